This design comes from an exercise in tuning for small area and a short achievable clock period on the open sky130 flow, not from production work. RTL that was checked went through simulation tests only; none was proved equivalent to the original. Runs are listed by start time; runs that overlapped did not see each other's results, and the first one shown may already differ from the original design. Not every run is shown, and edits may drop behaviour that the tests do not exercise. For runs 2 to 8, 13 to 15 and 26, only the layout was checked, not whether the RTL still works.

File: flow/config.mk
export PLATFORM = sky130hd
export DESIGN_NAME = nes_cpu
export DESIGN_NICKNAME = nes_cpu
export VERILOG_FILES = /design/flow/design.v
export SDC_FILE = /design/flow/constraint.sdc
export NUM_CORES = 4
export LEC_CHECK = 0
export CAP_MARGIN = 20
export CORE_MARGIN = 2
export CORE_UTILIZATION = 40
export SLEW_MARGIN = 20
File: flow/constraint.sdc
create_clock -name core_clock -period 12.0 [get_ports {clk}]
set_input_delay 2.4000 -clock core_clock [delete_from_list [all_inputs] [get_ports {clk}]]
set_output_delay 2.4000 -clock core_clock [all_outputs]
set_load 0.01 [all_outputs]
File: flow/design.v
  parameter OR  = 2'b00;     
  parameter AND = 2'b01;     
  parameter XOR = 2'b10;     
  parameter ADC = 2'b11;     
  parameter SHR = 2'b00;     
  parameter SHL = 2'b01;     
  parameter INC = 2'b10;     
  parameter DEC = 2'b11;     
  parameter PCL_to_ADL    = 3'b000;
  parameter SP_to_ADL     = 3'b001;
  parameter DIR_to_ADL    = 3'b010;
  parameter ALUout_to_ADL = 3'b011;
  parameter DMABy_to_ADL  = 3'b100;
  parameter PPU04_to_ADL  = 3'b101;
  parameter PCH_to_ADH    = 3'b000;
  parameter SB_to_ADH     = 3'b001;
  parameter DIR_to_ADH    = 3'b010;
  parameter Pg0_to_ADH    = 3'b011;
  parameter Pg1_to_ADH    = 3'b100;
  parameter DMAPg_to_ADH  = 3'b101;
  parameter PPU20_to_ADH  = 3'b110;
  parameter PR_to_DB      = 3'b000;
  parameter DIR_to_DB     = 3'b001;
  parameter PCL_to_DB     = 3'b010;
  parameter PCH_to_DB     = 3'b011;
  parameter ACC_to_DB     = 3'b100;
  parameter SB_to_DB      = 3'b101;
  parameter ADL_to_SB      = 3'b000;
  parameter ADH_to_SB     = 3'b001;
  parameter XR_to_SB      = 3'b010;
  parameter YR_to_SB      = 3'b011;
  parameter ACC_to_SB     = 3'b100;
  parameter SP_to_SB      = 3'b101;
  parameter ALUout_to_SB  = 3'b110;
  parameter Zero_to_OpAB  = 1'b0;
  parameter SB_to_OpAB    = 1'b1;
  parameter ADH_to_OpBB   = 2'b00;
  parameter ADL_to_OpBB   = 2'b01;
  parameter DB_to_OpBB    = 2'b10;
  parameter bDB_to_OpBB   = 2'b11;
  parameter PCp1_to_PCB     = 3'b000;
  parameter ADDp1_to_PCB    = 3'b001;
  parameter VctIRQ_to_PCB   = 3'b010;
  parameter VctNMI_to_PCB   = 3'b011;
  parameter VctSTART_to_PCB = 3'b100;
  parameter ADD_to_PCB      = 3'b101;   
 parameter En    = 1'b1,
           Dis   = 1'b0,
           Read  = 1'b1,
           Write = 1'b0,
           On    = 1'b1,
           Off   = 1'b0,
           bOn   = 1'b0,
           bOff  = 1'b1;
 parameter [5:0] IS0 = 6'b000000,
                 IS1 = 6'b000001,
                 IS2 = 6'b000010,
                 IS3 = 6'b000011,
                 IS4 = 6'b000100,
                 IS5 = 6'b000101,
                 IS6 = 6'b000110,
                 ST0 = 6'b000111,
              ST1_01 = 6'b001000,
              ST1_02 = 6'b001001,
              ST1_03 = 6'b001010,
              ST1_04 = 6'b001011,
              ST1_05 = 6'b001100,
              ST1_06 = 6'b001101,
              ST1_07 = 6'b001110,
              ST2_01 = 6'b001111,
              ST2_02 = 6'b010000,
              ST2_03 = 6'b010001,
              ST2_04 = 6'b010010,
              ST2_05 = 6'b010011,
              ST2_06 = 6'b010100,
              ST2_07 = 6'b010101,
              ST2_08 = 6'b010110,
              ST2_09 = 6'b010111,
              ST2_10 = 6'b011000,
              ST3_01 = 6'b011001,
              ST3_02 = 6'b011010,
              ST3_03 = 6'b011011,
              ST3_04 = 6'b011100,
              ST3_05 = 6'b011101,
              ST3_06 = 6'b011110,
              ST3_07 = 6'b011111,
              ST3_08 = 6'b100000,
              ST3_09 = 6'b100001,
              ST4_01 = 6'b100010,
              ST4_02 = 6'b100011,
              ST4_03 = 6'b100100,
              ST4_04 = 6'b100101,
              ST5_01 = 6'b100110,
              ST5_02 = 6'b100111,
                DMA0 = 6'b101000,
                DMA1 = 6'b101001;
module NES_ALU #(parameter NumB=8)(
  input [1:0] ALU_Funct,                
  input [1:0] ALU_OpB_Funct,            
  input       ALU_OpB_FunctEn,          
  input       Cin,                      
  output reg [NumB-1:0] ALU_Rslt,       
  output      CFlg, NFlg, VFlg, ZFlg,   
	input [NumB-1:0] OpA,			            
	input [NumB-1:0] OpB			            
  );
  parameter OR  = 2'b00;     
  parameter AND = 2'b01;     
  parameter XOR = 2'b10;     
  parameter ADC = 2'b11;     
  parameter SHR = 2'b00;     
  parameter SHL = 2'b01;     
  parameter INC = 2'b10;     
  parameter DEC = 2'b11;     
  reg [NumB-1:0] OpB_reg;
  reg            CShFlg_reg;
  reg            CAdFlg_reg;
  always @*
  begin
    if(ALU_OpB_FunctEn)
      case (ALU_OpB_Funct)
        SHR:     {OpB_reg, CShFlg_reg} = {Cin, OpB[NumB-1:0]};
        SHL:     {CShFlg_reg, OpB_reg} = {OpB[NumB-1:0], Cin};
        INC:     {CShFlg_reg, OpB_reg} = OpB + 1'b1;
        DEC:     {CShFlg_reg, OpB_reg} = OpB - 1'b1;
        default: {CShFlg_reg, OpB_reg} = {1'b0, OpB};
      endcase
    else
      {CShFlg_reg, OpB_reg} = {1'b0, OpB};
  end
  always @*
  begin
    case (ALU_Funct)
      OR:       {CAdFlg_reg, ALU_Rslt} = {1'b0, OpA | OpB_reg};
      AND:      {CAdFlg_reg, ALU_Rslt} = {1'b0, OpA & OpB_reg};
      XOR:      {CAdFlg_reg, ALU_Rslt} = {1'b0, OpA ^ OpB_reg};
      ADC:      {CAdFlg_reg, ALU_Rslt} = OpA + OpB_reg + Cin;
      default:  {CAdFlg_reg, ALU_Rslt} = {1'b0, OpA | OpB_reg};
    endcase
  end
  assign NFlg = ALU_Rslt[NumB-1];
  assign ZFlg = (ALU_Rslt) ? 1'b0 : 1'b1;
  assign VFlg = (ALU_Funct == AND) ? ALU_Rslt[NumB-2] :
                (ALU_Funct == ADC) ? ( (OpA[NumB-1] ~^ OpB_reg[NumB-1]) & (OpA[NumB-1] ^ ALU_Rslt[NumB-1]) ) :
                1'b0;
  assign CFlg = (ALU_Funct == ADC) ? CAdFlg_reg : CShFlg_reg;
endmodule:NES_ALU
module CPU_DP #(parameter NumDb=8)(
  input clk, b_rst,
  input CU_R_bW,
  input CU_PCH_EN, CU_PCL_EN, CU_SP_EN, CU_ABL_EN, CU_ABH_EN, CU_DIR_EN, CU_DMA_By_EN, CU_InstrR_EN,
        CU_PstInstrR_EN, CU_PstInstrR_Clr,
        CU_XR_EN, CU_YR_EN, CU_ACC_EN, CU_OpA_EN, CU_OpB_EN,
  input [2:0] CU_PCB_Sel, CU_ADL_Sel, CU_ADH_Sel, CU_DB_Sel, CU_SB_Sel,
  input       CU_OpAB_Sel,
  input [1:0] CU_OpBB_Sel,
  input CU_NFlgB, CU_VFlgB, CU_BFlgB, CU_DFlgB, CU_IFlgB, CU_ZFlgB, CU_CFlgB,
  input CU_PR_EN, CU_NFlg_EN, CU_VFlg_EN, CU_BFlg_EN, CU_DFlg_EN, CU_IFlg_EN, CU_ZFlg_EN, CU_CFlg_EN,
  output reg [NumDb-1:0] o_DP_InstrR, o_DP_PstInstrR, o_DP_DMA_By,
  output reg o_DP_bDMA_Flg, o_DP_NFlg, o_DP_ZFlg, o_DP_CFlg, o_DP_VFlg, o_DP_IFlg,
  output o_DP_OpB_sign,
  input [NumDb-1:0] ALU_Rslt,
  output [NumDb-1:0] ALU_OpA, ALU_OpB,
  output reg r_bw,
  output [2*NumDb-1:0] addr,
  input  [NumDb-1:0] data_in,
  output [NumDb-1:0] data_out
  );
  parameter OR  = 2'b00;     
  parameter AND = 2'b01;     
  parameter XOR = 2'b10;     
  parameter ADC = 2'b11;     
  parameter SHR = 2'b00;     
  parameter SHL = 2'b01;     
  parameter INC = 2'b10;     
  parameter DEC = 2'b11;     
  parameter PCL_to_ADL    = 3'b000;
  parameter SP_to_ADL     = 3'b001;
  parameter DIR_to_ADL    = 3'b010;
  parameter ALUout_to_ADL = 3'b011;
  parameter DMABy_to_ADL  = 3'b100;
  parameter PPU04_to_ADL  = 3'b101;
  parameter PCH_to_ADH    = 3'b000;
  parameter SB_to_ADH     = 3'b001;
  parameter DIR_to_ADH    = 3'b010;
  parameter Pg0_to_ADH    = 3'b011;
  parameter Pg1_to_ADH    = 3'b100;
  parameter DMAPg_to_ADH  = 3'b101;
  parameter PPU20_to_ADH  = 3'b110;
  parameter PR_to_DB      = 3'b000;
  parameter DIR_to_DB     = 3'b001;
  parameter PCL_to_DB     = 3'b010;
  parameter PCH_to_DB     = 3'b011;
  parameter ACC_to_DB     = 3'b100;
  parameter SB_to_DB      = 3'b101;
  parameter ADL_to_SB      = 3'b000;
  parameter ADH_to_SB     = 3'b001;
  parameter XR_to_SB      = 3'b010;
  parameter YR_to_SB      = 3'b011;
  parameter ACC_to_SB     = 3'b100;
  parameter SP_to_SB      = 3'b101;
  parameter ALUout_to_SB  = 3'b110;
  parameter Zero_to_OpAB  = 1'b0;
  parameter SB_to_OpAB    = 1'b1;
  parameter ADH_to_OpBB   = 2'b00;
  parameter ADL_to_OpBB   = 2'b01;
  parameter DB_to_OpBB    = 2'b10;
  parameter bDB_to_OpBB   = 2'b11;
  parameter PCp1_to_PCB     = 3'b000;
  parameter ADDp1_to_PCB    = 3'b001;
  parameter VctIRQ_to_PCB   = 3'b010;
  parameter VctNMI_to_PCB   = 3'b011;
  parameter VctSTART_to_PCB = 3'b100;
  parameter ADD_to_PCB      = 3'b101;   
 parameter En    = 1'b1,
           Dis   = 1'b0,
           Read  = 1'b1,
           Write = 1'b0,
           On    = 1'b1,
           Off   = 1'b0,
           bOn   = 1'b0,
           bOff  = 1'b1;
 parameter [5:0] IS0 = 6'b000000,
                 IS1 = 6'b000001,
                 IS2 = 6'b000010,
                 IS3 = 6'b000011,
                 IS4 = 6'b000100,
                 IS5 = 6'b000101,
                 IS6 = 6'b000110,
                 ST0 = 6'b000111,
              ST1_01 = 6'b001000,
              ST1_02 = 6'b001001,
              ST1_03 = 6'b001010,
              ST1_04 = 6'b001011,
              ST1_05 = 6'b001100,
              ST1_06 = 6'b001101,
              ST1_07 = 6'b001110,
              ST2_01 = 6'b001111,
              ST2_02 = 6'b010000,
              ST2_03 = 6'b010001,
              ST2_04 = 6'b010010,
              ST2_05 = 6'b010011,
              ST2_06 = 6'b010100,
              ST2_07 = 6'b010101,
              ST2_08 = 6'b010110,
              ST2_09 = 6'b010111,
              ST2_10 = 6'b011000,
              ST3_01 = 6'b011001,
              ST3_02 = 6'b011010,
              ST3_03 = 6'b011011,
              ST3_04 = 6'b011100,
              ST3_05 = 6'b011101,
              ST3_06 = 6'b011110,
              ST3_07 = 6'b011111,
              ST3_08 = 6'b100000,
              ST3_09 = 6'b100001,
              ST4_01 = 6'b100010,
              ST4_02 = 6'b100011,
              ST4_03 = 6'b100100,
              ST4_04 = 6'b100101,
              ST5_01 = 6'b100110,
              ST5_02 = 6'b100111,
                DMA0 = 6'b101000,
                DMA1 = 6'b101001;
  wire [NumDb-1:0] DP_PCLB;    
  wire [NumDb-1:0] DP_PCHB;    
  reg [NumDb-1:0] DP_PCL;     
  reg [NumDb-1:0] DP_PCH;     
  reg [NumDb-1:0] DP_SP; 
  wire [NumDb-1:0] DP_ADL;     
  wire [NumDb-1:0] DP_ADH;     
  reg [NumDb-1:0] DP_ABL;     
  reg [NumDb-1:0] DP_ABH;     
  reg [NumDb-1:0] DP_DOR;         
  reg [NumDb-1:0] DP_DIR;         
  reg [NumDb-1:0] DP_InstrR;      
  reg [NumDb-1:0] DP_PstInstrR;   
  reg [NumDb-1:0] DP_XR;          
  reg [NumDb-1:0] DP_YR;          
  reg [NumDb-1:0] DP_ACC;         
  reg [NumDb-1:0] DP_OpA;         
  reg [NumDb-1:0] DP_OpB;         
  wire [NumDb-1:0] DP_DB;      
  wire [NumDb-1:0] DP_SB;      
  wire [NumDb-1:0] DP_OpAB;    
  wire [NumDb-1:0] DP_OpBB;    
  reg DP_NFlg;          
  reg DP_ZFlg;          
  reg DP_CFlg;          
  reg DP_VFlg;          
  reg DP_IFlg;          
  reg DP_BFlg;          
  reg DP_DFlg;          
  wire [NumDb-1:0] DP_PR;
  assign DP_PR = {DP_NFlg,DP_VFlg,1'b1,DP_BFlg,DP_DFlg,DP_IFlg,DP_ZFlg,DP_CFlg};
  wire [NumDb-1:0] DP_ALUout;
  reg   DP_bDMA_Flg;
  reg [NumDb-1:0] DP_DMA_Pg;
  reg [NumDb-1:0] DP_DMA_By;
  always_comb
    begin
      o_DP_InstrR = DP_InstrR;
      o_DP_PstInstrR = DP_PstInstrR;
      o_DP_bDMA_Flg = DP_bDMA_Flg;
      o_DP_DMA_By = DP_DMA_By;
      o_DP_NFlg = DP_NFlg;
      o_DP_ZFlg = DP_ZFlg;
      o_DP_CFlg = DP_CFlg;
      o_DP_VFlg = DP_VFlg;
      o_DP_IFlg = DP_IFlg;
    end
  always @ (posedge clk or negedge b_rst)    
  begin
    if (!b_rst)
    begin
      DP_bDMA_Flg <= bOff;
      DP_DMA_Pg <= {NumDb{1'b0}};
      DP_DMA_By <= {NumDb{1'b0}};
    end
    else if (!r_bw & addr==16'h4014)
    begin
      DP_bDMA_Flg <= bOn;
      DP_DMA_Pg <= ext_data;
      DP_DMA_By <= {NumDb{1'b0}};
    end
    else if (CU_DMA_By_EN)
      DP_DMA_By <= DP_DMA_By + 8'd1;
    else
      DP_bDMA_Flg <= bOff;
  end
  always @(negedge clk or negedge b_rst)
  begin
    if (!b_rst)
    begin
      DP_DOR <= {NumDb{1'b0}};
      DP_ABL <= {NumDb{1'b0}};
      DP_ABH <= {NumDb{1'b0}};
      r_bw <= 1'b1;
    end
    else
    begin
    DP_DOR <= DP_DB;
    if (CU_ABL_EN)
      DP_ABL <= DP_ADL;
    if (CU_ABH_EN)
      DP_ABH <= DP_ADH;
    r_bw <= CU_R_bW;
    end
  end
  wire [NumDb-1:0] ext_data;
  assign ext_data = r_bw ? data_in : DP_DOR;
  assign data_out = DP_DOR;
  assign addr = {DP_ABH,DP_ABL};
  always @(posedge clk or negedge b_rst)
  begin
    if (!b_rst)
    begin
      DP_InstrR <= 8'hEA;
      DP_PstInstrR <= {NumDb{1'b0}};
      DP_PCL <= {NumDb{1'b0}};
      DP_PCH <= {NumDb{1'b0}};
      DP_SP <= {NumDb{1'b0}};
      DP_DIR <= {NumDb{1'b0}};
      DP_XR <= {NumDb{1'b0}};
      DP_YR <= {NumDb{1'b0}};
      DP_ACC <= {NumDb{1'b0}};
      DP_OpA <= {NumDb{1'b0}};
      DP_OpB <= {NumDb{1'b0}};
      {DP_NFlg,DP_VFlg,DP_BFlg,DP_DFlg,DP_IFlg,DP_ZFlg,DP_CFlg} <= 7'b0;
    end
    else
    begin
    if (CU_InstrR_EN)
      DP_InstrR <= ext_data;
    if (CU_PstInstrR_Clr)
      DP_PstInstrR <= {NumDb{1'b0}};
    else if (CU_PstInstrR_EN)
      DP_PstInstrR <= DP_InstrR;
    if (CU_PCL_EN)
      DP_PCL <= DP_PCLB;
    if (CU_PCH_EN)
      DP_PCH <= DP_PCHB;
    if (CU_SP_EN)
      DP_SP <= DP_SB;
    if (CU_DIR_EN)
      DP_DIR <= ext_data;
    if (CU_XR_EN)
      DP_XR <= DP_SB;
    if (CU_YR_EN)
      DP_YR <= DP_SB;
    if (CU_ACC_EN)
      DP_ACC <= DP_SB;
    if (CU_OpA_EN)
      DP_OpA <= DP_OpAB;
    if (CU_OpB_EN)
      DP_OpB <= DP_OpBB;
    if (CU_PR_EN)
      {DP_NFlg,DP_VFlg,DP_BFlg,DP_DFlg,DP_IFlg,DP_ZFlg,DP_CFlg} <= {DP_DB[7:6],DP_DB[4:0]};
    else
    begin
      if (CU_NFlg_EN)
        DP_NFlg <= CU_NFlgB;
      if (CU_VFlg_EN)
        DP_VFlg <= CU_VFlgB;
      if (CU_BFlg_EN)
        DP_BFlg <= CU_BFlgB;
      if (CU_DFlg_EN)
        DP_DFlg <= CU_DFlgB;
      if (CU_IFlg_EN)
        DP_IFlg <= CU_IFlgB;
      if (CU_ZFlg_EN)
        DP_ZFlg <= CU_ZFlgB;
      if (CU_CFlg_EN)
        DP_CFlg <= CU_CFlgB;
    end  
    end
  end
  reg [NumDb-1:0] DP_ADL_m, DP_ADH_base, DP_SB_m, DP_ADH_m, DP_DB_m, DP_OpAB_m, DP_OpBB_m;
  reg [2*NumDb-1:0] DP_PCB_m;
  always @*
  begin
    case (CU_ADL_Sel)
      PCL_to_ADL:    DP_ADL_m = DP_PCL;
      SP_to_ADL:     DP_ADL_m = DP_SP;
      DIR_to_ADL:    DP_ADL_m = DP_DIR;
      ALUout_to_ADL: DP_ADL_m = DP_ALUout;
      DMABy_to_ADL:  DP_ADL_m = DP_DMA_By;
      PPU04_to_ADL:  DP_ADL_m = 8'h04;
      default:       DP_ADL_m = {NumDb{1'b0}};
    endcase
    case (CU_ADH_Sel)
      PCH_to_ADH:    DP_ADH_base = DP_PCH;
      DIR_to_ADH:    DP_ADH_base = DP_DIR;
      Pg0_to_ADH:    DP_ADH_base = {NumDb{1'b0}};
      Pg1_to_ADH:    DP_ADH_base = {{(NumDb-1){1'b0}},1'b1};
      DMAPg_to_ADH:  DP_ADH_base = DP_DMA_Pg;
      PPU20_to_ADH:  DP_ADH_base = 8'h20;
      default:       DP_ADH_base = {NumDb{1'b0}};
    endcase
    case (CU_SB_Sel)
      ADL_to_SB:     DP_SB_m = DP_ADL_m;
      ADH_to_SB:     DP_SB_m = DP_ADH_base;
      XR_to_SB:      DP_SB_m = DP_XR;
      YR_to_SB:      DP_SB_m = DP_YR;
      ACC_to_SB:     DP_SB_m = DP_ACC;
      SP_to_SB:      DP_SB_m = DP_SP;
      ALUout_to_SB:  DP_SB_m = DP_ALUout;
      default:       DP_SB_m = {NumDb{1'b0}};
    endcase
    DP_ADH_m = (CU_ADH_Sel==SB_to_ADH) ? DP_SB_m : DP_ADH_base;
    case (CU_DB_Sel)
      SB_to_DB:      DP_DB_m = DP_SB_m;
      PR_to_DB:      DP_DB_m = DP_PR;
      DIR_to_DB:     DP_DB_m = DP_DIR;
      PCL_to_DB:     DP_DB_m = DP_PCL;
      PCH_to_DB:     DP_DB_m = DP_PCH;
      ACC_to_DB:     DP_DB_m = DP_ACC;
      default:       DP_DB_m = {NumDb{1'b0}};
    endcase
    DP_OpAB_m = (CU_OpAB_Sel==SB_to_OpAB) ? DP_SB_m : {NumDb{1'b0}};
    case (CU_OpBB_Sel)
      ADH_to_OpBB:   DP_OpBB_m = DP_ADH_m;
      ADL_to_OpBB:   DP_OpBB_m = DP_ADL_m;
      DB_to_OpBB:    DP_OpBB_m = DP_DB_m;
      default:       DP_OpBB_m = ~DP_DB_m;
    endcase
    case (CU_PCB_Sel)
      PCp1_to_PCB:     DP_PCB_m = {DP_PCH,DP_PCL} + 1'b1;
      ADDp1_to_PCB:    DP_PCB_m = {DP_ADH_m,DP_ADL_m} + 1'b1;
      VctIRQ_to_PCB:   DP_PCB_m = {{2*NumDb-3{1'b1}},3'b110};
      VctNMI_to_PCB:   DP_PCB_m = {{2*NumDb-3{1'b1}},3'b010};
      VctSTART_to_PCB: DP_PCB_m = {{2*NumDb-3{1'b1}},3'b100};
      ADD_to_PCB:      DP_PCB_m = {DP_ADH_m,DP_ADL_m};
      default:         DP_PCB_m = {2*NumDb{1'b0}};
    endcase
  end
  assign DP_ADL = DP_ADL_m;
  assign DP_ADH = DP_ADH_m;
  assign DP_SB  = DP_SB_m;
  assign DP_DB  = DP_DB_m;
  assign DP_OpAB = DP_OpAB_m;
  assign DP_OpBB = DP_OpBB_m;
  assign {DP_PCHB,DP_PCLB} = DP_PCB_m;
 	assign o_DP_OpB_sign = DP_OpB[NumDb-1];
 	assign DP_ALUout = ALU_Rslt;
  assign ALU_OpA = DP_OpA;
  assign ALU_OpB = DP_OpB;
endmodule:CPU_DP
module CU_IntCpt(
  input  CU_clk, CU_bRST,    
  input  CU_bNMI, CU_bIRQ,   
  input  CU_bNMI_SD,         
  input  CU_bIRQ_SD,         
  output reg CU_bNMI_Flg,    
  output reg CU_bIRQ_Flg     
  );
  parameter OR  = 2'b00;     
  parameter AND = 2'b01;     
  parameter XOR = 2'b10;     
  parameter ADC = 2'b11;     
  parameter SHR = 2'b00;     
  parameter SHL = 2'b01;     
  parameter INC = 2'b10;     
  parameter DEC = 2'b11;     
  parameter PCL_to_ADL    = 3'b000;
  parameter SP_to_ADL     = 3'b001;
  parameter DIR_to_ADL    = 3'b010;
  parameter ALUout_to_ADL = 3'b011;
  parameter DMABy_to_ADL  = 3'b100;
  parameter PPU04_to_ADL  = 3'b101;
  parameter PCH_to_ADH    = 3'b000;
  parameter SB_to_ADH     = 3'b001;
  parameter DIR_to_ADH    = 3'b010;
  parameter Pg0_to_ADH    = 3'b011;
  parameter Pg1_to_ADH    = 3'b100;
  parameter DMAPg_to_ADH  = 3'b101;
  parameter PPU20_to_ADH  = 3'b110;
  parameter PR_to_DB      = 3'b000;
  parameter DIR_to_DB     = 3'b001;
  parameter PCL_to_DB     = 3'b010;
  parameter PCH_to_DB     = 3'b011;
  parameter ACC_to_DB     = 3'b100;
  parameter SB_to_DB      = 3'b101;
  parameter ADL_to_SB      = 3'b000;
  parameter ADH_to_SB     = 3'b001;
  parameter XR_to_SB      = 3'b010;
  parameter YR_to_SB      = 3'b011;
  parameter ACC_to_SB     = 3'b100;
  parameter SP_to_SB      = 3'b101;
  parameter ALUout_to_SB  = 3'b110;
  parameter Zero_to_OpAB  = 1'b0;
  parameter SB_to_OpAB    = 1'b1;
  parameter ADH_to_OpBB   = 2'b00;
  parameter ADL_to_OpBB   = 2'b01;
  parameter DB_to_OpBB    = 2'b10;
  parameter bDB_to_OpBB   = 2'b11;
  parameter PCp1_to_PCB     = 3'b000;
  parameter ADDp1_to_PCB    = 3'b001;
  parameter VctIRQ_to_PCB   = 3'b010;
  parameter VctNMI_to_PCB   = 3'b011;
  parameter VctSTART_to_PCB = 3'b100;
  parameter ADD_to_PCB      = 3'b101;   
 parameter En    = 1'b1,
           Dis   = 1'b0,
           Read  = 1'b1,
           Write = 1'b0,
           On    = 1'b1,
           Off   = 1'b0,
           bOn   = 1'b0,
           bOff  = 1'b1;
 parameter [5:0] IS0 = 6'b000000,
                 IS1 = 6'b000001,
                 IS2 = 6'b000010,
                 IS3 = 6'b000011,
                 IS4 = 6'b000100,
                 IS5 = 6'b000101,
                 IS6 = 6'b000110,
                 ST0 = 6'b000111,
              ST1_01 = 6'b001000,
              ST1_02 = 6'b001001,
              ST1_03 = 6'b001010,
              ST1_04 = 6'b001011,
              ST1_05 = 6'b001100,
              ST1_06 = 6'b001101,
              ST1_07 = 6'b001110,
              ST2_01 = 6'b001111,
              ST2_02 = 6'b010000,
              ST2_03 = 6'b010001,
              ST2_04 = 6'b010010,
              ST2_05 = 6'b010011,
              ST2_06 = 6'b010100,
              ST2_07 = 6'b010101,
              ST2_08 = 6'b010110,
              ST2_09 = 6'b010111,
              ST2_10 = 6'b011000,
              ST3_01 = 6'b011001,
              ST3_02 = 6'b011010,
              ST3_03 = 6'b011011,
              ST3_04 = 6'b011100,
              ST3_05 = 6'b011101,
              ST3_06 = 6'b011110,
              ST3_07 = 6'b011111,
              ST3_08 = 6'b100000,
              ST3_09 = 6'b100001,
              ST4_01 = 6'b100010,
              ST4_02 = 6'b100011,
              ST4_03 = 6'b100100,
              ST4_04 = 6'b100101,
              ST5_01 = 6'b100110,
              ST5_02 = 6'b100111,
                DMA0 = 6'b101000,
                DMA1 = 6'b101001;
  reg CU_bNMI_d, CU_bIRQ_d;
always @ (posedge CU_clk or negedge CU_bRST)
  begin
    if (!CU_bRST)
    begin
      CU_bNMI_d   <= 1'b1;
      CU_bIRQ_d   <= 1'b1;
      CU_bNMI_Flg <= bOff;
      CU_bIRQ_Flg <= bOff;
    end
    else
    begin
      CU_bNMI_d <= CU_bNMI;
      CU_bIRQ_d <= CU_bIRQ;
      if (~CU_bNMI_SD)
        CU_bNMI_Flg <= bOff;
      else if (CU_bNMI_d & ~CU_bNMI)
        CU_bNMI_Flg <= bOn;
      if (~CU_bIRQ_SD)
        CU_bIRQ_Flg <= bOff;
      else if (CU_bIRQ_d & ~CU_bIRQ)
        CU_bIRQ_Flg <= bOn;
    end
  end
endmodule:CU_IntCpt
module CU_FSM(
  input CU_phi2, CU_bRST,      
  input CU_bIRQ_Flg, CU_bNMI_Flg, CU_ALU_CFlg, CU_OpB_sign,
        CU_IFlg, CU_NFlg, CU_VFlg, CU_CFlg, CU_ZFlg,
        CU_bDMA_Flg,
  input [7:0] CU_DMA_By,
  input [2:0] CU_InstrX,
  input [2:0] CU_InstrY,
  input [1:0] CU_InstrZ,
  input [2:0] CU_PstInstrX,
  output reg [5:0] cur_state,
  output reg [5:0] next_state
  );
  parameter OR  = 2'b00;     
  parameter AND = 2'b01;     
  parameter XOR = 2'b10;     
  parameter ADC = 2'b11;     
  parameter SHR = 2'b00;     
  parameter SHL = 2'b01;     
  parameter INC = 2'b10;     
  parameter DEC = 2'b11;     
  parameter PCL_to_ADL    = 3'b000;
  parameter SP_to_ADL     = 3'b001;
  parameter DIR_to_ADL    = 3'b010;
  parameter ALUout_to_ADL = 3'b011;
  parameter DMABy_to_ADL  = 3'b100;
  parameter PPU04_to_ADL  = 3'b101;
  parameter PCH_to_ADH    = 3'b000;
  parameter SB_to_ADH     = 3'b001;
  parameter DIR_to_ADH    = 3'b010;
  parameter Pg0_to_ADH    = 3'b011;
  parameter Pg1_to_ADH    = 3'b100;
  parameter DMAPg_to_ADH  = 3'b101;
  parameter PPU20_to_ADH  = 3'b110;
  parameter PR_to_DB      = 3'b000;
  parameter DIR_to_DB     = 3'b001;
  parameter PCL_to_DB     = 3'b010;
  parameter PCH_to_DB     = 3'b011;
  parameter ACC_to_DB     = 3'b100;
  parameter SB_to_DB      = 3'b101;
  parameter ADL_to_SB      = 3'b000;
  parameter ADH_to_SB     = 3'b001;
  parameter XR_to_SB      = 3'b010;
  parameter YR_to_SB      = 3'b011;
  parameter ACC_to_SB     = 3'b100;
  parameter SP_to_SB      = 3'b101;
  parameter ALUout_to_SB  = 3'b110;
  parameter Zero_to_OpAB  = 1'b0;
  parameter SB_to_OpAB    = 1'b1;
  parameter ADH_to_OpBB   = 2'b00;
  parameter ADL_to_OpBB   = 2'b01;
  parameter DB_to_OpBB    = 2'b10;
  parameter bDB_to_OpBB   = 2'b11;
  parameter PCp1_to_PCB     = 3'b000;
  parameter ADDp1_to_PCB    = 3'b001;
  parameter VctIRQ_to_PCB   = 3'b010;
  parameter VctNMI_to_PCB   = 3'b011;
  parameter VctSTART_to_PCB = 3'b100;
  parameter ADD_to_PCB      = 3'b101;   
 parameter En    = 1'b1,
           Dis   = 1'b0,
           Read  = 1'b1,
           Write = 1'b0,
           On    = 1'b1,
           Off   = 1'b0,
           bOn   = 1'b0,
           bOff  = 1'b1;
 parameter [5:0] IS0 = 6'b000000,
                 IS1 = 6'b000001,
                 IS2 = 6'b000010,
                 IS3 = 6'b000011,
                 IS4 = 6'b000100,
                 IS5 = 6'b000101,
                 IS6 = 6'b000110,
                 ST0 = 6'b000111,
              ST1_01 = 6'b001000,
              ST1_02 = 6'b001001,
              ST1_03 = 6'b001010,
              ST1_04 = 6'b001011,
              ST1_05 = 6'b001100,
              ST1_06 = 6'b001101,
              ST1_07 = 6'b001110,
              ST2_01 = 6'b001111,
              ST2_02 = 6'b010000,
              ST2_03 = 6'b010001,
              ST2_04 = 6'b010010,
              ST2_05 = 6'b010011,
              ST2_06 = 6'b010100,
              ST2_07 = 6'b010101,
              ST2_08 = 6'b010110,
              ST2_09 = 6'b010111,
              ST2_10 = 6'b011000,
              ST3_01 = 6'b011001,
              ST3_02 = 6'b011010,
              ST3_03 = 6'b011011,
              ST3_04 = 6'b011100,
              ST3_05 = 6'b011101,
              ST3_06 = 6'b011110,
              ST3_07 = 6'b011111,
              ST3_08 = 6'b100000,
              ST3_09 = 6'b100001,
              ST4_01 = 6'b100010,
              ST4_02 = 6'b100011,
              ST4_03 = 6'b100100,
              ST4_04 = 6'b100101,
              ST5_01 = 6'b100110,
              ST5_02 = 6'b100111,
                DMA0 = 6'b101000,
                DMA1 = 6'b101001;
always @(posedge CU_phi2 or negedge CU_bRST)
  begin
    if (!CU_bRST)
      cur_state <= IS0;
    else
      cur_state <= next_state;  
  end
always @*
begin
  case (cur_state)
    IS0:
      next_state = IS1;
    IS1:
      next_state = IS2;
    IS2:
      next_state = IS3;
    IS3:
      next_state = IS4;
    IS4:
      next_state = IS5;
    IS5:
      next_state = IS6;
    IS6:
    begin
      if ((!CU_bIRQ_Flg & !CU_IFlg) | (!CU_bNMI_Flg))
        next_state = IS0;
      else
        next_state = ST0;
    end
    ST0:
      begin
        if ((((CU_InstrX[2:1]==2'b11)|(CU_InstrX[2]==1'b0))&(CU_InstrY==3'b101)&(CU_InstrZ==2'b10)) | ((CU_InstrY==3'b101)&(((CU_InstrX[2:1]==2'b10)&(CU_InstrZ[0]==1'b0))|(CU_InstrZ==2'b01))) | ((CU_InstrY==3'b100)&(CU_InstrZ==2'b01)))
          next_state = ST1_01;
        else if ((((CU_InstrY[2:1]==2'b11)&(CU_InstrZ==2'b01))|((CU_InstrX==3'b101)&(CU_InstrY==3'b111)&(CU_InstrZ[0]==1'b0))) |(((CU_InstrX[2]==1'b0)|(CU_InstrX[2:1]==2'b11))&(CU_InstrY==3'b111)&(CU_InstrZ==2'b10))|(((CU_InstrY==3'b010)&(CU_InstrZ==2'b01)&(CU_InstrX!=3'b100))|((CU_InstrY==3'b000)&(((CU_InstrX==3'b101)&(CU_InstrZ[0]==1'b0))|((CU_InstrX[2:1]==2'b11)&(CU_InstrZ==2'b00))))))
          next_state = ST1_02;
        else if (((((((CU_InstrX[2]==1'b0)|(CU_InstrX[2:1]==2'b11))&(CU_InstrY==3'b010))|((CU_InstrX[2:1]==2'b10)&(CU_InstrY[1:0]==2'b10)))&(CU_InstrZ==2'b10))|(((CU_InstrY==3'b110)|((CU_InstrX[2]==1'b1)&(CU_InstrY==3'b010)))&(CU_InstrZ==2'b00))))
          next_state = ST1_03;
        else if (((CU_InstrY==3'b011)&((CU_InstrZ==2'b01)|((CU_InstrX[2:1]==2'b10)&(CU_InstrZ[0]==1'b0))|((CU_InstrZ==2'b00)&((CU_InstrX[2:1]==2'b11)|(CU_InstrX==3'b001))))) | (((CU_InstrX[2]==1'b0)|(CU_InstrX[2:1]==2'b11))&(CU_InstrY==3'b011)&(CU_InstrZ==2'b10)) | ((CU_InstrX==3'b010)&(CU_InstrY==3'b011)&(CU_InstrZ==2'b00)) | ((CU_InstrX==3'b011)&(CU_InstrY==3'b011)&(CU_InstrZ==2'b00)) | ((CU_InstrY==3'b100)&(CU_InstrZ==2'b00)))
          next_state = ST1_04;
        else if (((CU_InstrY==3'b000)&(CU_InstrZ==2'b01)) | (((CU_InstrX[2]==1'b0)|(CU_InstrX[2:1]==2'b11))&(CU_InstrY==3'b001)&(CU_InstrZ==2'b10)) | ((CU_InstrY==3'b001)&((CU_InstrZ==2'b01)|((CU_InstrX[2:1]==2'b10)&(CU_InstrZ[0]==1'b0))|(((CU_InstrX[2:1]==2'b11)|(CU_InstrX==3'b001))&(CU_InstrZ==2'b00)))))
          next_state = ST1_05;
        else if (((CU_InstrX==3'b001)&(CU_InstrY==3'b000)&(CU_InstrZ==2'b00)))
          next_state = ST1_06;
        else if (((CU_InstrX[2]==1'b0)&(CU_InstrX[0]==1'b1)&(CU_InstrY==3'b010)&(CU_InstrZ==2'b00)) | ((CU_InstrX==3'b010)&(CU_InstrY==3'b000)&(CU_InstrZ==2'b00)) | ((CU_InstrX==3'b011)&(CU_InstrY==3'b000)&(CU_InstrZ==2'b00)) | ((CU_InstrX[2]==1'b0)&(CU_InstrX[0]==1'b0)&(CU_InstrY==3'b010)&(CU_InstrZ==2'b00)))
          next_state = ST1_07;
        else
          next_state = IS1;
      end
    ST1_01:
      begin
        if ((((CU_InstrX[2:1]==2'b11)|(CU_InstrX[2]==1'b0))&(CU_InstrY==3'b101)&(CU_InstrZ==2'b10)) | ((CU_InstrY==3'b101)&(((CU_InstrX[2:1]==2'b10)&(CU_InstrZ[0]==1'b0))|(CU_InstrZ==2'b01))))
          next_state = ST2_01;
        else if (((CU_InstrY==3'b100)&(CU_InstrZ==2'b01)))
          next_state = ST2_02;
        else
          next_state = IS1;
      end 
    ST1_02:
      begin
        if ((((CU_InstrY[2:1]==2'b11)&(CU_InstrZ==2'b01))|((CU_InstrX==3'b101)&(CU_InstrY==3'b111)&(CU_InstrZ[0]==1'b0)))|(((CU_InstrX[2]==1'b0)|(CU_InstrX[2:1]==2'b11))&(CU_InstrY==3'b111)&(CU_InstrZ==2'b10)))
          next_state = ST2_03;
        else if ((((CU_InstrY==3'b010)&(CU_InstrZ==2'b01)&(CU_InstrX!=3'b100))|((CU_InstrY==3'b000)&(((CU_InstrX==3'b101)&(CU_InstrZ[0]==1'b0))|((CU_InstrX[2:1]==2'b11)&(CU_InstrZ==2'b00))))))
        begin
          if ((!CU_bIRQ_Flg & !CU_IFlg) | (!CU_bNMI_Flg))
            next_state = IS0;
          else
            next_state = ST0;
        end
        else
          next_state = IS1;
      end
    ST1_03:
    begin
      if ((!CU_bIRQ_Flg & !CU_IFlg) | (!CU_bNMI_Flg))
        next_state = IS0;
      else
        next_state = ST0;
    end
    ST1_04:
      begin
        if (((CU_InstrY==3'b011)&((CU_InstrZ==2'b01)|((CU_InstrX[2:1]==2'b10)&(CU_InstrZ[0]==1'b0))|((CU_InstrZ==2'b00)&((CU_InstrX[2:1]==2'b11)|(CU_InstrX==3'b001))))) | (((CU_InstrX[2]==1'b0)|(CU_InstrX[2:1]==2'b11))&(CU_InstrY==3'b011)&(CU_InstrZ==2'b10)) | ((CU_InstrX==3'b010)&(CU_InstrY==3'b011)&(CU_InstrZ==2'b00)) | ((CU_InstrX==3'b011)&(CU_InstrY==3'b011)&(CU_InstrZ==2'b00)))
          next_state = ST2_04;
        else if (((CU_InstrY==3'b100)&(CU_InstrZ==2'b00)))
          next_state = ST2_05;
        else
          next_state = IS1;
      end
    ST1_05:
    begin
      if (((CU_InstrY==3'b000)&(CU_InstrZ==2'b01)))
        next_state = ST2_01;
      else if ((((CU_InstrX[2]==1'b0)|(CU_InstrX[2:1]==2'b11))&(CU_InstrY==3'b001)&(CU_InstrZ==2'b10)))
        next_state = ST2_06;
      else if (((CU_InstrY==3'b001)&((CU_InstrZ==2'b01)|((CU_InstrX[2:1]==2'b10)&(CU_InstrZ[0]==1'b0))|(((CU_InstrX[2:1]==2'b11)|(CU_InstrX==3'b001))&(CU_InstrZ==2'b00)))))
        next_state = ST2_07;
      else
        next_state = IS1;
    end
    ST1_06:
	  next_state = ST2_08;
    ST1_07:
    begin
      if (((CU_InstrX[2]==1'b0)&(CU_InstrX[0]==1'b1)&(CU_InstrY==3'b010)&(CU_InstrZ==2'b00)) | ((CU_InstrX==3'b010)&(CU_InstrY==3'b000)&(CU_InstrZ==2'b00)) | ((CU_InstrX==3'b011)&(CU_InstrY==3'b000)&(CU_InstrZ==2'b00)))
        next_state = ST2_09;
      else if (((CU_InstrX[2]==1'b0)&(CU_InstrX[0]==1'b0)&(CU_InstrY==3'b010)&(CU_InstrZ==2'b00)))
        next_state = ST2_10;
      else
          next_state = IS1;
    end
    ST2_01:
    begin
      if ((((CU_InstrX[2:1]==2'b11)|(CU_InstrX[2]==1'b0))&(CU_InstrY==3'b101)&(CU_InstrZ==2'b10)))
        next_state = ST2_06;
      else if (((CU_InstrY==3'b101)&(((CU_InstrX[2:1]==2'b10)&(CU_InstrZ[0]==1'b0))|(CU_InstrZ==2'b01))))
        next_state = ST2_07;
      else if (((CU_InstrY==3'b000)&(CU_InstrZ==2'b01)))
        next_state = ST3_05;
      else
        next_state = IS1;
    end
    ST2_02:
      next_state = ST2_03;
    ST2_03:
    begin
      if (((((CU_InstrY[2:1]==2'b11)&(CU_InstrZ==2'b01))|((CU_InstrX==3'b101)&(CU_InstrY==3'b111)&(CU_InstrZ[0]==1'b0))) | ((CU_InstrY==3'b100)&(CU_InstrZ==2'b01))) & (CU_ALU_CFlg))
        next_state = ST3_01;
      else if ((((CU_InstrX[2]==1'b0)|(CU_InstrX[2:1]==2'b11))&(CU_InstrY==3'b111)&(CU_InstrZ==2'b10)))
        next_state = ST3_02;
      else if (((((CU_InstrY[2:1]==2'b11)&(CU_InstrZ==2'b01))|((CU_InstrX==3'b101)&(CU_InstrY==3'b111)&(CU_InstrZ[0]==1'b0))) | ((CU_InstrY==3'b100)&(CU_InstrZ==2'b01))))
        next_state = ST2_07;      
      else 
        next_state = IS1;
    end
    ST2_04:
    begin
      if (((CU_InstrY==3'b011)&((CU_InstrZ==2'b01)|((CU_InstrX[2:1]==2'b10)&(CU_InstrZ[0]==1'b0))|((CU_InstrZ==2'b00)&((CU_InstrX[2:1]==2'b11)|(CU_InstrX==3'b001))))) |((CU_InstrY==3'b000)&(CU_InstrZ==2'b01)))
        next_state = ST2_07;
      else if ((((CU_InstrX[2]==1'b0)|(CU_InstrX[2:1]==2'b11))&(CU_InstrY==3'b011)&(CU_InstrZ==2'b10)))
        next_state = ST2_06;
      else if (((CU_InstrX==3'b011)&(CU_InstrY==3'b011)&(CU_InstrZ==2'b00)))
        next_state = ST3_03;
      else if (((CU_InstrX==3'b010)&(CU_InstrY==3'b011)&(CU_InstrZ==2'b00)) | ((CU_InstrX==3'b011)&(CU_InstrY==3'b011)&(CU_InstrZ==2'b00)))
      begin
        if ((!CU_bIRQ_Flg & !CU_IFlg) | (!CU_bNMI_Flg))
          next_state = IS0;
        else
          next_state = ST0;
      end
      else
        next_state = IS1;
    end
    ST2_05:     
    begin
      if (((CU_PstInstrX==3'b000) & ~CU_NFlg) | ((CU_PstInstrX==3'b001) & CU_NFlg) | ((CU_PstInstrX==3'b010) & ~CU_VFlg) | ((CU_PstInstrX==3'b011) & CU_VFlg) | ((CU_PstInstrX==3'b100) & ~CU_CFlg) | ((CU_PstInstrX==3'b101) & CU_CFlg) | ((CU_PstInstrX==3'b110) & ~CU_ZFlg) | ((CU_PstInstrX==3'b111) & CU_ZFlg))
      begin  
        if (((~CU_OpB_sign & CU_ALU_CFlg)|(CU_OpB_sign & ~CU_ALU_CFlg)))
          next_state = ST3_04;
        else 
        begin
          if ((!CU_bIRQ_Flg & !CU_IFlg) | (!CU_bNMI_Flg))
            next_state = IS0;
          else
            next_state = ST0;
        end
      end
      else
      begin
        if ((((CU_InstrX[2:1]==2'b11)|(CU_InstrX[2]==1'b0))&(CU_InstrY==3'b101)&(CU_InstrZ==2'b10)) | ((CU_InstrY==3'b101)&(((CU_InstrX[2:1]==2'b10)&(CU_InstrZ[0]==1'b0))|(CU_InstrZ==2'b01))) | ((CU_InstrY==3'b100)&(CU_InstrZ==2'b01)))
          next_state = ST1_01;
        else if ((((CU_InstrY[2:1]==2'b11)&(CU_InstrZ==2'b01))|((CU_InstrX==3'b101)&(CU_InstrY==3'b111)&(CU_InstrZ[0]==1'b0))) |(((CU_InstrX[2]==1'b0)|(CU_InstrX[2:1]==2'b11))&(CU_InstrY==3'b111)&(CU_InstrZ==2'b10))|(((CU_InstrY==3'b010)&(CU_InstrZ==2'b01)&(CU_InstrX!=3'b100))|((CU_InstrY==3'b000)&(((CU_InstrX==3'b101)&(CU_InstrZ[0]==1'b0))|((CU_InstrX[2:1]==2'b11)&(CU_InstrZ==2'b00))))))
          next_state = ST1_02;
        else if (((((((CU_InstrX[2]==1'b0)|(CU_InstrX[2:1]==2'b11))&(CU_InstrY==3'b010))|((CU_InstrX[2:1]==2'b10)&(CU_InstrY[1:0]==2'b10)))&(CU_InstrZ==2'b10))|(((CU_InstrY==3'b110)|((CU_InstrX[2]==1'b1)&(CU_InstrY==3'b010)))&(CU_InstrZ==2'b00))))
          next_state = ST1_03;
        else if (((CU_InstrY==3'b011)&((CU_InstrZ==2'b01)|((CU_InstrX[2:1]==2'b10)&(CU_InstrZ[0]==1'b0))|((CU_InstrZ==2'b00)&((CU_InstrX[2:1]==2'b11)|(CU_InstrX==3'b001))))) | (((CU_InstrX[2]==1'b0)|(CU_InstrX[2:1]==2'b11))&(CU_InstrY==3'b011)&(CU_InstrZ==2'b10)) | ((CU_InstrX==3'b010)&(CU_InstrY==3'b011)&(CU_InstrZ==2'b00)) | ((CU_InstrX==3'b011)&(CU_InstrY==3'b011)&(CU_InstrZ==2'b00)) | ((CU_InstrY==3'b100)&(CU_InstrZ==2'b00)))
          next_state = ST1_04;
        else if (((CU_InstrY==3'b000)&(CU_InstrZ==2'b01)) | (((CU_InstrX[2]==1'b0)|(CU_InstrX[2:1]==2'b11))&(CU_InstrY==3'b001)&(CU_InstrZ==2'b10)) | ((CU_InstrY==3'b001)&((CU_InstrZ==2'b01)|((CU_InstrX[2:1]==2'b10)&(CU_InstrZ[0]==1'b0))|(((CU_InstrX[2:1]==2'b11)|(CU_InstrX==3'b001))&(CU_InstrZ==2'b00)))))
          next_state = ST1_05;
        else if (((CU_InstrX==3'b001)&(CU_InstrY==3'b000)&(CU_InstrZ==2'b00)))
          next_state = ST1_06;
        else if (((CU_InstrX[2]==1'b0)&(CU_InstrX[0]==1'b1)&(CU_InstrY==3'b010)&(CU_InstrZ==2'b00)) | ((CU_InstrX==3'b010)&(CU_InstrY==3'b000)&(CU_InstrZ==2'b00)) | ((CU_InstrX==3'b011)&(CU_InstrY==3'b000)&(CU_InstrZ==2'b00)) | ((CU_InstrX[2]==1'b0)&(CU_InstrX[0]==1'b0)&(CU_InstrY==3'b010)&(CU_InstrZ==2'b00)))
          next_state = ST1_07;
        else
          next_state = IS1;
      end
    end
    ST2_06:
    begin
      if ((((CU_InstrX[2]==1'b0)|(CU_InstrX[2:1]==2'b11))&(CU_InstrY==3'b001)&(CU_InstrZ==2'b10))|(((CU_InstrX[2]==1'b0)|(CU_InstrX[2:1]==2'b11))&(CU_InstrY==3'b011)&(CU_InstrZ==2'b10))|(((CU_InstrX[2]==1'b0)|(CU_InstrX[2:1]==2'b11))&(CU_InstrY==3'b111)&(CU_InstrZ==2'b10))|(((CU_InstrX[2:1]==2'b11)|(CU_InstrX[2]==1'b0))&(CU_InstrY==3'b101)&(CU_InstrZ==2'b10)))
	    next_state = ST3_06;
	  else
        next_state = IS1;
    end
    ST2_07:
    begin
      if(((CU_InstrY==3'b001)&((CU_InstrZ==2'b01)|((CU_InstrX[2:1]==2'b10)&(CU_InstrZ[0]==1'b0))|(((CU_InstrX[2:1]==2'b11)|(CU_InstrX==3'b001))&(CU_InstrZ==2'b00))))|((CU_InstrY==3'b011)&((CU_InstrZ==2'b01)|((CU_InstrX[2:1]==2'b10)&(CU_InstrZ[0]==1'b0))|((CU_InstrZ==2'b00)&((CU_InstrX[2:1]==2'b11)|(CU_InstrX==3'b001)))))|((CU_InstrY==3'b101)&(((CU_InstrX[2:1]==2'b10)&(CU_InstrZ[0]==1'b0))|(CU_InstrZ==2'b01))) |(((CU_InstrY[2:1]==2'b11)&(CU_InstrZ==2'b01))|((CU_InstrX==3'b101)&(CU_InstrY==3'b111)&(CU_InstrZ[0]==1'b0))) |((CU_InstrY==3'b000)&(CU_InstrZ==2'b01)) | ((CU_InstrY==3'b100)&(CU_InstrZ==2'b01)))
      begin
        if (!CU_bDMA_Flg)
          next_state = DMA0;
        else if ((!CU_bIRQ_Flg & !CU_IFlg) | (!CU_bNMI_Flg))
          next_state = IS0;
        else
          next_state = ST0;
      end
      else
        next_state = IS1;
    end
    ST2_08:
      next_state = ST3_07;
    ST2_09:
    begin
      if (((CU_InstrX[2]==1'b0)&(CU_InstrX[0]==1'b1)&(CU_InstrY==3'b010)&(CU_InstrZ==2'b00)))
        next_state = ST3_08;
      else if (((CU_InstrX==3'b010)&(CU_InstrY==3'b000)&(CU_InstrZ==2'b00)) | ((CU_InstrX==3'b011)&(CU_InstrY==3'b000)&(CU_InstrZ==2'b00)))
        next_state = ST3_09;
      else
        next_state = IS1;
    end
    ST2_10:
    begin
      if (((CU_InstrX[2]==1'b0)&(CU_InstrX[0]==1'b0)&(CU_InstrY==3'b010)&(CU_InstrZ==2'b00)))
      begin
        if ((!CU_bIRQ_Flg & !CU_IFlg) | (!CU_bNMI_Flg))
          next_state = IS0;
        else
          next_state = ST0;
      end
      else if (((CU_InstrX==3'b001)&(CU_InstrY==3'b000)&(CU_InstrZ==2'b00)))
        next_state = ST5_01;
      else
        next_state = IS1;
    end
    ST3_01:
    begin
      if ((((CU_InstrY[2:1]==2'b11)&(CU_InstrZ==2'b01))|((CU_InstrX==3'b101)&(CU_InstrY==3'b111)&(CU_InstrZ[0]==1'b0))) | ((CU_InstrY==3'b100)&(CU_InstrZ==2'b01)))
        next_state = ST2_07;
      else
        next_state = IS1;
    end
    ST3_02:
      next_state = ST2_06;
    ST3_03:
      next_state = ST4_04;
    ST3_04:
    begin
      if ((!CU_bIRQ_Flg & !CU_IFlg) | (!CU_bNMI_Flg))
        next_state = IS0;
      else
        next_state = ST0;
    end
    ST3_05:
      next_state = ST2_04;
    ST3_06:
    begin
      if ((((CU_InstrX[2]==1'b0)|(CU_InstrX[2:1]==2'b11))&(CU_InstrY==3'b001)&(CU_InstrZ==2'b10))|(((CU_InstrX[2]==1'b0)|(CU_InstrX[2:1]==2'b11))&(CU_InstrY==3'b011)&(CU_InstrZ==2'b10))|(((CU_InstrX[2]==1'b0)|(CU_InstrX[2:1]==2'b11))&(CU_InstrY==3'b111)&(CU_InstrZ==2'b10))|(((CU_InstrX[2:1]==2'b11)|(CU_InstrX[2]==1'b0))&(CU_InstrY==3'b101)&(CU_InstrZ==2'b10)))
        next_state = ST4_01;
      else
        next_state = IS1;
    end
    ST3_07:
      next_state = ST2_10;
    ST3_08:
    begin
      if ((!CU_bIRQ_Flg & !CU_IFlg) | (!CU_bNMI_Flg))
        next_state = IS0;
      else
        next_state = ST0;
    end
    ST3_09:
    begin
      if (((CU_InstrX==3'b010)&(CU_InstrY==3'b000)&(CU_InstrZ==2'b00)))
        next_state = ST4_02;
      else if (((CU_InstrX==3'b011)&(CU_InstrY==3'b000)&(CU_InstrZ==2'b00)))
        next_state = ST4_03;
      else
        next_state = IS1;
    end
    ST4_01:
    begin
      if((((CU_InstrX[2]==1'b0)|(CU_InstrX[2:1]==2'b11))&(CU_InstrY==3'b001)&(CU_InstrZ==2'b10))|(((CU_InstrX[2]==1'b0)|(CU_InstrX[2:1]==2'b11))&(CU_InstrY==3'b011)&(CU_InstrZ==2'b10))|(((CU_InstrX[2]==1'b0)|(CU_InstrX[2:1]==2'b11))&(CU_InstrY==3'b111)&(CU_InstrZ==2'b10))|(((CU_InstrX[2:1]==2'b11)|(CU_InstrX[2]==1'b0))&(CU_InstrY==3'b101)&(CU_InstrZ==2'b10)))
      begin
        if ((!CU_bIRQ_Flg & !CU_IFlg) | (!CU_bNMI_Flg))
          next_state = IS0;
        else
          next_state = ST0;
      end
      else
        next_state = IS1;
    end
    ST4_02:
      next_state = ST5_01;
    ST4_03:
      next_state = ST5_02;
    ST4_04:
    begin
      if ((!CU_bIRQ_Flg & !CU_IFlg) | (!CU_bNMI_Flg))
        next_state = IS0;
      else
        next_state = ST0;
    end
    ST5_01:
    begin
      if (((CU_InstrX==3'b010)&(CU_InstrY==3'b000)&(CU_InstrZ==2'b00)) |((CU_InstrX==3'b001)&(CU_InstrY==3'b000)&(CU_InstrZ==2'b00)))
      begin
        if ((!CU_bIRQ_Flg & !CU_IFlg) | (!CU_bNMI_Flg))
          next_state = IS0;
        else
          next_state = ST0;
      end
      else
        next_state = IS1;
    end
    ST5_02:
    begin
      if ((!CU_bIRQ_Flg & !CU_IFlg) | (!CU_bNMI_Flg))
        next_state = IS0;
      else
        next_state = ST0;
    end
    DMA0:
      next_state = DMA1;
    DMA1:
    begin
      if (CU_DMA_By == 8'h00)
      begin
        if ((!CU_bIRQ_Flg & !CU_IFlg) | (!CU_bNMI_Flg))
          next_state = IS0;
        else
          next_state = ST0;
      end
      else
        next_state = DMA0;
    end
    default: 
		next_state = IS0;
  endcase
end
endmodule:CU_FSM
module CU_CtlGen (
  input CU_phi2, CU_bRST,       
  input [5:0] cur_state,
  input [5:0] next_state,
  input CU_bIRQ_Flg, CU_bNMI_Flg,
  input CU_bDMA_Flg,
  input [7:0] CU_DMA_By,
  input [7:0] CU_InstrR,
  input [7:0] CU_PstInstrR,
  input CU_OpB_sign,
  input CU_ZFlg, CU_NFlg, CU_CFlg, CU_VFlg, CU_IFlg,
  input CU_ALU_ZFlg, CU_ALU_VFlg, CU_ALU_CFlg, CU_ALU_NFlg,
  output reg CU_ALU_Cin,
  output reg [1:0] CU_ALU_Funct,
  output reg [1:0] CU_ALU_OpBFunct,
  output reg CU_ALU_OpBFunctEN,
  output reg CU_R_bW,
  output reg CU_DMA_By_EN, CU_PCH_EN, CU_PCL_EN, CU_SP_EN, CU_ABL_EN, CU_ABH_EN, CU_DIR_EN, CU_InstrR_EN, CU_PstInstrR_EN,
  output reg CU_PstInstrR_Clr,
  output reg CU_XR_EN, CU_YR_EN, CU_ACC_EN, CU_OpA_EN, CU_OpB_EN,
  output reg [2:0] CU_PC_Bus_Sel,
  output reg [2:0] CU_ADL_Sel,
  output reg [2:0] CU_ADH_Sel,
  output reg [2:0] CU_DB_Sel,
  output reg [2:0] CU_SB_Sel,
  output reg       CU_OpA_Bus_Sel,
  output reg [1:0] CU_OpB_Bus_Sel,
  output reg CU_BFlgB, CU_DFlgB, CU_IFlgB, CU_ZFlgB, CU_NFlgB, CU_CFlgB, CU_VFlgB,
  output reg CU_PR_EN, CU_NFlg_EN, CU_VFlg_EN, CU_BFlg_EN, CU_DFlg_EN, CU_IFlg_EN, CU_ZFlg_EN, CU_CFlg_EN,
  output reg CU_bNMI_SD, CU_bIRQ_SD,
  output [2:0] CU_InstrX,
  output [2:0] CU_InstrY,
  output [1:0] CU_InstrZ,
  output [2:0] CU_PstInstrX
  );
  parameter OR  = 2'b00;     
  parameter AND = 2'b01;     
  parameter XOR = 2'b10;     
  parameter ADC = 2'b11;     
  parameter SHR = 2'b00;     
  parameter SHL = 2'b01;     
  parameter INC = 2'b10;     
  parameter DEC = 2'b11;     
  parameter PCL_to_ADL    = 3'b000;
  parameter SP_to_ADL     = 3'b001;
  parameter DIR_to_ADL    = 3'b010;
  parameter ALUout_to_ADL = 3'b011;
  parameter DMABy_to_ADL  = 3'b100;
  parameter PPU04_to_ADL  = 3'b101;
  parameter PCH_to_ADH    = 3'b000;
  parameter SB_to_ADH     = 3'b001;
  parameter DIR_to_ADH    = 3'b010;
  parameter Pg0_to_ADH    = 3'b011;
  parameter Pg1_to_ADH    = 3'b100;
  parameter DMAPg_to_ADH  = 3'b101;
  parameter PPU20_to_ADH  = 3'b110;
  parameter PR_to_DB      = 3'b000;
  parameter DIR_to_DB     = 3'b001;
  parameter PCL_to_DB     = 3'b010;
  parameter PCH_to_DB     = 3'b011;
  parameter ACC_to_DB     = 3'b100;
  parameter SB_to_DB      = 3'b101;
  parameter ADL_to_SB      = 3'b000;
  parameter ADH_to_SB     = 3'b001;
  parameter XR_to_SB      = 3'b010;
  parameter YR_to_SB      = 3'b011;
  parameter ACC_to_SB     = 3'b100;
  parameter SP_to_SB      = 3'b101;
  parameter ALUout_to_SB  = 3'b110;
  parameter Zero_to_OpAB  = 1'b0;
  parameter SB_to_OpAB    = 1'b1;
  parameter ADH_to_OpBB   = 2'b00;
  parameter ADL_to_OpBB   = 2'b01;
  parameter DB_to_OpBB    = 2'b10;
  parameter bDB_to_OpBB   = 2'b11;
  parameter PCp1_to_PCB     = 3'b000;
  parameter ADDp1_to_PCB    = 3'b001;
  parameter VctIRQ_to_PCB   = 3'b010;
  parameter VctNMI_to_PCB   = 3'b011;
  parameter VctSTART_to_PCB = 3'b100;
  parameter ADD_to_PCB      = 3'b101;   
 parameter En    = 1'b1,
           Dis   = 1'b0,
           Read  = 1'b1,
           Write = 1'b0,
           On    = 1'b1,
           Off   = 1'b0,
           bOn   = 1'b0,
           bOff  = 1'b1;
 parameter [5:0] IS0 = 6'b000000,
                 IS1 = 6'b000001,
                 IS2 = 6'b000010,
                 IS3 = 6'b000011,
                 IS4 = 6'b000100,
                 IS5 = 6'b000101,
                 IS6 = 6'b000110,
                 ST0 = 6'b000111,
              ST1_01 = 6'b001000,
              ST1_02 = 6'b001001,
              ST1_03 = 6'b001010,
              ST1_04 = 6'b001011,
              ST1_05 = 6'b001100,
              ST1_06 = 6'b001101,
              ST1_07 = 6'b001110,
              ST2_01 = 6'b001111,
              ST2_02 = 6'b010000,
              ST2_03 = 6'b010001,
              ST2_04 = 6'b010010,
              ST2_05 = 6'b010011,
              ST2_06 = 6'b010100,
              ST2_07 = 6'b010101,
              ST2_08 = 6'b010110,
              ST2_09 = 6'b010111,
              ST2_10 = 6'b011000,
              ST3_01 = 6'b011001,
              ST3_02 = 6'b011010,
              ST3_03 = 6'b011011,
              ST3_04 = 6'b011100,
              ST3_05 = 6'b011101,
              ST3_06 = 6'b011110,
              ST3_07 = 6'b011111,
              ST3_08 = 6'b100000,
              ST3_09 = 6'b100001,
              ST4_01 = 6'b100010,
              ST4_02 = 6'b100011,
              ST4_03 = 6'b100100,
              ST4_04 = 6'b100101,
              ST5_01 = 6'b100110,
              ST5_02 = 6'b100111,
                DMA0 = 6'b101000,
                DMA1 = 6'b101001;
  reg Offset_sign;
  reg Offset_carry;
  wire [2:0] CU_PstInstrY;
  wire [1:0] CU_PstInstrZ;
  assign CU_InstrX = CU_InstrR[7:5];
  assign CU_InstrY = CU_InstrR[4:2];
  assign CU_InstrZ = CU_InstrR[1:0];
  assign CU_PstInstrX = CU_PstInstrR[7:5];
  assign CU_PstInstrY = CU_PstInstrR[4:2];
  assign CU_PstInstrZ = CU_PstInstrR[1:0];
always @(posedge CU_phi2 or negedge CU_bRST)
  begin      
    if (!CU_bRST)
    begin
      Offset_sign <= 1'b0;
      Offset_carry <= 1'b0;
    end
    else if (cur_state == ST2_05)
    begin
      Offset_sign <= CU_OpB_sign;
      Offset_carry <= CU_ALU_CFlg;
    end
  end
always @*
 begin
 CU_ALU_Cin = Off;
 CU_ALU_Funct = OR;
 CU_ALU_OpBFunct = INC;
 CU_ALU_OpBFunctEN = Dis;
 CU_R_bW = Read;
 CU_DMA_By_EN = Dis;
 CU_PCH_EN = Dis;
 CU_PCL_EN = Dis;
 CU_SP_EN = Dis;
 CU_ABL_EN = En;
 CU_ABH_EN = En;
 CU_DIR_EN = Dis;
 CU_InstrR_EN = Dis;
 CU_PstInstrR_EN = Dis;
 CU_PstInstrR_Clr = Off;
 CU_XR_EN = Dis;
 CU_YR_EN = Dis;
 CU_ACC_EN = Dis;
 CU_OpA_EN = Dis;
 CU_OpB_EN = Dis;
 CU_PC_Bus_Sel = PCp1_to_PCB;
 CU_ADL_Sel = PCL_to_ADL;
 CU_ADH_Sel = PCH_to_ADH;
 CU_DB_Sel = DIR_to_DB;
 CU_SB_Sel = ALUout_to_SB;
 CU_OpA_Bus_Sel = Zero_to_OpAB;
 CU_OpB_Bus_Sel = ADH_to_OpBB;
 CU_BFlgB = Off;
 CU_DFlgB = Off;
 CU_IFlgB = Off;
 CU_ZFlgB = Off;
 CU_NFlgB = Off;
 CU_CFlgB = Off;
 CU_VFlgB = Off;
 CU_PR_EN = Dis;
 CU_NFlg_EN = Dis;
 CU_VFlg_EN = Dis;
 CU_BFlg_EN = Dis;
 CU_DFlg_EN = Dis;
 CU_IFlg_EN = Dis;
 CU_ZFlg_EN = Dis;
 CU_CFlg_EN = Dis;
 CU_bNMI_SD = bOff;
 CU_bIRQ_SD = bOff;
   case (cur_state)
    IS0:                          
    begin
      CU_R_bW = Read;
      CU_ADL_Sel = PCL_to_ADL;
      CU_ADH_Sel = PCH_to_ADH;
    end
    IS1:
    begin
      if (!CU_bIRQ_Flg |((CU_InstrX==3'b000)&(CU_InstrY==3'b000)&(CU_InstrZ==2'b00)) |!CU_bNMI_Flg)
        CU_R_bW = Write;
      else 
        CU_R_bW = Read;
      CU_IFlgB = On;
      CU_ADL_Sel = SP_to_ADL;
      CU_ADH_Sel = Pg1_to_ADH;
      CU_DB_Sel = PCH_to_DB;
    end
    IS2:
    begin
      if (!CU_bIRQ_Flg |((CU_InstrX==3'b000)&(CU_InstrY==3'b000)&(CU_InstrZ==2'b00)) |!CU_bNMI_Flg)
        CU_R_bW = Write;
      else 
        CU_R_bW = Read;
      CU_ALU_Funct = OR;
      CU_ALU_OpBFunct = DEC;
      CU_ALU_OpBFunctEN = En;
      CU_ADL_Sel = ALUout_to_ADL;
      CU_ADH_Sel = Pg1_to_ADH;
      CU_DB_Sel = PCL_to_DB;
    end
    IS3:
    begin
      if (!CU_bIRQ_Flg |((CU_InstrX==3'b000)&(CU_InstrY==3'b000)&(CU_InstrZ==2'b00)) |!CU_bNMI_Flg)
        CU_R_bW = Write;
      else 
        CU_R_bW = Read;
      CU_ALU_Funct = OR;
      CU_ALU_OpBFunct = DEC;
      CU_ALU_OpBFunctEN = En;
      CU_ADL_Sel = ALUout_to_ADL;
      CU_ADH_Sel = Pg1_to_ADH;
      CU_DB_Sel = PR_to_DB;
    end
    IS4:
    begin
      CU_R_bW = Read;
      CU_ALU_Funct = OR;
      CU_ALU_OpBFunct = DEC;
      CU_ALU_OpBFunctEN = En;
      CU_SB_Sel = ALUout_to_SB;
      CU_ADL_Sel = PCL_to_ADL;
      CU_ADH_Sel = PCH_to_ADH;
    end
    IS5:
    begin
      CU_R_bW = Read;
      CU_ADL_Sel = PCL_to_ADL;
      CU_ADH_Sel = PCH_to_ADH;
      CU_DB_Sel = DIR_to_DB;
      CU_bNMI_SD = bOn;
      CU_bIRQ_SD = bOn;
    end
    IS6:
    begin
      CU_R_bW = Read;
      CU_ALU_Funct = OR;
      CU_ADH_Sel = DIR_to_ADH;
      CU_ADL_Sel = ALUout_to_ADL;
      CU_bNMI_SD = bOff;
      CU_bIRQ_SD = bOff;
    end
    ST0:
    begin
      CU_R_bW = Read;
      CU_ADH_Sel = PCH_to_ADH;
      CU_ADL_Sel = PCL_to_ADL;      
    end
    ST1_01:
    begin
      CU_R_bW = Read;
      CU_ADH_Sel = Pg0_to_ADH;
      CU_ADL_Sel = DIR_to_ADL;
      if (((CU_InstrX[2:1]==2'b10)&(CU_InstrZ==2'b10)))
        CU_SB_Sel = YR_to_SB;
      else
        CU_SB_Sel = XR_to_SB;
    end
    ST1_02:
    begin
      CU_R_bW = Read;
      CU_DB_Sel = DIR_to_DB;
      CU_ADH_Sel = PCH_to_ADH;
      CU_ADL_Sel = PCL_to_ADL;
      if ((((CU_InstrY==3'b010)&(CU_InstrZ==2'b01)&(CU_InstrX!=3'b100))|((CU_InstrY==3'b000)&(((CU_InstrX==3'b101)&(CU_InstrZ[0]==1'b0))|((CU_InstrX[2:1]==2'b11)&(CU_InstrZ==2'b00))))) & ((CU_InstrX==3'b111) & ((CU_InstrY==3'b011)|(CU_InstrY==3'b001)|(CU_InstrY==3'b000)) & (CU_InstrZ==2'b00)))
        CU_SB_Sel = XR_to_SB;
      else if ((((CU_InstrY==3'b010)&(CU_InstrZ==2'b01)&(CU_InstrX!=3'b100))|((CU_InstrY==3'b000)&(((CU_InstrX==3'b101)&(CU_InstrZ[0]==1'b0))|((CU_InstrX[2:1]==2'b11)&(CU_InstrZ==2'b00))))) & ((CU_InstrX==3'b110) & ((CU_InstrY==3'b011)|(CU_InstrY==3'b001)|(CU_InstrY==3'b000)) & (CU_InstrZ==2'b00)))
        CU_SB_Sel = YR_to_SB;
      else if ((((CU_InstrY==3'b010)&(CU_InstrZ==2'b01)&(CU_InstrX!=3'b100))|((CU_InstrY==3'b000)&(((CU_InstrX==3'b101)&(CU_InstrZ[0]==1'b0))|((CU_InstrX[2:1]==2'b11)&(CU_InstrZ==2'b00))))))
        CU_SB_Sel = ACC_to_SB;
      else if (((CU_InstrY[0]==1'b1) & (CU_InstrZ[1]==1'b0)) | (((CU_InstrX[2]==1'b0)|(CU_InstrX[2:1]==2'b11))&(CU_InstrY==3'b111)&(CU_InstrZ==2'b10)))
        CU_SB_Sel = XR_to_SB;
      else if (((CU_InstrY[0]==1'b0) | (CU_InstrZ[1]==1'b1)))
        CU_SB_Sel = YR_to_SB;      
    end
    ST1_03:
    begin
      CU_R_bW = Read;
      CU_DB_Sel = SB_to_DB;
      CU_ADH_Sel = PCH_to_ADH;
      CU_ADL_Sel = PCL_to_ADL;
      if ((((CU_InstrX==3'b101)&(CU_InstrY==3'b010))&(CU_InstrZ[0]==1'b0)) | ((CU_InstrX[2]==1'b0) & (CU_InstrY==3'b010) & (CU_InstrZ==2'b10)))
        CU_SB_Sel = ACC_to_SB;
      else if (((CU_InstrR==8'hE8)|(((((CU_InstrX==3'b100)|(CU_InstrX==3'b110))&(CU_InstrY==3'b010))|((CU_InstrX==3'b100)&(CU_InstrY==3'b110)))&(CU_InstrZ==2'b10))))
        CU_SB_Sel = XR_to_SB;
      else if (((CU_InstrZ==2'b00)&(((CU_InstrX==3'b100)&((CU_InstrY==3'b110)|(CU_InstrY==3'b010)))|((CU_InstrX==3'b110)&(CU_InstrY==3'b010)))))
        CU_SB_Sel = YR_to_SB;
      else if (((CU_InstrX==3'b101)&(CU_InstrY==3'b110)&(CU_InstrZ==2'b10)))
        CU_SB_Sel = SP_to_SB;
    end
    ST1_04:
    begin
      CU_R_bW = Read;
      CU_DB_Sel = DIR_to_DB;
      CU_SB_Sel = ADL_to_SB;
      CU_ADH_Sel = PCH_to_ADH;
      CU_ADL_Sel = PCL_to_ADL;
    end
    ST1_05:
    begin
      CU_ADH_Sel = Pg0_to_ADH;
      CU_ADL_Sel = DIR_to_ADL;
      if((CU_InstrX==3'b100) & ~((CU_InstrY==3'b000)&(CU_InstrZ==2'b01)))
        begin
        CU_R_bW = Write;
        CU_DB_Sel = SB_to_DB;
        end
      else
        CU_R_bW = Read;
      if ((CU_InstrX==3'b100) & (CU_InstrZ==2'b00))
        CU_SB_Sel = YR_to_SB;
      else if ((CU_InstrX==3'b100) & (CU_InstrZ==2'b01))
        CU_SB_Sel = ACC_to_SB;
      else
        CU_SB_Sel = XR_to_SB;
    end
    ST1_06:
    begin
      CU_R_bW = Read;
      CU_ADH_Sel = Pg1_to_ADH;
      CU_ADL_Sel = SP_to_ADL;
    end
    ST1_07:
    begin
      CU_ADH_Sel = Pg1_to_ADH;
      CU_ADL_Sel = SP_to_ADL;
      if(((CU_InstrX[2]==1'b0)&(CU_InstrX[0]==1'b0)&(CU_InstrY==3'b010)&(CU_InstrZ==2'b00)))
        CU_R_bW = Write;
      else
        CU_R_bW = Read;
      if ((CU_InstrX[1]==1'b0) & ((CU_InstrX[2]==1'b0)&(CU_InstrX[0]==1'b0)&(CU_InstrY==3'b010)&(CU_InstrZ==2'b00)))
        CU_DB_Sel = PR_to_DB;
      else if ((CU_InstrX[1]==1'b1) & ((CU_InstrX[2]==1'b0)&(CU_InstrX[0]==1'b0)&(CU_InstrY==3'b010)&(CU_InstrZ==2'b00)))
        CU_DB_Sel = ACC_to_DB;
      else
        CU_DB_Sel = PR_to_DB;   
    end
    ST2_01:
    begin
      CU_ALU_Funct = ADC;
      CU_ALU_Cin = Off;
      CU_ADH_Sel = Pg0_to_ADH;
      CU_ADL_Sel = ALUout_to_ADL;
      if((CU_InstrX==3'b100) & ~((CU_InstrY==3'b000)&(CU_InstrZ==2'b01)))
        begin
        CU_R_bW = Write;
        CU_DB_Sel = SB_to_DB;
        end
      else
        CU_R_bW = Read;
      if ((CU_InstrX==3'b100) & (CU_InstrZ==2'b00))
        CU_SB_Sel = YR_to_SB;
      else if ((CU_InstrX==3'b100) & (CU_InstrZ==2'b01))
        CU_SB_Sel = ACC_to_SB;
      else
        CU_SB_Sel = XR_to_SB;
    end
    ST2_02:
    begin
      CU_R_bW = Read;
      CU_SB_Sel = YR_to_SB;
      CU_DB_Sel = DIR_to_DB;
      CU_ALU_Funct = OR;
      CU_ALU_OpBFunct = INC;
      CU_ALU_OpBFunctEN = En;
      CU_ADH_Sel = Pg0_to_ADH;
      CU_ADL_Sel = ALUout_to_ADL;
    end
    ST2_03:
    begin 
      CU_DB_Sel = ACC_to_DB;
      CU_ALU_Funct = ADC;
      CU_ALU_Cin = Dis;
      CU_ADL_Sel = ALUout_to_ADL;
      CU_ADH_Sel = DIR_to_ADH;
      if ((CU_InstrX==3'b100) & !(CU_ALU_CFlg))
        CU_R_bW = Write;
      else 
        CU_R_bW = Read;
        CU_ABL_EN = En;
        CU_ABH_EN = En;
    end
    ST2_04:
    begin
      CU_R_bW = Read;
      CU_ALU_Funct = OR;
      CU_ADH_Sel = DIR_to_ADH;
      CU_ADL_Sel = ALUout_to_ADL;
      if((CU_InstrX==3'b100))
        begin
        CU_R_bW = Write;
        CU_DB_Sel = SB_to_DB;
        end
      else
        CU_R_bW = Read;
      if ((CU_InstrX==3'b100) & (CU_InstrZ==2'b00))
        CU_SB_Sel = YR_to_SB;
      else if ((CU_InstrX==3'b100) & (CU_InstrZ==2'b01))
        CU_SB_Sel = ACC_to_SB;
      else
        CU_SB_Sel = XR_to_SB;
    end
    ST2_05:
    begin
      if (((CU_PstInstrX==3'b000) & ~CU_NFlg) | ((CU_PstInstrX==3'b001) & CU_NFlg) | ((CU_PstInstrX==3'b010) & ~CU_VFlg) | ((CU_PstInstrX==3'b011) & CU_VFlg) | ((CU_PstInstrX==3'b100) & ~CU_CFlg) | ((CU_PstInstrX==3'b101) & CU_CFlg) | ((CU_PstInstrX==3'b110) & ~CU_ZFlg) | ((CU_PstInstrX==3'b111) & CU_ZFlg))
        begin
          CU_R_bW = Read;
          CU_ALU_Funct = ADC;
          CU_ALU_Cin = Off;
          CU_ADH_Sel = PCH_to_ADH;
          CU_ADL_Sel = ALUout_to_ADL;
        end
      else
      begin
        CU_R_bW = Read;
        CU_ADH_Sel = PCH_to_ADH;
        CU_ADL_Sel = PCL_to_ADL;
      end 
    end
    ST2_06:
    begin
      CU_ABL_EN = Dis;  
      CU_ABH_EN = Dis;
      CU_R_bW = Write;
      CU_DB_Sel = DIR_to_DB;
    end
    ST2_07:
    begin
      if (!CU_bDMA_Flg)
      begin
        CU_R_bW = Read;
        CU_ADL_Sel = DMABy_to_ADL;
        CU_ADH_Sel = DMAPg_to_ADH;
      end
      else
      begin
        CU_R_bW = Read;
        CU_DB_Sel = DIR_to_DB;
        CU_ADH_Sel = PCH_to_ADH;
        CU_ADL_Sel = PCL_to_ADL;
        if (((CU_InstrX==3'b111) & ((CU_InstrY==3'b011)|(CU_InstrY==3'b001)|(CU_InstrY==3'b000)) & (CU_InstrZ==2'b00)))
          CU_SB_Sel = XR_to_SB;
        else if (((CU_InstrX==3'b110) & ((CU_InstrY==3'b011)|(CU_InstrY==3'b001)|(CU_InstrY==3'b000)) & (CU_InstrZ==2'b00)))
          CU_SB_Sel = YR_to_SB;
        else 
          CU_SB_Sel = ACC_to_SB;
      end
    end
    ST2_08:
    begin
      CU_R_bW = Write;
      CU_DB_Sel = PCH_to_DB;
      CU_ADH_Sel = Pg1_to_ADH;
      CU_ADL_Sel = SP_to_ADL;  
    end
    ST2_09:
    begin
      CU_R_bW = Read;
      CU_ALU_Funct = OR;
      CU_ALU_OpBFunct = INC;
      CU_ALU_OpBFunctEN = En;
      CU_DB_Sel = DIR_to_DB;
      CU_SB_Sel = ALUout_to_SB;
      CU_ADL_Sel = ALUout_to_ADL;
      CU_ADH_Sel = Pg1_to_ADH;
   end
    ST2_10:
    begin
      CU_R_bW = Read;
      CU_ALU_Funct = OR;
      CU_ALU_OpBFunct = DEC;
      CU_ALU_OpBFunctEN = En;
      CU_DB_Sel = DIR_to_DB;
      CU_SB_Sel = ALUout_to_SB;
      CU_ADL_Sel = PCL_to_ADL;
      CU_ADH_Sel = PCH_to_ADH;
    end
    ST3_01:
    begin
      CU_ALU_Funct = OR;
      CU_ALU_OpBFunct = INC;
      CU_ALU_OpBFunctEN = En;
      CU_SB_Sel = ALUout_to_SB;
      CU_ADH_Sel = SB_to_ADH;
      if((CU_InstrX==3'b100))
        begin
          CU_R_bW = Write;
        end
      else
        CU_R_bW = Read; 
      CU_ABL_EN = Dis;
      CU_ABH_EN = En;
    end
    ST3_02:
    begin
      CU_ABH_EN = Dis;
      CU_ABL_EN = Dis;
      CU_R_bW = Read;  
    end
    ST3_03: 
    begin
      CU_R_bW = Read;
      CU_DB_Sel = DIR_to_DB;
      CU_ADL_Sel = PCL_to_ADL;
      CU_ADH_Sel = PCH_to_ADH;
    end
    ST3_04:
    begin
      if (~Offset_sign)
        begin
          CU_ALU_Funct = OR;
          CU_ALU_OpBFunct = INC;
          CU_ALU_OpBFunctEN = En;
        end
      else if (Offset_sign)
        begin
          CU_ALU_Funct = OR;
          CU_ALU_OpBFunct = DEC;
          CU_ALU_OpBFunctEN = En;
        end
      CU_SB_Sel = ALUout_to_SB;
      CU_ADH_Sel = SB_to_ADH;
    end
    ST3_05:
    begin
      CU_R_bW = Read;
      CU_DB_Sel = DIR_to_DB;
      CU_ALU_Funct = ADC;
      CU_ALU_Cin = On;
      CU_ADL_Sel = ALUout_to_ADL;
      CU_ADH_Sel = Pg0_to_ADH;
    end
    ST3_06:
    begin
      CU_ABH_EN = Dis;
      CU_ABL_EN = Dis;
      CU_R_bW = Write; 
      if ((CU_InstrX==3'b000))
        begin
        CU_ALU_Funct = OR;
        CU_ALU_OpBFunct = SHL;
        CU_ALU_OpBFunctEN = En;
        CU_ALU_Cin = Off; 
        end
      else if ((CU_InstrX==3'b010))
      begin
        CU_ALU_Funct = OR;
        CU_ALU_OpBFunct = SHR;
        CU_ALU_OpBFunctEN = En;
        CU_ALU_Cin = Off;
      end
      else if ((CU_InstrX==3'b001))
      begin
        CU_ALU_Funct = OR;
        CU_ALU_OpBFunct = SHL;
        CU_ALU_OpBFunctEN = En;
        CU_ALU_Cin = CU_CFlg;
      end
      else if ((CU_InstrX==3'b011))
      begin
        CU_ALU_Funct = OR;
        CU_ALU_OpBFunct = SHR;
        CU_ALU_OpBFunctEN = En;
        CU_ALU_Cin = CU_CFlg;
      end
      else if ((CU_InstrX==3'b110))
      begin
        CU_ALU_Funct = OR;
        CU_ALU_OpBFunct = DEC;
        CU_ALU_OpBFunctEN = En;
      end
      else if ((CU_InstrX==3'b111))
      begin
        CU_ALU_Funct = OR;
        CU_ALU_OpBFunct = INC;
        CU_ALU_OpBFunctEN = En;
      end
        CU_SB_Sel = ALUout_to_SB;
        CU_DB_Sel = SB_to_DB;
    end
    ST3_07:
    begin
      CU_R_bW = Write;
      CU_DB_Sel = PCL_to_DB;
      CU_ALU_Funct = OR;
      CU_ALU_OpBFunct = DEC;
      CU_ALU_OpBFunctEN = En;
      CU_ADL_Sel = ALUout_to_ADL;
      CU_ADH_Sel = Pg1_to_ADH;      
    end
    ST3_08:
    begin
      CU_R_bW = Read;
      CU_DB_Sel = DIR_to_DB;
      CU_ADL_Sel = PCL_to_ADL;
      CU_ADH_Sel = PCH_to_ADH;
    end
    ST3_09:
    begin
      CU_R_bW = Read;
      CU_ALU_Funct = OR;
      CU_ALU_OpBFunct = INC;
      CU_ALU_OpBFunctEN = En;
      CU_DB_Sel = DIR_to_DB;
      CU_SB_Sel = ALUout_to_SB;
      CU_ADL_Sel = ALUout_to_ADL;
      CU_ADH_Sel = Pg1_to_ADH;
    end
    ST4_01:
    begin
      CU_ABH_EN = En;
      CU_ABL_EN = En;
      CU_R_bW = Read;
      CU_ADL_Sel = PCL_to_ADL;
      CU_ADH_Sel = PCH_to_ADH;
    end
    ST4_02:
    begin
      CU_R_bW = Read;
      CU_ALU_Funct = OR;
      CU_ALU_OpBFunct = INC;
      CU_ALU_OpBFunctEN = En;
      CU_SB_Sel = ALUout_to_SB;
      CU_ADL_Sel = ALUout_to_ADL;
      CU_ADH_Sel = Pg1_to_ADH;
      CU_DB_Sel = DIR_to_DB;
    end
    ST4_03:
    begin
      CU_R_bW = Read;
      CU_ALU_Funct = OR;
      CU_ADL_Sel = ALUout_to_ADL;
      CU_ADH_Sel = DIR_to_ADH;
    end
    ST4_04:
    begin
      CU_R_bW = Read;
      CU_ALU_Funct = OR;
      CU_ADH_Sel = DIR_to_ADH;
      CU_ADL_Sel = ALUout_to_ADL;
      CU_R_bW = Read;
    end
    ST5_01:
    begin
      CU_R_bW = Read;
      CU_ALU_Funct = OR;
      CU_ADL_Sel = ALUout_to_ADL;
      CU_ADH_Sel = DIR_to_ADH;
    end
    ST5_02:
    begin
      CU_R_bW = Read;
      CU_ADL_Sel = PCL_to_ADL;
      CU_ADH_Sel = PCH_to_ADH;
    end
    DMA0:
    begin
      CU_R_bW = Write;
      CU_ADL_Sel = PPU04_to_ADL;
      CU_ADH_Sel = PPU20_to_ADH;
    end
    DMA1:
    begin
      if(CU_DMA_By == 8'h00)
      begin
        CU_R_bW = Read;
        CU_DB_Sel = DIR_to_DB;
        CU_ADH_Sel = PCH_to_ADH;
        CU_ADL_Sel = PCL_to_ADL;
        if (((CU_InstrX==3'b111) & ((CU_InstrY==3'b011)|(CU_InstrY==3'b001)|(CU_InstrY==3'b000)) & (CU_InstrZ==2'b00)))
          CU_SB_Sel = XR_to_SB;
        else if (((CU_InstrX==3'b110) & ((CU_InstrY==3'b011)|(CU_InstrY==3'b001)|(CU_InstrY==3'b000)) & (CU_InstrZ==2'b00)))
          CU_SB_Sel = YR_to_SB;
        else 
          CU_SB_Sel = ACC_to_SB;
      end
      else
      begin
        CU_R_bW = Read;
        CU_ADL_Sel = DMABy_to_ADL;
        CU_ADH_Sel = DMAPg_to_ADH;
      end
    end
  endcase
    case (next_state)
    IS0:
    begin
      CU_InstrR_EN =  En;
      CU_PCH_EN = En;
      CU_PCL_EN = En;
      CU_PC_Bus_Sel = ADD_to_PCB;
    end
    IS1:
    begin
     CU_DIR_EN = Dis; 
     CU_PstInstrR_Clr = On;
    end
    IS2:
    begin
      CU_IFlg_EN = En;
      CU_OpB_Bus_Sel = ADL_to_OpBB;
      CU_OpA_Bus_Sel = Zero_to_OpAB;
      CU_OpA_EN = En;
      CU_OpB_EN = En;
    end
    IS3:
    begin
      CU_OpB_Bus_Sel = ADL_to_OpBB;
      CU_OpA_Bus_Sel = Zero_to_OpAB;
      CU_OpA_EN = En;
      CU_OpB_EN = En;
    end
    IS4:
    begin
      CU_OpB_Bus_Sel = ADL_to_OpBB;
      CU_OpA_Bus_Sel = Zero_to_OpAB;
      CU_OpA_EN = En;
      CU_OpB_EN = En;
      if (!CU_bNMI_Flg)
        CU_PC_Bus_Sel = VctNMI_to_PCB;
      else if (!CU_bIRQ_Flg | ((CU_InstrX==3'b000)&(CU_InstrY==3'b000)&(CU_InstrZ==2'b00)))
        CU_PC_Bus_Sel = VctIRQ_to_PCB;
      else 
        CU_PC_Bus_Sel = VctSTART_to_PCB;
      CU_PCH_EN = En;
      CU_PCL_EN = En;
    end
    IS5:
    begin
      CU_DIR_EN = En;
      CU_PC_Bus_Sel = PCp1_to_PCB;
      CU_PCH_EN = En;
      CU_PCL_EN = En;
      CU_SP_EN = En;
    end
    IS6:
    begin
      CU_DIR_EN = En;
      CU_OpB_Bus_Sel = DB_to_OpBB;
      CU_OpA_Bus_Sel = Zero_to_OpAB;
      CU_OpA_EN = En;
      CU_OpB_EN = En;
    end
    ST0:
    begin
      CU_InstrR_EN =  En;
      CU_PCH_EN = En;
      CU_PCL_EN = En;
      if (((CU_PstInstrX==3'b001)&(CU_PstInstrY==3'b000)&(CU_PstInstrZ==2'b00)) | ((CU_PstInstrX==3'b010)&(CU_PstInstrY==3'b011)&(CU_PstInstrZ==2'b00)) | ((CU_PstInstrX==3'b011)&(CU_PstInstrY==3'b011)&(CU_PstInstrZ==2'b00)) | ((CU_PstInstrX[2]==1'b0)&(CU_PstInstrX[0]==1'b0)&(CU_PstInstrY==3'b010)&(CU_PstInstrZ==2'b00)) | ((CU_PstInstrX==3'b010)&(CU_PstInstrY==3'b000)&(CU_PstInstrZ==2'b00)))  
        CU_PC_Bus_Sel = ADDp1_to_PCB;
      else
        CU_PC_Bus_Sel = ADDp1_to_PCB;
    end
    ST1_01:
    begin
      CU_DIR_EN = En;
      CU_PC_Bus_Sel = PCp1_to_PCB;
      CU_PCH_EN = En;
      CU_PCL_EN = En;
      CU_PstInstrR_EN = En;
    end
    ST1_02:
    begin
      CU_DIR_EN = En;
      CU_PC_Bus_Sel = PCp1_to_PCB;
      CU_PCH_EN = En;
      CU_PCL_EN = En;
      CU_PstInstrR_EN = En;
    end
    ST1_03:
    begin
      CU_DIR_EN = Dis; 
      CU_PstInstrR_EN = En;
    end
    ST1_04:
    begin
      CU_DIR_EN = En;
      CU_PC_Bus_Sel = PCp1_to_PCB;
      CU_PCH_EN = En;
      CU_PCL_EN = En;
      CU_PstInstrR_EN = En;
    end
    ST1_05:
    begin
      CU_DIR_EN = En;
      CU_PC_Bus_Sel = PCp1_to_PCB;
      CU_PCH_EN = En;
      CU_PCL_EN = En;
      CU_PstInstrR_EN = En;
    end
    ST1_06:
    begin
      CU_DIR_EN = En;
      CU_PC_Bus_Sel = PCp1_to_PCB;
      CU_PCH_EN = En;
      CU_PCL_EN = En;
      CU_PstInstrR_EN = En;
    end
    ST1_07:
    begin
      CU_DIR_EN = Dis;
      CU_PstInstrR_EN = En;
    end
    ST2_01:
    begin
      CU_DIR_EN = Dis;
      CU_OpB_Bus_Sel = ADL_to_OpBB;
      CU_OpA_Bus_Sel = SB_to_OpAB;
      CU_OpA_EN = En;
      CU_OpB_EN = En;
    end
    ST2_02:
    begin
      CU_DIR_EN = En;
      CU_OpB_Bus_Sel = ADL_to_OpBB;
      CU_OpA_Bus_Sel = Zero_to_OpAB;
      CU_OpA_EN = En;
      CU_OpB_EN = En;
    end
    ST2_03:
    begin
      CU_DIR_EN = En;
      CU_OpB_Bus_Sel = DB_to_OpBB;
      CU_OpA_Bus_Sel = SB_to_OpAB;
      CU_OpA_EN = En;
      CU_OpB_EN = En;
      CU_PC_Bus_Sel = PCp1_to_PCB;
      if (((CU_InstrY==3'b100)&(CU_InstrZ==2'b01)))
      begin
        CU_PCH_EN = Dis;
        CU_PCL_EN = Dis;
      end
      else
      begin
        CU_PCH_EN = En;
        CU_PCL_EN = En;
      end
    end
    ST2_04:
    begin
      CU_DIR_EN = En;
      CU_OpB_Bus_Sel = DB_to_OpBB;
      CU_OpA_Bus_Sel = Zero_to_OpAB;
      CU_OpA_EN = En;
      CU_OpB_EN = En;
      CU_PC_Bus_Sel = PCp1_to_PCB;
      if (((CU_InstrY==3'b000)&(CU_InstrZ==2'b01)))
        begin
        CU_PCH_EN = Dis;
        CU_PCL_EN = Dis;
        end
      else
        begin
        CU_PCH_EN = En;
        CU_PCL_EN = En;
        end
    end
    ST2_05:
    begin
      CU_InstrR_EN = En;
      CU_OpB_Bus_Sel = DB_to_OpBB;
      CU_OpA_Bus_Sel = SB_to_OpAB;
      CU_OpA_EN = En;
      CU_OpB_EN = En;
      CU_ABH_EN = En;
      CU_ABL_EN = En;
      if (((CU_PstInstrX==3'b000) & ~CU_NFlg) | ((CU_PstInstrX==3'b001) & CU_NFlg) | ((CU_PstInstrX==3'b010) & ~CU_VFlg) | ((CU_PstInstrX==3'b011) & CU_VFlg) | ((CU_PstInstrX==3'b100) & ~CU_CFlg) | ((CU_PstInstrX==3'b101) & CU_CFlg) | ((CU_PstInstrX==3'b110) & ~CU_ZFlg) | ((CU_PstInstrX==3'b111) & CU_ZFlg) )
        CU_PC_Bus_Sel = ADD_to_PCB;
      else
        CU_PC_Bus_Sel = ADDp1_to_PCB;
      CU_PCH_EN = En;
      CU_PCL_EN = En;
    end
    ST2_06:
    begin
      CU_DIR_EN = En;
    end
    ST2_07:
    begin
      if ((CU_InstrX==3'b100))
        CU_DIR_EN = Dis;
      else
        CU_DIR_EN = En; 
    end
    ST2_08:
    begin
      CU_DIR_EN = Dis;
    end
    ST2_09:
    begin
      CU_DIR_EN = Dis;
      CU_OpB_Bus_Sel = ADL_to_OpBB;
      CU_OpA_Bus_Sel = Zero_to_OpAB;
      CU_OpA_EN = En;
      CU_OpB_EN = En;
    end
    ST2_10:
    begin
      CU_OpB_Bus_Sel = ADL_to_OpBB;
      CU_OpA_Bus_Sel = Zero_to_OpAB;
      CU_OpA_EN = En;
      CU_OpB_EN = En;
      CU_PCH_EN = Dis;
      CU_PCL_EN = Dis;
    end
    ST3_01:
    begin
      CU_DIR_EN = Dis;
      CU_OpB_Bus_Sel = ADH_to_OpBB;
      CU_OpA_Bus_Sel = Zero_to_OpAB;
      CU_OpA_EN = En;
      CU_OpB_EN = En;
    end
    ST3_02:
    begin
      CU_DIR_EN = Dis;
    end
    ST3_03:
    begin
      CU_DIR_EN = En;
      CU_PC_Bus_Sel = ADDp1_to_PCB;
      CU_PCH_EN = En;
      CU_PCL_EN = En;
    end
    ST3_04:
    begin
      CU_PC_Bus_Sel = ADD_to_PCB;
      CU_OpB_Bus_Sel = ADH_to_OpBB;
      CU_OpA_Bus_Sel = Zero_to_OpAB;
      CU_OpA_EN = En;
      CU_OpB_EN = En;
      CU_DIR_EN = Dis;
      CU_PCH_EN = Dis;
      CU_PCL_EN = En;
      CU_ABL_EN = Dis;
      CU_ABH_EN = En;
    end
    ST3_05:
    begin
      CU_DIR_EN = En;
      CU_ABL_EN = En;
      CU_ABH_EN = En;
    end
    ST3_06:
    begin
      CU_DIR_EN = Dis;
      CU_OpB_Bus_Sel = DB_to_OpBB;
      CU_OpA_Bus_Sel = Zero_to_OpAB;
      CU_OpA_EN = En;
      CU_OpB_EN = En;
    end
    ST3_07:
    begin
      CU_OpB_Bus_Sel = ADL_to_OpBB;
      CU_OpA_Bus_Sel = Zero_to_OpAB;
      CU_OpA_EN = En;
      CU_OpB_EN = En;
    end
    ST3_08:
    begin
      CU_DIR_EN = En;
      CU_SP_EN = En;
    end
    ST3_09:
    begin
      CU_DIR_EN = En;
      CU_OpB_Bus_Sel = ADL_to_OpBB;
      CU_OpA_Bus_Sel = Zero_to_OpAB;
      CU_OpA_EN = En;
      CU_OpB_EN = En;
    end
    ST4_01:
    begin
      CU_NFlgB = CU_ALU_NFlg;
      CU_ZFlgB = CU_ALU_ZFlg;
      CU_CFlgB = CU_ALU_CFlg;
      CU_NFlg_EN = En;
      CU_ZFlg_EN = En;
      if (((CU_InstrX[2]==1'b0)&(CU_InstrZ==2'b10)))
        CU_CFlg_EN = En; 
    end
    ST4_02:
    begin
      CU_DIR_EN = En;
      CU_OpB_Bus_Sel = ADL_to_OpBB;
      CU_OpA_Bus_Sel = Zero_to_OpAB;
      CU_OpA_EN = En;
      CU_OpB_EN = En;
      CU_PR_EN = En;
    end
    ST4_03:
    begin
      CU_DIR_EN = En;
      CU_SP_EN = En;
      CU_OpB_Bus_Sel = DB_to_OpBB;
      CU_OpA_Bus_Sel = Zero_to_OpAB;
      CU_OpA_EN = En;
      CU_OpB_EN = En;  
    end
    ST4_04:
    begin
      CU_DIR_EN = En;
      CU_OpB_Bus_Sel = DB_to_OpBB;
      CU_OpA_Bus_Sel = Zero_to_OpAB;
      CU_OpA_EN = En;
      CU_OpB_EN = En;
      CU_PC_Bus_Sel = PCp1_to_PCB;
      CU_PCH_EN = En;
      CU_PCL_EN = En;   
    end
    ST5_01:
    begin
      CU_DIR_EN = En;
      CU_SP_EN = En;
      CU_OpB_Bus_Sel = DB_to_OpBB;
      CU_OpA_Bus_Sel = Zero_to_OpAB;
      CU_OpA_EN = En;
      CU_OpB_EN = En;  
    end
    ST5_02:
    begin
      CU_DIR_EN = Dis;
      CU_PC_Bus_Sel = ADDp1_to_PCB;
      CU_PCH_EN = En;
      CU_PCL_EN = En;
    end
    DMA0:
    begin
      CU_DMA_By_EN = En;
      CU_DIR_EN = En;
    end
    DMA1:
    begin
      if(CU_DMA_By == 8'hFF)
      begin
        if ((CU_InstrX==3'b100))
          CU_DIR_EN = Dis;
        else
          CU_DIR_EN = En; 
      end
    end 
  endcase
    if (cur_state == ST0 | cur_state == IS0)
    if (((CU_PstInstrX==3'b000) & (CU_PstInstrZ==2'b01)))
    begin
      CU_ALU_Funct = OR;
      CU_SB_Sel = ALUout_to_SB;
    end
    else if (((CU_PstInstrX==3'b001) & (CU_PstInstrZ==2'b01)))
    begin
      CU_ALU_Funct = AND;
      CU_SB_Sel = ALUout_to_SB;
    end
    else if (((CU_PstInstrX==3'b010) & (CU_PstInstrZ==2'b01)))
    begin
      CU_ALU_Funct = XOR;
      CU_SB_Sel = ALUout_to_SB;
    end
    else if (((CU_PstInstrX==3'b011) & (CU_PstInstrZ==2'b01)))
    begin
      CU_ALU_Funct = ADC;
      CU_SB_Sel = ALUout_to_SB;
      CU_ALU_Cin = CU_CFlg;
    end
    else if (((CU_PstInstrX==3'b101) & (CU_PstInstrZ==2'b01)) | ((CU_PstInstrX==3'b101) & (CU_PstInstrZ==2'b10) & (CU_PstInstrY!=3'b010) & (CU_PstInstrY!=3'b100) & (CU_PstInstrY!=3'b110)) | ((CU_PstInstrX==3'b101) & (CU_PstInstrZ==2'b00) & (CU_PstInstrY!=3'b010) & (CU_PstInstrY!=3'b100) & (CU_PstInstrY!=3'b110)) |((CU_PstInstrX==3'b101)&(CU_PstInstrY==3'b110)&(CU_PstInstrZ==2'b10)) |((CU_PstInstrX==3'b100)&(CU_PstInstrY[1:0]==2'b10)&(CU_PstInstrZ==2'b10)) |((CU_PstInstrX==3'b100)&(CU_PstInstrY==3'b110)&(CU_PstInstrZ==2'b00)) |((CU_PstInstrX==3'b101)&(CU_PstInstrY==3'b010)&(CU_PstInstrZ[0]==1'b0)) | ((CU_PstInstrX[2]==1'b0)&(CU_PstInstrX[0]==1'b1)&(CU_PstInstrY==3'b010)&(CU_PstInstrZ==2'b00)))
    begin
      CU_ALU_Funct = OR;
      CU_DB_Sel = SB_to_DB;
      if (((CU_PstInstrX==3'b101)&(CU_PstInstrY==3'b010)&(CU_PstInstrZ[0]==1'b0)))
        CU_SB_Sel = ACC_to_SB;
      else if (((CU_PstInstrX==3'b100)&(CU_PstInstrY[1:0]==2'b10)&(CU_PstInstrZ==2'b10)))
        CU_SB_Sel = XR_to_SB;
      else if (((CU_PstInstrX==3'b100)&(CU_PstInstrY==3'b110)&(CU_PstInstrZ==2'b00)))
        CU_SB_Sel = YR_to_SB;
      else if (((CU_PstInstrX==3'b101)&(CU_PstInstrY==3'b110)&(CU_PstInstrZ==2'b10)))
        CU_SB_Sel = SP_to_SB;
      else
        CU_SB_Sel = ALUout_to_SB;
    end
    else if (((CU_PstInstrX==3'b110) & (CU_PstInstrZ==2'b01)))
    begin
      CU_ALU_Funct = ADC;
      CU_ALU_Cin = On;
      CU_SB_Sel = ALUout_to_SB;
    end
    else if (((CU_PstInstrX==3'b111) & (CU_PstInstrZ==2'b01)) )
    begin
      CU_ALU_Funct = ADC;
      CU_ALU_Cin = CU_CFlg;
      CU_SB_Sel = ALUout_to_SB;
    end
    else if (((CU_PstInstrZ==2'b00) & (CU_PstInstrX==3'b111) & ((CU_PstInstrY==3'b000) | (CU_PstInstrY==3'b001) | (CU_PstInstrY==3'b011))) |((CU_PstInstrZ==2'b00) & (CU_PstInstrX==3'b110) & ((CU_PstInstrY==3'b000) | (CU_PstInstrY==3'b001) | (CU_PstInstrY==3'b011))))
    begin
      CU_ALU_Funct = ADC;
      CU_ALU_Cin = On;
      CU_SB_Sel = ALUout_to_SB;
    end
    else if (((CU_PstInstrX==3'b001) & ((CU_PstInstrY==3'b001)|(CU_PstInstrY==3'b011))&(CU_PstInstrZ==2'b00)))
    begin
      CU_ALU_Funct = AND;
      CU_SB_Sel = ALUout_to_SB;
    end
    else if (((CU_PstInstrX==3'b000) & (CU_PstInstrY==3'b010) & (CU_PstInstrZ==2'b10)))
    begin
      CU_ALU_Funct = OR;
      CU_ALU_OpBFunct = SHL;
      CU_ALU_OpBFunctEN = En;
      CU_SB_Sel = ALUout_to_SB;
    end
    else if (((CU_PstInstrX==3'b010) & (CU_PstInstrY==3'b010) & (CU_PstInstrZ==2'b10)))
    begin
      CU_ALU_Funct = OR;
      CU_ALU_OpBFunct = SHR;
      CU_ALU_OpBFunctEN = En;
      CU_SB_Sel = ALUout_to_SB;
    end
    else if (((CU_PstInstrX==3'b001) & (CU_PstInstrY==3'b010) & (CU_PstInstrZ==2'b10)))
    begin
      CU_ALU_Funct = OR;
      CU_ALU_OpBFunct = SHL;
      CU_ALU_OpBFunctEN = En;
      CU_ALU_Cin = CU_CFlg;
      CU_SB_Sel = ALUout_to_SB;
    end
    else if (((CU_PstInstrX==3'b011) & (CU_PstInstrY==3'b010) & (CU_PstInstrZ==2'b10)))
    begin
      CU_ALU_Funct = OR;
      CU_ALU_OpBFunct = SHR;
      CU_ALU_OpBFunctEN = En;
      CU_ALU_Cin = CU_CFlg;
      CU_SB_Sel = ALUout_to_SB;
    end
    else if (((((CU_PstInstrX==3'b100) & (CU_PstInstrZ==2'b00)) | ((CU_PstInstrX==3'b110) & (CU_PstInstrZ==2'b10))) & (CU_PstInstrY==3'b010)))
    begin
      CU_ALU_Funct = OR;
      CU_ALU_OpBFunct = DEC;
      CU_ALU_OpBFunctEN = En;
      CU_SB_Sel = ALUout_to_SB;
    end
    else if (((CU_PstInstrX[2:1]==2'b11) & (CU_PstInstrY==3'b010) & (CU_PstInstrZ==2'b00)))
    begin
      CU_ALU_Funct = OR;
      CU_ALU_OpBFunct = INC;
      CU_ALU_OpBFunctEN = En;
      CU_SB_Sel = ALUout_to_SB;
    end    
  if (next_state == ST0 | next_state == IS0)
    if (((CU_PstInstrX==3'b000) & (CU_PstInstrZ==2'b01)) | ((CU_PstInstrX==3'b001) & (CU_PstInstrZ==2'b01)) | ((CU_PstInstrX==3'b010) & (CU_PstInstrZ==2'b01)) | ((CU_PstInstrX==3'b011) & (CU_PstInstrZ==2'b01)) | ((CU_PstInstrX==3'b001) & ((CU_PstInstrY==3'b001)|(CU_PstInstrY==3'b011))&(CU_PstInstrZ==2'b00)))
      begin
        CU_OpA_Bus_Sel = SB_to_OpAB;
        CU_OpB_Bus_Sel = DB_to_OpBB;
        CU_OpA_EN = En;
        CU_OpB_EN = En;
      end
    else if (((CU_PstInstrX==3'b101) & (CU_PstInstrZ==2'b01)) | ((CU_PstInstrX==3'b101) & (CU_PstInstrZ==2'b10) & (CU_PstInstrY!=3'b010) & (CU_PstInstrY!=3'b100) & (CU_PstInstrY!=3'b110)) | ((CU_PstInstrX==3'b101) & (CU_PstInstrZ==2'b00) & (CU_PstInstrY!=3'b010) & (CU_PstInstrY!=3'b100) & (CU_PstInstrY!=3'b110)) |((CU_PstInstrX==3'b101)&(CU_PstInstrY==3'b110)&(CU_PstInstrZ==2'b10)) |((CU_PstInstrX==3'b100)&(CU_PstInstrY[1:0]==2'b10)&(CU_PstInstrZ==2'b10)) |((CU_PstInstrX==3'b100)&(CU_PstInstrY==3'b110)&(CU_PstInstrZ==2'b00)) |((CU_PstInstrX==3'b101)&(CU_PstInstrY==3'b010)&(CU_PstInstrZ[0]==1'b0)) | ((CU_PstInstrX[2]==1'b0)&(CU_PstInstrX[0]==1'b1)&(CU_PstInstrY==3'b010)&(CU_PstInstrZ==2'b00)) |((CU_PstInstrX==3'b000) & (CU_PstInstrY==3'b010) & (CU_PstInstrZ==2'b10)) | ((CU_PstInstrX==3'b010) & (CU_PstInstrY==3'b010) & (CU_PstInstrZ==2'b10)) |((CU_PstInstrX==3'b001) & (CU_PstInstrY==3'b010) & (CU_PstInstrZ==2'b10)) |((CU_PstInstrX==3'b011) & (CU_PstInstrY==3'b010) & (CU_PstInstrZ==2'b10)) |((((CU_PstInstrX==3'b100) & (CU_PstInstrZ==2'b00)) | ((CU_PstInstrX==3'b110) & (CU_PstInstrZ==2'b10))) & (CU_PstInstrY==3'b010)) |((CU_PstInstrX[2:1]==2'b11) & (CU_PstInstrY==3'b010) & (CU_PstInstrZ==2'b00)))
      begin
        CU_OpA_Bus_Sel = Zero_to_OpAB;
        CU_OpB_Bus_Sel = DB_to_OpBB;
        CU_OpA_EN = En;
        CU_OpB_EN = En;
      end
    else if (((CU_PstInstrX==3'b110) & (CU_PstInstrZ==2'b01)) | ((CU_PstInstrX==3'b111) & (CU_PstInstrZ==2'b01)) |((CU_PstInstrZ==2'b00) & (CU_PstInstrX==3'b111) & ((CU_PstInstrY==3'b000) | (CU_PstInstrY==3'b001) | (CU_PstInstrY==3'b011))) |((CU_PstInstrZ==2'b00) & (CU_PstInstrX==3'b110) & ((CU_PstInstrY==3'b000) | (CU_PstInstrY==3'b001) | (CU_PstInstrY==3'b011))))
      begin
        CU_OpA_Bus_Sel = SB_to_OpAB;
        CU_OpB_Bus_Sel = bDB_to_OpBB;
        CU_OpA_EN = En;
        CU_OpB_EN = En;
      end
    else if (((CU_PstInstrX[2]==1'b0)&(CU_PstInstrX[0]==1'b0)&(CU_PstInstrY==3'b010)&(CU_PstInstrZ==2'b00))) 
      begin
          CU_SP_EN = En;
      end
    else if (((CU_PstInstrY==3'b110) & (CU_PstInstrZ==2'b00) &(CU_PstInstrX==3'b010)))
      begin
        CU_IFlgB = Off;
        CU_IFlg_EN = En;
      end
    else if (((CU_PstInstrY==3'b110) & (CU_PstInstrZ==2'b00) &(CU_PstInstrX==3'b011)))
      begin
        CU_IFlgB = On;
        CU_IFlg_EN = En;
      end
    else if (((CU_PstInstrY==3'b110) & (CU_PstInstrZ==2'b00) &(CU_PstInstrX==3'b000)))
      begin
        CU_CFlgB = Off;
        CU_CFlg_EN = En;
      end
    else if (((CU_PstInstrY==3'b110) & (CU_PstInstrZ==2'b00) &(CU_PstInstrX==3'b001)))
      begin
        CU_CFlgB = On;
        CU_CFlg_EN = En;
      end
    else if (((CU_PstInstrY==3'b110) & (CU_PstInstrZ==2'b00) &(CU_PstInstrX==3'b101)))
      begin
        CU_VFlgB = Off;
        CU_VFlg_EN = En;
      end
    else if (((CU_PstInstrY==3'b110) & (CU_PstInstrZ==2'b00) &(CU_PstInstrX==3'b111)))
      begin
        CU_DFlgB = On;
        CU_DFlg_EN = En;
      end
    else if (((CU_PstInstrY==3'b110) & (CU_PstInstrZ==2'b00) &(CU_PstInstrX==3'b110)))
      begin
        CU_DFlgB = Off;
        CU_DFlg_EN = En;
      end
    if ((next_state == ST1_01) | (next_state == ST1_02) | (next_state == ST1_03) | (next_state == ST1_04) | (next_state == ST1_05) | (next_state == ST1_06) | (next_state == ST1_07) | (next_state == IS1))
      begin
        CU_NFlgB = CU_ALU_NFlg;
        CU_ZFlgB = CU_ALU_ZFlg; 
        CU_CFlgB = CU_ALU_CFlg;
        CU_VFlgB = CU_ALU_VFlg;
        if (((CU_PstInstrZ==2'b01) & (CU_PstInstrX!=3'b100) & (CU_PstInstrX!=3'b110)) | (((CU_PstInstrX==3'b011) |(CU_PstInstrX==3'b000)|(CU_PstInstrX==3'b001)|(CU_PstInstrX==3'b010)) & (CU_PstInstrY==3'b010) & (CU_PstInstrZ==2'b10)) | ((CU_PstInstrX==3'b101) & (CU_PstInstrZ==2'b10) & (CU_PstInstrY!=3'b010) & (CU_PstInstrY!=3'b100) & (CU_PstInstrY!=3'b110)) |((CU_PstInstrX==3'b101) & (CU_PstInstrZ==2'b00) & (CU_PstInstrY!=3'b010) & (CU_PstInstrY!=3'b100) & (CU_PstInstrY!=3'b110)) | ((CU_PstInstrX==3'b110) & (CU_PstInstrZ==2'b01)) | ((CU_PstInstrZ==2'b00) & (CU_PstInstrX==3'b111) & ((CU_PstInstrY==3'b000) | (CU_PstInstrY==3'b001) | (CU_PstInstrY==3'b011))) | ((CU_PstInstrZ==2'b00) & (CU_PstInstrX==3'b110) & ((CU_PstInstrY==3'b000) | (CU_PstInstrY==3'b001) | (CU_PstInstrY==3'b011))) | ((CU_PstInstrX==3'b011)&(CU_PstInstrY==3'b010)&(CU_PstInstrZ==2'b00)) | ((CU_PstInstrX==3'b100)&(((CU_PstInstrY==3'b010)&(CU_PstInstrZ==2'b10))|((CU_PstInstrY==3'b110)&(CU_PstInstrZ==2'b00)))) |((((((CU_PstInstrX==3'b110)|(CU_PstInstrX==3'b101))&(CU_PstInstrY==3'b010))|((CU_PstInstrX==3'b101)&(CU_PstInstrY==3'b110)))&(CU_PstInstrZ==2'b10))|(CU_PstInstrR==8'hE8)) | (((CU_PstInstrX==3'b101)|(CU_PstInstrX==3'b100)|(CU_PstInstrX==3'b110))&(CU_PstInstrY==3'b010)&(CU_PstInstrZ==2'b00)) | ((CU_PstInstrX==3'b001) & ((CU_PstInstrY==3'b001)|(CU_PstInstrY==3'b011))&(CU_PstInstrZ==2'b00)))
        begin
          CU_NFlg_EN = En;
          CU_ZFlg_EN = En;
        end
        if (((CU_PstInstrX==3'b110) & (CU_PstInstrZ==2'b01)) | ((CU_PstInstrZ==2'b00) & (CU_PstInstrX==3'b111) & ((CU_PstInstrY==3'b000) | (CU_PstInstrY==3'b001) | (CU_PstInstrY==3'b011))) | ((CU_PstInstrZ==2'b00) & (CU_PstInstrX==3'b110) & ((CU_PstInstrY==3'b000) | (CU_PstInstrY==3'b001) | (CU_PstInstrY==3'b011))) | ((CU_PstInstrX==3'b011) & (CU_PstInstrZ==2'b01)) | ((CU_PstInstrX==3'b111) & (CU_PstInstrZ==2'b01)) | (((CU_PstInstrX==3'b011) |(CU_PstInstrX==3'b000)|(CU_PstInstrX==3'b001)|(CU_PstInstrX==3'b010)) & (CU_PstInstrY==3'b010) & (CU_PstInstrZ==2'b10)))
          CU_CFlg_EN = En;
        if (((CU_PstInstrX==3'b001) & ((CU_PstInstrY==3'b001)|(CU_PstInstrY==3'b011))&(CU_PstInstrZ==2'b00)) | ((CU_PstInstrX==3'b011) & (CU_PstInstrZ==2'b01)) | ((CU_PstInstrX==3'b111) & (CU_PstInstrZ==2'b01)))
          CU_VFlg_EN = En;
        if (((CU_PstInstrX==3'b100)&(CU_PstInstrY==3'b110)&(CU_PstInstrZ==2'b10)))
          CU_SP_EN = En;
        else if(((CU_PstInstrZ==2'b01) & (CU_PstInstrX!=3'b100) & (CU_PstInstrX!=3'b110)) | (((CU_PstInstrX==3'b011) |(CU_PstInstrX==3'b000)|(CU_PstInstrX==3'b001)|(CU_PstInstrX==3'b010)) & (CU_PstInstrY==3'b010) & (CU_PstInstrZ==2'b10)) | ((CU_PstInstrX==3'b011)&(CU_PstInstrY==3'b010)&(CU_PstInstrZ==2'b00)) | ((CU_PstInstrX==3'b100)&(((CU_PstInstrY==3'b010)&(CU_PstInstrZ==2'b10))|((CU_PstInstrY==3'b110)&(CU_PstInstrZ==2'b00)))))
          CU_ACC_EN = En;
        else if (((CU_PstInstrX==3'b101) & (CU_PstInstrZ==2'b10) & (CU_PstInstrY!=3'b010) & (CU_PstInstrY!=3'b100) & (CU_PstInstrY!=3'b110)) | ((((((CU_PstInstrX==3'b110)|(CU_PstInstrX==3'b101))&(CU_PstInstrY==3'b010))|((CU_PstInstrX==3'b101)&(CU_PstInstrY==3'b110)))&(CU_PstInstrZ==2'b10))|(CU_PstInstrR==8'hE8)))
          CU_XR_EN = En;
        else if (((CU_PstInstrX==3'b101) & (CU_PstInstrZ==2'b00) & (CU_PstInstrY!=3'b010) & (CU_PstInstrY!=3'b100) & (CU_PstInstrY!=3'b110)) | (((CU_PstInstrX==3'b101)|(CU_PstInstrX==3'b100)|(CU_PstInstrX==3'b110))&(CU_PstInstrY==3'b010)&(CU_PstInstrZ==2'b00)))
          CU_YR_EN = En;
        if (((CU_PstInstrX==3'b001)&(CU_PstInstrY==3'b010)&(CU_PstInstrZ==2'b00)))
          CU_PR_EN = En;
      end           
end
endmodule:CU_CtlGen
module nes_cpu (
  input         clk,        
  input         b_rst,      
  input         b_nmi,      
  input         b_irq,      
  input  [7:0]  data_in,    
  output [15:0] addr,       
  output        r_bw,       
  output [7:0]  data_out    
  );
  wire CU_R_bW;
  wire CU_DMA_By_EN, CU_PCH_EN, CU_PCL_EN, CU_SP_EN, CU_ABL_EN, CU_ABH_EN, CU_DIR_EN, CU_InstrR_EN, CU_PstInstrR_EN;
  wire CU_PstInstrR_Clr;
  wire CU_XR_EN, CU_YR_EN, CU_ACC_EN, CU_OpA_EN, CU_OpB_EN;
  wire [2:0] CU_PCB_Sel, CU_ADL_Sel, CU_ADH_Sel, CU_DB_Sel, CU_SB_Sel;
  wire       CU_OpAB_Sel;
  wire [1:0] CU_OpBB_Sel;
  wire CU_BFlgB, CU_DFlgB, CU_IFlgB, CU_ZFlgB, CU_NFlgB, CU_CFlgB, CU_VFlgB;
  wire CU_PR_EN, CU_NFlg_EN, CU_VFlg_EN, CU_BFlg_EN, CU_DFlg_EN, CU_IFlg_EN, CU_ZFlg_EN, CU_CFlg_EN;
  wire [7:0] DP_InstrR, DP_PstInstrR, DP_DMA_By;
  wire DP_bDMA_Flg, DP_NFlg, DP_ZFlg, DP_CFlg, DP_VFlg, DP_IFlg, DP_OpB_sign;
  wire [1:0] ALU_Funct, ALU_OpB_Funct;
  wire ALU_OpB_FunctEn, ALU_Cin;
  wire [7:0] ALU_Rslt, ALU_OpA, ALU_OpB;
  wire ALU_CFlg, ALU_NFlg, ALU_VFlg, ALU_ZFlg;
  wire [5:0] cur_state, nxt_state;
  wire bnmi_flg, birq_flg, bnmi_sd, birq_sd;
  wire [2:0] instrX, instrY, pst_instrX;
  wire [1:0] instrZ;
  CPU_DP CPU_DP_I0(
    .clk(clk), .b_rst(b_rst),
    .CU_R_bW(CU_R_bW),
    .CU_PCH_EN(CU_PCH_EN), .CU_PCL_EN(CU_PCL_EN), .CU_SP_EN(CU_SP_EN), .CU_ABL_EN(CU_ABL_EN),
    .CU_ABH_EN(CU_ABH_EN), .CU_DIR_EN(CU_DIR_EN), .CU_DMA_By_EN(CU_DMA_By_EN), .CU_InstrR_EN(CU_InstrR_EN),
    .CU_PstInstrR_EN(CU_PstInstrR_EN), .CU_PstInstrR_Clr(CU_PstInstrR_Clr),
    .CU_XR_EN(CU_XR_EN), .CU_YR_EN(CU_YR_EN), .CU_ACC_EN(CU_ACC_EN), .CU_OpA_EN(CU_OpA_EN), .CU_OpB_EN(CU_OpB_EN),
    .CU_PCB_Sel(CU_PCB_Sel), .CU_ADL_Sel(CU_ADL_Sel), .CU_ADH_Sel(CU_ADH_Sel), .CU_DB_Sel(CU_DB_Sel),
    .CU_SB_Sel(CU_SB_Sel), .CU_OpAB_Sel(CU_OpAB_Sel), .CU_OpBB_Sel(CU_OpBB_Sel),
    .CU_NFlgB(CU_NFlgB), .CU_VFlgB(CU_VFlgB), .CU_BFlgB(CU_BFlgB), .CU_DFlgB(CU_DFlgB),
    .CU_IFlgB(CU_IFlgB), .CU_ZFlgB(CU_ZFlgB), .CU_CFlgB(CU_CFlgB),
    .CU_PR_EN(CU_PR_EN), .CU_NFlg_EN(CU_NFlg_EN), .CU_VFlg_EN(CU_VFlg_EN), .CU_BFlg_EN(CU_BFlg_EN),
    .CU_DFlg_EN(CU_DFlg_EN), .CU_IFlg_EN(CU_IFlg_EN), .CU_ZFlg_EN(CU_ZFlg_EN), .CU_CFlg_EN(CU_CFlg_EN),
    .o_DP_InstrR(DP_InstrR), .o_DP_PstInstrR(DP_PstInstrR), .o_DP_DMA_By(DP_DMA_By),
    .o_DP_bDMA_Flg(DP_bDMA_Flg), .o_DP_NFlg(DP_NFlg), .o_DP_ZFlg(DP_ZFlg), .o_DP_CFlg(DP_CFlg), .o_DP_VFlg(DP_VFlg), .o_DP_IFlg(DP_IFlg),
    .o_DP_OpB_sign(DP_OpB_sign),
    .ALU_Rslt(ALU_Rslt), .ALU_OpA(ALU_OpA), .ALU_OpB(ALU_OpB),
    .r_bw(r_bw), .addr(addr), .data_in(data_in), .data_out(data_out)
  );
  NES_ALU NES_ALU_I0(
    .ALU_Funct(ALU_Funct), .ALU_OpB_Funct(ALU_OpB_Funct), .ALU_OpB_FunctEn(ALU_OpB_FunctEn), .Cin(ALU_Cin),
    .ALU_Rslt(ALU_Rslt), .CFlg(ALU_CFlg), .NFlg(ALU_NFlg), .VFlg(ALU_VFlg), .ZFlg(ALU_ZFlg),
    .OpA(ALU_OpA), .OpB(ALU_OpB)
  );
  CU_IntCpt CU_IntCpt_I0(
    .CU_clk(clk), .CU_bRST(b_rst),
    .CU_bNMI(b_nmi), .CU_bIRQ(b_irq),
    .CU_bNMI_SD(bnmi_sd), .CU_bIRQ_SD(birq_sd),
    .CU_bNMI_Flg(bnmi_flg), .CU_bIRQ_Flg(birq_flg)
  );
  CU_CtlGen CU_CtlGen_I0(
    .CU_phi2(clk), .CU_bRST(b_rst),
    .cur_state(cur_state), .next_state(nxt_state),
    .CU_bIRQ_Flg(birq_flg), .CU_bNMI_Flg(bnmi_flg),
    .CU_bDMA_Flg(DP_bDMA_Flg), .CU_DMA_By(DP_DMA_By), .CU_InstrR(DP_InstrR), .CU_PstInstrR(DP_PstInstrR),
    .CU_OpB_sign(DP_OpB_sign),
    .CU_ZFlg(DP_ZFlg), .CU_NFlg(DP_NFlg), .CU_CFlg(DP_CFlg), .CU_VFlg(DP_VFlg), .CU_IFlg(DP_IFlg),
    .CU_ALU_ZFlg(ALU_ZFlg), .CU_ALU_VFlg(ALU_VFlg), .CU_ALU_CFlg(ALU_CFlg), .CU_ALU_NFlg(ALU_NFlg),
    .CU_ALU_Cin(ALU_Cin), .CU_ALU_Funct(ALU_Funct), .CU_ALU_OpBFunct(ALU_OpB_Funct), .CU_ALU_OpBFunctEN(ALU_OpB_FunctEn),
    .CU_R_bW(CU_R_bW),
    .CU_DMA_By_EN(CU_DMA_By_EN), .CU_PCH_EN(CU_PCH_EN), .CU_PCL_EN(CU_PCL_EN), .CU_SP_EN(CU_SP_EN),
    .CU_ABL_EN(CU_ABL_EN), .CU_ABH_EN(CU_ABH_EN), .CU_DIR_EN(CU_DIR_EN), .CU_InstrR_EN(CU_InstrR_EN),
    .CU_PstInstrR_EN(CU_PstInstrR_EN), .CU_PstInstrR_Clr(CU_PstInstrR_Clr),
    .CU_XR_EN(CU_XR_EN), .CU_YR_EN(CU_YR_EN), .CU_ACC_EN(CU_ACC_EN), .CU_OpA_EN(CU_OpA_EN), .CU_OpB_EN(CU_OpB_EN),
    .CU_PC_Bus_Sel(CU_PCB_Sel), .CU_ADL_Sel(CU_ADL_Sel), .CU_ADH_Sel(CU_ADH_Sel), .CU_DB_Sel(CU_DB_Sel),
    .CU_SB_Sel(CU_SB_Sel), .CU_OpA_Bus_Sel(CU_OpAB_Sel), .CU_OpB_Bus_Sel(CU_OpBB_Sel),
    .CU_BFlgB(CU_BFlgB), .CU_DFlgB(CU_DFlgB), .CU_IFlgB(CU_IFlgB), .CU_ZFlgB(CU_ZFlgB),
    .CU_NFlgB(CU_NFlgB), .CU_CFlgB(CU_CFlgB), .CU_VFlgB(CU_VFlgB),
    .CU_PR_EN(CU_PR_EN), .CU_NFlg_EN(CU_NFlg_EN), .CU_VFlg_EN(CU_VFlg_EN), .CU_BFlg_EN(CU_BFlg_EN),
    .CU_DFlg_EN(CU_DFlg_EN), .CU_IFlg_EN(CU_IFlg_EN), .CU_ZFlg_EN(CU_ZFlg_EN), .CU_CFlg_EN(CU_CFlg_EN),
    .CU_bNMI_SD(bnmi_sd), .CU_bIRQ_SD(birq_sd),
    .CU_InstrX(instrX), .CU_InstrY(instrY), .CU_InstrZ(instrZ), .CU_PstInstrX(pst_instrX)
  );
  CU_FSM CU_FSM_I0(
    .CU_phi2(clk), .CU_bRST(b_rst),
    .CU_bIRQ_Flg(birq_flg), .CU_bNMI_Flg(bnmi_flg), .CU_ALU_CFlg(ALU_CFlg), .CU_OpB_sign(DP_OpB_sign),
    .CU_IFlg(DP_IFlg), .CU_NFlg(DP_NFlg), .CU_VFlg(DP_VFlg), .CU_CFlg(DP_CFlg), .CU_ZFlg(DP_ZFlg),
    .CU_bDMA_Flg(DP_bDMA_Flg), .CU_DMA_By(DP_DMA_By),
    .CU_InstrX(instrX), .CU_InstrY(instrY), .CU_InstrZ(instrZ), .CU_PstInstrX(pst_instrX),
    .cur_state(cur_state), .next_state(nxt_state)
  );
endmodule
File: flow/run.sh
#!/bin/bash
# synth_recipe.tcl (not shown) runs the flow's synth.tcl, then flattens the netlist and writes it again
# the make line also repeats each setting of config.mk as NAME=value (left out here)
make -C /OpenROAD-flow-scripts/flow DESIGN_CONFIG=/design/flow/config.mk WORK_HOME=/design/flow/orfs CLKGATE_MAP_FILE= SYNTH_SCRIPT=/design/flow/synth_recipe.tcl finish
==> results of run 1 <==
-- cell families after synthesis --
family,count (synthesis)
XOR/XNOR,32
AND/OR/NAND/NOR,661
adder cells (fa/ha/maj),24
buffers and inverters,179
AO/OA/AOI/OAI,542
flip-flops,148
multiplexers,112
-- placed cells by master (no fill, tap or decap), drive strengths merged, types with 10 or more instances in the layout --
| cell | netlist | routed |
|---|---|---|
| a221o | 17 | 17 |
| dfrtp | 113 | 113 |
| dfstp | 11 | 11 |
| and2 | 14 | 14 |
| o211ai | 19 | 19 |
| nand3 | 68 | 68 |
| nor2b | 35 | 35 |
| clkdlybuf4s50 | 0 | 35 |
| xnor2 | 22 | 22 |
| a22oi | 20 | 20 |
| mux2i | 35 | 35 |
| or3 | 17 | 17 |
| nor2 | 167 | 167 |
| or2 | 18 | 18 |
| xor2 | 10 | 10 |
| mux2 | 76 | 76 |
| a21boi | 13 | 13 |
| a21oi | 123 | 123 |
| clkbuf | 77 | 19 |
| nor3b | 10 | 10 |
| nand2b | 29 | 29 |
| nor4 | 21 | 21 |
| a222oi | 14 | 14 |
| nand2 | 130 | 130 |
| inv | 63 | 71 |
| buf | 39 | 78 |
| a211oi | 24 | 24 |
| a22o | 17 | 17 |
| a21o | 21 | 21 |
| dfrtn | 24 | 24 |
| o21ai | 87 | 87 |
| or4 | 10 | 10 |
| a211o | 12 | 12 |
| a221oi | 14 | 14 |
| and3 | 16 | 16 |
| nor3 | 69 | 69 |
| o22ai | 19 | 19 |
| nand4 | 18 | 18 |
| a31oi | 27 | 27 |
| ha | 21 | 21 |
-- worst reg2reg max path, stage by stage, from the launching register on --
cell      delay [ns]
dfrtp_1         0.49
or3_1           0.41
a21o_1          0.34
or4_1           0.53
and3_4          0.29
a21oi_1         0.18
o22ai_1         0.10
a22oi_1         0.14
nand2_1         0.07
a21oi_1         0.13
a31oi_1         0.06
mux2_2          0.29
inv_1           0.06
ha_1            0.25
a21boi_0        0.14
o21ai_0         0.27
a21oi_1         0.11
nor3_1          0.28
o31ai_1         0.15
buf_4           0.22
a221o_1         0.42
a221oi_1        0.27
buf_4           0.20
a21oi_1         0.07
-- timing repair --
action | 4_1_cts | 5_1_grt
setup endpoints to repair | 0 | 2
endpoints found under the hold margin | 0 | 0
resized for setup | 0 | 2
-- layer usage --
layer  track usage  routed length, microns
met5             0                       9
met3        0.0844                    7460
met2         0.488                   25000
met4         0.150                    3160
met1         0.490                   25800
-- synthesized netlist by cell type, types with 17 or more instances --
library cell    n
a221o_1        17
nand2_1       130
a21oi_1       123
nor4_1         19
clkbuf_1       77
o22ai_1        19
a211oi_1       22
or3_1          17
ha_1           21
mux2i_1        35
nor2b_1        35
a31oi_1        27
nor2_1        166
a21o_1         21
buf_2          24
nand4_1        18
or2_2          18
nand3_1        68
xnor2_1        21
dfrtn_1        24
nor3_1         68
dfrtp_1       113
nand2b_1       29
a22oi_1        20
inv_1          61
o21ai_0        80
mux2_2         74
-- worst max path at each step --
stage                                start                   to  slack (ns)  depth (start not counted)
finish              CU_FSM_I0.cur_state[1]  CPU_DP_I0.DP_ABH[5]        0.32                         23
global route        CU_FSM_I0.cur_state[1]  CPU_DP_I0.DP_ABH[6]        0.01                         20
CTS                 CU_FSM_I0.cur_state[1]  CPU_DP_I0.DP_ABH[5]        0.37                         22
detailed placement  CU_FSM_I0.cur_state[1]  CPU_DP_I0.DP_ABH[5]        0.44                         22
global placement    CU_FSM_I0.cur_state[1]  CPU_DP_I0.DP_ABH[5]        0.53                         22
floorplan           CU_FSM_I0.cur_state[2]  CPU_DP_I0.DP_ABL[6]        0.31                         24
-- flip-flops by register name, indices dropped and copies added (netlist names), 6 cells and up --
register                flops
CPU_DP_I0.DP_ACC            8
CPU_DP_I0.DP_InstrR         8
CPU_DP_I0.DP_DIR            8
CPU_DP_I0.DP_DMA_By         8
CPU_DP_I0.DP_PCH            8
CPU_DP_I0.DP_DOR            8
CPU_DP_I0.DP_DMA_Pg         8
CU_FSM_I0.cur_state         6
CPU_DP_I0.DP_OpA            8
CPU_DP_I0.DP_SP             8
CPU_DP_I0.DP_XR             8
CPU_DP_I0.DP_ABH            8
CPU_DP_I0.DP_OpB            8
CPU_DP_I0.DP_PCL            8
CPU_DP_I0.DP_PstInstrR      8
CPU_DP_I0.DP_YR             8
CPU_DP_I0.DP_ABL            8
-- per-stage QoR --
stage / cells / util
detailed placement: 2143 / 0.437
CTS: 2175 / 0.455
global route: 2175 / 0.455
global placement: 2142 / 0.437
finish: 2175 / 0.455
floorplan: 1698 / -
-- final cells by class --
| type | count | share of cell area |
|---|---|---|
| multi-input cells | 1371 | 0.602 |
| flip-flops and latches | 148 | 0.244 |
| repair buffers | 113 | 0.0627 |
| well taps | 448 | 0.0368 |
| clock buffers | 19 | 0.0305 |
| inverters | 62 | 0.0153 |
| clock inverters | 14 | 0.00920 |
==> impl_metrics.toml, run 1 <==
[critical_path]
endpoint_kind = "register"
path_max_fanout = 22
worst-setup-path-type = "register to register"
reg2reg_from = "CU_FSM_I0.cur_state[1]"
crit_required_ns = 6.24
path_cells = "or3_1 > a21o_1 > or4_1 > and3_4 > a21oi_1 > o22ai_1 > a22oi_1 > nand2_1 > a21oi_1 > a31oi_1 > mux2_2 > inv_1 > ha_1 > a21boi_0 > o21ai_0 > a21oi_1 > nor3_1 > o31ai_1 > buf_4 > a221o_1 > a221oi_1 > buf_4 > a21oi_1"
r2r_cells = 23
start_kind = "register"
cp_common_cell = "a21oi_1"
cpMaxStageDelayCell = "or4_1"
crit_arrival_ns = 5.92
regToRegEndpoint = "CPU_DP_I0.DP_ABH[5]"
worst-r2r-setup-slack_ns = 0.32
crit_buf_inv = 3
critPathTopFamily = "compound AO/OA/AOI/OAI gates"
slowest_delay_ns = 0.53

[floorplan]
dieArea_sq_um = 35400
die_height_microns = 188
fp.dieW_microns = 188
core_area_sq_um = 33400
row_count = 67
io_pins = 37
start_util = 0.405

[sta]
worstMarginPinSlew_ns = 1.17
slew_headroom = 0.217
slew_viol_final = 0
fin_skew_ns = 0.0389
setup_viol = 0
hold_violations = 0
setup_ws_ns = 0.317
hold_ws_ns = 0.478
rsz0062_at_grt = "false"
tns_ns = 0

[grt]
overflow = 0
grt_antenna_before_repair = 2
grt_pass1_vias = 13700
track_usage = 0.343
grt_pass1_wl_mm = 91.1
grt_max_degree = 74

[logic_synthesis]
synthMuxAreaShare = 0.0909
synth_edf_count = 0
yosysSeqAreaShare = 0.274
synth.avg_cell_area_sq_um = 7.98
synth-main-ff-cell = "dfrtp_1"
synth-xor-area-share = 0.0212
synth_fa_ha_area_frac = 0.0231
async_reset_ff_frac = 1.00
ys_seq_elements = 148
synth_simple_gate_area_frac = 0.250
synth_top_family_by_area = "compound AO/OA/AOI/OAI gates"
synth_area_leaders = "dfrtp_1 21%, mux2_2 6.1%, nor2_1 4.6%, a21oi_1 4.5%, dfrtn_1 4.4%"
ys_types = 103
syn_nets = 1733
synth_top_area_frac = 0.209
ys_warn_count = 5
synth_compound_area_frac = 0.287
yosysTopAreaCell = "dfrtp_1"
synthCells = 1698
synthesis.area_sq_um = 13600

[drt]
ant_nets = 0
drc = 0
firstDrtPassIters = 7
wire_per_inst_microns = 28.2
vias_per_cell = 6.83
first_iter_violations = 2359
routed_wl_mm = 61.4
routed-via-count = 14900

[min_path]
hold_path_depth = 1
hold_path.class = "register to register"
hold_end = "CPU_DP_I0.DP_ABL[2]"
hp-start = "CPU_DP_I0.DP_ABL[2]"

[clocking]
cts_setup_buffers = 0
cts-htree-levels = 4
path_clk_slew_ns = 0.06
cts_hold_buf = 0
clock_latency_ns = 0.45
clockBufferDepth = 2
cts.sinks = 148
cts-root-buf = "clkbuf_16"
cts_tree = "yes"
cts-buffers-inserted = 17

[layout]
fin_area_sq_um = 15200
multi_input_area_sq_um = 9160
seq_area_sq_um = 3720
area_delta_synth_final_pct = 12.4
n_antenna_cell = 0
nFillCells = 3266
fin_nets = 1749
drive_above_1_share = 0.152

[placed_design]
dp_slack_ns = 0.435
dpl_cell_area_sq_um = 14600
gp_congestion = 1.04
hpwl_mm = 47.1
port_buffers = 36

[run]
max_cap_violations = 0

[run_status]
status = "finished clean"
Power of run 1 is not shown: the default activity estimate is doubtful for this run.
==> run 2: changes to the inputs <==
--- a/flow/design.v
+++ b/flow/design.v
@@ -328,25 +328,27 @@
     else
       DP_bDMA_Flg <= bOff;
   end
-  always @(negedge clk or negedge b_rst)
+  reg [NumDb-1:0] DP_ABL_q, DP_ABH_q;
+  always @(posedge clk or negedge b_rst)
   begin
     if (!b_rst)
     begin
-      DP_DOR <= {NumDb{1'b0}};
-      DP_ABL <= {NumDb{1'b0}};
-      DP_ABH <= {NumDb{1'b0}};
-      r_bw <= 1'b1;
+      DP_ABL_q <= {NumDb{1'b0}};
+      DP_ABH_q <= {NumDb{1'b0}};
     end
     else
     begin
-    DP_DOR <= DP_DB;
-    if (CU_ABL_EN)
-      DP_ABL <= DP_ADL;
-    if (CU_ABH_EN)
-      DP_ABH <= DP_ADH;
-    r_bw <= CU_R_bW;
+      DP_ABL_q <= DP_ABL;
+      DP_ABH_q <= DP_ABH;
     end
   end
+  always @*
+  begin
+    DP_DOR = DP_DB;
+    DP_ABL = CU_ABL_EN ? DP_ADL : DP_ABL_q;
+    DP_ABH = CU_ABH_EN ? DP_ADH : DP_ABH_q;
+    r_bw = CU_R_bW;
+  end
   wire [NumDb-1:0] ext_data;
   assign ext_data = r_bw ? data_in : DP_DOR;
   assign data_out = DP_DOR;
==> run 2 against run 1 <==
Still clean. Worst hold slack better by 0.0024 ns. Area after synthesis is 0.91% higher. Cell count is 1.3% higher. Global-route usage is 1.1 points higher. Setup slack better by 0.64 ns. Count of clock-buffer cells in the layout is 2 higher. Largest cell class unchanged.
==> impl_metrics.toml, run 2 <==
[run_status]
status = "finished clean"

[sta]
rsz0062_at_grt = "false"
setup_viol = 0
hold_violations = 0
max_freq_ghz = 0.0906
finalCriticalPeriod_ns = 11.04
tns_ns = 0
fin_crit_sh = 0.920
slew_viol_final = 0
slew_headroom = 0.214
worstMarginPinSlew_ns = 1.16
hold_ws_ns = 0.481
fin_skew_ns = 0.0143

[clocking]
post_cts_resized = 0
cts-buffers-inserted = 17
clockBufferDepth = 2
cts_hold_buf = 0
clock_latency_ns = 0.45
cts-root-buf = "clkbuf_16"
path_clk_slew_ns = 0.07
cts_setup_buffers = 0
cts-htree-levels = 4
cts.sinks = 139
cts_tree = "yes"

[layout]
layout_common_cells = "186 x nand2_1, 167 x nor2_1, 129 x dfrtp_1"
mostFrequentLayoutCell = "nand2_1"
area_delta_synth_final_pct = 9.71
drive_above_1_share = 0.112
fin_nets = 1778
n_antenna_cell = 0

[critical_path]
cpMaxStageDelayCell = "nor4bb_1"
start_kind = "register"
crit_required_ns = 9.60
path_max_fanout = 16
cp_common_cell = "a21oi_1"
endpoint_kind = "primary output"
regToRegEndpoint = "CPU_DP_I0.DP_PCH[0]"
crit_path_start = "CU_FSM_I0.cur_state[1]"
worst-r2r-setup-slack_ns = 2.18
r2r_cells = 32
reg2reg_from = "CU_FSM_I0.cur_state[1]"
crit_arrival_ns = 8.64
slowest_delay_ns = 1.01
worst-setup-path-type = "register to primary output"

[drt]
routed_wl_mm = 63.6
firstDrtPassIters = 9
ant_nets = 0
first_iter_violations = 2244
vias_per_cell = 7.02
drc = 0
routed-via-count = 15500
wire_per_inst_microns = 28.9

[logic_synthesis]
synth_fa_ha_area_frac = 0.0229
ys_warn_count = 5
ys_seq_elements = 139
synth-xor-area-share = 0.0254
synth_top_family_by_area = "compound AO/OA/AOI/OAI gates"
synth_compound_area_frac = 0.299
synth_top_area_frac = 0.236
yosysTopAreaCell = "dfrtp_1"
synth.avg_cell_area_sq_um = 7.74
ys_types = 116
yosysMostFrequentCell = "nand2_1"
synthCells = 1767
synth_area_leaders = "dfrtp_1 24%, nand2_1 5.1%, nor2_1 4.6%, a21oi_1 4.0%, mux2_2 3.9%"
synth_simple_gate_area_frac = 0.273
synthMuxAreaShare = 0.0633
synth_edf_count = 0
yosysSeqAreaShare = 0.255
async_reset_ff_frac = 1.00
synth_common_cells = "186 x nand2_1, 167 x nor2_1, 129 x dfrtp_1"
synth-main-ff-cell = "dfrtp_1"
syn_nets = 1802
synthesis.area_sq_um = 13700

[floorplan]
fp.dieW_microns = 189
dieArea_sq_um = 35700
io_pins = 37
die_height_microns = 189
row_count = 67
core_area_sq_um = 33600
start_util = 0.407

[grt]
grt_antenna_before_repair = 0
overflow = 0
track_usage = 0.354
met2_usage = 0.520
grt_pass1_wl_mm = 95.4
grt.busiest_layer = "met2"
grt_pass1_vias = 14400
grtUsageMet1 = 0.512
use_met3 = 0.0749
grt_max_degree = 93

[placed_design]
gp_congestion = 1.05
hpwl_mm = 48.0
port_buffers = 36

[min_path]
hold_end = "CPU_DP_I0.DP_YR[6]"
hold_path_depth = 2
hp-start = "CPU_DP_I0.DP_YR[6]"
hold_path.class = "register to register"

[run]
max_cap_violations = 0
## run 2: stage by stage
| stage | utilization | area (sq um) | instances | setup slack, ns |
|---|---|---|---|---|
| after floorplan | - | 13700 | 1767 | 4.44 |
| after global placement | 0.429 | 14400 | 2172 | 1.96 |
| after detailed placement | 0.429 | 14400 | 2172 | 1.88 |
| after CTS | 0.446 | 15000 | 2204 | 1.40 |
| after global routing | 0.446 | 15000 | 2204 | 0.768 |
| final | 0.446 | 15000 | 2204 | 0.957 |
## run 2: how the worst max path moves through the flow
stage                   to  slack [ns]  cells after the start
6_report       data_out[7]        0.96                     26
5_1_grt        data_out[7]        0.77                     27
4_1_cts        data_out[7]        1.40                     26
3_5_place_dp   data_out[7]        1.88                     26
3_3_place_gp   data_out[7]        1.96                     26
2_1_floorplan  data_out[7]        4.44                     27
## run 2: cell type report
cell class	instances	area, sq um
flip-flops and latches	139	3490
clock buffers	21	450
clock inverters	11	135
repair buffers	90	767
fillers	3372	18600
inverters	64	240
well taps	448	561
multi-input cells	1431	9360
## run 2: critical path, delay by kind of cell (launching register included)
family | cells | cell delay (ns)
simple gates | 3 | 1.62
mux | 1 | 0.18
buf+inv | 4 | 1.15
compound gates | 16 | 4.22
flops | 1 | 0.53
xor+xnor | 1 | 0.15
fa+ha+maj | 1 | 0.33
## run 2: per-layer routing
metal / vias up / part of all wire
met5: - / 0
met4: 0 / 0.038
met3: 165 / 0.11
met2: 1078 / 0.42
met1: 7580 / 0.43
li1: 6649 / -
## run 2: kinds of logic (layout without fill, tap and decap cells)
| kind of cell | count (synthesis) | after routing |
|---|---|---|
| and+or+nand+nor | 722 | 722 |
| AOI/OAI and AO/OA | 568 | 568 |
| buffers and inverters | 197 | 186 |
| DFF | 139 | 139 |
| muxes | 79 | 79 |
| xor gates and xnor gates | 38 | 38 |
| adders and majority gates | 24 | 24 |
Power of run 2 is not shown: the default activity estimate is doubtful for this run.
==> run 3: changes to the inputs <==
--- a/flow/config.mk
+++ b/flow/config.mk
@@ -5,6 +5,7 @@
 export SDC_FILE = /design/flow/constraint.sdc
 export NUM_CORES = 4
 export LEC_CHECK = 0
+export ABC_CLOCK_PERIOD_IN_PS = 7000
 export CAP_MARGIN = 20
 export CORE_MARGIN = 2
 export CORE_UTILIZATION = 40
==> run 3 against run 2 <==
Utilization unchanged. Via count unchanged. Wire length unchanged. Clock skew unchanged. Flip-flop and latch count unchanged. Fmax unchanged. Still clean on timing, DRC and antenna. Synthesized cell count unchanged. Design area unchanged. First-iteration DRC count unchanged.
==> impl_metrics.toml, run 3 <==
[clocking]
cts_setup_buffers = 0
cts-root-buf = "clkbuf_16"
clock_latency_ns = 0.45
cts.sinks = 139
cts_hold_buf = 0
clockBufferDepth = 2
post_cts_resized = 0
path_clk_slew_ns = 0.07
cts-htree-levels = 4
cts-buffers-inserted = 17
cts_tree = "yes"

[floorplan]
start_util = 0.407
dieArea_sq_um = 35700
die_height_microns = 189
row_count = 67
io_pins = 37
fp.dieW_microns = 189
core_area_sq_um = 33600

[drt]
routed_wl_mm = 63.6
wl_met1_mm = 27.2
drc = 0
vias_per_cell = 7.02
top_layer = "met4"
firstDrtPassIters = 9
wl_met2_mm = 26.7
routed-via-count = 15500
first_iter_violations = 2244
ant_nets = 0
met3_length_mm = 7.25
wire_per_inst_microns = 28.9

[layout]
mostFrequentLayoutCell = "nand2_1"
fin_area_sq_um = 15000
area_delta_synth_final_pct = 9.71
layout_common_cells = "186 x nand2_1, 167 x nor2_1, 129 x dfrtp_1"
drive_above_1_share = 0.112
nFillCells = 3372
fin_nets = 1778
seq_area_sq_um = 3490
n_antenna_cell = 0
post-route-util = 0.446
multi_input_area_sq_um = 9360

[grt]
grt_max_degree = 93
track_usage = 0.354
grt_pass1_wl_mm = 95.4
grt_pass1_vias = 14400
overflow = 0
grt_antenna_before_repair = 0

[sta]
worstMarginPinSlew_ns = 1.16
fin_skew_ns = 0.0143
max_freq_ghz = 0.0906
slew_headroom = 0.214
rsz0062_at_grt = "false"
hold_violations = 0
fin_crit_sh = 0.920
hold_ws_ns = 0.481
slew_viol_final = 0
setup_viol = 0
finalCriticalPeriod_ns = 11.04
tns_ns = 0

[critical_path]
worst-setup-path-type = "register to primary output"
endpoint_kind = "primary output"
slowest_delay_ns = 1.01
crit_required_ns = 9.60
r2r_cells = 32
crit_arrival_ns = 8.64
start_kind = "register"
regToRegEndpoint = "CPU_DP_I0.DP_PCH[0]"
cpMaxStageDelayCell = "nor4bb_1"
crit_path_start = "CU_FSM_I0.cur_state[1]"
crit_path_end = "data_out[7]"
path_max_fanout = 16
reg2reg_from = "CU_FSM_I0.cur_state[1]"
cp_common_cell = "a21oi_1"
worst-r2r-setup-slack_ns = 2.18
critPathTopFamily = "compound AO/OA/AOI/OAI gates"
cp_num_cells = 26
crit_buf_inv = 4

[logic_synthesis]
ys_types = 116
yosysSeqAreaShare = 0.255
synth_area_leaders = "dfrtp_1 24%, nand2_1 5.1%, nor2_1 4.6%, a21oi_1 4.0%, mux2_2 3.9%"
synth-main-ff-cell = "dfrtp_1"
async_reset_ff_frac = 1.00
yosysTopAreaCell = "dfrtp_1"
synth.avg_cell_area_sq_um = 7.74
ys_seq_elements = 139
syn_nets = 1802
yosysMostFrequentCell = "nand2_1"
synth_top_area_frac = 0.236
synth_edf_count = 0
synthesis.area_sq_um = 13700
ys_warn_count = 5
synth_common_cells = "186 x nand2_1, 167 x nor2_1, 129 x dfrtp_1"
synthCells = 1767

[placed_design]
gp_congestion = 1.05
dpl_cell_area_sq_um = 14400
port_buffers = 36
hpwl_mm = 48.0

[min_path]
hold_path.class = "register to register"

[run_status]
status = "finished clean"

[run]
max_cap_violations = 0
## run 3: cell counts after synthesis
Identical to the previous run, type by type.
## run 3: routing by layer
layer  track usage  vias to the layer above
met2         0.520                     1078
li1              -                     6649
met1         0.512                     7580
met3        0.0749                      165
met4         0.123                        0
met5             0                        -
## run 3: stage by stage
step / setup WS [ns] / std cells
after floorplan: 4.44 / 1767
after global placement: 1.96 / 2172
after detailed placement: 1.88 / 2172
after CTS: 1.40 / 2204
after global routing: 0.768 / 2204
final: 0.957 / 2204
## run 3: final cells by class
class | count | area share
Clock buffer | 21 | 0.0300
Clock inverter | 11 | 0.00900
Inverter | 64 | 0.0160
Multi-Input combinational cell | 1431 | 0.624
Sequential cell | 139 | 0.233
Tap cell | 448 | 0.0373
Timing Repair Buffer | 90 | 0.0511
## run 3: worst reg2reg max path: cells and delay by family, from the launching register on
family,cells,cell delay (ns)
AO/OA/AOI/OAI,14,4.37
adder cells (fa/ha/maj),2,0.53
multiplexers,1,0.49
flip-flops,1,0.53
AND/OR/NAND/NOR,13,3.22
buffers and inverters,1,0.30
XOR/XNOR,1,0.27
## run 3: worst min-delay path by stage
| stage | start | end | slack, ns | depth (start not counted) |
|---|---|---|---|---|
| after CTS | CPU_DP_I0.DP_YR[6] | CPU_DP_I0.DP_YR[6] | 0.48 | 2 |
| after floorplan | CPU_DP_I0.DP_YR[6] | CPU_DP_I0.DP_YR[6] | 0.44 | 2 |
| after global routing | CPU_DP_I0.DP_YR[7] | CPU_DP_I0.DP_YR[7] | 0.50 | 2 |
| after detailed placement | CPU_DP_I0.DP_YR[6] | CPU_DP_I0.DP_YR[6] | 0.47 | 2 |
| final | CPU_DP_I0.DP_YR[6] | CPU_DP_I0.DP_YR[6] | 0.48 | 2 |
| after global placement | CPU_DP_I0.DP_YR[6] | CPU_DP_I0.DP_YR[6] | 0.46 | 2 |
## run 3: cells by family (layout without fill, tap and decap cells)
group / count (synthesis) / count (layout) / synth area share
AO/OA/AOI/OAI: 568 / 568 / 0.299
XOR/XNOR: 38 / 38 / 0.0254
adder cells (fa/ha/maj): 24 / 24 / 0.0229
buffers and inverters: 197 / 186 / 0.0606
flip-flops: 139 / 139 / 0.255
multiplexers: 79 / 79 / 0.0633
AND/OR/NAND/NOR: 722 / 722 / 0.273
Power of run 3 is not shown: the default activity estimate is doubtful for this run.
==> run 4: changes to the inputs <==
--- a/flow/config.mk
+++ b/flow/config.mk
@@ -5,8 +5,8 @@
 export SDC_FILE = /design/flow/constraint.sdc
 export NUM_CORES = 4
 export LEC_CHECK = 0
-export ABC_CLOCK_PERIOD_IN_PS = 7000
 export CAP_MARGIN = 20
 export CORE_MARGIN = 2
 export CORE_UTILIZATION = 40
+export SETUP_SLACK_MARGIN = 3.5
 export SLEW_MARGIN = 20
==> run 4 against run 3 <==
Setup slack improved by 2.6 ns. Critical endpoint is now data_out[0]. Wire length rose by 3.3%. Flip-flop and latch count unchanged. Non-clock buffer count rose by 66. Area after synthesis unchanged. Count of clock-buffer cells in the layout stayed put. Global-route usage rose by 1.0 points. Fmax increased by 31%. Critical path depth fell by 13. First-iteration DRC count increased by 16%. Via count grew 2.0%. Utilization increased by 4.0 points.
==> impl_metrics.toml, run 4 <==
[logic_synthesis]
synth_simple_gate_area_frac = 0.273
synth_edf_count = 0
synth-main-ff-cell = "dfrtp_1"
yosysMostFrequentCell = "nand2_1"
async_reset_ff_frac = 1.00
synth_common_cells = "186 x nand2_1, 167 x nor2_1, 129 x dfrtp_1"
synthesis.area_sq_um = 13700
ys_types = 116
synth_top_area_frac = 0.236
synthMuxAreaShare = 0.0633
yosysTopAreaCell = "dfrtp_1"
synth_top_family_by_area = "compound AO/OA/AOI/OAI gates"
ys_seq_elements = 139
synthCells = 1767
synth-xor-area-share = 0.0254
syn_nets = 1802
synth.avg_cell_area_sq_um = 7.74
synth_area_leaders = "dfrtp_1 24%, nand2_1 5.1%, nor2_1 4.6%, a21oi_1 4.0%, mux2_2 3.9%"
yosysSeqAreaShare = 0.255
synth_fa_ha_area_frac = 0.0229
ys_warn_count = 5
synth_compound_area_frac = 0.299

[sta]
worstMarginPinSlew_ns = 1.19
hold_violations = 0
finalCriticalPeriod_ns = 8.45
fin_skew_ns = 0.0133
setup_viol = 0
max_freq_ghz = 0.118
slew_headroom = 0.197
slew_viol_final = 0
rsz0062_at_grt = "true"
fin_crit_sh = 0.704
tns_ns = 0

[layout]
area_delta_synth_final_pct = 19.4
nFillCells = 3285
drive_above_1_share = 0.206
n_antenna_cell = 0
layout_common_cells = "185 x nand2_1, 164 x nor2_1, 120 x dfrtp_1"
fin_nets = 1845
multi_input_area_sq_um = 10100
mostFrequentLayoutCell = "nand2_1"
seq_area_sq_um = 3520

[grt]
grt_pass1_vias = 14800
grt_pass1_wl_mm = 98.0
grt_max_degree = 93
grt_antenna_before_repair = 0
overflow = 0
track_usage = 0.364

[critical_path]
worst-setup-path-type = "register to primary output"
crit_required_ns = 9.60
slowest_delay_ns = 0.58
path_cells = "buf_12 > nor2b_1 > buf_4 > nand3_1 > o21ai_2 > a31o_1 > a22oi_1 > a21o_1 > o31ai_2 > o21ai_0 > a311o_1 > a221o_1 > clkdlybuf4s50_1"
crit_arrival_ns = 6.05
worst-r2r-setup-slack_ns = 3.96
path_max_fanout = 34
start_kind = "register"
cpMaxStageDelayCell = "o31ai_2"
endpoint_kind = "primary output"

[drt]
routed-via-count = 15800
drc = 0
wl_met2_mm = 27.9
firstDrtPassIters = 8
wl_met1_mm = 27.6
ant_nets = 0
routed_wl_mm = 65.7
vias_per_cell = 6.95
first_iter_violations = 2608
met3_length_mm = 7.51
top_layer = "met4"
wire_per_inst_microns = 28.9

[floorplan]
row_count = 67
core_area_sq_um = 33600
start_util = 0.407
fp.dieW_microns = 189
dieArea_sq_um = 35700
io_pins = 37
die_height_microns = 189

[clocking]
cts-htree-levels = 4
cts-buffers-inserted = 17
cts_tree = "yes"
clockBufferDepth = 2
path_clk_slew_ns = 0.07
clock_latency_ns = 0.45
cts_hold_buf = 0
cts-root-buf = "clkbuf_16"
cts.sinks = 139

[placed_design]
port_buffers = 36
gp_congestion = 1.05
hpwl_mm = 48.0

[min_path]
hold_path.class = "register to register"

[run]
max_cap_violations = 0

[run_status]
status = "finished clean"
==> run 4: cell counts after synthesis <==
No cell type changed its count.
==> run 4: cell families after synthesis <==
group / Yosys count
muxes: 79
DFF: 139
xor gates and xnor gates: 38
buffers and inverters: 197
and+or+nand+nor: 722
adders and majority gates: 24
AOI/OAI and AO/OA: 568
==> run 4: worst paths after layout <==
check	to	startpoint	cells past startpoint
max in group asynchronous	CPU_DP_I0.DP_PstInstrR[7]	b_rst	2
min in group asynchronous	CPU_DP_I0.DP_ABL_q[5]	b_rst	1
worst max register to register	CPU_DP_I0.DP_PCH[4]	CU_FSM_I0.cur_state[5]	33
worst max-delay path	data_out[0]	CU_FSM_I0.cur_state[4]	13
worst min-delay path	CPU_DP_I0.DP_XR[6]	CPU_DP_I0.DP_XR[6]	2
worst min register to register	CPU_DP_I0.DP_XR[6]	CPU_DP_I0.DP_XR[6]	2
==> run 4: repair_timing <==
action / CTS / global route
cloned: 1 / 0
endpoints found under the setup margin: 33 / 28
pin swaps: 30 / 48
gates resized for setup: 117 / 88
setup buffers: 34 / 32
==> run 4: worst max-delay path: cells and delay by family, from the launching register on <==
family	cells	cell delay [ns]
flops	1	0.46
buf+inv	3	0.98
simple gates	2	0.52
compound gates	8	3.61
==> run 4: routing by layer <==
layer | vias to the layer above | global-route usage
met5 | - | 0
met4 | 0 | 0.127
met3 | 182 | 0.0808
met2 | 1065 | 0.540
met1 | 7753 | 0.519
li1 | 6776 | -
==> run 4: per-stage QoR <==
step	std cells	hold slack (ns)	setup WS [ns]	utilization	cell area, sq um
after floorplan	1767	0.445	4.44	-	13700
after global placement	2172	0.457	1.96	0.429	14400
after detailed placement	2172	0.466	1.88	0.429	14400
after CTS	2239	0.486	3.30	0.469	15800
after global routing	2271	0.501	3.41	0.486	16300
final	2271	0.485	3.55	0.486	16300
==> run 4: area by class of cell <==
type                       count  area share
tap                          448      0.0343
clock buffer                  21      0.0276
multi-input combinational   1432       0.618
inverter                      64      0.0149
timing repair buffer         156      0.0811
clock inverter                11     0.00827
sequential                   139       0.215
Power of run 4 is not shown: the default activity estimate is doubtful for this run.
==> run 5: changes to the inputs <==
--- a/flow/config.mk
+++ b/flow/config.mk
@@ -8,5 +8,5 @@
 export CAP_MARGIN = 20
 export CORE_MARGIN = 2
 export CORE_UTILIZATION = 40
-export SETUP_SLACK_MARGIN = 3.5
+export SETUP_SLACK_MARGIN = 5
 export SLEW_MARGIN = 20
==> run 5 against run 4 <==
Still clean on timing, DRC and antenna. Critical path depth is 13 higher. Cell count is 7.0% higher. Setup slack better by 0.24 ns. Sequential share of layout area is 2.9 points lower. Utilization is 7.8 points higher. Register-to-register slack better by 0.45 ns. Via count is 9.0% higher. Design area is 16% higher. Clock skew is 0.0066 ns higher. Critical path type unchanged. Critical endpoint is now data_out[6]. Largest cell class unchanged.
==> impl_metrics.toml, run 5 <==
[run_status]
status = "finished clean"

[logic_synthesis]
synth.avg_cell_area_sq_um = 7.74
ys_warn_count = 5
yosysTopAreaCell = "dfrtp_1"
synthCells = 1767
yosysSeqAreaShare = 0.255
synth_area_leaders = "dfrtp_1 24%, nand2_1 5.1%, nor2_1 4.6%, a21oi_1 4.0%, mux2_2 3.9%"
synthesis.area_sq_um = 13700
ys_seq_elements = 139
yosysMostFrequentCell = "nand2_1"
synth-main-ff-cell = "dfrtp_1"
syn_nets = 1802
synth_edf_count = 0
synth_common_cells = "186 x nand2_1, 167 x nor2_1, 129 x dfrtp_1"
ys_types = 116
async_reset_ff_frac = 1.00
synth_top_area_frac = 0.236

[layout]
layout_common_cells = "206 x buf_4, 172 x nand2_1, 152 x nor2_1"
post-route-util = 0.564
fin_area_sq_um = 19000
mostFrequentLayoutCell = "buf_4"
fin_nets = 2003
area_delta_synth_final_pct = 38.6
nFillCells = 2970
drive_above_1_share = 0.343

[clocking]
cts-root-buf = "clkbuf_16"
cts.sinks = 139
cts-buffers-inserted = 17
cts-htree-levels = 4
clockBufferDepth = 2
path_clk_slew_ns = 0.07
clock_latency_ns = 0.46
cts_tree = "yes"

[sta]
worstMarginPinSlew_ns = 1.12
rsz0062_at_grt = "true"
fin_skew_ns = 0.0199
slew_headroom = 0.252
hold_violations = 0
slew_viol_final = 0
tns_ns = 0
fin_crit_sh = 0.684
finalCriticalPeriod_ns = 8.21
setup_viol = 0
max_freq_ghz = 0.122

[grt]
grt_pass1_vias = 15400
grt_pass1_wl_mm = 104
track_usage = 0.390
grt_antenna_before_repair = 3
grt_max_degree = 82
overflow = 0

[placed_design]
port_buffers = 36
dpl_cell_area_sq_um = 14600
gp_congestion = 1.03
hpwl_mm = 49.0

[floorplan]
start_util = 0.407
die_height_microns = 189
fp.dieW_microns = 189
row_count = 67
io_pins = 37
dieArea_sq_um = 35700
core_area_sq_um = 33600

[min_path]
hp-start = "CPU_DP_I0.DP_XR[5]"
hold_path.class = "register to register"

[drt]
drc = 0
firstDrtPassIters = 7
first_iter_violations = 2984
vias_per_cell = 7.08
wire_per_inst_microns = 30.2
ant_nets = 0
routed_wl_mm = 73.4
routed-via-count = 17200

[critical_path]
crit_required_ns = 9.60
path_max_fanout = 9
worst-setup-path-type = "register to primary output"
reg2reg_from = "CPU_DP_I0.DP_InstrR[7]"
endpoint_kind = "primary output"
start_kind = "register"
crit_path_start = "CPU_DP_I0.DP_InstrR[7]"
crit_arrival_ns = 5.81

[run]
max_cap_violations = 0
[run 5: changes by cell type in the layout (fill, tap and decap cells not counted), moves of 9 or more]
cell | previous run | this run
clkdlybuf4s50_1 | 25 | 12
buf_2 | 0 | 11
buf_6 | 9 | 60
nor2_1 | 164 | 152
buf_4 | 107 | 206
nand3_1 | 59 | 49
buf_12 | 3 | 12
nand2_1 | 185 | 172
nor2_4 | 1 | 10
[run 5: path summary, 6_finish.rpt]
path	depth (start not counted)	slack (ns)	end
worst max-delay path	26	3.79	data_out[6]
worst max register to register	38	4.41	CPU_DP_I0.DP_PCH[0]
worst min register to register	2	0.49	CPU_DP_I0.DP_XR[5]
min in group asynchronous	1	2.01	CPU_DP_I0.DP_ABL_q[7]
max in group asynchronous	2	8.50	CPU_DP_I0.DP_PstInstrR[6]
worst min-delay path	2	0.49	CPU_DP_I0.DP_XR[5]
[run 5: repair_timing]
action	4_1_cts	5_1_grt
endpoints found under the setup margin	131	111
gates resized for setup	311	197
hold buffers	0	0
setup buffers	126	86
cloned	7	7
pin swaps	91	101
[run 5: layer usage]
metal / vias to the layer above / GRT usage / share of wire
li1: 7094 / - / -
met4: 4 / 0.155 / 0.053
met2: 1436 / 0.567 / 0.41
met3: 323 / 0.126 / 0.14
met1: 8343 / 0.533 / 0.40
met5: - / 0 / 0.00031
[run 5: cells by family after synthesis]
logic type / after synthesis / synth area share
XOR/XNOR: 38 / 0.0254
flip-flops: 139 / 0.255
buffers and inverters: 197 / 0.0606
AND/OR/NAND/NOR: 722 / 0.273
adder cells (fa/ha/maj): 24 / 0.0229
multiplexers: 79 / 0.0633
AO/OA/AOI/OAI: 568 / 0.299
[run 5: final cells by class]
class,count,area (sq um),area share
timing repair buffer,313,2920,0.154
clock buffer,19,433,0.0228
sequential,139,3530,0.186
clock inverter,13,144,0.00759
tap,448,561,0.0296
multi-input combinational,1433,11100,0.586
inverter,64,250,0.0132
antenna,2,5.00,0.000264
[run 5: worst max-delay path, stage by stage, from the launching register on]
cell	delay, ns
dfstp_4	0.71
buf_4	0.15
nor2b_4	0.21
o32ai_1	0.12
a211o_1	0.31
a211oi_2	0.33
buf_6	0.18
nor3_4	0.05
a21oi_2	0.15
o21ai_2	0.09
inv_2	0.07
fa_2	0.21
inv_2	0.04
fa_2	0.35
a21oi_2	0.18
buf_4	0.16
o2111ai_4	0.13
a32o_2	0.31
o211ai_1	0.23
a21oi_2	0.09
o31ai_1	0.24
o21ai_1	0.13
a22oi_2	0.25
a21oi_4	0.05
o2111ai_2	0.23
buf_6	0.16
clkdlybuf4s15_2	0.22
[run 5: stage by stage]
| stage | std cells | setup WS [ns] | hold WS (ns) |
|---|---|---|---|
| after floorplan | 1767 | 4.90 | 0.445 |
| after global placement | 2171 | 2.64 | 0.459 |
| after detailed placement | 2171 | 2.65 | 0.471 |
| after CTS | 2336 | 3.90 | 0.486 |
| after global routing | 2429 | 3.70 | 0.518 |
| final | 2431 | 3.79 | 0.486 |
Power of run 5 is not shown: the default activity estimate is doubtful for this run.
==> run 6: changes to the inputs <==
--- a/flow/design.v
+++ b/flow/design.v
@@ -159,6 +159,7 @@
   output reg [NumDb-1:0] o_DP_InstrR, o_DP_PstInstrR, o_DP_DMA_By,
   output reg o_DP_bDMA_Flg, o_DP_NFlg, o_DP_ZFlg, o_DP_CFlg, o_DP_VFlg, o_DP_IFlg,
   output o_DP_OpB_sign,
+  output [NumDb-1:0] o_DP_InstrR_D, o_DP_PstInstrR_D,    
   input [NumDb-1:0] ALU_Rslt,
   output [NumDb-1:0] ALU_OpA, ALU_OpB,
   output reg r_bw,
@@ -353,6 +354,8 @@
   assign ext_data = r_bw ? data_in : DP_DOR;
   assign data_out = DP_DOR;
   assign addr = {DP_ABH,DP_ABL};
+  assign o_DP_InstrR_D = CU_InstrR_EN ? ext_data : DP_InstrR;
+  assign o_DP_PstInstrR_D = CU_PstInstrR_Clr ? {NumDb{1'b0}} : CU_PstInstrR_EN ? DP_InstrR : DP_PstInstrR;
   always @(posedge clk or negedge b_rst)
   begin
     if (!b_rst)
@@ -494,7 +497,9 @@
   input  CU_bNMI_SD,         
   input  CU_bIRQ_SD,         
   output reg CU_bNMI_Flg,    
-  output reg CU_bIRQ_Flg     
+  output reg CU_bIRQ_Flg,    
+  output CU_bNMI_Flg_D,      
+  output CU_bIRQ_Flg_D
   );
   parameter OR  = 2'b00;     
   parameter AND = 2'b01;     
@@ -593,6 +598,8 @@
                 DMA0 = 6'b101000,
                 DMA1 = 6'b101001;
   reg CU_bNMI_d, CU_bIRQ_d;
+  assign CU_bNMI_Flg_D = ~CU_bNMI_SD ? bOff : (CU_bNMI_d & ~CU_bNMI) ? bOn : CU_bNMI_Flg;
+  assign CU_bIRQ_Flg_D = ~CU_bIRQ_SD ? bOff : (CU_bIRQ_d & ~CU_bIRQ) ? bOn : CU_bIRQ_Flg;
 always @ (posedge CU_clk or negedge CU_bRST)
   begin
     if (!CU_bRST)
@@ -1063,40 +1070,12 @@
   endcase
 end
 endmodule:CU_FSM
-module CU_CtlGen (
-  input CU_phi2, CU_bRST,       
+module CU_CurDec (
   input [5:0] cur_state,
-  input [5:0] next_state,
-  input CU_bIRQ_Flg, CU_bNMI_Flg,
-  input CU_bDMA_Flg,
-  input [7:0] CU_DMA_By,
   input [7:0] CU_InstrR,
   input [7:0] CU_PstInstrR,
-  input CU_OpB_sign,
-  input CU_ZFlg, CU_NFlg, CU_CFlg, CU_VFlg, CU_IFlg,
-  input CU_ALU_ZFlg, CU_ALU_VFlg, CU_ALU_CFlg, CU_ALU_NFlg,
-  output reg CU_ALU_Cin,
-  output reg [1:0] CU_ALU_Funct,
-  output reg [1:0] CU_ALU_OpBFunct,
-  output reg CU_ALU_OpBFunctEN,
-  output reg CU_R_bW,
-  output reg CU_DMA_By_EN, CU_PCH_EN, CU_PCL_EN, CU_SP_EN, CU_ABL_EN, CU_ABH_EN, CU_DIR_EN, CU_InstrR_EN, CU_PstInstrR_EN,
-  output reg CU_PstInstrR_Clr,
-  output reg CU_XR_EN, CU_YR_EN, CU_ACC_EN, CU_OpA_EN, CU_OpB_EN,
-  output reg [2:0] CU_PC_Bus_Sel,
-  output reg [2:0] CU_ADL_Sel,
-  output reg [2:0] CU_ADH_Sel,
-  output reg [2:0] CU_DB_Sel,
-  output reg [2:0] CU_SB_Sel,
-  output reg       CU_OpA_Bus_Sel,
-  output reg [1:0] CU_OpB_Bus_Sel,
-  output reg CU_BFlgB, CU_DFlgB, CU_IFlgB, CU_ZFlgB, CU_NFlgB, CU_CFlgB, CU_VFlgB,
-  output reg CU_PR_EN, CU_NFlg_EN, CU_VFlg_EN, CU_BFlg_EN, CU_DFlg_EN, CU_IFlg_EN, CU_ZFlg_EN, CU_CFlg_EN,
-  output reg CU_bNMI_SD, CU_bIRQ_SD,
-  output [2:0] CU_InstrX,
-  output [2:0] CU_InstrY,
-  output [1:0] CU_InstrZ,
-  output [2:0] CU_PstInstrX
+  input CU_bIRQ_Flg, CU_bNMI_Flg,
+  output [29:0] ctl
   );
   parameter OR  = 2'b00;     
   parameter AND = 2'b01;     
@@ -1194,73 +1173,41 @@
               ST5_02 = 6'b100111,
                 DMA0 = 6'b101000,
                 DMA1 = 6'b101001;
-  reg Offset_sign;
-  reg Offset_carry;
-  wire [2:0] CU_PstInstrY;
-  wire [1:0] CU_PstInstrZ;
-  assign CU_InstrX = CU_InstrR[7:5];
-  assign CU_InstrY = CU_InstrR[4:2];
-  assign CU_InstrZ = CU_InstrR[1:0];
-  assign CU_PstInstrX = CU_PstInstrR[7:5];
-  assign CU_PstInstrY = CU_PstInstrR[4:2];
-  assign CU_PstInstrZ = CU_PstInstrR[1:0];
-always @(posedge CU_phi2 or negedge CU_bRST)
-  begin      
-    if (!CU_bRST)
-    begin
-      Offset_sign <= 1'b0;
-      Offset_carry <= 1'b0;
-    end
-    else if (cur_state == ST2_05)
-    begin
-      Offset_sign <= CU_OpB_sign;
-      Offset_carry <= CU_ALU_CFlg;
-    end
-  end
+  wire [2:0] CU_InstrX = CU_InstrR[7:5];
+  wire [2:0] CU_InstrY = CU_InstrR[4:2];
+  wire [1:0] CU_InstrZ = CU_InstrR[1:0];
+  wire [2:0] CU_PstInstrX = CU_PstInstrR[7:5];
+  wire [2:0] CU_PstInstrY = CU_PstInstrR[4:2];
+  wire [1:0] CU_PstInstrZ = CU_PstInstrR[1:0];
+  reg CU_ALU_Cin, CinUseC;
+  reg [1:0] CU_ALU_Funct, CU_ALU_OpBFunct;
+  reg CU_ALU_OpBFunctEN, CU_R_bW, W203, S205, S207, S304, SDMA1;
+  reg [2:0] CU_ADL_Sel, CU_ADH_Sel, CU_DB_Sel, CU_SB_Sel;
+  reg CU_bNMI_SD, CU_bIRQ_SD, CU_IFlgB, CU_ABL_EN, CU_ABH_EN;
+  assign ctl = {CU_ALU_Cin, CinUseC, CU_ALU_Funct, CU_ALU_OpBFunct, CU_ALU_OpBFunctEN, CU_R_bW,
+                W203, S205, S207, S304, SDMA1,
+                CU_ADL_Sel, CU_ADH_Sel, CU_DB_Sel, CU_SB_Sel,
+                CU_bNMI_SD, CU_bIRQ_SD, CU_IFlgB, CU_ABL_EN, CU_ABH_EN};
 always @*
  begin
  CU_ALU_Cin = Off;
+ CinUseC = 1'b0;
  CU_ALU_Funct = OR;
  CU_ALU_OpBFunct = INC;
  CU_ALU_OpBFunctEN = Dis;
  CU_R_bW = Read;
- CU_DMA_By_EN = Dis;
- CU_PCH_EN = Dis;
- CU_PCL_EN = Dis;
- CU_SP_EN = Dis;
+ W203 = 1'b0;
+ S205 = 1'b0;
+ S207 = 1'b0;
+ S304 = 1'b0;
+ SDMA1 = 1'b0;
  CU_ABL_EN = En;
  CU_ABH_EN = En;
- CU_DIR_EN = Dis;
- CU_InstrR_EN = Dis;
- CU_PstInstrR_EN = Dis;
- CU_PstInstrR_Clr = Off;
- CU_XR_EN = Dis;
- CU_YR_EN = Dis;
- CU_ACC_EN = Dis;
- CU_OpA_EN = Dis;
- CU_OpB_EN = Dis;
- CU_PC_Bus_Sel = PCp1_to_PCB;
  CU_ADL_Sel = PCL_to_ADL;
  CU_ADH_Sel = PCH_to_ADH;
  CU_DB_Sel = DIR_to_DB;
  CU_SB_Sel = ALUout_to_SB;
- CU_OpA_Bus_Sel = Zero_to_OpAB;
- CU_OpB_Bus_Sel = ADH_to_OpBB;
- CU_BFlgB = Off;
- CU_DFlgB = Off;
  CU_IFlgB = Off;
- CU_ZFlgB = Off;
- CU_NFlgB = Off;
- CU_CFlgB = Off;
- CU_VFlgB = Off;
- CU_PR_EN = Dis;
- CU_NFlg_EN = Dis;
- CU_VFlg_EN = Dis;
- CU_BFlg_EN = Dis;
- CU_DFlg_EN = Dis;
- CU_IFlg_EN = Dis;
- CU_ZFlg_EN = Dis;
- CU_CFlg_EN = Dis;
  CU_bNMI_SD = bOff;
  CU_bIRQ_SD = bOff;
    case (cur_state)
@@ -1468,10 +1415,8 @@
       CU_ALU_Cin = Dis;
       CU_ADL_Sel = ALUout_to_ADL;
       CU_ADH_Sel = DIR_to_ADH;
-      if ((CU_InstrX==3'b100) & !(CU_ALU_CFlg))
-        CU_R_bW = Write;
-      else 
-        CU_R_bW = Read;
+      CU_R_bW = Read;
+      W203 = (CU_InstrX==3'b100);
         CU_ABL_EN = En;
         CU_ABH_EN = En;
     end
@@ -1497,20 +1442,10 @@
     end
     ST2_05:
     begin
-      if (((CU_PstInstrX==3'b000) & ~CU_NFlg) | ((CU_PstInstrX==3'b001) & CU_NFlg) | ((CU_PstInstrX==3'b010) & ~CU_VFlg) | ((CU_PstInstrX==3'b011) & CU_VFlg) | ((CU_PstInstrX==3'b100) & ~CU_CFlg) | ((CU_PstInstrX==3'b101) & CU_CFlg) | ((CU_PstInstrX==3'b110) & ~CU_ZFlg) | ((CU_PstInstrX==3'b111) & CU_ZFlg))
-        begin
-          CU_R_bW = Read;
-          CU_ALU_Funct = ADC;
-          CU_ALU_Cin = Off;
-          CU_ADH_Sel = PCH_to_ADH;
-          CU_ADL_Sel = ALUout_to_ADL;
-        end
-      else
-      begin
-        CU_R_bW = Read;
-        CU_ADH_Sel = PCH_to_ADH;
-        CU_ADL_Sel = PCL_to_ADL;
-      end 
+      S205 = 1'b1;
+      CU_R_bW = Read;
+      CU_ADH_Sel = PCH_to_ADH;
+      CU_ADL_Sel = PCL_to_ADL;
     end
     ST2_06:
     begin
@@ -1521,13 +1456,7 @@
     end
     ST2_07:
     begin
-      if (!CU_bDMA_Flg)
-      begin
-        CU_R_bW = Read;
-        CU_ADL_Sel = DMABy_to_ADL;
-        CU_ADH_Sel = DMAPg_to_ADH;
-      end
-      else
+      S207 = 1'b1;
       begin
         CU_R_bW = Read;
         CU_DB_Sel = DIR_to_DB;
@@ -1601,18 +1530,10 @@
     end
     ST3_04:
     begin
-      if (~Offset_sign)
-        begin
-          CU_ALU_Funct = OR;
-          CU_ALU_OpBFunct = INC;
-          CU_ALU_OpBFunctEN = En;
-        end
-      else if (Offset_sign)
-        begin
-          CU_ALU_Funct = OR;
-          CU_ALU_OpBFunct = DEC;
-          CU_ALU_OpBFunctEN = En;
-        end
+      S304 = 1'b1;
+      CU_ALU_Funct = OR;
+      CU_ALU_OpBFunct = INC;
+      CU_ALU_OpBFunctEN = En;
       CU_SB_Sel = ALUout_to_SB;
       CU_ADH_Sel = SB_to_ADH;
     end
@@ -1649,14 +1570,14 @@
         CU_ALU_Funct = OR;
         CU_ALU_OpBFunct = SHL;
         CU_ALU_OpBFunctEN = En;
-        CU_ALU_Cin = CU_CFlg;
+        CU_ALU_Cin = Off; CinUseC = 1'b1;
       end
       else if ((CU_InstrX==3'b011))
       begin
         CU_ALU_Funct = OR;
         CU_ALU_OpBFunct = SHR;
         CU_ALU_OpBFunctEN = En;
-        CU_ALU_Cin = CU_CFlg;
+        CU_ALU_Cin = Off; CinUseC = 1'b1;
       end
       else if ((CU_InstrX==3'b110))
       begin
@@ -1756,7 +1677,7 @@
     end
     DMA1:
     begin
-      if(CU_DMA_By == 8'h00)
+      SDMA1 = 1'b1;
       begin
         CU_R_bW = Read;
         CU_DB_Sel = DIR_to_DB;
@@ -1769,14 +1690,337 @@
         else 
           CU_SB_Sel = ACC_to_SB;
       end
-      else
-      begin
-        CU_R_bW = Read;
-        CU_ADL_Sel = DMABy_to_ADL;
-        CU_ADH_Sel = DMAPg_to_ADH;
-      end
     end
   endcase
+    if (cur_state == ST0 | cur_state == IS0)
+    if (((CU_PstInstrX==3'b000) & (CU_PstInstrZ==2'b01)))
+    begin
+      CU_ALU_Funct = OR;
+      CU_SB_Sel = ALUout_to_SB;
+    end
+    else if (((CU_PstInstrX==3'b001) & (CU_PstInstrZ==2'b01)))
+    begin
+      CU_ALU_Funct = AND;
+      CU_SB_Sel = ALUout_to_SB;
+    end
+    else if (((CU_PstInstrX==3'b010) & (CU_PstInstrZ==2'b01)))
+    begin
+      CU_ALU_Funct = XOR;
+      CU_SB_Sel = ALUout_to_SB;
+    end
+    else if (((CU_PstInstrX==3'b011) & (CU_PstInstrZ==2'b01)))
+    begin
+      CU_ALU_Funct = ADC;
+      CU_SB_Sel = ALUout_to_SB;
+      CU_ALU_Cin = Off; CinUseC = 1'b1;
+    end
+    else if (((CU_PstInstrX==3'b101) & (CU_PstInstrZ==2'b01)) | ((CU_PstInstrX==3'b101) & (CU_PstInstrZ==2'b10) & (CU_PstInstrY!=3'b010) & (CU_PstInstrY!=3'b100) & (CU_PstInstrY!=3'b110)) | ((CU_PstInstrX==3'b101) & (CU_PstInstrZ==2'b00) & (CU_PstInstrY!=3'b010) & (CU_PstInstrY!=3'b100) & (CU_PstInstrY!=3'b110)) |((CU_PstInstrX==3'b101)&(CU_PstInstrY==3'b110)&(CU_PstInstrZ==2'b10)) |((CU_PstInstrX==3'b100)&(CU_PstInstrY[1:0]==2'b10)&(CU_PstInstrZ==2'b10)) |((CU_PstInstrX==3'b100)&(CU_PstInstrY==3'b110)&(CU_PstInstrZ==2'b00)) |((CU_PstInstrX==3'b101)&(CU_PstInstrY==3'b010)&(CU_PstInstrZ[0]==1'b0)) | ((CU_PstInstrX[2]==1'b0)&(CU_PstInstrX[0]==1'b1)&(CU_PstInstrY==3'b010)&(CU_PstInstrZ==2'b00)))
+    begin
+      CU_ALU_Funct = OR;
+      CU_DB_Sel = SB_to_DB;
+      if (((CU_PstInstrX==3'b101)&(CU_PstInstrY==3'b010)&(CU_PstInstrZ[0]==1'b0)))
+        CU_SB_Sel = ACC_to_SB;
+      else if (((CU_PstInstrX==3'b100)&(CU_PstInstrY[1:0]==2'b10)&(CU_PstInstrZ==2'b10)))
+        CU_SB_Sel = XR_to_SB;
+      else if (((CU_PstInstrX==3'b100)&(CU_PstInstrY==3'b110)&(CU_PstInstrZ==2'b00)))
+        CU_SB_Sel = YR_to_SB;
+      else if (((CU_PstInstrX==3'b101)&(CU_PstInstrY==3'b110)&(CU_PstInstrZ==2'b10)))
+        CU_SB_Sel = SP_to_SB;
+      else
+        CU_SB_Sel = ALUout_to_SB;
+    end
+    else if (((CU_PstInstrX==3'b110) & (CU_PstInstrZ==2'b01)))
+    begin
+      CU_ALU_Funct = ADC;
+      CU_ALU_Cin = On;
+      CU_SB_Sel = ALUout_to_SB;
+    end
+    else if (((CU_PstInstrX==3'b111) & (CU_PstInstrZ==2'b01)) )
+    begin
+      CU_ALU_Funct = ADC;
+      CU_ALU_Cin = Off; CinUseC = 1'b1;
+      CU_SB_Sel = ALUout_to_SB;
+    end
+    else if (((CU_PstInstrZ==2'b00) & (CU_PstInstrX==3'b111) & ((CU_PstInstrY==3'b000) | (CU_PstInstrY==3'b001) | (CU_PstInstrY==3'b011))) |((CU_PstInstrZ==2'b00) & (CU_PstInstrX==3'b110) & ((CU_PstInstrY==3'b000) | (CU_PstInstrY==3'b001) | (CU_PstInstrY==3'b011))))
+    begin
+      CU_ALU_Funct = ADC;
+      CU_ALU_Cin = On;
+      CU_SB_Sel = ALUout_to_SB;
+    end
+    else if (((CU_PstInstrX==3'b001) & ((CU_PstInstrY==3'b001)|(CU_PstInstrY==3'b011))&(CU_PstInstrZ==2'b00)))
+    begin
+      CU_ALU_Funct = AND;
+      CU_SB_Sel = ALUout_to_SB;
+    end
+    else if (((CU_PstInstrX==3'b000) & (CU_PstInstrY==3'b010) & (CU_PstInstrZ==2'b10)))
+    begin
+      CU_ALU_Funct = OR;
+      CU_ALU_OpBFunct = SHL;
+      CU_ALU_OpBFunctEN = En;
+      CU_SB_Sel = ALUout_to_SB;
+    end
+    else if (((CU_PstInstrX==3'b010) & (CU_PstInstrY==3'b010) & (CU_PstInstrZ==2'b10)))
+    begin
+      CU_ALU_Funct = OR;
+      CU_ALU_OpBFunct = SHR;
+      CU_ALU_OpBFunctEN = En;
+      CU_SB_Sel = ALUout_to_SB;
+    end
+    else if (((CU_PstInstrX==3'b001) & (CU_PstInstrY==3'b010) & (CU_PstInstrZ==2'b10)))
+    begin
+      CU_ALU_Funct = OR;
+      CU_ALU_OpBFunct = SHL;
+      CU_ALU_OpBFunctEN = En;
+      CU_ALU_Cin = Off; CinUseC = 1'b1;
+      CU_SB_Sel = ALUout_to_SB;
+    end
+    else if (((CU_PstInstrX==3'b011) & (CU_PstInstrY==3'b010) & (CU_PstInstrZ==2'b10)))
+    begin
+      CU_ALU_Funct = OR;
+      CU_ALU_OpBFunct = SHR;
+      CU_ALU_OpBFunctEN = En;
+      CU_ALU_Cin = Off; CinUseC = 1'b1;
+      CU_SB_Sel = ALUout_to_SB;
+    end
+    else if (((((CU_PstInstrX==3'b100) & (CU_PstInstrZ==2'b00)) | ((CU_PstInstrX==3'b110) & (CU_PstInstrZ==2'b10))) & (CU_PstInstrY==3'b010)))
+    begin
+      CU_ALU_Funct = OR;
+      CU_ALU_OpBFunct = DEC;
+      CU_ALU_OpBFunctEN = En;
+      CU_SB_Sel = ALUout_to_SB;
+    end
+    else if (((CU_PstInstrX[2:1]==2'b11) & (CU_PstInstrY==3'b010) & (CU_PstInstrZ==2'b00)))
+    begin
+      CU_ALU_Funct = OR;
+      CU_ALU_OpBFunct = INC;
+      CU_ALU_OpBFunctEN = En;
+      CU_SB_Sel = ALUout_to_SB;
+    end    
+end
+endmodule:CU_CurDec
+module CU_CtlGen (
+  input CU_phi2, CU_bRST,       
+  input [5:0] cur_state,
+  input [5:0] next_state,
+  input CU_bIRQ_Flg, CU_bNMI_Flg,
+  input CU_bDMA_Flg,
+  input [7:0] CU_DMA_By,
+  input [7:0] CU_InstrR,
+  input [7:0] CU_PstInstrR,
+  input [7:0] CU_InstrR_D,
+  input [7:0] CU_PstInstrR_D,
+  input CU_bIRQ_Flg_D, CU_bNMI_Flg_D,
+  input CU_OpB_sign,
+  input CU_ZFlg, CU_NFlg, CU_CFlg, CU_VFlg, CU_IFlg,
+  input CU_ALU_ZFlg, CU_ALU_VFlg, CU_ALU_CFlg, CU_ALU_NFlg,
+  output reg CU_ALU_Cin,
+  output reg [1:0] CU_ALU_Funct,
+  output reg [1:0] CU_ALU_OpBFunct,
+  output reg CU_ALU_OpBFunctEN,
+  output reg CU_R_bW,
+  output reg CU_DMA_By_EN, CU_PCH_EN, CU_PCL_EN, CU_SP_EN, CU_ABL_EN, CU_ABH_EN, CU_DIR_EN, CU_InstrR_EN, CU_PstInstrR_EN,
+  output reg CU_PstInstrR_Clr,
+  output reg CU_XR_EN, CU_YR_EN, CU_ACC_EN, CU_OpA_EN, CU_OpB_EN,
+  output reg [2:0] CU_PC_Bus_Sel,
+  output reg [2:0] CU_ADL_Sel,
+  output reg [2:0] CU_ADH_Sel,
+  output reg [2:0] CU_DB_Sel,
+  output reg [2:0] CU_SB_Sel,
+  output reg       CU_OpA_Bus_Sel,
+  output reg [1:0] CU_OpB_Bus_Sel,
+  output reg CU_BFlgB, CU_DFlgB, CU_IFlgB, CU_ZFlgB, CU_NFlgB, CU_CFlgB, CU_VFlgB,
+  output reg CU_PR_EN, CU_NFlg_EN, CU_VFlg_EN, CU_BFlg_EN, CU_DFlg_EN, CU_IFlg_EN, CU_ZFlg_EN, CU_CFlg_EN,
+  output reg CU_bNMI_SD, CU_bIRQ_SD,
+  output [2:0] CU_InstrX,
+  output [2:0] CU_InstrY,
+  output [1:0] CU_InstrZ,
+  output [2:0] CU_PstInstrX
+  );
+  parameter OR  = 2'b00;     
+  parameter AND = 2'b01;     
+  parameter XOR = 2'b10;     
+  parameter ADC = 2'b11;     
+  parameter SHR = 2'b00;     
+  parameter SHL = 2'b01;     
+  parameter INC = 2'b10;     
+  parameter DEC = 2'b11;     
+  parameter PCL_to_ADL    = 3'b000;
+  parameter SP_to_ADL     = 3'b001;
+  parameter DIR_to_ADL    = 3'b010;
+  parameter ALUout_to_ADL = 3'b011;
+  parameter DMABy_to_ADL  = 3'b100;
+  parameter PPU04_to_ADL  = 3'b101;
+  parameter PCH_to_ADH    = 3'b000;
+  parameter SB_to_ADH     = 3'b001;
+  parameter DIR_to_ADH    = 3'b010;
+  parameter Pg0_to_ADH    = 3'b011;
+  parameter Pg1_to_ADH    = 3'b100;
+  parameter DMAPg_to_ADH  = 3'b101;
+  parameter PPU20_to_ADH  = 3'b110;
+  parameter PR_to_DB      = 3'b000;
+  parameter DIR_to_DB     = 3'b001;
+  parameter PCL_to_DB     = 3'b010;
+  parameter PCH_to_DB     = 3'b011;
+  parameter ACC_to_DB     = 3'b100;
+  parameter SB_to_DB      = 3'b101;
+  parameter ADL_to_SB      = 3'b000;
+  parameter ADH_to_SB     = 3'b001;
+  parameter XR_to_SB      = 3'b010;
+  parameter YR_to_SB      = 3'b011;
+  parameter ACC_to_SB     = 3'b100;
+  parameter SP_to_SB      = 3'b101;
+  parameter ALUout_to_SB  = 3'b110;
+  parameter Zero_to_OpAB  = 1'b0;
+  parameter SB_to_OpAB    = 1'b1;
+  parameter ADH_to_OpBB   = 2'b00;
+  parameter ADL_to_OpBB   = 2'b01;
+  parameter DB_to_OpBB    = 2'b10;
+  parameter bDB_to_OpBB   = 2'b11;
+  parameter PCp1_to_PCB     = 3'b000;
+  parameter ADDp1_to_PCB    = 3'b001;
+  parameter VctIRQ_to_PCB   = 3'b010;
+  parameter VctNMI_to_PCB   = 3'b011;
+  parameter VctSTART_to_PCB = 3'b100;
+  parameter ADD_to_PCB      = 3'b101;   
+ parameter En    = 1'b1,
+           Dis   = 1'b0,
+           Read  = 1'b1,
+           Write = 1'b0,
+           On    = 1'b1,
+           Off   = 1'b0,
+           bOn   = 1'b0,
+           bOff  = 1'b1;
+ parameter [5:0] IS0 = 6'b000000,
+                 IS1 = 6'b000001,
+                 IS2 = 6'b000010,
+                 IS3 = 6'b000011,
+                 IS4 = 6'b000100,
+                 IS5 = 6'b000101,
+                 IS6 = 6'b000110,
+                 ST0 = 6'b000111,
+              ST1_01 = 6'b001000,
+              ST1_02 = 6'b001001,
+              ST1_03 = 6'b001010,
+              ST1_04 = 6'b001011,
+              ST1_05 = 6'b001100,
+              ST1_06 = 6'b001101,
+              ST1_07 = 6'b001110,
+              ST2_01 = 6'b001111,
+              ST2_02 = 6'b010000,
+              ST2_03 = 6'b010001,
+              ST2_04 = 6'b010010,
+              ST2_05 = 6'b010011,
+              ST2_06 = 6'b010100,
+              ST2_07 = 6'b010101,
+              ST2_08 = 6'b010110,
+              ST2_09 = 6'b010111,
+              ST2_10 = 6'b011000,
+              ST3_01 = 6'b011001,
+              ST3_02 = 6'b011010,
+              ST3_03 = 6'b011011,
+              ST3_04 = 6'b011100,
+              ST3_05 = 6'b011101,
+              ST3_06 = 6'b011110,
+              ST3_07 = 6'b011111,
+              ST3_08 = 6'b100000,
+              ST3_09 = 6'b100001,
+              ST4_01 = 6'b100010,
+              ST4_02 = 6'b100011,
+              ST4_03 = 6'b100100,
+              ST4_04 = 6'b100101,
+              ST5_01 = 6'b100110,
+              ST5_02 = 6'b100111,
+                DMA0 = 6'b101000,
+                DMA1 = 6'b101001;
+  reg Offset_sign;
+  wire [2:0] CU_PstInstrY;
+  wire [1:0] CU_PstInstrZ;
+  assign CU_InstrX = CU_InstrR[7:5];
+  assign CU_InstrY = CU_InstrR[4:2];
+  assign CU_InstrZ = CU_InstrR[1:0];
+  assign CU_PstInstrX = CU_PstInstrR[7:5];
+  assign CU_PstInstrY = CU_PstInstrR[4:2];
+  assign CU_PstInstrZ = CU_PstInstrR[1:0];
+always @(posedge CU_phi2 or negedge CU_bRST)
+  begin      
+    if (!CU_bRST)
+      Offset_sign <= 1'b0;
+    else if (cur_state == ST2_05)
+      Offset_sign <= CU_OpB_sign;
+  end
+  wire [29:0] ctl_d;
+  reg  [29:0] ctl_q;
+  CU_CurDec CU_CurDec_I0(
+    .cur_state(next_state), .CU_InstrR(CU_InstrR_D), .CU_PstInstrR(CU_PstInstrR_D),
+    .CU_bIRQ_Flg(CU_bIRQ_Flg_D), .CU_bNMI_Flg(CU_bNMI_Flg_D), .ctl(ctl_d));
+  always @(posedge CU_phi2 or negedge CU_bRST)
+    if (!CU_bRST)
+      ctl_q <= {1'b0, 1'b0, OR, INC, Dis, Read, 5'b00000,
+                PCL_to_ADL, PCH_to_ADH, DIR_to_DB, ALUout_to_SB,
+                bOff, bOff, Off, En, En};
+    else
+      ctl_q <= ctl_d;
+  wire cq_Cin, cq_CinUseC, cq_OpBFEN, cq_RbW, cq_W203, cq_S205, cq_S207, cq_S304, cq_SDMA1;
+  wire [1:0] cq_Funct, cq_OpBF;
+  wire [2:0] cq_ADL, cq_ADH, cq_DB, cq_SB;
+  wire cq_NMI_SD, cq_IRQ_SD, cq_IFlgB, cq_ABL_EN, cq_ABH_EN;
+  assign {cq_Cin, cq_CinUseC, cq_Funct, cq_OpBF, cq_OpBFEN, cq_RbW,
+          cq_W203, cq_S205, cq_S207, cq_S304, cq_SDMA1,
+          cq_ADL, cq_ADH, cq_DB, cq_SB,
+          cq_NMI_SD, cq_IRQ_SD, cq_IFlgB, cq_ABL_EN, cq_ABH_EN} = ctl_q;
+  wire br_taken = ((CU_PstInstrX==3'b000) & ~CU_NFlg) | ((CU_PstInstrX==3'b001) & CU_NFlg) | ((CU_PstInstrX==3'b010) & ~CU_VFlg) | ((CU_PstInstrX==3'b011) & CU_VFlg) | ((CU_PstInstrX==3'b100) & ~CU_CFlg) | ((CU_PstInstrX==3'b101) & CU_CFlg) | ((CU_PstInstrX==3'b110) & ~CU_ZFlg) | ((CU_PstInstrX==3'b111) & CU_ZFlg);
+  wire br_add = cq_S205 & br_taken;
+  wire dma_sel = (cq_S207 & !CU_bDMA_Flg) | (cq_SDMA1 & (CU_DMA_By != 8'h00));
+  always @*
+  begin
+    CU_ALU_Cin = cq_Cin | (cq_CinUseC & CU_CFlg);
+    CU_ALU_Funct = br_add ? ADC : cq_Funct;
+    CU_ALU_OpBFunct = {cq_OpBF[1], cq_OpBF[0] | (cq_S304 & Offset_sign)};
+    CU_ALU_OpBFunctEN = cq_OpBFEN;
+    CU_R_bW = cq_RbW & ~(cq_W203 & ~CU_ALU_CFlg);
+    CU_ADL_Sel = br_add ? ALUout_to_ADL : dma_sel ? DMABy_to_ADL : cq_ADL;
+    CU_ADH_Sel = dma_sel ? DMAPg_to_ADH : cq_ADH;
+    CU_DB_Sel = cq_DB;
+    CU_SB_Sel = dma_sel ? ALUout_to_SB : cq_SB;
+    CU_bNMI_SD = cq_NMI_SD;
+    CU_bIRQ_SD = cq_IRQ_SD;
+  end
+always @*
+ begin
+ begin
+ CU_DMA_By_EN = Dis;
+ CU_PCH_EN = Dis;
+ CU_PCL_EN = Dis;
+ CU_SP_EN = Dis;
+ CU_ABL_EN = cq_ABL_EN;
+ CU_ABH_EN = cq_ABH_EN;
+ CU_DIR_EN = Dis;
+ CU_InstrR_EN = Dis;
+ CU_PstInstrR_EN = Dis;
+ CU_PstInstrR_Clr = Off;
+ CU_XR_EN = Dis;
+ CU_YR_EN = Dis;
+ CU_ACC_EN = Dis;
+ CU_OpA_EN = Dis;
+ CU_OpB_EN = Dis;
+ CU_PC_Bus_Sel = PCp1_to_PCB;
+ CU_OpA_Bus_Sel = Zero_to_OpAB;
+ CU_OpB_Bus_Sel = ADH_to_OpBB;
+ CU_BFlgB = Off;
+ CU_DFlgB = Off;
+ CU_IFlgB = cq_IFlgB;
+ CU_ZFlgB = Off;
+ CU_NFlgB = Off;
+ CU_CFlgB = Off;
+ CU_VFlgB = Off;
+ CU_PR_EN = Dis;
+ CU_NFlg_EN = Dis;
+ CU_VFlg_EN = Dis;
+ CU_BFlg_EN = Dis;
+ CU_DFlg_EN = Dis;
+ CU_IFlg_EN = Dis;
+ CU_ZFlg_EN = Dis;
+ CU_CFlg_EN = Dis;
     case (next_state)
     IS0:
     begin
@@ -2135,110 +2379,6 @@
       end
     end 
   endcase
-    if (cur_state == ST0 | cur_state == IS0)
-    if (((CU_PstInstrX==3'b000) & (CU_PstInstrZ==2'b01)))
-    begin
-      CU_ALU_Funct = OR;
-      CU_SB_Sel = ALUout_to_SB;
-    end
-    else if (((CU_PstInstrX==3'b001) & (CU_PstInstrZ==2'b01)))
-    begin
-      CU_ALU_Funct = AND;
-      CU_SB_Sel = ALUout_to_SB;
-    end
-    else if (((CU_PstInstrX==3'b010) & (CU_PstInstrZ==2'b01)))
-    begin
-      CU_ALU_Funct = XOR;
-      CU_SB_Sel = ALUout_to_SB;
-    end
-    else if (((CU_PstInstrX==3'b011) & (CU_PstInstrZ==2'b01)))
-    begin
-      CU_ALU_Funct = ADC;
-      CU_SB_Sel = ALUout_to_SB;
-      CU_ALU_Cin = CU_CFlg;
-    end
-    else if (((CU_PstInstrX==3'b101) & (CU_PstInstrZ==2'b01)) | ((CU_PstInstrX==3'b101) & (CU_PstInstrZ==2'b10) & (CU_PstInstrY!=3'b010) & (CU_PstInstrY!=3'b100) & (CU_PstInstrY!=3'b110)) | ((CU_PstInstrX==3'b101) & (CU_PstInstrZ==2'b00) & (CU_PstInstrY!=3'b010) & (CU_PstInstrY!=3'b100) & (CU_PstInstrY!=3'b110)) |((CU_PstInstrX==3'b101)&(CU_PstInstrY==3'b110)&(CU_PstInstrZ==2'b10)) |((CU_PstInstrX==3'b100)&(CU_PstInstrY[1:0]==2'b10)&(CU_PstInstrZ==2'b10)) |((CU_PstInstrX==3'b100)&(CU_PstInstrY==3'b110)&(CU_PstInstrZ==2'b00)) |((CU_PstInstrX==3'b101)&(CU_PstInstrY==3'b010)&(CU_PstInstrZ[0]==1'b0)) | ((CU_PstInstrX[2]==1'b0)&(CU_PstInstrX[0]==1'b1)&(CU_PstInstrY==3'b010)&(CU_PstInstrZ==2'b00)))
-    begin
-      CU_ALU_Funct = OR;
-      CU_DB_Sel = SB_to_DB;
-      if (((CU_PstInstrX==3'b101)&(CU_PstInstrY==3'b010)&(CU_PstInstrZ[0]==1'b0)))
-        CU_SB_Sel = ACC_to_SB;
-      else if (((CU_PstInstrX==3'b100)&(CU_PstInstrY[1:0]==2'b10)&(CU_PstInstrZ==2'b10)))
-        CU_SB_Sel = XR_to_SB;
-      else if (((CU_PstInstrX==3'b100)&(CU_PstInstrY==3'b110)&(CU_PstInstrZ==2'b00)))
-        CU_SB_Sel = YR_to_SB;
-      else if (((CU_PstInstrX==3'b101)&(CU_PstInstrY==3'b110)&(CU_PstInstrZ==2'b10)))
-        CU_SB_Sel = SP_to_SB;
-      else
-        CU_SB_Sel = ALUout_to_SB;
-    end
-    else if (((CU_PstInstrX==3'b110) & (CU_PstInstrZ==2'b01)))
-    begin
-      CU_ALU_Funct = ADC;
-      CU_ALU_Cin = On;
-      CU_SB_Sel = ALUout_to_SB;
-    end
-    else if (((CU_PstInstrX==3'b111) & (CU_PstInstrZ==2'b01)) )
-    begin
-      CU_ALU_Funct = ADC;
-      CU_ALU_Cin = CU_CFlg;
-      CU_SB_Sel = ALUout_to_SB;
-    end
-    else if (((CU_PstInstrZ==2'b00) & (CU_PstInstrX==3'b111) & ((CU_PstInstrY==3'b000) | (CU_PstInstrY==3'b001) | (CU_PstInstrY==3'b011))) |((CU_PstInstrZ==2'b00) & (CU_PstInstrX==3'b110) & ((CU_PstInstrY==3'b000) | (CU_PstInstrY==3'b001) | (CU_PstInstrY==3'b011))))
-    begin
-      CU_ALU_Funct = ADC;
-      CU_ALU_Cin = On;
-      CU_SB_Sel = ALUout_to_SB;
-    end
-    else if (((CU_PstInstrX==3'b001) & ((CU_PstInstrY==3'b001)|(CU_PstInstrY==3'b011))&(CU_PstInstrZ==2'b00)))
-    begin
-      CU_ALU_Funct = AND;
-      CU_SB_Sel = ALUout_to_SB;
-    end
-    else if (((CU_PstInstrX==3'b000) & (CU_PstInstrY==3'b010) & (CU_PstInstrZ==2'b10)))
-    begin
-      CU_ALU_Funct = OR;
-      CU_ALU_OpBFunct = SHL;
-      CU_ALU_OpBFunctEN = En;
-      CU_SB_Sel = ALUout_to_SB;
-    end
-    else if (((CU_PstInstrX==3'b010) & (CU_PstInstrY==3'b010) & (CU_PstInstrZ==2'b10)))
-    begin
-      CU_ALU_Funct = OR;
-      CU_ALU_OpBFunct = SHR;
-      CU_ALU_OpBFunctEN = En;
-      CU_SB_Sel = ALUout_to_SB;
-    end
-    else if (((CU_PstInstrX==3'b001) & (CU_PstInstrY==3'b010) & (CU_PstInstrZ==2'b10)))
-    begin
-      CU_ALU_Funct = OR;
-      CU_ALU_OpBFunct = SHL;
-      CU_ALU_OpBFunctEN = En;
-      CU_ALU_Cin = CU_CFlg;
-      CU_SB_Sel = ALUout_to_SB;
-    end
-    else if (((CU_PstInstrX==3'b011) & (CU_PstInstrY==3'b010) & (CU_PstInstrZ==2'b10)))
-    begin
-      CU_ALU_Funct = OR;
-      CU_ALU_OpBFunct = SHR;
-      CU_ALU_OpBFunctEN = En;
-      CU_ALU_Cin = CU_CFlg;
-      CU_SB_Sel = ALUout_to_SB;
-    end
-    else if (((((CU_PstInstrX==3'b100) & (CU_PstInstrZ==2'b00)) | ((CU_PstInstrX==3'b110) & (CU_PstInstrZ==2'b10))) & (CU_PstInstrY==3'b010)))
-    begin
-      CU_ALU_Funct = OR;
-      CU_ALU_OpBFunct = DEC;
-      CU_ALU_OpBFunctEN = En;
-      CU_SB_Sel = ALUout_to_SB;
-    end
-    else if (((CU_PstInstrX[2:1]==2'b11) & (CU_PstInstrY==3'b010) & (CU_PstInstrZ==2'b00)))
-    begin
-      CU_ALU_Funct = OR;
-      CU_ALU_OpBFunct = INC;
-      CU_ALU_OpBFunctEN = En;
-      CU_SB_Sel = ALUout_to_SB;
-    end    
   if (next_state == ST0 | next_state == IS0)
     if (((CU_PstInstrX==3'b000) & (CU_PstInstrZ==2'b01)) | ((CU_PstInstrX==3'b001) & (CU_PstInstrZ==2'b01)) | ((CU_PstInstrX==3'b010) & (CU_PstInstrZ==2'b01)) | ((CU_PstInstrX==3'b011) & (CU_PstInstrZ==2'b01)) | ((CU_PstInstrX==3'b001) & ((CU_PstInstrY==3'b001)|(CU_PstInstrY==3'b011))&(CU_PstInstrZ==2'b00)))
       begin
@@ -2327,6 +2467,7 @@
           CU_PR_EN = En;
       end           
 end
+end
 endmodule:CU_CtlGen
 module nes_cpu (
   input         clk,        
@@ -2354,7 +2495,8 @@
   wire [7:0] ALU_Rslt, ALU_OpA, ALU_OpB;
   wire ALU_CFlg, ALU_NFlg, ALU_VFlg, ALU_ZFlg;
   wire [5:0] cur_state, nxt_state;
-  wire bnmi_flg, birq_flg, bnmi_sd, birq_sd;
+  wire bnmi_flg, birq_flg, bnmi_sd, birq_sd, bnmi_flg_d, birq_flg_d;
+  wire [7:0] DP_InstrR_D, DP_PstInstrR_D;
   wire [2:0] instrX, instrY, pst_instrX;
   wire [1:0] instrZ;
   CPU_DP CPU_DP_I0(
@@ -2372,7 +2514,7 @@
     .CU_DFlg_EN(CU_DFlg_EN), .CU_IFlg_EN(CU_IFlg_EN), .CU_ZFlg_EN(CU_ZFlg_EN), .CU_CFlg_EN(CU_CFlg_EN),
     .o_DP_InstrR(DP_InstrR), .o_DP_PstInstrR(DP_PstInstrR), .o_DP_DMA_By(DP_DMA_By),
     .o_DP_bDMA_Flg(DP_bDMA_Flg), .o_DP_NFlg(DP_NFlg), .o_DP_ZFlg(DP_ZFlg), .o_DP_CFlg(DP_CFlg), .o_DP_VFlg(DP_VFlg), .o_DP_IFlg(DP_IFlg),
-    .o_DP_OpB_sign(DP_OpB_sign),
+    .o_DP_OpB_sign(DP_OpB_sign), .o_DP_InstrR_D(DP_InstrR_D), .o_DP_PstInstrR_D(DP_PstInstrR_D),
     .ALU_Rslt(ALU_Rslt), .ALU_OpA(ALU_OpA), .ALU_OpB(ALU_OpB),
     .r_bw(r_bw), .addr(addr), .data_in(data_in), .data_out(data_out)
   );
@@ -2385,13 +2527,15 @@
     .CU_clk(clk), .CU_bRST(b_rst),
     .CU_bNMI(b_nmi), .CU_bIRQ(b_irq),
     .CU_bNMI_SD(bnmi_sd), .CU_bIRQ_SD(birq_sd),
-    .CU_bNMI_Flg(bnmi_flg), .CU_bIRQ_Flg(birq_flg)
+    .CU_bNMI_Flg(bnmi_flg), .CU_bIRQ_Flg(birq_flg),
+    .CU_bNMI_Flg_D(bnmi_flg_d), .CU_bIRQ_Flg_D(birq_flg_d)
   );
   CU_CtlGen CU_CtlGen_I0(
     .CU_phi2(clk), .CU_bRST(b_rst),
     .cur_state(cur_state), .next_state(nxt_state),
     .CU_bIRQ_Flg(birq_flg), .CU_bNMI_Flg(bnmi_flg),
     .CU_bDMA_Flg(DP_bDMA_Flg), .CU_DMA_By(DP_DMA_By), .CU_InstrR(DP_InstrR), .CU_PstInstrR(DP_PstInstrR),
+    .CU_InstrR_D(DP_InstrR_D), .CU_PstInstrR_D(DP_PstInstrR_D), .CU_bIRQ_Flg_D(birq_flg_d), .CU_bNMI_Flg_D(bnmi_flg_d),
     .CU_OpB_sign(DP_OpB_sign),
     .CU_ZFlg(DP_ZFlg), .CU_NFlg(DP_NFlg), .CU_CFlg(DP_CFlg), .CU_VFlg(DP_VFlg), .CU_IFlg(DP_IFlg),
     .CU_ALU_ZFlg(ALU_ZFlg), .CU_ALU_VFlg(ALU_VFlg), .CU_ALU_CFlg(ALU_CFlg), .CU_ALU_NFlg(ALU_NFlg),
--- a/flow/config.mk
+++ b/flow/config.mk
@@ -8,5 +8,5 @@
 export CAP_MARGIN = 20
 export CORE_MARGIN = 2
 export CORE_UTILIZATION = 40
-export SETUP_SLACK_MARGIN = 5
+export SETUP_SLACK_MARGIN = 3.5
 export SLEW_MARGIN = 20
==> run 6 against run 5 <==
First-iteration DRC count down 24%. Setup slack worse by 0.090 ns. Critical path depth down 10. Utilization down 13 points. Register-to-register slack worse by 0.06 ns. Area after synthesis up 13%. Worst hold slack worse by 0.0051 ns. Fmax down 1.1%. Clock skew down 0.0021 ns. Via count down 6.6%. Sequential share of layout area up 6.8 points. Cell count down 2.6%. Largest cell class unchanged.
==> impl_metrics.toml, run 6 <==
[critical_path]
worst-setup-path-type = "register to primary output"
start_kind = "register"
crit_required_ns = 9.60
path_max_fanout = 15
endpoint_kind = "primary output"
crit_arrival_ns = 5.90

[drt]
ant_nets = 0
vias_per_cell = 6.78
first_iter_violations = 2261
firstDrtPassIters = 6
wire_per_inst_microns = 28.3
routed-via-count = 16100
routed_wl_mm = 67.0
drc = 0

[clocking]
clockBufferDepth = 2
cts-buffers-inserted = 17
path_clk_slew_ns = 0.07
cts-root-buf = "clkbuf_16"
cts.sinks = 168
cts_tree = "yes"
post_cts_resized = 0
cts_hold_buf = 0
cts_setup_buffers = 0
cts-htree-levels = 4
clock_latency_ns = 0.50

[run]
max_cap_violations = 0

[grt]
grt_pass1_wl_mm = 99.5
grt_pass1_vias = 14800
grt_max_degree = 78
grt_antenna_before_repair = 0
track_usage = 0.330
overflow = 0

[logic_synthesis]
syn_nets = 1929
async_reset_ff_frac = 1.00
synth_top_area_frac = 0.243
synth_edf_count = 0
ys_warn_count = 6
synth_simple_gate_area_frac = 0.276
ys_types = 125
yosysSeqAreaShare = 0.274
yosysMostFrequentCell = "nor2_1"
ys_seq_elements = 168
synth_compound_area_frac = 0.248
synth_common_cells = "185 x nor2_1, 156 x nand2_1, 150 x dfrtp_1"
yosysTopAreaCell = "dfrtp_1"
synth-xor-area-share = 0.0175
synth_fa_ha_area_frac = 0.0196
synthMuxAreaShare = 0.101
synth-main-ff-cell = "dfrtp_1"
synthesis.area_sq_um = 15400
synth_area_leaders = "dfrtp_1 24%, mux2_2 5.0%, nor2_1 4.5%, mux2i_1 3.9%, nand2_1 3.8%"
synth.avg_cell_area_sq_um = 8.14
synthCells = 1894
synth_top_family_by_area = "simple AND/OR/NAND/NOR gates"

[layout]
fin_nets = 1881
top_register = "CU_CtlGen_I0.ctl_q"
fin_cells = 2369
nFillCells = 3878
drive_above_1_share = 0.125
post-route-util = 0.439
largest_reg_flops = 29
area_delta_synth_final_pct = 7.64
n_antenna_cell = 0
layout_common_cells = "185 x nor2_1, 156 x nand2_1, 150 x dfrtp_1"
mostFrequentLayoutCell = "nor2_1"

[sta]
rsz0062_at_grt = "false"
slew_headroom = 0.267
fin_skew_ns = 0.0178
fin_crit_sh = 0.692
tns_ns = 0
worstMarginPinSlew_ns = 1.09
hold_ws_ns = 0.481
setup_viol = 0
hold_violations = 0
slew_viol_final = 0
max_freq_ghz = 0.120
finalCriticalPeriod_ns = 8.30

[floorplan]
dieArea_sq_um = 40100
start_util = 0.407
die_height_microns = 200
fp.dieW_microns = 200
io_pins = 37
core_area_sq_um = 37800
row_count = 71

[placed_design]
hpwl_mm = 51.1
port_buffers = 36
gp_congestion = 1.02
placed_cells = 2338

[min_path]
hold_path.class = "register to register"

[run_status]
status = "finished clean"
==> run 6: cell count changes in the layout (fill, tap and decap cells not counted), moves of 23 or more <==
cell	before	now
buf_6	60	2
mux2_2	44	68
nand3_1	49	73
a21oi_1	81	104
o21ai_0	66	96
mux2i_1	22	60
dfrtp_1	116	150
buf_4	206	28
nor2_1	152	185
inv_1	53	79
clkdlybuf4s50_1	12	35
==> run 6: worst paths after layout <==
kind / start / slack, ns / end / cells past startpoint
max: CU_CtlGen_I0.ctl_q[18] / 3.70 / addr[10] / 16
min: CU_CtlGen_I0.ctl_q[4] / 0.48 / CU_IntCpt_I0.CU_bIRQ_Flg / 1
max reg2reg: CU_CtlGen_I0.ctl_q[18] / 4.35 / CPU_DP_I0.DP_PCH[6] / 28
min reg2reg: CU_CtlGen_I0.ctl_q[4] / 0.48 / CU_IntCpt_I0.CU_bIRQ_Flg / 1
max in group asynchronous: b_rst / 8.37 / CPU_DP_I0.DP_OpA[5] / 3
min in group asynchronous: b_rst / 1.85 / CU_FSM_I0.cur_state[4] / 1
==> run 6: per-layer routing <==
layer | vias to the layer above | wire length, microns | GRT usage
met3 | 151 | 6090 | 0.0545
li1 | 7045 | - | -
met4 | 0 | 2260 | 0.121
met2 | 943 | 29400 | 0.501
met5 | - | 0 | 0
met1 | 7932 | 29200 | 0.469
==> run 6: layout make-up <==
cell class | count | area [sq um] | share of cell area
clock inverters | 10 | 145 | 0.00874
flip-flops and latches | 168 | 4230 | 0.255
clock buffers | 21 | 450 | 0.0271
inverters | 84 | 318 | 0.0191
multi-input cells | 1510 | 10200 | 0.617
well taps | 511 | 639 | 0.0385
repair buffers | 65 | 583 | 0.0351
==> run 6: critical path: stages (launching register included) <==
cell	delay, ns
dfrtp_1	0.48
a21o_2	0.34
nor2_1	0.06
a21oi_1	0.12
o211ai_1	0.09
o21ai_0	0.15
inv_1	0.11
fa_1	0.44
fa_1	0.43
a31oi_1	0.17
o221ai_1	0.28
a22oi_1	0.65
o21ai_1	0.36
mux2i_1	0.60
inv_1	0.26
mux2_2	0.38
clkdlybuf4s50_1	0.50
==> run 6: per-stage QoR <==
step           setup WS, ns  instance area (sq um)
2_1_floorplan          5.50                  15400
3_3_place_gp           4.21                  16000
3_5_place_dp           4.18                  16000
4_1_cts                3.63                  16600
5_1_grt                3.55                  16600
6_report               3.70                  16600
==> run 6: logic make-up after synthesis <==
family | after synthesis
muxes | 138
xor gates and xnor gates | 30
buffers and inverters | 216
AOI/OAI and AO/OA | 539
and+or+nand+nor | 780
adders and majority gates | 23
DFF | 168
Power of run 6 is not shown: the default activity estimate is doubtful for this run.
==> run 7: changes to the inputs <==
--- a/flow/config.mk
+++ b/flow/config.mk
@@ -8,5 +8,5 @@
 export CAP_MARGIN = 20
 export CORE_MARGIN = 2
 export CORE_UTILIZATION = 40
-export SETUP_SLACK_MARGIN = 3.5
+export SETUP_SLACK_MARGIN = 5
 export SLEW_MARGIN = 20
==> run 7 against run 6 <==
Setup slack improved by 1.1 ns. Utilization increased by 2.5 points. Die area is the same. Still clean on timing, DRC and antenna. Fmax is 15% higher. Synthesized cell count did not move. Critical path type unchanged. Area after synthesis did not move.
==> impl_metrics.toml, run 7 <==
[sta]
setup_viol = 0
tns_ns = 0
slew_headroom = 0.269
slew_viol_final = 0
rsz0062_at_grt = "true"
fin_skew_ns = 0.0189
fin_crit_sh = 0.600
max_freq_ghz = 0.139
finalCriticalPeriod_ns = 7.20
hold_violations = 0
worstMarginPinSlew_ns = 1.09

[grt]
track_usage = 0.334
met2_usage = 0.510
grtUsageMet1 = 0.473
use_met3 = 0.0605
grt_pass1_wl_mm = 101
grt.busiest_layer = "met2"
grt_pass1_vias = 15100
grt_antenna_before_repair = 1
overflow = 0
grt_max_degree = 78

[drt]
first_iter_violations = 2236
vias_per_cell = 6.75
routed-via-count = 16400
ant_nets = 0
drc = 0
firstDrtPassIters = 7
wire_per_inst_microns = 28.2
routed_wl_mm = 68.7

[floorplan]
start_util = 0.407
dieArea_sq_um = 40100
fp.dieW_microns = 200
row_count = 71
die_height_microns = 200
core_area_sq_um = 37800
io_pins = 37

[placed_design]
port_buffers = 36
placed_cells = 2338
hpwl_mm = 51.1
gp_congestion = 1.02

[logic_synthesis]
synth-main-ff-cell = "dfrtp_1"
synth_area_leaders = "dfrtp_1 24%, mux2_2 5.0%, nor2_1 4.5%, mux2i_1 3.9%, nand2_1 3.8%"
synth_edf_count = 0
synthCells = 1894
yosysSeqAreaShare = 0.274
syn_nets = 1929
yosysTopAreaCell = "dfrtp_1"
yosysMostFrequentCell = "nor2_1"
ys_seq_elements = 168
synth_common_cells = "185 x nor2_1, 156 x nand2_1, 150 x dfrtp_1"
ys_types = 125
synthesis.area_sq_um = 15400
ys_warn_count = 6
synth.avg_cell_area_sq_um = 8.14
synth_top_area_frac = 0.243
async_reset_ff_frac = 1.00

[clocking]
cts.sinks = 168
cts-buffers-inserted = 17
cts-root-buf = "clkbuf_16"
cts-htree-levels = 4
clockBufferDepth = 2
clock_latency_ns = 0.51
path_clk_slew_ns = 0.07
cts_tree = "yes"
cts_hold_buf = 0

[layout]
fin_nets = 1948
largest_reg_flops = 29
area_delta_synth_final_pct = 13.8
n_antenna_cell = 0
drive_above_1_share = 0.203
layout_common_cells = "181 x nor2_1, 152 x nand2_1, 141 x dfrtp_1"
fin_cells = 2436
mostFrequentLayoutCell = "nor2_1"
top_register = "CU_CtlGen_I0.ctl_q"

[min_path]
hold_path.class = "register to register"
hold_path_depth = 1
hold_end = "CU_IntCpt_I0.CU_bIRQ_Flg"
hp-start = "CU_CtlGen_I0.ctl_q[4]"

[critical_path]
worst-setup-path-type = "register to primary output"
worst-r2r-setup-slack_ns = 5.18
regToRegEndpoint = "CPU_DP_I0.DP_PCH[6]"
crit_required_ns = 9.60
endpoint_kind = "primary output"
reg2reg_from = "CU_CtlGen_I0.ctl_q[18]"
path_max_fanout = 6
slowest_delay_ns = 0.48
crit_arrival_ns = 4.80
start_kind = "register"
path_cells = "a21o_4 > a21oi_2 > o211ai_1 > o21ai_1 > inv_1 > fa_2 > fa_2 > nor2b_4 > o2111a_1 > o211ai_1 > buf_4 > a21oi_4 > or4_4 > and2_4 > inv_4 > or3_4 > buf_4 > mux2_2 > buf_2"
r2r_cells = 31
cpMaxStageDelayCell = "dfrtp_2"

[run]
max_cap_violations = 0

[run_status]
status = "finished clean"
[run 7: cell counts after synthesis]
Identical to the previous run, type by type.
[run 7: logic make-up (layout without fill, tap and decap cells)]
group	after synthesis	after routing	synth area share
adder cells (fa/ha/maj)	23	23	0.0196
flip-flops	168	168	0.274
XOR/XNOR	30	30	0.0175
buffers and inverters	216	246	0.0642
multiplexers	138	138	0.101
AND/OR/NAND/NOR	780	780	0.276
AO/OA/AOI/OAI	539	540	0.248
[run 7: how the worst max path moves through the flow]
stage                     depth (start not counted)  endpoint  slack, ns                   start
after floorplan                                  17   addr[9]       5.50  CU_CtlGen_I0.ctl_q[25]
after global placement                           18   addr[9]       4.21  CU_CtlGen_I0.ctl_q[18]
after detailed placement                         18   addr[9]       4.18  CU_CtlGen_I0.ctl_q[18]
after CTS                                        18   addr[5]       4.83  CU_CtlGen_I0.ctl_q[18]
after global routing                             17   addr[7]       4.76  CU_CtlGen_I0.ctl_q[18]
final                                            19  addr[15]       4.80  CU_CtlGen_I0.ctl_q[18]
[run 7: layout make-up]
cell class              count  area (sq um)
fillers                  3811         20300
flip-flops and latches    168          4240
multi-input cells        1511         10700
repair buffers            131          1070
inverters                  84           328
clock buffers              21           450
well taps                 511           639
clock inverters            10           145
[run 7: critical path: cells and delay by family, from the launching register on]
family	cells	cell delay [ns]
AOI/OAI and AO/OA	7	1.19
and+or+nand+nor	4	0.96
adders and majority gates	2	0.75
buffers and inverters	5	0.61
DFF	1	0.48
muxes	1	0.29
[run 7: metal layers]
layer	routed length [microns]	share of wire
met5	10	0.00015
met1	29600	0.43
met2	30200	0.44
met4	2410	0.035
met3	6490	0.095
[run 7: per-stage QoR]
step                utilization  setup WS [ns]  hold slack (ns)  area (sq um)
floorplan                     -           5.50            0.441         15400
global placement          0.422           4.21            0.457         16000
detailed placement        0.422           4.18            0.462         16000
CTS                       0.452           4.83            0.482         17100
global route              0.464           4.76            0.507         17600
finish                    0.464           4.80            0.482         17600
[run 7: timing repair]
action	4_1_cts	5_1_grt
resized for setup	113	72
cloned	0	1
setup endpoints to repair	29	29
pin swaps	16	18
setup buffers	37	29
Power of run 7 is not shown: the default activity estimate is doubtful for this run.
==> run 8: changes to the inputs <==
--- a/flow/config.mk
+++ b/flow/config.mk
@@ -5,8 +5,9 @@
 export SDC_FILE = /design/flow/constraint.sdc
 export NUM_CORES = 4
 export LEC_CHECK = 0
+export ABC_AREA = 1
 export CAP_MARGIN = 20
 export CORE_MARGIN = 2
 export CORE_UTILIZATION = 40
-export SETUP_SLACK_MARGIN = 5
+export SETUP_SLACK_MARGIN = 4
 export SLEW_MARGIN = 20
==> run 8 against run 7 <==
Still clean on timing, DRC and antenna. Count of clock-buffer cells in the layout decreased by 4. Die area fell by 5.8%. Fmax fell by 7.5%. Clock skew fell by 0.0039 ns. Flip-flop and latch count unchanged. Via count fell by 0.16%. Global-route usage about the same. First-iteration DRC count is 20% lower. Wire length is 7.9% lower. Critical path type unchanged. Critical endpoint is now addr[10].
==> impl_metrics.toml, run 8 <==
[run_status]
status = "finished clean"

[floorplan]
fp.dieW_microns = 194
die_height_microns = 194
start_util = 0.407
dieArea_sq_um = 37800
io_pins = 37
row_count = 69
core_area_sq_um = 35700

[logic_synthesis]
synth_simple_gate_area_frac = 0.431
synthCells = 2332
synth_fa_ha_area_frac = 0.0209
synthesis.area_sq_um = 14500
synth_common_cells = "679 x nand2_1, 312 x inv_1, 288 x nor2_1"
synthMuxAreaShare = 0.000690
async_reset_ff_frac = 1.00
synth_area_leaders = "dfrtp_1 26%, nand2_1 18%, inv_1 8.1%, nand3_1 7.6%, nor2_1 7.5%"
ys_seq_elements = 168
synth_edf_count = 0
yosysSeqAreaShare = 0.291
yosysTopAreaCell = "dfrtp_1"
yosysMostFrequentCell = "nand2_1"
ys_warn_count = 6
synth_top_area_frac = 0.259
synth.avg_cell_area_sq_um = 6.22
synth-main-ff-cell = "dfrtp_1"
synth_compound_area_frac = 0.146
syn_nets = 2367
synth-xor-area-share = 0.00604
synth_top_family_by_area = "simple AND/OR/NAND/NOR gates"
ys_types = 66

[sta]
tns_ns = 0
slew_viol_final = 0
fin_crit_sh = 0.648
fin_skew_ns = 0.0151
setup_viol = 0
finalCriticalPeriod_ns = 7.78
slew_headroom = 0.308
worstMarginPinSlew_ns = 1.03
hold_ws_ns = 0.478
max_freq_ghz = 0.129
rsz0062_at_grt = "true"
hold_violations = 0

[critical_path]
crit_buf_inv = 7
path_max_fanout = 9
crit_arrival_ns = 5.38
cpMaxStageDelayCell = "dfstp_2"
start_kind = "register"
worst-setup-path-type = "register to primary output"
crit_required_ns = 9.60
critPathTopFamily = "simple AND/OR/NAND/NOR gates"
slowest_delay_ns = 0.64
endpoint_kind = "primary output"
cp_common_cell = "inv_1"

[placed_design]
hpwl_mm = 50.6
port_buffers = 36
gp_congestion = 1.02

[clocking]
clockBufferDepth = 2
cts_hold_buf = 0
cts-buffers-inserted = 17
cts-htree-levels = 4
cts.sinks = 168
path_clk_slew_ns = 0.08
cts-root-buf = "clkbuf_16"
clock_latency_ns = 0.48
cts_tree = "yes"

[grt]
overflow = 0
grt_antenna_before_repair = 0
grt_max_degree = 101
grt_pass1_wl_mm = 95.5
grt_pass1_vias = 15200
track_usage = 0.334

[layout]
area_delta_synth_final_pct = 11.6
nFillCells = 3857
largest_reg_flops = 29
layout_common_cells = "677 x nand2_1, 309 x inv_1, 283 x nor2_1"
top_register = "CU_CtlGen_I0.ctl_q"
fin_nets = 2407
mostFrequentLayoutCell = "nand2_1"
drive_above_1_share = 0.0990

[drt]
ant_nets = 0
wire_per_inst_microns = 22.2
vias_per_cell = 5.77
routed_wl_mm = 63.3
first_iter_violations = 1798
drc = 0
firstDrtPassIters = 19
routed-via-count = 16400

[run]
max_cap_violations = 0

[min_path]
hold_path.class = "register to register"
-- run 8: changes by cell type in the layout (fill, tap and decap cells not counted), moves of 21 or more --
cell / change
mux2_2: -64
a21oi_1: -22
and3_1: -22
nor2_1: +102
nor4_1: -21
o21ai_0: +43
mux2i_1: -55
nand3_1: +149
nand2b_1: -26
nand2_1: +525
nor2b_1: -26
inv_2: +23
buf_4: -69
inv_1: +236
-- run 8: repair_timing --
action,in CTS,in global routing
resized for setup,12,29
pin swaps,0,4
setup buffers,0,14
gates cloned,0,2
endpoints found under the setup margin,16,16
-- run 8: worst paths after layout --
path | start | cells past startpoint | endpoint | slack (ns)
max | CU_CtlGen_I0.ctl_q[25] | 25 | addr[10] | 4.22
min | CU_CtlGen_I0.ctl_q[4] | 1 | CU_IntCpt_I0.CU_bIRQ_Flg | 0.48
max reg2reg | CU_CtlGen_I0.ctl_q[25] | 28 | CPU_DP_I0.DP_OpB[7] | 5.81
min reg2reg | CU_CtlGen_I0.ctl_q[4] | 1 | CU_IntCpt_I0.CU_bIRQ_Flg | 0.48
max in group asynchronous | b_rst | 2 | CPU_DP_I0.DP_OpB[2] | 8.49
min in group asynchronous | b_rst | 1 | CPU_DP_I0.DP_ACC[5] | 1.96
-- run 8: worst reg2reg max path, delay by kind of cell (launching register included) --
kind	cells	cell delay, ns
compound gates	5	0.84
simple gates	15	2.84
flops	1	0.64
fa+ha+maj	2	0.80
buf+inv	6	0.98
-- run 8: per-stage QoR --
step                area (sq um)   util  setup slack (ns)  instances
finish                     16200  0.454              4.22       2847
global route               16200  0.454              3.93       2846
CTS                        15900  0.447              4.00       2830
detailed placement         15300  0.428              4.23       2798
global placement           15300  0.428              4.36       2798
floorplan                  14500      -              5.58       2332
-- run 8: cells by family after synthesis --
kind of cell | after synthesis
DFF | 168
muxes | 1
adders and majority gates | 23
and+or+nand+nor | 1394
buffers and inverters | 381
xor gates and xnor gates | 10
AOI/OAI and AO/OA | 355
-- run 8: cell type report --
cell class	instances	area (sq um)	area share
diodes	1	2.50	0.000155
clock buffers	17	425	0.0263
clock inverters	15	189	0.0117
inverters	342	1290	0.0795
multi-input cells	1785	8910	0.551
flip-flops and latches	168	4230	0.261
well taps	461	577	0.0357
repair buffers	58	554	0.0343
-- run 8: layer usage --
layer,track usage,up-vias,wire [microns]
met4,0.142,0,2920
met5,0,-,0
met2,0.534,772,28700
met1,0.455,7773,27100
li1,-,7737,-
met3,0.0451,135,4530
Power of run 8 is not shown: the default activity estimate is doubtful for this run.
==> run 9: changes to the inputs <==
--- a/flow/design.v
+++ b/flow/design.v
@@ -115,33 +115,34 @@
   reg [NumB-1:0] OpB_reg;
   reg            CShFlg_reg;
   reg            CAdFlg_reg;
+  wire           dec = ALU_OpB_Funct[0];
+  wire [NumB-1:0] OpB_x = OpB ^ {NumB{dec}};
+  wire [NumB:0]   OpB_inc = {1'b0, OpB_x} + 1'b1;
   always @*
   begin
     if(ALU_OpB_FunctEn)
       case (ALU_OpB_Funct)
         SHR:     {OpB_reg, CShFlg_reg} = {Cin, OpB[NumB-1:0]};
         SHL:     {CShFlg_reg, OpB_reg} = {OpB[NumB-1:0], Cin};
-        INC:     {CShFlg_reg, OpB_reg} = OpB + 1'b1;
-        DEC:     {CShFlg_reg, OpB_reg} = OpB - 1'b1;
-        default: {CShFlg_reg, OpB_reg} = {1'b0, OpB};
+        default: {CShFlg_reg, OpB_reg} = {OpB_inc[NumB], OpB_inc[NumB-1:0] ^ {NumB{dec}}};
       endcase
     else
       {CShFlg_reg, OpB_reg} = {1'b0, OpB};
   end
+  wire [NumB:0] Sum = OpA + OpB + Cin;
   always @*
   begin
     case (ALU_Funct)
       OR:       {CAdFlg_reg, ALU_Rslt} = {1'b0, OpA | OpB_reg};
       AND:      {CAdFlg_reg, ALU_Rslt} = {1'b0, OpA & OpB_reg};
       XOR:      {CAdFlg_reg, ALU_Rslt} = {1'b0, OpA ^ OpB_reg};
-      ADC:      {CAdFlg_reg, ALU_Rslt} = OpA + OpB_reg + Cin;
-      default:  {CAdFlg_reg, ALU_Rslt} = {1'b0, OpA | OpB_reg};
+      default:  {CAdFlg_reg, ALU_Rslt} = Sum;
     endcase
   end
   assign NFlg = ALU_Rslt[NumB-1];
   assign ZFlg = (ALU_Rslt) ? 1'b0 : 1'b1;
   assign VFlg = (ALU_Funct == AND) ? ALU_Rslt[NumB-2] :
-                (ALU_Funct == ADC) ? ( (OpA[NumB-1] ~^ OpB_reg[NumB-1]) & (OpA[NumB-1] ^ ALU_Rslt[NumB-1]) ) :
+                (ALU_Funct == ADC) ? ( (OpA[NumB-1] ~^ OpB[NumB-1]) & (OpA[NumB-1] ^ ALU_Rslt[NumB-1]) ) :
                 1'b0;
   assign CFlg = (ALU_Funct == ADC) ? CAdFlg_reg : CShFlg_reg;
 endmodule:NES_ALU
@@ -421,7 +422,7 @@
     end
   end
   reg [NumDb-1:0] DP_ADL_m, DP_ADH_base, DP_SB_m, DP_ADH_m, DP_DB_m, DP_OpAB_m, DP_OpBB_m;
-  reg [2*NumDb-1:0] DP_PCB_m;
+  reg [2*NumDb-1:0] DP_PCB_m, DP_PCB_inc;
   always @*
   begin
     case (CU_ADL_Sel)
@@ -469,13 +470,15 @@
       DB_to_OpBB:    DP_OpBB_m = DP_DB_m;
       default:       DP_OpBB_m = ~DP_DB_m;
     endcase
+    DP_PCB_inc = ((CU_PCB_Sel==PCp1_to_PCB) ? {DP_PCH,DP_PCL} : {DP_ADH_m,DP_ADL_m})
+                 + (CU_PCB_Sel==PCp1_to_PCB || CU_PCB_Sel==ADDp1_to_PCB);
     case (CU_PCB_Sel)
-      PCp1_to_PCB:     DP_PCB_m = {DP_PCH,DP_PCL} + 1'b1;
-      ADDp1_to_PCB:    DP_PCB_m = {DP_ADH_m,DP_ADL_m} + 1'b1;
+      PCp1_to_PCB,
+      ADDp1_to_PCB,
+      ADD_to_PCB:      DP_PCB_m = DP_PCB_inc;
       VctIRQ_to_PCB:   DP_PCB_m = {{2*NumDb-3{1'b1}},3'b110};
       VctNMI_to_PCB:   DP_PCB_m = {{2*NumDb-3{1'b1}},3'b010};
       VctSTART_to_PCB: DP_PCB_m = {{2*NumDb-3{1'b1}},3'b100};
-      ADD_to_PCB:      DP_PCB_m = {DP_ADH_m,DP_ADL_m};
       default:         DP_PCB_m = {2*NumDb{1'b0}};
     endcase
   end
--- a/flow/config.mk
+++ b/flow/config.mk
@@ -5,9 +5,8 @@
 export SDC_FILE = /design/flow/constraint.sdc
 export NUM_CORES = 4
 export LEC_CHECK = 0
-export ABC_AREA = 1
 export CAP_MARGIN = 20
 export CORE_MARGIN = 2
 export CORE_UTILIZATION = 40
-export SETUP_SLACK_MARGIN = 4
+export SETUP_SLACK_MARGIN = 5
 export SLEW_MARGIN = 20
==> run 9 against run 8 <==
Clock skew is 0.0081 ns higher. Critical path depth is 14 lower. Register-to-register slack worse by 0.50 ns. Still clean on timing, DRC and antenna. Cell count is 13% lower. Synthesized cell count is 17% lower. Setup slack better by 0.66 ns. Area after synthesis is 5.8% higher. Fmax is 9.3% higher. Utilization is 0.89 points higher. Count of clock-buffer cells in the layout is 2 higher. Via count is 1.6% higher. Critical endpoint unchanged.
==> impl_metrics.toml, run 9 <==
[logic_synthesis]
yosysMostFrequentCell = "nor2_1"
ys_warn_count = 6
synthCells = 1943
synth_area_leaders = "dfrtp_1 24%, nor2_1 5.0%, mux2_2 4.3%, nand2_1 4.3%, o21ai_0 3.8%"
ys_seq_elements = 168
syn_nets = 1984
yosysSeqAreaShare = 0.276
synth-main-ff-cell = "dfrtp_1"
yosysTopAreaCell = "dfrtp_1"
synth_common_cells = "204 x nor2_1, 176 x nand2_1, 150 x dfrtp_1"
synthesis.area_sq_um = 15300
synth.avg_cell_area_sq_um = 7.89
ys_types = 114
synth_edf_count = 0
async_reset_ff_frac = 1.00
synth_top_area_frac = 0.245

[critical_path]
critPathTopFamily = "compound AO/OA/AOI/OAI gates"
start_kind = "register"
crit_required_ns = 9.60
slowest_delay_ns = 0.68
crit_arrival_ns = 4.72
path_cells = "inv_1 > ha_1 > nor3b_2 > o211a_2 > nand2_1 > a221oi_1 > nor2_1 > a211o_2 > a21o_1 > mux2_2 > clkdlybuf4s50_1"
crit_buf_inv = 2
worst-setup-path-type = "register to primary output"
path_max_fanout = 18
cpMaxStageDelayCell = "a221oi_1"
endpoint_kind = "primary output"
worst-r2r-setup-slack_ns = 5.31

[layout]
largest_reg_flops = 29
layout_common_cells = "202 x nor2_1, 172 x nand2_1, 132 x dfrtp_1"
post-route-util = 0.463
area_delta_synth_final_pct = 13.9
fin_nets = 1988
mostFrequentLayoutCell = "nor2_1"
fin_cells = 2471
fin_area_sq_um = 17500
n_antenna_cell = 0
top_register = "CU_CtlGen_I0.ctl_q"
drive_above_1_share = 0.166

[run_status]
status = "finished clean"

[grt]
grt_max_degree = 99
grt_antenna_before_repair = 0
overflow = 0
grt_pass1_wl_mm = 102
track_usage = 0.344
grt_pass1_vias = 15700

[clocking]
path_clk_slew_ns = 0.08
cts.sinks = 168
clock_latency_ns = 0.48
cts_tree = "yes"
cts-buffers-inserted = 17
cts-root-buf = "clkbuf_16"
cts-htree-levels = 4
clockBufferDepth = 2

[placed_design]
port_buffers = 36
hpwl_mm = 51.7
gp_congestion = 1.02
placed_cells = 2395
dpl_cell_area_sq_um = 16000

[sta]
setup_viol = 0
rsz0062_at_grt = "true"
tns_ns = 0
hold_violations = 0
slew_headroom = 0.261
fin_skew_ns = 0.0232
fin_crit_sh = 0.593
max_freq_ghz = 0.140
finalCriticalPeriod_ns = 7.12
slew_viol_final = 0
worstMarginPinSlew_ns = 1.10

[run]
max_cap_violations = 0

[drt]
drc = 0
first_iter_violations = 1982
wire_per_inst_microns = 27.8
ant_nets = 0
firstDrtPassIters = 6
routed_wl_mm = 68.6
vias_per_cell = 6.75
routed-via-count = 16700

[floorplan]
io_pins = 37
row_count = 71
start_util = 0.406
fp.dieW_microns = 200
die_height_microns = 200
core_area_sq_um = 37800
dieArea_sq_um = 39900

[min_path]
hold_path.class = "register to register"
-- run 9: metal layers --
layer	up-vias	GRT usage	part of all wire
met3	154	0.0736	0.097
met1	8277	0.481	0.43
li1	7299	-	-
met5	-	0	0
met2	951	0.526	0.44
met4	0	0.120	0.036
-- run 9: stage by stage --
step / hold WS, ns / setup slack, ns
after global routing: 0.503 / 4.81
after global placement: 0.467 / 4.24
after CTS: 0.492 / 5.01
final: 0.485 / 4.88
after floorplan: 0.441 / 5.65
after detailed placement: 0.474 / 4.12
-- run 9: path summary, 6_finish.rpt --
check                                        from                         to  cells after the start
setup / recovery           CPU_DP_I0.DP_DMA_By[0]                   addr[10]                     11
hold / removal              CPU_DP_I0.DP_ABH_q[7]      CPU_DP_I0.DP_ABH_q[7]                      2
setup reg to reg           CU_FSM_I0.cur_state[4]        CPU_DP_I0.DP_OpB[2]                     18
hold reg to reg             CPU_DP_I0.DP_ABH_q[7]      CPU_DP_I0.DP_ABH_q[7]                      2
max in group asynchronous                   b_rst        CPU_DP_I0.DP_OpB[4]                      2
min in group asynchronous                   b_rst  CPU_DP_I0.DP_PstInstrR[2]                      1
-- run 9: cell families after synthesis --
family,share of synthesized area
AND/OR/NAND/NOR,0.282
AO/OA/AOI/OAI,0.260
buffers and inverters,0.0509
flip-flops,0.276
multiplexers,0.0969
adder cells (fa/ha/maj),0.0246
XOR/XNOR,0.0103
-- run 9: layout make-up --
cell class,instances,area (sq um)
sequential,168,4270
multi-input combinational,1585,10800
timing repair buffer,100,895
clock inverter,13,183
fill,3758,20300
clock buffer,19,443
tap,511,639
inverter,75,287
-- run 9: tightest hold or removal path, stage by stage (launching register included) --
cell     delay, ns
dfrtp_1       0.33
nand2_1       0.05
o21ai_2       0.07
-- run 9: what timing repair did --
action,CTS,global route
gates resized for setup,93,51
endpoints found under the setup margin,45,29
gates cloned,0,1
hold buffers,0,0
setup buffers,31,12
pin swaps,18,12
Power of run 9 is not shown: the default activity estimate is doubtful for this run.
==> run 10: changes to the inputs <==
--- a/flow/config.mk
+++ b/flow/config.mk
@@ -5,8 +5,9 @@
 export SDC_FILE = /design/flow/constraint.sdc
 export NUM_CORES = 4
 export LEC_CHECK = 0
+export ABC_AREA = 1
 export CAP_MARGIN = 20
 export CORE_MARGIN = 2
-export CORE_UTILIZATION = 40
+export CORE_UTILIZATION = 60
 export SETUP_SLACK_MARGIN = 5
 export SLEW_MARGIN = 20
==> run 10 against run 9 <==
Still clean. Synthesized cell count grew 13%. Die area shrank 40%. Non-clock buffer count shrank 47. Critical path depth grew 9. Count of clock-buffer cells in the layout shrank 1. Worst hold slack gained 0.0046 ns. Flip-flop and latch count is the same. Clock skew shrank 0.0057 ns. Design area shrank 13%. Via count shrank 2.8%. Area after synthesis shrank 10%. Largest cell class unchanged.
==> impl_metrics.toml, run 10 <==
[drt]
first_iter_violations = 2648
drc = 0
ant_nets = 0
firstDrtPassIters = 10
wire_per_inst_microns = 22.3
vias_per_cell = 6.41
routed_wl_mm = 56.4
routed-via-count = 16200

[critical_path]
crit_path_start = "CPU_DP_I0.DP_DMA_By[0]"
worst-r2r-setup-slack_ns = 6.77
worst-setup-path-type = "register to primary output"
crit_required_ns = 9.60
crit_path_end = "addr[12]"
endpoint_kind = "primary output"
start_kind = "register"
slowest_delay_ns = 0.55
cpMaxStageDelayCell = "clkdlybuf4s50_1"
reg2reg_from = "CPU_DP_I0.DP_PstInstrR[5]"
path_max_fanout = 10
path_cells = "inv_1 > ha_1 > and3_1 > nand2_1 > nand2_1 > nand2_2 > inv_1 > a21oi_1 > inv_1 > nor2_1 > o2bb2ai_1 > nor2_1 > nand2_1 > nand2_1 > nand4_1 > inv_1 > nor2_1 > nor2_1 > a21oi_2 > clkdlybuf4s50_1"
crit_arrival_ns = 4.52
r2r_cells = 33
regToRegEndpoint = "CPU_DP_I0.DP_PCH[6]"

[run_status]
status = "finished clean"

[logic_synthesis]
synth_top_area_frac = 0.273
synth_simple_gate_area_frac = 0.398
synth_edf_count = 0
synthesis.area_sq_um = 13700
synth_top_family_by_area = "simple AND/OR/NAND/NOR gates"
synth_area_leaders = "dfrtp_1 27%, nand2_1 17%, inv_1 8.6%, nor2_1 7.3%, nand3_1 6.1%"
synth-xor-area-share = 0.00701
yosysTopAreaCell = "dfrtp_1"
yosysSeqAreaShare = 0.307
ys_types = 64
synthMuxAreaShare = 0
synth_common_cells = "640 x nand2_1, 314 x inv_1, 267 x nor2_1"
ys_seq_elements = 168
synth_compound_area_frac = 0.154
synthCells = 2194
synth-main-ff-cell = "dfrtp_1"
synth.avg_cell_area_sq_um = 6.27
async_reset_ff_frac = 1.00
yosysMostFrequentCell = "nand2_1"
synth_fa_ha_area_frac = 0.0275
syn_nets = 2235
ys_warn_count = 6

[floorplan]
fp.dieW_microns = 155
row_count = 55
core_area_sq_um = 22600
io_pins = 37
start_util = 0.609
die_height_microns = 155
dieArea_sq_um = 24100

[sta]
max_freq_ghz = 0.144
setup_ws_ns = 5.08
finalCriticalPeriod_ns = 6.92
fin_skew_ns = 0.0175
rsz0062_at_grt = "true"
slew_headroom = 0.217
setup_viol = 0
hold_violations = 0
slew_viol_final = 0
tns_ns = 0
hold_ws_ns = 0.490
fin_crit_sh = 0.577
worstMarginPinSlew_ns = 1.17

[layout]
nFillCells = 2031
area_delta_synth_final_pct = 10.2
top_register = "CU_CtlGen_I0.ctl_q"
layout_common_cells = "634 x nand2_1, 314 x inv_1, 260 x nor2_1"
largest_reg_flops = 29
fin_nets = 2274
seq_area_sq_um = 4230
fin_cells = 2532
mostFrequentLayoutCell = "nand2_1"
multi_input_area_sq_um = 8180
drive_above_1_share = 0.0833

[grt]
grt_pass1_wl_mm = 84.0
grt_max_degree = 110
grt_pass1_vias = 14700
track_usage = 0.460
overflow = 0
grt_antenna_before_repair = 2

[clocking]
cts-root-buf = "clkbuf_16"
cts.sinks = 168
clockBufferDepth = 2
path_clk_slew_ns = 0.07
clock_latency_ns = 0.46
cts_hold_buf = 0
cts-htree-levels = 4
cts_tree = "yes"
cts-buffers-inserted = 17

[placed_design]
dp_slack_ns = 5.03
port_buffers = 36
hpwl_mm = 44.5
gp_congestion = 1.16
placed_cells = 2491

[min_path]
hold_path.class = "register to register"

[run]
max_cap_violations = 0
## run 10: cell types whose count changed in the layout (fill, tap and decap cells not counted), sizes merged, moves of 40 or more
| cell | before | now |
|---|---|---|
| nor2 | 204 | 285 |
| inv | 79 | 343 |
| mux2 | 70 | 0 |
| nor2b | 45 | 1 |
| o21ai | 124 | 167 |
| mux2i | 57 | 0 |
| nand2 | 178 | 661 |
| nand3 | 89 | 175 |
| buf | 65 | 16 |
| nand2b | 41 | 1 |
## run 10: worst min-delay path by stage
stage	start	to	slack [ns]	depth (start not counted)
4_1_cts	CPU_DP_I0.DP_DMA_Pg[7]	CPU_DP_I0.DP_DMA_Pg[7]	0.49	2
5_1_grt	CPU_DP_I0.DP_DMA_Pg[0]	CPU_DP_I0.DP_DMA_Pg[0]	0.50	2
3_3_place_gp	CPU_DP_I0.DP_PCH[2]	CPU_DP_I0.DP_PCH[2]	0.46	2
2_1_floorplan	CU_CtlGen_I0.ctl_q[4]	CU_IntCpt_I0.CU_bIRQ_Flg	0.45	1
6_report	CPU_DP_I0.DP_DMA_Pg[0]	CPU_DP_I0.DP_DMA_Pg[0]	0.49	2
3_5_place_dp	CPU_DP_I0.DP_DMA_Pg[7]	CPU_DP_I0.DP_DMA_Pg[7]	0.47	2
## run 10: timing repair
action,4_1_cts,5_1_grt
setup buffers,1,6
endpoints found under the setup margin,17,20
cloned,0,0
pin swaps,0,6
gates resized for setup,8,43
## run 10: cell type report
cell class                      count  share of cell area
Antenna cell                        1            0.000165
Clock buffer                       18              0.0283
Clock inverter                     14             0.00991
Inverter                          338              0.0837
Multi-Input combinational cell   1655               0.540
Sequential cell                   168               0.279
Tap cell                          285              0.0235
Timing Repair Buffer               53              0.0351
## run 10: critical path, delay by kind of cell, from the launching register on
kind,cells,cell delay (ns)
AND/OR/NAND/NOR,11,1.64
buffers and inverters,5,1.05
AO/OA/AOI/OAI,3,0.79
flip-flops,1,0.36
adder cells (fa/ha/maj),1,0.20
## run 10: metal layers
| metal | share of wire | wire (microns) | GRT usage |
|---|---|---|---|
| met5 | 0.00021 | 12 | 0 |
| met4 | 0.062 | 3500 | 0.230 |
| met3 | 0.14 | 8000 | 0.145 |
| met2 | 0.42 | 23700 | 0.693 |
| met1 | 0.37 | 21100 | 0.598 |
## run 10: kinds of logic (layout without fill, tap and decap cells)
| group | count (synthesis) | after routing |
|---|---|---|
| other cells | 0 | 1 |
| xor+xnor | 11 | 11 |
| simple gates | 1259 | 1259 |
| compound gates | 356 | 356 |
| buf+inv | 371 | 423 |
| fa+ha+maj | 29 | 29 |
| flops | 168 | 168 |
## run 10: through the flow
step | instance area [sq um] | utilization
after CTS | 15000 | 0.663
after global routing | 15100 | 0.671
after detailed placement | 14300 | 0.635
final | 15200 | 0.671
after floorplan | 13700 | -
after global placement | 14300 | 0.635
Power of run 10 is not shown: the default activity estimate is doubtful for this run.
==> run 11: changes to the inputs <==
--- a/flow/config.mk
+++ b/flow/config.mk
@@ -8,6 +8,7 @@
 export ABC_AREA = 1
 export CAP_MARGIN = 20
 export CORE_MARGIN = 2
-export CORE_UTILIZATION = 60
+export CORE_UTILIZATION = 40
+export CTS_BUF_LIST = sky130_fd_sc_hd__clkbuf_4 sky130_fd_sc_hd__clkbuf_8
 export SETUP_SLACK_MARGIN = 5
 export SLEW_MARGIN = 20
==> run 11 against run 10 <==
Still clean on timing, DRC and antenna. Utilization decreased by 22 points. First-iteration DRC count decreased by 29%. Fmax increased by 0.15%. Area after synthesis unchanged. Cell count increased by 6.4%. Clock skew increased by 0.0045 ns. Non-clock buffer count increased by 1. Count of clock-buffer cells in the layout increased by 1. Sequential share of layout area about the same. Critical path depth increased by 1. Wire length increased by 6.6%. Largest cell class unchanged.
==> impl_metrics.toml, run 11 <==
[run_status]
status = "finished clean"

[floorplan]
fp.dieW_microns = 189
core_area_sq_um = 33700
dieArea_sq_um = 35900
io_pins = 37
row_count = 67
start_util = 0.408
die_height_microns = 189

[sta]
worstMarginPinSlew_ns = 1.19
fin_crit_sh = 0.576
finalCriticalPeriod_ns = 6.91
slew_viol_final = 0
fin_skew_ns = 0.0220
tns_ns = 0
setup_viol = 0
max_freq_ghz = 0.145
slew_headroom = 0.201
rsz0062_at_grt = "true"
hold_violations = 0

[logic_synthesis]
synth_common_cells = "640 x nand2_1, 314 x inv_1, 267 x nor2_1"
async_reset_ff_frac = 1.00
yosysSeqAreaShare = 0.307
synth.avg_cell_area_sq_um = 6.27
yosysTopAreaCell = "dfrtp_1"
synth_edf_count = 0
synthesis.area_sq_um = 13700
syn_nets = 2235
synth_area_leaders = "dfrtp_1 27%, nand2_1 17%, inv_1 8.6%, nor2_1 7.3%, nand3_1 6.1%"
ys_warn_count = 6
synth_top_area_frac = 0.273
synthCells = 2194
yosysMostFrequentCell = "nand2_1"
ys_types = 64
synth-main-ff-cell = "dfrtp_1"
ys_seq_elements = 168

[drt]
ant_nets = 0
first_iter_violations = 1877
routed-via-count = 15600
routed_wl_mm = 60.1
wire_per_inst_microns = 22.3
vias_per_cell = 5.79
firstDrtPassIters = 6
drc = 0

[placed_design]
hpwl_mm = 48.7
placed_cells = 2653
gp_congestion = 1.01
port_buffers = 36

[critical_path]
slowest_delay_ns = 0.59
path_cells = "inv_2 > nor2_1 > inv_1 > nor2_2 > inv_1 > nor2_1 > nor2_1 > and2_0 > nand3_1 > nor2_1 > nand2_1 > a21oi_1 > nand2_2 > nor2_4 > nand3_2 > nand2_1 > inv_2 > nand3b_1 > buf_12 > o21ai_0 > clkdlybuf4s50_1"
start_kind = "register"
crit_arrival_ns = 4.51
endpoint_kind = "primary output"
cp_common_cell = "nor2_1"
crit_required_ns = 9.60
critPathTopFamily = "simple AND/OR/NAND/NOR gates"
cpMaxStageDelayCell = "clkdlybuf4s50_1"
worst-setup-path-type = "register to primary output"
path_max_fanout = 16
crit_buf_inv = 6

[grt]
track_usage = 0.336
grt_pass1_vias = 14100
grt_max_degree = 102
grt_pass1_wl_mm = 90.2
overflow = 0
grt_antenna_before_repair = 0

[clocking]
cts-htree-levels = 4
cts_hold_buf = 0
path_clk_slew_ns = 0.09
clockBufferDepth = 2
clock_latency_ns = 0.52
cts_tree = "yes"
cts.sinks = 168
cts-buffers-inserted = 17
cts-root-buf = "clkbuf_8"

[layout]
area_delta_synth_final_pct = 10.2
mostFrequentLayoutCell = "nand2_1"
fin_cells = 2695
n_antenna_cell = 0
largest_reg_flops = 29
drive_above_1_share = 0.0872
layout_common_cells = "634 x nand2_1, 314 x inv_1, 260 x nor2_1"
top_register = "CU_CtlGen_I0.ctl_q"
fin_nets = 2275

[run]
max_cap_violations = 0

[min_path]
hold_path.class = "register to register"
-- run 11: cell count changes in the layout (fill, tap and decap cells not counted), sizes merged, moves of 2 or more --
cell | before | now
dlygate4sd2 | 0 | 6
clkdlybuf4s50 | 23 | 20
dlymetal6s2s | 12 | 9
inv | 343 | 340
buf | 16 | 18
-- run 11: stage by stage --
stage               area [sq um]  hold slack (ns)  setup slack (ns)   util
floorplan                  13700            0.447              6.23      -
global placement           14500            0.467              5.15  0.431
detailed placement         14500            0.469              5.04  0.431
CTS                        14900            0.491              4.93  0.444
global route               15200            0.522              4.85  0.450
finish                     15200            0.487              5.09  0.450
-- run 11: path summary, 6_finish.rpt --
path,endpoint,cells past startpoint,from,slack (ns)
setup / recovery,addr[14],21,CPU_DP_I0.DP_InstrR[0],5.09
hold / removal,CPU_DP_I0.DP_PCH[7],2,CPU_DP_I0.DP_PCH[7],0.49
setup reg to reg,CPU_DP_I0.DP_PCH[6],33,CPU_DP_I0.DP_PstInstrR[7],6.63
hold reg to reg,CPU_DP_I0.DP_PCH[7],2,CPU_DP_I0.DP_PCH[7],0.49
max in group asynchronous,CPU_DP_I0.DP_InstrR[2],2,b_rst,8.53
min in group asynchronous,CPU_DP_I0.DP_OpB[5],1,b_rst,2.01
-- run 11: cell type report --
type,count,area (sq um)
Clock inverter,13,96.3
Inverter,338,1270
Clock buffer,19,255
Timing Repair Buffer,54,524
Multi-Input combinational cell,1655,8220
Tap cell,448,561
Fill cell,3618,18500
Sequential cell,168,4230
-- run 11: cells by family (layout without fill, tap and decap cells) --
group           after synthesis  in the layout  synth area share
flops                       168            168             0.307
compound gates              356            356             0.154
simple gates               1259           1259             0.398
xor+xnor                     11             11           0.00701
fa+ha+maj                    29             29            0.0275
buf+inv                     371            424             0.106
-- run 11: worst register-to-register path: cells and delay by family (launching register included) --
family / cells / cell delay (ns)
AOI/OAI and AO/OA: 1 / 0.21
adders and majority gates: 2 / 0.47
buffers and inverters: 2 / 0.34
DFF: 1 / 0.54
and+or+nand+nor: 28 / 3.70
-- run 11: timing repair --
item / CTS / global route
gates resized for setup: 18 / 42
pin swaps: 1 / 5
setup buffers: 2 / 8
setup endpoints to repair: 17 / 23
cloned: 0 / 0
-- run 11: per-layer routing --
metal  track usage  wire length [microns]
met5             0                      0
met4         0.111                   1990
met3        0.0580                   5770
met2         0.500                  25700
met1         0.490                  26700
Power of run 11 is not shown: the default activity estimate is doubtful for this run.
==> run 12: changes to the inputs <==
--- a/flow/config.mk
+++ b/flow/config.mk
@@ -9,6 +9,5 @@
 export CAP_MARGIN = 20
 export CORE_MARGIN = 2
 export CORE_UTILIZATION = 40
-export CTS_BUF_LIST = sky130_fd_sc_hd__clkbuf_4 sky130_fd_sc_hd__clkbuf_8
 export SETUP_SLACK_MARGIN = 5
 export SLEW_MARGIN = 20
==> run 12 against run 11 <==
Via count shrank 0.19%. Fmax increased by 1.0%. Die area unchanged. Count of clock-buffer cells in the layout unchanged. Sequential share of layout area shrank 0.25 points. Critical path depth increased by 3. Register-to-register slack worse by 0.12 ns. Global-route usage increased by 0.091 points. Worst hold slack got worse by 0.0058 ns. Synthesized cell count is the same. Non-clock buffer count decreased by 4. Critical endpoint is now data_out[7].
==> impl_metrics.toml, run 12 <==
[drt]
firstDrtPassIters = 7
ant_nets = 0
drc = 0
routed-via-count = 15600
vias_per_cell = 5.79
wire_per_inst_microns = 22.3
routed_wl_mm = 60.1
first_iter_violations = 1991

[critical_path]
crit_required_ns = 9.60
endpoint_kind = "primary output"
worst-r2r-setup-slack_ns = 6.51
reg2reg_from = "CPU_DP_I0.DP_InstrR[6]"
path_max_fanout = 13
start_kind = "register"
regToRegEndpoint = "CU_CtlGen_I0.ctl_q[6]"
crit_arrival_ns = 4.44
cpMaxStageDelayCell = "clkdlybuf4s50_1"
path_cells = "nand2_4 > nand2_4 > nand2_1 > nand2_1 > inv_1 > nand2_1 > nor2_2 > nand2_1 > nor2_2 > nand3_1 > a21oi_1 > o21ai_0 > a22oi_2 > inv_1 > ha_1 > a21oi_1 > o211ai_1 > nand3_1 > nand2_1 > nand2_1 > nand2_1 > nand2_1 > nand2_4 > clkdlybuf4s50_1"
cp_common_cell = "nand2_1"
r2r_cells = 25
worst-setup-path-type = "register to primary output"
slowest_delay_ns = 0.55

[sta]
rsz0062_at_grt = "true"
setup_viol = 0
worstMarginPinSlew_ns = 1.12
tns_ns = 0
fin_crit_sh = 0.570
slew_viol_final = 0
finalCriticalPeriod_ns = 6.84
setup_ws_ns = 5.16
max_freq_ghz = 0.146
hold_violations = 0
slew_headroom = 0.245
fin_skew_ns = 0.0121

[logic_synthesis]
syn_nets = 2235
synth-main-ff-cell = "dfrtp_1"
yosysSeqAreaShare = 0.307
synth_area_leaders = "dfrtp_1 27%, nand2_1 17%, inv_1 8.6%, nor2_1 7.3%, nand3_1 6.1%"
yosysMostFrequentCell = "nand2_1"
ys_types = 64
ys_seq_elements = 168
yosysTopAreaCell = "dfrtp_1"
synthesis.area_sq_um = 13700
synth_common_cells = "640 x nand2_1, 314 x inv_1, 267 x nor2_1"
synthCells = 2194
synth_edf_count = 0
synth.avg_cell_area_sq_um = 6.27
async_reset_ff_frac = 1.00
ys_warn_count = 6
synth_top_area_frac = 0.273

[floorplan]
core_area_sq_um = 33700
row_count = 67
io_pins = 37
fp.dieW_microns = 189
die_height_microns = 189
start_util = 0.408
dieArea_sq_um = 35900

[layout]
mostFrequentLayoutCell = "nand2_1"
nFillCells = 3593
fin_cells = 2691
post-route-util = 0.454
drive_above_1_share = 0.0811
layout_common_cells = "637 x nand2_1, 314 x inv_1, 262 x nor2_1"
fin_nets = 2271
n_antenna_cell = 0
top_register = "CU_CtlGen_I0.ctl_q"
largest_reg_flops = 29
area_delta_synth_final_pct = 11.2

[clocking]
cts-htree-levels = 4
cts-root-buf = "clkbuf_16"
clockBufferDepth = 2
cts.sinks = 168
path_clk_slew_ns = 0.07
clock_latency_ns = 0.47
cts-buffers-inserted = 17
cts_tree = "yes"

[grt]
grt.busiest_layer = "met2"
grt_antenna_before_repair = 0
use_met3 = 0.0647
grtUsageMet1 = 0.490
met2_usage = 0.502
grt_pass1_wl_mm = 90.3
grt_max_degree = 102
overflow = 0
track_usage = 0.336
grt_pass1_vias = 14200

[placed_design]
port_buffers = 36
placed_cells = 2653
gp_congestion = 1.01
hpwl_mm = 48.7
dp_slack_ns = 5.04

[run_status]
status = "finished clean"

[min_path]
hp-start = "CPU_DP_I0.DP_PCH[7]"
hold_path_depth = 2
hold_path.class = "register to register"
hold_end = "CPU_DP_I0.DP_PCH[7]"

[run]
max_cap_violations = 0
## run 12: repair_timing
item	in CTS	in global routing
setup buffers	1	5
hold buffers	0	0
cloned	0	0
gates resized for setup	6	43
pin swaps	1	4
setup endpoints to repair	17	24
## run 12: metrics by stage
step	instance area [sq um]	hold slack [ns]
4_1_cts	15100	0.485
5_1_grt	15300	0.516
3_3_place_gp	14500	0.467
3_5_place_dp	14500	0.469
6_report	15300	0.481
2_1_floorplan	13700	0.447
## run 12: final cells by class
cell class                      instances  area [sq um]  area share
Multi-Input combinational cell       1655          8180       0.535
Clock inverter                         13          96.3     0.00630
Clock buffer                           19           443      0.0290
Sequential cell                       168          4230       0.277
Inverter                              338          1270      0.0830
Timing Repair Buffer                   50           513      0.0335
Tap cell                              448           561      0.0367
## run 12: metal layers
layer	vias to the layer above	routed length, microns
li1	7231	-
met1	7358	27000
met2	868	25600
met3	122	5600
met4	0	1900
met5	-	0
## run 12: logic make-up (layout without fill, tap and decap cells)
logic type | after synthesis | in the layout | share of synthesized area
DFF | 168 | 168 | 0.307
xor gates and xnor gates | 11 | 11 | 0.00701
AOI/OAI and AO/OA | 356 | 356 | 0.154
and+or+nand+nor | 1259 | 1259 | 0.398
adders and majority gates | 29 | 29 | 0.0275
buffers and inverters | 371 | 420 | 0.106
## run 12: worst max path at each step
stage                                        start           to  cells after the start
after floorplan                CPU_DP_I0.DP_OpB[0]     addr[15]                     20
after global placement           CPU_DP_I0.DP_CFlg      addr[9]                     20
after detailed placement         CPU_DP_I0.DP_CFlg     addr[15]                     20
after CTS                 CU_CtlGen_I0.Offset_sign     addr[15]                     24
after global routing        CPU_DP_I0.DP_DMA_By[1]      addr[9]                     18
final                     CU_CtlGen_I0.Offset_sign  data_out[7]                     24
## run 12: critical path, delay by kind of cell, from the launching register on
kind | cells | cell delay [ns]
AND/OR/NAND/NOR | 15 | 1.80
flip-flops | 1 | 0.41
AO/OA/AOI/OAI | 5 | 0.80
buffers and inverters | 3 | 0.70
adder cells (fa/ha/maj) | 1 | 0.28
Power of run 12 is not shown: the default activity estimate is doubtful for this run.
==> run 13: changes to the inputs <==
--- a/flow/design.v
+++ b/flow/design.v
@@ -1972,15 +1972,18 @@
           cq_ADL, cq_ADH, cq_DB, cq_SB,
           cq_NMI_SD, cq_IRQ_SD, cq_IFlgB, cq_ABL_EN, cq_ABH_EN} = ctl_q;
   wire br_taken = ((CU_PstInstrX==3'b000) & ~CU_NFlg) | ((CU_PstInstrX==3'b001) & CU_NFlg) | ((CU_PstInstrX==3'b010) & ~CU_VFlg) | ((CU_PstInstrX==3'b011) & CU_VFlg) | ((CU_PstInstrX==3'b100) & ~CU_CFlg) | ((CU_PstInstrX==3'b101) & CU_CFlg) | ((CU_PstInstrX==3'b110) & ~CU_ZFlg) | ((CU_PstInstrX==3'b111) & CU_ZFlg);
-  wire br_add = cq_S205 & br_taken;
-  wire dma_sel = (cq_S207 & !CU_bDMA_Flg) | (cq_SDMA1 & (CU_DMA_By != 8'h00));
+  wire cs_S205 = (cur_state == ST2_05);
+  wire cs_S304 = (cur_state == ST3_04);
+  wire cs_W203 = (cur_state == ST2_03) & (CU_InstrX==3'b100);
+  wire br_add = cs_S205 & br_taken;
+  wire dma_sel = ((cur_state == ST2_07) & !CU_bDMA_Flg) | ((cur_state == DMA1) & (CU_DMA_By != 8'h00));
   always @*
   begin
     CU_ALU_Cin = cq_Cin | (cq_CinUseC & CU_CFlg);
     CU_ALU_Funct = br_add ? ADC : cq_Funct;
-    CU_ALU_OpBFunct = {cq_OpBF[1], cq_OpBF[0] | (cq_S304 & Offset_sign)};
+    CU_ALU_OpBFunct = {cq_OpBF[1], cq_OpBF[0] | (cs_S304 & Offset_sign)};
     CU_ALU_OpBFunctEN = cq_OpBFEN;
-    CU_R_bW = cq_RbW & ~(cq_W203 & ~CU_ALU_CFlg);
+    CU_R_bW = cq_RbW & ~(cs_W203 & ~CU_ALU_CFlg);
     CU_ADL_Sel = br_add ? ALUout_to_ADL : dma_sel ? DMABy_to_ADL : cq_ADL;
     CU_ADH_Sel = dma_sel ? DMAPg_to_ADH : cq_ADH;
     CU_DB_Sel = cq_DB;
@@ -1995,7 +1998,7 @@
  CU_PCH_EN = Dis;
  CU_PCL_EN = Dis;
  CU_SP_EN = Dis;
- CU_ABL_EN = cq_ABL_EN;
+ CU_ABL_EN = cq_ABL_EN & ~(br_add & (CU_OpB_sign ^ CU_ALU_CFlg));
  CU_ABH_EN = cq_ABH_EN;
  CU_DIR_EN = Dis;
  CU_InstrR_EN = Dis;
@@ -2204,8 +2207,6 @@
       CU_OpA_Bus_Sel = SB_to_OpAB;
       CU_OpA_EN = En;
       CU_OpB_EN = En;
-      CU_ABH_EN = En;
-      CU_ABL_EN = En;
       if (((CU_PstInstrX==3'b000) & ~CU_NFlg) | ((CU_PstInstrX==3'b001) & CU_NFlg) | ((CU_PstInstrX==3'b010) & ~CU_VFlg) | ((CU_PstInstrX==3'b011) & CU_VFlg) | ((CU_PstInstrX==3'b100) & ~CU_CFlg) | ((CU_PstInstrX==3'b101) & CU_CFlg) | ((CU_PstInstrX==3'b110) & ~CU_ZFlg) | ((CU_PstInstrX==3'b111) & CU_ZFlg) )
         CU_PC_Bus_Sel = ADD_to_PCB;
       else
@@ -2274,14 +2275,10 @@
       CU_DIR_EN = Dis;
       CU_PCH_EN = Dis;
       CU_PCL_EN = En;
-      CU_ABL_EN = Dis;
-      CU_ABH_EN = En;
     end
     ST3_05:
     begin
       CU_DIR_EN = En;
-      CU_ABL_EN = En;
-      CU_ABH_EN = En;
     end
     ST3_06:
     begin
==> run 13 against run 12 <==
Worst hold slack improved by 0.0084 ns. Critical path depth up 5. Count of clock-buffer cells in the layout is the same. Global-route usage increased by 0.12 points. Cell count grew 2.8%. Critical endpoint is now addr[12].
==> impl_metrics.toml, run 13 <==
[drt]
wl_met2_mm = 26.4
vias_per_cell = 5.87
drc = 0
routed-via-count = 16200
routed_wl_mm = 61.7
wire_per_inst_microns = 22.3
wl_met1_mm = 26.5
firstDrtPassIters = 6
top_layer = "met4"
ant_nets = 0
first_iter_violations = 1938
met3_length_mm = 6.19

[critical_path]
worst-setup-path-type = "register to primary output"
cpMaxStageDelayCell = "clkdlybuf4s50_1"
crit_path_start = "CU_FSM_I0.cur_state[1]"
endpoint_kind = "primary output"
crit_arrival_ns = 4.53
crit_required_ns = 9.60
path_max_fanout = 5
r2r_cells = 28
reg2reg_from = "CPU_DP_I0.DP_InstrR[4]"
start_kind = "register"
cp_common_cell = "nand2_1"
slowest_delay_ns = 0.54

[logic_synthesis]
synth-xor-area-share = 0.00557
ys_seq_elements = 163
syn_nets = 2287
yosysSeqAreaShare = 0.290
synthesis.area_sq_um = 14200
yosysMostFrequentCell = "nand2_1"
synth_common_cells = "619 x nand2_1, 310 x inv_1, 265 x nor2_1"
synth_fa_ha_area_frac = 0.0267
synth_top_family_by_area = "simple AND/OR/NAND/NOR gates"
synth_compound_area_frac = 0.154
async_reset_ff_frac = 1.00
synthMuxAreaShare = 0
ys_warn_count = 6
synth_edf_count = 0
synth_top_area_frac = 0.256
ys_types = 66
synthCells = 2246
synth-main-ff-cell = "dfrtp_1"
synth.avg_cell_area_sq_um = 6.30
yosysTopAreaCell = "dfrtp_1"
synth_simple_gate_area_frac = 0.411
synth_area_leaders = "dfrtp_1 26%, nand2_1 16%, inv_1 8.2%, nor2_1 7.0%, nand3_1 5.9%"

[sta]
setup_viol = 0
hold_ws_ns = 0.489
finalCriticalPeriod_ns = 6.93
fin_skew_ns = 0.0186
hold_violations = 0
slew_headroom = 0.174
worstMarginPinSlew_ns = 1.24
rsz0062_at_grt = "true"
max_freq_ghz = 0.144
tns_ns = 0
fin_crit_sh = 0.577
slew_viol_final = 0

[layout]
nFillCells = 3735
largest_reg_flops = 24
layout_common_cells = "605 x nand2_1, 305 x inv_1, 253 x nor2_1"
seq_area_sq_um = 4110
area_delta_synth_final_pct = 13.2
top_register = "CU_CtlGen_I0.ctl_q"
drive_above_1_share = 0.139
fin_nets = 2340
mostFrequentLayoutCell = "nand2_1"
multi_input_area_sq_um = 8750
n_antenna_cell = 0

[run]
max_cap_violations = 0

[grt]
grt_pass1_wl_mm = 92.6
grt_pass1_vias = 15200
grt_antenna_before_repair = 1
overflow = 0
grt_max_degree = 95
track_usage = 0.338

[min_path]
hp-start = "CPU_DP_I0.DP_NFlg"
hold_path_depth = 2
hold_path.class = "register to register"

[clocking]
clockBufferDepth = 2
cts_tree = "yes"
cts-buffers-inserted = 17
cts-root-buf = "clkbuf_16"
cts-htree-levels = 4
cts.sinks = 163
cts_hold_buf = 0
path_clk_slew_ns = 0.08
clock_latency_ns = 0.47

[placed_design]
gp_congestion = 1.06
hpwl_mm = 48.5
port_buffers = 36

[floorplan]
core_area_sq_um = 34700
row_count = 68
die_height_microns = 192
start_util = 0.408
dieArea_sq_um = 36900
io_pins = 37
fp.dieW_microns = 192

[run_status]
status = "finished clean"
run 13: cell count changes after synthesis, moves of 7 or more:
cell / previous run / this run
a21oi_1: 74 / 58
inv_2: 22 / 53
nand2_1: 640 / 619
nand2_2: 11 / 33
nor2_2: 12 / 21
o21ai_0: 142 / 133
o21ai_1: 14 / 41
o31ai_1: 4 / 11
run 13: kinds of logic after synthesis:
family,after synthesis
and+or+nand+nor,1276
buffers and inverters,402
AOI/OAI and AO/OA,367
DFF,163
adders and majority gates,29
xor gates and xnor gates,9
run 13: final timing paths:
check / end / slack, ns
max: addr[12] / 5.07
max reg2reg: CPU_DP_I0.DP_PCH[0] / 5.96
min in group asynchronous: CPU_DP_I0.DP_PstInstrR[1] / 2.01
max in group asynchronous: CPU_DP_I0.DP_CFlg / 8.34
min: CPU_DP_I0.DP_NFlg / 0.49
min reg2reg: CPU_DP_I0.DP_NFlg / 0.49
run 13: timing repair:
action | 4_1_cts | 5_1_grt
pin swaps | 8 | 16
buffers inserted | 12 | 16
resized for setup | 38 | 61
endpoints found under the setup margin | 21 | 25
run 13: routing by layer:
layer  GRT usage  vias up
met5           0        -
met4       0.146        0
met3      0.0755      169
met2       0.509      961
met1       0.462     7661
li1            -     7447
run 13: final cells by class:
cell class / instances / area share
Sequential cell: 163 / 0.256
Clock buffer: 19 / 0.0276
Multi-Input combinational cell: 1681 / 0.546
Clock inverter: 13 / 0.00882
Inverter: 366 / 0.0858
Tap cell: 455 / 0.0355
Timing Repair Buffer: 70 / 0.0401
run 13: per-stage QoR:
step                std cells  utilization  setup slack [ns]  area (sq um)
floorplan                2246            -              6.39         14200
global placement         2707        0.430              4.66         14900
detailed placement       2707        0.430              4.68         14900
CTS                      2751        0.452              4.93         15700
global route             2767        0.462              4.78         16000
finish                   2767        0.462              5.07         16000
run 13: critical path, delay by kind of cell (launching register included):
kind | cells | cell delay [ns]
AND/OR/NAND/NOR | 17 | 1.78
buffers and inverters | 7 | 1.04
AO/OA/AOI/OAI | 4 | 0.48
flip-flops | 1 | 0.45
adder cells (fa/ha/maj) | 1 | 0.28
Power of run 13 is not shown: the default activity estimate is doubtful for this run.
==> run 14: changes to the inputs <==
--- a/flow/design.v
+++ b/flow/design.v
@@ -633,6 +633,7 @@
         CU_IFlg, CU_NFlg, CU_VFlg, CU_CFlg, CU_ZFlg,
         CU_bDMA_Flg,
   input [7:0] CU_DMA_By,
+  input [7:0] CU_InstrR,
   input [2:0] CU_InstrX,
   input [2:0] CU_InstrY,
   input [1:0] CU_InstrZ,
@@ -743,28 +744,18 @@
     else
       cur_state <= next_state;  
   end
+  wire intr = (!CU_bIRQ_Flg & !CU_IFlg) | (!CU_bNMI_Flg);
+  wire br_taken = ((CU_PstInstrX==3'b000) & ~CU_NFlg) | ((CU_PstInstrX==3'b001) & CU_NFlg) | ((CU_PstInstrX==3'b010) & ~CU_VFlg) | ((CU_PstInstrX==3'b011) & CU_VFlg) | ((CU_PstInstrX==3'b100) & ~CU_CFlg) | ((CU_PstInstrX==3'b101) & CU_CFlg) | ((CU_PstInstrX==3'b110) & ~CU_ZFlg) | ((CU_PstInstrX==3'b111) & CU_ZFlg);
 always @*
 begin
   case (cur_state)
-    IS0:
-      next_state = IS1;
-    IS1:
-      next_state = IS2;
-    IS2:
-      next_state = IS3;
-    IS3:
-      next_state = IS4;
-    IS4:
-      next_state = IS5;
-    IS5:
-      next_state = IS6;
-    IS6:
-    begin
-      if ((!CU_bIRQ_Flg & !CU_IFlg) | (!CU_bNMI_Flg))
-        next_state = IS0;
-      else
-        next_state = ST0;
-    end
+    IS0: next_state = IS1;
+    IS1: next_state = IS2;
+    IS2: next_state = IS3;
+    IS3: next_state = IS4;
+    IS4: next_state = IS5;
+    IS5: next_state = IS6;
+    IS6: next_state = (intr ? IS0 : ST0);
     ST0:
       begin
         if ((((CU_InstrX[2:1]==2'b11)|(CU_InstrX[2]==1'b0))&(CU_InstrY==3'b101)&(CU_InstrZ==2'b10)) | ((CU_InstrY==3'b101)&(((CU_InstrX[2:1]==2'b10)&(CU_InstrZ[0]==1'b0))|(CU_InstrZ==2'b01))) | ((CU_InstrY==3'b100)&(CU_InstrZ==2'b01)))
@@ -785,108 +776,69 @@
           next_state = IS1;
       end
     ST1_01:
-      begin
-        if ((((CU_InstrX[2:1]==2'b11)|(CU_InstrX[2]==1'b0))&(CU_InstrY==3'b101)&(CU_InstrZ==2'b10)) | ((CU_InstrY==3'b101)&(((CU_InstrX[2:1]==2'b10)&(CU_InstrZ[0]==1'b0))|(CU_InstrZ==2'b01))))
-          next_state = ST2_01;
-        else if (((CU_InstrY==3'b100)&(CU_InstrZ==2'b01)))
-          next_state = ST2_02;
-        else
-          next_state = IS1;
-      end 
+      case (CU_InstrR[2])
+        1'b1: next_state = ST2_01;
+        default: next_state = ST2_02;
+      endcase
     ST1_02:
-      begin
-        if ((((CU_InstrY[2:1]==2'b11)&(CU_InstrZ==2'b01))|((CU_InstrX==3'b101)&(CU_InstrY==3'b111)&(CU_InstrZ[0]==1'b0)))|(((CU_InstrX[2]==1'b0)|(CU_InstrX[2:1]==2'b11))&(CU_InstrY==3'b111)&(CU_InstrZ==2'b10)))
-          next_state = ST2_03;
-        else if ((((CU_InstrY==3'b010)&(CU_InstrZ==2'b01)&(CU_InstrX!=3'b100))|((CU_InstrY==3'b000)&(((CU_InstrX==3'b101)&(CU_InstrZ[0]==1'b0))|((CU_InstrX[2:1]==2'b11)&(CU_InstrZ==2'b00))))))
-        begin
-          if ((!CU_bIRQ_Flg & !CU_IFlg) | (!CU_bNMI_Flg))
-            next_state = IS0;
-          else
-            next_state = ST0;
-        end
-        else
-          next_state = IS1;
-      end
-    ST1_03:
-    begin
-      if ((!CU_bIRQ_Flg & !CU_IFlg) | (!CU_bNMI_Flg))
-        next_state = IS0;
-      else
-        next_state = ST0;
-    end
+      case (CU_InstrR[4])
+        1'b1: next_state = ST2_03;
+        default: next_state = (intr ? IS0 : ST0);
+      endcase
+    ST1_03: next_state = (intr ? IS0 : ST0);
     ST1_04:
-      begin
-        if (((CU_InstrY==3'b011)&((CU_InstrZ==2'b01)|((CU_InstrX[2:1]==2'b10)&(CU_InstrZ[0]==1'b0))|((CU_InstrZ==2'b00)&((CU_InstrX[2:1]==2'b11)|(CU_InstrX==3'b001))))) | (((CU_InstrX[2]==1'b0)|(CU_InstrX[2:1]==2'b11))&(CU_InstrY==3'b011)&(CU_InstrZ==2'b10)) | ((CU_InstrX==3'b010)&(CU_InstrY==3'b011)&(CU_InstrZ==2'b00)) | ((CU_InstrX==3'b011)&(CU_InstrY==3'b011)&(CU_InstrZ==2'b00)))
-          next_state = ST2_04;
-        else if (((CU_InstrY==3'b100)&(CU_InstrZ==2'b00)))
-          next_state = ST2_05;
-        else
-          next_state = IS1;
-      end
+      case (CU_InstrR[2])
+        1'b0: next_state = ST2_05;
+        default: next_state = ST2_04;
+      endcase
     ST1_05:
-    begin
-      if (((CU_InstrY==3'b000)&(CU_InstrZ==2'b01)))
-        next_state = ST2_01;
-      else if ((((CU_InstrX[2]==1'b0)|(CU_InstrX[2:1]==2'b11))&(CU_InstrY==3'b001)&(CU_InstrZ==2'b10)))
-        next_state = ST2_06;
-      else if (((CU_InstrY==3'b001)&((CU_InstrZ==2'b01)|((CU_InstrX[2:1]==2'b10)&(CU_InstrZ[0]==1'b0))|(((CU_InstrX[2:1]==2'b11)|(CU_InstrX==3'b001))&(CU_InstrZ==2'b00)))))
-        next_state = ST2_07;
-      else
-        next_state = IS1;
-    end
-    ST1_06:
-	  next_state = ST2_08;
+      case ({CU_InstrR[1],CU_InstrR[2],CU_InstrR[6],CU_InstrR[7]})
+        4'b0000: next_state = ST2_01;
+        4'b0001: next_state = ST2_01;
+        4'b0010: next_state = ST2_01;
+        4'b0011: next_state = ST2_01;
+        4'b1100: next_state = ST2_06;
+        4'b1110: next_state = ST2_06;
+        4'b1111: next_state = ST2_06;
+        default: next_state = ST2_07;
+      endcase
+    ST1_06: next_state = ST2_08;
     ST1_07:
-    begin
-      if (((CU_InstrX[2]==1'b0)&(CU_InstrX[0]==1'b1)&(CU_InstrY==3'b010)&(CU_InstrZ==2'b00)) | ((CU_InstrX==3'b010)&(CU_InstrY==3'b000)&(CU_InstrZ==2'b00)) | ((CU_InstrX==3'b011)&(CU_InstrY==3'b000)&(CU_InstrZ==2'b00)))
-        next_state = ST2_09;
-      else if (((CU_InstrX[2]==1'b0)&(CU_InstrX[0]==1'b0)&(CU_InstrY==3'b010)&(CU_InstrZ==2'b00)))
-        next_state = ST2_10;
-      else
-          next_state = IS1;
-    end
+      case ({CU_InstrR[3],CU_InstrR[5]})
+        2'b10: next_state = ST2_10;
+        default: next_state = ST2_09;
+      endcase
     ST2_01:
-    begin
-      if ((((CU_InstrX[2:1]==2'b11)|(CU_InstrX[2]==1'b0))&(CU_InstrY==3'b101)&(CU_InstrZ==2'b10)))
-        next_state = ST2_06;
-      else if (((CU_InstrY==3'b101)&(((CU_InstrX[2:1]==2'b10)&(CU_InstrZ[0]==1'b0))|(CU_InstrZ==2'b01))))
-        next_state = ST2_07;
-      else if (((CU_InstrY==3'b000)&(CU_InstrZ==2'b01)))
-        next_state = ST3_05;
-      else
-        next_state = IS1;
-    end
-    ST2_02:
-      next_state = ST2_03;
+      case ({CU_InstrR[0],CU_InstrR[2],CU_InstrR[6],CU_InstrR[7]})
+        4'b0100: next_state = ST2_06;
+        4'b0110: next_state = ST2_06;
+        4'b0111: next_state = ST2_06;
+        4'b1000: next_state = ST3_05;
+        4'b1001: next_state = ST3_05;
+        4'b1010: next_state = ST3_05;
+        4'b1011: next_state = ST3_05;
+        default: next_state = ST2_07;
+      endcase
+    ST2_02: next_state = ST2_03;
     ST2_03:
-    begin
-      if (((((CU_InstrY[2:1]==2'b11)&(CU_InstrZ==2'b01))|((CU_InstrX==3'b101)&(CU_InstrY==3'b111)&(CU_InstrZ[0]==1'b0))) | ((CU_InstrY==3'b100)&(CU_InstrZ==2'b01))) & (CU_ALU_CFlg))
-        next_state = ST3_01;
-      else if ((((CU_InstrX[2]==1'b0)|(CU_InstrX[2:1]==2'b11))&(CU_InstrY==3'b111)&(CU_InstrZ==2'b10)))
-        next_state = ST3_02;
-      else if (((((CU_InstrY[2:1]==2'b11)&(CU_InstrZ==2'b01))|((CU_InstrX==3'b101)&(CU_InstrY==3'b111)&(CU_InstrZ[0]==1'b0))) | ((CU_InstrY==3'b100)&(CU_InstrZ==2'b01))))
-        next_state = ST2_07;      
-      else 
-        next_state = IS1;
-    end
+      case ({CU_InstrR[0],CU_InstrR[6],CU_InstrR[7]})
+        3'b000: next_state = ST3_02;
+        3'b010: next_state = ST3_02;
+        3'b011: next_state = ST3_02;
+        default: next_state = (CU_ALU_CFlg ? ST3_01 : ST2_07);
+      endcase
     ST2_04:
-    begin
-      if (((CU_InstrY==3'b011)&((CU_InstrZ==2'b01)|((CU_InstrX[2:1]==2'b10)&(CU_InstrZ[0]==1'b0))|((CU_InstrZ==2'b00)&((CU_InstrX[2:1]==2'b11)|(CU_InstrX==3'b001))))) |((CU_InstrY==3'b000)&(CU_InstrZ==2'b01)))
-        next_state = ST2_07;
-      else if ((((CU_InstrX[2]==1'b0)|(CU_InstrX[2:1]==2'b11))&(CU_InstrY==3'b011)&(CU_InstrZ==2'b10)))
-        next_state = ST2_06;
-      else if (((CU_InstrX==3'b011)&(CU_InstrY==3'b011)&(CU_InstrZ==2'b00)))
-        next_state = ST3_03;
-      else if (((CU_InstrX==3'b010)&(CU_InstrY==3'b011)&(CU_InstrZ==2'b00)) | ((CU_InstrX==3'b011)&(CU_InstrY==3'b011)&(CU_InstrZ==2'b00)))
-      begin
-        if ((!CU_bIRQ_Flg & !CU_IFlg) | (!CU_bNMI_Flg))
-          next_state = IS0;
-        else
-          next_state = ST0;
-      end
-      else
-        next_state = IS1;
-    end
+      case ({CU_InstrR[0],CU_InstrR[1],CU_InstrR[5],CU_InstrR[6],CU_InstrR[7]})
+        5'b00010: next_state = (intr ? IS0 : ST0);
+        5'b00110: next_state = ST3_03;
+        5'b01000: next_state = ST2_06;
+        5'b01010: next_state = ST2_06;
+        5'b01011: next_state = ST2_06;
+        5'b01100: next_state = ST2_06;
+        5'b01110: next_state = ST2_06;
+        5'b01111: next_state = ST2_06;
+        default: next_state = ST2_07;
+      endcase
     ST2_05:     
     begin
       if (((CU_PstInstrX==3'b000) & ~CU_NFlg) | ((CU_PstInstrX==3'b001) & CU_NFlg) | ((CU_PstInstrX==3'b010) & ~CU_VFlg) | ((CU_PstInstrX==3'b011) & CU_VFlg) | ((CU_PstInstrX==3'b100) & ~CU_CFlg) | ((CU_PstInstrX==3'b101) & CU_CFlg) | ((CU_PstInstrX==3'b110) & ~CU_ZFlg) | ((CU_PstInstrX==3'b111) & CU_ZFlg))
@@ -921,153 +873,40 @@
           next_state = IS1;
       end
     end
-    ST2_06:
-    begin
-      if ((((CU_InstrX[2]==1'b0)|(CU_InstrX[2:1]==2'b11))&(CU_InstrY==3'b001)&(CU_InstrZ==2'b10))|(((CU_InstrX[2]==1'b0)|(CU_InstrX[2:1]==2'b11))&(CU_InstrY==3'b011)&(CU_InstrZ==2'b10))|(((CU_InstrX[2]==1'b0)|(CU_InstrX[2:1]==2'b11))&(CU_InstrY==3'b111)&(CU_InstrZ==2'b10))|(((CU_InstrX[2:1]==2'b11)|(CU_InstrX[2]==1'b0))&(CU_InstrY==3'b101)&(CU_InstrZ==2'b10)))
-	    next_state = ST3_06;
-	  else
-        next_state = IS1;
-    end
-    ST2_07:
-    begin
-      if(((CU_InstrY==3'b001)&((CU_InstrZ==2'b01)|((CU_InstrX[2:1]==2'b10)&(CU_InstrZ[0]==1'b0))|(((CU_InstrX[2:1]==2'b11)|(CU_InstrX==3'b001))&(CU_InstrZ==2'b00))))|((CU_InstrY==3'b011)&((CU_InstrZ==2'b01)|((CU_InstrX[2:1]==2'b10)&(CU_InstrZ[0]==1'b0))|((CU_InstrZ==2'b00)&((CU_InstrX[2:1]==2'b11)|(CU_InstrX==3'b001)))))|((CU_InstrY==3'b101)&(((CU_InstrX[2:1]==2'b10)&(CU_InstrZ[0]==1'b0))|(CU_InstrZ==2'b01))) |(((CU_InstrY[2:1]==2'b11)&(CU_InstrZ==2'b01))|((CU_InstrX==3'b101)&(CU_InstrY==3'b111)&(CU_InstrZ[0]==1'b0))) |((CU_InstrY==3'b000)&(CU_InstrZ==2'b01)) | ((CU_InstrY==3'b100)&(CU_InstrZ==2'b01)))
-      begin
-        if (!CU_bDMA_Flg)
-          next_state = DMA0;
-        else if ((!CU_bIRQ_Flg & !CU_IFlg) | (!CU_bNMI_Flg))
-          next_state = IS0;
-        else
-          next_state = ST0;
-      end
-      else
-        next_state = IS1;
-    end
-    ST2_08:
-      next_state = ST3_07;
+    ST2_06: next_state = ST3_06;
+    ST2_07: next_state = (intr ? (!CU_bDMA_Flg ? DMA0 : IS0) : (!CU_bDMA_Flg ? DMA0 : ST0));
+    ST2_08: next_state = ST3_07;
     ST2_09:
-    begin
-      if (((CU_InstrX[2]==1'b0)&(CU_InstrX[0]==1'b1)&(CU_InstrY==3'b010)&(CU_InstrZ==2'b00)))
-        next_state = ST3_08;
-      else if (((CU_InstrX==3'b010)&(CU_InstrY==3'b000)&(CU_InstrZ==2'b00)) | ((CU_InstrX==3'b011)&(CU_InstrY==3'b000)&(CU_InstrZ==2'b00)))
-        next_state = ST3_09;
-      else
-        next_state = IS1;
-    end
+      case (CU_InstrR[3])
+        1'b0: next_state = ST3_09;
+        default: next_state = ST3_08;
+      endcase
     ST2_10:
-    begin
-      if (((CU_InstrX[2]==1'b0)&(CU_InstrX[0]==1'b0)&(CU_InstrY==3'b010)&(CU_InstrZ==2'b00)))
-      begin
-        if ((!CU_bIRQ_Flg & !CU_IFlg) | (!CU_bNMI_Flg))
-          next_state = IS0;
-        else
-          next_state = ST0;
-      end
-      else if (((CU_InstrX==3'b001)&(CU_InstrY==3'b000)&(CU_InstrZ==2'b00)))
-        next_state = ST5_01;
-      else
-        next_state = IS1;
-    end
-    ST3_01:
-    begin
-      if ((((CU_InstrY[2:1]==2'b11)&(CU_InstrZ==2'b01))|((CU_InstrX==3'b101)&(CU_InstrY==3'b111)&(CU_InstrZ[0]==1'b0))) | ((CU_InstrY==3'b100)&(CU_InstrZ==2'b01)))
-        next_state = ST2_07;
-      else
-        next_state = IS1;
-    end
-    ST3_02:
-      next_state = ST2_06;
-    ST3_03:
-      next_state = ST4_04;
-    ST3_04:
-    begin
-      if ((!CU_bIRQ_Flg & !CU_IFlg) | (!CU_bNMI_Flg))
-        next_state = IS0;
-      else
-        next_state = ST0;
-    end
-    ST3_05:
-      next_state = ST2_04;
-    ST3_06:
-    begin
-      if ((((CU_InstrX[2]==1'b0)|(CU_InstrX[2:1]==2'b11))&(CU_InstrY==3'b001)&(CU_InstrZ==2'b10))|(((CU_InstrX[2]==1'b0)|(CU_InstrX[2:1]==2'b11))&(CU_InstrY==3'b011)&(CU_InstrZ==2'b10))|(((CU_InstrX[2]==1'b0)|(CU_InstrX[2:1]==2'b11))&(CU_InstrY==3'b111)&(CU_InstrZ==2'b10))|(((CU_InstrX[2:1]==2'b11)|(CU_InstrX[2]==1'b0))&(CU_InstrY==3'b101)&(CU_InstrZ==2'b10)))
-        next_state = ST4_01;
-      else
-        next_state = IS1;
-    end
-    ST3_07:
-      next_state = ST2_10;
-    ST3_08:
-    begin
-      if ((!CU_bIRQ_Flg & !CU_IFlg) | (!CU_bNMI_Flg))
-        next_state = IS0;
-      else
-        next_state = ST0;
-    end
+      case (CU_InstrR[3])
+        1'b0: next_state = ST5_01;
+        default: next_state = (intr ? IS0 : ST0);
+      endcase
+    ST3_01: next_state = ST2_07;
+    ST3_02: next_state = ST2_06;
+    ST3_03: next_state = ST4_04;
+    ST3_04: next_state = (intr ? IS0 : ST0);
+    ST3_05: next_state = ST2_04;
+    ST3_06: next_state = ST4_01;
+    ST3_07: next_state = ST2_10;
+    ST3_08: next_state = (intr ? IS0 : ST0);
     ST3_09:
-    begin
-      if (((CU_InstrX==3'b010)&(CU_InstrY==3'b000)&(CU_InstrZ==2'b00)))
-        next_state = ST4_02;
-      else if (((CU_InstrX==3'b011)&(CU_InstrY==3'b000)&(CU_InstrZ==2'b00)))
-        next_state = ST4_03;
-      else
-        next_state = IS1;
-    end
-    ST4_01:
-    begin
-      if((((CU_InstrX[2]==1'b0)|(CU_InstrX[2:1]==2'b11))&(CU_InstrY==3'b001)&(CU_InstrZ==2'b10))|(((CU_InstrX[2]==1'b0)|(CU_InstrX[2:1]==2'b11))&(CU_InstrY==3'b011)&(CU_InstrZ==2'b10))|(((CU_InstrX[2]==1'b0)|(CU_InstrX[2:1]==2'b11))&(CU_InstrY==3'b111)&(CU_InstrZ==2'b10))|(((CU_InstrX[2:1]==2'b11)|(CU_InstrX[2]==1'b0))&(CU_InstrY==3'b101)&(CU_InstrZ==2'b10)))
-      begin
-        if ((!CU_bIRQ_Flg & !CU_IFlg) | (!CU_bNMI_Flg))
-          next_state = IS0;
-        else
-          next_state = ST0;
-      end
-      else
-        next_state = IS1;
-    end
-    ST4_02:
-      next_state = ST5_01;
-    ST4_03:
-      next_state = ST5_02;
-    ST4_04:
-    begin
-      if ((!CU_bIRQ_Flg & !CU_IFlg) | (!CU_bNMI_Flg))
-        next_state = IS0;
-      else
-        next_state = ST0;
-    end
-    ST5_01:
-    begin
-      if (((CU_InstrX==3'b010)&(CU_InstrY==3'b000)&(CU_InstrZ==2'b00)) |((CU_InstrX==3'b001)&(CU_InstrY==3'b000)&(CU_InstrZ==2'b00)))
-      begin
-        if ((!CU_bIRQ_Flg & !CU_IFlg) | (!CU_bNMI_Flg))
-          next_state = IS0;
-        else
-          next_state = ST0;
-      end
-      else
-        next_state = IS1;
-    end
-    ST5_02:
-    begin
-      if ((!CU_bIRQ_Flg & !CU_IFlg) | (!CU_bNMI_Flg))
-        next_state = IS0;
-      else
-        next_state = ST0;
-    end
-    DMA0:
-      next_state = DMA1;
-    DMA1:
-    begin
-      if (CU_DMA_By == 8'h00)
-      begin
-        if ((!CU_bIRQ_Flg & !CU_IFlg) | (!CU_bNMI_Flg))
-          next_state = IS0;
-        else
-          next_state = ST0;
-      end
-      else
-        next_state = DMA0;
-    end
+      case (CU_InstrR[5])
+        1'b1: next_state = ST4_03;
+        default: next_state = ST4_02;
+      endcase
+    ST4_01: next_state = (intr ? IS0 : ST0);
+    ST4_02: next_state = ST5_01;
+    ST4_03: next_state = ST5_02;
+    ST4_04: next_state = (intr ? IS0 : ST0);
+    ST5_01: next_state = (intr ? IS0 : ST0);
+    ST5_02: next_state = (intr ? IS0 : ST0);
+    DMA0: next_state = DMA1;
+    DMA1: next_state = (intr ? ((CU_DMA_By == 8'h00) ? IS0 : DMA0) : ((CU_DMA_By == 8'h00) ? ST0 : DMA0));
     default: 
 		next_state = IS0;
   endcase
@@ -2559,7 +2398,7 @@
     .CU_bIRQ_Flg(birq_flg), .CU_bNMI_Flg(bnmi_flg), .CU_ALU_CFlg(ALU_CFlg), .CU_OpB_sign(DP_OpB_sign),
     .CU_IFlg(DP_IFlg), .CU_NFlg(DP_NFlg), .CU_VFlg(DP_VFlg), .CU_CFlg(DP_CFlg), .CU_ZFlg(DP_ZFlg),
     .CU_bDMA_Flg(DP_bDMA_Flg), .CU_DMA_By(DP_DMA_By),
-    .CU_InstrX(instrX), .CU_InstrY(instrY), .CU_InstrZ(instrZ), .CU_PstInstrX(pst_instrX),
+    .CU_InstrR(DP_InstrR), .CU_InstrX(instrX), .CU_InstrY(instrY), .CU_InstrZ(instrZ), .CU_PstInstrX(pst_instrX),
     .cur_state(cur_state), .next_state(nxt_state)
   );
 endmodule
==> run 14 against run 13 <==
Setup slack better by 0.014 ns. Via count is 6.4% lower. Sequential share of layout area is 1.0 points higher. Worst hold slack hardly changed. Die area is 4.2% lower. Critical path type unchanged.
==> impl_metrics.toml, run 14 <==
[logic_synthesis]
synth_edf_count = 0
ys_seq_elements = 163
synthCells = 2119
synthesis.area_sq_um = 13600
synth_common_cells = "564 x nand2_1, 312 x inv_1, 240 x nor2_1"
yosysTopAreaCell = "dfrtp_1"
ys_warn_count = 6
synth.avg_cell_area_sq_um = 6.40
ys_types = 62
syn_nets = 2160
synth-main-ff-cell = "dfrtp_1"
synth_top_area_frac = 0.268
synth_area_leaders = "dfrtp_1 27%, nand2_1 16%, inv_1 8.6%, nor2_1 6.6%, nand3_1 5.7%"
async_reset_ff_frac = 1.00
yosysMostFrequentCell = "nand2_1"
yosysSeqAreaShare = 0.303

[layout]
largest_reg_flops = 24
area_delta_synth_final_pct = 13.7
nFillCells = 3505
post-route-util = 0.461
layout_common_cells = "552 x nand2_1, 309 x inv_1, 233 x nor2_1"
fin_nets = 2217
top_register = "CU_CtlGen_I0.ctl_q"
mostFrequentLayoutCell = "nand2_1"
drive_above_1_share = 0.121
n_antenna_cell = 0

[drt]
vias_per_cell = 5.76
firstDrtPassIters = 8
first_iter_violations = 2265
wire_per_inst_microns = 22.4
drc = 0
ant_nets = 0
routed-via-count = 15200
routed_wl_mm = 59.0

[sta]
hold_violations = 0
tns_ns = 0
worstMarginPinSlew_ns = 1.08
fin_skew_ns = 0.0147
finalCriticalPeriod_ns = 6.91
slew_viol_final = 0
fin_crit_sh = 0.576
rsz0062_at_grt = "true"
max_freq_ghz = 0.145
setup_ws_ns = 5.09
hold_ws_ns = 0.489
setup_viol = 0
slew_headroom = 0.276

[critical_path]
endpoint_kind = "primary output"
crit_buf_inv = 8
path_max_fanout = 5
slowest_delay_ns = 0.64
path_cells = "nor2_8 > nand4_4 > buf_4 > buf_4 > nand4_1 > nand2_1 > inv_1 > nor2_4 > inv_1 > nor2_1 > inv_1 > a21oi_1 > o21ai_0 > nand3_1 > o21ai_2 > inv_1 > ha_1 > o21ai_0 > o211ai_1 > nand3_1 > nand2_1 > inv_1 > o21ai_0 > clkdlybuf4s50_1"
crit_path_start = "CU_FSM_I0.cur_state[5]"
crit_arrival_ns = 4.51
crit_required_ns = 9.60
reg2reg_from = "CPU_DP_I0.DP_InstrR[6]"
critPathTopFamily = "buffers and inverters"
cp_common_cell = "inv_1"
worst-setup-path-type = "register to primary output"
cpMaxStageDelayCell = "clkdlybuf4s50_1"
start_kind = "register"

[grt]
use_met3 = 0.0554
grt_max_degree = 95
overflow = 0
grt.busiest_layer = "met2"
met2_usage = 0.528
track_usage = 0.335
grt_pass1_vias = 14300
grt_antenna_before_repair = 0
grt_pass1_wl_mm = 89.2
grtUsageMet1 = 0.468

[clocking]
cts-root-buf = "clkbuf_16"
cts-htree-levels = 4
path_clk_slew_ns = 0.08
clock_latency_ns = 0.46
clockBufferDepth = 2
cts.sinks = 163
cts_tree = "yes"
cts-buffers-inserted = 17

[floorplan]
row_count = 67
start_util = 0.405
io_pins = 37
die_height_microns = 188
fp.dieW_microns = 188
core_area_sq_um = 33400
dieArea_sq_um = 35400

[min_path]
hp-start = "CPU_DP_I0.DP_PCH[5]"
hold_path.class = "register to register"

[placed_design]
gp_congestion = 1.01
dp_slack_ns = 4.85
port_buffers = 36
hpwl_mm = 47.0

[run]
max_cap_violations = 0

[run_status]
status = "finished clean"
[run 14: repair_timing]
item / in CTS / in global routing
pin swaps: 8 / 10
endpoints found under the setup margin: 22 / 23
setup buffers: 12 / 15
gates resized for setup: 36 / 41
hold buffers: 0 / 0
[run 14: worst paths after layout]
path | cells after the start | slack, ns | endpoint
max | 24 | 5.09 | addr[6]
min | 2 | 0.49 | CPU_DP_I0.DP_PCH[5]
max reg2reg | 25 | 6.05 | CPU_DP_I0.DP_PCH[4]
min reg2reg | 2 | 0.49 | CPU_DP_I0.DP_PCH[5]
max in group asynchronous | 2 | 8.34 | CPU_DP_I0.DP_CFlg
min in group asynchronous | 1 | 2.04 | CPU_DP_I0.DP_OpB[3]
[run 14: per-stage QoR]
step                instances  cell area, sq um
floorplan                2119             13600
global placement         2578             14400
detailed placement       2578             14400
CTS                      2622             15200
global route             2637             15400
finish                   2637             15400
[run 14: cell families after synthesis]
| kind of cell | count (synthesis) | synth area share |
|---|---|---|
| buffers and inverters | 373 | 0.107 |
| DFF | 163 | 0.303 |
| adders and majority gates | 29 | 0.0279 |
| and+or+nand+nor | 1170 | 0.396 |
| AOI/OAI and AO/OA | 376 | 0.161 |
| xor gates and xnor gates | 8 | 0.00517 |
[run 14: layer usage]
metal / wire, microns / share of wire
met1: 25800 / 0.44
met2: 26200 / 0.45
met3: 5070 / 0.086
met4: 1890 / 0.032
met5: 0 / 0
[run 14: layout make-up]
cell class / count / area (sq um) / share of cell area
Tap cell: 448 / 561 / 0.0364
Clock inverter: 15 / 171 / 0.0111
Clock buffer: 17 / 425 / 0.0276
Timing Repair Buffer: 70 / 631 / 0.0409
Sequential cell: 163 / 4110 / 0.267
Inverter: 341 / 1290 / 0.0835
Multi-Input combinational cell: 1583 / 8230 / 0.534
[run 14: worst min-delay path, stage by stage, from the launching register on]
cell     delay [ns]
dfrtp_1        0.34
nand2_1        0.05
nand2_1        0.06
Power of run 14 is not shown: the default activity estimate is doubtful for this run.
==> run 15: changes to the inputs <==
--- a/flow/design.v
+++ b/flow/design.v
@@ -1811,18 +1811,15 @@
           cq_ADL, cq_ADH, cq_DB, cq_SB,
           cq_NMI_SD, cq_IRQ_SD, cq_IFlgB, cq_ABL_EN, cq_ABH_EN} = ctl_q;
   wire br_taken = ((CU_PstInstrX==3'b000) & ~CU_NFlg) | ((CU_PstInstrX==3'b001) & CU_NFlg) | ((CU_PstInstrX==3'b010) & ~CU_VFlg) | ((CU_PstInstrX==3'b011) & CU_VFlg) | ((CU_PstInstrX==3'b100) & ~CU_CFlg) | ((CU_PstInstrX==3'b101) & CU_CFlg) | ((CU_PstInstrX==3'b110) & ~CU_ZFlg) | ((CU_PstInstrX==3'b111) & CU_ZFlg);
-  wire cs_S205 = (cur_state == ST2_05);
-  wire cs_S304 = (cur_state == ST3_04);
-  wire cs_W203 = (cur_state == ST2_03) & (CU_InstrX==3'b100);
-  wire br_add = cs_S205 & br_taken;
-  wire dma_sel = ((cur_state == ST2_07) & !CU_bDMA_Flg) | ((cur_state == DMA1) & (CU_DMA_By != 8'h00));
+  wire br_add = cq_S205 & br_taken;
+  wire dma_sel = (cq_S207 & !CU_bDMA_Flg) | (cq_SDMA1 & (CU_DMA_By != 8'h00));
   always @*
   begin
     CU_ALU_Cin = cq_Cin | (cq_CinUseC & CU_CFlg);
     CU_ALU_Funct = br_add ? ADC : cq_Funct;
-    CU_ALU_OpBFunct = {cq_OpBF[1], cq_OpBF[0] | (cs_S304 & Offset_sign)};
+    CU_ALU_OpBFunct = {cq_OpBF[1], cq_OpBF[0] | (cq_S304 & Offset_sign)};
     CU_ALU_OpBFunctEN = cq_OpBFEN;
-    CU_R_bW = cq_RbW & ~(cs_W203 & ~CU_ALU_CFlg);
+    CU_R_bW = cq_RbW & ~(cq_W203 & ~CU_ALU_CFlg);
     CU_ADL_Sel = br_add ? ALUout_to_ADL : dma_sel ? DMABy_to_ADL : cq_ADL;
     CU_ADH_Sel = dma_sel ? DMAPg_to_ADH : cq_ADH;
     CU_DB_Sel = cq_DB;
@@ -1837,7 +1834,7 @@
  CU_PCH_EN = Dis;
  CU_PCL_EN = Dis;
  CU_SP_EN = Dis;
- CU_ABL_EN = cq_ABL_EN & ~(br_add & (CU_OpB_sign ^ CU_ALU_CFlg));
+ CU_ABL_EN = cq_ABL_EN;
  CU_ABH_EN = cq_ABH_EN;
  CU_DIR_EN = Dis;
  CU_InstrR_EN = Dis;
@@ -2046,6 +2043,8 @@
       CU_OpA_Bus_Sel = SB_to_OpAB;
       CU_OpA_EN = En;
       CU_OpB_EN = En;
+      CU_ABH_EN = En;
+      CU_ABL_EN = En;
       if (((CU_PstInstrX==3'b000) & ~CU_NFlg) | ((CU_PstInstrX==3'b001) & CU_NFlg) | ((CU_PstInstrX==3'b010) & ~CU_VFlg) | ((CU_PstInstrX==3'b011) & CU_VFlg) | ((CU_PstInstrX==3'b100) & ~CU_CFlg) | ((CU_PstInstrX==3'b101) & CU_CFlg) | ((CU_PstInstrX==3'b110) & ~CU_ZFlg) | ((CU_PstInstrX==3'b111) & CU_ZFlg) )
         CU_PC_Bus_Sel = ADD_to_PCB;
       else
@@ -2114,10 +2113,14 @@
       CU_DIR_EN = Dis;
       CU_PCH_EN = Dis;
       CU_PCL_EN = En;
+      CU_ABL_EN = Dis;
+      CU_ABH_EN = En;
     end
     ST3_05:
     begin
       CU_DIR_EN = En;
+      CU_ABL_EN = En;
+      CU_ABH_EN = En;
     end
     ST3_06:
     begin
==> run 15 against run 14 <==
Still clean on timing, DRC and antenna. Non-clock buffer count fell by 15. Utilization decreased by 0.29 points. Synthesized cell count rose by 4.9%. Flip-flop and latch count is 5 higher. Wire length increased by 0.88%. Design area is 0.13% lower. Worst hold slack got worse by 0.0068 ns. Register-to-register slack improved by 0.24 ns. Clock skew is 0.0013 ns lower. Via count is 3.3% higher. Cell count up 3.3%. Count of clock-buffer cells in the layout increased by 3. Critical endpoint is now addr[12]. Highest routed layer is now met5.
==> impl_metrics.toml, run 15 <==
[run_status]
status = "finished clean"

[critical_path]
crit_path_end = "addr[12]"
worst-r2r-setup-slack_ns = 6.29
crit_path_start = "CPU_DP_I0.DP_CFlg"
crit_arrival_ns = 4.59
worst-setup-path-type = "register to primary output"
reg2reg_from = "CU_FSM_I0.cur_state[5]"
r2r_cells = 26
endpoint_kind = "primary output"
regToRegEndpoint = "CPU_DP_I0.DP_PCH[6]"
crit_required_ns = 9.60
start_kind = "register"
path_max_fanout = 14

[placed_design]
gp_congestion = 1.09
port_buffers = 36
placed_cells = 2677
hpwl_mm = 47.1

[layout]
fin_nets = 2303
largest_reg_flops = 29
post-route-util = 0.458
drive_above_1_share = 0.0800
area_delta_synth_final_pct = 12.2
fin_cells = 2723
layout_common_cells = "697 x nand2_1, 299 x inv_1, 252 x nor2_1"
mostFrequentLayoutCell = "nand2_1"
n_antenna_cell = 0
top_register = "CU_CtlGen_I0.ctl_q"
nFillCells = 3593

[sta]
worstMarginPinSlew_ns = 1.13
tns_ns = 0
slew_headroom = 0.246
rsz0062_at_grt = "true"
slew_viol_final = 0
fin_skew_ns = 0.0134
max_freq_ghz = 0.143
fin_crit_sh = 0.582
finalCriticalPeriod_ns = 6.99
setup_viol = 0
hold_violations = 0

[clocking]
cts.sinks = 168
cts-root-buf = "clkbuf_16"
cts-htree-levels = 4
clock_latency_ns = 0.46
cts_tree = "yes"
path_clk_slew_ns = 0.07
clockBufferDepth = 2
cts_hold_buf = 0
cts-buffers-inserted = 17

[grt]
overflow = 0
grt_pass1_vias = 14400
grt_max_degree = 66
grt_antenna_before_repair = 1
grt_pass1_wl_mm = 88.8
track_usage = 0.330

[floorplan]
die_height_microns = 189
dieArea_sq_um = 35800
row_count = 67
core_area_sq_um = 33600
fp.dieW_microns = 189
start_util = 0.408
io_pins = 37

[drt]
first_iter_violations = 2054
wire_per_inst_microns = 21.8
vias_per_cell = 5.76
drc = 0
routed_wl_mm = 59.5
routed-via-count = 15700
ant_nets = 0
firstDrtPassIters = 6

[logic_synthesis]
syn_nets = 2263
synthesis.area_sq_um = 13700
ys_warn_count = 6
yosysTopAreaCell = "dfrtp_1"
ys_seq_elements = 168
yosysSeqAreaShare = 0.308
async_reset_ff_frac = 1.00
synth_edf_count = 0
synth_area_leaders = "dfrtp_1 27%, nand2_1 19%, inv_1 8.2%, nor2_1 7.2%, nand3_1 6.6%"
synth-main-ff-cell = "dfrtp_1"
ys_types = 56
synth_top_area_frac = 0.274
synthCells = 2222
synth_common_cells = "705 x nand2_1, 301 x inv_1, 263 x nor2_1"
yosysMostFrequentCell = "nand2_1"
synth.avg_cell_area_sq_um = 6.17

[min_path]
hold_path.class = "register to register"

[run]
max_cap_violations = 0
==> run 15: cell types whose count changed after synthesis, sizes merged, moves of 8 or more <==
cell	delta
inv	-19
nand2	+130
nand4	+13
o22ai	-17
nand3	+26
a21oi	+25
buf	+8
o211ai	-10
o21ai	-28
==> run 15: through the flow <==
stage / hold slack (ns) / instance area (sq um) / setup WS (ns)
after detailed placement: 0.465 / 14500 / 5.02
after CTS: 0.484 / 15100 / 4.99
after floorplan: 0.444 / 13700 / 6.54
after global placement: 0.454 / 14500 / 5.09
final: 0.482 / 15400 / 5.01
after global routing: 0.498 / 15400 / 4.81
==> run 15: worst min path at each step <==
stage	to	slack [ns]	from	depth (start not counted)
5_1_grt	CU_IntCpt_I0.CU_bIRQ_Flg	0.50	CU_CtlGen_I0.ctl_q[4]	1
3_5_place_dp	CU_IntCpt_I0.CU_bIRQ_Flg	0.47	CU_CtlGen_I0.ctl_q[4]	1
4_1_cts	CU_IntCpt_I0.CU_bIRQ_Flg	0.48	CU_CtlGen_I0.ctl_q[4]	1
2_1_floorplan	CPU_DP_I0.DP_DMA_Pg[0]	0.44	CPU_DP_I0.DP_DMA_Pg[0]	2
3_3_place_gp	CU_IntCpt_I0.CU_bIRQ_Flg	0.45	CU_CtlGen_I0.ctl_q[4]	1
6_report	CU_IntCpt_I0.CU_bIRQ_Flg	0.48	CU_CtlGen_I0.ctl_q[4]	1
==> run 15: logic make-up after synthesis <==
group           after synthesis  share of synthesized area
buf+inv                     357                      0.101
simple gates               1318                      0.413
flops                       168                      0.308
fa+ha+maj                    29                     0.0276
compound gates              337                      0.141
xor+xnor                     13                    0.00830
==> run 15: critical path: stages, from the launching register on <==
cell,delay (ns)
dfrtp_1,0.38
a21oi_1,0.16
fa_1,0.44
fa_1,0.41
inv_1,0.08
nand3_1,0.08
nand2_1,0.11
nand4_1,0.09
o211ai_1,0.11
nand2_2,0.17
nand3_1,0.20
nand3_1,0.11
nand2_2,0.12
nand2_4,0.09
nor2_4,0.21
nand2_8,0.15
nand4_1,0.12
buf_4,0.19
inv_4,0.08
o21ai_1,0.22
clkdlybuf4s50_1,0.58
==> run 15: area by class of cell <==
cell class,instances,area (sq um),area share
clock buffers,20,467,0.0303
clock inverters,12,103,0.00667
inverters,322,1210,0.0789
multi-input cells,1698,8290,0.539
flip-flops and latches,168,4230,0.275
well taps,448,561,0.0364
repair buffers,55,529,0.0344
==> run 15: what timing repair did <==
item                                    4_1_cts  5_1_grt
endpoints found under the setup margin       19       24
setup buffers                                 3       10
gates cloned                                  0        1
gates resized for setup                      13       49
pin swaps                                     4        6
==> run 15: routing by layer <==
layer,up-vias,global-route usage,share of wire
li1,7314,-,-
met1,7368,0.479,0.44
met2,906,0.494,0.43
met3,105,0.0612,0.097
met4,2,0.104,0.029
met5,-,0,0.00025
Power of run 15 is not shown: default switching activity piles up to over one toggle a cycle in this logic, so the estimate is an artifact.
==> run 16: changes to the inputs <==
==> flow/design.v: back to that of run 9 <==
==> flow/flow/run.sh (new file) <==
#!/bin/bash
set -euo pipefail
export SETUP_SLACK_MARGIN=6.5
bash standard.sh finish > standard_flow.log 2>&1
==> flow/standard.sh (new file) <==
#!/bin/bash
# synth_recipe.tcl (not shown) runs the flow's synth.tcl, then flattens the netlist and writes it again
# the make line also repeats each setting of config.mk as NAME=value (left out here)
make -C /OpenROAD-flow-scripts/flow DESIGN_CONFIG=/design/flow/config.mk WORK_HOME=/design/flow/orfs CLKGATE_MAP_FILE= SYNTH_SCRIPT=/design/flow/synth_recipe.tcl "${@:-finish}"
--- a/flow/config.mk
+++ b/flow/config.mk
@@ -9,5 +9,4 @@
 export CAP_MARGIN = 20
 export CORE_MARGIN = 2
 export CORE_UTILIZATION = 40
-export SETUP_SLACK_MARGIN = 5
 export SLEW_MARGIN = 20
removed: flow/run.sh
==> run 16 against run 15 <==
Still clean on timing, DRC and antenna. Flip-flop and latch count unchanged. Worst hold slack got worse by 0.0022 ns. Clock skew increased by 0.0029 ns. Design area increased by 21%. Register-to-register slack got worse by 0.14 ns. Non-clock buffer count increased by 181.
==> impl_metrics.toml, run 16 <==
[run_status]
status = "finished clean"

[run]
max_cap_violations = 0

[logic_synthesis]
synth-main-ff-cell = "dfrtp_1"
synthCells = 2194
synth_compound_area_frac = 0.154
synth_fa_ha_area_frac = 0.0275
synth_simple_gate_area_frac = 0.398
yosysTopAreaCell = "dfrtp_1"
synthMuxAreaShare = 0
ys_types = 64
synth_area_leaders = "dfrtp_1 27%, nand2_1 17%, inv_1 8.6%, nor2_1 7.3%, nand3_1 6.1%"
yosysSeqAreaShare = 0.307
synth_edf_count = 0
syn_nets = 2235
ys_seq_elements = 168
synthesis.area_sq_um = 13700
synth_common_cells = "640 x nand2_1, 314 x inv_1, 267 x nor2_1"
synth.avg_cell_area_sq_um = 6.27
async_reset_ff_frac = 1.00
synth_top_family_by_area = "simple AND/OR/NAND/NOR gates"
yosysMostFrequentCell = "nand2_1"
synth-xor-area-share = 0.00701
synth_top_area_frac = 0.273
ys_warn_count = 6

[layout]
n_antenna_cell = 0
area_delta_synth_final_pct = 35.0
drive_above_1_share = 0.293
fin_nets = 2457
top_register = "CU_CtlGen_I0.ctl_q"
mostFrequentLayoutCell = "nand2_1"
layout_common_cells = "533 x nand2_1, 268 x inv_1, 200 x nor2_1"
nFillCells = 3353
largest_reg_flops = 29

[critical_path]
critPathTopFamily = "simple AND/OR/NAND/NOR gates"
crit_arrival_ns = 3.81
crit_required_ns = 9.60
slowest_delay_ns = 0.39
cpMaxStageDelayCell = "dfrtp_1"
endpoint_kind = "primary output"
worst-setup-path-type = "register to primary output"
crit_buf_inv = 4
path_cells = "nand2_4 > buf_6 > nand3_2 > nand2_2 > inv_2 > nand2_2 > nor2_4 > nand2_4 > nor2_4 > nand3_2 > a21oi_2 > o21ai_1 > a22oi_2 > inv_2 > ha_4 > a21oi_2 > o211ai_1 > nand3_1 > nand2_1 > nand2_1 > nand2_2 > nand2_4 > a31oi_4 > buf_6"
path_max_fanout = 4
start_kind = "register"

[clocking]
cts-htree-levels = 4
path_clk_slew_ns = 0.07
cts_tree = "yes"
cts_hold_buf = 0
clock_latency_ns = 0.46
cts.sinks = 168
clockBufferDepth = 2
cts-buffers-inserted = 17
cts-root-buf = "clkbuf_16"

[floorplan]
core_area_sq_um = 33700
fp.dieW_microns = 189
dieArea_sq_um = 35900
io_pins = 37
row_count = 67
die_height_microns = 189
start_util = 0.408

[drt]
ant_nets = 0
routed_wl_mm = 65.6
vias_per_cell = 5.78
firstDrtPassIters = 6
routed-via-count = 16600
first_iter_violations = 1873
drc = 0
wire_per_inst_microns = 22.8

[sta]
slew_viol_final = 0
tns_ns = 0
worstMarginPinSlew_ns = 1.33
rsz0062_at_grt = "true"
slew_headroom = 0.110
setup_viol = 0
hold_violations = 0
max_freq_ghz = 0.161
fin_skew_ns = 0.0163
finalCriticalPeriod_ns = 6.21
fin_crit_sh = 0.517

[placed_design]
gp_congestion = 1.04
port_buffers = 36
hpwl_mm = 49.7

[grt]
grt_max_degree = 68
grt_pass1_vias = 15200
track_usage = 0.356
grt_antenna_before_repair = 0
grt_pass1_wl_mm = 95.1
overflow = 0

[min_path]
hold_path.class = "register to register"
-- run 16: cell types whose count changed after synthesis, sizes merged, moves of 13 or more --
cell | previous run | this run
inv | 322 | 336
a21oi | 98 | 75
nand2 | 723 | 661
nor2 | 272 | 285
nand3 | 193 | 175
o21ai | 149 | 167
-- run 16: worst reg2reg max path, delay by kind of cell (launching register included) --
family	cells	cell delay [ns]
AOI/OAI and AO/OA	5	0.51
adders and majority gates	4	1.25
buffers and inverters	15	1.79
DFF	1	0.42
and+or+nand+nor	16	1.73
-- run 16: final timing paths --
check	from	end	slack, ns	depth (start not counted)
worst max-delay path	CU_CtlGen_I0.Offset_sign	addr[15]	5.79	24
worst min-delay path	CU_CtlGen_I0.ctl_q[4]	CU_IntCpt_I0.CU_bIRQ_Flg	0.48	1
worst max register to register	CPU_DP_I0.DP_CFlg	CPU_DP_I0.DP_PCL[6]	6.15	40
worst min register to register	CU_CtlGen_I0.ctl_q[4]	CU_IntCpt_I0.CU_bIRQ_Flg	0.48	1
max in group asynchronous	b_rst	CPU_DP_I0.DP_OpB[2]	8.80	2
min in group asynchronous	b_rst	CU_CtlGen_I0.ctl_q[23]	1.86	1
-- run 16: final cells by class --
cell class / instances / area, sq um / share of cell area
Clock inverter: 10 / 85.1 / 0.00458
Multi-Input combinational cell: 1655 / 9810 / 0.529
Tap cell: 448 / 561 / 0.0302
Timing Repair Buffer: 236 / 2070 / 0.112
Clock buffer: 22 / 464 / 0.0250
Sequential cell: 168 / 4240 / 0.228
Inverter: 338 / 1330 / 0.0717
-- run 16: kinds of logic (layout without fill, tap and decap cells) --
logic type               Yosys count  after routing
AO/OA/AOI/OAI                    356            356
XOR/XNOR                          11             11
adder cells (fa/ha/maj)           29             29
buffers and inverters            371            606
flip-flops                       168            168
AND/OR/NAND/NOR                 1259           1259
-- run 16: timing repair --
action,CTS,global route
hold endpoints to repair,0,0
endpoints found under the setup margin,27,67
resized for setup,350,308
cloned,1,1
buffers inserted,102,88
pin swaps,81,93
-- run 16: routing by layer --
metal	track usage	up-vias	part of all wire
met5	0	-	0
met4	0.120	0	0.039
met3	0.0673	155	0.094
met2	0.546	908	0.44
met1	0.502	7963	0.43
li1	-	7604	-
-- run 16: metrics by stage --
step / area [sq um] / setup slack, ns / hold slack (ns) / utilization / std cells
3_3_place_gp: 14600 / 4.95 / 0.464 / 0.433 / 2653
6_report: 18600 / 5.79 / 0.480 / 0.551 / 2877
4_1_cts: 16800 / 5.81 / 0.483 / 0.499 / 2788
3_5_place_dp: 14600 / 4.88 / 0.467 / 0.433 / 2653
2_1_floorplan: 13800 / 6.51 / 0.447 / - / 2194
5_1_grt: 18600 / 5.67 / 0.492 / 0.551 / 2877
Power of run 16 is not shown: the default activity estimate is doubtful for this run.
## Run 17: large edit since run 16, in outline
flow/design.v: 2568 -> 3639 lines; modules unchanged: 0
  nes_cpu: edited, 94 -> 3639 lines, shown in part
  removed: NES_ALU, CPU_DP, CU_IntCpt, CU_FSM, CU_CurDec, CU_CtlGen
  code outside the modules changed too, not shown
==> module nes_cpu as of run 17, first 113 of 3639 lines <==
module nes_cpu(clk, b_rst, b_nmi, b_irq, data_in, addr, r_bw, data_out);
  input clk;
  wire clk;
  input b_rst;
  wire b_rst;
  input b_nmi;
  wire b_nmi;
  input b_irq;
  wire b_irq;
  input [7:0] data_in;
  wire [7:0] data_in;
  output [15:0] addr;
  wire [15:0] addr;
  output r_bw;
  wire r_bw;
  output [7:0] data_out;
  wire [7:0] data_out;
  wire pn0000;
  wire pn0001;
  wire pn0002;
  wire pn0003;
  wire pn0004;
  wire pn0005;
  wire pn0006;
  wire pn0007;
  wire pn0008;
  wire pn0009;
  wire pn0010;
  wire pn0011;
  wire pn0012;
  wire pn0013;
  wire pn0014;
  wire pn0015;
  wire pn0016;
  wire pn0017;
  wire pn0018;
  wire pn0019;
  wire pn0020;
  wire pn0021;
  wire pn0022;
  wire pn0023;
  wire pn0024;
  wire pn0025;
  wire pn0026;
  wire pn0027;
  wire pn0028;
  wire pn0029;
  wire pn0030;
  wire pn0031;
  wire pn0032;
  wire pn0033;
  wire pn0034;
  wire pn0035;
  wire pn0036;
  wire pn0037;
  wire pn0038;
  wire pn0039;
  wire pn0040;
  wire pn0041;
  wire pn0042;
  wire pn0043;
  wire pn0044;
  wire pn0045;
  wire pn0046;
  wire pn0047;
  wire pn0048;
  wire pn0049;
  wire pn0050;
  wire pn0051;
  wire pn0052;
  wire pn0053;
  wire pn0054;
  wire pn0055;
  wire pn0056;
  wire pn0057;
  wire pn0058;
  wire pn0059;
  wire pn0060;
  wire pn0061;
  wire pn0062;
  wire pn0063;
  wire pn0064;
  wire pn0065;
  wire pn0066;
  wire pn0067;
  wire pn0068;
  wire pn0069;
  wire pn0070;
  wire pn0071;
  wire pn0072;
  wire pn0073;
  wire pn0074;
  wire pn0075;
  wire pn0076;
  wire pn0077;
  wire pn0078;
  wire pn0079;
  wire pn0080;
  wire pn0081;
  wire pn0082;
  wire pn0083;
  wire pn0084;
  wire pn0085;
  wire pn0086;
  wire pn0087;
  wire pn0088;
  wire pn0089;
  wire pn0090;
  wire pn0091;
  wire pn0092;
  wire pn0093;
  wire pn0094;
  wire pn0095;
removed: flow/flow/run.sh
removed: flow/standard.sh
==> flow/run.sh (new file) <==
#!/bin/bash
# synth_recipe.tcl (not shown) runs the flow's synth.tcl, then flattens the netlist and writes it again
# the make line also repeats each setting of config.mk as NAME=value (left out here)
make -C /OpenROAD-flow-scripts/flow DESIGN_CONFIG=/design/flow/config.mk WORK_HOME=/design/flow/orfs CLKGATE_MAP_FILE= SYNTH_SCRIPT=/design/flow/synth_recipe.tcl finish
--- a/flow/config.mk
+++ b/flow/config.mk
@@ -9,4 +9,5 @@
 export CAP_MARGIN = 20
 export CORE_MARGIN = 2
 export CORE_UTILIZATION = 40
+export SETUP_SLACK_MARGIN = 5
 export SLEW_MARGIN = 20
==> run 17 against run 16 <==
Flip-flop and latch count unchanged. Wire length fell by 22%. Clock skew hardly changed. Area after synthesis decreased by 13%. Critical path depth rose by 7. Non-clock buffer count fell by 159. Utilization decreased by 7.6 points. Critical path type unchanged. Largest cell class unchanged.
==> impl_metrics.toml, run 17 <==
[floorplan]
io_pins = 37
core_area_sq_um = 29600
row_count = 63
die_height_microns = 177
dieArea_sq_um = 31300
fp.dieW_microns = 177
start_util = 0.405

[clocking]
cts_tree = "yes"
cts-buffers-inserted = 17
clockBufferDepth = 2
clock_latency_ns = 0.45
cts.sinks = 168
path_clk_slew_ns = 0.08
cts-htree-levels = 4
cts-root-buf = "clkbuf_16"

[logic_synthesis]
synth_top_area_frac = 0.264
yosysMostFrequentCell = "nand2_1"
synthesis.area_sq_um = 12000
synth_edf_count = 0
synth.avg_cell_area_sq_um = 6.80
ys_types = 64
synth_common_cells = "435 x nand2_1, 265 x inv_1, 200 x o21ai_0"
yosysTopAreaCell = "dfrtp_1"
ys_seq_elements = 168
syn_nets = 1808
yosysSeqAreaShare = 0.343
synthCells = 1760
synth-main-ff-cell = "dfrtp_1"
async_reset_ff_frac = 0.857
synth_area_leaders = "dfrtp_1 26%, nand2_1 14%, o21ai_0 8.4%, inv_1 8.3%, nor2_1 5.0%"
ys_warn_count = 1

[placed_design]
gp_congestion = 1.00
hpwl_mm = 40.6
port_buffers = 36

[sta]
slew_headroom = 0.227
setup_viol = 0
tns_ns = 0
hold_violations = 0
fin_crit_sh = 0.582
max_freq_ghz = 0.143
rsz0062_at_grt = "true"
fin_skew_ns = 0.0163
worstMarginPinSlew_ns = 1.14
slew_viol_final = 0
finalCriticalPeriod_ns = 6.98

[critical_path]
critPathTopFamily = "simple AND/OR/NAND/NOR gates"
worst-r2r-setup-slack_ns = 5.21
crit_arrival_ns = 4.58
worst-setup-path-type = "register to primary output"
endpoint_kind = "primary output"
path_max_fanout = 10
start_kind = "register"
crit_buf_inv = 8
slowest_delay_ns = 0.43
cp_common_cell = "nand2_2"
crit_required_ns = 9.60
cpMaxStageDelayCell = "dfrtp_2"

[drt]
routed_wl_mm = 51.2
wire_per_inst_microns = 23.0
ant_nets = 0
routed-via-count = 12900
first_iter_violations = 1480
firstDrtPassIters = 5
drc = 0
vias_per_cell = 5.78

[layout]
n_antenna_cell = 0
layout_common_cells = "419 x nand2_1, 259 x inv_1, 190 x o21ai_0"
area_delta_synth_final_pct = 17.3
drive_above_1_share = 0.134
mostFrequentLayoutCell = "nand2_1"
fin_nets = 1872
post-route-util = 0.475
nFillCells = 3055

[grt]
grt_pass1_wl_mm = 76.0
overflow = 0
grt_pass1_vias = 12200
grt_antenna_before_repair = 0
grt_max_degree = 82
track_usage = 0.327

[run_status]
status = "finished clean"

[run]
max_cap_violations = 0

[min_path]
hold_path.class = "register to register"
run 17: cell type report:
class	count	area (sq um)	share of cell area
clock buffers	19	464	0.0331
clock inverters	13	143	0.0102
inverters	282	1080	0.0767
multi-input cells	1278	7040	0.502
flip-flops and latches	168	4110	0.293
well taps	390	488	0.0348
repair buffers	77	706	0.0503
run 17: cell families after synthesis:
family	synth area share
DFF	0.343
and+or+nand+nor	0.327
adders and majority gates	0.0377
buffers and inverters	0.103
muxes	0.00282
AOI/OAI and AO/OA	0.184
xor gates and xnor gates	0.00282
run 17: through the flow:
stage	hold slack, ns	setup slack [ns]	cell area (sq um)	std cells
2_1_floorplan	0.434	5.18	12000	1760
3_3_place_gp	0.440	4.55	12700	2161
3_5_place_dp	0.448	4.31	12700	2161
4_1_cts	0.465	4.93	13500	2207
5_1_grt	0.480	4.81	14000	2227
6_report	0.463	5.02	14000	2227
run 17: path summary, 6_finish.rpt:
path | start | end | cells after the start
max in group asynchronous | b_rst | CPU_DP_I0_DP_CFlg | 2
min in group asynchronous | b_rst | CU_CtlGen_I0_cur_state[4] | 1
worst min register to register | CU_CtlGen_I0_CU_bIRQ_SD | CU_CtlGen_I0_CU_bIRQ_Flg | 1
worst max register to register | CU_CtlGen_I0_cq_CinUseC | CPU_DP_I0_DP_PCH[7] | 53
worst min-delay path | CU_CtlGen_I0_CU_bIRQ_SD | CU_CtlGen_I0_CU_bIRQ_Flg | 1
worst max-delay path | CPU_DP_I0_DP_CFlg | addr[2] | 31
run 17: per-layer routing:
layer / track usage / vias up / share of wire
met5: 0 / - / 0
met3: 0.0393 / 153 / 0.067
met1: 0.437 / 6112 / 0.43
met4: 0.168 / 0 / 0.054
met2: 0.520 / 638 / 0.45
li1: - / 5978 / -
run 17: timing repair:
| action | 4_1_cts | 5_1_grt |
|---|---|---|
| cloned | 0 | 0 |
| setup buffers | 14 | 20 |
| hold buffers | 0 | 0 |
| endpoints found under the setup margin | 24 | 30 |
| pin swaps | 7 | 36 |
| resized for setup | 28 | 99 |
Power of run 17 is not shown: the default activity estimate is doubtful for this run.
==> run 18: changes to the inputs <==
--- a/flow/config.mk
+++ b/flow/config.mk
@@ -11,3 +11,4 @@
 export CORE_UTILIZATION = 40
 export SETUP_SLACK_MARGIN = 5
 export SLEW_MARGIN = 20
+export TNS_END_PERCENT = 5
==> run 18 against run 17 <==
Still clean on timing, DRC and antenna. Setup slack worse by 0.12 ns. Utilization fell by 1.3 points. Area after synthesis unchanged. Largest cell class unchanged.
==> impl_metrics.toml, run 18 <==
[run_status]
status = "finished clean"

[drt]
firstDrtPassIters = 6
drc = 0
first_iter_violations = 1327
ant_nets = 0
met3_length_mm = 3.41
vias_per_cell = 5.77
wl_met1_mm = 21.6
routed-via-count = 12800
wl_met2_mm = 22.8
top_layer = "met4"
wire_per_inst_microns = 22.9
routed_wl_mm = 50.7

[sta]
tns_ns = 0
slew_viol_final = 0
max_freq_ghz = 0.141
hold_violations = 0
finalCriticalPeriod_ns = 7.11
slew_headroom = 0.218
fin_crit_sh = 0.592
fin_skew_ns = 0.0145
rsz0062_at_grt = "true"
hold_ws_ns = 0.462
setup_viol = 0
worstMarginPinSlew_ns = 1.16

[logic_synthesis]
synth_area_leaders = "dfrtp_1 26%, nand2_1 14%, o21ai_0 8.4%, inv_1 8.3%, nor2_1 5.0%"
yosysTopAreaCell = "dfrtp_1"
ys_types = 64
synthesis.area_sq_um = 12000
ys_seq_elements = 168
syn_nets = 1808
synth_edf_count = 0
synth-main-ff-cell = "dfrtp_1"
synth_top_area_frac = 0.264
async_reset_ff_frac = 0.857
yosysSeqAreaShare = 0.343
yosysMostFrequentCell = "nand2_1"
synthCells = 1760
synth_common_cells = "435 x nand2_1, 265 x inv_1, 200 x o21ai_0"
ys_warn_count = 1
synth.avg_cell_area_sq_um = 6.80

[layout]
mostFrequentLayoutCell = "nand2_1"
fin_nets = 1860
drive_above_1_share = 0.108
layout_common_cells = "426 x nand2_1, 263 x inv_1, 192 x o21ai_0"
nFillCells = 3126
post-route-util = 0.461
n_antenna_cell = 0
area_delta_synth_final_pct = 14.0
fin_cells = 2215

[critical_path]
reg2reg_from = "ALU_OpB_reg_0_"
regToRegEndpoint = "CPU_DP_I0_DP_PCH[7]"
r2r_cells = 52
crit_required_ns = 9.60
crit_path_end = "addr[14]"
cpMaxStageDelayCell = "clkdlybuf4s50_1"
crit_arrival_ns = 4.71
crit_path_start = "ALU_OpB_reg_0_"
worst-setup-path-type = "register to primary output"
slowest_delay_ns = 0.60
endpoint_kind = "primary output"
start_kind = "register"
worst-r2r-setup-slack_ns = 5.04
path_max_fanout = 6

[clocking]
cts-root-buf = "clkbuf_16"
clock_latency_ns = 0.45
cts-htree-levels = 4
cts-buffers-inserted = 17
cts_hold_buf = 0
cts_tree = "yes"
cts.sinks = 168
path_clk_slew_ns = 0.07
clockBufferDepth = 2

[grt]
track_usage = 0.325
grt_pass1_vias = 12200
grt_pass1_wl_mm = 75.6
grt_antenna_before_repair = 0
overflow = 0
grt_max_degree = 82

[floorplan]
io_pins = 37
die_height_microns = 177
row_count = 63
dieArea_sq_um = 31300
fp.dieW_microns = 177
core_area_sq_um = 29600
start_util = 0.405

[placed_design]
hpwl_mm = 40.6
gp_congestion = 1.00
placed_cells = 2161
port_buffers = 36

[run]
max_cap_violations = 0

[min_path]
hold_path.class = "register to register"
[run 18: through the flow]
stage	setup slack (ns)	cell area, sq um
3_3_place_gp	4.55	12700
3_5_place_dp	4.31	12700
5_1_grt	4.62	13600
6_report	4.89	13600
2_1_floorplan	5.18	12000
4_1_cts	4.81	13400
[run 18: area by class of cell]
class	count	area [sq um]	area share
repair buffers	65	594	0.0436
inverters	282	1070	0.0784
flip-flops and latches	168	4110	0.301
well taps	390	488	0.0358
clock inverters	13	143	0.0105
clock buffers	19	464	0.0340
multi-input cells	1278	6770	0.497
[run 18: cell families after synthesis]
logic type	synth area share
buffers and inverters	0.103
XOR/XNOR	0.00282
AO/OA/AOI/OAI	0.184
flip-flops	0.343
adder cells (fa/ha/maj)	0.0377
multiplexers	0.00282
AND/OR/NAND/NOR	0.327
[run 18: metal layers]
metal,global-route usage,vias to the layer above
met5,0,-
met4,0.173,0
met3,0.0380,157
met2,0.517,636
met1,0.434,6042
li1,-,5951
[run 18: how the worst min path moves through the flow]
stage | start | endpoint | slack (ns) | depth (start not counted)
floorplan | CU_CtlGen_I0_CU_bIRQ_SD | CU_CtlGen_I0_CU_bIRQ_Flg | 0.43 | 1
global placement | CU_CtlGen_I0_CU_bIRQ_SD | CU_CtlGen_I0_CU_bIRQ_Flg | 0.44 | 1
detailed placement | CU_CtlGen_I0_CU_bIRQ_SD | CU_CtlGen_I0_CU_bIRQ_Flg | 0.45 | 1
CTS | CU_CtlGen_I0_CU_bIRQ_SD | CU_CtlGen_I0_CU_bIRQ_Flg | 0.47 | 1
global route | CU_CtlGen_I0_CU_bIRQ_SD | CU_CtlGen_I0_CU_bIRQ_Flg | 0.48 | 1
finish | CU_CtlGen_I0_CU_bIRQ_SD | CU_CtlGen_I0_CU_bIRQ_Flg | 0.46 | 1
[run 18: what timing repair did]
action                     CTS  global route
setup endpoints to repair   24            31
pin swaps                    3            14
resized for setup           14            37
buffers inserted             8            14
[run 18: critical path, delay by kind of cell (launching register included)]
| kind | cells | cell delay (ns) |
|---|---|---|
| adder cells (fa/ha/maj) | 3 | 0.51 |
| AND/OR/NAND/NOR | 17 | 1.78 |
| flip-flops | 1 | 0.40 |
| buffers and inverters | 8 | 1.27 |
| AO/OA/AOI/OAI | 2 | 0.28 |
Power of run 18 is not shown: the default activity estimate is doubtful for this run.
==> run 19: changes to the inputs <==
--- a/flow/config.mk
+++ b/flow/config.mk
@@ -9,6 +9,7 @@
 export CAP_MARGIN = 20
 export CORE_MARGIN = 2
 export CORE_UTILIZATION = 40
+export CTS_BUF_LIST = sky130_fd_sc_hd__clkbuf_8
+export CTS_CLUSTER_SIZE = 30
 export SETUP_SLACK_MARGIN = 5
 export SLEW_MARGIN = 20
-export TNS_END_PERCENT = 5
==> run 19 against run 18 <==
Cell count increased by 1.1%. Register-to-register slack lost 0.05 ns. Clock skew increased by 0.0095 ns. Worst hold slack improved by 0.0095 ns. Fmax is 1.3% higher. Design area up 1.7%. Area after synthesis unchanged. Die area is the same. Largest cell class unchanged. Utilization increased by 0.79 points. Sequential share of layout area down 0.51 points. Count of clock-buffer cells in the layout fell by 1.
==> impl_metrics.toml, run 19 <==
[run_status]
status = "finished clean"

[critical_path]
crit_path_start = "CPU_DP_I0_DP_CFlg"
cp_num_cells = 52
worst-setup-path-type = "register to register"
slowest_delay_ns = 0.41
crit_buf_inv = 10
r2r_cells = 52
path_max_fanout = 5
reg2reg_from = "CPU_DP_I0_DP_CFlg"
crit_arrival_ns = 7.44
endpoint_kind = "register"
cpMaxStageDelayCell = "dfrtp_2"
crit_required_ns = 12.43
start_kind = "register"
cp_common_cell = "ha_2"
critPathTopFamily = "adder cells"

[run]
max_cap_violations = 0

[logic_synthesis]
ys_seq_elements = 168
synth.avg_cell_area_sq_um = 6.80
yosysTopAreaCell = "dfrtp_1"
synthesis.area_sq_um = 12000
synth_top_area_frac = 0.264
yosysMostFrequentCell = "nand2_1"
ys_warn_count = 1
async_reset_ff_frac = 0.857
ys_types = 64
synth_edf_count = 0
synth-main-ff-cell = "dfrtp_1"
syn_nets = 1808
yosysSeqAreaShare = 0.343
synth_common_cells = "435 x nand2_1, 265 x inv_1, 200 x o21ai_0"
synth_area_leaders = "dfrtp_1 26%, nand2_1 14%, o21ai_0 8.4%, inv_1 8.3%, nor2_1 5.0%"
synthCells = 1760

[sta]
rsz0062_at_grt = "true"
slew_viol_final = 0
setup_ws_ns = 4.99
hold_violations = 0
finalCriticalPeriod_ns = 7.01
worstMarginPinSlew_ns = 1.08
setup_viol = 0
max_freq_ghz = 0.143
slew_headroom = 0.268
fin_crit_sh = 0.584
tns_ns = 0
fin_skew_ns = 0.0240
hold_ws_ns = 0.471

[layout]
layout_common_cells = "416 x nand2_1, 260 x inv_1, 182 x o21ai_0"
nFillCells = 3078
area_delta_synth_final_pct = 16.0
drive_above_1_share = 0.149
n_antenna_cell = 0
fin_nets = 1884
mostFrequentLayoutCell = "nand2_1"

[clocking]
clockBufferDepth = 2
clock_latency_ns = 0.50
cts-buffers-inserted = 17
cts.sinks = 168
path_clk_slew_ns = 0.11
cts-htree-levels = 4
cts-root-buf = "clkbuf_8"
cts_hold_buf = 0
cts_tree = "yes"

[placed_design]
port_buffers = 36
gp_congestion = 1.00
dp_slack_ns = 4.31
hpwl_mm = 40.6

[floorplan]
fp.dieW_microns = 177
row_count = 63
dieArea_sq_um = 31300
start_util = 0.405
die_height_microns = 177
core_area_sq_um = 29600
io_pins = 37

[drt]
routed_wl_mm = 51.6
vias_per_cell = 5.81
drc = 0
first_iter_violations = 1497
wire_per_inst_microns = 23.0
ant_nets = 0
routed-via-count = 13000
firstDrtPassIters = 9

[grt]
grt_max_degree = 82
grt_pass1_vias = 12200
grt_antenna_before_repair = 0
track_usage = 0.327
overflow = 0
grt_pass1_wl_mm = 76.1

[min_path]
hold_path.class = "register to register"
hold_path_depth = 1
hp-start = "CU_CtlGen_I0_CU_bIRQ_SD"
-- run 19: cell types whose count changed in the layout (fill, tap and decap cells not counted), sizes merged --
cell	before	now
bufinv	1	2
clkdlybuf4s15	0	1
dlymetal6s2s	2	6
clkbuf	19	25
inv	289	288
clkdlybuf4s50	31	16
buf	30	59
clkinvlp	1	2
dlygate4sd2	2	0
-- run 19: final timing paths --
| check | endpoint | slack, ns |
|---|---|---|
| min reg2reg | CU_CtlGen_I0_CU_bIRQ_Flg | 0.47 |
| max | CPU_DP_I0_DP_PCH[7] | 4.99 |
| max in group asynchronous | CPU_DP_I0_DP_CFlg | 8.61 |
| min in group asynchronous | CU_CtlGen_I0_cur_state[4] | 1.94 |
| max reg2reg | CPU_DP_I0_DP_PCH[7] | 4.99 |
| min | CU_CtlGen_I0_CU_bIRQ_Flg | 0.47 |
-- run 19: per-layer routing --
layer | global-route usage | part of all wire | vias up
met5 | 0 | 0 | -
met4 | 0.172 | 0.056 | 0
met3 | 0.0412 | 0.063 | 166
met2 | 0.516 | 0.45 | 628
met1 | 0.438 | 0.43 | 6219
li1 | - | - | 5992
-- run 19: kinds of logic after synthesis --
| group | share of synthesized area |
|---|---|
| XOR/XNOR | 0.00282 |
| adder cells (fa/ha/maj) | 0.0377 |
| AO/OA/AOI/OAI | 0.184 |
| buffers and inverters | 0.103 |
| flip-flops | 0.343 |
| AND/OR/NAND/NOR | 0.327 |
| multiplexers | 0.00282 |
-- run 19: timing repair --
| action | in CTS | in global routing |
|---|---|---|
| pin swaps | 8 | 35 |
| gates resized for setup | 39 | 135 |
| setup buffers | 18 | 27 |
| endpoints found under the setup margin | 25 | 31 |
-- run 19: cell type report --
type | count | area, sq um | share of cell area
Sequential cell | 168 | 4110 | 0.296
Timing Repair Buffer | 89 | 772 | 0.0556
Inverter | 282 | 1080 | 0.0776
Multi-Input combinational cell | 1278 | 7010 | 0.505
Tap cell | 390 | 488 | 0.0352
Clock inverter | 14 | 173 | 0.0124
Clock buffer | 18 | 248 | 0.0179
-- run 19: worst register-to-register path, delay by kind of cell (launching register included) --
family | cells | cell delay, ns
fa+ha+maj | 17 | 2.76
simple gates | 19 | 1.82
xor+xnor | 1 | 0.16
buf+inv | 10 | 1.03
flops | 1 | 0.41
compound gates | 5 | 0.78
-- run 19: through the flow --
stage	std cells	util	area [sq um]
after global placement	2161	0.430	12700
final	2239	0.469	13900
after global routing	2239	0.469	13900
after floorplan	1760	-	12000
after detailed placement	2161	0.430	12700
after CTS	2211	0.451	13300
Power of run 19 is not shown: the default activity estimate is doubtful for this run.
==> run 20: too many edits to list; what changed since run 19 <==
flow/design.v: 3639 -> 3571 lines; modules unchanged: 0
  nes_cpu: edited, 3639 -> 3571 lines, shown in part
==> module nes_cpu as of run 20, first 113 of 3571 lines <==
module nes_cpu(clk, b_rst, b_nmi, b_irq, data_in, addr, r_bw, data_out);
  input clk;
  wire clk;
  input b_rst;
  wire b_rst;
  input b_nmi;
  wire b_nmi;
  input b_irq;
  wire b_irq;
  input [7:0] data_in;
  wire [7:0] data_in;
  output [15:0] addr;
  wire [15:0] addr;
  output r_bw;
  wire r_bw;
  output [7:0] data_out;
  wire [7:0] data_out;
  wire pn0000;
  wire pn0001;
  wire pn0002;
  wire pn0003;
  wire pn0004;
  wire pn0005;
  wire pn0006;
  wire pn0007;
  wire pn0008;
  wire pn0009;
  wire pn0010;
  wire pn0011;
  wire pn0012;
  wire pn0013;
  wire pn0014;
  wire pn0015;
  wire pn0016;
  wire pn0017;
  wire pn0018;
  wire pn0019;
  wire pn0020;
  wire pn0021;
  wire pn0022;
  wire pn0023;
  wire pn0024;
  wire pn0025;
  wire pn0026;
  wire pn0027;
  wire pn0028;
  wire pn0029;
  wire pn0030;
  wire pn0031;
  wire pn0032;
  wire pn0033;
  wire pn0034;
  wire pn0035;
  wire pn0036;
  wire pn0037;
  wire pn0038;
  wire pn0039;
  wire pn0040;
  wire pn0041;
  wire pn0042;
  wire pn0043;
  wire pn0044;
  wire pn0045;
  wire pn0046;
  wire pn0047;
  wire pn0048;
  wire pn0049;
  wire pn0050;
  wire pn0051;
  wire pn0052;
  wire pn0053;
  wire pn0054;
  wire pn0055;
  wire pn0056;
  wire pn0057;
  wire pn0058;
  wire pn0059;
  wire pn0060;
  wire pn0061;
  wire pn0062;
  wire pn0063;
  wire pn0064;
  wire pn0065;
  wire pn0066;
  wire pn0067;
  wire pn0068;
  wire pn0069;
  wire pn0070;
  wire pn0071;
  wire pn0072;
  wire pn0073;
  wire pn0074;
  wire pn0075;
  wire pn0076;
  wire pn0077;
  wire pn0078;
  wire pn0079;
  wire pn0080;
  wire pn0081;
  wire pn0082;
  wire pn0083;
  wire pn0084;
  wire pn0085;
  wire pn0086;
  wire pn0087;
  wire pn0088;
  wire pn0089;
  wire pn0090;
  wire pn0091;
  wire pn0092;
  wire pn0093;
  wire pn0094;
  wire pn0095;
--- a/flow/config.mk
+++ b/flow/config.mk
@@ -9,7 +9,5 @@
 export CAP_MARGIN = 20
 export CORE_MARGIN = 2
 export CORE_UTILIZATION = 40
-export CTS_BUF_LIST = sky130_fd_sc_hd__clkbuf_8
-export CTS_CLUSTER_SIZE = 30
 export SETUP_SLACK_MARGIN = 5
 export SLEW_MARGIN = 20
==> run 20 against run 19 <==
Die area fell by 1.9%. Sequential share of layout area fell by 0.78 points. First-iteration DRC count rose by 5.1%. Flip-flop and latch count fell by 4. Utilization rose by 1.3 points. Worst hold slack improved by 0.0082 ns. Via count fell by 2.9%.
==> impl_metrics.toml, run 20 <==
[run_status]
status = "finished clean"

[drt]
first_iter_violations = 1573
vias_per_cell = 5.72
drc = 0
routed_wl_mm = 48.8
wire_per_inst_microns = 22.1
ant_nets = 0
firstDrtPassIters = 6
routed-via-count = 12600

[grt]
grt_antenna_before_repair = 2
grt_pass1_wl_mm = 72.1
overflow = 0
grt_pass1_vias = 11700
grt_max_degree = 72
track_usage = 0.316

[critical_path]
reg2reg_from = "ALU_OpB_Funct_reg_1_"
cp_common_cell = "nand2_2"
r2r_cells = 53
worst-r2r-setup-slack_ns = 5.14
worst-setup-path-type = "register to primary output"
critPathTopFamily = "simple AND/OR/NAND/NOR gates"
crit_path_start = "ALU_OpB_Funct_reg_1_"
cp_num_cells = 28
crit_arrival_ns = 4.57
regToRegEndpoint = "CPU_DP_I0_DP_PCH[6]"
start_kind = "register"
path_max_fanout = 5
cpMaxStageDelayCell = "clkdlybuf4s50_1"
crit_buf_inv = 7
crit_required_ns = 9.60
slowest_delay_ns = 0.57
endpoint_kind = "primary output"

[layout]
n_antenna_cell = 0
nFillCells = 2942
fin_nets = 1859
layout_common_cells = "372 x nand2_1, 286 x inv_1, 157 x o21ai_0"
mostFrequentLayoutCell = "nand2_1"
drive_above_1_share = 0.144
fin_cells = 2208
area_delta_synth_final_pct = 18.4

[logic_synthesis]
synth_edf_count = 0
yosysMostFrequentCell = "nand2_1"
ys_seq_elements = 164
syn_nets = 1772
ys_warn_count = 1
yosysTopAreaCell = "dfrtp_1"
async_reset_ff_frac = 0.854
synth_top_area_frac = 0.267
synthesis.area_sq_um = 11700
synth.avg_cell_area_sq_um = 6.80
synth_common_cells = "386 x nand2_1, 290 x inv_1, 170 x o21ai_0"
yosysSeqAreaShare = 0.341
synth_area_leaders = "dfrtp_1 27%, nand2_1 12%, inv_1 9.3%, o21ai_0 7.3%, nand3_1 4.8%"
synthCells = 1724
synth-main-ff-cell = "dfrtp_1"
ys_types = 61

[sta]
finalCriticalPeriod_ns = 6.97
max_freq_ghz = 0.144
tns_ns = 0
rsz0062_at_grt = "true"
slew_headroom = 0.305
fin_skew_ns = 0.0187
setup_viol = 0
slew_viol_final = 0
setup_ws_ns = 5.03
worstMarginPinSlew_ns = 1.04
hold_violations = 0
fin_crit_sh = 0.580
hold_ws_ns = 0.479

[floorplan]
core_area_sq_um = 28800
start_util = 0.408
fp.dieW_microns = 175
die_height_microns = 175
row_count = 62
io_pins = 37
dieArea_sq_um = 30700

[placed_design]
gp_congestion = 1.00
hpwl_mm = 38.5
dp_slack_ns = 3.65
placed_cells = 2124
port_buffers = 36

[clocking]
cts-buffers-inserted = 17
cts.sinks = 164
cts_tree = "yes"
path_clk_slew_ns = 0.07
clock_latency_ns = 0.46
cts-htree-levels = 4
clockBufferDepth = 2
cts-root-buf = "clkbuf_16"

[min_path]
hp-start = "CPU_DP_I0_DP_ABL_q[7]"
hold_end = "CPU_DP_I0_DP_ABL_q[7]"
hold_path_depth = 2
hold_path.class = "register to register"

[run]
max_cap_violations = 0
run 20: what timing repair did:
item                       in CTS  in global routing
setup endpoints to repair      33                 28
cloned                          1                  0
pin swaps                      13                 26
gates resized for setup        37                 73
buffers inserted               22                 29
hold buffers                    0                  0
run 20: worst min-delay path, cell delays in order, from the launching register on:
cell and delay (ns):
dfxtp_1 0.31, mux2i_1 0.06, inv_1 0.08
run 20: cell type report:
cell class	instances	area [sq um]	share of cell area
sequential	164	4010	0.288
clock buffer	17	425	0.0306
tap	384	480	0.0346
multi-input combinational	1226	6760	0.486
inverter	308	1170	0.0842
clock inverter	15	203	0.0146
timing repair buffer	94	851	0.0612
run 20: metrics by stage:
stage | cell area (sq um) | utilization
final | 13900 | 0.483
after global routing | 13900 | 0.483
after CTS | 13400 | 0.466
after detailed placement | 12500 | 0.434
after global placement | 12500 | 0.434
after floorplan | 11700 | -
run 20: worst max-delay path by stage:
stage / end / slack, ns
2_1_floorplan: CPU_DP_I0_DP_PCH[6] / 5.35
3_3_place_gp: CPU_DP_I0_DP_PCH[6] / 3.89
3_5_place_dp: CPU_DP_I0_DP_PCH[6] / 3.65
4_1_cts: CPU_DP_I0_DP_PCH[6] / 4.91
5_1_grt: CPU_DP_I0_DP_PCH[6] / 4.80
6_report: addr[13] / 5.03
run 20: cell families (layout without fill, tap and decap cells):
logic type               Yosys count  in the layout  share of synthesized area
AND/OR/NAND/NOR                  795            796                      0.308
flip-flops                       164            164                      0.341
buffers and inverters            335            434                      0.111
AO/OA/AOI/OAI                    384            384                      0.193
adder cells (fa/ha/maj)           36             36                     0.0384
XOR/XNOR                           6              6                    0.00512
multiplexers                       4              4                    0.00341
run 20: routing by layer:
metal / vias to the layer above / global-route usage / part of all wire
li1: 5899 / - / -
met5: - / 0 / 0.00027
met4: 2 / 0.157 / 0.048
met1: 5995 / 0.426 / 0.43
met2: 612 / 0.494 / 0.45
met3: 120 / 0.0457 / 0.074
Power of run 20 is not shown: the default activity estimate is doubtful for this run.
==> run 21: changes to the inputs <==
--- a/flow/config.mk
+++ b/flow/config.mk
@@ -6,8 +6,8 @@
 export NUM_CORES = 4
 export LEC_CHECK = 0
 export ABC_AREA = 1
-export CAP_MARGIN = 20
+export CAP_MARGIN = 5
 export CORE_MARGIN = 2
 export CORE_UTILIZATION = 40
 export SETUP_SLACK_MARGIN = 5
-export SLEW_MARGIN = 20
+export SLEW_MARGIN = 5
==> run 21 against run 20 <==
Register-to-register slack barely moved. Flip-flop and latch count did not move. Worst hold slack did not move. Wire length did not move. Critical endpoint unchanged. Highest routed layer unchanged.
==> impl_metrics.toml, run 21 <==
[run_status]
status = "finished clean"

[clocking]
cts-root-buf = "clkbuf_16"
cts_tree = "yes"
cts_hold_buf = 0
cts-htree-levels = 4
cts-buffers-inserted = 17
cts.sinks = 164
path_clk_slew_ns = 0.07
clock_latency_ns = 0.46
clockBufferDepth = 2

[min_path]
hold_path.class = "register to register"

[grt]
grt_max_degree = 72
track_usage = 0.316
grt_pass1_wl_mm = 72.1
grt_pass1_vias = 11700
overflow = 0
grt_antenna_before_repair = 2

[critical_path]
endpoint_kind = "primary output"
start_kind = "register"
worst-setup-path-type = "register to primary output"
path_max_fanout = 5
cpMaxStageDelayCell = "clkdlybuf4s50_1"
crit_required_ns = 9.60
slowest_delay_ns = 0.57
cp_common_cell = "nand2_2"
crit_arrival_ns = 4.57

[placed_design]
dpl_cell_area_sq_um = 12500
gp_congestion = 1.00
placed_cells = 2124
hpwl_mm = 38.5
port_buffers = 36

[logic_synthesis]
synth_common_cells = "386 x nand2_1, 290 x inv_1, 170 x o21ai_0"
synthesis.area_sq_um = 11700
synth_edf_count = 0
yosysMostFrequentCell = "nand2_1"
synth_area_leaders = "dfrtp_1 27%, nand2_1 12%, inv_1 9.3%, o21ai_0 7.3%, nand3_1 4.8%"
synth_top_area_frac = 0.267
async_reset_ff_frac = 0.854
yosysSeqAreaShare = 0.341
yosysTopAreaCell = "dfrtp_1"
ys_seq_elements = 164
syn_nets = 1772
ys_types = 61
synthCells = 1724
synth.avg_cell_area_sq_um = 6.80
synth-main-ff-cell = "dfrtp_1"
ys_warn_count = 1

[floorplan]
die_height_microns = 175
start_util = 0.408
fp.dieW_microns = 175
row_count = 62
core_area_sq_um = 28800
dieArea_sq_um = 30700
io_pins = 37

[run]
max_cap_violations = 0

[layout]
fin_nets = 1859
drive_above_1_share = 0.144
mostFrequentLayoutCell = "nand2_1"
fin_area_sq_um = 13900
area_delta_synth_final_pct = 18.4
n_antenna_cell = 0
layout_common_cells = "372 x nand2_1, 286 x inv_1, 157 x o21ai_0"
fin_cells = 2208

[drt]
firstDrtPassIters = 6
ant_nets = 0
drc = 0
vias_per_cell = 5.72
routed_wl_mm = 48.8
first_iter_violations = 1573
routed-via-count = 12600
wire_per_inst_microns = 22.1

[sta]
hold_ws_ns = 0.479
slew_viol_final = 0
worstMarginPinSlew_ns = 1.04
hold_violations = 0
fin_skew_ns = 0.0187
max_freq_ghz = 0.144
rsz0062_at_grt = "true"
setup_viol = 0
finalCriticalPeriod_ns = 6.97
slew_headroom = 0.305
tns_ns = 0
fin_crit_sh = 0.580
==> run 21: cell counts after synthesis <==
No cell type changed its count.
==> run 21: routing by layer <==
layer | routed length [microns] | vias to the layer above | global-route usage
met5 | 13 | - | 0
met2 | 21900 | 612 | 0.494
met1 | 20900 | 5995 | 0.426
met4 | 2360 | 2 | 0.157
li1 | - | 5899 | -
met3 | 3610 | 120 | 0.0457
==> run 21: cell families after synthesis <==
group,share of synthesized area
AND/OR/NAND/NOR,0.308
AO/OA/AOI/OAI,0.193
buffers and inverters,0.111
flip-flops,0.341
adder cells (fa/ha/maj),0.0384
XOR/XNOR,0.00512
multiplexers,0.00341
==> run 21: final cells by class <==
cell class	count	area [sq um]
Inverter	308	1170
Clock inverter	15	203
Clock buffer	17	425
Multi-Input combinational cell	1226	6760
Sequential cell	164	4010
Timing Repair Buffer	94	851
Fill cell	2942	14900
Tap cell	384	480
==> run 21: path summary, 6_finish.rpt <==
kind / startpoint / to / slack [ns] / depth (start not counted)
setup / recovery: ALU_OpB_Funct_reg_1_ / addr[13] / 5.03 / 28
hold / removal: CPU_DP_I0_DP_ABL_q[7] / CPU_DP_I0_DP_ABL_q[7] / 0.48 / 2
setup reg to reg: ALU_OpB_Funct_reg_1_ / CPU_DP_I0_DP_PCH[6] / 5.14 / 53
hold reg to reg: CPU_DP_I0_DP_ABL_q[7] / CPU_DP_I0_DP_ABL_q[7] / 0.48 / 2
max in group asynchronous: b_rst / CPU_DP_I0_DP_PstInstrR[6] / 8.57 / 2
min in group asynchronous: b_rst / CPU_DP_I0_DP_PCL[5] / 1.96 / 1
==> run 21: metrics by stage <==
step | utilization | setup slack, ns
2_1_floorplan | - | 5.35
3_3_place_gp | 0.434 | 3.89
3_5_place_dp | 0.434 | 3.65
4_1_cts | 0.466 | 4.91
5_1_grt | 0.483 | 4.80
6_report | 0.483 | 5.03
==> run 21: critical path, delay by kind of cell, from the launching register on <==
family          cells  cell delay, ns
compound gates      7            1.00
fa+ha+maj           1            0.18
buf+inv             7            1.18
flops               1            0.56
simple gates       13            1.21
==> run 21: repair_timing <==
| action | CTS | global route |
|---|---|---|
| pin swaps | 13 | 26 |
| resized for setup | 37 | 73 |
| cloned | 1 | 0 |
| setup buffers | 22 | 29 |
| endpoints found under the setup margin | 33 | 28 |
Power of run 21 is not shown: the default activity estimate is doubtful for this run.
## Run 22: large edit since run 21, in outline
flow/design.v: 3571 -> 3587 lines; modules unchanged: 0
  nes_cpu: edited, 3571 -> 3587 lines, shown in part
==> module nes_cpu, changes in run 22, first 46 of 3229 lines <==
@@ -1431,8 +1431,16 @@
   wire pn1413;
   wire pn1414;
   wire pn1415;
-  wire [7:0] pn1416;
-  wire [7:0] pn1417;
+  wire pn1416;
+  wire pn1417;
+  wire pn1418;
+  wire pn1419;
+  wire pn1420;
+  wire pn1421;
+  wire pn1422;
+  wire pn1423;
+  wire [7:0] pn1424;
+  wire [7:0] pn1425;
   reg [7:0] ALU_OpA;
   wire [7:0] ALU_OpB;
   wire [1:0] ALU_OpB_Funct;
@@ -1514,1562 +1522,1570 @@
   reg [5:0] CU_CtlGen_I0_cur_state ;
   reg CU_IntCpt_I0_CU_bIRQ_d ;
   reg CU_IntCpt_I0_CU_bNMI_d ;
-  assign pn0761 = ~(CPU_DP_I0_DP_DMA_By [5] | CPU_DP_I0_DP_DMA_By [4]);
-  assign pn0762 = CPU_DP_I0_DP_DMA_By [6] | CPU_DP_I0_DP_DMA_By [7];
-  assign pn0763 = pn0761 & ~(pn0762);
-  assign pn0764 = CPU_DP_I0_DP_DMA_By [1] | CPU_DP_I0_DP_DMA_By [0];
-  assign pn0765 = CPU_DP_I0_DP_DMA_By [3] | CPU_DP_I0_DP_DMA_By [2];
-  assign pn0766 = pn0765 | pn0764;
-  assign pn0767 = pn0763 & ~(pn0766);
-  assign pn0768 = CU_CtlGen_I0_cq_SDMA1  & ~(pn0767);
-  assign pn0769 = CU_CtlGen_I0_cq_S207  & ~(CPU_DP_I0_DP_bDMA_Flg );
-  assign pn0770 = pn0769 | pn0768;
-  assign pn0771 = pn0770 | CU_CtlGen_I0_cq_SB [2];
-  assign pn0772 = CU_CtlGen_I0_cq_SB [1] | ~(CU_CtlGen_I0_cq_SB [0]);
-  assign pn0773 = ~(pn0772 | pn0771);
-  assign pn0774 = pn0770 | CU_CtlGen_I0_cq_ADH [0];
-  assign pn0775 = CU_CtlGen_I0_cq_ADH [1] & ~(pn0774);
-  assign pn0776 = CU_CtlGen_I0_cq_ADH [2] | ~(pn0775);
-  assign pn0777 = pn0776 | ~(CPU_DP_I0_DP_DIR [2]);
-  assign pn0778 = CU_CtlGen_I0_cq_ADH [2] & ~(CU_CtlGen_I0_cq_ADH [1]);
-  assign pn0779 = ~(pn0778 | pn0770);
-  assign pn0780 = pn0779 | ~(pn0774);
-  assign pn0781 = CPU_DP_I0_DP_DMA_Pg [2] & ~(pn0780);
-  assign pn0782 = ~(pn0774 | CU_CtlGen_I0_cq_ADH [1]);
-  assign pn0783 = CU_CtlGen_I0_cq_ADH [2] | ~(pn0782);
--- a/flow/config.mk
+++ b/flow/config.mk
@@ -6,8 +6,8 @@
 export NUM_CORES = 4
 export LEC_CHECK = 0
 export ABC_AREA = 1
-export CAP_MARGIN = 5
+export CAP_MARGIN = 20
 export CORE_MARGIN = 2
 export CORE_UTILIZATION = 40
 export SETUP_SLACK_MARGIN = 5
-export SLEW_MARGIN = 5
+export SLEW_MARGIN = 20
==> run 22 against run 21 <==
Flip-flop and latch count is the same. Sequential share of layout area rose by 0.90 points. Fmax increased by 1.7%. Count of clock-buffer cells in the layout did not move. Area after synthesis down 1.5%. Worst hold slack better by 0.0074 ns. Non-clock buffer count down 14. Register-to-register slack improved by 0.14 ns. Via count shrank 2.5%. First-iteration DRC count decreased by 5.7%. Largest cell class unchanged. Utilization shrank 0.98 points. Design area is 2.8% lower.
==> impl_metrics.toml, run 22 <==
[run_status]
status = "finished clean"

[layout]
drive_above_1_share = 0.143
seq_area_sq_um = 4020
fin_nets = 1793
multi_input_area_sq_um = 6560
area_delta_synth_final_pct = 16.8
n_antenna_cell = 0
layout_common_cells = "338 x nand2_1, 250 x inv_1, 173 x nor2_1"
mostFrequentLayoutCell = "nand2_1"
nFillCells = 3049

[logic_synthesis]
async_reset_ff_frac = 0.854
yosysTopAreaCell = "dfrtp_1"
synth-main-ff-cell = "dfrtp_1"
synthMuxAreaShare = 0.00184
synth_compound_area_frac = 0.204
synth_top_area_frac = 0.266
synth_top_family_by_area = "simple AND/OR/NAND/NOR gates"
synthesis.area_sq_um = 11600
yosysMostFrequentCell = "nand2_1"
syn_nets = 1721
synthCells = 1680
ys_types = 72
synth_simple_gate_area_frac = 0.308
synth_common_cells = "348 x nand2_1, 254 x inv_1, 182 x nor2_1"
synth_edf_count = 0
yosysSeqAreaShare = 0.347
ys_warn_count = 1
synth_fa_ha_area_frac = 0.0314
synth-xor-area-share = 0.00292
synth_area_leaders = "dfrtp_1 27%, nand2_1 11%, inv_1 8.3%, o21ai_0 7.5%, nor2_1 5.9%"
synth.avg_cell_area_sq_um = 6.88
ys_seq_elements = 164

[clocking]
cts.sinks = 164
cts-htree-levels = 4
cts-buffers-inserted = 17
path_clk_slew_ns = 0.08
cts_hold_buf = 0
clock_latency_ns = 0.46
cts_tree = "yes"
cts-root-buf = "clkbuf_16"
clockBufferDepth = 2

[grt]
grt_antenna_before_repair = 0
overflow = 0
grt_pass1_vias = 11800
track_usage = 0.319
grt_max_degree = 79
grt_pass1_wl_mm = 73.1

[drt]
drc = 0
ant_nets = 0
wire_per_inst_microns = 22.4
firstDrtPassIters = 8
routed_wl_mm = 48.2
routed-via-count = 12300
first_iter_violations = 1484
vias_per_cell = 5.73

[critical_path]
critPathTopFamily = "simple AND/OR/NAND/NOR gates"
worst-setup-path-type = "register to primary output"
cp_common_cell = "nand2_1"
cpMaxStageDelayCell = "clkdlybuf4s50_1"
crit_required_ns = 9.60
worst-r2r-setup-slack_ns = 5.28
path_max_fanout = 7
slowest_delay_ns = 0.57
endpoint_kind = "primary output"
path_cells = "nor4_1 > nand4_1 > nand2_1 > o21ai_0 > buf_4 > inv_1 > o21ai_0 > nand2_1 > inv_1 > a221oi_1 > nand2_1 > nand2_1 > o2111ai_1 > nor2_4 > o21ai_1 > clkdlybuf4s50_1"
crit_buf_inv = 4
start_kind = "register"
crit_arrival_ns = 4.45

[placed_design]
dp_slack_ns = 4.05
hpwl_mm = 38.6
gp_congestion = 1.01
port_buffers = 36

[sta]
finalCriticalPeriod_ns = 6.85
slew_headroom = 0.272
setup_ws_ns = 5.15
max_freq_ghz = 0.146
hold_violations = 0
worstMarginPinSlew_ns = 1.08
setup_viol = 0
slew_viol_final = 0
rsz0062_at_grt = "true"
tns_ns = 0
fin_skew_ns = 0.0130
fin_crit_sh = 0.571

[floorplan]
die_height_microns = 174
start_util = 0.405
core_area_sq_um = 28500
dieArea_sq_um = 30300
fp.dieW_microns = 174
row_count = 62
io_pins = 37

[min_path]
hold_path.class = "register to register"

[run]
max_cap_violations = 0
==> run 22: cell count changes after synthesis, sizes merged, moves of 7 or more <==
cell,change
nor2,+42
a221oi,+8
o21ai,-7
nand3,-8
nand2,-47
o22ai,-10
ha,-7
a22oi,+13
inv,-17
==> run 22: metrics by stage <==
stage	instance area (sq um)	instances	util	hold WS, ns
2_1_floorplan	11600	1680	-	0.448
3_5_place_dp	12300	2080	0.432	0.474
6_report	13500	2149	0.473	0.487
4_1_cts	13100	2125	0.460	0.493
5_1_grt	13500	2149	0.473	0.516
3_3_place_gp	12300	2080	0.432	0.468
==> run 22: area by class of cell <==
cell class              count  area share
inverters                 289      0.0812
well taps                 384      0.0356
clock buffers              17      0.0315
clock inverters            15      0.0158
repair buffers             80      0.0527
flip-flops and latches    164       0.297
multi-input cells        1200       0.486
==> run 22: routing by layer <==
metal,up-vias,global-route usage,share of wire
li1,5774,-,-
met1,5791,0.417,0.42
met2,602,0.521,0.46
met3,149,0.0472,0.066
met4,0,0.151,0.054
met5,-,0,0
==> run 22: logic make-up (layout without fill, tap and decap cells) <==
group	Yosys count	in the layout
AND/OR/NAND/NOR	781	781
multiplexers	2	2
buffers and inverters	316	401
adder cells (fa/ha/maj)	29	29
flip-flops	164	164
AO/OA/AOI/OAI	385	385
XOR/XNOR	3	3
==> run 22: worst register-to-register path, delay by kind of cell (launching register included) <==
kind | cells | cell delay [ns]
and+or+nand+nor | 17 | 2.10
buffers and inverters | 7 | 0.80
adders and majority gates | 13 | 2.35
AOI/OAI and AO/OA | 5 | 0.54
xor gates and xnor gates | 1 | 0.14
DFF | 1 | 0.67
==> run 22: final timing paths <==
check                                          start                        end  cells past startpoint
setup / recovery              CPU_DP_I0_DP_DMA_By[6]                data_out[1]                     16
hold / removal                 CPU_DP_I0_DP_ABH_q[7]      CPU_DP_I0_DP_ABH_q[7]                      2
setup reg to reg           CU_CtlGen_I0_cur_state[0]        CPU_DP_I0_DP_PCH[7]                     43
hold reg to reg                CPU_DP_I0_DP_ABH_q[7]      CPU_DP_I0_DP_ABH_q[7]                      2
max in group asynchronous                      b_rst  CU_CtlGen_I0_cur_state[4]                      2
min in group asynchronous                      b_rst        CPU_DP_I0_DP_PCL[4]                      1
==> run 22: repair_timing <==
item / CTS / global route
cloned: 1 / 0
setup buffers: 12 / 24
endpoints found under the setup margin: 24 / 27
resized for setup: 20 / 59
pin swaps: 6 / 20
Power of run 22 is not shown: the default activity estimate is doubtful for this run.
==> run 23: changes to the inputs <==
--- a/flow/config.mk
+++ b/flow/config.mk
@@ -9,5 +9,7 @@
 export CAP_MARGIN = 20
 export CORE_MARGIN = 2
 export CORE_UTILIZATION = 40
+export CTS_CLUSTER_DIAMETER = 60
+export CTS_CLUSTER_SIZE = 20
 export SETUP_SLACK_MARGIN = 5
 export SLEW_MARGIN = 20
==> run 23 against run 22 <==
Still clean. Sequential share of layout area stayed put. First-iteration DRC count stayed put. Via count stayed put. Clock skew stayed put. Die area stayed put. Non-clock buffer count stayed put. Setup slack stayed put. Fmax stayed put. Utilization stayed put. Synthesized cell count stayed put. Critical endpoint unchanged.
==> impl_metrics.toml, run 23 <==
[run_status]
status = "finished clean"

[grt]
grt_max_degree = 79
track_usage = 0.319
grt_antenna_before_repair = 0
grt_pass1_vias = 11800
grt_pass1_wl_mm = 73.1
overflow = 0

[logic_synthesis]
yosysTopAreaCell = "dfrtp_1"
synth_area_leaders = "dfrtp_1 27%, nand2_1 11%, inv_1 8.3%, o21ai_0 7.5%, nor2_1 5.9%"
synthesis.area_sq_um = 11600
ys_types = 72
synth_common_cells = "348 x nand2_1, 254 x inv_1, 182 x nor2_1"
synthCells = 1680
synth_edf_count = 0
ys_seq_elements = 164
synth.avg_cell_area_sq_um = 6.88
yosysSeqAreaShare = 0.347
yosysMostFrequentCell = "nand2_1"
synth_top_area_frac = 0.266
syn_nets = 1721
synth-main-ff-cell = "dfrtp_1"
ys_warn_count = 1
async_reset_ff_frac = 0.854

[clocking]
cts_hold_buf = 0
cts_tree = "yes"
cts-buffers-inserted = 17
path_clk_slew_ns = 0.08
clockBufferDepth = 2
cts-root-buf = "clkbuf_16"
cts.sinks = 164
cts-htree-levels = 4
clock_latency_ns = 0.46

[critical_path]
r2r_cells = 43
reg2reg_from = "CU_CtlGen_I0_cur_state[0]"
crit_required_ns = 9.60
crit_buf_inv = 4
cpMaxStageDelayCell = "clkdlybuf4s50_1"
worst-r2r-setup-slack_ns = 5.28
start_kind = "register"
critPathTopFamily = "simple AND/OR/NAND/NOR gates"
cp_common_cell = "nand2_1"
slowest_delay_ns = 0.57
path_max_fanout = 7
regToRegEndpoint = "CPU_DP_I0_DP_PCH[7]"
worst-setup-path-type = "register to primary output"
crit_arrival_ns = 4.45
path_cells = "nor4_1 > nand4_1 > nand2_1 > o21ai_0 > buf_4 > inv_1 > o21ai_0 > nand2_1 > inv_1 > a221oi_1 > nand2_1 > nand2_1 > o2111ai_1 > nor2_4 > o21ai_1 > clkdlybuf4s50_1"
endpoint_kind = "primary output"

[layout]
n_antenna_cell = 0
layout_common_cells = "338 x nand2_1, 250 x inv_1, 173 x nor2_1"
area_delta_synth_final_pct = 16.8
drive_above_1_share = 0.143
fin_area_sq_um = 13500
mostFrequentLayoutCell = "nand2_1"
nFillCells = 3049
fin_nets = 1793

[sta]
setup_viol = 0
finalCriticalPeriod_ns = 6.85
hold_violations = 0
fin_skew_ns = 0.0130
fin_crit_sh = 0.571
slew_viol_final = 0
max_freq_ghz = 0.146
tns_ns = 0
slew_headroom = 0.272
worstMarginPinSlew_ns = 1.08
rsz0062_at_grt = "true"

[min_path]
hp-start = "CPU_DP_I0_DP_ABH_q[7]"
hold_end = "CPU_DP_I0_DP_ABH_q[7]"
hold_path.class = "register to register"
hold_path_depth = 2

[placed_design]
dpl_cell_area_sq_um = 12300
hpwl_mm = 38.6
port_buffers = 36
gp_congestion = 1.01

[drt]
firstDrtPassIters = 8
wire_per_inst_microns = 22.4
vias_per_cell = 5.73
routed_wl_mm = 48.2
routed-via-count = 12300
ant_nets = 0
drc = 0
first_iter_violations = 1484

[floorplan]
io_pins = 37
dieArea_sq_um = 30300
start_util = 0.405
core_area_sq_um = 28500
fp.dieW_microns = 174
row_count = 62
die_height_microns = 174

[run]
max_cap_violations = 0
## run 23: worst register-to-register path: cells and delay by family (launching register included)
kind / cells / cell delay, ns
adder cells (fa/ha/maj): 13 / 2.35
AND/OR/NAND/NOR: 17 / 2.10
buffers and inverters: 7 / 0.80
flip-flops: 1 / 0.67
AO/OA/AOI/OAI: 5 / 0.54
XOR/XNOR: 1 / 0.14
## run 23: through the flow
step | hold WS [ns] | worst slack, ns | cells | util
after global placement | 0.468 | 4.16 | 2080 | 0.432
after detailed placement | 0.474 | 4.05 | 2080 | 0.432
final | 0.487 | 5.15 | 2149 | 0.473
after CTS | 0.493 | 4.96 | 2125 | 0.460
after global routing | 0.516 | 4.79 | 2149 | 0.473
after floorplan | 0.448 | 5.56 | 1680 | -
## run 23: metal layers
metal | part of all wire | wire length [microns] | global-route usage
met1 | 0.42 | 20300 | 0.417
met2 | 0.46 | 22100 | 0.521
met3 | 0.066 | 3170 | 0.0472
met4 | 0.054 | 2590 | 0.151
met5 | 0 | 0 | 0
## run 23: layout make-up
class                   instances  area (sq um)  area share
well taps                     384           480      0.0356
clock buffers                  17           425      0.0315
inverters                     289          1100      0.0812
repair buffers                 80           712      0.0527
clock inverters                15           213      0.0158
multi-input cells            1200          6560       0.486
flip-flops and latches        164          4020       0.297
## run 23: timing repair
action | CTS | global route
resized for setup | 20 | 59
endpoints found under the setup margin | 24 | 27
setup buffers | 12 | 24
gates cloned | 1 | 0
pin swaps | 6 | 20
## run 23: logic make-up after synthesis
group / synth area share
mux: 0.00184
simple gates: 0.308
fa+ha+maj: 0.0314
compound gates: 0.204
buf+inv: 0.105
xor+xnor: 0.00292
flops: 0.347
## run 23: worst max-delay path by stage
stage                                   from  slack (ns)  cells after the start             endpoint
global placement    CU_CtlGen_I0_Offset_sign        4.16                     50  CPU_DP_I0_DP_PCH[7]
global route        CU_CtlGen_I0_Offset_sign        4.79                     53  CPU_DP_I0_DP_PCH[7]
floorplan               ALU_OpB_Funct_reg_1_        5.56                     50  CPU_DP_I0_DP_PCH[7]
detailed placement  CU_CtlGen_I0_Offset_sign        4.05                     50  CPU_DP_I0_DP_PCH[7]
CTS                     ALU_OpB_Funct_reg_1_        4.96                     51  CPU_DP_I0_DP_PCH[7]
finish                CPU_DP_I0_DP_DMA_By[6]        5.15                     16          data_out[1]
Power of run 23 is not shown: the default activity estimate is doubtful for this run.
==> run 24: changes to the inputs <==
--- a/flow/config.mk
+++ b/flow/config.mk
@@ -9,7 +9,8 @@
 export CAP_MARGIN = 20
 export CORE_MARGIN = 2
 export CORE_UTILIZATION = 40
-export CTS_CLUSTER_DIAMETER = 60
-export CTS_CLUSTER_SIZE = 20
+export CTS_BUF_LIST = sky130_fd_sc_hd__clkbuf_16
+export CTS_CLUSTER_DIAMETER = 100
+export CTS_CLUSTER_SIZE = 40
 export SETUP_SLACK_MARGIN = 5
 export SLEW_MARGIN = 20
==> run 24 against run 23 <==
Setup slack stayed put. Highest routed layer unchanged. Clock skew stayed put. Count of clock-buffer cells in the layout stayed put. Flip-flop and latch count stayed put. Still clean on timing, DRC and antenna. Sequential share of layout area stayed put. Design area stayed put. Cell count stayed put. Critical path type unchanged.
==> impl_metrics.toml, run 24 <==
[floorplan]
start_util = 0.405
fp.dieW_microns = 174
core_area_sq_um = 28500
dieArea_sq_um = 30300
die_height_microns = 174
row_count = 62
io_pins = 37

[grt]
overflow = 0
grt_max_degree = 79
grt_pass1_vias = 11800
met2_usage = 0.521
grt_antenna_before_repair = 0
grt_pass1_wl_mm = 73.1
use_met3 = 0.0472
grtUsageMet1 = 0.417
track_usage = 0.319
grt.busiest_layer = "met2"

[clocking]
cts-buffers-inserted = 17
cts-root-buf = "clkbuf_16"
clockBufferDepth = 2
clock_latency_ns = 0.46
path_clk_slew_ns = 0.08
cts.sinks = 164
cts_tree = "yes"
cts-htree-levels = 4

[critical_path]
worst-setup-path-type = "register to primary output"
start_kind = "register"
cp_common_cell = "nand2_1"
endpoint_kind = "primary output"
crit_arrival_ns = 4.45
path_cells = "nor4_1 > nand4_1 > nand2_1 > o21ai_0 > buf_4 > inv_1 > o21ai_0 > nand2_1 > inv_1 > a221oi_1 > nand2_1 > nand2_1 > o2111ai_1 > nor2_4 > o21ai_1 > clkdlybuf4s50_1"
cpMaxStageDelayCell = "clkdlybuf4s50_1"
slowest_delay_ns = 0.57
path_max_fanout = 7
crit_required_ns = 9.60

[logic_synthesis]
ys_types = 72
synthesis.area_sq_um = 11600
yosysTopAreaCell = "dfrtp_1"
synth_area_leaders = "dfrtp_1 27%, nand2_1 11%, inv_1 8.3%, o21ai_0 7.5%, nor2_1 5.9%"
yosysSeqAreaShare = 0.347
synth_common_cells = "348 x nand2_1, 254 x inv_1, 182 x nor2_1"
yosysMostFrequentCell = "nand2_1"
async_reset_ff_frac = 0.854
ys_warn_count = 1
synth.avg_cell_area_sq_um = 6.88
synth-main-ff-cell = "dfrtp_1"
ys_seq_elements = 164
syn_nets = 1721
synth_edf_count = 0
synth_top_area_frac = 0.266
synthCells = 1680

[layout]
fin_nets = 1793
nFillCells = 3049
seq_area_sq_um = 4020
mostFrequentLayoutCell = "nand2_1"
drive_above_1_share = 0.143
fin_area_sq_um = 13500
area_delta_synth_final_pct = 16.8
n_antenna_cell = 0
fin_cells = 2149
layout_common_cells = "338 x nand2_1, 250 x inv_1, 173 x nor2_1"
multi_input_area_sq_um = 6560

[sta]
hold_ws_ns = 0.487
slew_viol_final = 0
finalCriticalPeriod_ns = 6.85
slew_headroom = 0.272
fin_skew_ns = 0.0130
rsz0062_at_grt = "true"
max_freq_ghz = 0.146
fin_crit_sh = 0.571
tns_ns = 0
hold_violations = 0
setup_viol = 0
worstMarginPinSlew_ns = 1.08

[drt]
drc = 0
ant_nets = 0
routed_wl_mm = 48.2
vias_per_cell = 5.73
firstDrtPassIters = 8
routed-via-count = 12300
wire_per_inst_microns = 22.4
first_iter_violations = 1484

[run]
max_cap_violations = 0

[placed_design]
port_buffers = 36
dpl_cell_area_sq_um = 12300
gp_congestion = 1.01
placed_cells = 2080
hpwl_mm = 38.6

[run_status]
status = "finished clean"

[min_path]
hold_path.class = "register to register"
-- run 24: cell counts in the layout (fill, tap and decap cells not counted) --
Identical to the previous run, type by type.
-- run 24: kinds of logic (layout without fill, tap and decap cells) --
family | Yosys count | after routing | share of synthesized area
simple gates | 781 | 781 | 0.308
compound gates | 385 | 385 | 0.204
buf+inv | 316 | 401 | 0.105
flops | 164 | 164 | 0.347
fa+ha+maj | 29 | 29 | 0.0314
xor+xnor | 3 | 3 | 0.00292
mux | 2 | 2 | 0.00184
-- run 24: critical path: cells and delay by family (launching register included) --
kind	cells	cell delay, ns
and+or+nand+nor	7	1.35
AOI/OAI and AO/OA	5	1.16
buffers and inverters	4	1.08
DFF	1	0.39
-- run 24: stage by stage --
| stage | util | setup slack (ns) |
|---|---|---|
| detailed placement | 0.432 | 4.05 |
| global route | 0.473 | 4.79 |
| global placement | 0.432 | 4.16 |
| CTS | 0.460 | 4.96 |
| floorplan | - | 5.56 |
| finish | 0.473 | 5.15 |
-- run 24: metal layers --
| layer | part of all wire | up-vias |
|---|---|---|
| met1 | 0.42 | 5791 |
| met2 | 0.46 | 602 |
| met5 | 0 | - |
| li1 | - | 5774 |
| met4 | 0.054 | 0 |
| met3 | 0.066 | 149 |
-- run 24: path summary, 6_finish.rpt --
kind | startpoint | endpoint | slack, ns | depth (start not counted)
max | CPU_DP_I0_DP_DMA_By[6] | data_out[1] | 5.15 | 16
min | CPU_DP_I0_DP_ABH_q[7] | CPU_DP_I0_DP_ABH_q[7] | 0.49 | 2
max reg2reg | CU_CtlGen_I0_cur_state[0] | CPU_DP_I0_DP_PCH[7] | 5.28 | 43
min reg2reg | CPU_DP_I0_DP_ABH_q[7] | CPU_DP_I0_DP_ABH_q[7] | 0.49 | 2
max in group asynchronous | b_rst | CU_CtlGen_I0_cur_state[4] | 8.64 | 2
min in group asynchronous | b_rst | CPU_DP_I0_DP_PCL[4] | 1.95 | 1
-- run 24: final cells by class --
class | count | area share
Clock buffer | 17 | 0.0315
Clock inverter | 15 | 0.0158
Inverter | 289 | 0.0812
Multi-Input combinational cell | 1200 | 0.486
Sequential cell | 164 | 0.297
Tap cell | 384 | 0.0356
Timing Repair Buffer | 80 | 0.0527
-- run 24: repair_timing --
action / in CTS / in global routing
gates resized for setup: 20 / 59
pin swaps: 6 / 20
endpoints found under the setup margin: 24 / 27
hold buffers: 0 / 0
setup buffers: 12 / 24
cloned: 1 / 0
endpoints found under the hold margin: 0 / 0
Power of run 24 is not shown: the default activity estimate is doubtful for this run.
==> run 25: changes to the inputs <==
==> flow/flow/run.sh (new file) <==
#!/bin/bash
# The standard layout, with clock tree synthesis told not to add dummy
# loads (unloaded clock inverters it otherwise adds to balance the tree).
set -euo pipefail
export CTS_ARGS="-sink_clustering_enable -repair_clock_nets -dont_use_dummy_load"
bash standard.sh finish > standard_flow.log 2>&1
==> flow/standard.sh (new file) <==
#!/bin/bash
# synth_recipe.tcl (not shown) runs the flow's synth.tcl, then flattens the netlist and writes it again
# the make line also repeats each setting of config.mk as NAME=value (left out here)
make -C /OpenROAD-flow-scripts/flow DESIGN_CONFIG=/design/flow/config.mk WORK_HOME=/design/flow/orfs CLKGATE_MAP_FILE= SYNTH_SCRIPT=/design/flow/synth_recipe.tcl "${@:-finish}"
--- a/flow/config.mk
+++ b/flow/config.mk
@@ -9,8 +9,5 @@
 export CAP_MARGIN = 20
 export CORE_MARGIN = 2
 export CORE_UTILIZATION = 40
-export CTS_BUF_LIST = sky130_fd_sc_hd__clkbuf_16
-export CTS_CLUSTER_DIAMETER = 100
-export CTS_CLUSTER_SIZE = 40
 export SETUP_SLACK_MARGIN = 5
 export SLEW_MARGIN = 20
removed: flow/run.sh
==> run 25 against run 24 <==
Still clean. Synthesized cell count is the same. Design area shrank 1.5%. Cell count shrank 0.70%. Critical path depth is the same. Count of clock-buffer cells in the layout is the same. Sequential share of layout area grew 0.47 points. Non-clock buffer count is the same. Wire length shrank 0.23%. Area after synthesis is the same. Clock skew grew 0.015 ns.
==> impl_metrics.toml, run 25 <==
[critical_path]
crit_required_ns = 9.60
endpoint_kind = "primary output"
path_max_fanout = 7
worst-setup-path-type = "register to primary output"
start_kind = "register"
crit_arrival_ns = 4.46

[logic_synthesis]
synth_simple_gate_area_frac = 0.308
syn_nets = 1721
synth_top_area_frac = 0.266
synth.avg_cell_area_sq_um = 6.88
async_reset_ff_frac = 0.854
ys_warn_count = 1
ys_types = 72
synthesis.area_sq_um = 11600
ys_seq_elements = 164
synth_top_family_by_area = "simple AND/OR/NAND/NOR gates"
yosysMostFrequentCell = "nand2_1"
synth-main-ff-cell = "dfrtp_1"
synthCells = 1680
synth_area_leaders = "dfrtp_1 27%, nand2_1 11%, inv_1 8.3%, o21ai_0 7.5%, nor2_1 5.9%"
synth_fa_ha_area_frac = 0.0314
yosysTopAreaCell = "dfrtp_1"
synth_compound_area_frac = 0.204
synth_edf_count = 0
synthMuxAreaShare = 0.00184
synth-xor-area-share = 0.00292
synth_common_cells = "348 x nand2_1, 254 x inv_1, 182 x nor2_1"
yosysSeqAreaShare = 0.347

[layout]
n_antenna_cell = 0
mostFrequentLayoutCell = "nand2_1"
area_delta_synth_final_pct = 15.0
layout_common_cells = "338 x nand2_1, 250 x inv_1, 173 x nor2_1"
fin_nets = 1793
drive_above_1_share = 0.135

[sta]
slew_viol_final = 0
max_freq_ghz = 0.146
fin_crit_sh = 0.572
hold_ws_ns = 0.483
tns_ns = 0
slew_headroom = 0.268
finalCriticalPeriod_ns = 6.86
worstMarginPinSlew_ns = 1.09
fin_skew_ns = 0.0282
rsz0062_at_grt = "true"
setup_viol = 0
hold_violations = 0

[grt]
overflow = 0
track_usage = 0.318
grt_pass1_vias = 11800
grt_max_degree = 79
grt_pass1_wl_mm = 72.7
grt_antenna_before_repair = 0

[floorplan]
io_pins = 37
fp.dieW_microns = 174
start_util = 0.405
row_count = 62
core_area_sq_um = 28500
die_height_microns = 174
dieArea_sq_um = 30300

[placed_design]
gp_congestion = 1.01
port_buffers = 36
hpwl_mm = 38.6

[drt]
firstDrtPassIters = 6
first_iter_violations = 1459
ant_nets = 0
vias_per_cell = 5.75
wire_per_inst_microns = 22.5
drc = 0
routed-via-count = 12300
routed_wl_mm = 48.0

[clocking]
cts-buffers-inserted = 17
cts-htree-levels = 4
cts_tree = "yes"
cts_hold_buf = 0
clock_latency_ns = 0.46
cts-root-buf = "clkbuf_16"
path_clk_slew_ns = 0.07
cts.sinks = 164
clockBufferDepth = 2

[min_path]
hold_path.class = "register to register"

[run]
max_cap_violations = 0

[run_status]
status = "finished clean"
run 25: cell counts after synthesis:
No cell type changed its count.
run 25: cell type report:
cell class                      instances  area [sq um]
Fill cell                            3081         15300
Multi-Input combinational cell       1200          6570
Sequential cell                       164          4020
Inverter                              289          1100
Timing Repair Buffer                   80           707
Tap cell                              384           480
Clock buffer                           17           425
run 25: repair_timing:
item / in CTS / in global routing
resized for setup: 20 / 64
endpoints found under the hold margin: 0 / 0
setup endpoints to repair: 24 / 27
gates cloned: 1 / 0
buffers inserted: 11 / 25
pin swaps: 5 / 22
run 25: per-layer routing:
metal	GRT usage	vias up	wire (microns)
met1	0.412	5768	20400
li1	-	5755	-
met4	0.154	0	2490
met5	0	-	0
met2	0.518	613	22000
met3	0.0501	144	3190
run 25: cells by family (layout without fill, tap and decap cells):
group           after synthesis  count (layout)
fa+ha+maj                    29              29
buf+inv                     316             386
flops                       164             164
xor+xnor                      3               3
mux                           2               2
compound gates              385             385
simple gates                781             781
run 25: stage by stage:
stage	instances	setup WS, ns	cell area, sq um	util
3_5_place_dp	2080	4.05	12300	0.432
5_1_grt	2134	4.84	13300	0.466
6_report	2134	5.14	13300	0.466
2_1_floorplan	1680	5.56	11600	-
4_1_cts	2109	4.97	12900	0.452
3_3_place_gp	2080	4.16	12300	0.432
run 25: path summary, 6_finish.rpt:
kind,slack (ns),cells past startpoint,from,end
max,5.14,16,CPU_DP_I0_DP_DMA_By[6],data_out[1]
min,0.48,2,CPU_DP_I0_DP_ABH_q[7],CPU_DP_I0_DP_ABH_q[7]
max reg2reg,5.31,53,CU_CtlGen_I0_Offset_sign,CPU_DP_I0_DP_PCH[7]
min reg2reg,0.48,2,CPU_DP_I0_DP_ABH_q[7],CPU_DP_I0_DP_ABH_q[7]
max in group asynchronous,8.62,2,b_rst,CU_CtlGen_I0_cur_state[4]
min in group asynchronous,1.96,1,b_rst,CPU_DP_I0_DP_PCL[3]
run 25: worst max-delay path: stages, from the launching register on:
cell and delay [ns]:
dfxtp_1 0.38, nor4_1 0.30, nand4_1 0.19, nand2_1 0.09, o21ai_0 0.09, buf_4 0.18, inv_1 0.18, o21ai_0 0.13
nand2_1 0.17, inv_1 0.15, a221oi_1 0.50, nand2_1 0.30, nand2_1 0.12, o2111ai_1 0.22, nor2_4 0.19, o21ai_1 0.24
clkdlybuf4s50_1 0.58
Power of run 25 is not shown: the default activity estimate is doubtful for this run.
--- run 26: outline of the changes from run 25 ---
flow/design.v: 3587 -> 3601 lines; modules unchanged: 0
  nes_cpu: edited, 3587 -> 3601 lines, shown in part
==> module nes_cpu, changes in run 26, first 46 of 3174 lines <==
@@ -1439,8 +1439,15 @@
   wire pn1421;
   wire pn1422;
   wire pn1423;
-  wire [7:0] pn1424;
-  wire [7:0] pn1425;
+  wire pn1424;
+  wire pn1425;
+  wire pn1426;
+  wire pn1427;
+  wire pn1428;
+  wire pn1429;
+  wire pn1430;
+  wire [7:0] pn1431;
+  wire [7:0] pn1432;
   reg [7:0] ALU_OpA;
   wire [7:0] ALU_OpB;
   wire [1:0] ALU_OpB_Funct;
@@ -1522,1570 +1529,1577 @@
   reg [5:0] CU_CtlGen_I0_cur_state ;
   reg CU_IntCpt_I0_CU_bIRQ_d ;
   reg CU_IntCpt_I0_CU_bNMI_d ;
-  assign pn0770 = ~(CPU_DP_I0_DP_DMA_By [4] | CPU_DP_I0_DP_DMA_By [5]);
-  assign pn0771 = CPU_DP_I0_DP_DMA_By [6] | CPU_DP_I0_DP_DMA_By [7];
-  assign pn0772 = pn0770 & ~(pn0771);
-  assign pn0773 = CPU_DP_I0_DP_DMA_By [1] | CPU_DP_I0_DP_DMA_By [0];
-  assign pn0774 = CPU_DP_I0_DP_DMA_By [2] | CPU_DP_I0_DP_DMA_By [3];
-  assign pn0775 = pn0774 | pn0773;
-  assign pn0776 = pn0772 & ~(pn0775);
-  assign pn0777 = CU_CtlGen_I0_cq_SDMA1  & ~(pn0776);
-  assign pn0778 = CU_CtlGen_I0_cq_S207  & ~(CPU_DP_I0_DP_bDMA_Flg );
-  assign pn0779 = pn0778 | pn0777;
-  assign pn0780 = pn0779 | CU_CtlGen_I0_cq_SB [2];
-  assign pn0781 = CU_CtlGen_I0_cq_SB [1] | ~(CU_CtlGen_I0_cq_SB [0]);
-  assign pn0782 = ~(pn0781 | pn0780);
-  assign pn0783 = ~CU_CtlGen_I0_cq_ADH [0];
-  assign pn0784 = pn0783 & ~(pn0779);
-  assign pn0785 = pn0784 & CU_CtlGen_I0_cq_ADH [1];
-  assign pn0786 = CU_CtlGen_I0_cq_ADH [2] | ~(pn0785);
-  assign pn0787 = pn0786 | ~(CPU_DP_I0_DP_DIR [1]);
-  assign pn0788 = CU_CtlGen_I0_cq_ADH [2] | CU_CtlGen_I0_cq_ADH [1];
-  assign pn0789 = pn0788 | ~(pn0784);
-  assign pn0790 = CPU_DP_I0_DP_PCH [1] & ~(pn0789);
-  assign pn0791 = CU_CtlGen_I0_cq_ADH [2] & ~(CU_CtlGen_I0_cq_ADH [1]);
-  assign pn0792 = ~(pn0791 | pn0779);
-  assign pn0793 = pn0792 | pn0784;
==> run 26 against run 25 <==
Still clean on timing, DRC and antenna. Fmax decreased by 0.90%. Critical path depth decreased by 1. Flip-flop and latch count unchanged. Non-clock buffer count down 8. Critical path type unchanged.
==> impl_metrics.toml, run 26 <==
[run_status]
status = "finished clean"

[logic_synthesis]
synth_fa_ha_area_frac = 0.0341
synth_common_cells = "372 x nand2_1, 255 x inv_1, 166 x o21ai_0"
synth_area_leaders = "dfrtp_1 27%, nand2_1 12%, inv_1 8.4%, o21ai_0 7.3%, nor2_1 5.3%"
synth_edf_count = 0
yosysTopAreaCell = "dfrtp_1"
synthCells = 1656
ys_types = 64
async_reset_ff_frac = 0.854
synth-xor-area-share = 0.00308
synth_simple_gate_area_frac = 0.296
syn_nets = 1699
synth_top_area_frac = 0.270
ys_warn_count = 1
synth_top_family_by_area = "simple AND/OR/NAND/NOR gates"
yosysMostFrequentCell = "nand2_1"
synth.avg_cell_area_sq_um = 6.87
synth_compound_area_frac = 0.212
yosysSeqAreaShare = 0.352
synth-main-ff-cell = "dfrtp_1"
synthesis.area_sq_um = 11400
ys_seq_elements = 164
synthMuxAreaShare = 0.00198

[layout]
layout_common_cells = "358 x nand2_1, 248 x inv_1, 159 x o21ai_0"
area_delta_synth_final_pct = 15.8
n_antenna_cell = 0
fin_nets = 1760
drive_above_1_share = 0.131
mostFrequentLayoutCell = "nand2_1"
fin_area_sq_um = 13200

[clocking]
cts_tree = "yes"
cts_hold_buf = 0
path_clk_slew_ns = 0.06
clock_latency_ns = 0.44
cts.sinks = 164
clockBufferDepth = 2
cts-htree-levels = 4
cts-root-buf = "clkbuf_16"
cts-buffers-inserted = 17

[critical_path]
path_cells = "nor4_1 > nand4_1 > nand2_1 > nand2_1 > inv_1 > nand4_1 > o22ai_1 > a221oi_1 > o21ai_0 > nand2_1 > nand3_1 > a21boi_0 > buf_4 > o21ai_0 > clkdlybuf4s50_1"
crit_path_end = "addr[13]"
crit_arrival_ns = 4.52
critPathTopFamily = "simple AND/OR/NAND/NOR gates"
cp_common_cell = "nand2_1"
reg2reg_from = "ALU_OpB_reg_0_"
r2r_cells = 51
crit_path_start = "CPU_DP_I0_DP_DMA_By[7]"
crit_buf_inv = 3
crit_required_ns = 9.60
path_max_fanout = 7
cp_num_cells = 15
slowest_delay_ns = 0.60
worst-r2r-setup-slack_ns = 5.22
worst-setup-path-type = "register to primary output"
cpMaxStageDelayCell = "clkdlybuf4s50_1"
start_kind = "register"
regToRegEndpoint = "CPU_DP_I0_DP_PCH[7]"
endpoint_kind = "primary output"

[sta]
slew_viol_final = 0
hold_ws_ns = 0.486
finalCriticalPeriod_ns = 6.92
fin_skew_ns = 0.0207
tns_ns = 0
worstMarginPinSlew_ns = 1.16
setup_viol = 0
max_freq_ghz = 0.144
slew_headroom = 0.216
hold_violations = 0
setup_ws_ns = 5.08
rsz0062_at_grt = "true"
fin_crit_sh = 0.577

[grt]
grt_pass1_vias = 11500
track_usage = 0.315
grt_max_degree = 93
grt_antenna_before_repair = 0
overflow = 0
grt_pass1_wl_mm = 71.6

[drt]
routed_wl_mm = 48.1
routed-via-count = 12400
ant_nets = 0
drc = 0
wire_per_inst_microns = 23.0
firstDrtPassIters = 6
vias_per_cell = 5.90
first_iter_violations = 1791

[floorplan]
io_pins = 37
row_count = 61
start_util = 0.408
dieArea_sq_um = 29800
fp.dieW_microns = 173
die_height_microns = 173
core_area_sq_um = 27900

[min_path]
hold_path.class = "register to register"

[placed_design]
hpwl_mm = 38.0
dp_slack_ns = 3.42
dpl_cell_area_sq_um = 12100
port_buffers = 36
gp_congestion = 1.06

[run]
max_cap_violations = 0
## run 26: changes by cell type in the layout (fill, tap and decap cells not counted), moves of 6 or more
cell,previous run,this run
a211oi_1,8,16
nand3_1,103,86
nand2_1,338,358
buf_4,42,34
nor2_1,173,145
o21ai_0,167,159
inv_2,35,14
o21ai_2,3,9
o21a_1,9,3
a21oi_1,50,66
o22ai_2,1,7
## run 26: how the worst min path moves through the flow
stage                             startpoint                  endpoint  cells past startpoint
global placement          CPU_DP_I0_DP_XR[1]        CPU_DP_I0_DP_XR[1]                      2
finish                    CPU_DP_I0_DP_YR[2]        CPU_DP_I0_DP_YR[2]                      2
CTS                 CU_CtlGen_I0_Offset_sign  CU_CtlGen_I0_Offset_sign                      2
detailed placement  CU_CtlGen_I0_Offset_sign  CU_CtlGen_I0_Offset_sign                      2
floorplan             CPU_DP_I0_DP_DMA_Pg[2]    CPU_DP_I0_DP_DMA_Pg[2]                      2
global route              CPU_DP_I0_DP_YR[1]        CPU_DP_I0_DP_YR[1]                      2
## run 26: worst reg2reg max path: cells and delay by family (launching register included)
family,cells,cell delay (ns)
XOR/XNOR,1,0.16
buffers and inverters,9,0.82
AND/OR/NAND/NOR,21,2.01
adder cells (fa/ha/maj),14,2.53
flip-flops,1,0.47
AO/OA/AOI/OAI,6,0.68
## run 26: what timing repair did
action	4_1_cts	5_1_grt
pin swaps	5	27
endpoints found under the hold margin	0	0
setup buffers	8	23
resized for setup	29	83
setup endpoints to repair	26	26
cloned	1	0
## run 26: final cells by class
cell class | instances | area, sq um
timing repair buffer | 72 | 633
inverter | 269 | 1030
clock buffer | 17 | 425
fill | 2988 | 14700
multi-input combinational | 1193 | 6610
sequential | 164 | 4020
tap | 378 | 473
## run 26: kinds of logic after synthesis
kind of cell               after synthesis
xor gates and xnor gates                 4
buffers and inverters                  300
DFF                                    164
AOI/OAI and AO/OA                      400
muxes                                    2
and+or+nand+nor                        755
adders and majority gates               31
## run 26: per-stage QoR
stage                      util  instances
after floorplan               -       1656
after global placement    0.434       2044
after detailed placement  0.434       2044
after CTS                 0.455       2070
after global routing      0.472       2093
final                     0.472       2093
## run 26: layer usage
metal  vias up  global-route usage  part of all wire
li1       5691                   -                 -
met3       123              0.0424             0.078
met2       639               0.491              0.44
met4         0               0.127             0.044
met1      5900               0.443              0.44
met5         -                   0                 0
Power of run 26 is not shown: the default activity estimate is doubtful for this run.
==> run 27: changes to the inputs <==
==> flow/design.v: back to that of run 22 <==
--- a/flow/config.mk
+++ b/flow/config.mk
@@ -9,5 +9,6 @@
 export CAP_MARGIN = 20
 export CORE_MARGIN = 2
 export CORE_UTILIZATION = 40
+export PLACE_DENSITY = 0.75
 export SETUP_SLACK_MARGIN = 5
 export SLEW_MARGIN = 20
==> run 27 against run 26 <==
Flip-flop and latch count did not move. First-iteration DRC count decreased by 18%. Synthesized cell count is 1.4% higher. Clock skew up 0.0023 ns. Area after synthesis grew 1.5%. Count of clock-buffer cells in the layout stayed put. Setup slack better by 0.061 ns. Critical endpoint is now CPU_DP_I0_DP_PCH[7].
==> impl_metrics.toml, run 27 <==
[drt]
drc = 0
vias_per_cell = 5.90
first_iter_violations = 1462
routed-via-count = 12600
firstDrtPassIters = 9
wire_per_inst_microns = 23.2
routed_wl_mm = 49.3
ant_nets = 0

[critical_path]
worst-setup-path-type = "register to register"
endpoint_kind = "register"
cp_common_cell = "ha_1"
start_kind = "register"
slowest_delay_ns = 0.53
cpMaxStageDelayCell = "dfrtp_1"
path_max_fanout = 12
crit_arrival_ns = 7.15
crit_required_ns = 12.29

[layout]
drive_above_1_share = 0.132
seq_area_sq_um = 4010
multi_input_area_sq_um = 6570
mostFrequentLayoutCell = "nand2_1"
fin_cells = 2129
layout_common_cells = "338 x nand2_1, 251 x inv_1, 174 x nor2_1"
fin_nets = 1788
nFillCells = 2981
n_antenna_cell = 0
post-route-util = 0.464
area_delta_synth_final_pct = 14.7

[logic_synthesis]
synthCells = 1680
synth_common_cells = "348 x nand2_1, 254 x inv_1, 182 x nor2_1"
synth_area_leaders = "dfrtp_1 27%, nand2_1 11%, inv_1 8.3%, o21ai_0 7.5%, nor2_1 5.9%"
ys_warn_count = 1
ys_seq_elements = 164
syn_nets = 1721
synth_top_area_frac = 0.266
synth_edf_count = 0
synthesis.area_sq_um = 11600
yosysMostFrequentCell = "nand2_1"
synth.avg_cell_area_sq_um = 6.88
async_reset_ff_frac = 0.854
ys_types = 72
yosysTopAreaCell = "dfrtp_1"
synth-main-ff-cell = "dfrtp_1"
yosysSeqAreaShare = 0.347

[run_status]
status = "finished clean"

[placed_design]
dp_slack_ns = 4.21
hpwl_mm = 39.1
gp_congestion = 1.04
placed_cells = 2081
port_buffers = 36

[sta]
hold_violations = 0
finalCriticalPeriod_ns = 6.86
slew_viol_final = 0
worstMarginPinSlew_ns = 1.02
tns_ns = 0
rsz0062_at_grt = "true"
setup_viol = 0
slew_headroom = 0.313
fin_skew_ns = 0.0230
fin_crit_sh = 0.572
max_freq_ghz = 0.146
setup_ws_ns = 5.14

[min_path]
hold_path.class = "register to register"

[clocking]
cts-buffers-inserted = 17
cts.sinks = 164
cts_tree = "yes"
cts-root-buf = "clkbuf_16"
clock_latency_ns = 0.44
cts-htree-levels = 4
clockBufferDepth = 2
path_clk_slew_ns = 0.07

[floorplan]
start_util = 0.405
die_height_microns = 174
dieArea_sq_um = 30300
fp.dieW_microns = 174
io_pins = 37
core_area_sq_um = 28500
row_count = 62

[grt]
grt_pass1_wl_mm = 73.0
overflow = 0
track_usage = 0.321
grt_antenna_before_repair = 1
grt_max_degree = 74
grt_pass1_vias = 11700

[run]
max_cap_violations = 0
run 27: cell types whose count changed in the layout (fill, tap and decap cells not counted), moves of 9 or more:
cell      change
inv_2        +19
a211oi_1      -9
o21ai_0      +11
nand2_1      -20
nand3_1      +17
nor2_1       +29
a21oi_1      -16
run 27: worst paths after layout:
path / slack (ns) / startpoint / cells after the start / to
max: 5.14 / CU_CtlGen_I0_cur_state[4] / 44 / CPU_DP_I0_DP_PCH[7]
min: 0.49 / CPU_DP_I0_DP_XR[0] / 2 / CPU_DP_I0_DP_XR[0]
max reg2reg: 5.14 / CU_CtlGen_I0_cur_state[4] / 44 / CPU_DP_I0_DP_PCH[7]
min reg2reg: 0.49 / CPU_DP_I0_DP_XR[0] / 2 / CPU_DP_I0_DP_XR[0]
max in group asynchronous: 8.57 / b_rst / 2 / CU_CtlGen_I0_cur_state[2]
min in group asynchronous: 1.99 / b_rst / 1 / CPU_DP_I0_DP_SP[6]
run 27: timing repair:
item,4_1_cts,5_1_grt
setup endpoints to repair,23,29
resized for setup,23,52
hold buffers,0,0
cloned,0,1
pin swaps,5,11
setup buffers,9,21
run 27: metrics by stage:
| step | hold slack (ns) | cell area, sq um |
|---|---|---|
| 2_1_floorplan | 0.448 | 11600 |
| 3_3_place_gp | 0.467 | 12300 |
| 3_5_place_dp | 0.477 | 12300 |
| 4_1_cts | 0.495 | 12900 |
| 5_1_grt | 0.505 | 13200 |
| 6_report | 0.494 | 13200 |
run 27: layer usage:
layer | share of wire | wire (microns) | global-route usage
met2 | 0.45 | 22100 | 0.511
met1 | 0.40 | 19800 | 0.412
met3 | 0.082 | 4050 | 0.0569
met5 | 0 | 0 | 0
met4 | 0.070 | 3440 | 0.187
run 27: final cells by class:
cell class / count / area share
repair buffers: 75 / 0.0501
multi-input cells: 1200 / 0.496
well taps: 384 / 0.0363
inverters: 289 / 0.0828
clock buffers: 17 / 0.0321
flip-flops and latches: 164 / 0.303
run 27: cell families (layout without fill, tap and decap cells):
kind of cell / count (synthesis) / in the layout / synth area share
simple gates: 781 / 781 / 0.308
buf+inv: 316 / 381 / 0.105
fa+ha+maj: 29 / 29 / 0.0314
xor+xnor: 3 / 3 / 0.00292
flops: 164 / 164 / 0.347
mux: 2 / 2 / 0.00184
compound gates: 385 / 385 / 0.204
run 27: critical path: cells and delay by family, from the launching register on:
kind / cells / cell delay [ns]
XOR/XNOR: 1 / 0.15
flip-flops: 1 / 0.53
adder cells (fa/ha/maj): 13 / 2.37
buffers and inverters: 6 / 0.50
AO/OA/AOI/OAI: 4 / 0.61
AND/OR/NAND/NOR: 20 / 2.57
Power of run 27 is not shown: the default activity estimate is doubtful for this run.
==> run 28: changes to the inputs <==
--- a/flow/config.mk
+++ b/flow/config.mk
@@ -8,7 +8,6 @@
 export ABC_AREA = 1
 export CAP_MARGIN = 20
 export CORE_MARGIN = 2
-export CORE_UTILIZATION = 40
-export PLACE_DENSITY = 0.75
+export CORE_UTILIZATION = 55
 export SETUP_SLACK_MARGIN = 5
 export SLEW_MARGIN = 20
==> run 28 against run 27 <==
Non-clock buffer count decreased by 5. Area after synthesis unchanged. Design area decreased by 1.3%. Synthesized cell count unchanged. Flip-flop and latch count unchanged. First-iteration DRC count increased by 23%. Setup slack got worse by 0.14 ns. Cell count decreased by 5.3%. Global-route usage increased by 8.9 points. Register-to-register slack got worse by 0.06 ns. Clock skew decreased by 0.0055 ns. Still clean on timing, DRC and antenna. Critical endpoint is now data_out[3]. Worst hold slack got worse by 0.021 ns.
==> impl_metrics.toml, run 28 <==
[logic_synthesis]
yosysMostFrequentCell = "nand2_1"
synth_edf_count = 0
synth-xor-area-share = 0.00292
synth.avg_cell_area_sq_um = 6.88
syn_nets = 1721
synth_top_family_by_area = "simple AND/OR/NAND/NOR gates"
yosysTopAreaCell = "dfrtp_1"
ys_types = 72
synth_common_cells = "348 x nand2_1, 254 x inv_1, 182 x nor2_1"
synth_area_leaders = "dfrtp_1 27%, nand2_1 11%, inv_1 8.3%, o21ai_0 7.5%, nor2_1 5.9%"
synth_simple_gate_area_frac = 0.308
synthMuxAreaShare = 0.00184
async_reset_ff_frac = 0.854
synthesis.area_sq_um = 11600
yosysSeqAreaShare = 0.347
synth-main-ff-cell = "dfrtp_1"
ys_seq_elements = 164
synth_top_area_frac = 0.266
synth_compound_area_frac = 0.204
synth_fa_ha_area_frac = 0.0314
ys_warn_count = 1
synthCells = 1680

[grt]
grt_pass1_vias = 11700
grt_max_degree = 74
grt_pass1_wl_mm = 68.6
overflow = 0
grt_antenna_before_repair = 0
track_usage = 0.410

[drt]
routed-via-count = 12800
firstDrtPassIters = 12
wire_per_inst_microns = 22.7
drc = 0
ant_nets = 0
vias_per_cell = 6.34
routed_wl_mm = 45.7
first_iter_violations = 1805

[clocking]
cts-htree-levels = 4
clock_latency_ns = 0.45
clockBufferDepth = 2
cts_tree = "yes"
cts-buffers-inserted = 17
path_clk_slew_ns = 0.07
cts.sinks = 164
cts-root-buf = "clkbuf_16"

[placed_design]
port_buffers = 36
placed_cells = 1968
dpl_cell_area_sq_um = 12200
hpwl_mm = 35.8
gp_congestion = 1.05

[sta]
fin_crit_sh = 0.583
max_freq_ghz = 0.143
slew_headroom = 0.244
rsz0062_at_grt = "true"
worstMarginPinSlew_ns = 1.12
setup_viol = 0
slew_viol_final = 0
tns_ns = 0
fin_skew_ns = 0.0175
finalCriticalPeriod_ns = 7.00
hold_violations = 0
hold_ws_ns = 0.473

[layout]
mostFrequentLayoutCell = "nand2_1"
area_delta_synth_final_pct = 13.2
layout_common_cells = "338 x nand2_1, 252 x inv_1, 173 x nor2_1"
fin_nets = 1783
fin_area_sq_um = 13100
drive_above_1_share = 0.128
fin_cells = 2016

[critical_path]
start_kind = "register"
worst-setup-path-type = "register to primary output"
path_max_fanout = 10
endpoint_kind = "primary output"
r2r_cells = 41
crit_required_ns = 9.60
crit_arrival_ns = 4.60

[floorplan]
start_util = 0.555
dieArea_sq_um = 22200
die_height_microns = 149
fp.dieW_microns = 149
core_area_sq_um = 20800
row_count = 53
io_pins = 37

[min_path]
hold_path.class = "register to register"
hold_path_depth = 2

[run_status]
status = "finished clean"

[run]
max_cap_violations = 0
run 28: final cells by class:
| class | instances | area (sq um) |
|---|---|---|
| diodes | 1 | 2.50 |
| clock buffers | 17 | 425 |
| fillers | 1949 | 7750 |
| inverters | 289 | 1090 |
| multi-input cells | 1200 | 6580 |
| flip-flops and latches | 164 | 4010 |
| well taps | 275 | 344 |
| repair buffers | 70 | 618 |
run 28: path summary, 6_finish.rpt:
check	slack, ns	start	end
max reg2reg	5.08	CU_CtlGen_I0_cur_state[2]	CPU_DP_I0_DP_PCH[7]
max	5.00	CPU_DP_I0_DP_PstInstrR[6]	data_out[3]
min	0.47	CPU_DP_I0_DP_ABH_q[7]	CPU_DP_I0_DP_ABH_q[7]
min in group asynchronous	1.95	b_rst	CPU_DP_I0_DP_PCL[6]
max in group asynchronous	8.59	b_rst	ALU_OpB_FunctEn
min reg2reg	0.47	CPU_DP_I0_DP_ABH_q[7]	CPU_DP_I0_DP_ABH_q[7]
run 28: through the flow:
step	utilization	setup WS (ns)
2_1_floorplan	-	5.56
3_3_place_gp	0.584	4.18
3_5_place_dp	0.585	4.07
4_1_cts	0.611	4.84
5_1_grt	0.628	4.80
6_report	0.628	5.00
run 28: worst max-delay path: stages (launching register included):
cell and delay, ns:
dfrtp_1 0.52, nor2_2 0.21, inv_2 0.07, o221ai_2 0.19, xor2_2 0.24, nand2_2 0.20
nand2_2 0.21, inv_2 0.12, o21ai_0 0.14, o21ai_0 0.26, nand3_1 0.19, o211ai_1 0.13
nand2_1 0.08, nand4_1 0.11, o21bai_1 0.20, inv_1 0.24, o21ai_0 0.14, nor2_2 0.22
inv_1 0.15, clkdlybuf4s50_1 0.50
run 28: per-layer routing:
layer	global-route usage	part of all wire	vias up
met2	0.645	0.45	888
met4	0.259	0.073	0
li1	-	-	5750
met5	0	0	-
met1	0.520	0.38	5907
met3	0.0786	0.10	232
run 28: what timing repair did:
item	in CTS	in global routing
hold buffers	0	0
gates resized for setup	18	54
pin swaps	4	14
setup buffers	7	22
setup endpoints to repair	27	27
cloned	0	1
run 28: cells by family after synthesis:
group | after synthesis
simple gates | 781
compound gates | 385
buf+inv | 316
flops | 164
fa+ha+maj | 29
xor+xnor | 3
mux | 2
Power of run 28 is not shown: the default activity estimate is doubtful for this run.

static timing again, ports no longer ideal:
Ports are ideal in the flow. The routed layouts listed here were re-timed in OpenROAD. Step 1 (the two cells are an assumption about what drives the block):
set clk [get_ports {clk}]
set_driving_cell -lib_cell sky130_fd_sc_hd__clkbuf_16 $clk
set_driving_cell -lib_cell sky130_fd_sc_hd__buf_2 [delete_from_list [all_inputs] $clk]
Step 2 adds t to the input delays and takes it off the output delays; t is the mean of the earliest and latest rising clock arrival at the registers after step 1. Input paths then give back, and output paths get back, about the clock's delay inside the block. Three values: ideal ports, drivers, drivers and shift; two values: the first two.
run | t (ns) | slack for setup (ns) | hold WS [ns] | worst setup path after step 2 | latest minus earliest clock arrival (ns)
run 2 | 0.488 | 0.957 / 0.908 / 1.396 | 0.481 / 0.481 / 0.481 | register to output | 0.015 / 0.014
run 3 | 0.488 | 0.957 / 0.908 / 1.396 | 0.481 / 0.481 / 0.481 | register to output | 0.015 / 0.014
run 4 | 0.490 | 3.549 / 3.499 / 3.962 | 0.485 / 0.485 / 0.485 | register to register | 0.013 / 0.013
run 5 | 0.504 | 3.791 / 3.736 / 4.240 | 0.486 / 0.486 / 0.486 | register to output | 0.020 / 0.020
run 6 | 0.545 | 3.701 / 3.643 / 4.188 | 0.481 / 0.481 / 0.481 | register to output | 0.017 / 0.018
run 7 | 0.552 | 4.801 / 4.744 / 5.177 | 0.482 / 0.482 / 0.482 | register to register | 0.019 / 0.019
run 8 | 0.528 | 4.218 / 4.161 / 4.690 | 0.478 / 0.478 / 0.478 | register to output | 0.015 / 0.015
run 9 | 0.522 | 4.880 / 4.828 / 5.310 | 0.485 / 0.485 / 0.485 | register to register | 0.023 / 0.023
run 10 | 0.497 | 5.077 / 5.027 / 5.524 | 0.490 / 0.490 / 0.490 | register to output | 0.017 / 0.017
run 11 | 0.560 | 5.087 / 5.036 / 5.596 | 0.487 / 0.487 / 0.487 | register to output | 0.022 / 0.022
run 12 | 0.516 | 5.159 / 5.103 / 5.619 | 0.481 / 0.481 / 0.481 | register to output | 0.012 / 0.013
run 13 | 0.515 | 5.073 / 5.014 / 5.529 | 0.489 / 0.489 / 0.489 | register to output | 0.019 / 0.020
run 14 | 0.510 | 5.087 / 5.032 / 5.542 | 0.489 / 0.489 / 0.489 | register to output | 0.015 / 0.015
run 15 | 0.509 | 5.013 / 4.959 / 5.468 | 0.482 / 0.482 / 0.482 | register to output | 0.014 / 0.014
run 16 | 0.512 | 5.793 / 5.736 / 6.150 | 0.480 / 0.480 / 0.480 | register to register | 0.017 / 0.017
run 17 | 0.493 | 5.020 / 4.970 / 5.208 | 0.463 / 0.463 / 0.463 | register to register | 0.016 / 0.017
run 18 | 0.489 | 4.895 / 4.843 / 5.044 | 0.462 / 0.462 / 0.462 | register to register | 0.014 / 0.015
run 19 | 0.526 | 4.989 / 4.989 / 4.989 | 0.471 / 0.471 / 0.471 | register to register | 0.024 / 0.024
run 20 | 0.498 | 5.035 / 4.985 / 5.144 | 0.479 / 0.479 / 0.479 | register to register | 0.019 / 0.019
run 21 | 0.498 | 5.035 / 4.985 / 5.144 | 0.479 / 0.479 / 0.479 | register to register | 0.019 / 0.019
run 22 | 0.498 | 5.148 / 5.099 / 5.281 | 0.487 / 0.487 / 0.487 | register to register | 0.013 / 0.013
run 23 | 0.498 | 5.148 / 5.099 / 5.281 | 0.487 / 0.487 / 0.487 | register to register | 0.013 / 0.013
run 24 | 0.498 | 5.148 / 5.099 / 5.281 | 0.487 / 0.487 / 0.487 | register to register | 0.013 / 0.013
run 25 | 0.490 | 5.139 / 5.091 / 5.312 | 0.483 / 0.483 / 0.483 | register to register | 0.028 / 0.028
run 26 | 0.487 | 5.077 / 5.025 / 5.217 | 0.486 / 0.486 / 0.486 | register to register | 0.021 / 0.020
run 27 | 0.482 | 5.138 / 5.121 / 5.138 | 0.494 / 0.494 / 0.494 | register to register | 0.023 / 0.023
run 28 | 0.487 | 4.999 / 4.948 / 5.076 | 0.473 / 0.473 / 0.473 | register to register | 0.017 / 0.017
After both steps setup and hold are still met in every run listed.
